This is an optimization exercise on Yosys and OpenROAD, whose aim is small area and a short achievable clock period, not a production implementation.
RTL that was checked went through simulation tests only; none was proved equivalent to the original.
The runs stand in the order in which they began. Some may have run side by side, so a run need not build on the results above it, and the first need not be the original design.
Some runs may be left out. An edit can pass the tests and still lose a function that they never use.
No functional check of the RTL was part of runs 1 to 7, 10 to 15, 17 and 18.

<file path="design/flow/run.sh">
#!/bin/bash
# synth_recipe.tcl (not shown) runs the flow's synth.tcl, then flattens the netlist and writes it again
# the make line also repeats each setting of config.mk as NAME=value (left out here)
make -C /OpenROAD-flow-scripts/flow DESIGN_CONFIG=/design/flow/config.mk WORK_HOME=/design/flow/orfs CLKGATE_MAP_FILE= SYNTH_SCRIPT=/design/flow/synth_recipe.tcl finish
</file>
<file path="design/flow/design.v">
module c_dff
  (clk, reset, active, d, q);
   parameter width = 32;
   parameter offset = 0;
   parameter reset_type = 0;
   parameter [offset:(offset+width)-1] reset_value = {width{1'b0}};
   input clk;
   wire  clk;
   input reset;
   wire  reset;
   input active;
   wire  active;   
   input [offset:(offset+width)-1] d;
   output [offset:(offset+width)-1] q;
   reg [offset:(offset+width)-1] q;
  generate
      case(reset_type)
	0:
	  always @(posedge clk, posedge reset)
	    if(reset)
	      q <= reset_value;
	    else if(active)
	      q <= d;
	1:
	  always @(posedge clk)
	    if(reset)
	      q <= reset_value;
	    else if(active)
	      q <= d;
      endcase 
  endgenerate
endmodule
module STDPmodel_4PWL
(reset,clk, A_pre,A_post,start_replay_phase, W_previous, W_new);
 	parameter buffer_size=32;	
	parameter buffer_Time=32;
	parameter reset_type = 1;
	parameter W_MAX=32'b00000000001000000000000000000000;
	parameter [4:0] nHistory=3'b110;
	input reset; 
	input clk;
    input A_pre;	
    input A_post;
    input start_replay_phase;
	wire   AdaptW;
	wire   AdaptW_2;
	wire   AdaptW_3;
	wire   AdaptW_4;
	input [buffer_size-1:0] W_previous;
	wire  [buffer_size-1:0] W_previous_q1;
	wire  [buffer_size-1:0] W_previous_q2;
	wire  [buffer_size-1:0] W_previous_q3;
    output [buffer_size-1:0] W_new;
	reg    [buffer_size-1:0] W_new;
	wire [buffer_Time-1:0] DeltaW;
	wire [buffer_Time-1:0] DeltaW_N;
	wire [buffer_Time-1:0]   DeltaT;
	wire [buffer_size-1:0]   abs_DELTA;
	wire   [buffer_size-1:0] W_q;	
	wire   [buffer_size-1:0] W_s;	
	wire   [buffer_size-1:0] W_B;	
	wire [buffer_size-1:0]  b0 = 32'b00000000111001000000000000000000;
	wire [buffer_size-1:0]  b1 = 32'b00000010100000000000000000000000;
	wire [buffer_size-1:0]  b2 = 32'b00000111100000000000000000000000;
	wire [buffer_size-1:0]  b3 = 32'b00000010101010000000000000000000;
    wire [buffer_size-1:0]  f_20;
    wire [buffer_size-1:0]  f_21;
    wire [buffer_size-1:0]  f_22;
    wire [buffer_size-1:0]  f_23;
	wire sign_dt_s1,sign_dt_q2;
	wire sign_dt_q3,sign_dt_q4;
	wire  [1:0] region;
	wire  sign_dw;
	wire    [buffer_size-1:0]  f_1_q;
	reg     [buffer_size-1:0]  f_2_s;
	wire    [buffer_size-1:0]  f_3_q;
	wire    [buffer_size-1:0]  f_3_q_N;
	generate
        reg [2:0] Count_pre; 
        reg [2:0] Count_post;
        wire[2:0] Delta_Count;
        wire[2:0] abs_Delta_Count;
        always @(posedge clk)
        if (reset==1'b1)
          Count_pre <= 3'b0;
        else
           if (A_pre==1'b1)
               Count_pre <= nHistory; 
           else     
               if(Count_pre==3'b0)
                   Count_pre <= Count_pre;
               else
                   Count_pre <= Count_pre-3'b1;
        always @(posedge clk)
        if (reset==1'b1)
           Count_post <= 3'b0;
        else
           if (A_post==1'b1)
               Count_post <= nHistory; 
           else     
               if(Count_post==3'b0)
                   Count_post <= Count_post;
               else
                   Count_post <= Count_post-3'b1;                   
	assign AdaptW= reset ? 1'b0 : ((Count_pre==3'b0) ? 1'b0 :((Count_post==3'b0)?   1'b0  :   1'b1));
	assign Delta_Count= AdaptW  ? Count_post-Count_pre : {buffer_size{1'b0}};
	reg sign_dt_hold;
	always @(posedge clk)
	if (reset==1'b1)
	   sign_dt_hold <= 1'b0;
	else
	   sign_dt_hold <= sign_dt_s1;
	assign sign_dt_s1 = AdaptW  ? (( Delta_Count[2])? 1'b1 : 1'b0) : (AdaptW_4 ? sign_dt_hold : 1'b0);
	assign abs_Delta_Count = AdaptW ? (sign_dt_s1 ?((~Delta_Count)+3'b001) : Delta_Count) :  3'b0;
	assign abs_DELTA = {4'b0,abs_Delta_Count,25'b0000000000000000000000000}; 
	assign region= (32'b00011110000000000000000000000000 <=abs_DELTA && abs_DELTA<=32'b01010000000000000000000000000000) ?  2'b01 :           
					  ((32'b00000000000000000000000000000000 <abs_DELTA  && abs_DELTA< 32'b00011110000000000000000000000000) ?  2'b10 :  2'b00	); 
	assign W_s= ( AdaptW_4 || AdaptW ) ?(sign_dt_s1 ? W_previous : W_MAX-W_previous) : W_previous;
	assign f_1_q=abs_DELTA >> 3;
	assign f_20=(f_1_q >> 4)+(f_1_q >> 6);  
	assign f_21=(f_1_q >> 1)+(f_1_q >> 6);
	assign f_22= f_1_q +(f_1_q >> 1)+(f_1_q >> 5);
	assign f_23=(f_1_q >> 2);
	wire [buffer_size-1:0]  f_2_q;
	always @(posedge clk)begin
	if (reset)
			f_2_s <= {buffer_size{1'b0}};
	else
	 if (AdaptW )
		case({region,sign_dt_s1})
		3'b011:
			f_2_s <= b0-f_20;
		3'b101:
			f_2_s <= b1-f_21;
		3'b100:
			f_2_s <= b2-f_22;
		3'b010:
			f_2_s <= b3-f_23;
		default:
			f_2_s <= {buffer_size{1'b0}}; 
		endcase
	else
	 f_2_s <= {buffer_size{1'b0}};
	end
		 c_dff
	     #(.width(1),
	       .reset_value(1'b0),
	       .reset_type(reset_type))
	   f2active
	     (.clk(clk),
	      .reset(reset),
	      .active(1'b1),
	      .d(AdaptW),
	      .q(AdaptW_2));
		c_dff
	     #(.width(1),
	       .reset_value(1'b0),
	       .reset_type(reset_type))
	   s02active
	     (.clk(clk),
	      .reset(reset),
	      .active(1'b1),
	      .d(sign_dt_s1),
	      .q(sign_dt_q2));
			 c_dff
	     #(.width(buffer_size),
	       .reset_value({buffer_size{1'b0}}),
	       .reset_type(reset_type))
	   w_1q
	     (.clk(clk),
	      .reset(reset),
	      .active(AdaptW),
	      .d(W_s),
	      .q(W_q));
	genvar i,k,l;
	integer j;
	wire  [buffer_size-1:0]  shift_reg_s  [0:buffer_size-1];
	wire  [buffer_size-1:0]  shift_reg_q  [0:buffer_size-1];
	wire  [buffer_size-1:0]  adder1       [0:buffer_size/2-1];
	wire  [buffer_size-1:0]  adder2       [0:buffer_size/2-1];
	wire  [buffer_size-1:0]  f_3_s;
	for (i = buffer_size-1; i >= 0; i = i -1) begin:WMultF1
		assign shift_reg_s[i]= W_q[i] ? (f_2_s >> (buffer_size-1-i)) : {buffer_size{1'b0}};
	end
	for (k = buffer_size-1; k >= 0; k = k -1) begin:WMult_shift
		 c_dff
	     #(.width(buffer_size),
	       .reset_value({buffer_size{1'b0}}),
	       .reset_type(reset_type))
	   shrq
	     (.clk(clk),
	      .reset(reset),
	      .active(1'b1),
	      .d(shift_reg_s[k]),
	      .q(shift_reg_q[k]));
	end
	c_dff
	     #(.width(1),
	       .reset_value(1'b0),
	       .reset_type(reset_type))
	   f3active
	     (.clk(clk),
	      .reset(reset),
	      .active(1'b1),
	      .d(AdaptW_2),
	      .q(AdaptW_3));
	c_dff
	     #(.width(1),
	       .reset_value(1'b0),
	       .reset_type(reset_type))
	   s03active
	     (.clk(clk),
	      .reset(reset),
	      .active(1'b1),
	      .d(sign_dt_q2),
	      .q(sign_dt_q3));
	assign adder1[0]=shift_reg_q[0];
	assign adder2[0]=shift_reg_q[16];
	for (l = 1; l <= buffer_size/2-1; l = l + 1) begin:WMultadd
			 assign adder1[l]= shift_reg_q[l]+adder1[l-1];
			 assign adder2[l]= shift_reg_q[l+buffer_size/2]+adder2[l-1];
	end
	assign f_3_s=adder1[buffer_size/2-1]+adder2[buffer_size/2-1];
		   c_dff
	     #(.width(buffer_size),
	       .reset_value({buffer_size{1'b0}}),
	       .reset_type(reset_type))
	   f3q
	     (.clk(clk),
	      .reset(reset),
	      .active(1'b1),
	      .d(f_3_s),
	      .q(f_3_q));
		c_dff
	     #(.width(1),
	       .reset_value(1'b0),
	       .reset_type(reset_type))
	   f4active
	     (.clk(clk),
	      .reset(reset),
	      .active(1'b1),
	      .d(AdaptW_3),
	      .q(AdaptW_4));
		c_dff
	     #(.width(1),
	       .reset_value(1'b0),
	       .reset_type(reset_type))
	   s04active
	     (.clk(clk),
	      .reset(reset),
	      .active(1'b1),
	      .d(sign_dt_q3),
	      .q(sign_dt_q4));	
	assign DeltaW = ( AdaptW_4 || AdaptW)  ? (sign_dt_q4 ? (~f_3_q+32'b00000000000000000000000000000001) : f_3_q) : {buffer_size{1'b0}} ;		  
		   c_dff
	     #(.width(buffer_size),
	       .reset_value({buffer_size{1'b0}}),
	       .reset_type(reset_type))
	   w_p_1q
	     (.clk(clk),
	      .reset(reset),
	      .active(AdaptW),
	      .d(W_previous),
	      .q(W_previous_q1));
			c_dff
	     #(.width(buffer_size),
	       .reset_value({buffer_size{1'b0}}),
	       .reset_type(reset_type))
	   w_p_2q
	     (.clk(clk),
	      .reset(reset),
	      .active(AdaptW),
	      .d(W_previous_q1),
	      .q(W_previous_q2));
			c_dff
	     #(.width(buffer_size),
	       .reset_value({buffer_size{1'b0}}),
	       .reset_type(reset_type))
	   w_p_3q
	     (.clk(clk),
	      .reset(reset),
	      .active(AdaptW),
	      .d(W_previous_q2),
	      .q(W_previous_q3));
	assign   W_B   = AdaptW_4 ? (W_previous_q3 + DeltaW) : (W_previous + DeltaW) ;
	assign   sign_dw = W_B[buffer_size-1];
	always @(posedge clk)
	if (start_replay_phase==1'b0)
		W_new <=  W_previous;
	else
		if ( AdaptW_4 || AdaptW)
			case ({sign_dw,sign_dt_q4})
				2'b00: W_new <=  W_B;
				2'b01: W_new <=  W_B;
				2'b10: W_new <=  W_MAX;
				2'b11: W_new <=  {buffer_size{1'b0}};
			endcase
		else
		W_new <= W_previous;		
		endgenerate
	endmodule
</file>
<file path="design/flow/constraint.sdc">
create_clock -name core_clock -period 7.5 [get_ports {clk}]
set_input_delay 1.5000 -clock core_clock [delete_from_list [all_inputs] [get_ports {clk}]]
set_output_delay 1.5000 -clock core_clock [all_outputs]
set_load 0.01 [all_outputs]
</file>
<file path="design/flow/config.mk">
export PLATFORM = sky130hd
export DESIGN_NAME = STDPmodel_4PWL
export DESIGN_NICKNAME = STDPmodel_4PWL
export VERILOG_FILES = /design/flow/design.v
export SDC_FILE = /design/flow/constraint.sdc
export NUM_CORES = 4
export LEC_CHECK = 0
export CAP_MARGIN = 20
export CORE_MARGIN = 2
export CORE_UTILIZATION = 40
export SLEW_MARGIN = 20
</file>
==> flow_summary.ini, run 1 <==
[yosys]
ys_async_sr_fraction = 0
synth_top_family_by_area = adder cells
synth.largest_area_cell = dfxtp_1
ys_top_cells_by_area = dfxtp_1 36%, fa_1 15%, ha_1 10%, and2_1 6.2%, inv_1 6.0%
yosys.area_share.xor_xnor = 0.0377
synth-simple-area-share = 0.136
synth_compound_area_frac = 0.114
yosys_warnings = 3
synth.net_count = 2946
syn_inst = 2509
synth_cell_types = 72
synth_edf_count = 0
synthFlopType = dfxtp_1
avgSynthCellArea_sq_um = 9.97
ys_ff_latch = 451
synth_top_cell_area_share = 0.361
synthMuxAreaShare = 0.0168
yosys-top-cells-count = 451 x dfxtp_1, 400 x inv_1, 246 x and2_1
synth.most_common_cell = dfxtp_1
synth-adder-area-share = 0.257
synth-seq-area-share = 0.361
syn-cell-area_sq_um = 25000

[clock_network]
htree_levels = 2
post_cts.repair.setup_buffers = 0
cts_max_path_buffers = 3
cts.sinks = 451
cts_hold_buf = 0
cts_root_buffer = clkbuf_16
cts_tree = done
cts_made_buffers = 47
insertion_delay_ps = 580
cts_resized = 0
clk_pin_slew_ps = 60

[sta]
slew-limit-headroom = 0.240
rsz0062_at_grt = false
fin_crit_ps = 6390
finalWorstSetupSlack_ps = 1110
fin_skew_ps = 11.0
setup_violations = 0
finalCritPeriodShare = 0.852
max_freq_mhz = 157
worst_pin_slew_ps = 1140
fin_tns_setup_ps = 0
finalMaxSlewViolations = 0
hold_viol_final = 0

[setup_path]
slowest_stage = fa_1
cp_common_cell = fa_1
critPathLaunchType = flip-flop
endpoint_kind = flip-flop
crit_family = adder cells
crit_start = WMult_shift[15].shrq.q[29]$_SDFF_PP0_
crit_path_max_incr_delay_ps = 550
crit_buf_inv = 6
cp_cell_sequence = inv_1 > fa_1 > inv_1 > fa_1 > fa_1 > ha_1 > inv_1 > fa_1 > inv_1 > fa_1 > inv_1 > fa_1 > inv_1 > ha_1 > fa_1 > a21oi_1 > o21bai_1 > a211oi_1 > o21bai_1 > a21boi_0 > o21ai_0 > xnor2_1 > nor2_1
cp_max_fo = 4
cp.arrival_ps = 6820
critical_path_class = reg -> reg
worstPathRequired_ps = 7930
r2r_start = WMult_shift[15].shrq.q[29]$_SDFF_PP0_

[flow_run]
drv_cap = 0

[floorplanning]
die_x_um = 254
dieArea_sq_um = 64500
ios = 69
start_util = 0.405
rows = 91
die-height_um = 254
core-area_sq_um = 61700

[global_routing]
grt_pass1_wl_um = 95200
track_usage = 0.187
grt_max_degree = 96
antenna_found_initial = 0
grt_overflow_total = 0
grt_pass1_vias = 17900

[placed_design]
io_buffers = 68
hpwl_um = 41500
placed_area_sq_um = 26400
place_ws_ps = 1200
gp_congestion = 0.860

[final_layout]
stdcell_area_sq_um = 28100
drive_gt1_frac = 0.0658
area_growth_pct = 12.3
nNetsFinal = 2970
final_util = 0.455

[route]
via_per_inst = 4.92
drc_errors = 0
drt-total-wl_um = 57500
drt-initial-drc-count = 1024
post_drt_wl_per_cell_um = 16.9
route.antenna.remaining_nets = 0
first_pass_iters = 7
num_vias = 16800

[hold_path]
min_path_type = reg -> reg
holdCritStartpoint = s03active.q$_SDFF_PP0_

[run_status]
outcome = no timing/DRC/antenna violations
## final cells by class
cell class | count | area, sq um
Antenna cell | 1 | 2.50
Clock buffer | 68 | 1420
Inverter | 400 | 1500
Multi-Input combinational cell | 1553 | 14100
Sequential cell | 451 | 9030
Clock inverter | 17 | 244
Tap cell | 837 | 1050
Timing Repair Buffer | 80 | 766
Fill cell | 5953 | 33600
## kinds of logic (layout without fill, tap and decap cells)
family                   Yosys count  in the layout
XOR/XNOR                         106            106
buffers and inverters            505            565
adder cells (fa/ha/maj)          400            400
AO/OA/AOI/OAI                    392            392
flip-flops                       451            451
AND/OR/NAND/NOR                  617            617
multiplexers                      38             38
other                              0              1
## metal layers
layer | global-route usage | vias up | routed length, um
li1 | - | 8173 | -
met1 | 0.248 | 8171 | 26200
met2 | 0.319 | 327 | 27300
met3 | 0.0261 | 94 | 2560
met4 | 0.0519 | 0 | 1410
met5 | 0 | - | 0
## through the flow
stage                     cells  hold slack [ps]
after floorplan            2509              414
after global placement     3321              424
after detailed placement   3321              430
after CTS                  3406              444
after global routing       3406              459
final                      3407              441
## layout by cell type (no fill, tap or decap), drive strengths merged, types with 11 or more instances in the layout
cell	count
dfxtp	451
inv	400
and2	246
ha	209
fa	191
nor2	122
a22o	94
nand2	88
o21ai	70
xor2	69
clkbuf	68
clkdlybuf4s50	67
a21oi	56
o31ai	43
nor2b	40
xnor2	36
mux2	32
a211oi	29
a21o	20
nor3	20
nand3	18
a31oi	15
or3	15
buf	13
nand2b	12
or2	11
nor4	11
o41ai	11
## sequential cells by signal (all words and copies together) (netlist names), 3 cells and up
signal and count:
f3q.q 31, WMult_shift.shrq.q 242, W_new 32, w_p_3q.q 32, w_p_1q.q 31, f_2_s 11
Count_post 3, w_p_2q.q 32, Count_pre 3, w_1q.q 28
## worst reg2reg max path: cells and delay by family, from the launching register on
family,cells,cell delay (ps)
xor gates and xnor gates,1,210
DFF,1,310
buffers and inverters,6,310
adders and majority gates,9,3860
and+or+nand+nor,1,60
AOI/OAI and AO/OA,6,1510
## worst paths after layout
path | to | slack (ps) | cells after the start
max | f3q.q[8]$_SDFF_PP0_ | 1110 | 23
min | s04active.q$_SDFF_PP0_ | 440 | 1
max reg2reg | f3q.q[8]$_SDFF_PP0_ | 1110 | 23
min reg2reg | s04active.q$_SDFF_PP0_ | 440 | 1
Power of run 1 is not shown: the default activity estimate is doubtful for this run.
==> run 2, diff against run 1 <==
==> design/flow/design.v (replaced) <==
module c_dff
  (clk, reset, active, d, q);
   parameter width = 32;
   parameter offset = 0;
   parameter reset_type = 0;
   parameter [offset:(offset+width)-1] reset_value = {width{1'b0}};
   input clk;
   wire  clk;
   input reset;
   wire  reset;
   input active;
   wire  active;   
   input [offset:(offset+width)-1] d;
   output [offset:(offset+width)-1] q;
   reg [offset:(offset+width)-1] q;
  generate
      case(reset_type)
	0:
	  always @(posedge clk, posedge reset)
	    if(reset)
	      q <= reset_value;
	    else if(active)
	      q <= d;
	1:
	  always @(posedge clk)
	    if(reset)
	      q <= reset_value;
	    else if(active)
	      q <= d;
      endcase 
  endgenerate
endmodule
module STDPmodel_4PWL
(reset, clk, A_pre, A_post, start_replay_phase, W_previous, W_new);
	input reset;
	input clk;
	input A_pre;
	input A_post;
	input start_replay_phase;
	input  [31:0] W_previous;
	output [31:0] W_new;
	reg    [31:0] W_new;
	localparam [31:0] W_MAX = 32'h0020_0000;
	reg [2:0] Count_pre, Count_post;
	always @(posedge clk)
	  if (reset)              Count_pre <= 3'd0;
	  else if (A_pre)         Count_pre <= 3'd6;
	  else if (Count_pre!=0)  Count_pre <= Count_pre - 3'd1;
	always @(posedge clk)
	  if (reset)              Count_post <= 3'd0;
	  else if (A_post)        Count_post <= 3'd6;
	  else if (Count_post!=0) Count_post <= Count_post - 3'd1;
	wire nz     = (Count_pre != 3'd0) && (Count_post != 3'd0);
	wire AdaptW = nz && !reset;
	wire [2:0] Delta_Count = Count_post - Count_pre;
	wire d2 = Delta_Count[2];
	wire [2:0] abs_dc = d2 ? (3'd0 - Delta_Count) : Delta_Count;
	reg AdaptW_2, AdaptW_3, AdaptW_4;
	reg sign_dt_hold, sign_dt_q2, sign_dt_q3, sign_dt_q4;
	wire sign_dt_s1 = AdaptW ? d2 : (AdaptW_4 ? sign_dt_hold : 1'b0);
	always @(posedge clk)
	  if (reset) begin
	    AdaptW_2 <= 1'b0; AdaptW_3 <= 1'b0; AdaptW_4 <= 1'b0;
	    sign_dt_hold <= 1'b0;
	    sign_dt_q2 <= 1'b0; sign_dt_q3 <= 1'b0; sign_dt_q4 <= 1'b0;
	  end else begin
	    AdaptW_2 <= AdaptW; AdaptW_3 <= AdaptW_2; AdaptW_4 <= AdaptW_3;
	    sign_dt_hold <= sign_dt_s1;
	    sign_dt_q2 <= sign_dt_s1; sign_dt_q3 <= sign_dt_q2; sign_dt_q4 <= sign_dt_q3;
	  end
	reg [31:0] W_previous_q1, W_previous_q2, W_previous_q3;
	reg v1, v2, v3;
	always @(posedge clk)
	  if (nz) begin
	    W_previous_q1 <= W_previous;
	    W_previous_q2 <= W_previous_q1;
	    W_previous_q3 <= W_previous_q2;
	  end
	always @(posedge clk)
	  if (reset) begin
	    v1 <= 1'b0; v2 <= 1'b0; v3 <= 1'b0;
	  end else if (nz) begin
	    v1 <= 1'b1; v2 <= v1; v3 <= v2;
	  end
	reg        sgn2;
	reg [2:0]  a2;
	always @(posedge clk)
	  if (reset || !AdaptW) begin
	    sgn2 <= 1'b0; a2 <= 3'd0;
	  end else begin
	    sgn2 <= d2; a2 <= abs_dc;
	  end
	reg [10:0] c2;
	always @* begin
	  case ({sgn2, a2})
	    4'b1_001: c2 = 11'd607;
	    4'b1_010: c2 = 11'd574;
	    4'b1_011: c2 = 11'd541;
	    4'b1_100: c2 = 11'd508;
	    4'b0_001: c2 = 11'd1822;
	    4'b0_010: c2 = 11'd1724;
	    4'b0_011: c2 = 11'd1626;
	    default:  c2 = 11'd0;
	  endcase
	end
	wire [31:0] W_s = sgn2 ? W_previous_q1 : (W_MAX - W_previous_q1);
	reg  [27:0] prod;
	integer j;
	always @* begin
	  prod = 28'd0;
	  for (j = 0; j <= 10; j = j + 1)
	    prod = prod + ({28{c2[j]}} & (W_s >> (15 - j)));
	end
	reg [27:0] P3;
	reg        sgn3;
	always @(posedge clk) begin
	  P3   <= prod;
	  sgn3 <= sgn2;
	end
	wire [31:0] base = nz ? (v2 ? W_previous_q2 : 32'd0)
	                      : (v3 ? W_previous_q3 : 32'd0);
	wire [31:0] dW   = sgn3 ? (32'd0 - {4'd0, P3}) : {4'd0, P3};
	reg  [31:0] WB4;
	always @(posedge clk)
	  WB4 <= base + dW;
	wire [31:0] W_B = AdaptW_4 ? WB4 : W_previous;
	always @(posedge clk)
	  if (start_replay_phase && (AdaptW_4 || AdaptW) && W_B[31])
	    W_new <= sign_dt_q4 ? 32'd0 : W_MAX;
	  else if (start_replay_phase && (AdaptW_4 || AdaptW))
	    W_new <= W_B;
	  else
	    W_new <= W_previous;
endmodule
==> run 2 against run 1 <==
  * Still clean on timing, DRC and antenna
  * Critical path depth is 1 higher
  * Final cell count down 32%
  * Flip-flop and latch count decreased by 243
  * Setup slack worse by 780 ps
  * Via count down 28%
==> flow_summary.ini, run 2 <==
[floorplanning]
start_util = 0.405
rows = 74
die_x_um = 207
core-area_sq_um = 40700
ios = 69
die-height_um = 207
dieArea_sq_um = 42900

[sta]
max_freq_mhz = 140
slew-limit-headroom = 0.358
rsz0062_at_grt = true
finalMaxSlewViolations = 0
finalCritPeriodShare = 0.955
setup_violations = 0
fin_skew_ps = 26.4
worst_pin_slew_ps = 963
fin_crit_ps = 7170
hold_viol_final = 0

[setup_path]
reg2reg_depth = 24
ff2ff_setup_slack_ps = 330
crit_start = W_previous_q1[1]$_DFFE_PP_
r2r-end = P3[26]$_DFF_P_
cp_max_fo = 10
critical_path_class = reg -> reg
r2r_start = W_previous_q1[1]$_DFFE_PP_
critPathLaunchType = flip-flop
worstPathRequired_ps = 7900
cp.arrival_ps = 7560
cp-endpoint = P3[26]$_DFF_P_
endpoint_kind = flip-flop

[yosys]
synth.largest_area_cell = fa_1
yosys-top-cells-count = 240 x nand2_1, 191 x inv_1, 190 x fa_1
synth_compound_area_frac = 0.116
synth_cell_types = 66
synth-adder-area-share = 0.298
synth-simple-area-share = 0.150
ys_ff_latch = 208
synth-seq-area-share = 0.310
syn_inst = 1683
synth.net_count = 1999
ys_top_cells_by_area = fa_1 23%, edfxtp_1 17%, dfxtp_1 14%, ha_1 6.7%, nand2_1 5.5%
synth.most_common_cell = nand2_1
yosys_warnings = 1
yosys.area_share.xor_xnor = 0.0643
avgSynthCellArea_sq_um = 9.81
ys_async_sr_fraction = 0
synth_top_family_by_area = adder cells
synthFlopType = dfxtp_1
synthMuxAreaShare = 0.00311
synth_top_cell_area_share = 0.230
synth_edf_count = 96
syn-cell-area_sq_um = 16500

[flow_run]
drv_cap = 0

[run_status]
outcome = no timing/DRC/antenna violations

[clock_network]
htree_levels = 1
clk_pin_slew_ps = 60
cts_tree = done
insertion_delay_ps = 520
cts_max_path_buffers = 3
cts_root_buffer = clkbuf_16
cts.sinks = 208
cts_made_buffers = 20

[final_layout]
nNetsFinal = 2092
final_common_cell = nand2_1
stdcell_area_sq_um = 18800
n_antenna_cell = 0
drive_gt1_frac = 0.0709
area_growth_pct = 13.9
fillerInstances = 3914
most-common-layout-cells = 240 x nand2_1, 191 x inv_1, 190 x fa_1

[route]
drt-initial-drc-count = 728
first_pass_iters = 5
post_drt_wl_per_cell_um = 17.6
route.antenna.remaining_nets = 0
via_per_inst = 5.19
drc_errors = 0
drt-total-wl_um = 40800
num_vias = 12100

[global_routing]
grt_pass1_vias = 12700
grt_overflow_total = 0
antenna_found_initial = 0
track_usage = 0.195
grt_pass1_wl_um = 67300
grt_max_degree = 72

[placed_design]
hpwl_um = 33000
placed_area_sq_um = 18100
gp_congestion = 0.924
io_buffers = 68

[hold_path]
min_path_type = reg -> reg
-- run 2: cell types whose count changed after synthesis, moves of 96 or more --
cell,previous run,this run
and2_1,246,13
dfxtp_1,451,112
edfxtp_1,0,96
ha_1,209,89
inv_1,400,191
nand2_1,86,240
-- run 2: cell families (layout without fill, tap and decap cells) --
group           Yosys count  after routing
buf+inv                 253            360
mux                       5              5
fa+ha+maj               279            279
xor+xnor                116            116
simple gates            532            532
compound gates          290            290
flops                   208            208
-- run 2: worst min path at each step --
| stage | slack (ps) | to | cells after the start | start |
|---|---|---|---|---|
| final | 420 | W_new[21]$_DFF_P_ | 1 | sign_dt_q4$_SDFF_PP0_ |
| after global routing | 440 | W_new[21]$_DFF_P_ | 1 | sign_dt_q4$_SDFF_PP0_ |
| after CTS | 420 | W_new[21]$_DFF_P_ | 1 | sign_dt_q4$_SDFF_PP0_ |
| after detailed placement | 410 | W_new[21]$_DFF_P_ | 1 | sign_dt_q4$_SDFF_PP0_ |
| after global placement | 410 | W_new[21]$_DFF_P_ | 1 | sign_dt_q4$_SDFF_PP0_ |
| after floorplan | 330 | sgn3$_DFF_P_ | 0 | sgn2$_SDFF_PP0_ |
-- run 2: final cells by class --
type	count	area (sq um)	share of cell area
well taps	532	666	0.0354
inverters	191	717	0.0381
clock buffers	31	583	0.0310
clock inverters	5	57.6	0.00306
flip-flops and latches	208	5120	0.273
multi-input cells	1222	10500	0.557
repair buffers	133	1180	0.0628
-- run 2: worst max-delay path, stage by stage, from the launching register on --
cell      delay (ps)
edfxtp_1         400
or4_4            580
nor4_4           140
buf_4            190
a31oi_4          210
nor2_4           230
a21oi_1          130
xnor2_2          230
or2_2            360
fa_1             510
inv_1             50
fa_1             460
fa_1             520
fa_1             570
inv_1             70
fa_1             520
inv_1             40
ha_1             370
a21oi_1          200
nor2_1            80
or4_1            480
a41o_1           270
a41oi_1          220
o21bai_1          90
xor2_1           140
-- run 2: timing repair --
action	in CTS	in global routing
buffers inserted	0	1
endpoints found under the setup margin	0	12
hold buffers	0	0
resized for setup	0	4
-- run 2: metrics by stage --
| step | util | TNS [ps] | std cells | setup WS, ps | hold WS, ps |
|---|---|---|---|---|---|
| after floorplan | - | 0 | 1683 | 631 | 329 |
| after global placement | 0.445 | 0 | 2285 | 149 | 406 |
| after detailed placement | 0.445 | 0 | 2285 | 24.0 | 407 |
| after CTS | 0.461 | 0 | 2321 | 30.2 | 421 |
| after global routing | 0.461 | -49.9 | 2322 | -28.2 | 437 |
| final | 0.461 | 0 | 2322 | 334 | 417 |
-- run 2: metal layers --
metal	vias up	routed length, um	global-route usage	share of wire
li1	5778	-	-	-
met1	5997	18400	0.261	0.45
met2	227	20200	0.342	0.50
met3	54	1360	0.0211	0.033
met4	0	832	0.0374	0.020
met5	-	0	0	0
Power of run 2 is not shown: the default activity estimate is doubtful for this run.
==> run 3, diff against run 2 <==
--- a/design/flow/design.v
+++ b/design/flow/design.v
@@ -90,27 +90,151 @@
 	  end else begin
 	    sgn2 <= d2; a2 <= abs_dc;
 	  end
-	reg [10:0] c2;
-	always @* begin
-	  case ({sgn2, a2})
-	    4'b1_001: c2 = 11'd607;
-	    4'b1_010: c2 = 11'd574;
-	    4'b1_011: c2 = 11'd541;
-	    4'b1_100: c2 = 11'd508;
-	    4'b0_001: c2 = 11'd1822;
-	    4'b0_010: c2 = 11'd1724;
-	    4'b0_011: c2 = 11'd1626;
-	    default:  c2 = 11'd0;
-	  endcase
-	end
-	wire [31:0] W_s = sgn2 ? W_previous_q1 : (W_MAX - W_previous_q1);
-	reg  [27:0] prod;
-	integer j;
-	always @* begin
-	  prod = 28'd0;
-	  for (j = 0; j <= 10; j = j + 1)
-	    prod = prod + ({28{c2[j]}} & (W_s >> (15 - j)));
-	end
+	wire [3:0] code = {sgn2, a2};
+	wire [31:0] ws = sgn2 ? W_previous_q1 : (W_MAX - W_previous_q1);
+	wire [16:0] yh = ws[31:15];
+	reg [2:0] bc0;
+	always @* begin
+	  case (code)
+	    4'b0001: bc0 = 3'd6;
+	    4'b0010: bc0 = 3'd0;
+	    4'b0011: bc0 = 3'd6;
+	    4'b1001: bc0 = 3'd5;
+	    4'b1010: bc0 = 3'd6;
+	    4'b1011: bc0 = 3'd1;
+	    4'b1100: bc0 = 3'd0;
+	    default: bc0 = 3'd0;
+	  endcase
+	end
+	wire [17:0] bm0 = ({18{bc0[0]}} & {1'b0, yh}) | ({18{bc0[1]}} & {yh, 1'b0});
+	wire [17:0] bx0 = bm0 ^ {18{bc0[2]}};
+	wire [27:0] row0 = {{28{1'b0}}, ~bc0[2], bx0} << 0;
+	wire [27:0] rown0 = {{27{1'b0}}, bc0[2]} << 0;
+	reg [2:0] bc1;
+	always @* begin
+	  case (code)
+	    4'b0001: bc1 = 3'd0;
+	    4'b0010: bc1 = 3'd5;
+	    4'b0011: bc1 = 3'd5;
+	    4'b1001: bc1 = 3'd0;
+	    4'b1010: bc1 = 3'd0;
+	    4'b1011: bc1 = 3'd5;
+	    4'b1100: bc1 = 3'd5;
+	    default: bc1 = 3'd0;
+	  endcase
+	end
+	wire [17:0] bm1 = ({18{bc1[0]}} & {1'b0, yh}) | ({18{bc1[1]}} & {yh, 1'b0});
+	wire [17:0] bx1 = bm1 ^ {18{bc1[2]}};
+	wire [27:0] row1 = {{28{1'b0}}, ~bc1[2], bx1} << 2;
+	wire [27:0] rown1 = {{27{1'b0}}, bc1[2]} << 2;
+	reg [2:0] bc2;
+	always @* begin
+	  case (code)
+	    4'b0001: bc2 = 3'd2;
+	    4'b0010: bc2 = 3'd0;
+	    4'b0011: bc2 = 3'd2;
+	    4'b1001: bc2 = 3'd2;
+	    4'b1010: bc2 = 3'd0;
+	    4'b1011: bc2 = 3'd2;
+	    4'b1100: bc2 = 3'd0;
+	    default: bc2 = 3'd0;
+	  endcase
+	end
+	wire [17:0] bm2 = ({18{bc2[0]}} & {1'b0, yh}) | ({18{bc2[1]}} & {yh, 1'b0});
+	wire [27:0] row2 = {{28{1'b0}}, bm2} << 4;
+	reg [2:0] bc3;
+	always @* begin
+	  case (code)
+	    4'b0001: bc3 = 3'd0;
+	    4'b0010: bc3 = 3'd5;
+	    4'b0011: bc3 = 3'd1;
+	    4'b1001: bc3 = 3'd1;
+	    4'b1010: bc3 = 3'd1;
+	    4'b1011: bc3 = 3'd0;
+	    4'b1100: bc3 = 3'd0;
+	    default: bc3 = 3'd0;
+	  endcase
+	end
+	wire [17:0] bm3 = ({18{bc3[0]}} & {1'b0, yh}) | ({18{bc3[1]}} & {yh, 1'b0});
+	wire [17:0] bx3 = bm3 ^ {18{bc3[2]}};
+	wire [27:0] row3 = {{28{1'b0}}, ~bc3[2], bx3} << 6;
+	wire [27:0] rown3 = {{27{1'b0}}, bc3[2]} << 6;
+	reg [2:0] bc4;
+	always @* begin
+	  case (code)
+	    4'b0001: bc4 = 3'd5;
+	    4'b0010: bc4 = 3'd5;
+	    4'b0011: bc4 = 3'd6;
+	    4'b1001: bc4 = 3'd2;
+	    4'b1010: bc4 = 3'd2;
+	    4'b1011: bc4 = 3'd2;
+	    4'b1100: bc4 = 3'd2;
+	    default: bc4 = 3'd0;
+	  endcase
+	end
+	wire [17:0] bm4 = ({18{bc4[0]}} & {1'b0, yh}) | ({18{bc4[1]}} & {yh, 1'b0});
+	wire [17:0] bx4 = bm4 ^ {18{bc4[2]}};
+	wire [27:0] row4 = {{28{1'b0}}, ~bc4[2], bx4} << 8;
+	wire [27:0] rown4 = {{27{1'b0}}, bc4[2]} << 8;
+	reg [2:0] bc5;
+	always @* begin
+	  case (code)
+	    4'b0001: bc5 = 3'd2;
+	    4'b0010: bc5 = 3'd2;
+	    4'b0011: bc5 = 3'd2;
+	    4'b1001: bc5 = 3'd0;
+	    4'b1010: bc5 = 3'd0;
+	    4'b1011: bc5 = 3'd0;
+	    4'b1100: bc5 = 3'd0;
+	    default: bc5 = 3'd0;
+	  endcase
+	end
+	wire [17:0] bm5 = ({18{bc5[0]}} & {1'b0, yh}) | ({18{bc5[1]}} & {yh, 1'b0});
+	wire [27:0] row5 = {{28{1'b0}}, bm5} << 10;
+	reg [10:0] cl;
+	always @* begin
+	  case (code)
+	    4'b0001: cl = 11'd1822;
+	    4'b0010: cl = 11'd1724;
+	    4'b0011: cl = 11'd1626;
+	    4'b1001: cl = 11'd607;
+	    4'b1010: cl = 11'd574;
+	    4'b1011: cl = 11'd541;
+	    4'b1100: cl = 11'd508;
+	    default: cl = 11'd0;
+	  endcase
+	end
+	wire [0:0] lw1 = ws[14:14] & {1{cl[1]}};
+	wire [1:0] lw2 = ws[14:13] & {2{cl[2]}};
+	wire [2:0] lw3 = ws[14:12] & {3{cl[3]}};
+	wire [3:0] lw4 = ws[14:11] & {4{cl[4]}};
+	wire [4:0] lw5 = ws[14:10] & {5{cl[5]}};
+	wire [5:0] lw6 = ws[14:9] & {6{cl[6]}};
+	wire [6:0] lw7 = ws[14:8] & {7{cl[7]}};
+	wire [7:0] lw8 = ws[14:7] & {8{cl[8]}};
+	wire [8:0] lw9 = ws[14:6] & {9{cl[9]}};
+	wire [9:0] lw10 = ws[14:5] & {10{cl[10]}};
+	wire [27:0] prod = row0
+	    + rown0
+	    + row1
+	    + rown1
+	    + row2
+	    + row3
+	    + rown3
+	    + row4
+	    + rown4
+	    + row5
+	    + {{27{1'b0}}, lw1}
+	    + {{26{1'b0}}, lw2}
+	    + {{25{1'b0}}, lw3}
+	    + {{24{1'b0}}, lw4}
+	    + {{23{1'b0}}, lw5}
+	    + {{22{1'b0}}, lw6}
+	    + {{21{1'b0}}, lw7}
+	    + {{20{1'b0}}, lw8}
+	    + {{19{1'b0}}, lw9}
+	    + {{18{1'b0}}, lw10}
+	    + 28'd183238656;
 	reg [27:0] P3;
 	reg        sgn3;
 	always @(posedge clk) begin
--- a/design/flow/config.mk
+++ b/design/flow/config.mk
@@ -5,7 +5,9 @@
 export SDC_FILE = /design/flow/constraint.sdc
 export NUM_CORES = 4
 export LEC_CHECK = 0
+export ABC_CLOCK_PERIOD_IN_PS = 5000
 export CAP_MARGIN = 20
 export CORE_MARGIN = 2
 export CORE_UTILIZATION = 40
+export SETUP_SLACK_MARGIN = 2.0
 export SLEW_MARGIN = 20
==> run 3 against run 2 <==
  * Non-clock buffer count up 52
  * Count of clock-buffer cells in the layout is 5 higher
  * Setup slack better by 350 ps
  * Hold slack worse by 13 ps
  * Sequential share of layout area is 1.4 points lower
  * Clock skew down 13 ps
  * Synthesized cell count grew 2.7%
  * Maximum frequency increased by 5.2%
  * First-iteration DRC count grew 26%
  * Critical path depth unchanged
  * Via count up 8.4%
  * Flip-flop and latch count unchanged
  * Critical path type unchanged
  * Critical endpoint is now P3[13]$_DFF_P_
==> flow_summary.ini, run 3 <==
[yosys]
synth_top_cell_area_share = 0.180
synth.net_count = 2003
avgSynthCellArea_sq_um = 9.26
yosys-top-cells-count = 174 x inv_1, 174 x nand2_1, 152 x nor2_1
syn_inst = 1729
synth_cell_types = 74
synth_edf_count = 96
ys_async_sr_fraction = 0
synthFlopType = dfxtp_1
ys_ff_latch = 208
syn-cell-area_sq_um = 16000
synth-seq-area-share = 0.320
yosys_warnings = 1
synth.largest_area_cell = edfxtp_1
ys_top_cells_by_area = edfxtp_1 18%, dfxtp_1 14%, fa_1 14%, ha_1 9.9%, xnor2_1 5.4%

[global_routing]
grt_pass1_vias = 12900
grt_use_met3 = 0.0432
grt_max_degree = 69
grt_pass1_wl_um = 72500
met2_usage = 0.345
track_usage = 0.221
grt_overflow_total = 0
use_met1 = 0.314
top_usage_layer = met2
antenna_found_initial = 0

[sta]
max_freq_mhz = 147
fin_crit_ps = 6810
finalMaxSlewViolations = 0
fin_tns_setup_ps = 0
rsz0062_at_grt = true
slew-limit-headroom = 0.387
fin_skew_ps = 13.6
worst_pin_slew_ps = 919
hold_viol_final = 0
finalCritPeriodShare = 0.908
setup_violations = 0

[setup_path]
cp_max_fo = 5
worstPathRequired_ps = 7970
slowest_stage = fa_2
cp_cell_sequence = or4_4 > nor4_4 > buf_6 > nand4_1 > nor3_4 > nor2_4 > xnor2_4 > a22oi_1 > nor2_1 > fa_2 > inv_2 > fa_2 > fa_1 > inv_2 > fa_2 > ha_4 > ha_4 > a21o_1 > or3_4 > o211a_1 > o21a_1 > o21a_1 > or4_4 > nand3_2
crit_cells = 24
reg2reg_depth = 24
cp_common_cell = fa_2
crit_buf_inv = 3
crit_path_max_incr_delay_ps = 590
endpoint_kind = flip-flop
cp.arrival_ps = 7290
crit_family = simple AND/OR/NAND/NOR gates
critPathLaunchType = flip-flop
critical_path_class = reg -> reg
ff2ff_setup_slack_ps = 690
r2r-end = P3[13]$_DFF_P_
r2r_start = W_previous_q1[2]$_DFFE_PP_

[route]
first_pass_iters = 6
drc_errors = 0
via_per_inst = 5.43
post_drt_wl_per_cell_um = 18.9
drt-total-wl_um = 45600
route.antenna.remaining_nets = 0
num_vias = 13100
drt-initial-drc-count = 920

[hold_path]
min_path_cells = 1
holdCritStartpoint = sign_dt_q4$_SDFF_PP0_
hold_path_end = W_new[21]$_DFF_P_
min_path_type = reg -> reg

[placed_design]
hpwl_um = 34300
gp_congestion = 0.935
io_buffers = 68

[final_layout]
fillerInstances = 3654
area_growth_pct = 23.9
most-common-layout-cells = 170 x nand2_1, 164 x inv_1, 136 x nor2_1
drive_gt1_frac = 0.173
n_antenna_cell = 0
final_common_cell = nand2_1
nNetsFinal = 2140

[clock_network]
clk_pin_slew_ps = 60
htree_levels = 1
cts_made_buffers = 24
cts_root_buffer = clkbuf_16
cts_tree = done
cts_hold_buf = 0
cts_max_path_buffers = 3
insertion_delay_ps = 540
cts.sinks = 208

[run_status]
outcome = no timing/DRC/antenna violations

[floorplanning]
die-height_um = 204
dieArea_sq_um = 41700
core-area_sq_um = 39600
rows = 73
die_x_um = 204
start_util = 0.404
ios = 69

[flow_run]
drv_cap = 0
-- run 3: cell types whose count changed in the layout (fill, tap and decap cells not counted), sizes merged, moves of 12 or more --
cell | previous run | this run
xnor2 | 76 | 99
o21ai | 36 | 71
ha | 89 | 127
and2 | 13 | 25
a21oi | 106 | 118
nor3 | 21 | 39
nor2b | 40 | 15
inv | 192 | 176
buf | 65 | 117
a31oi | 6 | 19
nand2 | 240 | 176
fa | 190 | 110
nor2 | 109 | 152
a22oi | 1 | 18
-- run 3: area by class of cell --
type	count	area, sq um	area share
multi-input combinational	1272	10900	0.552
inverter	175	657	0.0331
clock inverter	8	125	0.00631
sequential	208	5120	0.258
tap	525	657	0.0331
clock buffer	36	717	0.0361
timing repair buffer	185	1610	0.0812
-- run 3: per-stage QoR --
stage	worst slack [ps]	cell area (sq um)	utilization	hold slack, ps	instances
floorplan	923	16200	-	329	1729
global route	435	19800	0.500	428	2409
detailed placement	334	17700	0.446	398	2300
global placement	393	17700	0.446	395	2300
CTS	764	19300	0.488	409	2384
finish	689	19800	0.500	404	2409
-- run 3: repair_timing --
| action | in CTS | in global routing |
|---|---|---|
| gates cloned | 1 | 0 |
| pin swaps | 59 | 60 |
| buffers inserted | 39 | 24 |
| endpoints found under the setup margin | 26 | 26 |
| gates resized for setup | 88 | 66 |
-- run 3: cell families (layout without fill, tap and decap cells) --
logic type / after synthesis / in the layout / synth area share
buffers and inverters: 249 / 404 / 0.0584
AOI/OAI and AO/OA: 380 / 380 / 0.154
and+or+nand+nor: 505 / 505 / 0.147
muxes: 17 / 17 / 0.0111
adders and majority gates: 238 / 238 / 0.237
xor gates and xnor gates: 132 / 132 / 0.0722
DFF: 208 / 208 / 0.320
-- run 3: layer usage --
| layer | vias up | routed length (um) |
|---|---|---|
| met5 | - | 0 |
| met3 | 58 | 2940 |
| li1 | 6226 | - |
| met1 | 6418 | 21100 |
| met4 | 0 | 956 |
| met2 | 371 | 20500 |
-- run 3: worst max path at each step --
stage	startpoint	to	slack, ps
after global routing	W_previous_q1[4]$_DFFE_PP_	P3[25]$_DFF_P_	430
after floorplan	W_previous_q1[4]$_DFFE_PP_	P3[27]$_DFF_P_	920
after detailed placement	W_previous_q1[4]$_DFFE_PP_	P3[26]$_DFF_P_	330
after CTS	W_previous_q1[1]$_DFFE_PP_	P3[26]$_DFF_P_	760
final	W_previous_q1[2]$_DFFE_PP_	P3[13]$_DFF_P_	690
after global placement	W_previous_q1[4]$_DFFE_PP_	P3[26]$_DFF_P_	390
Power of run 3 is not shown: the default activity estimate is doubtful for this run.
==> run 4, diff against run 3 <==
--- a/design/flow/design.v
+++ b/design/flow/design.v
@@ -108,8 +108,6 @@
 	end
 	wire [17:0] bm0 = ({18{bc0[0]}} & {1'b0, yh}) | ({18{bc0[1]}} & {yh, 1'b0});
 	wire [17:0] bx0 = bm0 ^ {18{bc0[2]}};
-	wire [27:0] row0 = {{28{1'b0}}, ~bc0[2], bx0} << 0;
-	wire [27:0] rown0 = {{27{1'b0}}, bc0[2]} << 0;
 	reg [2:0] bc1;
 	always @* begin
 	  case (code)
@@ -125,8 +123,6 @@
 	end
 	wire [17:0] bm1 = ({18{bc1[0]}} & {1'b0, yh}) | ({18{bc1[1]}} & {yh, 1'b0});
 	wire [17:0] bx1 = bm1 ^ {18{bc1[2]}};
-	wire [27:0] row1 = {{28{1'b0}}, ~bc1[2], bx1} << 2;
-	wire [27:0] rown1 = {{27{1'b0}}, bc1[2]} << 2;
 	reg [2:0] bc2;
 	always @* begin
 	  case (code)
@@ -141,7 +137,6 @@
 	  endcase
 	end
 	wire [17:0] bm2 = ({18{bc2[0]}} & {1'b0, yh}) | ({18{bc2[1]}} & {yh, 1'b0});
-	wire [27:0] row2 = {{28{1'b0}}, bm2} << 4;
 	reg [2:0] bc3;
 	always @* begin
 	  case (code)
@@ -157,8 +152,6 @@
 	end
 	wire [17:0] bm3 = ({18{bc3[0]}} & {1'b0, yh}) | ({18{bc3[1]}} & {yh, 1'b0});
 	wire [17:0] bx3 = bm3 ^ {18{bc3[2]}};
-	wire [27:0] row3 = {{28{1'b0}}, ~bc3[2], bx3} << 6;
-	wire [27:0] rown3 = {{27{1'b0}}, bc3[2]} << 6;
 	reg [2:0] bc4;
 	always @* begin
 	  case (code)
@@ -174,8 +167,6 @@
 	end
 	wire [17:0] bm4 = ({18{bc4[0]}} & {1'b0, yh}) | ({18{bc4[1]}} & {yh, 1'b0});
 	wire [17:0] bx4 = bm4 ^ {18{bc4[2]}};
-	wire [27:0] row4 = {{28{1'b0}}, ~bc4[2], bx4} << 8;
-	wire [27:0] rown4 = {{27{1'b0}}, bc4[2]} << 8;
 	reg [2:0] bc5;
 	always @* begin
 	  case (code)
@@ -190,7 +181,6 @@
 	  endcase
 	end
 	wire [17:0] bm5 = ({18{bc5[0]}} & {1'b0, yh}) | ({18{bc5[1]}} & {yh, 1'b0});
-	wire [27:0] row5 = {{28{1'b0}}, bm5} << 10;
 	reg [10:0] cl;
 	always @* begin
 	  case (code)
@@ -214,39 +204,308 @@
 	wire [7:0] lw8 = ws[14:7] & {8{cl[8]}};
 	wire [8:0] lw9 = ws[14:6] & {9{cl[9]}};
 	wire [9:0] lw10 = ws[14:5] & {10{cl[10]}};
-	wire [27:0] prod = row0
-	    + rown0
-	    + row1
-	    + rown1
-	    + row2
-	    + row3
-	    + rown3
-	    + row4
-	    + rown4
-	    + row5
-	    + {{27{1'b0}}, lw1}
-	    + {{26{1'b0}}, lw2}
-	    + {{25{1'b0}}, lw3}
-	    + {{24{1'b0}}, lw4}
-	    + {{23{1'b0}}, lw5}
-	    + {{22{1'b0}}, lw6}
-	    + {{21{1'b0}}, lw7}
-	    + {{20{1'b0}}, lw8}
-	    + {{19{1'b0}}, lw9}
-	    + {{18{1'b0}}, lw10}
-	    + 28'd183238656;
-	reg [27:0] P3;
+	wire m_s0 = bx0[0] ^ bc0[2] ^ lw1[0];
+	wire m_c0 = (bx0[0] & bc0[2]) | (bx0[0] & lw1[0]) | (bc0[2] & lw1[0]);
+	wire m_s1 = lw2[0] ^ lw3[0];
+	wire m_c1 = lw2[0] & lw3[0];
+	wire m_s2 = bx0[1] ^ lw2[1] ^ lw3[1];
+	wire m_c2 = (bx0[1] & lw2[1]) | (bx0[1] & lw3[1]) | (lw2[1] & lw3[1]);
+	wire m_s3 = lw4[1] ^ lw5[1];
+	wire m_c3 = lw4[1] & lw5[1];
+	wire m_s4 = bx0[2] ^ bx1[0] ^ bc1[2];
+	wire m_c4 = (bx0[2] & bx1[0]) | (bx0[2] & bc1[2]) | (bx1[0] & bc1[2]);
+	wire m_s5 = lw3[2] ^ lw4[2] ^ lw5[2];
+	wire m_c5 = (lw3[2] & lw4[2]) | (lw3[2] & lw5[2]) | (lw4[2] & lw5[2]);
+	wire m_s6 = bx0[3] ^ bx1[1] ^ lw4[3];
+	wire m_c6 = (bx0[3] & bx1[1]) | (bx0[3] & lw4[3]) | (bx1[1] & lw4[3]);
+	wire m_s7 = bx0[4] ^ bx1[2];
+	wire m_c7 = bx0[4] & bx1[2];
+	wire m_s8 = m_s0 ^ m_s1 ^ lw4[0];
+	wire m_c8 = (m_s0 & m_s1) | (m_s0 & lw4[0]) | (m_s1 & lw4[0]);
+	wire m_s9 = lw5[0] ^ lw6[0];
+	wire m_c9 = lw5[0] & lw6[0];
+	wire m_s10 = m_s2 ^ m_s3 ^ lw6[1];
+	wire m_c10 = (m_s2 & m_s3) | (m_s2 & lw6[1]) | (m_s3 & lw6[1]);
+	wire m_s11 = lw7[1] ^ lw8[1] ^ lw9[1];
+	wire m_c11 = (lw7[1] & lw8[1]) | (lw7[1] & lw9[1]) | (lw8[1] & lw9[1]);
+	wire m_s12 = lw10[1] ^ m_c0;
+	wire m_c12 = lw10[1] & m_c0;
+	wire m_s13 = m_s4 ^ m_s5 ^ lw6[2];
+	wire m_c13 = (m_s4 & m_s5) | (m_s4 & lw6[2]) | (m_s5 & lw6[2]);
+	wire m_s14 = lw7[2] ^ lw8[2] ^ lw9[2];
+	wire m_c14 = (lw7[2] & lw8[2]) | (lw7[2] & lw9[2]) | (lw8[2] & lw9[2]);
+	wire m_s15 = lw10[2] ^ m_c2 ^ m_c3;
+	wire m_c15 = (lw10[2] & m_c2) | (lw10[2] & m_c3) | (m_c2 & m_c3);
+	wire m_s16 = m_s6 ^ lw5[3] ^ lw6[3];
+	wire m_c16 = (m_s6 & lw5[3]) | (m_s6 & lw6[3]) | (lw5[3] & lw6[3]);
+	wire m_s17 = lw7[3] ^ lw8[3] ^ lw9[3];
+	wire m_c17 = (lw7[3] & lw8[3]) | (lw7[3] & lw9[3]) | (lw8[3] & lw9[3]);
+	wire m_s18 = lw10[3] ^ m_c4 ^ m_c5;
+	wire m_c18 = (lw10[3] & m_c4) | (lw10[3] & m_c5) | (m_c4 & m_c5);
+	wire m_s19 = m_s7 ^ bm2[0] ^ lw5[4];
+	wire m_c19 = (m_s7 & bm2[0]) | (m_s7 & lw5[4]) | (bm2[0] & lw5[4]);
+	wire m_s20 = lw6[4] ^ lw7[4] ^ lw8[4];
+	wire m_c20 = (lw6[4] & lw7[4]) | (lw6[4] & lw8[4]) | (lw7[4] & lw8[4]);
+	wire m_s21 = lw9[4] ^ lw10[4] ^ m_c6;
+	wire m_c21 = (lw9[4] & lw10[4]) | (lw9[4] & m_c6) | (lw10[4] & m_c6);
+	wire m_s22 = bx0[5] ^ bx1[3] ^ bm2[1];
+	wire m_c22 = (bx0[5] & bx1[3]) | (bx0[5] & bm2[1]) | (bx1[3] & bm2[1]);
+	wire m_s23 = lw6[5] ^ lw7[5] ^ lw8[5];
+	wire m_c23 = (lw6[5] & lw7[5]) | (lw6[5] & lw8[5]) | (lw7[5] & lw8[5]);
+	wire m_s24 = lw9[5] ^ lw10[5] ^ m_c7;
+	wire m_c24 = (lw9[5] & lw10[5]) | (lw9[5] & m_c7) | (lw10[5] & m_c7);
+	wire m_s25 = bx0[6] ^ bx1[4] ^ bm2[2];
+	wire m_c25 = (bx0[6] & bx1[4]) | (bx0[6] & bm2[2]) | (bx1[4] & bm2[2]);
+	wire m_s26 = bx3[0] ^ bc3[2] ^ lw7[6];
+	wire m_c26 = (bx3[0] & bc3[2]) | (bx3[0] & lw7[6]) | (bc3[2] & lw7[6]);
+	wire m_s27 = lw8[6] ^ lw9[6] ^ lw10[6];
+	wire m_c27 = (lw8[6] & lw9[6]) | (lw8[6] & lw10[6]) | (lw9[6] & lw10[6]);
+	wire m_s28 = bx0[7] ^ bx1[5] ^ bm2[3];
+	wire m_c28 = (bx0[7] & bx1[5]) | (bx0[7] & bm2[3]) | (bx1[5] & bm2[3]);
+	wire m_s29 = bx3[1] ^ lw8[7] ^ lw9[7];
+	wire m_c29 = (bx3[1] & lw8[7]) | (bx3[1] & lw9[7]) | (lw8[7] & lw9[7]);
+	wire m_s30 = bx0[8] ^ bx1[6] ^ bm2[4];
+	wire m_c30 = (bx0[8] & bx1[6]) | (bx0[8] & bm2[4]) | (bx1[6] & bm2[4]);
+	wire m_s31 = bx3[2] ^ bx4[0] ^ bc4[2];
+	wire m_c31 = (bx3[2] & bx4[0]) | (bx3[2] & bc4[2]) | (bx4[0] & bc4[2]);
+	wire m_s32 = bx0[9] ^ bx1[7] ^ bm2[5];
+	wire m_c32 = (bx0[9] & bx1[7]) | (bx0[9] & bm2[5]) | (bx1[7] & bm2[5]);
+	wire m_s33 = bx0[10] ^ bx1[8];
+	wire m_c33 = bx0[10] & bx1[8];
+	wire m_s34 = bx0[11] ^ bx1[9];
+	wire m_c34 = bx0[11] & bx1[9];
+	wire m_s35 = bx0[12] ^ bx1[10];
+	wire m_c35 = bx0[12] & bx1[10];
+	wire m_s36 = bx0[13] ^ bx1[11];
+	wire m_c36 = bx0[13] & bx1[11];
+	wire m_s37 = bx0[14] ^ bx1[12];
+	wire m_c37 = bx0[14] & bx1[12];
+	wire m_s38 = bx0[15] ^ bx1[13];
+	wire m_c38 = bx0[15] & bx1[13];
+	wire m_s39 = bx0[16] ^ bx1[14];
+	wire m_c39 = bx0[16] & bx1[14];
+	wire m_s40 = bx0[17] ^ bx1[15];
+	wire m_c40 = bx0[17] & bx1[15];
+	wire m_s41 = ~bc0[2] ^ bx1[16] ^ bm2[14];
+	wire m_c41 = (~bc0[2] & bx1[16]) | (~bc0[2] & bm2[14]) | (bx1[16] & bm2[14]);
+	wire m_s42 = bx1[17] ^ bm2[15];
+	wire m_c42 = bx1[17] & bm2[15];
+	wire m_s43 = m_s8 ^ m_s9 ^ lw7[0];
+	wire m_c43 = (m_s8 & m_s9) | (m_s8 & lw7[0]) | (m_s9 & lw7[0]);
+	wire m_s44 = m_s10 ^ m_s11 ^ m_s12;
+	wire m_c44 = (m_s10 & m_s11) | (m_s10 & m_s12) | (m_s11 & m_s12);
+	wire m_s45 = m_c1 ^ m_c8;
+	wire m_c45 = m_c1 & m_c8;
+	wire m_s46 = m_s13 ^ m_s14 ^ m_s15;
+	wire m_c46 = (m_s13 & m_s14) | (m_s13 & m_s15) | (m_s14 & m_s15);
+	wire m_s47 = m_c10 ^ m_c11 ^ m_c12;
+	wire m_c47 = (m_c10 & m_c11) | (m_c10 & m_c12) | (m_c11 & m_c12);
+	wire m_s48 = m_s16 ^ m_s17 ^ m_s18;
+	wire m_c48 = (m_s16 & m_s17) | (m_s16 & m_s18) | (m_s17 & m_s18);
+	wire m_s49 = m_c13 ^ m_c14 ^ m_c15;
+	wire m_c49 = (m_c13 & m_c14) | (m_c13 & m_c15) | (m_c14 & m_c15);
+	wire m_s50 = m_s19 ^ m_s20 ^ m_s21;
+	wire m_c50 = (m_s19 & m_s20) | (m_s19 & m_s21) | (m_s20 & m_s21);
+	wire m_s51 = m_c16 ^ m_c17 ^ m_c18;
+	wire m_c51 = (m_c16 & m_c17) | (m_c16 & m_c18) | (m_c17 & m_c18);
+	wire m_s52 = m_s22 ^ m_s23 ^ m_s24;
+	wire m_c52 = (m_s22 & m_s23) | (m_s22 & m_s24) | (m_s23 & m_s24);
+	wire m_s53 = m_c19 ^ m_c20 ^ m_c21;
+	wire m_c53 = (m_c19 & m_c20) | (m_c19 & m_c21) | (m_c20 & m_c21);
+	wire m_s54 = m_s25 ^ m_s26 ^ m_s27;
+	wire m_c54 = (m_s25 & m_s26) | (m_s25 & m_s27) | (m_s26 & m_s27);
+	wire m_s55 = m_c22 ^ m_c23 ^ m_c24;
+	wire m_c55 = (m_c22 & m_c23) | (m_c22 & m_c24) | (m_c23 & m_c24);
+	wire m_s56 = m_s28 ^ m_s29 ^ lw10[7];
+	wire m_c56 = (m_s28 & m_s29) | (m_s28 & lw10[7]) | (m_s29 & lw10[7]);
+	wire m_s57 = m_c25 ^ m_c26 ^ m_c27;
+	wire m_c57 = (m_c25 & m_c26) | (m_c25 & m_c27) | (m_c26 & m_c27);
+	wire m_s58 = m_s30 ^ m_s31 ^ lw9[8];
+	wire m_c58 = (m_s30 & m_s31) | (m_s30 & lw9[8]) | (m_s31 & lw9[8]);
+	wire m_s59 = lw10[8] ^ m_c28 ^ m_c29;
+	wire m_c59 = (lw10[8] & m_c28) | (lw10[8] & m_c29) | (m_c28 & m_c29);
+	wire m_s60 = m_s32 ^ bx3[3] ^ bx4[1];
+	wire m_c60 = (m_s32 & bx3[3]) | (m_s32 & bx4[1]) | (bx3[3] & bx4[1]);
+	wire m_s61 = lw10[9] ^ m_c30 ^ m_c31;
+	wire m_c61 = (lw10[9] & m_c30) | (lw10[9] & m_c31) | (m_c30 & m_c31);
+	wire m_s62 = m_s33 ^ bm2[6] ^ bx3[4];
+	wire m_c62 = (m_s33 & bm2[6]) | (m_s33 & bx3[4]) | (bm2[6] & bx3[4]);
+	wire m_s63 = bx4[2] ^ bm5[0] ^ m_c32;
+	wire m_c63 = (bx4[2] & bm5[0]) | (bx4[2] & m_c32) | (bm5[0] & m_c32);
+	wire m_s64 = m_s34 ^ bm2[7] ^ bx3[5];
+	wire m_c64 = (m_s34 & bm2[7]) | (m_s34 & bx3[5]) | (bm2[7] & bx3[5]);
+	wire m_s65 = bx4[3] ^ bm5[1] ^ m_c33;
+	wire m_c65 = (bx4[3] & bm5[1]) | (bx4[3] & m_c33) | (bm5[1] & m_c33);
+	wire m_s66 = m_s35 ^ bm2[8] ^ bx3[6];
+	wire m_c66 = (m_s35 & bm2[8]) | (m_s35 & bx3[6]) | (bm2[8] & bx3[6]);
+	wire m_s67 = bx4[4] ^ bm5[2] ^ m_c34;
+	wire m_c67 = (bx4[4] & bm5[2]) | (bx4[4] & m_c34) | (bm5[2] & m_c34);
+	wire m_s68 = m_s36 ^ bm2[9] ^ bx3[7];
+	wire m_c68 = (m_s36 & bm2[9]) | (m_s36 & bx3[7]) | (bm2[9] & bx3[7]);
+	wire m_s69 = bx4[5] ^ bm5[3] ^ m_c35;
+	wire m_c69 = (bx4[5] & bm5[3]) | (bx4[5] & m_c35) | (bm5[3] & m_c35);
+	wire m_s70 = m_s37 ^ bm2[10] ^ bx3[8];
+	wire m_c70 = (m_s37 & bm2[10]) | (m_s37 & bx3[8]) | (bm2[10] & bx3[8]);
+	wire m_s71 = bx4[6] ^ bm5[4] ^ m_c36;
+	wire m_c71 = (bx4[6] & bm5[4]) | (bx4[6] & m_c36) | (bm5[4] & m_c36);
+	wire m_s72 = m_s38 ^ bm2[11] ^ bx3[9];
+	wire m_c72 = (m_s38 & bm2[11]) | (m_s38 & bx3[9]) | (bm2[11] & bx3[9]);
+	wire m_s73 = bx4[7] ^ bm5[5] ^ m_c37;
+	wire m_c73 = (bx4[7] & bm5[5]) | (bx4[7] & m_c37) | (bm5[5] & m_c37);
+	wire m_s74 = m_s39 ^ bm2[12] ^ bx3[10];
+	wire m_c74 = (m_s39 & bm2[12]) | (m_s39 & bx3[10]) | (bm2[12] & bx3[10]);
+	wire m_s75 = bx4[8] ^ bm5[6] ^ m_c38;
+	wire m_c75 = (bx4[8] & bm5[6]) | (bx4[8] & m_c38) | (bm5[6] & m_c38);
+	wire m_s76 = m_s40 ^ bm2[13] ^ bx3[11];
+	wire m_c76 = (m_s40 & bm2[13]) | (m_s40 & bx3[11]) | (bm2[13] & bx3[11]);
+	wire m_s77 = bx4[9] ^ bm5[7] ^ m_c39;
+	wire m_c77 = (bx4[9] & bm5[7]) | (bx4[9] & m_c39) | (bm5[7] & m_c39);
+	wire m_s78 = m_s41 ^ bx3[12] ^ bx4[10];
+	wire m_c78 = (m_s41 & bx3[12]) | (m_s41 & bx4[10]) | (bx3[12] & bx4[10]);
+	wire m_s79 = bm5[8] ^ m_c40 ^ 1'b1;
+	wire m_c79 = (bm5[8] & m_c40) | (bm5[8] & 1'b1) | (m_c40 & 1'b1);
+	wire m_s80 = m_s42 ^ bx3[13] ^ bx4[11];
+	wire m_c80 = (m_s42 & bx3[13]) | (m_s42 & bx4[11]) | (bx3[13] & bx4[11]);
+	wire m_s81 = bm5[9] ^ m_c41 ^ 1'b1;
+	wire m_c81 = (bm5[9] & m_c41) | (bm5[9] & 1'b1) | (m_c41 & 1'b1);
+	wire m_s82 = ~bc1[2] ^ bm2[16] ^ bx3[14];
+	wire m_c82 = (~bc1[2] & bm2[16]) | (~bc1[2] & bx3[14]) | (bm2[16] & bx3[14]);
+	wire m_s83 = bx4[12] ^ bm5[10] ^ m_c42;
+	wire m_c83 = (bx4[12] & bm5[10]) | (bx4[12] & m_c42) | (bm5[10] & m_c42);
+	wire m_s84 = bm2[17] ^ bx3[15] ^ bx4[13];
+	wire m_c84 = (bm2[17] & bx3[15]) | (bm2[17] & bx4[13]) | (bx3[15] & bx4[13]);
+	wire m_s85 = bm5[11] ^ 1'b1;
+	wire m_c85 = bm5[11] & 1'b1;
+	wire m_s86 = bx3[16] ^ bx4[14] ^ bm5[12];
+	wire m_c86 = (bx3[16] & bx4[14]) | (bx3[16] & bm5[12]) | (bx4[14] & bm5[12]);
+	wire m_s87 = bx3[17] ^ bx4[15];
+	wire m_c87 = bx3[17] & bx4[15];
+	wire m_s88 = m_s43 ^ lw8[0];
+	wire m_c88 = m_s43 & lw8[0];
+	wire m_s89 = m_s44 ^ m_s45 ^ m_c9;
+	wire m_c89 = (m_s44 & m_s45) | (m_s44 & m_c9) | (m_s45 & m_c9);
+	wire m_s90 = m_s46 ^ m_s47 ^ m_c44;
+	wire m_c90 = (m_s46 & m_s47) | (m_s46 & m_c44) | (m_s47 & m_c44);
+	wire m_s91 = m_s48 ^ m_s49 ^ m_c46;
+	wire m_c91 = (m_s48 & m_s49) | (m_s48 & m_c46) | (m_s49 & m_c46);
+	wire m_s92 = m_s50 ^ m_s51 ^ m_c48;
+	wire m_c92 = (m_s50 & m_s51) | (m_s50 & m_c48) | (m_s51 & m_c48);
+	wire m_s93 = m_s52 ^ m_s53 ^ m_c50;
+	wire m_c93 = (m_s52 & m_s53) | (m_s52 & m_c50) | (m_s53 & m_c50);
+	wire m_s94 = m_s54 ^ m_s55 ^ m_c52;
+	wire m_c94 = (m_s54 & m_s55) | (m_s54 & m_c52) | (m_s55 & m_c52);
+	wire m_s95 = m_s56 ^ m_s57 ^ m_c54;
+	wire m_c95 = (m_s56 & m_s57) | (m_s56 & m_c54) | (m_s57 & m_c54);
+	wire m_s96 = m_s58 ^ m_s59 ^ m_c56;
+	wire m_c96 = (m_s58 & m_s59) | (m_s58 & m_c56) | (m_s59 & m_c56);
+	wire m_s97 = m_s60 ^ m_s61 ^ m_c58;
+	wire m_c97 = (m_s60 & m_s61) | (m_s60 & m_c58) | (m_s61 & m_c58);
+	wire m_s98 = m_s62 ^ m_s63 ^ m_c60;
+	wire m_c98 = (m_s62 & m_s63) | (m_s62 & m_c60) | (m_s63 & m_c60);
+	wire m_s99 = m_s64 ^ m_s65 ^ m_c62;
+	wire m_c99 = (m_s64 & m_s65) | (m_s64 & m_c62) | (m_s65 & m_c62);
+	wire m_s100 = m_s66 ^ m_s67 ^ m_c64;
+	wire m_c100 = (m_s66 & m_s67) | (m_s66 & m_c64) | (m_s67 & m_c64);
+	wire m_s101 = m_s68 ^ m_s69 ^ m_c66;
+	wire m_c101 = (m_s68 & m_s69) | (m_s68 & m_c66) | (m_s69 & m_c66);
+	wire m_s102 = m_s70 ^ m_s71 ^ m_c68;
+	wire m_c102 = (m_s70 & m_s71) | (m_s70 & m_c68) | (m_s71 & m_c68);
+	wire m_s103 = m_s72 ^ m_s73 ^ m_c70;
+	wire m_c103 = (m_s72 & m_s73) | (m_s72 & m_c70) | (m_s73 & m_c70);
+	wire m_s104 = m_s74 ^ m_s75 ^ m_c72;
+	wire m_c104 = (m_s74 & m_s75) | (m_s74 & m_c72) | (m_s75 & m_c72);
+	wire m_s105 = m_s76 ^ m_s77 ^ m_c74;
+	wire m_c105 = (m_s76 & m_s77) | (m_s76 & m_c74) | (m_s77 & m_c74);
+	wire m_s106 = m_s78 ^ m_s79 ^ m_c76;
+	wire m_c106 = (m_s78 & m_s79) | (m_s78 & m_c76) | (m_s79 & m_c76);
+	wire m_s107 = m_s80 ^ m_s81 ^ m_c78;
+	wire m_c107 = (m_s80 & m_s81) | (m_s80 & m_c78) | (m_s81 & m_c78);
+	wire m_s108 = m_s82 ^ m_s83 ^ m_c80;
+	wire m_c108 = (m_s82 & m_s83) | (m_s82 & m_c80) | (m_s83 & m_c80);
+	wire m_s109 = m_s84 ^ m_s85 ^ m_c82;
+	wire m_c109 = (m_s84 & m_s85) | (m_s84 & m_c82) | (m_s85 & m_c82);
+	wire m_s110 = m_s86 ^ m_c84 ^ m_c85;
+	wire m_c110 = (m_s86 & m_c84) | (m_s86 & m_c85) | (m_c84 & m_c85);
+	wire m_s111 = m_s87 ^ bm5[13] ^ m_c86;
+	wire m_c111 = (m_s87 & bm5[13]) | (m_s87 & m_c86) | (bm5[13] & m_c86);
+	wire m_s112 = ~bc3[2] ^ bx4[16] ^ bm5[14];
+	wire m_c112 = (~bc3[2] & bx4[16]) | (~bc3[2] & bm5[14]) | (bx4[16] & bm5[14]);
+	wire m_s113 = bx4[17] ^ bm5[15];
+	wire m_c113 = bx4[17] & bm5[15];
+	wire m_s114 = m_s88 ^ lw9[0];
+	wire m_c114 = m_s88 & lw9[0];
+	wire m_s115 = m_s89 ^ m_c43 ^ m_c88;
+	wire m_c115 = (m_s89 & m_c43) | (m_s89 & m_c88) | (m_c43 & m_c88);
+	wire m_s116 = m_s90 ^ m_c45 ^ m_c89;
+	wire m_c116 = (m_s90 & m_c45) | (m_s90 & m_c89) | (m_c45 & m_c89);
+	wire m_s117 = m_s91 ^ m_c47 ^ m_c90;
+	wire m_c117 = (m_s91 & m_c47) | (m_s91 & m_c90) | (m_c47 & m_c90);
+	wire m_s118 = m_s92 ^ m_c49 ^ m_c91;
+	wire m_c118 = (m_s92 & m_c49) | (m_s92 & m_c91) | (m_c49 & m_c91);
+	wire m_s119 = m_s93 ^ m_c51 ^ m_c92;
+	wire m_c119 = (m_s93 & m_c51) | (m_s93 & m_c92) | (m_c51 & m_c92);
+	wire m_s120 = m_s94 ^ m_c53 ^ m_c93;
+	wire m_c120 = (m_s94 & m_c53) | (m_s94 & m_c93) | (m_c53 & m_c93);
+	wire m_s121 = m_s95 ^ m_c55 ^ m_c94;
+	wire m_c121 = (m_s95 & m_c55) | (m_s95 & m_c94) | (m_c55 & m_c94);
+	wire m_s122 = m_s96 ^ m_c57 ^ m_c95;
+	wire m_c122 = (m_s96 & m_c57) | (m_s96 & m_c95) | (m_c57 & m_c95);
+	wire m_s123 = m_s97 ^ m_c59 ^ m_c96;
+	wire m_c123 = (m_s97 & m_c59) | (m_s97 & m_c96) | (m_c59 & m_c96);
+	wire m_s124 = m_s98 ^ m_c61 ^ m_c97;
+	wire m_c124 = (m_s98 & m_c61) | (m_s98 & m_c97) | (m_c61 & m_c97);
+	wire m_s125 = m_s99 ^ m_c63 ^ m_c98;
+	wire m_c125 = (m_s99 & m_c63) | (m_s99 & m_c98) | (m_c63 & m_c98);
+	wire m_s126 = m_s100 ^ m_c65 ^ m_c99;
+	wire m_c126 = (m_s100 & m_c65) | (m_s100 & m_c99) | (m_c65 & m_c99);
+	wire m_s127 = m_s101 ^ m_c67 ^ m_c100;
+	wire m_c127 = (m_s101 & m_c67) | (m_s101 & m_c100) | (m_c67 & m_c100);
+	wire m_s128 = m_s102 ^ m_c69 ^ m_c101;
+	wire m_c128 = (m_s102 & m_c69) | (m_s102 & m_c101) | (m_c69 & m_c101);
+	wire m_s129 = m_s103 ^ m_c71 ^ m_c102;
+	wire m_c129 = (m_s103 & m_c71) | (m_s103 & m_c102) | (m_c71 & m_c102);
+	wire m_s130 = m_s104 ^ m_c73 ^ m_c103;
+	wire m_c130 = (m_s104 & m_c73) | (m_s104 & m_c103) | (m_c73 & m_c103);
+	wire m_s131 = m_s105 ^ m_c75 ^ m_c104;
+	wire m_c131 = (m_s105 & m_c75) | (m_s105 & m_c104) | (m_c75 & m_c104);
+	wire m_s132 = m_s106 ^ m_c77 ^ m_c105;
+	wire m_c132 = (m_s106 & m_c77) | (m_s106 & m_c105) | (m_c77 & m_c105);
+	wire m_s133 = m_s107 ^ m_c79 ^ m_c106;
+	wire m_c133 = (m_s107 & m_c79) | (m_s107 & m_c106) | (m_c79 & m_c106);
+	wire m_s134 = m_s108 ^ m_c81 ^ m_c107;
+	wire m_c134 = (m_s108 & m_c81) | (m_s108 & m_c107) | (m_c81 & m_c107);
+	wire m_s135 = m_s109 ^ m_c83 ^ m_c108;
+	wire m_c135 = (m_s109 & m_c83) | (m_s109 & m_c108) | (m_c83 & m_c108);
+	wire m_s136 = m_s110 ^ m_c109 ^ 1'b1;
+	wire m_c136 = (m_s110 & m_c109) | (m_s110 & 1'b1) | (m_c109 & 1'b1);
+	wire m_s137 = m_s111 ^ m_c110 ^ 1'b1;
+	wire m_c137 = (m_s111 & m_c110) | (m_s111 & 1'b1) | (m_c110 & 1'b1);
+	wire m_s138 = m_s112 ^ m_c87 ^ m_c111;
+	wire m_c138 = (m_s112 & m_c87) | (m_s112 & m_c111) | (m_c87 & m_c111);
+	wire m_s139 = m_s113 ^ m_c112 ^ 1'b1;
+	wire m_c139 = (m_s113 & m_c112) | (m_s113 & 1'b1) | (m_c112 & 1'b1);
+	wire m_s140 = ~bc4[2] ^ bm5[16] ^ m_c113;
+	wire m_c140 = (~bc4[2] & bm5[16]) | (~bc4[2] & m_c113) | (bm5[16] & m_c113);
+	wire m_s141 = bm5[17] ^ 1'b1;
+	wire m_c141 = bm5[17] & 1'b1;
+	wire [31:0] prod_a = {1'b1, 1'b1, 1'b1, 1'b1, m_s141, m_s140, m_s139, m_s138, m_s137, m_s136, m_s135, m_s134, m_s133, m_s132, m_s131, m_s130, m_s129, m_s128, m_s127, m_s126, m_s125, m_s124, m_s123, m_s122, m_s121, m_s120, m_s119, m_s118, m_s117, m_s116, m_s115, m_s114};
+	wire [31:0] prod_b = {1'b0, 1'b0, 1'b0, m_c141, m_c140, m_c139, m_c138, m_c137, m_c136, m_c135, m_c134, m_c133, m_c132, m_c131, m_c130, m_c129, m_c128, m_c127, m_c126, m_c125, m_c124, m_c123, m_c122, m_c121, m_c120, m_c119, m_c118, m_c117, m_c116, m_c115, m_c114, lw10[0]};
+	reg [31:0] P3a, P3b;
 	reg        sgn3;
 	always @(posedge clk) begin
-	  P3   <= prod;
+	  P3a  <= prod_a;
+	  P3b  <= prod_b;
 	  sgn3 <= sgn2;
 	end
 	wire [31:0] base = nz ? (v2 ? W_previous_q2 : 32'd0)
 	                      : (v3 ? W_previous_q3 : 32'd0);
-	wire [31:0] dW   = sgn3 ? (32'd0 - {4'd0, P3}) : {4'd0, P3};
+	wire [31:0] xa = P3a ^ {32{sgn3}};
+	wire [31:0] xb = P3b ^ {32{sgn3}};
+	wire [31:0] cs_s = base ^ xa ^ xb;
+	wire [31:0] cs_c = (base & xa) | (base & xb) | (xa & xb);
 	reg  [31:0] WB4;
 	always @(posedge clk)
-	  WB4 <= base + dW;
+	  WB4 <= cs_s + {cs_c[30:0], sgn3} + {31'd0, sgn3};
 	wire [31:0] W_B = AdaptW_4 ? WB4 : W_previous;
 	always @(posedge clk)
 	  if (start_replay_phase && (AdaptW_4 || AdaptW) && W_B[31])
==> design/flow/config.mk (replaced) <==
export PLATFORM = sky130hd
export DESIGN_NAME = STDPmodel_4PWL
export DESIGN_NICKNAME = STDPmodel_4PWL
export VERILOG_FILES = /design/flow/design.v
export SDC_FILE = /design/flow/constraint.sdc
export NUM_CORES = 4
export LEC_CHECK = 0
export ABC_CLOCK_PERIOD_IN_PS = 4000
export CAP_MARGIN = 20
export CORE_MARGIN = 2
export CORE_UTILIZATION = 40
export SETUP_SLACK_MARGIN = 3.5
export SLEW_MARGIN = 20
==> run 4 against run 3 <==
  * Still clean
  * Non-clock buffer count up 38
  * Global-route usage grew 0.31 points
  * Hold slack improved by 2.3 ps
  * Count of clock-buffer cells in the layout shrank 7
  * Critical path type unchanged
==> flow_summary.ini, run 4 <==
[run_status]
outcome = no timing/DRC/antenna violations

[clock_network]
cts_max_path_buffers = 3
htree_levels = 1
cts_hold_buf = 0
cts.sinks = 237
clk_pin_slew_ps = 60
insertion_delay_ps = 540
cts_tree = done
cts_root_buffer = clkbuf_16
cts_made_buffers = 27

[sta]
setup_violations = 0
rsz0062_at_grt = true
fin_tns_setup_ps = 0
finalCritPeriodShare = 0.649
fin_skew_ps = 17.3
worst_pin_slew_ps = 931
max_freq_mhz = 205
slew-limit-headroom = 0.379
finalMaxSlewViolations = 0
fin_crit_ps = 4870
hold_viol_final = 0
finalWorstSetupSlack_ps = 2630

[floorplanning]
dieArea_sq_um = 40900
ios = 69
die_x_um = 202
rows = 72
start_util = 0.406
die-height_um = 202
core-area_sq_um = 38700

[setup_path]
critPathLaunchType = flip-flop
endpoint_kind = flip-flop
critical_path_class = reg -> reg
worstPathRequired_ps = 7980
cp.arrival_ps = 5350
cp_max_fo = 40
ff2ff_setup_slack_ps = 2630

[yosys]
synth.largest_area_cell = edfxtp_1
yosys_warnings = 1
yosys-top-cells-count = 173 x inv_1, 167 x nor2_1, 151 x nand2_1
avgSynthCellArea_sq_um = 9.86
ys_async_sr_fraction = 0
synth.most_common_cell = inv_1
syn_inst = 1594
ys_ff_latch = 237
ys_top_cells_by_area = edfxtp_1 18%, dfxtp_1 18%, fa_1 18%, ha_1 5.4%, xor2_1 5.0%
syn-cell-area_sq_um = 15700
synth_top_cell_area_share = 0.183
synth.net_count = 1839
synth-seq-area-share = 0.363
synth_cell_types = 75
synthFlopType = dfxtp_1
synth_edf_count = 96

[placed_design]
io_buffers = 68
gp_congestion = 0.914
dpl.cell_count = 2126
hpwl_um = 32700
placed_area_sq_um = 17400
place_ws_ps = 2190

[flow_run]
drv_cap = 0

[route]
drt-total-wl_um = 46200
route.antenna.remaining_nets = 0
num_vias = 12100
post_drt_wl_per_cell_um = 20.0
drc_errors = 0
via_per_inst = 5.25
drt-initial-drc-count = 1017
first_pass_iters = 6

[hold_path]
min_path_type = reg -> reg

[final_layout]
nNetsFinal = 2015
drive_gt1_frac = 0.287
most-common-layout-cells = 139 x nand2_1, 133 x dfxtp_1, 133 x nor2_1
stdcell_area_sq_um = 20800
area_growth_pct = 32.1
final_common_cell = nand2_1
fin_cells = 2310

[global_routing]
antenna_found_initial = 1
grt_max_degree = 70
grt_pass1_wl_um = 71400
grt_pass1_vias = 12300
grt_overflow_total = 0
track_usage = 0.224
==> run 4: cells by family after synthesis <==
group	share of synthesized area
fa+ha+maj	0.232
buf+inv	0.0607
simple gates	0.129
flops	0.363
mux	0.00645
compound gates	0.123
xor+xnor	0.0860
==> run 4: final timing paths <==
| check | cells past startpoint | end | start |
|---|---|---|---|
| worst max register to register | 14 | P3a[7]$_DFF_P_ | a2[0]$_SDFF_PP0_ |
| worst max-delay path | 14 | P3a[7]$_DFF_P_ | a2[0]$_SDFF_PP0_ |
| worst min-delay path | 1 | W_new[21]$_DFF_P_ | sign_dt_q4$_SDFF_PP0_ |
| worst min register to register | 1 | W_new[21]$_DFF_P_ | sign_dt_q4$_SDFF_PP0_ |
==> run 4: repair_timing <==
| action | in CTS | in global routing |
|---|---|---|
| pin swaps | 130 | 65 |
| setup buffers | 108 | 23 |
| gates cloned | 2 | 0 |
| resized for setup | 208 | 91 |
| endpoints found under the setup margin | 78 | 69 |
==> run 4: per-layer routing <==
| metal | track usage | part of all wire |
|---|---|---|
| met1 | 0.324 | 0.46 |
| met3 | 0.0384 | 0.068 |
| met2 | 0.349 | 0.45 |
| met5 | 0 | 0 |
| met4 | 0.0587 | 0.021 |
==> run 4: layout make-up <==
| class | count | area (sq um) |
|---|---|---|
| diodes | 2 | 5.00 |
| clock buffers | 29 | 683 |
| clock inverters | 20 | 260 |
| fillers | 3369 | 18000 |
| inverters | 176 | 662 |
| multi-input cells | 1105 | 10600 |
| flip-flops and latches | 237 | 5720 |
| well taps | 518 | 648 |
| repair buffers | 223 | 2160 |
==> run 4: per-stage QoR <==
| stage | util | hold slack (ps) |
|---|---|---|
| final | 0.536 | 406 |
| after global routing | 0.536 | 441 |
| after CTS | 0.523 | 410 |
| after detailed placement | 0.450 | 404 |
| after global placement | 0.450 | 399 |
| after floorplan | - | 354 |
==> run 4: critical path: stages (launching register included) <==
cell	delay (ps)
dfxtp_1	300
buf_4	420
clkinv_2	320
nor2_4	380
nand2_1	290
nand2_1	160
nand2_1	260
or2_2	430
fa_2	570
inv_2	40
fa_1	490
inv_1	50
fa_2	530
inv_2	40
fa_2	510
Power of run 4 is not shown: the default activity estimate is doubtful for this run.
==> run 5, diff against run 4 <==
==> design/flow/config.mk (replaced) <==
export PLATFORM = sky130hd
export DESIGN_NAME = STDPmodel_4PWL
export DESIGN_NICKNAME = STDPmodel_4PWL
export VERILOG_FILES = /design/flow/design.v
export SDC_FILE = /design/flow/constraint.sdc
export NUM_CORES = 4
export LEC_CHECK = 0
export CAP_MARGIN = 20
export CORE_MARGIN = 2
export CORE_UTILIZATION = 40
export SLEW_MARGIN = 20
==> run 5 against run 4 <==
  * Register-to-register slack got worse by 580 ps
  * Utilization fell by 7.7 points
  * Critical path type unchanged
  * Routed wire length fell by 5.7%
  * Non-clock buffer count fell by 138
  * Still clean
  * Global-route usage fell by 1.1 points
==> flow_summary.ini, run 5 <==
[setup_path]
ff2ff_setup_slack_ps = 2050
slowest_stage = xnor2_1
r2r_start = W_previous_q1[0]$_DFFE_PP_
worstPathRequired_ps = 7910
endpoint_kind = flip-flop
cp_max_fo = 8
cp.arrival_ps = 5850
cp_cell_sequence = or4_4 > nor3_4 > nand2b_1 > nor2_1 > a21oi_1 > xnor2_1 > nor2_1 > fa_1 > fa_1 > inv_1 > fa_1 > fa_1 > inv_1 > fa_1
reg2reg_depth = 14
crit_cells = 14
cp_common_cell = fa_1
critPathLaunchType = flip-flop
crit_buf_inv = 2
crit_family = adder cells
cp-endpoint = P3a[1]$_DFF_P_
r2r-end = P3a[1]$_DFF_P_
crit_path_max_incr_delay_ps = 640
crit_start = W_previous_q1[0]$_DFFE_PP_
critical_path_class = reg -> reg

[route]
drt-total-wl_um = 43600
via_per_inst = 5.24
first_pass_iters = 6
route.antenna.remaining_nets = 0
post_drt_wl_per_cell_um = 20.1
num_vias = 11400
drc_errors = 0
drt-initial-drc-count = 1003

[yosys]
synth-seq-area-share = 0.363
syn-cell-area_sq_um = 15700
ys_ff_latch = 237
synth.most_common_cell = inv_1
ys_top_cells_by_area = edfxtp_1 18%, dfxtp_1 18%, fa_1 18%, ha_1 5.4%, xor2_1 5.0%
syn_inst = 1594
yosys_warnings = 1
synthFlopType = dfxtp_1
synth.net_count = 1839
synth_edf_count = 96
synth_top_cell_area_share = 0.183
synth_cell_types = 75
yosys-top-cells-count = 173 x inv_1, 167 x nor2_1, 151 x nand2_1
synth.largest_area_cell = edfxtp_1
avgSynthCellArea_sq_um = 9.86
ys_async_sr_fraction = 0

[final_layout]
stdcell_area_sq_um = 17800
final_util = 0.459
most-common-layout-cells = 173 x inv_1, 165 x nor2_1, 151 x nand2_1
final_common_cell = inv_1
nNetsFinal = 1876
area_growth_pct = 13.1
n_antenna_cell = 0
drive_gt1_frac = 0.0569
fillerInstances = 3664

[clock_network]
cts_made_buffers = 26
insertion_delay_ps = 570
cts_hold_buf = 0
cts_resized = 0
clk_pin_slew_ps = 60
htree_levels = 1
cts.sinks = 237
cts_max_path_buffers = 3
post_cts.repair.setup_buffers = 0
cts_root_buffer = clkbuf_16
cts_tree = done

[sta]
max_freq_mhz = 184
fin_tns_setup_ps = 0
worst_pin_slew_ps = 1000
finalWorstSetupSlack_ps = 2050
rsz0062_at_grt = false
setup_violations = 0
fin_crit_ps = 5450
fin_skew_ps = 41.2
slew-limit-headroom = 0.330
finalCritPeriodShare = 0.726
finalMaxSlewViolations = 0
hold_viol_final = 0

[floorplanning]
ios = 69
start_util = 0.406
dieArea_sq_um = 40900
rows = 72
die-height_um = 202
core-area_sq_um = 38700
die_x_um = 202

[placed_design]
io_buffers = 68
hpwl_um = 33100
place_ws_ps = 2120
gp_congestion = 0.946
placed_area_sq_um = 16900

[run_status]
outcome = no timing/DRC/antenna violations

[global_routing]
track_usage = 0.213
grt_overflow_total = 0
grt_pass1_wl_um = 67600
grt_max_degree = 71
grt_pass1_vias = 11300
antenna_found_initial = 0

[flow_run]
drv_cap = 0

[hold_path]
min_path_type = reg -> reg
[run 5: cell counts after synthesis]
No cell type changed its count.
[run 5: how the worst min path moves through the flow]
stage,start,to,slack (ps),cells past startpoint
after floorplan,sgn2$_SDFF_PP0_,sgn3$_DFF_P_,350,0
after global placement,sign_dt_q4$_SDFF_PP0_,W_new[21]$_DFF_P_,410,1
after detailed placement,sign_dt_q4$_SDFF_PP0_,W_new[21]$_DFF_P_,410,1
after CTS,sign_dt_q4$_SDFF_PP0_,W_new[21]$_DFF_P_,420,1
after global routing,sign_dt_q4$_SDFF_PP0_,W_new[21]$_DFF_P_,430,1
final,sign_dt_q4$_SDFF_PP0_,W_new[21]$_DFF_P_,410,1
[run 5: area by class of cell]
type | instances | area [sq um] | share of cell area
Timing Repair Buffer | 85 | 808 | 0.0455
Clock buffer | 34 | 732 | 0.0412
Tap cell | 518 | 648 | 0.0365
Multi-Input combinational cell | 1105 | 9070 | 0.510
Inverter | 176 | 661 | 0.0372
Sequential cell | 237 | 5710 | 0.321
Clock inverter | 14 | 149 | 0.00837
[run 5: logic make-up after synthesis]
logic type	after synthesis	share of synthesized area
adder cells (fa/ha/maj)	208	0.232
buffers and inverters	252	0.0607
XOR/XNOR	151	0.0860
AND/OR/NAND/NOR	444	0.129
flip-flops	237	0.363
AO/OA/AOI/OAI	292	0.123
multiplexers	10	0.00645
[run 5: through the flow]
stage | hold WS (ps) | cells
floorplan | 354 | 1594
detailed placement | 408 | 2121
global placement | 413 | 2121
finish | 413 | 2169
global route | 432 | 2169
CTS | 417 | 2169
[run 5: layer usage]
metal | global-route usage | up-vias | wire [um]
li1 | - | 5338 | -
met1 | 0.327 | 5597 | 21100
met2 | 0.315 | 381 | 18500
met3 | 0.0332 | 49 | 3230
met4 | 0.0482 | 0 | 771
met5 | 0 | - | 0
Power of run 5 is not shown: the default activity estimate is doubtful for this run.
==> run 6, diff against run 5 <==
--- a/design/flow/design.v
+++ b/design/flow/design.v
@@ -68,14 +68,16 @@
 	    sign_dt_hold <= sign_dt_s1;
 	    sign_dt_q2 <= sign_dt_s1; sign_dt_q3 <= sign_dt_q2; sign_dt_q4 <= sign_dt_q3;
 	  end
-	reg [31:0] W_previous_q1, W_previous_q2, W_previous_q3;
-	reg v1, v2, v3;
+	wire [31:0] ws_in = d2 ? W_previous : (W_MAX - W_previous);
+	reg [31:0] Ws_q1, Ws_q2, Ws_q3;
+	reg g1, g2, g3;
 	always @(posedge clk)
 	  if (nz) begin
-	    W_previous_q1 <= W_previous;
-	    W_previous_q2 <= W_previous_q1;
-	    W_previous_q3 <= W_previous_q2;
+	    Ws_q1 <= ws_in;  g1 <= d2;
+	    Ws_q2 <= Ws_q1;  g2 <= g1;
+	    Ws_q3 <= Ws_q2;  g3 <= g2;
 	  end
+	reg v1, v2, v3;
 	always @(posedge clk)
 	  if (reset) begin
 	    v1 <= 1'b0; v2 <= 1'b0; v3 <= 1'b0;
@@ -83,137 +85,55 @@
 	    v1 <= 1'b1; v2 <= v1; v3 <= v2;
 	  end
 	reg        sgn2;
-	reg [2:0]  a2;
-	always @(posedge clk)
-	  if (reset || !AdaptW) begin
-	    sgn2 <= 1'b0; a2 <= 3'd0;
-	  end else begin
-	    sgn2 <= d2; a2 <= abs_dc;
-	  end
-	wire [3:0] code = {sgn2, a2};
-	wire [31:0] ws = sgn2 ? W_previous_q1 : (W_MAX - W_previous_q1);
-	wire [16:0] yh = ws[31:15];
-	reg [2:0] bc0;
-	always @* begin
-	  case (code)
-	    4'b0001: bc0 = 3'd6;
-	    4'b0010: bc0 = 3'd0;
-	    4'b0011: bc0 = 3'd6;
-	    4'b1001: bc0 = 3'd5;
-	    4'b1010: bc0 = 3'd6;
-	    4'b1011: bc0 = 3'd1;
-	    4'b1100: bc0 = 3'd0;
-	    default: bc0 = 3'd0;
-	  endcase
-	end
-	wire [17:0] bm0 = ({18{bc0[0]}} & {1'b0, yh}) | ({18{bc0[1]}} & {yh, 1'b0});
-	wire [17:0] bx0 = bm0 ^ {18{bc0[2]}};
-	reg [2:0] bc1;
-	always @* begin
-	  case (code)
-	    4'b0001: bc1 = 3'd0;
-	    4'b0010: bc1 = 3'd5;
-	    4'b0011: bc1 = 3'd5;
-	    4'b1001: bc1 = 3'd0;
-	    4'b1010: bc1 = 3'd0;
-	    4'b1011: bc1 = 3'd5;
-	    4'b1100: bc1 = 3'd5;
-	    default: bc1 = 3'd0;
-	  endcase
-	end
-	wire [17:0] bm1 = ({18{bc1[0]}} & {1'b0, yh}) | ({18{bc1[1]}} & {yh, 1'b0});
-	wire [17:0] bx1 = bm1 ^ {18{bc1[2]}};
-	reg [2:0] bc2;
-	always @* begin
-	  case (code)
-	    4'b0001: bc2 = 3'd2;
-	    4'b0010: bc2 = 3'd0;
-	    4'b0011: bc2 = 3'd2;
-	    4'b1001: bc2 = 3'd2;
-	    4'b1010: bc2 = 3'd0;
-	    4'b1011: bc2 = 3'd2;
-	    4'b1100: bc2 = 3'd0;
-	    default: bc2 = 3'd0;
-	  endcase
-	end
-	wire [17:0] bm2 = ({18{bc2[0]}} & {1'b0, yh}) | ({18{bc2[1]}} & {yh, 1'b0});
-	reg [2:0] bc3;
-	always @* begin
-	  case (code)
-	    4'b0001: bc3 = 3'd0;
-	    4'b0010: bc3 = 3'd5;
-	    4'b0011: bc3 = 3'd1;
-	    4'b1001: bc3 = 3'd1;
-	    4'b1010: bc3 = 3'd1;
-	    4'b1011: bc3 = 3'd0;
-	    4'b1100: bc3 = 3'd0;
-	    default: bc3 = 3'd0;
-	  endcase
-	end
-	wire [17:0] bm3 = ({18{bc3[0]}} & {1'b0, yh}) | ({18{bc3[1]}} & {yh, 1'b0});
-	wire [17:0] bx3 = bm3 ^ {18{bc3[2]}};
-	reg [2:0] bc4;
-	always @* begin
-	  case (code)
-	    4'b0001: bc4 = 3'd5;
-	    4'b0010: bc4 = 3'd5;
-	    4'b0011: bc4 = 3'd6;
-	    4'b1001: bc4 = 3'd2;
-	    4'b1010: bc4 = 3'd2;
-	    4'b1011: bc4 = 3'd2;
-	    4'b1100: bc4 = 3'd2;
-	    default: bc4 = 3'd0;
-	  endcase
-	end
-	wire [17:0] bm4 = ({18{bc4[0]}} & {1'b0, yh}) | ({18{bc4[1]}} & {yh, 1'b0});
-	wire [17:0] bx4 = bm4 ^ {18{bc4[2]}};
-	reg [2:0] bc5;
-	always @* begin
-	  case (code)
-	    4'b0001: bc5 = 3'd2;
-	    4'b0010: bc5 = 3'd2;
-	    4'b0011: bc5 = 3'd2;
-	    4'b1001: bc5 = 3'd0;
-	    4'b1010: bc5 = 3'd0;
-	    4'b1011: bc5 = 3'd0;
-	    4'b1100: bc5 = 3'd0;
-	    default: bc5 = 3'd0;
-	  endcase
-	end
-	wire [17:0] bm5 = ({18{bc5[0]}} & {1'b0, yh}) | ({18{bc5[1]}} & {yh, 1'b0});
-	reg [10:0] cl;
+	always @(posedge clk) sgn2 <= d2;
+	wire [3:0]  codeT = {d2, abs_dc};
+	wire [31:0] ws = Ws_q1;
+	reg [17:0] ctl_d;
 	always @* begin
-	  case (code)
-	    4'b0001: cl = 11'd1822;
-	    4'b0010: cl = 11'd1724;
-	    4'b0011: cl = 11'd1626;
-	    4'b1001: cl = 11'd607;
-	    4'b1010: cl = 11'd574;
-	    4'b1011: cl = 11'd541;
-	    4'b1100: cl = 11'd508;
-	    default: cl = 11'd0;
+	  case (codeT)
+	    4'b0001: ctl_d = 18'b110001110100100110;
+	    4'b0010: ctl_d = 18'b101011110111001000;
+	    4'b0011: ctl_d = 18'b100101011001101110;
+	    4'b1001: ctl_d = 18'b100101101001100101;
+	    4'b1010: ctl_d = 18'b100011101001000110;
+	    4'b1011: ctl_d = 18'b100001101000101001;
+	    4'b1100: ctl_d = 18'b011111101000001000;
+	    default: ctl_d = 18'b0;
 	  endcase
 	end
-	wire [0:0] lw1 = ws[14:14] & {1{cl[1]}};
-	wire [1:0] lw2 = ws[14:13] & {2{cl[2]}};
-	wire [2:0] lw3 = ws[14:12] & {3{cl[3]}};
-	wire [3:0] lw4 = ws[14:11] & {4{cl[4]}};
-	wire [4:0] lw5 = ws[14:10] & {5{cl[5]}};
-	wire [5:0] lw6 = ws[14:9] & {6{cl[6]}};
-	wire [6:0] lw7 = ws[14:8] & {7{cl[7]}};
-	wire [7:0] lw8 = ws[14:7] & {8{cl[8]}};
-	wire [8:0] lw9 = ws[14:6] & {9{cl[9]}};
-	wire [9:0] lw10 = ws[14:5] & {10{cl[10]}};
-	wire m_s0 = bx0[0] ^ bc0[2] ^ lw1[0];
-	wire m_c0 = (bx0[0] & bc0[2]) | (bx0[0] & lw1[0]) | (bc0[2] & lw1[0]);
+	reg [17:0] ctl;
+	always @(posedge clk) ctl <= ctl_d;
+	wire [16:0] yh = ws[31:15];
+	wire [17:0] bm0 = ({18{ctl[0]}} & {1'b0, yh}) | ({18{ctl[1]}} & {yh, 1'b0});
+	wire [17:0] bx0 = bm0 ^ {18{ctl[2]}};
+	wire [17:0] bm1 = ({18{ctl[3]}} & {1'b0, yh});
+	wire [17:0] bx1 = bm1 ^ {18{ctl[3]}};
+	wire [17:0] bm2 = ({18{ctl[5]}} & {yh, 1'b0});
+	wire [17:0] bm3 = ({18{ctl[6]}} & {1'b0, yh});
+	wire [17:0] bx3 = bm3 ^ {18{ctl[7]}};
+	wire [17:0] bm4 = ({18{ctl[8]}} & {1'b0, yh}) | ({18{ctl[9]}} & {yh, 1'b0});
+	wire [17:0] bx4 = bm4 ^ {18{ctl[10]}};
+	wire [17:0] bm5 = ({18{ctl[10]}} & {yh, 1'b0});
+	wire [0:0] lw1 = ws[14:14] & {1{ctl[2]}};
+	wire [1:0] lw2 = ws[14:13] & {2{ctl[11]}};
+	wire [2:0] lw3 = ws[14:12] & {3{ctl[12]}};
+	wire [3:0] lw4 = ws[14:11] & {4{ctl[12]}};
+	wire [4:0] lw5 = ws[14:10] & {5{ctl[13]}};
+	wire [5:0] lw6 = ws[14:9] & {6{ctl[14]}};
+	wire [6:0] lw7 = ws[14:8] & {7{ctl[15]}};
+	wire [7:0] lw8 = ws[14:7] & {8{ctl[16]}};
+	wire [8:0] lw9 = ws[14:6] & {9{ctl[17]}};
+	wire [9:0] lw10 = ws[14:5] & {10{ctl[10]}};
+	wire m_s0 = bx0[0] ^ ctl[2] ^ lw1[0];
+	wire m_c0 = (bx0[0] & ctl[2]) | (bx0[0] & lw1[0]) | (ctl[2] & lw1[0]);
 	wire m_s1 = lw2[0] ^ lw3[0];
 	wire m_c1 = lw2[0] & lw3[0];
 	wire m_s2 = bx0[1] ^ lw2[1] ^ lw3[1];
 	wire m_c2 = (bx0[1] & lw2[1]) | (bx0[1] & lw3[1]) | (lw2[1] & lw3[1]);
 	wire m_s3 = lw4[1] ^ lw5[1];
 	wire m_c3 = lw4[1] & lw5[1];
-	wire m_s4 = bx0[2] ^ bx1[0] ^ bc1[2];
-	wire m_c4 = (bx0[2] & bx1[0]) | (bx0[2] & bc1[2]) | (bx1[0] & bc1[2]);
+	wire m_s4 = bx0[2] ^ bx1[0] ^ ctl[3];
+	wire m_c4 = (bx0[2] & bx1[0]) | (bx0[2] & ctl[3]) | (bx1[0] & ctl[3]);
 	wire m_s5 = lw3[2] ^ lw4[2] ^ lw5[2];
 	wire m_c5 = (lw3[2] & lw4[2]) | (lw3[2] & lw5[2]) | (lw4[2] & lw5[2]);
 	wire m_s6 = bx0[3] ^ bx1[1] ^ lw4[3];
@@ -256,8 +176,8 @@
 	wire m_c24 = (lw9[5] & lw10[5]) | (lw9[5] & m_c7) | (lw10[5] & m_c7);
 	wire m_s25 = bx0[6] ^ bx1[4] ^ bm2[2];
 	wire m_c25 = (bx0[6] & bx1[4]) | (bx0[6] & bm2[2]) | (bx1[4] & bm2[2]);
-	wire m_s26 = bx3[0] ^ bc3[2] ^ lw7[6];
-	wire m_c26 = (bx3[0] & bc3[2]) | (bx3[0] & lw7[6]) | (bc3[2] & lw7[6]);
+	wire m_s26 = bx3[0] ^ ctl[7] ^ lw7[6];
+	wire m_c26 = (bx3[0] & ctl[7]) | (bx3[0] & lw7[6]) | (ctl[7] & lw7[6]);
 	wire m_s27 = lw8[6] ^ lw9[6] ^ lw10[6];
 	wire m_c27 = (lw8[6] & lw9[6]) | (lw8[6] & lw10[6]) | (lw9[6] & lw10[6]);
 	wire m_s28 = bx0[7] ^ bx1[5] ^ bm2[3];
@@ -266,8 +186,8 @@
 	wire m_c29 = (bx3[1] & lw8[7]) | (bx3[1] & lw9[7]) | (lw8[7] & lw9[7]);
 	wire m_s30 = bx0[8] ^ bx1[6] ^ bm2[4];
 	wire m_c30 = (bx0[8] & bx1[6]) | (bx0[8] & bm2[4]) | (bx1[6] & bm2[4]);
-	wire m_s31 = bx3[2] ^ bx4[0] ^ bc4[2];
-	wire m_c31 = (bx3[2] & bx4[0]) | (bx3[2] & bc4[2]) | (bx4[0] & bc4[2]);
+	wire m_s31 = bx3[2] ^ bx4[0] ^ ctl[10];
+	wire m_c31 = (bx3[2] & bx4[0]) | (bx3[2] & ctl[10]) | (bx4[0] & ctl[10]);
 	wire m_s32 = bx0[9] ^ bx1[7] ^ bm2[5];
 	wire m_c32 = (bx0[9] & bx1[7]) | (bx0[9] & bm2[5]) | (bx1[7] & bm2[5]);
 	wire m_s33 = bx0[10] ^ bx1[8];
@@ -286,8 +206,8 @@
 	wire m_c39 = bx0[16] & bx1[14];
 	wire m_s40 = bx0[17] ^ bx1[15];
 	wire m_c40 = bx0[17] & bx1[15];
-	wire m_s41 = ~bc0[2] ^ bx1[16] ^ bm2[14];
-	wire m_c41 = (~bc0[2] & bx1[16]) | (~bc0[2] & bm2[14]) | (bx1[16] & bm2[14]);
+	wire m_s41 = ~ctl[2] ^ bx1[16] ^ bm2[14];
+	wire m_c41 = (~ctl[2] & bx1[16]) | (~ctl[2] & bm2[14]) | (bx1[16] & bm2[14]);
 	wire m_s42 = bx1[17] ^ bm2[15];
 	wire m_c42 = bx1[17] & bm2[15];
 	wire m_s43 = m_s8 ^ m_s9 ^ lw7[0];
@@ -368,8 +288,8 @@
 	wire m_c80 = (m_s42 & bx3[13]) | (m_s42 & bx4[11]) | (bx3[13] & bx4[11]);
 	wire m_s81 = bm5[9] ^ m_c41 ^ 1'b1;
 	wire m_c81 = (bm5[9] & m_c41) | (bm5[9] & 1'b1) | (m_c41 & 1'b1);
-	wire m_s82 = ~bc1[2] ^ bm2[16] ^ bx3[14];
-	wire m_c82 = (~bc1[2] & bm2[16]) | (~bc1[2] & bx3[14]) | (bm2[16] & bx3[14]);
+	wire m_s82 = ~ctl[3] ^ bm2[16] ^ bx3[14];
+	wire m_c82 = (~ctl[3] & bm2[16]) | (~ctl[3] & bx3[14]) | (bm2[16] & bx3[14]);
 	wire m_s83 = bx4[12] ^ bm5[10] ^ m_c42;
 	wire m_c83 = (bx4[12] & bm5[10]) | (bx4[12] & m_c42) | (bm5[10] & m_c42);
 	wire m_s84 = bm2[17] ^ bx3[15] ^ bx4[13];
@@ -428,8 +348,8 @@
 	wire m_c110 = (m_s86 & m_c84) | (m_s86 & m_c85) | (m_c84 & m_c85);
 	wire m_s111 = m_s87 ^ bm5[13] ^ m_c86;
 	wire m_c111 = (m_s87 & bm5[13]) | (m_s87 & m_c86) | (bm5[13] & m_c86);
-	wire m_s112 = ~bc3[2] ^ bx4[16] ^ bm5[14];
-	wire m_c112 = (~bc3[2] & bx4[16]) | (~bc3[2] & bm5[14]) | (bx4[16] & bm5[14]);
+	wire m_s112 = ~ctl[7] ^ bx4[16] ^ bm5[14];
+	wire m_c112 = (~ctl[7] & bx4[16]) | (~ctl[7] & bm5[14]) | (bx4[16] & bm5[14]);
 	wire m_s113 = bx4[17] ^ bm5[15];
 	wire m_c113 = bx4[17] & bm5[15];
 	wire m_s114 = m_s88 ^ lw9[0];
@@ -484,8 +404,8 @@
 	wire m_c138 = (m_s112 & m_c87) | (m_s112 & m_c111) | (m_c87 & m_c111);
 	wire m_s139 = m_s113 ^ m_c112 ^ 1'b1;
 	wire m_c139 = (m_s113 & m_c112) | (m_s113 & 1'b1) | (m_c112 & 1'b1);
-	wire m_s140 = ~bc4[2] ^ bm5[16] ^ m_c113;
-	wire m_c140 = (~bc4[2] & bm5[16]) | (~bc4[2] & m_c113) | (bm5[16] & m_c113);
+	wire m_s140 = ~ctl[10] ^ bm5[16] ^ m_c113;
+	wire m_c140 = (~ctl[10] & bm5[16]) | (~ctl[10] & m_c113) | (bm5[16] & m_c113);
 	wire m_s141 = bm5[17] ^ 1'b1;
 	wire m_c141 = bm5[17] & 1'b1;
 	wire [31:0] prod_a = {1'b1, 1'b1, 1'b1, 1'b1, m_s141, m_s140, m_s139, m_s138, m_s137, m_s136, m_s135, m_s134, m_s133, m_s132, m_s131, m_s130, m_s129, m_s128, m_s127, m_s126, m_s125, m_s124, m_s123, m_s122, m_s121, m_s120, m_s119, m_s118, m_s117, m_s116, m_s115, m_s114};
@@ -497,15 +417,16 @@
 	  P3b  <= prod_b;
 	  sgn3 <= sgn2;
 	end
-	wire [31:0] base = nz ? (v2 ? W_previous_q2 : 32'd0)
-	                      : (v3 ? W_previous_q3 : 32'd0);
-	wire [31:0] xa = P3a ^ {32{sgn3}};
-	wire [31:0] xb = P3b ^ {32{sgn3}};
-	wire [31:0] cs_s = base ^ xa ^ xb;
-	wire [31:0] cs_c = (base & xa) | (base & xb) | (xa & xb);
+	wire [31:0] bs = nz ? Ws_q2 : Ws_q3;
+	wire        bg = nz ? g2 : g3;
+	wire        bv = nz ? v2 : v3;
+	wire        e  = bv & ~bg;
+	wire [31:0] bq = bv ? (bs ^ {32{~bg}}) : 32'd0;
+	wire [31:0] k  = e ? (sgn3 ? 32'hFFDF_FFFF : 32'h0020_0001) : 32'd0;
+	wire [31:0] r  = (bq ^ {32{sgn3}}) + P3a + P3b + k;
 	reg  [31:0] WB4;
 	always @(posedge clk)
-	  WB4 <= cs_s + {cs_c[30:0], sgn3} + {31'd0, sgn3};
+	  WB4 <= r ^ {32{sgn3}};
 	wire [31:0] W_B = AdaptW_4 ? WB4 : W_previous;
 	always @(posedge clk)
 	  if (start_replay_phase && (AdaptW_4 || AdaptW) && W_B[31])
==> run 6 against run 5 <==
  * Maximum frequency fell by 7.8%
  * Count of clock-buffer cells in the layout increased by 7
  * Register-to-register slack worse by 460 ps
  * Setup slack worse by 460 ps
  * Sequential share of layout area down 1.1 points
  * Hold slack worse by 89 ps
  * Clock skew is 29 ps lower
  * Synthesized cell count is 8.2% higher
  * Utilization fell by 0.32 points
  * Die area is 4.8% higher
==> flow_summary.ini, run 6 <==
[setup_path]
cp_max_fo = 42
critical_path_class = reg -> reg
slowest_stage = and2_2
worstPathRequired_ps = 7960
r2r_start = Count_post[1]$_SDFFE_PP0P_
reg2reg_depth = 19
crit_path_max_incr_delay_ps = 890
cp-endpoint = WB4[29]$_DFF_P_
ff2ff_setup_slack_ps = 1590
r2r-end = WB4[29]$_DFF_P_
cp_cell_sequence = or2_1 > o32ai_4 > mux2i_4 > inv_2 > nor2_1 > and2_2 > a21oi_1 > fa_1 > inv_1 > ha_1 > nor2b_1 > o2111ai_1 > a21boi_1 > o311ai_1 > a21oi_1 > a31o_2 > a31oi_4 > nor2_1 > a211oi_1
endpoint_kind = flip-flop
critPathLaunchType = flip-flop
cp.arrival_ps = 6370
crit_start = Count_post[1]$_SDFFE_PP0P_

[clock_network]
clk_pin_slew_ps = 60
cts_resized = 0
cts.sinks = 254
cts_root_buffer = clkbuf_16
insertion_delay_ps = 550
htree_levels = 1
cts_tree = done
post_cts.repair.setup_buffers = 0
cts_hold_buf = 0
cts_max_path_buffers = 3
cts_made_buffers = 28

[floorplanning]
core-area_sq_um = 40700
die-height_um = 207
rows = 74
start_util = 0.405
dieArea_sq_um = 42900
ios = 69
die_x_um = 207

[route]
post_drt_wl_per_cell_um = 17.4
drc_errors = 0
via_per_inst = 5.05
drt-total-wl_um = 40000
route.antenna.remaining_nets = 0
drt-initial-drc-count = 655
num_vias = 11600
first_pass_iters = 7

[yosys]
synth.largest_area_cell = dfxtp_1
ys_ff_latch = 254
synth_edf_count = 66
synth-seq-area-share = 0.348
synthFlopType = dfxtp_1
ys_top_cells_by_area = dfxtp_1 23%, fa_1 17%, edfxtp_1 12%, xnor2_1 8.0%, ha_1 6.8%
syn_inst = 1724
avgSynthCellArea_sq_um = 9.56
synth_cell_types = 63
synth.most_common_cell = nand2_1
synth_top_cell_area_share = 0.228
yosys-top-cells-count = 268 x nand2_1, 188 x dfxtp_1, 182 x inv_1
synth.net_count = 1991
ys_async_sr_fraction = 0
syn-cell-area_sq_um = 16500
yosys_warnings = 1

[global_routing]
track_usage = 0.187
antenna_found_initial = 0
grt_max_degree = 71
grt_pass1_vias = 11800
grt_pass1_wl_um = 64500
grt_overflow_total = 0

[flow_run]
drv_cap = 0

[placed_design]
hpwl_um = 29400
gp_congestion = 0.883
io_buffers = 68
place_ws_ps = 1580

[run_status]
outcome = no timing/DRC/antenna violations

[final_layout]
most-common-layout-cells = 268 x nand2_1, 186 x dfxtp_1, 181 x inv_1
multi_input_area_sq_um = 9740
regArea_sq_um = 5750
fillerInstances = 3887
drive_gt1_frac = 0.0457
n_antenna_cell = 0
final_common_cell = nand2_1
final_util = 0.456
area_growth_pct = 12.6
nNetsFinal = 2016

[sta]
setup_violations = 0
finalMaxSlewViolations = 0
slew-limit-headroom = 0.272
rsz0062_at_grt = false
finalCritPeriodShare = 0.788
hold_viol_final = 0
fin_tns_setup_ps = 0
fin_skew_ps = 12.1
worst_pin_slew_ps = 1090
max_freq_mhz = 169
fin_crit_ps = 5910
finalWorstSetupSlack_ps = 1590

[hold_path]
min_path_type = reg -> reg
==> run 6: per-stage QoR <==
step                      cell area (sq um)  cells  hold WS, ps
after floorplan                       16500   1724          310
after global placement                17600   2251          312
after detailed placement              17600   2251          315
after CTS                             18600   2303          326
after global routing                  18600   2303          332
final                                 18600   2303          325
==> run 6: worst min-delay path by stage <==
stage	depth (start not counted)	to	from	slack (ps)
3_5_place_dp	0	sgn3$_DFF_P_	sgn2$_DFF_P_	310
3_3_place_gp	0	sgn3$_DFF_P_	sgn2$_DFF_P_	310
4_1_cts	0	sgn3$_DFF_P_	sgn2$_DFF_P_	330
5_1_grt	0	sgn3$_DFF_P_	sgn2$_DFF_P_	330
2_1_floorplan	0	sgn3$_DFF_P_	sgn2$_DFF_P_	310
6_report	0	sgn3$_DFF_P_	sgn2$_DFF_P_	320
==> run 6: cell families after synthesis <==
| kind of cell | Yosys count | share of synthesized area |
|---|---|---|
| xor+xnor | 207 | 0.110 |
| simple gates | 524 | 0.148 |
| mux | 3 | 0.00182 |
| buf+inv | 271 | 0.0630 |
| compound gates | 235 | 0.0899 |
| fa+ha+maj | 230 | 0.239 |
| flops | 254 | 0.348 |
==> run 6: cell type report <==
| class | count | area share |
|---|---|---|
| sequential | 254 | 0.310 |
| tap | 532 | 0.0358 |
| multi-input combinational | 1199 | 0.524 |
| inverter | 185 | 0.0375 |
| timing repair buffer | 81 | 0.0419 |
| clock buffer | 41 | 0.0431 |
| clock inverter | 11 | 0.00761 |
==> run 6: layer usage <==
| layer | global-route usage | part of all wire | vias up |
|---|---|---|---|
| met5 | 0 | 0 | - |
| met3 | 0.0253 | 0.041 | 64 |
| met1 | 0.246 | 0.44 | 5767 |
| li1 | - | - | 5572 |
| met2 | 0.323 | 0.50 | 224 |
| met4 | 0.0483 | 0.024 | 0 |
==> run 6: worst max-delay path, delay by kind of cell (launching register included) <==
family,cells,cell delay (ps)
AOI/OAI and AO/OA,9,2490
and+or+nand+nor,5,1620
adders and majority gates,2,880
DFF,1,350
muxes,1,320
buffers and inverters,2,120
Power of run 6 is not shown: the default activity estimate is doubtful for this run.
==> run 7, diff against run 6 <==
--- a/design/flow/config.mk
+++ b/design/flow/config.mk
@@ -8,4 +8,5 @@
 export CAP_MARGIN = 20
 export CORE_MARGIN = 2
 export CORE_UTILIZATION = 40
+export SETUP_SLACK_MARGIN = 3.0
 export SLEW_MARGIN = 20
==> run 7 against run 6 <==
  * Via count up 3.8%
  * Utilization increased by 3.4 points
  * Maximum frequency is 26% higher
  * Area after synthesis unchanged
  * Synthesized cell count unchanged
  * Die area unchanged
  * Still clean
  * Critical endpoint is now WB4[28]$_DFF_P_
  * Highest routed layer unchanged
  * Global-route usage increased by 0.94 points
==> flow_summary.ini, run 7 <==
[sta]
max_freq_mhz = 213
fin_tns_setup_ps = 0
fin_crit_ps = 4680
finalMaxSlewViolations = 0
finalCritPeriodShare = 0.625
hold_ws_ps = 334
fin_skew_ps = 22.7
worst_pin_slew_ps = 965
slew-limit-headroom = 0.356
rsz0062_at_grt = true
hold_viol_final = 0
setup_violations = 0

[hold_path]
min_path_type = reg -> reg

[route]
drt-initial-drc-count = 738
route.antenna.remaining_nets = 0
post_drt_wl_per_cell_um = 18.0
num_vias = 12100
drc_errors = 0
via_per_inst = 5.09
drt-total-wl_um = 42700
first_pass_iters = 5

[setup_path]
critical_path_class = reg -> reg
critPathLaunchType = flip-flop
worstPathRequired_ps = 7920
endpoint_kind = flip-flop
cp_max_fo = 6
cp.arrival_ps = 5110

[clock_network]
insertion_delay_ps = 560
cts_made_buffers = 28
htree_levels = 1
clk_pin_slew_ps = 60
cts_tree = done
cts_hold_buf = 0
cts_max_path_buffers = 3
cts_root_buffer = clkbuf_16
cts.sinks = 254

[final_layout]
final_common_cell = nand2_1
multi_input_area_sq_um = 10300
area_growth_pct = 21.1
final_util = 0.490
most-common-layout-cells = 265 x nand2_1, 182 x dfxtp_1, 178 x inv_1
drive_gt1_frac = 0.132
n_antenna_cell = 0
fillerInstances = 3760
regArea_sq_um = 5760
fin_cells = 2372
nNetsFinal = 2085

[yosys]
ys_async_sr_fraction = 0
syn-cell-area_sq_um = 16500
synth.net_count = 1991
syn_inst = 1724
synth_cell_types = 63
synth-seq-area-share = 0.348
synthFlopType = dfxtp_1
avgSynthCellArea_sq_um = 9.56
synth.most_common_cell = nand2_1
ys_ff_latch = 254
synth_edf_count = 66
synth_top_cell_area_share = 0.228
synth.largest_area_cell = dfxtp_1
yosys-top-cells-count = 268 x nand2_1, 188 x dfxtp_1, 182 x inv_1
ys_top_cells_by_area = dfxtp_1 23%, fa_1 17%, edfxtp_1 12%, xnor2_1 8.0%, ha_1 6.8%
yosys_warnings = 1

[floorplanning]
die_x_um = 207
start_util = 0.405
rows = 74
ios = 69
die-height_um = 207
core-area_sq_um = 40700
dieArea_sq_um = 42900

[global_routing]
grt_overflow_total = 0
track_usage = 0.196
grt_pass1_wl_um = 66900
antenna_found_initial = 0
grt_pass1_vias = 12200
grt_max_degree = 54

[placed_design]
io_buffers = 68
hpwl_um = 29300
dpl.cell_count = 2252
gp_congestion = 0.885

[flow_run]
drv_cap = 0

[run_status]
outcome = no timing/DRC/antenna violations
-- run 7: cell types whose count changed in the layout (fill, tap and decap cells not counted), moves of 7 or more --
cell	change
xnor2_1	-8
buf_12	+10
buf_4	+42
a21oi_2	+17
nor3b_1	-15
o21ai_0	-7
a21oi_1	-20
ha_2	+9
clkinv_2	+7
nor3b_2	+14
ha_1	-15
-- run 7: final cells by class --
| type | instances | area share |
|---|---|---|
| Multi-Input combinational cell | 1199 | 0.515 |
| Sequential cell | 254 | 0.288 |
| Clock buffer | 38 | 0.0390 |
| Tap cell | 532 | 0.0333 |
| Timing Repair Buffer | 149 | 0.0843 |
| Timing Repair inverter | 1 | 0.000439 |
| Clock inverter | 14 | 0.00401 |
| Inverter | 185 | 0.0356 |
-- run 7: kinds of logic (layout without fill, tap and decap cells) --
| family | count (synthesis) | after routing | synth area share |
|---|---|---|---|
| buf+inv | 271 | 387 | 0.0630 |
| flops | 254 | 254 | 0.348 |
| xor+xnor | 207 | 207 | 0.110 |
| compound gates | 235 | 235 | 0.0899 |
| simple gates | 524 | 524 | 0.148 |
| mux | 3 | 3 | 0.00182 |
| fa+ha+maj | 230 | 230 | 0.239 |
-- run 7: worst max-delay path, stage by stage, from the launching register on --
cell and delay [ps]:
dfxtp_4 340, or2_4 240, o32ai_4 220, buf_12 180, mux2i_4 260, nor2_4 70, and2_4 210, buf_6 130
buf_12 130, xnor2_4 120, fa_1 520, inv_2 50, ha_4 240, a21o_1 190, a221oi_4 340, o2111ai_2 200
nor3_4 280, nor3_4 80, a2111oi_4 290, a21oi_2 130, nor4b_2 230, a211oi_1 80
-- run 7: worst paths after layout --
path | startpoint | to | slack (ps) | depth (start not counted)
hold reg to reg | sgn2$_DFF_P_ | sgn3$_DFF_P_ | 330 | 0
setup reg to reg | Count_post[1]$_SDFFE_PP0P_ | WB4[28]$_DFF_P_ | 2820 | 21
setup / recovery | Count_post[1]$_SDFFE_PP0P_ | WB4[28]$_DFF_P_ | 2820 | 21
hold / removal | sgn2$_DFF_P_ | sgn3$_DFF_P_ | 330 | 0
-- run 7: timing repair --
item,in CTS,in global routing
endpoints found under the setup margin,22,15
buffers inserted,33,24
gates cloned,9,2
pin swaps,25,39
resized for setup,86,68
endpoints found under the hold margin,0,0
-- run 7: layer usage --
metal | part of all wire | track usage
met4 | 0.027 | 0.0549
met2 | 0.49 | 0.331
met1 | 0.43 | 0.260
met5 | 0 | 0
met3 | 0.052 | 0.0329
-- run 7: stage by stage --
step                worst slack (ps)  instance area (sq um)
detailed placement              1780                  17600
finish                          2820                  20000
floorplan                       3000                  16500
global route                    2660                  20000
global placement                1870                  17600
CTS                             2810                  19400
Power of run 7 is not shown: the default activity estimate is doubtful for this run.
==> run 8, diff against run 7 <==
==> design/flow/design.v (replaced) <==
module c_dff
  (clk, reset, active, d, q);
   parameter width = 32;
   parameter offset = 0;
   parameter reset_type = 0;
   parameter [offset:(offset+width)-1] reset_value = {width{1'b0}};
   input clk;
   wire  clk;
   input reset;
   wire  reset;
   input active;
   wire  active;   
   input [offset:(offset+width)-1] d;
   output [offset:(offset+width)-1] q;
   reg [offset:(offset+width)-1] q;
  generate
      case(reset_type)
	0:
	  always @(posedge clk, posedge reset)
	    if(reset)
	      q <= reset_value;
	    else if(active)
	      q <= d;
	1:
	  always @(posedge clk)
	    if(reset)
	      q <= reset_value;
	    else if(active)
	      q <= d;
      endcase 
  endgenerate
endmodule
module STDPmodel_4PWL
(reset, clk, A_pre, A_post, start_replay_phase, W_previous, W_new);
	input reset;
	input clk;
	input A_pre;
	input A_post;
	input start_replay_phase;
	input  [31:0] W_previous;
	output [31:0] W_new;
	reg    [31:0] W_new;
	localparam [31:0] W_MAX = 32'h0020_0000;
	reg [2:0] Count_pre, Count_post;
	always @(posedge clk)
	  if (reset)              Count_pre <= 3'd0;
	  else if (A_pre)         Count_pre <= 3'd6;
	  else if (Count_pre!=0)  Count_pre <= Count_pre - 3'd1;
	always @(posedge clk)
	  if (reset)              Count_post <= 3'd0;
	  else if (A_post)        Count_post <= 3'd6;
	  else if (Count_post!=0) Count_post <= Count_post - 3'd1;
	reg nz;
	always @(posedge clk)
	  nz <= !reset && (A_pre || Count_pre > 3'd1) && (A_post || Count_post > 3'd1);
	wire AdaptW = nz && !reset;
	wire [2:0] Delta_Count = Count_post - Count_pre;
	wire d2 = Delta_Count[2];
	wire [2:0] abs_dc = d2 ? (3'd0 - Delta_Count) : Delta_Count;
	reg AdaptW_2, AdaptW_3, AdaptW_4;
	reg sign_dt_hold, sign_dt_q2, sign_dt_q3, sign_dt_q4;
	wire sign_dt_s1 = AdaptW ? d2 : (AdaptW_4 ? sign_dt_hold : 1'b0);
	always @(posedge clk)
	  if (reset) begin
	    AdaptW_2 <= 1'b0; AdaptW_3 <= 1'b0; AdaptW_4 <= 1'b0;
	    sign_dt_hold <= 1'b0;
	    sign_dt_q2 <= 1'b0; sign_dt_q3 <= 1'b0; sign_dt_q4 <= 1'b0;
	  end else begin
	    AdaptW_2 <= AdaptW; AdaptW_3 <= AdaptW_2; AdaptW_4 <= AdaptW_3;
	    sign_dt_hold <= sign_dt_s1;
	    sign_dt_q2 <= sign_dt_s1; sign_dt_q3 <= sign_dt_q2; sign_dt_q4 <= sign_dt_q3;
	  end
	wire [31:0] ws_in = d2 ? W_previous : (W_MAX - W_previous);
	reg  [31:0] Ws_q1, W_previous_q2, W_previous_q3;
	reg  g1;
	wire [31:0] w_q1  = g1 ? Ws_q1 : (W_MAX - Ws_q1);
	always @(posedge clk)
	  if (nz) begin
	    Ws_q1 <= ws_in;  g1 <= d2;
	    W_previous_q2 <= w_q1;
	    W_previous_q3 <= W_previous_q2;
	  end
	reg v1, v2, v3;
	always @(posedge clk)
	  if (reset) begin
	    v1 <= 1'b0; v2 <= 1'b0; v3 <= 1'b0;
	  end else if (nz) begin
	    v1 <= 1'b1; v2 <= v1; v3 <= v2;
	  end
	wire [3:0]  codeT = {d2, abs_dc};
	reg         sgn2;
	always @(posedge clk) sgn2 <= d2;
	wire [31:0] ws = Ws_q1;
	reg [6:0] seg;
	always @(posedge clk)
	  case (codeT)
	    4'b1001: seg <= 7'b0000001;
	    4'b1010: seg <= 7'b0000010;
	    4'b1011: seg <= 7'b0000100;
	    4'b1100: seg <= 7'b0001000;
	    4'b0001: seg <= 7'b0010000;
	    4'b0010: seg <= 7'b0100000;
	    4'b0011: seg <= 7'b1000000;
	    default: seg <= 7'b0;
	  endcase
	wire z5_1 = (ws[5] & ~ws[6]);
	wire z5_2 = (~ws[5] & ws[6]);
	wire z5_3 = (ws[5] & ws[6]);
	wire z7_1 = (ws[7] & ~ws[8]);
	wire z7_2 = (~ws[7] & ws[8]);
	wire z7_3 = (ws[7] & ws[8]);
	wire z9_1 = (ws[9] & ~ws[10]);
	wire z9_2 = (~ws[9] & ws[10]);
	wire z9_3 = (ws[9] & ws[10]);
	wire z11_1 = (ws[11] & ~ws[12]);
	wire z11_2 = (~ws[11] & ws[12]);
	wire z11_3 = (ws[11] & ws[12]);
	wire z13_1 = (ws[13] & ~ws[14]);
	wire z13_2 = (~ws[13] & ws[14]);
	wire z13_3 = (ws[13] & ws[14]);
	wire z15_1 = (ws[15] & ~ws[16]);
	wire z15_2 = (~ws[15] & ws[16]);
	wire z15_3 = (ws[15] & ws[16]);
	wire z17_1 = (ws[17] & ~ws[18]);
	wire z17_2 = (~ws[17] & ws[18]);
	wire z17_3 = (ws[17] & ws[18]);
	wire z19_1 = (ws[19] & ~ws[20]);
	wire z19_2 = (~ws[19] & ws[20]);
	wire z19_3 = (ws[19] & ws[20]);
	wire z21_1 = (ws[21] & ~ws[22]);
	wire z21_2 = (~ws[21] & ws[22]);
	wire z21_3 = (ws[21] & ws[22]);
	wire z23_1 = (ws[23] & ~ws[24]);
	wire z23_2 = (~ws[23] & ws[24]);
	wire z23_3 = (ws[23] & ws[24]);
	wire z25_1 = (ws[25] & ~ws[26]);
	wire z25_2 = (~ws[25] & ws[26]);
	wire z25_3 = (ws[25] & ws[26]);
	wire z27_1 = (ws[27] & ~ws[28]);
	wire z27_2 = (~ws[27] & ws[28]);
	wire z27_3 = (ws[27] & ws[28]);
	wire z29_1 = (ws[29] & ~ws[30]);
	wire z29_2 = (~ws[29] & ws[30]);
	wire z29_3 = (ws[29] & ws[30]);
	wire z31_1 = ws[31];
	wire z31_3 = (ws[31] & ws[32]);
	wire k0 = seg[4] | seg[5] | seg[6];
	wire k1 = seg[0] | seg[1] | seg[2] | seg[4] | seg[5] | seg[6];
	wire k2 = seg[0] | seg[1] | seg[2];
	wire k3 = seg[3] | seg[4];
	wire k4 = seg[3] | seg[5];
	wire k5 = seg[4] | seg[5];
	wire k6 = seg[0] | seg[1] | seg[2] | seg[5] | seg[6];
	wire k7 = seg[0] | seg[1] | seg[2] | seg[3] | seg[4];
	wire k8 = seg[0] | seg[3] | seg[6];
	wire k9 = seg[1] | seg[3] | seg[5];
	wire k10 = seg[0] | seg[1] | seg[5] | seg[6];
	wire k11 = seg[0] | seg[3] | seg[5] | seg[6];
	wire k12 = seg[3] | seg[4] | seg[5];
	wire k13 = seg[0] | seg[1] | seg[2] | seg[3] | seg[4] | seg[5] | seg[6];
	wire k14 = seg[2] | seg[3] | seg[4];
	wire k15 = seg[1] | seg[3];
	wire k16 = seg[0] | seg[3] | seg[4] | seg[6];
	wire k17 = seg[0] | seg[1] | seg[2] | seg[6];
	wire k18 = seg[0] | seg[1] | seg[2] | seg[3] | seg[4] | seg[5];
	wire k19 = seg[0] | seg[1] | seg[4] | seg[6];
	wire k20 = seg[2] | seg[3] | seg[5] | seg[6];
	wire k21 = seg[0] | seg[2];
	wire k22 = seg[1] | seg[2] | seg[4] | seg[6];
	wire k23 = seg[0] | seg[2] | seg[3] | seg[5] | seg[6];
	wire pp5_0 = (z5_1 & k0) | (z5_2 & k1) | (z5_3 & k2);
	wire pp5_1 = (z5_2 & k0);
	wire pp5_2 = (z5_3 & k0);
	wire pp7_0 = (z7_1 & k3) | (z7_2 & k4) | (z7_3 & k5);
	wire pp7_1 = (z7_1 & k1) | (z7_2 & k3) | (z7_3 & k6);
	wire pp7_2 = (z7_1 & k0) | (z7_2 & k1) | (z7_3 & k7);
	wire pp7_3 = (z7_2 & k0);
	wire pp7_4 = (z7_3 & k0);
	wire pp9_0 = (z9_1 & k8) | (z9_2 & k9) | (z9_3 & k10);
	wire pp9_1 = (z9_1 & k4) | (z9_2 & k8) | (z9_3 & k11);
	wire pp9_2 = (z9_1 & k3) | (z9_2 & k4) | (z9_3 & k12);
	wire pp9_3 = (z9_1 & k1) | (z9_2 & k3) | (z9_3 & k6);
	wire pp9_4 = (z9_1 & k0) | (z9_2 & k1) | (z9_3 & k7);
	wire pp9_5 = (z9_2 & k0);
	wire pp9_6 = (z9_3 & k0);
	wire pp11_0 = (z11_1 & k13) | (z11_2 & k13);
	wire pp11_1 = (z11_1 & k9) | (z11_2 & k13) | (z11_3 & k9);
	wire pp11_2 = (z11_1 & k8) | (z11_2 & k9) | (z11_3 & k14);
	wire pp11_3 = (z11_1 & k4) | (z11_2 & k8) | (z11_3 & k15);
	wire pp11_4 = (z11_1 & k3) | (z11_2 & k4) | (z11_3 & k16);
	wire pp11_5 = (z11_1 & k1) | (z11_2 & k3) | (z11_3 & k17);
	wire pp11_6 = (z11_1 & k0) | (z11_2 & k1) | (z11_3 & k18);
	wire pp11_7 = (z11_2 & k0);
	wire pp11_8 = (z11_3 & k0);
	wire pp13_0 = (z13_1 & k18) | (z13_2 & k19) | (z13_3 & k20);
	wire pp13_1 = (z13_1 & k13) | (z13_2 & k18) | (z13_3 & k19);
	wire pp13_2 = (z13_1 & k13) | (z13_2 & k13) | (z13_3 & k18);
	wire pp13_3 = (z13_1 & k9) | (z13_2 & k13) | (z13_3 & k9);
	wire pp13_4 = (z13_1 & k8) | (z13_2 & k9) | (z13_3 & k14);
	wire pp13_5 = (z13_1 & k4) | (z13_2 & k8) | (z13_3 & k15);
	wire pp13_6 = (z13_1 & k3) | (z13_2 & k4) | (z13_3 & k16);
	wire pp13_7 = (z13_1 & k1) | (z13_2 & k3) | (z13_3 & k17);
	wire pp13_8 = (z13_1 & k0) | (z13_2 & k1) | (z13_3 & k18);
	wire pp13_9 = (z13_2 & k0);
	wire pp13_10 = (z13_3 & k0);
	wire pp15_0 = (z15_1 & k21) | (z15_3 & k21);
	wire pp15_1 = (z15_1 & k19) | (z15_2 & k21) | (z15_3 & k22);
	wire pp15_2 = (z15_1 & k18) | (z15_2 & k19) | (z15_3 & k23);
	wire pp15_3 = (z15_1 & k13) | (z15_2 & k18) | (z15_3 & k19);
	wire pp15_4 = (z15_1 & k13) | (z15_2 & k13) | (z15_3 & k18);
	wire pp15_5 = (z15_1 & k9) | (z15_2 & k13) | (z15_3 & k9);
	wire pp15_6 = (z15_1 & k8) | (z15_2 & k9) | (z15_3 & k14);
	wire pp15_7 = (z15_1 & k4) | (z15_2 & k8) | (z15_3 & k15);
	wire pp15_8 = (z15_1 & k3) | (z15_2 & k4) | (z15_3 & k16);
	wire pp15_9 = (z15_1 & k1) | (z15_2 & k3) | (z15_3 & k17);
	wire pp15_10 = (z15_1 & k0) | (z15_2 & k1) | (z15_3 & k18);
	wire pp15_11 = (z15_2 & k0);
	wire pp15_12 = (z15_3 & k0);
	wire pp17_2 = (z17_1 & k21) | (z17_3 & k21);
	wire pp17_3 = (z17_1 & k19) | (z17_2 & k21) | (z17_3 & k22);
	wire pp17_4 = (z17_1 & k18) | (z17_2 & k19) | (z17_3 & k23);
	wire pp17_5 = (z17_1 & k13) | (z17_2 & k18) | (z17_3 & k19);
	wire pp17_6 = (z17_1 & k13) | (z17_2 & k13) | (z17_3 & k18);
	wire pp17_7 = (z17_1 & k9) | (z17_2 & k13) | (z17_3 & k9);
	wire pp17_8 = (z17_1 & k8) | (z17_2 & k9) | (z17_3 & k14);
	wire pp17_9 = (z17_1 & k4) | (z17_2 & k8) | (z17_3 & k15);
	wire pp17_10 = (z17_1 & k3) | (z17_2 & k4) | (z17_3 & k16);
	wire pp17_11 = (z17_1 & k1) | (z17_2 & k3) | (z17_3 & k17);
	wire pp17_12 = (z17_1 & k0) | (z17_2 & k1) | (z17_3 & k18);
	wire pp17_13 = (z17_2 & k0);
	wire pp17_14 = (z17_3 & k0);
	wire pp19_4 = (z19_1 & k21) | (z19_3 & k21);
	wire pp19_5 = (z19_1 & k19) | (z19_2 & k21) | (z19_3 & k22);
	wire pp19_6 = (z19_1 & k18) | (z19_2 & k19) | (z19_3 & k23);
	wire pp19_7 = (z19_1 & k13) | (z19_2 & k18) | (z19_3 & k19);
	wire pp19_8 = (z19_1 & k13) | (z19_2 & k13) | (z19_3 & k18);
	wire pp19_9 = (z19_1 & k9) | (z19_2 & k13) | (z19_3 & k9);
	wire pp19_10 = (z19_1 & k8) | (z19_2 & k9) | (z19_3 & k14);
	wire pp19_11 = (z19_1 & k4) | (z19_2 & k8) | (z19_3 & k15);
	wire pp19_12 = (z19_1 & k3) | (z19_2 & k4) | (z19_3 & k16);
	wire pp19_13 = (z19_1 & k1) | (z19_2 & k3) | (z19_3 & k17);
	wire pp19_14 = (z19_1 & k0) | (z19_2 & k1) | (z19_3 & k18);
	wire pp19_15 = (z19_2 & k0);
	wire pp19_16 = (z19_3 & k0);
	wire pp21_6 = (z21_1 & k21) | (z21_3 & k21);
	wire pp21_7 = (z21_1 & k19) | (z21_2 & k21) | (z21_3 & k22);
	wire pp21_8 = (z21_1 & k18) | (z21_2 & k19) | (z21_3 & k23);
	wire pp21_9 = (z21_1 & k13) | (z21_2 & k18) | (z21_3 & k19);
	wire pp21_10 = (z21_1 & k13) | (z21_2 & k13) | (z21_3 & k18);
	wire pp21_11 = (z21_1 & k9) | (z21_2 & k13) | (z21_3 & k9);
	wire pp21_12 = (z21_1 & k8) | (z21_2 & k9) | (z21_3 & k14);
	wire pp21_13 = (z21_1 & k4) | (z21_2 & k8) | (z21_3 & k15);
	wire pp21_14 = (z21_1 & k3) | (z21_2 & k4) | (z21_3 & k16);
	wire pp21_15 = (z21_1 & k1) | (z21_2 & k3) | (z21_3 & k17);
	wire pp21_16 = (z21_1 & k0) | (z21_2 & k1) | (z21_3 & k18);
	wire pp21_17 = (z21_2 & k0);
	wire pp21_18 = (z21_3 & k0);
	wire pp23_8 = (z23_1 & k21) | (z23_3 & k21);
	wire pp23_9 = (z23_1 & k19) | (z23_2 & k21) | (z23_3 & k22);
	wire pp23_10 = (z23_1 & k18) | (z23_2 & k19) | (z23_3 & k23);
	wire pp23_11 = (z23_1 & k13) | (z23_2 & k18) | (z23_3 & k19);
	wire pp23_12 = (z23_1 & k13) | (z23_2 & k13) | (z23_3 & k18);
	wire pp23_13 = (z23_1 & k9) | (z23_2 & k13) | (z23_3 & k9);
	wire pp23_14 = (z23_1 & k8) | (z23_2 & k9) | (z23_3 & k14);
	wire pp23_15 = (z23_1 & k4) | (z23_2 & k8) | (z23_3 & k15);
	wire pp23_16 = (z23_1 & k3) | (z23_2 & k4) | (z23_3 & k16);
	wire pp23_17 = (z23_1 & k1) | (z23_2 & k3) | (z23_3 & k17);
	wire pp23_18 = (z23_1 & k0) | (z23_2 & k1) | (z23_3 & k18);
	wire pp23_19 = (z23_2 & k0);
	wire pp23_20 = (z23_3 & k0);
	wire pp25_10 = (z25_1 & k21) | (z25_3 & k21);
	wire pp25_11 = (z25_1 & k19) | (z25_2 & k21) | (z25_3 & k22);
	wire pp25_12 = (z25_1 & k18) | (z25_2 & k19) | (z25_3 & k23);
	wire pp25_13 = (z25_1 & k13) | (z25_2 & k18) | (z25_3 & k19);
	wire pp25_14 = (z25_1 & k13) | (z25_2 & k13) | (z25_3 & k18);
	wire pp25_15 = (z25_1 & k9) | (z25_2 & k13) | (z25_3 & k9);
	wire pp25_16 = (z25_1 & k8) | (z25_2 & k9) | (z25_3 & k14);
	wire pp25_17 = (z25_1 & k4) | (z25_2 & k8) | (z25_3 & k15);
	wire pp25_18 = (z25_1 & k3) | (z25_2 & k4) | (z25_3 & k16);
	wire pp25_19 = (z25_1 & k1) | (z25_2 & k3) | (z25_3 & k17);
	wire pp25_20 = (z25_1 & k0) | (z25_2 & k1) | (z25_3 & k18);
	wire pp25_21 = (z25_2 & k0);
	wire pp25_22 = (z25_3 & k0);
	wire pp27_12 = (z27_1 & k21) | (z27_3 & k21);
	wire pp27_13 = (z27_1 & k19) | (z27_2 & k21) | (z27_3 & k22);
	wire pp27_14 = (z27_1 & k18) | (z27_2 & k19) | (z27_3 & k23);
	wire pp27_15 = (z27_1 & k13) | (z27_2 & k18) | (z27_3 & k19);
	wire pp27_16 = (z27_1 & k13) | (z27_2 & k13) | (z27_3 & k18);
	wire pp27_17 = (z27_1 & k9) | (z27_2 & k13) | (z27_3 & k9);
	wire pp27_18 = (z27_1 & k8) | (z27_2 & k9) | (z27_3 & k14);
	wire pp27_19 = (z27_1 & k4) | (z27_2 & k8) | (z27_3 & k15);
	wire pp27_20 = (z27_1 & k3) | (z27_2 & k4) | (z27_3 & k16);
	wire pp27_21 = (z27_1 & k1) | (z27_2 & k3) | (z27_3 & k17);
	wire pp27_22 = (z27_1 & k0) | (z27_2 & k1) | (z27_3 & k18);
	wire pp27_23 = (z27_2 & k0);
	wire pp27_24 = (z27_3 & k0);
	wire pp29_14 = (z29_1 & k21) | (z29_3 & k21);
	wire pp29_15 = (z29_1 & k19) | (z29_2 & k21) | (z29_3 & k22);
	wire pp29_16 = (z29_1 & k18) | (z29_2 & k19) | (z29_3 & k23);
	wire pp29_17 = (z29_1 & k13) | (z29_2 & k18) | (z29_3 & k19);
	wire pp29_18 = (z29_1 & k13) | (z29_2 & k13) | (z29_3 & k18);
	wire pp29_19 = (z29_1 & k9) | (z29_2 & k13) | (z29_3 & k9);
	wire pp29_20 = (z29_1 & k8) | (z29_2 & k9) | (z29_3 & k14);
	wire pp29_21 = (z29_1 & k4) | (z29_2 & k8) | (z29_3 & k15);
	wire pp29_22 = (z29_1 & k3) | (z29_2 & k4) | (z29_3 & k16);
	wire pp29_23 = (z29_1 & k1) | (z29_2 & k3) | (z29_3 & k17);
	wire pp29_24 = (z29_1 & k0) | (z29_2 & k1) | (z29_3 & k18);
	wire pp29_25 = (z29_2 & k0);
	wire pp29_26 = (z29_3 & k0);
	wire pp31_16 = (z31_1 & k21) | (z31_3 & k21);
	wire pp31_17 = (z31_1 & k19) | (z31_3 & k19);
	wire pp31_18 = (z31_1 & k18) | (z31_3 & k18);
	wire pp31_19 = (z31_1 & k13) | (z31_3 & k13);
	wire pp31_20 = (z31_1 & k13) | (z31_3 & k13);
	wire pp31_21 = (z31_1 & k9) | (z31_3 & k9);
	wire pp31_22 = (z31_1 & k8) | (z31_3 & k8);
	wire pp31_23 = (z31_1 & k4) | (z31_3 & k4);
	wire pp31_24 = (z31_1 & k3) | (z31_3 & k3);
	wire pp31_25 = (z31_1 & k1) | (z31_3 & k1);
	wire pp31_26 = (z31_1 & k0) | (z31_3 & k0);
	wire m_s0 = pp5_2 ^ pp7_2;
	wire m_c0 = pp5_2 & pp7_2;
	wire m_s1 = pp7_3 ^ pp9_3;
	wire m_c1 = pp7_3 & pp9_3;
	wire m_s2 = pp7_4 ^ pp9_4 ^ pp11_4;
	wire m_c2 = (pp7_4 & pp9_4) | (pp7_4 & pp11_4) | (pp9_4 & pp11_4);
	wire m_s3 = pp9_5 ^ pp11_5;
	wire m_c3 = pp9_5 & pp11_5;
	wire m_s4 = pp9_6 ^ pp11_6 ^ pp13_6;
	wire m_c4 = (pp9_6 & pp11_6) | (pp9_6 & pp13_6) | (pp11_6 & pp13_6);
	wire m_s5 = pp11_7 ^ pp13_7;
	wire m_c5 = pp11_7 & pp13_7;
	wire m_s6 = pp11_8 ^ pp13_8 ^ pp15_8;
	wire m_c6 = (pp11_8 & pp13_8) | (pp11_8 & pp15_8) | (pp13_8 & pp15_8);
	wire m_s7 = pp13_9 ^ pp15_9;
	wire m_c7 = pp13_9 & pp15_9;
	wire m_s8 = pp13_10 ^ pp15_10 ^ pp17_10;
	wire m_c8 = (pp13_10 & pp15_10) | (pp13_10 & pp17_10) | (pp15_10 & pp17_10);
	wire m_s9 = pp15_11 ^ pp17_11;
	wire m_c9 = pp15_11 & pp17_11;
	wire m_s10 = pp15_12 ^ pp17_12 ^ pp19_12;
	wire m_c10 = (pp15_12 & pp17_12) | (pp15_12 & pp19_12) | (pp17_12 & pp19_12);
	wire m_s11 = pp17_13 ^ pp19_13;
	wire m_c11 = pp17_13 & pp19_13;
	wire m_s12 = pp17_14 ^ pp19_14 ^ pp21_14;
	wire m_c12 = (pp17_14 & pp19_14) | (pp17_14 & pp21_14) | (pp19_14 & pp21_14);
	wire m_s13 = pp19_15 ^ pp21_15;
	wire m_c13 = pp19_15 & pp21_15;
	wire m_s14 = pp19_16 ^ pp21_16 ^ pp23_16;
	wire m_c14 = (pp19_16 & pp21_16) | (pp19_16 & pp23_16) | (pp21_16 & pp23_16);
	wire m_s15 = pp21_17 ^ pp23_17;
	wire m_c15 = pp21_17 & pp23_17;
	wire m_s16 = pp21_18 ^ pp23_18;
	wire m_c16 = pp21_18 & pp23_18;
	wire m_s17 = pp5_0 ^ pp7_0 ^ pp9_0;
	wire m_c17 = (pp5_0 & pp7_0) | (pp5_0 & pp9_0) | (pp7_0 & pp9_0);
	wire m_s18 = pp5_1 ^ pp7_1 ^ pp9_1;
	wire m_c18 = (pp5_1 & pp7_1) | (pp5_1 & pp9_1) | (pp7_1 & pp9_1);
	wire m_s19 = pp11_1 ^ pp13_1;
	wire m_c19 = pp11_1 & pp13_1;
	wire m_s20 = m_s0 ^ pp9_2 ^ pp11_2;
	wire m_c20 = (m_s0 & pp9_2) | (m_s0 & pp11_2) | (pp9_2 & pp11_2);
	wire m_s21 = pp13_2 ^ pp15_2 ^ pp17_2;
	wire m_c21 = (pp13_2 & pp15_2) | (pp13_2 & pp17_2) | (pp15_2 & pp17_2);
	wire m_s22 = m_s1 ^ pp11_3 ^ pp13_3;
	wire m_c22 = (m_s1 & pp11_3) | (m_s1 & pp13_3) | (pp11_3 & pp13_3);
	wire m_s23 = pp15_3 ^ pp17_3 ^ m_c0;
	wire m_c23 = (pp15_3 & pp17_3) | (pp15_3 & m_c0) | (pp17_3 & m_c0);
	wire m_s24 = m_s2 ^ pp13_4 ^ pp15_4;
	wire m_c24 = (m_s2 & pp13_4) | (m_s2 & pp15_4) | (pp13_4 & pp15_4);
	wire m_s25 = pp17_4 ^ pp19_4 ^ m_c1;
	wire m_c25 = (pp17_4 & pp19_4) | (pp17_4 & m_c1) | (pp19_4 & m_c1);
	wire m_s26 = m_s3 ^ pp13_5 ^ pp15_5;
	wire m_c26 = (m_s3 & pp13_5) | (m_s3 & pp15_5) | (pp13_5 & pp15_5);
	wire m_s27 = pp17_5 ^ pp19_5 ^ m_c2;
	wire m_c27 = (pp17_5 & pp19_5) | (pp17_5 & m_c2) | (pp19_5 & m_c2);
	wire m_s28 = m_s4 ^ pp15_6 ^ pp17_6;
	wire m_c28 = (m_s4 & pp15_6) | (m_s4 & pp17_6) | (pp15_6 & pp17_6);
	wire m_s29 = pp19_6 ^ pp21_6 ^ m_c3;
	wire m_c29 = (pp19_6 & pp21_6) | (pp19_6 & m_c3) | (pp21_6 & m_c3);
	wire m_s30 = m_s5 ^ pp15_7 ^ pp17_7;
	wire m_c30 = (m_s5 & pp15_7) | (m_s5 & pp17_7) | (pp15_7 & pp17_7);
	wire m_s31 = pp19_7 ^ pp21_7 ^ m_c4;
	wire m_c31 = (pp19_7 & pp21_7) | (pp19_7 & m_c4) | (pp21_7 & m_c4);
	wire m_s32 = m_s6 ^ pp17_8 ^ pp19_8;
	wire m_c32 = (m_s6 & pp17_8) | (m_s6 & pp19_8) | (pp17_8 & pp19_8);
	wire m_s33 = pp21_8 ^ pp23_8 ^ m_c5;
	wire m_c33 = (pp21_8 & pp23_8) | (pp21_8 & m_c5) | (pp23_8 & m_c5);
	wire m_s34 = m_s7 ^ pp17_9 ^ pp19_9;
	wire m_c34 = (m_s7 & pp17_9) | (m_s7 & pp19_9) | (pp17_9 & pp19_9);
	wire m_s35 = pp21_9 ^ pp23_9 ^ m_c6;
	wire m_c35 = (pp21_9 & pp23_9) | (pp21_9 & m_c6) | (pp23_9 & m_c6);
	wire m_s36 = m_s8 ^ pp19_10 ^ pp21_10;
	wire m_c36 = (m_s8 & pp19_10) | (m_s8 & pp21_10) | (pp19_10 & pp21_10);
	wire m_s37 = pp23_10 ^ pp25_10 ^ m_c7;
	wire m_c37 = (pp23_10 & pp25_10) | (pp23_10 & m_c7) | (pp25_10 & m_c7);
	wire m_s38 = m_s9 ^ pp19_11 ^ pp21_11;
	wire m_c38 = (m_s9 & pp19_11) | (m_s9 & pp21_11) | (pp19_11 & pp21_11);
	wire m_s39 = pp23_11 ^ pp25_11 ^ m_c8;
	wire m_c39 = (pp23_11 & pp25_11) | (pp23_11 & m_c8) | (pp25_11 & m_c8);
	wire m_s40 = m_s10 ^ pp21_12 ^ pp23_12;
	wire m_c40 = (m_s10 & pp21_12) | (m_s10 & pp23_12) | (pp21_12 & pp23_12);
	wire m_s41 = pp25_12 ^ pp27_12 ^ m_c9;
	wire m_c41 = (pp25_12 & pp27_12) | (pp25_12 & m_c9) | (pp27_12 & m_c9);
	wire m_s42 = m_s11 ^ pp21_13 ^ pp23_13;
	wire m_c42 = (m_s11 & pp21_13) | (m_s11 & pp23_13) | (pp21_13 & pp23_13);
	wire m_s43 = pp25_13 ^ pp27_13 ^ m_c10;
	wire m_c43 = (pp25_13 & pp27_13) | (pp25_13 & m_c10) | (pp27_13 & m_c10);
	wire m_s44 = m_s12 ^ pp23_14 ^ pp25_14;
	wire m_c44 = (m_s12 & pp23_14) | (m_s12 & pp25_14) | (pp23_14 & pp25_14);
	wire m_s45 = pp27_14 ^ pp29_14 ^ m_c11;
	wire m_c45 = (pp27_14 & pp29_14) | (pp27_14 & m_c11) | (pp29_14 & m_c11);
	wire m_s46 = m_s13 ^ pp23_15 ^ pp25_15;
	wire m_c46 = (m_s13 & pp23_15) | (m_s13 & pp25_15) | (pp23_15 & pp25_15);
	wire m_s47 = pp27_15 ^ pp29_15 ^ m_c12;
	wire m_c47 = (pp27_15 & pp29_15) | (pp27_15 & m_c12) | (pp29_15 & m_c12);
	wire m_s48 = m_s14 ^ pp25_16 ^ pp27_16;
	wire m_c48 = (m_s14 & pp25_16) | (m_s14 & pp27_16) | (pp25_16 & pp27_16);
	wire m_s49 = pp29_16 ^ pp31_16 ^ m_c13;
	wire m_c49 = (pp29_16 & pp31_16) | (pp29_16 & m_c13) | (pp31_16 & m_c13);
	wire m_s50 = m_s15 ^ pp25_17 ^ pp27_17;
	wire m_c50 = (m_s15 & pp25_17) | (m_s15 & pp27_17) | (pp25_17 & pp27_17);
	wire m_s51 = pp29_17 ^ pp31_17 ^ m_c14;
	wire m_c51 = (pp29_17 & pp31_17) | (pp29_17 & m_c14) | (pp31_17 & m_c14);
	wire m_s52 = m_s16 ^ pp25_18 ^ pp27_18;
	wire m_c52 = (m_s16 & pp25_18) | (m_s16 & pp27_18) | (pp25_18 & pp27_18);
	wire m_s53 = pp29_18 ^ pp31_18 ^ m_c15;
	wire m_c53 = (pp29_18 & pp31_18) | (pp29_18 & m_c15) | (pp31_18 & m_c15);
	wire m_s54 = pp23_19 ^ pp25_19 ^ pp27_19;
	wire m_c54 = (pp23_19 & pp25_19) | (pp23_19 & pp27_19) | (pp25_19 & pp27_19);
	wire m_s55 = pp29_19 ^ pp31_19 ^ m_c16;
	wire m_c55 = (pp29_19 & pp31_19) | (pp29_19 & m_c16) | (pp31_19 & m_c16);
	wire m_s56 = pp23_20 ^ pp25_20 ^ pp27_20;
	wire m_c56 = (pp23_20 & pp25_20) | (pp23_20 & pp27_20) | (pp25_20 & pp27_20);
	wire m_s57 = pp29_20 ^ pp31_20;
	wire m_c57 = pp29_20 & pp31_20;
	wire m_s58 = pp25_21 ^ pp27_21 ^ pp29_21;
	wire m_c58 = (pp25_21 & pp27_21) | (pp25_21 & pp29_21) | (pp27_21 & pp29_21);
	wire m_s59 = pp25_22 ^ pp27_22;
	wire m_c59 = pp25_22 & pp27_22;
	wire m_s60 = m_s17 ^ pp11_0;
	wire m_c60 = m_s17 & pp11_0;
	wire m_s61 = m_s18 ^ m_s19 ^ pp15_1;
	wire m_c61 = (m_s18 & m_s19) | (m_s18 & pp15_1) | (m_s19 & pp15_1);
	wire m_s62 = m_s20 ^ m_s21 ^ m_c18;
	wire m_c62 = (m_s20 & m_s21) | (m_s20 & m_c18) | (m_s21 & m_c18);
	wire m_s63 = m_s22 ^ m_s23 ^ m_c20;
	wire m_c63 = (m_s22 & m_s23) | (m_s22 & m_c20) | (m_s23 & m_c20);
	wire m_s64 = m_s24 ^ m_s25 ^ m_c22;
	wire m_c64 = (m_s24 & m_s25) | (m_s24 & m_c22) | (m_s25 & m_c22);
	wire m_s65 = m_s26 ^ m_s27 ^ m_c24;
	wire m_c65 = (m_s26 & m_s27) | (m_s26 & m_c24) | (m_s27 & m_c24);
	wire m_s66 = m_s28 ^ m_s29 ^ m_c26;
	wire m_c66 = (m_s28 & m_s29) | (m_s28 & m_c26) | (m_s29 & m_c26);
	wire m_s67 = m_s30 ^ m_s31 ^ m_c28;
	wire m_c67 = (m_s30 & m_s31) | (m_s30 & m_c28) | (m_s31 & m_c28);
	wire m_s68 = m_s32 ^ m_s33 ^ m_c30;
	wire m_c68 = (m_s32 & m_s33) | (m_s32 & m_c30) | (m_s33 & m_c30);
	wire m_s69 = m_s34 ^ m_s35 ^ m_c32;
	wire m_c69 = (m_s34 & m_s35) | (m_s34 & m_c32) | (m_s35 & m_c32);
	wire m_s70 = m_s36 ^ m_s37 ^ m_c34;
	wire m_c70 = (m_s36 & m_s37) | (m_s36 & m_c34) | (m_s37 & m_c34);
	wire m_s71 = m_s38 ^ m_s39 ^ m_c36;
	wire m_c71 = (m_s38 & m_s39) | (m_s38 & m_c36) | (m_s39 & m_c36);
	wire m_s72 = m_s40 ^ m_s41 ^ m_c38;
	wire m_c72 = (m_s40 & m_s41) | (m_s40 & m_c38) | (m_s41 & m_c38);
	wire m_s73 = m_s42 ^ m_s43 ^ m_c40;
	wire m_c73 = (m_s42 & m_s43) | (m_s42 & m_c40) | (m_s43 & m_c40);
	wire m_s74 = m_s44 ^ m_s45 ^ m_c42;
	wire m_c74 = (m_s44 & m_s45) | (m_s44 & m_c42) | (m_s45 & m_c42);
	wire m_s75 = m_s46 ^ m_s47 ^ m_c44;
	wire m_c75 = (m_s46 & m_s47) | (m_s46 & m_c44) | (m_s47 & m_c44);
	wire m_s76 = m_s48 ^ m_s49 ^ m_c46;
	wire m_c76 = (m_s48 & m_s49) | (m_s48 & m_c46) | (m_s49 & m_c46);
	wire m_s77 = m_s50 ^ m_s51 ^ m_c48;
	wire m_c77 = (m_s50 & m_s51) | (m_s50 & m_c48) | (m_s51 & m_c48);
	wire m_s78 = m_s52 ^ m_s53 ^ m_c50;
	wire m_c78 = (m_s52 & m_s53) | (m_s52 & m_c50) | (m_s53 & m_c50);
	wire m_s79 = m_s54 ^ m_s55 ^ m_c52;
	wire m_c79 = (m_s54 & m_s55) | (m_s54 & m_c52) | (m_s55 & m_c52);
	wire m_s80 = m_s56 ^ m_s57 ^ m_c54;
	wire m_c80 = (m_s56 & m_s57) | (m_s56 & m_c54) | (m_s57 & m_c54);
	wire m_s81 = m_s58 ^ pp31_21 ^ m_c56;
	wire m_c81 = (m_s58 & pp31_21) | (m_s58 & m_c56) | (pp31_21 & m_c56);
	wire m_s82 = m_s59 ^ pp29_22 ^ pp31_22;
	wire m_c82 = (m_s59 & pp29_22) | (m_s59 & pp31_22) | (pp29_22 & pp31_22);
	wire m_s83 = pp27_23 ^ pp29_23 ^ pp31_23;
	wire m_c83 = (pp27_23 & pp29_23) | (pp27_23 & pp31_23) | (pp29_23 & pp31_23);
	wire m_s84 = pp27_24 ^ pp29_24;
	wire m_c84 = pp27_24 & pp29_24;
	wire m_s85 = m_s60 ^ pp13_0;
	wire m_c85 = m_s60 & pp13_0;
	wire m_s86 = m_s61 ^ m_c17 ^ m_c60;
	wire m_c86 = (m_s61 & m_c17) | (m_s61 & m_c60) | (m_c17 & m_c60);
	wire m_s87 = m_s62 ^ m_c19 ^ m_c61;
	wire m_c87 = (m_s62 & m_c19) | (m_s62 & m_c61) | (m_c19 & m_c61);
	wire m_s88 = m_s63 ^ m_c21 ^ m_c62;
	wire m_c88 = (m_s63 & m_c21) | (m_s63 & m_c62) | (m_c21 & m_c62);
	wire m_s89 = m_s64 ^ m_c23 ^ m_c63;
	wire m_c89 = (m_s64 & m_c23) | (m_s64 & m_c63) | (m_c23 & m_c63);
	wire m_s90 = m_s65 ^ m_c25 ^ m_c64;
	wire m_c90 = (m_s65 & m_c25) | (m_s65 & m_c64) | (m_c25 & m_c64);
	wire m_s91 = m_s66 ^ m_c27 ^ m_c65;
	wire m_c91 = (m_s66 & m_c27) | (m_s66 & m_c65) | (m_c27 & m_c65);
	wire m_s92 = m_s67 ^ m_c29 ^ m_c66;
	wire m_c92 = (m_s67 & m_c29) | (m_s67 & m_c66) | (m_c29 & m_c66);
	wire m_s93 = m_s68 ^ m_c31 ^ m_c67;
	wire m_c93 = (m_s68 & m_c31) | (m_s68 & m_c67) | (m_c31 & m_c67);
	wire m_s94 = m_s69 ^ m_c33 ^ m_c68;
	wire m_c94 = (m_s69 & m_c33) | (m_s69 & m_c68) | (m_c33 & m_c68);
	wire m_s95 = m_s70 ^ m_c35 ^ m_c69;
	wire m_c95 = (m_s70 & m_c35) | (m_s70 & m_c69) | (m_c35 & m_c69);
	wire m_s96 = m_s71 ^ m_c37 ^ m_c70;
	wire m_c96 = (m_s71 & m_c37) | (m_s71 & m_c70) | (m_c37 & m_c70);
	wire m_s97 = m_s72 ^ m_c39 ^ m_c71;
	wire m_c97 = (m_s72 & m_c39) | (m_s72 & m_c71) | (m_c39 & m_c71);
	wire m_s98 = m_s73 ^ m_c41 ^ m_c72;
	wire m_c98 = (m_s73 & m_c41) | (m_s73 & m_c72) | (m_c41 & m_c72);
	wire m_s99 = m_s74 ^ m_c43 ^ m_c73;
	wire m_c99 = (m_s74 & m_c43) | (m_s74 & m_c73) | (m_c43 & m_c73);
	wire m_s100 = m_s75 ^ m_c45 ^ m_c74;
	wire m_c100 = (m_s75 & m_c45) | (m_s75 & m_c74) | (m_c45 & m_c74);
	wire m_s101 = m_s76 ^ m_c47 ^ m_c75;
	wire m_c101 = (m_s76 & m_c47) | (m_s76 & m_c75) | (m_c47 & m_c75);
	wire m_s102 = m_s77 ^ m_c49 ^ m_c76;
	wire m_c102 = (m_s77 & m_c49) | (m_s77 & m_c76) | (m_c49 & m_c76);
	wire m_s103 = m_s78 ^ m_c51 ^ m_c77;
	wire m_c103 = (m_s78 & m_c51) | (m_s78 & m_c77) | (m_c51 & m_c77);
	wire m_s104 = m_s79 ^ m_c53 ^ m_c78;
	wire m_c104 = (m_s79 & m_c53) | (m_s79 & m_c78) | (m_c53 & m_c78);
	wire m_s105 = m_s80 ^ m_c55 ^ m_c79;
	wire m_c105 = (m_s80 & m_c55) | (m_s80 & m_c79) | (m_c55 & m_c79);
	wire m_s106 = m_s81 ^ m_c57 ^ m_c80;
	wire m_c106 = (m_s81 & m_c57) | (m_s81 & m_c80) | (m_c57 & m_c80);
	wire m_s107 = m_s82 ^ m_c58 ^ m_c81;
	wire m_c107 = (m_s82 & m_c58) | (m_s82 & m_c81) | (m_c58 & m_c81);
	wire m_s108 = m_s83 ^ m_c59 ^ m_c82;
	wire m_c108 = (m_s83 & m_c59) | (m_s83 & m_c82) | (m_c59 & m_c82);
	wire m_s109 = m_s84 ^ pp31_24 ^ m_c83;
	wire m_c109 = (m_s84 & pp31_24) | (m_s84 & m_c83) | (pp31_24 & m_c83);
	wire m_s110 = pp29_25 ^ pp31_25 ^ m_c84;
	wire m_c110 = (pp29_25 & pp31_25) | (pp29_25 & m_c84) | (pp31_25 & m_c84);
	wire m_s111 = pp29_26 ^ pp31_26;
	wire m_c111 = pp29_26 & pp31_26;
	wire [27:0] prod_a = {m_c111, m_s111, m_s110, m_s109, m_s108, m_s107, m_s106, m_s105, m_s104, m_s103, m_s102, m_s101, m_s100, m_s99, m_s98, m_s97, m_s96, m_s95, m_s94, m_s93, m_s92, m_s91, m_s90, m_s89, m_s88, m_s87, m_s86, m_s85};
	wire [27:0] prod_b = {1'b0, m_c110, m_c109, m_c108, m_c107, m_c106, m_c105, m_c104, m_c103, m_c102, m_c101, m_c100, m_c99, m_c98, m_c97, m_c96, m_c95, m_c94, m_c93, m_c92, m_c91, m_c90, m_c89, m_c88, m_c87, m_c86, m_c85, pp15_0};
	reg [27:0] P3a, P3b;
	reg        sgn3;
	always @(posedge clk) begin
	  P3a  <= prod_a;
	  P3b  <= prod_b;
	  sgn3 <= sgn2;
	end
	wire [31:0] base = nz ? (v2 ? W_previous_q2 : 32'd0)
	                      : (v3 ? W_previous_q3 : 32'd0);
	wire [31:0] r = (base ^ {32{sgn3}}) + {4'd0, P3a} + {4'd0, P3b};
	reg  [31:0] WB4;
	always @(posedge clk)
	  WB4 <= r ^ {32{sgn3}};
	wire [31:0] W_B = AdaptW_4 ? WB4 : W_previous;
	always @(posedge clk)
	  if (start_replay_phase && (AdaptW_4 || AdaptW) && W_B[31])
	    W_new <= sign_dt_q4 ? 32'd0 : W_MAX;
	  else if (start_replay_phase && (AdaptW_4 || AdaptW))
	    W_new <= W_B;
	  else
	    W_new <= W_previous;
endmodule
==> run 8 against run 7 <==
  * Area after synthesis is 4.1% lower
  * Critical path type unchanged
  * Global-route usage is 2.6 points higher
  * Flip-flop and latch count decreased by 13
  * Register-to-register slack improved by 340 ps
==> flow_summary.ini, run 8 <==
[yosys]
yosys-top-cells-count = 201 x nand2_1, 144 x dfxtp_1, 130 x nor2_1
ys_top_cells_by_area = edfxtp_1 18%, dfxtp_1 18%, fa_1 16%, nand2_1 4.8%, xnor2_1 4.6%
ys_ff_latch = 241
syn-cell-area_sq_um = 15800
synth-seq-area-share = 0.366
synth.largest_area_cell = edfxtp_1
avgSynthCellArea_sq_um = 9.35
synthFlopType = dfxtp_1
synth_top_cell_area_share = 0.184
ys_async_sr_fraction = 0
syn_inst = 1692
yosys_warnings = 2
synth.net_count = 1907
synth_edf_count = 97
synth.most_common_cell = nand2_1
synth_cell_types = 53

[setup_path]
worstPathRequired_ps = 7900
r2r-end = P3a[16]$_DFF_P_
endpoint_kind = flip-flop
critPathLaunchType = flip-flop
ff2ff_setup_slack_ps = 3150
reg2reg_depth = 13
r2r_start = seg[2]$_DFF_P_
critical_path_class = reg -> reg
cp.arrival_ps = 4740
cp_max_fo = 22
crit_start = seg[2]$_DFF_P_

[floorplanning]
die_x_um = 203
ios = 69
core-area_sq_um = 38800
die-height_um = 203
dieArea_sq_um = 41200
rows = 72
start_util = 0.407

[placed_design]
io_buffers = 68
gp_congestion = 0.875
dpl.cell_count = 2181
hpwl_um = 33800

[final_layout]
fillerInstances = 3686
regArea_sq_um = 5800
fin_cells = 2230
drive_gt1_frac = 0.0567
most-common-layout-cells = 199 x nand2_1, 142 x dfxtp_1, 128 x nor2_1
area_growth_pct = 12.8
multi_input_area_sq_um = 9220
n_antenna_cell = 0
nNetsFinal = 1907
final_common_cell = nand2_1

[sta]
fin_tns_setup_ps = 0
finalMaxSlewViolations = 0
rsz0062_at_grt = false
max_freq_mhz = 230
fin_crit_ps = 4350
setup_violations = 0
slew-limit-headroom = 0.304
hold_viol_final = 0
finalCritPeriodShare = 0.579
fin_skew_ps = 41.1
worst_pin_slew_ps = 1040

[clock_network]
cts_made_buffers = 26
cts_tree = done
cts_max_path_buffers = 3
insertion_delay_ps = 560
cts_hold_buf = 0
cts_root_buffer = clkbuf_16
clk_pin_slew_ps = 60
htree_levels = 1
cts.sinks = 241

[run_status]
outcome = no timing/DRC/antenna violations

[flow_run]
drv_cap = 0

[global_routing]
grt_overflow_total = 0
grt_max_degree = 67
antenna_found_initial = 0
grt_pass1_vias = 12100
track_usage = 0.222
grt_pass1_wl_um = 71000

[route]
drt-total-wl_um = 45500
route.antenna.remaining_nets = 0
drc_errors = 0
via_per_inst = 5.53
drt-initial-drc-count = 1182
first_pass_iters = 5
num_vias = 12300
post_drt_wl_per_cell_um = 20.4

[hold_path]
min_path_cells = 0
hold_path_end = sgn3$_DFF_P_
holdCritStartpoint = sgn2$_DFF_P_
min_path_type = reg -> reg
[run 8: changes by cell type after synthesis, sizes merged, moves of 31 or more]
cell and change:
xnor2 -68, nand2 -67, inv -65, o21ai +63, and2 -47, dfxtp -44
nor2 +41, clkbuf +36, ha -35, o211ai +32, edfxtp +31, nor3b -31
[run 8: cells by family (layout without fill, tap and decap cells)]
logic type / after synthesis / in the layout / share of synthesized area
buf+inv: 238 / 258 / 0.0570
compound gates: 398 / 398 / 0.154
fa+ha+maj: 178 / 178 / 0.200
mux: 3 / 3 / 0.00206
flops: 241 / 241 / 0.366
simple gates: 485 / 485 / 0.139
xor+xnor: 149 / 149 / 0.0825
[run 8: timing repair]
item	CTS	global route
hold endpoints to repair	0	0
gates resized for setup	7	6
endpoints found under the setup margin	32	26
buffers inserted	0	1
[run 8: stage by stage]
| step | area, sq um | setup WS [ps] | util | hold WS (ps) |
|---|---|---|---|---|
| final | 17800 | 3150 | 0.459 | 335 |
| after global routing | 17800 | 3000 | 0.459 | 334 |
| after CTS | 17800 | 3000 | 0.458 | 335 |
| after detailed placement | 16900 | 2480 | 0.436 | 318 |
| after global placement | 16900 | 2660 | 0.435 | 313 |
| after floorplan | 15800 | 3070 | - | 310 |
[run 8: critical path: stages (launching register included)]
cell     delay [ps]
dfxtp_1         380
or2_2           530
nor2_2          300
nand2_2         250
nand2_1         180
o21ai_0         110
nand2_1         100
o21ai_0         130
fa_1            520
fa_1            570
inv_1            60
fa_1            530
inv_1            60
fa_1            490
[run 8: how the worst max path moves through the flow]
stage | to | slack, ps
2_1_floorplan | WB4[25]$_DFF_P_ | 3070
3_3_place_gp | WB4[22]$_DFF_P_ | 2660
3_5_place_dp | WB4[22]$_DFF_P_ | 2480
4_1_cts | P3a[16]$_DFF_P_ | 3000
5_1_grt | P3b[11]$_DFF_P_ | 3000
6_report | P3a[16]$_DFF_P_ | 3150
[run 8: layer usage]
| metal | global-route usage | share of wire | vias to the layer above |
|---|---|---|---|
| li1 | - | - | 5726 |
| met1 | 0.310 | 0.44 | 6051 |
| met2 | 0.365 | 0.46 | 462 |
| met3 | 0.0252 | 0.064 | 91 |
| met4 | 0.0660 | 0.030 | 0 |
| met5 | 0 | 0 | - |
[run 8: layout make-up]
| cell class | count | area share |
|---|---|---|
| multi-input cells | 1213 | 0.517 |
| clock inverters | 12 | 0.00828 |
| flip-flops and latches | 241 | 0.325 |
| repair buffers | 91 | 0.0492 |
| clock buffers | 36 | 0.0391 |
| well taps | 518 | 0.0363 |
| inverters | 119 | 0.0250 |
Power of run 8 is not shown: the default activity estimate is doubtful for this run.
==> run 9, diff against run 8 <==
--- a/design/flow/config.mk
+++ b/design/flow/config.mk
@@ -5,6 +5,7 @@
 export SDC_FILE = /design/flow/constraint.sdc
 export NUM_CORES = 4
 export LEC_CHECK = 0
+export ABC_CLOCK_PERIOD_IN_PS = 3500
 export CAP_MARGIN = 20
 export CORE_MARGIN = 2
 export CORE_UTILIZATION = 40
==> run 9 against run 8 <==
  * Still clean on timing, DRC and antenna
  * Global-route usage is the same
  * Critical path depth unchanged
  * Clock skew stayed put
  * Maximum frequency stayed put
  * Non-clock buffer count unchanged
  * Sequential share of layout area unchanged
  * Hold slack is the same
  * Register-to-register slack about the same
  * Routed wire length stayed put
  * Setup slack did not move
  * Via count is the same
  * Final area is the same
  * Highest routed layer unchanged
==> flow_summary.ini, run 9 <==
[run_status]
outcome = no timing/DRC/antenna violations

[sta]
fin_tns_setup_ps = 0
fin_skew_ps = 41.1
max_freq_mhz = 230
hold_ws_ps = 335
fin_crit_ps = 4350
slew-limit-headroom = 0.304
setup_violations = 0
finalCritPeriodShare = 0.579
rsz0062_at_grt = false
finalMaxSlewViolations = 0
hold_viol_final = 0
worst_pin_slew_ps = 1040

[hold_path]
holdCritStartpoint = sgn2$_DFF_P_
min_path_cells = 0
min_path_type = reg -> reg
hold_path_end = sgn3$_DFF_P_

[setup_path]
worstPathRequired_ps = 7900
cp.arrival_ps = 4740
reg2reg_depth = 13
endpoint_kind = flip-flop
crit_path_max_incr_delay_ps = 570
critPathLaunchType = flip-flop
critical_path_class = reg -> reg
r2r-end = P3a[16]$_DFF_P_
cp_cell_sequence = or2_2 > nor2_2 > nand2_2 > nand2_1 > o21ai_0 > nand2_1 > o21ai_0 > fa_1 > fa_1 > inv_1 > fa_1 > inv_1 > fa_1
crit_buf_inv = 2
slowest_stage = fa_1
r2r_start = seg[2]$_DFF_P_
ff2ff_setup_slack_ps = 3150
crit_family = adder cells
cp_max_fo = 22
cp_common_cell = fa_1

[yosys]
ys_ff_latch = 241
synth_cell_types = 53
yosys_warnings = 2
ys_async_sr_fraction = 0
synth_top_cell_area_share = 0.184
syn-cell-area_sq_um = 15800
synthFlopType = dfxtp_1
avgSynthCellArea_sq_um = 9.35
synth_edf_count = 97
synth-seq-area-share = 0.366
synth.largest_area_cell = edfxtp_1
synth.net_count = 1907
synth.most_common_cell = nand2_1
syn_inst = 1692
ys_top_cells_by_area = edfxtp_1 18%, dfxtp_1 18%, fa_1 16%, nand2_1 4.8%, xnor2_1 4.6%
yosys-top-cells-count = 201 x nand2_1, 144 x dfxtp_1, 130 x nor2_1

[final_layout]
final_common_cell = nand2_1
n_antenna_cell = 0
drive_gt1_frac = 0.0567
stdcell_area_sq_um = 17800
area_growth_pct = 12.8
most-common-layout-cells = 199 x nand2_1, 142 x dfxtp_1, 128 x nor2_1
nNetsFinal = 1907

[clock_network]
htree_levels = 1
insertion_delay_ps = 560
cts_hold_buf = 0
cts.sinks = 241
cts_max_path_buffers = 3
cts_made_buffers = 26
cts_root_buffer = clkbuf_16
clk_pin_slew_ps = 60
cts_tree = done

[route]
drt-total-wl_um = 45500
num_vias = 12300
post_drt_wl_per_cell_um = 20.4
route.antenna.remaining_nets = 0
via_per_inst = 5.53
drt-initial-drc-count = 1182
first_pass_iters = 5
drc_errors = 0

[floorplanning]
die_x_um = 203
dieArea_sq_um = 41200
start_util = 0.407
ios = 69
core-area_sq_um = 38800
die-height_um = 203
rows = 72

[global_routing]
grt_max_degree = 67
grt_pass1_vias = 12100
antenna_found_initial = 0
grt_pass1_wl_um = 71000
grt_overflow_total = 0
track_usage = 0.222

[placed_design]
io_buffers = 68
gp_congestion = 0.875
placed_area_sq_um = 16900
hpwl_um = 33800

[flow_run]
drv_cap = 0
-- run 9: how the worst max path moves through the flow --
stage	cells after the start	from	endpoint
finish	13	seg[2]$_DFF_P_	P3a[16]$_DFF_P_
global route	13	seg[4]$_DFF_P_	P3b[11]$_DFF_P_
floorplan	16	nz$_DFF_P_	WB4[25]$_DFF_P_
global placement	12	nz$_DFF_P_	WB4[22]$_DFF_P_
CTS	13	seg[2]$_DFF_P_	P3a[16]$_DFF_P_
detailed placement	12	nz$_DFF_P_	WB4[22]$_DFF_P_
-- run 9: metal layers --
| layer | part of all wire | vias up | GRT usage |
|---|---|---|---|
| li1 | - | 5726 | - |
| met1 | 0.44 | 6051 | 0.310 |
| met2 | 0.46 | 462 | 0.365 |
| met3 | 0.064 | 91 | 0.0252 |
| met4 | 0.030 | 0 | 0.0660 |
| met5 | 0 | - | 0 |
-- run 9: cell families after synthesis --
| family | Yosys count | synth area share |
|---|---|---|
| and+or+nand+nor | 485 | 0.139 |
| AOI/OAI and AO/OA | 398 | 0.154 |
| DFF | 241 | 0.366 |
| buffers and inverters | 238 | 0.0570 |
| adders and majority gates | 178 | 0.200 |
| xor gates and xnor gates | 149 | 0.0825 |
| muxes | 3 | 0.00206 |
-- run 9: cell type report --
type,instances,area [sq um]
clock buffers,36,698
clock inverters,12,148
fillers,3686,21000
inverters,119,447
multi-input cells,1213,9220
flip-flops and latches,241,5800
well taps,518,648
repair buffers,91,877
-- run 9: what timing repair did --
action                     CTS  global route
gates resized for setup      7             6
setup buffers                0             1
setup endpoints to repair   32            26
pin swaps                    0             0
-- run 9: per-stage QoR --
step,setup slack (ps),util,instances
after floorplan,3070,-,1692
after global placement,2660,0.435,2181
after detailed placement,2480,0.436,2181
after CTS,3000,0.458,2229
after global routing,3000,0.459,2230
final,3150,0.459,2230
Power of run 9 is not shown: the default activity estimate is doubtful for this run.
==> run 10, diff against run 9 <==
--- a/design/flow/design.v
+++ b/design/flow/design.v
@@ -70,10 +70,22 @@
 	    sign_dt_hold <= sign_dt_s1;
 	    sign_dt_q2 <= sign_dt_s1; sign_dt_q3 <= sign_dt_q2; sign_dt_q4 <= sign_dt_q3;
 	  end
-	wire [31:0] ws_in = d2 ? W_previous : (W_MAX - W_previous);
+	function [31:0] wmax_minus_mask;
+	  input [31:0] x;
+	  integer i;
+	  reg b;
+	  begin
+	    b = 1'b0;
+	    for (i = 0; i < 32; i = i + 1) begin
+	      wmax_minus_mask[i] = W_MAX[i] ^ b;
+	      b = W_MAX[i] ? (x[i] & b) : (x[i] | b);
+	    end
+	  end
+	endfunction
+	wire [31:0] ws_in = W_previous ^ ({32{~d2}} & wmax_minus_mask(W_previous));
 	reg  [31:0] Ws_q1, W_previous_q2, W_previous_q3;
 	reg  g1;
-	wire [31:0] w_q1  = g1 ? Ws_q1 : (W_MAX - Ws_q1);
+	wire [31:0] w_q1  = Ws_q1 ^ ({32{~g1}} & wmax_minus_mask(Ws_q1));
 	always @(posedge clk)
 	  if (nz) begin
 	    Ws_q1 <= ws_in;  g1 <= d2;
@@ -91,17 +103,17 @@
 	reg         sgn2;
 	always @(posedge clk) sgn2 <= d2;
 	wire [31:0] ws = Ws_q1;
-	reg [6:0] seg;
+	reg [23:0] kc;
 	always @(posedge clk)
 	  case (codeT)
-	    4'b1001: seg <= 7'b0000001;
-	    4'b1010: seg <= 7'b0000010;
-	    4'b1011: seg <= 7'b0000100;
-	    4'b1100: seg <= 7'b0001000;
-	    4'b0001: seg <= 7'b0010000;
-	    4'b0010: seg <= 7'b0100000;
-	    4'b0011: seg <= 7'b1000000;
-	    default: seg <= 7'b0;
+	    4'b1001: kc <= 24'b101011110010110111000110;
+	    4'b1010: kc <= 24'b010011101010011011000110;
+	    4'b1011: kc <= 24'b111101100110000011000110;
+	    4'b1100: kc <= 24'b100101011111101110011000;
+	    4'b0001: kc <= 24'b010011010111000010101011;
+	    4'b0010: kc <= 24'b100101000011111001110011;
+	    4'b0011: kc <= 24'b110110110010110101000011;
+	    default: kc <= 24'b0;
 	  endcase
 	wire z5_1 = (ws[5] & ~ws[6]);
 	wire z5_2 = (~ws[5] & ws[6]);
@@ -144,30 +156,30 @@
 	wire z29_3 = (ws[29] & ws[30]);
 	wire z31_1 = ws[31];
 	wire z31_3 = (ws[31] & ws[32]);
-	wire k0 = seg[4] | seg[5] | seg[6];
-	wire k1 = seg[0] | seg[1] | seg[2] | seg[4] | seg[5] | seg[6];
-	wire k2 = seg[0] | seg[1] | seg[2];
-	wire k3 = seg[3] | seg[4];
-	wire k4 = seg[3] | seg[5];
-	wire k5 = seg[4] | seg[5];
-	wire k6 = seg[0] | seg[1] | seg[2] | seg[5] | seg[6];
-	wire k7 = seg[0] | seg[1] | seg[2] | seg[3] | seg[4];
-	wire k8 = seg[0] | seg[3] | seg[6];
-	wire k9 = seg[1] | seg[3] | seg[5];
-	wire k10 = seg[0] | seg[1] | seg[5] | seg[6];
-	wire k11 = seg[0] | seg[3] | seg[5] | seg[6];
-	wire k12 = seg[3] | seg[4] | seg[5];
-	wire k13 = seg[0] | seg[1] | seg[2] | seg[3] | seg[4] | seg[5] | seg[6];
-	wire k14 = seg[2] | seg[3] | seg[4];
-	wire k15 = seg[1] | seg[3];
-	wire k16 = seg[0] | seg[3] | seg[4] | seg[6];
-	wire k17 = seg[0] | seg[1] | seg[2] | seg[6];
-	wire k18 = seg[0] | seg[1] | seg[2] | seg[3] | seg[4] | seg[5];
-	wire k19 = seg[0] | seg[1] | seg[4] | seg[6];
-	wire k20 = seg[2] | seg[3] | seg[5] | seg[6];
-	wire k21 = seg[0] | seg[2];
-	wire k22 = seg[1] | seg[2] | seg[4] | seg[6];
-	wire k23 = seg[0] | seg[2] | seg[3] | seg[5] | seg[6];
+	wire k0 = kc[0];
+	wire k1 = kc[1];
+	wire k2 = kc[2];
+	wire k3 = kc[3];
+	wire k4 = kc[4];
+	wire k5 = kc[5];
+	wire k6 = kc[6];
+	wire k7 = kc[7];
+	wire k8 = kc[8];
+	wire k9 = kc[9];
+	wire k10 = kc[10];
+	wire k11 = kc[11];
+	wire k12 = kc[12];
+	wire k13 = kc[13];
+	wire k14 = kc[14];
+	wire k15 = kc[15];
+	wire k16 = kc[16];
+	wire k17 = kc[17];
+	wire k18 = kc[18];
+	wire k19 = kc[19];
+	wire k20 = kc[20];
+	wire k21 = kc[21];
+	wire k22 = kc[22];
+	wire k23 = kc[23];
 	wire pp5_0 = (z5_1 & k0) | (z5_2 & k1) | (z5_3 & k2);
 	wire pp5_1 = (z5_2 & k0);
 	wire pp5_2 = (z5_3 & k0);
@@ -553,7 +565,10 @@
 	end
 	wire [31:0] base = nz ? (v2 ? W_previous_q2 : 32'd0)
 	                      : (v3 ? W_previous_q3 : 32'd0);
-	wire [31:0] r = (base ^ {32{sgn3}}) + {4'd0, P3a} + {4'd0, P3b};
+	wire [31:0] bx = base ^ {32{sgn3}};
+	wire [27:0] cs_s = bx[27:0] ^ P3a ^ P3b;
+	wire [27:0] cs_c = (bx[27:0] & P3a) | (bx[27:0] & P3b) | (P3a & P3b);
+	wire [31:0] r = {bx[31:28], cs_s} + {3'd0, cs_c, 1'b0};
 	reg  [31:0] WB4;
 	always @(posedge clk)
 	  WB4 <= r ^ {32{sgn3}};
==> design/flow/config.mk (replaced) <==
export PLATFORM = sky130hd
export DESIGN_NAME = STDPmodel_4PWL
export DESIGN_NICKNAME = STDPmodel_4PWL
export VERILOG_FILES = /design/flow/design.v
export SDC_FILE = /design/flow/constraint.sdc
export NUM_CORES = 4
export LEC_CHECK = 0
export CAP_MARGIN = 20
export CORE_MARGIN = 2
export CORE_UTILIZATION = 40
export SETUP_SLACK_MARGIN = 3
export SLEW_MARGIN = 20
==> run 10 against run 9 <==
  * Still clean
  * Setup slack got worse by 35 ps
  * Maximum frequency decreased by 0.79%
  * Routed wire length increased by 0.96%
  * Register-to-register slack got worse by 30 ps
  * Final area increased by 4.3%
  * Utilization decreased by 0.36 points
  * Non-clock buffer count unchanged
  * Global-route usage decreased by 1.2 points
  * Die area increased by 4.3%
  * Hold slack got worse by 8.4 ps
  * Flip-flop and latch count increased by 17
  * Count of clock-buffer cells in the layout increased by 6
  * Highest routed layer is now met5
==> flow_summary.ini, run 10 <==
[run_status]
outcome = no timing/DRC/antenna violations

[yosys]
synth_top_cell_area_share = 0.195
syn-cell-area_sq_um = 16500
yosys-top-cells-count = 216 x inv_1, 161 x dfxtp_1, 156 x nand2_1
synthFlopType = dfxtp_1
synth_cell_types = 59
ys_ff_latch = 258
avgSynthCellArea_sq_um = 9.77
yosys_warnings = 2
synth.net_count = 1903
synth_edf_count = 97
synth-seq-area-share = 0.372
synth.largest_area_cell = dfxtp_1
ys_async_sr_fraction = 0
syn_inst = 1690
ys_top_cells_by_area = dfxtp_1 20%, edfxtp_1 18%, fa_1 15%, inv_1 4.9%, xnor2_1 4.2%
synth.most_common_cell = inv_1

[route]
first_pass_iters = 5
highest_layer = met5
drt-initial-drc-count = 854
via_per_inst = 5.38
post_drt_wl_per_cell_um = 20.4
num_vias = 12100
drc_errors = 0
wl_met3_um = 2740
drt-total-wl_um = 46000
route.antenna.remaining_nets = 0
wl_met2_um = 22000
met1Wirelength_um = 19800

[setup_path]
slowest_stage = fa_1
cp.arrival_ps = 4870
cp_max_fo = 12
endpoint_kind = flip-flop
ff2ff_setup_slack_ps = 3120
crit_path_max_incr_delay_ps = 500
cp_cell_sequence = nor2b_2 > a22oi_1 > xor2_1 > fa_1 > inv_1 > ha_1 > fa_1 > a211o_1 > a2111oi_2 > o21a_1 > a211o_1 > a21oi_1 > o221ai_1 > xor2_1
critPathLaunchType = flip-flop
critical_path_class = reg -> reg
worstPathRequired_ps = 7990

[floorplanning]
core-area_sq_um = 40800
die_x_um = 207
start_util = 0.404
rows = 74
dieArea_sq_um = 42900
ios = 69
die-height_um = 207

[placed_design]
gp_congestion = 0.908
io_buffers = 68
hpwl_um = 33000

[sta]
worst_pin_slew_ps = 1210
setup_violations = 0
finalMaxSlewViolations = 0
fin_crit_ps = 4380
fin_skew_ps = 15.6
max_freq_mhz = 228
rsz0062_at_grt = false
slew-limit-headroom = 0.195
finalCritPeriodShare = 0.584
hold_viol_final = 0
fin_tns_setup_ps = 0

[clock_network]
cts_tree = done
htree_levels = 1
cts_made_buffers = 29
cts.sinks = 258
cts_root_buffer = clkbuf_16
clk_pin_slew_ps = 60
cts_hold_buf = 0
cts_max_path_buffers = 3
insertion_delay_ps = 560

[final_layout]
drive_gt1_frac = 0.0731
nNetsFinal = 1913
final_common_cell = inv_1
most-common-layout-cells = 216 x inv_1, 158 x dfxtp_1, 155 x nand2_1
n_antenna_cell = 0
area_growth_pct = 12.7
fillerInstances = 3844

[global_routing]
grt_pass1_wl_um = 70800
grt_max_degree = 62
grt_overflow_total = 0
track_usage = 0.210
grt_pass1_vias = 12400
antenna_found_initial = 1

[flow_run]
drv_cap = 0

[hold_path]
min_path_type = reg -> reg
==> run 10: changes by cell type after synthesis, moves of 9 or more <==
cell | before | now
nor2_1 | 130 | 86
o21ai_0 | 97 | 59
inv_1 | 119 | 216
mux2i_1 | 1 | 33
o22ai_1 | 11 | 2
a22oi_1 | 42 | 65
o211ai_1 | 33 | 3
dfxtp_1 | 144 | 161
a22o_1 | 14 | 37
a21oi_1 | 127 | 102
nand2_1 | 201 | 156
nor3_1 | 32 | 17
mux2_2 | 2 | 40
==> run 10: per-layer routing <==
| metal | vias to the layer above | GRT usage |
|---|---|---|
| met4 | 2 | 0.0650 |
| met3 | 92 | 0.0297 |
| met5 | - | 0 |
| li1 | 5634 | - |
| met1 | 6006 | 0.276 |
| met2 | 405 | 0.360 |
==> run 10: critical path: cells and delay by family (launching register included) <==
kind,cells,cell delay [ps]
compound gates,7,1850
flops,1,430
simple gates,1,420
xor+xnor,2,340
fa+ha+maj,3,1200
buf+inv,1,40
==> run 10: path summary, 6_finish.rpt <==
| check | from | endpoint | depth (start not counted) |
|---|---|---|---|
| worst min-delay path | sgn2$_DFF_P_ | sgn3$_DFF_P_ | 0 |
| worst min register to register | sgn2$_DFF_P_ | sgn3$_DFF_P_ | 0 |
| worst max register to register | nz$_DFF_P_ | WB4[31]$_DFF_P_ | 14 |
| worst max-delay path | nz$_DFF_P_ | WB4[31]$_DFF_P_ | 14 |
==> run 10: logic make-up after synthesis <==
| family | after synthesis | share of synthesized area |
|---|---|---|
| AOI/OAI and AO/OA | 341 | 0.135 |
| xor gates and xnor gates | 152 | 0.0806 |
| adders and majority gates | 176 | 0.190 |
| buffers and inverters | 330 | 0.0754 |
| DFF | 258 | 0.372 |
| muxes | 73 | 0.0473 |
| and+or+nand+nor | 360 | 0.100 |
==> run 10: area by class of cell <==
class | count | area [sq um] | area share
sequential | 258 | 6140 | 0.330
timing repair buffer | 91 | 881 | 0.0473
multi-input combinational | 1102 | 9170 | 0.492
inverter | 218 | 818 | 0.0440
tap | 532 | 666 | 0.0358
clock buffer | 42 | 805 | 0.0432
clock inverter | 12 | 131 | 0.00706
==> run 10: metrics by stage <==
| step | util | hold WS, ps | instance area (sq um) | cells | setup slack, ps |
|---|---|---|---|---|---|
| 6_report | 0.456 | 327 | 18600 | 2255 | 3120 |
| 2_1_floorplan | - | 310 | 16500 | 1690 | 3000 |
| 4_1_cts | 0.455 | 326 | 18600 | 2254 | 3080 |
| 3_5_place_dp | 0.431 | 315 | 17600 | 2199 | 2550 |
| 5_1_grt | 0.456 | 334 | 18600 | 2255 | 3000 |
| 3_3_place_gp | 0.431 | 311 | 17600 | 2199 | 2640 |
==> run 10: repair_timing <==
item                       CTS  global route
gates resized for setup      2             4
setup endpoints to repair   19            13
buffers inserted             1             1
gates cloned                 0             0
Power of run 10 is not shown: the default activity estimate is doubtful for this run.
==> run 11, diff against run 10 <==
--- a/design/flow/config.mk
+++ b/design/flow/config.mk
@@ -8,5 +8,5 @@
 export CAP_MARGIN = 20
 export CORE_MARGIN = 2
 export CORE_UTILIZATION = 40
-export SETUP_SLACK_MARGIN = 3
+export SETUP_SLACK_MARGIN = 4
 export SLEW_MARGIN = 20
==> run 11 against run 10 <==
  * Maximum frequency grew 23%
  * Flip-flop and latch count is the same
  * Critical path depth is the same
  * Non-clock buffer count grew 67
  * Critical endpoint is now WB4[17]$_DFF_P_
==> flow_summary.ini, run 11 <==
[route]
via_per_inst = 5.41
post_drt_wl_per_cell_um = 19.7
drt-total-wl_um = 45700
drc_errors = 0
first_pass_iters = 6
drt-initial-drc-count = 964
num_vias = 12600
route.antenna.remaining_nets = 0

[setup_path]
crit_buf_inv = 2
crit_family = compound AO/OA/AOI/OAI gates
endpoint_kind = flip-flop
reg2reg_depth = 14
ff2ff_setup_slack_ps = 3930
slowest_stage = fa_1
cp.arrival_ps = 4000
critPathLaunchType = flip-flop
r2r_start = nz$_DFF_P_
crit_path_max_incr_delay_ps = 490
r2r-end = WB4[17]$_DFF_P_
cp_cell_sequence = and2_4 > a22oi_2 > xor2_1 > fa_1 > inv_1 > ha_2 > fa_2 > a211o_1 > a2111oi_4 > o21a_2 > buf_4 > a21oi_2 > a311oi_2 > xnor2_1
worstPathRequired_ps = 7930
critical_path_class = reg -> reg
cp_max_fo = 6

[floorplanning]
dieArea_sq_um = 42900
core-area_sq_um = 40800
ios = 69
die_x_um = 207
start_util = 0.404
rows = 74
die-height_um = 207

[yosys]
synth.most_common_cell = inv_1
yosys_warnings = 2
yosys-top-cells-count = 216 x inv_1, 161 x dfxtp_1, 156 x nand2_1
synthFlopType = dfxtp_1
ys_ff_latch = 258
synth_edf_count = 97
synth-seq-area-share = 0.372
syn-cell-area_sq_um = 16500
synth.largest_area_cell = dfxtp_1
synth.net_count = 1903
synth_cell_types = 59
ys_async_sr_fraction = 0
avgSynthCellArea_sq_um = 9.77
ys_top_cells_by_area = dfxtp_1 20%, edfxtp_1 18%, fa_1 15%, inv_1 4.9%, xnor2_1 4.2%
synth_top_cell_area_share = 0.195
syn_inst = 1690

[final_layout]
drive_gt1_frac = 0.165
final_common_cell = inv_1
nNetsFinal = 1980
area_growth_pct = 19.9
fillerInstances = 3721
multi_input_area_sq_um = 9750
regArea_sq_um = 6150
most-common-layout-cells = 211 x inv_1, 154 x dfxtp_1, 153 x nand2_1

[hold_path]
min_path_cells = 0
min_path_type = reg -> reg
holdCritStartpoint = sgn2$_DFF_P_
hold_path_end = sgn3$_DFF_P_

[sta]
finalMaxSlewViolations = 0
finalCritPeriodShare = 0.476
max_freq_mhz = 280
worst_pin_slew_ps = 1140
fin_crit_ps = 3570
slew-limit-headroom = 0.239
setup_violations = 0
fin_tns_setup_ps = 0
fin_skew_ps = 22.1
rsz0062_at_grt = true
hold_viol_final = 0

[clock_network]
cts_made_buffers = 28
insertion_delay_ps = 560
cts.sinks = 258
cts_tree = done
htree_levels = 1
cts_hold_buf = 0
cts_max_path_buffers = 3
cts_root_buffer = clkbuf_16
clk_pin_slew_ps = 60

[global_routing]
grt_overflow_total = 0
grt_max_degree = 66
track_usage = 0.210
grt_pass1_wl_um = 71300
antenna_found_initial = 0
grt_pass1_vias = 13000

[flow_run]
drv_cap = 0

[placed_design]
gp_congestion = 0.862
hpwl_um = 30700
io_buffers = 68

[run_status]
outcome = no timing/DRC/antenna violations
## run 11: cell counts after synthesis
Identical to the previous run, type by type.
## run 11: kinds of logic after synthesis
group / count (synthesis) / synth area share
xor+xnor: 152 / 0.0806
mux: 73 / 0.0473
flops: 258 / 0.372
compound gates: 341 / 0.135
fa+ha+maj: 176 / 0.190
buf+inv: 330 / 0.0754
simple gates: 360 / 0.100
## run 11: stage by stage
| step | utilization | hold slack (ps) | setup WS [ps] | instances | instance area (sq um) |
|---|---|---|---|---|---|
| floorplan | - | 310 | 3190 | 1690 | 16800 |
| global placement | 0.437 | 313 | 2860 | 2196 | 17800 |
| detailed placement | 0.437 | 315 | 2810 | 2196 | 17800 |
| CTS | 0.471 | 327 | 3850 | 2289 | 19200 |
| global route | 0.485 | 337 | 3760 | 2321 | 19800 |
| finish | 0.485 | 326 | 3930 | 2322 | 19800 |
## run 11: layout make-up
| cell class | instances | area share |
|---|---|---|
| multi-input cells | 1103 | 0.492 |
| flip-flops and latches | 258 | 0.311 |
| repair buffers | 158 | 0.0740 |
| inverters | 218 | 0.0420 |
| clock buffers | 39 | 0.0411 |
| well taps | 532 | 0.0336 |
| clock inverters | 13 | 0.00619 |
| diodes | 1 | 0.000126 |
## run 11: repair_timing
item / 4_1_cts / 5_1_grt
setup endpoints to repair: 73 / 38
buffers inserted: 39 / 31
gates resized for setup: 65 / 94
pin swaps: 27 / 31
cloned: 2 / 0
## run 11: how the worst max path moves through the flow
stage                       start                   to  slack [ps]  cells after the start
floorplan              nz$_DFF_P_      WB4[17]$_DFF_P_        3190                     15
global placement    W_previous[0]  Ws_q1[31]$_DFFE_PP_        2860                      8
detailed placement  W_previous[0]  Ws_q1[31]$_DFFE_PP_        2810                      8
CTS                    nz$_DFF_P_      WB4[31]$_DFF_P_        3850                     14
global route           nz$_DFF_P_      WB4[17]$_DFF_P_        3760                     14
finish                 nz$_DFF_P_      WB4[17]$_DFF_P_        3930                     14
## run 11: layer usage
layer | routed length [um] | track usage | vias to the layer above
met2 | 22300 | 0.356 | 447
met3 | 3100 | 0.0405 | 90
li1 | - | - | 5764
met4 | 1560 | 0.0781 | 0
met5 | 0 | 0 | -
met1 | 18700 | 0.267 | 6252
Power of run 11 is not shown: the default activity estimate is doubtful for this run.
==> run 12, diff against run 11 <==
--- a/design/flow/config.mk
+++ b/design/flow/config.mk
@@ -8,5 +8,5 @@
 export CAP_MARGIN = 20
 export CORE_MARGIN = 2
 export CORE_UTILIZATION = 40
-export SETUP_SLACK_MARGIN = 4
+export SETUP_SLACK_MARGIN = 5
 export SLEW_MARGIN = 20
==> run 12 against run 11 <==
  * Maximum frequency shrank 1.5%
  * Count of clock-buffer cells in the layout shrank 5
  * Largest cell class unchanged
  * Still clean on timing, DRC and antenna
  * Critical path depth grew 1
==> flow_summary.ini, run 12 <==
[run_status]
outcome = no timing/DRC/antenna violations

[clock_network]
cts_tree = done
cts.sinks = 258
htree_levels = 1
cts_max_path_buffers = 3
cts_root_buffer = clkbuf_16
cts_hold_buf = 0
clk_pin_slew_ps = 60
cts_made_buffers = 28
insertion_delay_ps = 560

[yosys]
syn_inst = 1690
ys_top_cells_by_area = dfxtp_1 20%, edfxtp_1 18%, fa_1 15%, inv_1 4.9%, xnor2_1 4.2%
synth.net_count = 1903
synth_cell_types = 59
synth_edf_count = 97
syn-cell-area_sq_um = 16500
yosys_warnings = 2
synth.largest_area_cell = dfxtp_1
ys_ff_latch = 258
ys_async_sr_fraction = 0
synth.most_common_cell = inv_1
synthFlopType = dfxtp_1
avgSynthCellArea_sq_um = 9.77
synth_top_cell_area_share = 0.195
yosys-top-cells-count = 216 x inv_1, 161 x dfxtp_1, 156 x nand2_1
synth-seq-area-share = 0.372

[sta]
hold_viol_final = 0
hold_ws_ps = 330
finalCritPeriodShare = 0.483
finalMaxSlewViolations = 0
max_freq_mhz = 276
fin_crit_ps = 3620
setup_violations = 0
slew-limit-headroom = 0.491
rsz0062_at_grt = true
worst_pin_slew_ps = 762
fin_tns_setup_ps = 0
fin_skew_ps = 20.2

[final_layout]
final_common_cell = inv_1
most-common-layout-cells = 173 x inv_1, 142 x nand2_1, 135 x dfxtp_1
nNetsFinal = 2110
drive_gt1_frac = 0.345
fin_cells = 2451
area_growth_pct = 33.6
n_antenna_cell = 0

[route]
num_vias = 13200
route.antenna.remaining_nets = 0
drt-initial-drc-count = 984
via_per_inst = 5.37
drt-total-wl_um = 50700
post_drt_wl_per_cell_um = 20.7
drc_errors = 0
first_pass_iters = 6

[setup_path]
critPathLaunchType = flip-flop
endpoint_kind = flip-flop
worstPathRequired_ps = 7990
cp_common_cell = xor2_1
cp.arrival_ps = 4110
slowest_stage = fa_1
crit_cells = 15
crit_buf_inv = 2
cp_max_fo = 4
reg2reg_depth = 15
crit_family = compound AO/OA/AOI/OAI gates
cp_cell_sequence = nor2b_4 > buf_12 > a22oi_2 > xor2_1 > fa_1 > inv_2 > ha_4 > fa_2 > a211o_1 > a2111oi_4 > o21a_2 > a211o_4 > a21oi_4 > o221ai_2 > xor2_1
critical_path_class = reg -> reg
crit_path_max_incr_delay_ps = 540

[hold_path]
min_path_type = reg -> reg
min_path_cells = 0

[floorplanning]
die-height_um = 207
dieArea_sq_um = 42900
rows = 74
core-area_sq_um = 40800
die_x_um = 207
ios = 69
start_util = 0.404

[placed_design]
gp_congestion = 0.865
dpl.cell_count = 2192
hpwl_um = 30900
io_buffers = 68

[global_routing]
track_usage = 0.227
antenna_found_initial = 1
grt_max_degree = 54
grt_pass1_vias = 13500
grt_overflow_total = 0
grt_pass1_wl_um = 76300

[flow_run]
drv_cap = 0
==> run 12: cell counts after synthesis <==
Identical to the previous run, type by type.
==> run 12: logic make-up after synthesis <==
logic type,Yosys count,share of synthesized area
flops,258,0.372
xor+xnor,152,0.0806
compound gates,341,0.135
fa+ha+maj,176,0.190
buf+inv,330,0.0754
simple gates,360,0.100
mux,73,0.0473
==> run 12: area by class of cell <==
type | instances | area [sq um]
fill | 3500 | 18800
multi-input combinational | 1104 | 10600
sequential | 258 | 6180
timing repair buffer | 287 | 2830
inverter | 218 | 845
clock buffer | 34 | 786
tap | 532 | 666
clock inverter | 18 | 189
==> run 12: per-stage QoR <==
| stage | setup WS [ps] | util | instance area, sq um |
|---|---|---|---|
| finish | 3880 | 0.540 | 22100 |
| detailed placement | 2740 | 0.442 | 18000 |
| global placement | 2780 | 0.442 | 18000 |
| global route | 3790 | 0.540 | 22100 |
| CTS | 3810 | 0.508 | 20800 |
| floorplan | 3200 | - | 17300 |
==> run 12: routing by layer <==
| metal | up-vias | wire (um) | GRT usage |
|---|---|---|---|
| met5 | - | 13 | 0 |
| met4 | 2 | 1910 | 0.0842 |
| met3 | 116 | 3100 | 0.0390 |
| met2 | 413 | 24600 | 0.381 |
| met1 | 6612 | 21100 | 0.295 |
| li1 | 6026 | - | - |
==> run 12: worst paths after layout <==
path / startpoint / to / slack [ps]
worst max-delay path: nz$_DFF_P_ / WB4[31]$_DFF_P_ / 3880
worst min-delay path: sgn2$_DFF_P_ / sgn3$_DFF_P_ / 330
worst max register to register: nz$_DFF_P_ / WB4[31]$_DFF_P_ / 3880
worst min register to register: sgn2$_DFF_P_ / sgn3$_DFF_P_ / 330
==> run 12: repair_timing <==
action | CTS | global route
cloned | 6 | 2
pin swaps | 95 | 107
endpoints found under the setup margin | 202 | 168
hold endpoints to repair | 0 | 0
gates resized for setup | 384 | 183
setup buffers | 135 | 62
Power of run 12 is not shown: the default activity estimate is doubtful for this run.
==> run 13, diff against run 12 <==
--- a/design/flow/design.v
+++ b/design/flow/design.v
@@ -50,9 +50,9 @@
 	  if (reset)              Count_post <= 3'd0;
 	  else if (A_post)        Count_post <= 3'd6;
 	  else if (Count_post!=0) Count_post <= Count_post - 3'd1;
+	wire nz_next = !reset && (A_pre || Count_pre > 3'd1) && (A_post || Count_post > 3'd1);
 	reg nz;
-	always @(posedge clk)
-	  nz <= !reset && (A_pre || Count_pre > 3'd1) && (A_post || Count_post > 3'd1);
+	always @(posedge clk) nz <= nz_next;
 	wire AdaptW = nz && !reset;
 	wire [2:0] Delta_Count = Count_post - Count_pre;
 	wire d2 = Delta_Count[2];
@@ -83,22 +83,27 @@
 	  end
 	endfunction
 	wire [31:0] ws_in = W_previous ^ ({32{~d2}} & wmax_minus_mask(W_previous));
-	reg  [31:0] Ws_q1, W_previous_q2, W_previous_q3;
-	reg  g1;
-	wire [31:0] w_q1  = Ws_q1 ^ ({32{~g1}} & wmax_minus_mask(Ws_q1));
+	reg  [31:0] Ws_q1, W_previous_q2, base_q;
+	reg  g1, v1, v2;
+	wire [31:0] w_q1 = Ws_q1 ^ ({32{~g1}} & wmax_minus_mask(Ws_q1));
 	always @(posedge clk)
 	  if (nz) begin
 	    Ws_q1 <= ws_in;  g1 <= d2;
 	    W_previous_q2 <= w_q1;
-	    W_previous_q3 <= W_previous_q2;
 	  end
-	reg v1, v2, v3;
 	always @(posedge clk)
 	  if (reset) begin
-	    v1 <= 1'b0; v2 <= 1'b0; v3 <= 1'b0;
+	    v1 <= 1'b0; v2 <= 1'b0;
 	  end else if (nz) begin
-	    v1 <= 1'b1; v2 <= v1; v3 <= v2;
+	    v1 <= 1'b1; v2 <= v1;
 	  end
+	wire [31:0] q2_next = nz ? w_q1 : W_previous_q2;
+	wire        v2_next = nz ? v1 : v2;
+	always @(posedge clk)
+	  if (reset)
+	    base_q <= 32'd0;
+	  else if (nz_next)
+	    base_q <= v2_next ? q2_next : 32'd0;
 	wire [3:0]  codeT = {d2, abs_dc};
 	reg         sgn2;
 	always @(posedge clk) sgn2 <= d2;
@@ -563,9 +568,7 @@
 	  P3b  <= prod_b;
 	  sgn3 <= sgn2;
 	end
-	wire [31:0] base = nz ? (v2 ? W_previous_q2 : 32'd0)
-	                      : (v3 ? W_previous_q3 : 32'd0);
-	wire [31:0] bx = base ^ {32{sgn3}};
+	wire [31:0] bx = base_q ^ {32{sgn3}};
 	wire [27:0] cs_s = bx[27:0] ^ P3a ^ P3b;
 	wire [27:0] cs_c = (bx[27:0] & P3a) | (bx[27:0] & P3b) | (P3a & P3b);
 	wire [31:0] r = {bx[31:28], cs_s} + {3'd0, cs_c, 1'b0};
--- a/design/flow/config.mk
+++ b/design/flow/config.mk
@@ -8,5 +8,5 @@
 export CAP_MARGIN = 20
 export CORE_MARGIN = 2
 export CORE_UTILIZATION = 40
-export SETUP_SLACK_MARGIN = 5
+export SETUP_SLACK_MARGIN = 4
 export SLEW_MARGIN = 20
==> run 13 against run 12 <==
  * Clock skew increased by 3.6 ps
  * Sequential share of layout area rose by 0.13 points
  * Register-to-register slack worse by 320 ps
  * Setup slack worse by 1400 ps
  * Die area fell by 1.5%
  * Maximum frequency fell by 27%
  * Global-route usage fell by 1.8 points
==> flow_summary.ini, run 13 <==
[sta]
rsz0062_at_grt = true
max_freq_mhz = 200
fin_tns_setup_ps = 0
hold_viol_final = 0
setup_violations = 0
slew-limit-headroom = 0.305
worst_pin_slew_ps = 1040
finalCritPeriodShare = 0.666
finalWorstSetupSlack_ps = 2500
finalMaxSlewViolations = 0
fin_crit_ps = 5000
fin_skew_ps = 23.8

[global_routing]
antenna_found_initial = 0
grt_max_degree = 68
grt_pass1_wl_um = 69300
grt_overflow_total = 0
grt_pass1_vias = 12700
track_usage = 0.210

[setup_path]
critPathLaunchType = primary input
endpoint_kind = flip-flop
cp.arrival_ps = 5290
worstPathRequired_ps = 7790
cp_max_fo = 5
critical_path_class = in -> reg

[final_layout]
n_antenna_cell = 0
nNetsFinal = 2028
final_common_cell = dfxtp_1
most-common-layout-cells = 220 x dfxtp_1, 214 x inv_1, 142 x nand2_1
area_growth_pct = 19.9
final_util = 0.488
drive_gt1_frac = 0.167

[yosys]
ys_top_cells_by_area = dfxtp_1 28%, fa_1 15%, xnor2_1 6.6%, edfxtp_1 6.1%, inv_1 5.0%
yosys_warnings = 2
synth_cell_types = 58
avgSynthCellArea_sq_um = 9.30
synth.net_count = 1961
synth.most_common_cell = dfxtp_1
yosys-top-cells-count = 224 x dfxtp_1, 218 x inv_1, 147 x nand2_1
ys_async_sr_fraction = 0
ys_ff_latch = 257
synth-seq-area-share = 0.337
synth_edf_count = 33
synthFlopType = dfxtp_1
syn-cell-area_sq_um = 16300
synth.largest_area_cell = dfxtp_1
synth_top_cell_area_share = 0.276
syn_inst = 1748

[route]
drc_errors = 0
via_per_inst = 5.25
drt-total-wl_um = 43700
drt-initial-drc-count = 892
num_vias = 12400
first_pass_iters = 5
route.antenna.remaining_nets = 0
post_drt_wl_per_cell_um = 18.5

[clock_network]
cts_made_buffers = 28
insertion_delay_ps = 560
cts_max_path_buffers = 3
cts.sinks = 257
cts_tree = done
cts_root_buffer = clkbuf_16
clk_pin_slew_ps = 60
htree_levels = 1

[placed_design]
gp_congestion = 0.833
io_buffers = 68
hpwl_um = 29100
place_ws_ps = 1500

[floorplanning]
dieArea_sq_um = 42300
die-height_um = 206
start_util = 0.407
die_x_um = 206
rows = 73
core-area_sq_um = 39900
ios = 69

[run_status]
outcome = no timing/DRC/antenna violations

[hold_path]
min_path_type = reg -> reg

[flow_run]
drv_cap = 0
-- run 13: stage by stage --
stage	instance area, sq um	std cells	hold WS [ps]
final	19500	2362	326
after global routing	19500	2362	330
after CTS	19100	2334	325
after detailed placement	17400	2235	313
after global placement	17400	2235	310
after floorplan	16500	1748	310
-- run 13: repair_timing --
| action | CTS | global route |
|---|---|---|
| hold buffers | 0 | 0 |
| resized for setup | 61 | 45 |
| setup endpoints to repair | 78 | 57 |
| pin swaps | 26 | 22 |
| buffers inserted | 46 | 27 |
| gates cloned | 1 | 0 |
-- run 13: final cells by class --
cell class                      count  area (sq um)
Clock buffer                       41           853
Clock inverter                     11           163
Fill cell                        3701         20400
Inverter                          218           822
Multi-Input combinational cell   1150         10000
Sequential cell                   257          5490
Tap cell                          525           657
Timing Repair Buffer              160          1490
-- run 13: cells by family after synthesis --
kind of cell	share of synthesized area
AOI/OAI and AO/OA	0.131
xor gates and xnor gates	0.0873
adders and majority gates	0.193
buffers and inverters	0.0790
DFF	0.337
muxes	0.0600
and+or+nand+nor	0.113
-- run 13: path summary, 6_finish.rpt --
check	slack, ps	cells after the start	startpoint	to
max	2500	12	W_previous[0]	Ws_q1[26]$_DFFE_PP_
min	330	0	sgn2$_DFF_P_	sgn3$_DFF_P_
max reg2reg	3560	16	sgn3$_DFF_P_	WB4[23]$_DFF_P_
min reg2reg	330	0	sgn2$_DFF_P_	sgn3$_DFF_P_
-- run 13: routing by layer --
metal	share of wire	global-route usage	wire, um
met5	0	0	0
met4	0.025	0.0532	1090
met1	0.43	0.270	18700
met3	0.047	0.0279	2030
met2	0.50	0.371	21800
-- run 13: critical path, cell delays in order --
cell and delay (ps):
buf_8 100, or4_4 550, or4_4 440, or4b_4 540
or4b_4 520, or4_4 450, or4_4 470, a21oi_4 210
buf_6 130, nor2b_4 130, a21oi_1 80, xor2_1 180
Power of run 13 is not shown: the default activity estimate is doubtful for this run.
==> run 14, diff against run 13 <==
--- a/design/flow/config.mk
+++ b/design/flow/config.mk
@@ -8,5 +8,5 @@
 export CAP_MARGIN = 20
 export CORE_MARGIN = 2
 export CORE_UTILIZATION = 40
-export SETUP_SLACK_MARGIN = 4
+export SETUP_SLACK_MARGIN = 5
 export SLEW_MARGIN = 20
==> run 14 against run 13 <==
  * Register-to-register slack improved by 70 ps
  * Area after synthesis unchanged
  * First-iteration DRC count increased by 11%
==> flow_summary.ini, run 14 <==
[yosys]
avgSynthCellArea_sq_um = 9.30
syn_inst = 1748
synth.largest_area_cell = dfxtp_1
synth_top_cell_area_share = 0.276
ys_async_sr_fraction = 0
ys_top_cells_by_area = dfxtp_1 28%, fa_1 15%, xnor2_1 6.6%, edfxtp_1 6.1%, inv_1 5.0%
synthFlopType = dfxtp_1
ys_ff_latch = 257
synth_cell_types = 58
syn-cell-area_sq_um = 16300
synth-seq-area-share = 0.337
yosys_warnings = 2
synth.most_common_cell = dfxtp_1
yosys-top-cells-count = 224 x dfxtp_1, 218 x inv_1, 147 x nand2_1
synth.net_count = 1961
synth_edf_count = 33

[sta]
rsz0062_at_grt = true
worst_pin_slew_ps = 941
slew-limit-headroom = 0.367
fin_crit_ps = 4920
finalMaxSlewViolations = 0
finalWorstSetupSlack_ps = 2580
finalCritPeriodShare = 0.656
max_freq_mhz = 203
fin_skew_ps = 17.4
fin_tns_setup_ps = 0
hold_viol_final = 0
setup_violations = 0

[setup_path]
endpoint_kind = flip-flop
worstPathRequired_ps = 7800
critical_path_class = in -> reg
cp.arrival_ps = 5220
cp_max_fo = 4
reg2reg_depth = 15
critPathLaunchType = primary input

[final_layout]
area_growth_pct = 33.2
drive_gt1_frac = 0.349
multi_input_area_sq_um = 11000
regArea_sq_um = 5530
fillerInstances = 3413
final_common_cell = dfxtp_1
most-common-layout-cells = 197 x dfxtp_1, 179 x inv_1, 136 x nand2_1
nNetsFinal = 2132
final_util = 0.542

[global_routing]
grt_use_met3 = 0.0290
track_usage = 0.232
met2_usage = 0.400
grt_overflow_total = 0
top_usage_layer = met2
grt_max_degree = 62
antenna_found_initial = 0
grt_pass1_wl_um = 75500
grt_pass1_vias = 13800
use_met1 = 0.294

[hold_path]
min_path_cells = 0
min_path_type = reg -> reg

[floorplanning]
core-area_sq_um = 39900
start_util = 0.407
dieArea_sq_um = 42300
rows = 73
ios = 69
die_x_um = 206
die-height_um = 206

[clock_network]
cts_made_buffers = 29
cts_max_path_buffers = 3
cts_tree = done
cts.sinks = 257
insertion_delay_ps = 560
htree_levels = 1
cts_root_buffer = clkbuf_16
clk_pin_slew_ps = 60

[flow_run]
drv_cap = 0

[route]
first_pass_iters = 5
drt-total-wl_um = 50000
num_vias = 13100
drt-initial-drc-count = 989
route.antenna.remaining_nets = 0
drc_errors = 0
via_per_inst = 5.33
post_drt_wl_per_cell_um = 20.2

[run_status]
outcome = no timing/DRC/antenna violations

[placed_design]
hpwl_um = 30600
place_ws_ps = 1530
gp_congestion = 0.842
io_buffers = 68
[run 14: cell count changes in the layout (fill, tap and decap cells not counted), sizes merged]
cell / previous run / this run
buf: 96 / 227
clkdlybuf4s50: 64 / 27
clkinv: 4 / 10
clkinvlp: 2 / 7
clkbuf: 41 / 37
bufbuf: 0 / 3
bufinv: 4 / 1
dlygate4sd2: 0 / 3
and2: 14 / 16
diode: 0 / 2
inv: 219 / 217
dlymetal6s2s: 0 / 1
nor2: 133 / 132
[run 14: kinds of logic after synthesis]
logic type | count (synthesis) | synth area share
xor gates and xnor gates | 162 | 0.0873
adders and majority gates | 176 | 0.193
and+or+nand+nor | 398 | 0.113
DFF | 257 | 0.337
buffers and inverters | 342 | 0.0790
AOI/OAI and AO/OA | 324 | 0.131
muxes | 89 | 0.0600
[run 14: through the flow]
step           hold WS [ps]  std cells  instance area [sq um]
3_5_place_dp            321       2239                  17900
5_1_grt                 330       2466                  21600
6_report                323       2468                  21600
4_1_cts                 327       2434                  20800
2_1_floorplan           310       1748                  17200
3_3_place_gp            314       2239                  17900
[run 14: routing by layer]
metal | vias to the layer above | wire length, um
met2 | 395 | 24400
li1 | 6071 | -
met4 | 0 | 2220
met3 | 126 | 2330
met1 | 6556 | 21000
met5 | - | 0
[run 14: what timing repair did]
action / CTS / global route
resized for setup: 402 / 146
hold buffers: 0 / 0
cloned: 4 / 3
setup buffers: 138 / 29
pin swaps: 107 / 123
endpoints found under the setup margin: 236 / 214
[run 14: area by class of cell]
class	instances	share of cell area
repair buffers	262	0.124
multi-input cells	1151	0.510
diodes	2	0.000231
well taps	525	0.0303
clock buffers	36	0.0357
inverters	218	0.0381
flip-flops and latches	257	0.255
clock inverters	17	0.00618
[run 14: worst paths after layout]
path                                    start                  end  slack (ps)
worst max-delay path            W_previous[0]  Ws_q1[31]$_DFFE_PP_        2580
worst min-delay path             sgn2$_DFF_P_         sgn3$_DFF_P_         320
worst min register to register   sgn2$_DFF_P_         sgn3$_DFF_P_         320
worst max register to register   sgn3$_DFF_P_      WB4[23]$_DFF_P_        3630
[run 14: critical path: stages]
cell,delay [ps]
buf_8,90
or4_4,530
or4_4,440
or4b_4,510
or4b_4,510
or4_4,450
or4_4,470
a21oi_4,230
nand3b_4,150
o41ai_4,240
xnor2_1,100
Power of run 14 is not shown: the default activity estimate is doubtful for this run.
==> run 15, diff against run 14 <==
--- a/design/flow/design.v
+++ b/design/flow/design.v
@@ -70,22 +70,10 @@
 	    sign_dt_hold <= sign_dt_s1;
 	    sign_dt_q2 <= sign_dt_s1; sign_dt_q3 <= sign_dt_q2; sign_dt_q4 <= sign_dt_q3;
 	  end
-	function [31:0] wmax_minus_mask;
-	  input [31:0] x;
-	  integer i;
-	  reg b;
-	  begin
-	    b = 1'b0;
-	    for (i = 0; i < 32; i = i + 1) begin
-	      wmax_minus_mask[i] = W_MAX[i] ^ b;
-	      b = W_MAX[i] ? (x[i] & b) : (x[i] | b);
-	    end
-	  end
-	endfunction
-	wire [31:0] ws_in = W_previous ^ ({32{~d2}} & wmax_minus_mask(W_previous));
+	wire [31:0] ws_in = d2 ? W_previous : (W_MAX - W_previous);
 	reg  [31:0] Ws_q1, W_previous_q2, base_q;
 	reg  g1, v1, v2;
-	wire [31:0] w_q1 = Ws_q1 ^ ({32{~g1}} & wmax_minus_mask(Ws_q1));
+	wire [31:0] w_q1 = g1 ? Ws_q1 : (W_MAX - Ws_q1);
 	always @(posedge clk)
 	  if (nz) begin
 	    Ws_q1 <= ws_in;  g1 <= d2;
@@ -108,17 +96,17 @@
 	reg         sgn2;
 	always @(posedge clk) sgn2 <= d2;
 	wire [31:0] ws = Ws_q1;
-	reg [23:0] kc;
+	reg [6:0] seg;
 	always @(posedge clk)
 	  case (codeT)
-	    4'b1001: kc <= 24'b101011110010110111000110;
-	    4'b1010: kc <= 24'b010011101010011011000110;
-	    4'b1011: kc <= 24'b111101100110000011000110;
-	    4'b1100: kc <= 24'b100101011111101110011000;
-	    4'b0001: kc <= 24'b010011010111000010101011;
-	    4'b0010: kc <= 24'b100101000011111001110011;
-	    4'b0011: kc <= 24'b110110110010110101000011;
-	    default: kc <= 24'b0;
+	    4'b1001: seg <= 7'b0000001;
+	    4'b1010: seg <= 7'b0000010;
+	    4'b1011: seg <= 7'b0000100;
+	    4'b1100: seg <= 7'b0001000;
+	    4'b0001: seg <= 7'b0010000;
+	    4'b0010: seg <= 7'b0100000;
+	    4'b0011: seg <= 7'b1000000;
+	    default: seg <= 7'b0;
 	  endcase
 	wire z5_1 = (ws[5] & ~ws[6]);
 	wire z5_2 = (~ws[5] & ws[6]);
@@ -161,30 +149,30 @@
 	wire z29_3 = (ws[29] & ws[30]);
 	wire z31_1 = ws[31];
 	wire z31_3 = (ws[31] & ws[32]);
-	wire k0 = kc[0];
-	wire k1 = kc[1];
-	wire k2 = kc[2];
-	wire k3 = kc[3];
-	wire k4 = kc[4];
-	wire k5 = kc[5];
-	wire k6 = kc[6];
-	wire k7 = kc[7];
-	wire k8 = kc[8];
-	wire k9 = kc[9];
-	wire k10 = kc[10];
-	wire k11 = kc[11];
-	wire k12 = kc[12];
-	wire k13 = kc[13];
-	wire k14 = kc[14];
-	wire k15 = kc[15];
-	wire k16 = kc[16];
-	wire k17 = kc[17];
-	wire k18 = kc[18];
-	wire k19 = kc[19];
-	wire k20 = kc[20];
-	wire k21 = kc[21];
-	wire k22 = kc[22];
-	wire k23 = kc[23];
+	wire k0 = seg[4] | seg[5] | seg[6];
+	wire k1 = seg[0] | seg[1] | seg[2] | seg[4] | seg[5] | seg[6];
+	wire k2 = seg[0] | seg[1] | seg[2];
+	wire k3 = seg[3] | seg[4];
+	wire k4 = seg[3] | seg[5];
+	wire k5 = seg[4] | seg[5];
+	wire k6 = seg[0] | seg[1] | seg[2] | seg[5] | seg[6];
+	wire k7 = seg[0] | seg[1] | seg[2] | seg[3] | seg[4];
+	wire k8 = seg[0] | seg[3] | seg[6];
+	wire k9 = seg[1] | seg[3] | seg[5];
+	wire k10 = seg[0] | seg[1] | seg[5] | seg[6];
+	wire k11 = seg[0] | seg[3] | seg[5] | seg[6];
+	wire k12 = seg[3] | seg[4] | seg[5];
+	wire k13 = seg[0] | seg[1] | seg[2] | seg[3] | seg[4] | seg[5] | seg[6];
+	wire k14 = seg[2] | seg[3] | seg[4];
+	wire k15 = seg[1] | seg[3];
+	wire k16 = seg[0] | seg[3] | seg[4] | seg[6];
+	wire k17 = seg[0] | seg[1] | seg[2] | seg[6];
+	wire k18 = seg[0] | seg[1] | seg[2] | seg[3] | seg[4] | seg[5];
+	wire k19 = seg[0] | seg[1] | seg[4] | seg[6];
+	wire k20 = seg[2] | seg[3] | seg[5] | seg[6];
+	wire k21 = seg[0] | seg[2];
+	wire k22 = seg[1] | seg[2] | seg[4] | seg[6];
+	wire k23 = seg[0] | seg[2] | seg[3] | seg[5] | seg[6];
 	wire pp5_0 = (z5_1 & k0) | (z5_2 & k1) | (z5_3 & k2);
 	wire pp5_1 = (z5_2 & k0);
 	wire pp5_2 = (z5_3 & k0);
--- a/design/flow/config.mk
+++ b/design/flow/config.mk
@@ -8,5 +8,5 @@
 export CAP_MARGIN = 20
 export CORE_MARGIN = 2
 export CORE_UTILIZATION = 40
-export SETUP_SLACK_MARGIN = 5
+export SETUP_SLACK_MARGIN = 4
 export SLEW_MARGIN = 20
==> run 15 against run 14 <==
  * Still clean on timing, DRC and antenna
  * Final area fell by 9.5%
  * Count of clock-buffer cells in the layout rose by 6
  * Die area fell by 1.4%
  * Clock skew rose by 3.6 ps
  * Utilization fell by 4.8 points
==> flow_summary.ini, run 15 <==
[clock_network]
cts_hold_buf = 0
htree_levels = 1
insertion_delay_ps = 560
cts_root_buffer = clkbuf_16
cts_max_path_buffers = 3
clk_pin_slew_ps = 60
cts.sinks = 240
cts_tree = done
cts_made_buffers = 28

[floorplanning]
die-height_um = 204
start_util = 0.404
rows = 73
ios = 69
core-area_sq_um = 39600
dieArea_sq_um = 41700
die_x_um = 204

[yosys]
synthFlopType = dfxtp_1
synth_cell_types = 66
yosys-top-cells-count = 225 x inv_1, 207 x dfxtp_1, 199 x nand2_1
ys_async_sr_fraction = 0
syn_inst = 1873
synth.net_count = 2088
synth.largest_area_cell = dfxtp_1
syn-cell-area_sq_um = 16000
synth_edf_count = 33
ys_ff_latch = 240
ys_top_cells_by_area = dfxtp_1 26%, fa_1 15%, a21oi_1 6.2%, edfxtp_1 6.2%, xnor2_1 5.5%
synth-seq-area-share = 0.320
synth.most_common_cell = inv_1
avgSynthCellArea_sq_um = 8.56
yosys_warnings = 2
synth_top_cell_area_share = 0.259

[sta]
fin_tns_setup_ps = 0
slew-limit-headroom = 0.322
hold_viol_final = 0
fin_skew_ps = 21.0
finalCritPeriodShare = 0.492
max_freq_mhz = 271
fin_crit_ps = 3690
worst_pin_slew_ps = 1020
setup_violations = 0
rsz0062_at_grt = true
finalMaxSlewViolations = 0

[final_layout]
fillerInstances = 3800
multi_input_area_sq_um = 10100
n_antenna_cell = 0
regArea_sq_um = 5170
area_growth_pct = 22.3
drive_gt1_frac = 0.164
most-common-layout-cells = 205 x inv_1, 198 x dfxtp_1, 191 x a21oi_1
final_common_cell = inv_1
nNetsFinal = 2191

[global_routing]
grt_pass1_vias = 13800
grt_max_degree = 60
grt_pass1_wl_um = 76700
grt_overflow_total = 0
track_usage = 0.238
antenna_found_initial = 0

[setup_path]
worstPathRequired_ps = 7930
cp_max_fo = 9
critPathLaunchType = flip-flop
cp.arrival_ps = 4120
endpoint_kind = flip-flop
critical_path_class = reg -> reg

[route]
drt-total-wl_um = 50200
route.antenna.remaining_nets = 0
drt-initial-drc-count = 1424
num_vias = 13900
post_drt_wl_per_cell_um = 19.9
drc_errors = 0
via_per_inst = 5.49
first_pass_iters = 6

[hold_path]
min_path_type = reg -> reg

[placed_design]
gp_congestion = 0.934
hpwl_um = 33900
io_buffers = 68

[flow_run]
drv_cap = 0

[run_status]
outcome = no timing/DRC/antenna violations
## run 15: changes by cell type after synthesis, sizes merged, moves of 15 or more
cell,previous run,this run
dfxtp,224,207
o22ai,1,28
a22o,43,22
and3,27,10
a21oi,124,198
o21ai,42,107
mux2,68,5
xnor2,122,101
nand2,147,200
a22oi,44,19
o211ai,1,26
nor3,12,30
mux2i,21,6
## run 15: repair_timing
action,4_1_cts,5_1_grt
endpoints found under the setup margin,78,61
resized for setup,73,110
gates cloned,2,2
setup buffers,59,42
pin swaps,28,68
## run 15: critical path: stages (launching register included)
cell,delay [ps]
edfxtp_1,560
clkinv_1,440
nand2_1,420
o22ai_2,130
fa_2,440
fa_2,530
inv_1,50
fa_2,510
inv_1,50
fa_1,440
## run 15: final cells by class
cell class                      count  share of cell area
Clock buffer                       42              0.0426
Multi-Input combinational cell   1285               0.516
Tap cell                          525              0.0335
Inverter                          228              0.0437
Clock inverter                     10             0.00549
Sequential cell                   240               0.264
Timing Repair Buffer              193              0.0950
## run 15: worst paths after layout
path | start | to | slack [ps] | cells past startpoint
max | Ws_q1[13]$_DFFE_PP_ | P3a[8]$_DFF_P_ | 3810 | 9
min | sgn2$_DFF_P_ | sgn3$_DFF_P_ | 330 | 0
max reg2reg | Ws_q1[13]$_DFFE_PP_ | P3a[8]$_DFF_P_ | 3810 | 9
min reg2reg | sgn2$_DFF_P_ | sgn3$_DFF_P_ | 330 | 0
## run 15: per-stage QoR
stage | area [sq um] | util | setup slack, ps | std cells | hold slack, ps
final | 19600 | 0.494 | 3810 | 2523 | 325
after global routing | 19600 | 0.494 | 3750 | 2523 | 331
after CTS | 18900 | 0.476 | 3910 | 2478 | 326
after detailed placement | 17100 | 0.432 | 2620 | 2365 | 314
after global placement | 17100 | 0.432 | 2750 | 2365 | 311
after floorplan | 16200 | - | 3900 | 1873 | 310
## run 15: metal layers
metal  track usage  up-vias  part of all wire
li1              -     6386                 -
met1         0.308     6675              0.41
met2         0.394      640              0.47
met3        0.0370      154             0.074
met4         0.106        0             0.049
met5             0        -                 0
## run 15: cell families after synthesis
logic type      Yosys count  synth area share
flops                   240             0.320
xor+xnor                148            0.0809
fa+ha+maj               178             0.197
mux                      11           0.00749
simple gates            482             0.138
buf+inv                 349            0.0827
compound gates          465             0.173
Power of run 15 is not shown: the default activity estimate is doubtful for this run.
==> run 16, diff against run 15 <==
--- a/design/flow/design.v
+++ b/design/flow/design.v
@@ -50,9 +50,9 @@
 	  if (reset)              Count_post <= 3'd0;
 	  else if (A_post)        Count_post <= 3'd6;
 	  else if (Count_post!=0) Count_post <= Count_post - 3'd1;
-	wire nz_next = !reset && (A_pre || Count_pre > 3'd1) && (A_post || Count_post > 3'd1);
 	reg nz;
-	always @(posedge clk) nz <= nz_next;
+	always @(posedge clk)
+	  nz <= !reset && (A_pre || Count_pre > 3'd1) && (A_post || Count_post > 3'd1);
 	wire AdaptW = nz && !reset;
 	wire [2:0] Delta_Count = Count_post - Count_pre;
 	wire d2 = Delta_Count[2];
@@ -71,27 +71,22 @@
 	    sign_dt_q2 <= sign_dt_s1; sign_dt_q3 <= sign_dt_q2; sign_dt_q4 <= sign_dt_q3;
 	  end
 	wire [31:0] ws_in = d2 ? W_previous : (W_MAX - W_previous);
-	reg  [31:0] Ws_q1, W_previous_q2, base_q;
-	reg  g1, v1, v2;
-	wire [31:0] w_q1 = g1 ? Ws_q1 : (W_MAX - Ws_q1);
+	reg  [31:0] Ws_q1, W_previous_q2, W_previous_q3;
+	reg  g1;
+	wire [31:0] w_q1  = g1 ? Ws_q1 : (W_MAX - Ws_q1);
 	always @(posedge clk)
 	  if (nz) begin
 	    Ws_q1 <= ws_in;  g1 <= d2;
 	    W_previous_q2 <= w_q1;
+	    W_previous_q3 <= W_previous_q2;
 	  end
+	reg v1, v2, v3;
 	always @(posedge clk)
 	  if (reset) begin
-	    v1 <= 1'b0; v2 <= 1'b0;
+	    v1 <= 1'b0; v2 <= 1'b0; v3 <= 1'b0;
 	  end else if (nz) begin
-	    v1 <= 1'b1; v2 <= v1;
+	    v1 <= 1'b1; v2 <= v1; v3 <= v2;
 	  end
-	wire [31:0] q2_next = nz ? w_q1 : W_previous_q2;
-	wire        v2_next = nz ? v1 : v2;
-	always @(posedge clk)
-	  if (reset)
-	    base_q <= 32'd0;
-	  else if (nz_next)
-	    base_q <= v2_next ? q2_next : 32'd0;
 	wire [3:0]  codeT = {d2, abs_dc};
 	reg         sgn2;
 	always @(posedge clk) sgn2 <= d2;
@@ -556,10 +551,9 @@
 	  P3b  <= prod_b;
 	  sgn3 <= sgn2;
 	end
-	wire [31:0] bx = base_q ^ {32{sgn3}};
-	wire [27:0] cs_s = bx[27:0] ^ P3a ^ P3b;
-	wire [27:0] cs_c = (bx[27:0] & P3a) | (bx[27:0] & P3b) | (P3a & P3b);
-	wire [31:0] r = {bx[31:28], cs_s} + {3'd0, cs_c, 1'b0};
+	wire [31:0] base = nz ? (v2 ? W_previous_q2 : 32'd0)
+	                      : (v3 ? W_previous_q3 : 32'd0);
+	wire [31:0] r = (base ^ {32{sgn3}}) + {4'd0, P3a} + {4'd0, P3b};
 	reg  [31:0] WB4;
 	always @(posedge clk)
 	  WB4 <= r ^ {32{sgn3}};
==> run 16 against run 15 <==
  * Critical path depth up 3
  * Critical path type unchanged
  * Non-clock buffer count down 30
  * Final area down 1.6%
  * First-iteration DRC count down 6.5%
  * Routed wire length down 4.1%
  * Register-to-register slack better by 98 ps
  * Critical endpoint is now P3a[14]$_DFF_P_
  * Largest cell class unchanged
==> flow_summary.ini, run 16 <==
[run_status]
outcome = no timing/DRC/antenna violations

[global_routing]
track_usage = 0.230
grt_pass1_wl_um = 73200
grt_overflow_total = 0
grt_pass1_vias = 12700
grt_max_degree = 75
antenna_found_initial = 0

[sta]
max_freq_mhz = 278
finalMaxSlewViolations = 0
rsz0062_at_grt = true
hold_viol_final = 0
fin_crit_ps = 3590
slew-limit-headroom = 0.335
setup_violations = 0
fin_tns_setup_ps = 0
worst_pin_slew_ps = 997
finalCritPeriodShare = 0.479
fin_skew_ps = 36.1

[route]
route.antenna.remaining_nets = 0
num_vias = 12900
via_per_inst = 5.57
first_pass_iters = 6
drc_errors = 0
drt-initial-drc-count = 1331
drt-total-wl_um = 48100
post_drt_wl_per_cell_um = 20.8

[yosys]
syn_inst = 1692
yosys_warnings = 2
ys_async_sr_fraction = 0
synth.net_count = 1907
synthFlopType = dfxtp_1
avgSynthCellArea_sq_um = 9.35
synth-seq-area-share = 0.366
synth_top_cell_area_share = 0.184
synth_edf_count = 97
ys_top_cells_by_area = edfxtp_1 18%, dfxtp_1 18%, fa_1 16%, nand2_1 4.8%, xnor2_1 4.6%
synth.largest_area_cell = edfxtp_1
ys_ff_latch = 241
yosys-top-cells-count = 201 x nand2_1, 144 x dfxtp_1, 130 x nor2_1
synth_cell_types = 53
synth.most_common_cell = nand2_1
syn-cell-area_sq_um = 15800

[clock_network]
htree_levels = 1
cts_root_buffer = clkbuf_16
insertion_delay_ps = 570
cts_max_path_buffers = 3
cts_tree = done
cts.sinks = 241
cts_made_buffers = 28
clk_pin_slew_ps = 60

[placed_design]
io_buffers = 68
hpwl_um = 32500
gp_congestion = 0.897
placed_area_sq_um = 17100
dpl.cell_count = 2178

[setup_path]
critPathLaunchType = flip-flop
reg2reg_depth = 12
cp.arrival_ps = 4100
cp_max_fo = 6
endpoint_kind = flip-flop
worstPathRequired_ps = 8010
r2r_start = seg[6]$_DFF_P_
ff2ff_setup_slack_ps = 3910
critical_path_class = reg -> reg
r2r-end = P3a[14]$_DFF_P_

[hold_path]
holdCritStartpoint = sgn2$_DFF_P_
min_path_type = reg -> reg
hold_path_end = sgn3$_DFF_P_
min_path_cells = 0

[floorplanning]
core-area_sq_um = 38800
start_util = 0.407
ios = 69
die-height_um = 203
dieArea_sq_um = 41200
rows = 72
die_x_um = 203

[final_layout]
stdcell_area_sq_um = 19300
most-common-layout-cells = 189 x nand2_1, 134 x dfxtp_1, 124 x nor2_1
n_antenna_cell = 0
drive_gt1_frac = 0.172
fin_cells = 2311
nNetsFinal = 1986
final_common_cell = nand2_1
area_growth_pct = 22.0

[flow_run]
drv_cap = 0
==> run 16: cell types whose count changed after synthesis, sizes merged, moves of 18 or more <==
| cell | delta |
|---|---|
| xnor2 | -18 |
| xor2 | +19 |
| edfxtp | +64 |
| a21oi | -71 |
| dfxtp | -63 |
| inv | -106 |
| a22oi | +23 |
==> run 16: repair_timing <==
item / CTS / global route
buffers inserted: 47 / 26
pin swaps: 27 / 61
gates cloned: 7 / 1
hold buffers: 0 / 0
resized for setup: 84 / 77
setup endpoints to repair: 77 / 58
==> run 16: cell type report <==
type / instances / area (sq um)
Clock inverter: 19 / 124
Timing Repair Buffer: 163 / 1560
Clock buffer: 33 / 793
Fill cell: 3571 / 19500
Sequential cell: 241 / 5830
Multi-Input combinational cell: 1218 / 9890
Tap cell: 518 / 648
Inverter: 119 / 447
==> run 16: how the worst max path moves through the flow <==
stage	depth (start not counted)	slack [ps]	startpoint	end
floorplan	16	3350	nz$_DFF_P_	WB4[21]$_DFF_P_
global placement	11	3070	seg[5]$_DFF_P_	P3a[14]$_DFF_P_
detailed placement	11	2970	seg[4]$_DFF_P_	P3a[16]$_DFF_P_
CTS	12	3930	seg[5]$_DFF_P_	P3a[16]$_DFF_P_
global route	12	3820	seg[3]$_DFF_P_	P3a[16]$_DFF_P_
finish	12	3910	seg[6]$_DFF_P_	P3a[14]$_DFF_P_
==> run 16: cells by family (layout without fill, tap and decap cells) <==
family / count (synthesis) / count (layout) / share of synthesized area
fa+ha+maj: 178 / 178 / 0.200
simple gates: 485 / 490 / 0.139
flops: 241 / 241 / 0.366
compound gates: 398 / 398 / 0.154
xor+xnor: 149 / 149 / 0.0825
mux: 3 / 3 / 0.00206
buf+inv: 238 / 334 / 0.0570
==> run 16: worst max-delay path, stage by stage (launching register included) <==
cell,delay (ps)
dfxtp_4,370
or3_4,400
nor3_4,240
buf_6,160
o21ai_2,70
nand2_1,80
o21ai_2,80
fa_2,490
fa_2,540
inv_2,40
fa_2,520
inv_2,40
fa_2,500
==> run 16: metal layers <==
layer / up-vias / track usage / share of wire
li1: 5902 / - / -
met2: 572 / 0.373 / 0.47
met4: 0 / 0.0938 / 0.041
met1: 6291 / 0.308 / 0.41
met3: 103 / 0.0356 / 0.073
met5: - / 0 / 0
==> run 16: through the flow <==
stage	setup slack, ps	utilization	hold WS, ps
2_1_floorplan	3350	-	310
3_3_place_gp	3070	0.439	311
3_5_place_dp	2970	0.439	313
4_1_cts	3930	0.484	326
5_1_grt	3820	0.497	333
6_report	3910	0.497	325
Power of run 16 is not shown: the default activity estimate is doubtful for this run.
==> run 17, diff against run 16 <==
--- a/design/flow/design.v
+++ b/design/flow/design.v
@@ -50,9 +50,9 @@
 	  if (reset)              Count_post <= 3'd0;
 	  else if (A_post)        Count_post <= 3'd6;
 	  else if (Count_post!=0) Count_post <= Count_post - 3'd1;
+	wire nz_next = !reset && (A_pre || Count_pre > 3'd1) && (A_post || Count_post > 3'd1);
 	reg nz;
-	always @(posedge clk)
-	  nz <= !reset && (A_pre || Count_pre > 3'd1) && (A_post || Count_post > 3'd1);
+	always @(posedge clk) nz <= nz_next;
 	wire AdaptW = nz && !reset;
 	wire [2:0] Delta_Count = Count_post - Count_pre;
 	wire d2 = Delta_Count[2];
@@ -71,22 +71,27 @@
 	    sign_dt_q2 <= sign_dt_s1; sign_dt_q3 <= sign_dt_q2; sign_dt_q4 <= sign_dt_q3;
 	  end
 	wire [31:0] ws_in = d2 ? W_previous : (W_MAX - W_previous);
-	reg  [31:0] Ws_q1, W_previous_q2, W_previous_q3;
-	reg  g1;
-	wire [31:0] w_q1  = g1 ? Ws_q1 : (W_MAX - Ws_q1);
+	reg  [31:0] Ws_q1, W_previous_q2, base_q;
+	reg  g1, v1, v2;
+	wire [31:0] w_q1 = g1 ? Ws_q1 : (W_MAX - Ws_q1);
 	always @(posedge clk)
 	  if (nz) begin
 	    Ws_q1 <= ws_in;  g1 <= d2;
 	    W_previous_q2 <= w_q1;
-	    W_previous_q3 <= W_previous_q2;
 	  end
-	reg v1, v2, v3;
 	always @(posedge clk)
 	  if (reset) begin
-	    v1 <= 1'b0; v2 <= 1'b0; v3 <= 1'b0;
+	    v1 <= 1'b0; v2 <= 1'b0;
 	  end else if (nz) begin
-	    v1 <= 1'b1; v2 <= v1; v3 <= v2;
+	    v1 <= 1'b1; v2 <= v1;
 	  end
+	wire [31:0] q2_next = nz ? w_q1 : W_previous_q2;
+	wire        v2_next = nz ? v1 : v2;
+	always @(posedge clk)
+	  if (reset)
+	    base_q <= 32'd0;
+	  else if (nz_next)
+	    base_q <= v2_next ? q2_next : 32'd0;
 	wire [3:0]  codeT = {d2, abs_dc};
 	reg         sgn2;
 	always @(posedge clk) sgn2 <= d2;
@@ -551,9 +556,10 @@
 	  P3b  <= prod_b;
 	  sgn3 <= sgn2;
 	end
-	wire [31:0] base = nz ? (v2 ? W_previous_q2 : 32'd0)
-	                      : (v3 ? W_previous_q3 : 32'd0);
-	wire [31:0] r = (base ^ {32{sgn3}}) + {4'd0, P3a} + {4'd0, P3b};
+	wire [31:0] bx = base_q ^ {32{sgn3}};
+	wire [27:0] cs_s = bx[27:0] ^ P3a ^ P3b;
+	wire [27:0] cs_c = (bx[27:0] & P3a) | (bx[27:0] & P3b) | (P3a & P3b);
+	wire [31:0] r = {bx[31:28], cs_s} + {3'd0, cs_c, 1'b0};
 	reg  [31:0] WB4;
 	always @(posedge clk)
 	  WB4 <= r ^ {32{sgn3}};
--- a/design/flow/config.mk
+++ b/design/flow/config.mk
@@ -8,5 +8,5 @@
 export CAP_MARGIN = 20
 export CORE_MARGIN = 2
 export CORE_UTILIZATION = 40
-export SETUP_SLACK_MARGIN = 4
+export SETUP_SLACK_MARGIN = 4.5
 export SLEW_MARGIN = 20
==> run 17 against run 16 <==
  * Final cell count up 11%
  * Maximum frequency down 1.3%
  * Routed wire length up 13%
  * Final area up 9.0%
  * Critical path depth up 1
  * Area after synthesis up 1.3%
  * Die area up 1.3%
  * Flip-flop and latch count down 1
  * First-iteration DRC count down 13%
  * Largest cell class unchanged
  * Clock skew down 20 ps
==> flow_summary.ini, run 17 <==
[route]
drt-total-wl_um = 54400
route.antenna.remaining_nets = 0
via_per_inst = 5.53
num_vias = 14200
drc_errors = 0
post_drt_wl_per_cell_um = 21.2
drt-initial-drc-count = 1163
first_pass_iters = 6

[floorplanning]
rows = 73
dieArea_sq_um = 41700
die_x_um = 204
die-height_um = 204
start_util = 0.404
core-area_sq_um = 39600
ios = 69

[placed_design]
io_buffers = 68
gp_congestion = 0.918
hpwl_um = 34800

[sta]
finalMaxSlewViolations = 0
fin_skew_ps = 15.9
fin_tns_setup_ps = 0
worst_pin_slew_ps = 913
hold_viol_final = 0
rsz0062_at_grt = true
slew-limit-headroom = 0.391
fin_crit_ps = 3640
max_freq_mhz = 275
finalCritPeriodShare = 0.485
setup_violations = 0

[yosys]
avgSynthCellArea_sq_um = 8.56
synth.largest_area_cell = dfxtp_1
ys_ff_latch = 240
syn_inst = 1873
synth_cell_types = 66
synth.most_common_cell = inv_1
synth-seq-area-share = 0.320
synth_top_cell_area_share = 0.259
yosys-top-cells-count = 225 x inv_1, 207 x dfxtp_1, 199 x nand2_1
synth.net_count = 2088
yosys_warnings = 2
syn-cell-area_sq_um = 16000
ys_top_cells_by_area = dfxtp_1 26%, fa_1 15%, a21oi_1 6.2%, edfxtp_1 6.2%, xnor2_1 5.5%
ys_async_sr_fraction = 0
synthFlopType = dfxtp_1
synth_edf_count = 33

[setup_path]
cp.arrival_ps = 4150
crit_buf_inv = 3
critPathLaunchType = flip-flop
crit_path_max_incr_delay_ps = 510
crit_family = adder cells
worstPathRequired_ps = 8010
cp_cell_sequence = or2_4 > nor3_4 > nand2b_4 > buf_12 > mux2_4 > nand2_2 > o21ai_2 > fa_2 > fa_1 > inv_1 > fa_1 > inv_2 > fa_2
cp_max_fo = 5
endpoint_kind = flip-flop
critical_path_class = reg -> reg
slowest_stage = fa_2

[clock_network]
cts_tree = done
cts_root_buffer = clkbuf_16
insertion_delay_ps = 570
cts_hold_buf = 0
clk_pin_slew_ps = 60
cts.sinks = 240
cts_max_path_buffers = 3
htree_levels = 1
cts_made_buffers = 29

[final_layout]
area_growth_pct = 31.2
final_common_cell = dfxtp_1
nNetsFinal = 2230
most-common-layout-cells = 198 x dfxtp_1, 185 x inv_1, 181 x nand2_1
drive_gt1_frac = 0.249

[run_status]
outcome = no timing/DRC/antenna violations

[flow_run]
drv_cap = 0

[global_routing]
antenna_found_initial = 0
grt_max_degree = 64
grt_pass1_vias = 14200
track_usage = 0.257
grt_overflow_total = 0
grt_pass1_wl_um = 82200

[hold_path]
min_path_type = reg -> reg
## run 17: cell types whose count changed in the layout (fill, tap and decap cells not counted), moves of 16 or more
cell / delta
buf_4: +31
inv_1: +78
edfxtp_1: -64
a21oi_1: +50
a22oi_1: -16
fa_2: +22
inv_2: +28
xor2_1: -19
dfxtp_1: +64
buf_6: +18
fa_1: -22
## run 17: what timing repair did
action / CTS / global route
buffers inserted: 91 / 40
pin swaps: 79 / 90
setup endpoints to repair: 97 / 131
cloned: 9 / 2
gates resized for setup: 237 / 149
## run 17: worst paths after layout
check / start / end / slack [ps] / cells past startpoint
worst max-delay path: seg[4]$_DFF_P_ / P3a[6]$_DFF_P_ / 3860 / 13
worst min-delay path: sgn2$_DFF_P_ / sgn3$_DFF_P_ / 330 / 0
worst max register to register: seg[4]$_DFF_P_ / P3a[6]$_DFF_P_ / 3860 / 13
worst min register to register: sgn2$_DFF_P_ / sgn3$_DFF_P_ / 330 / 0
## run 17: through the flow
stage	worst slack [ps]	hold slack, ps	utilization	std cells	instance area (sq um)
2_1_floorplan	3910	310	-	1873	16300
3_3_place_gp	3220	312	0.435	2366	17200
3_5_place_dp	3090	314	0.436	2367	17300
4_1_cts	3890	328	0.509	2521	20200
5_1_grt	3760	338	0.530	2563	21000
6_report	3860	334	0.530	2564	21000
## run 17: final cells by class
class                      count  area, sq um
fill                        3600        18600
multi-input combinational   1286        10900
sequential                   240         5170
timing repair buffer         230         2410
inverter                     228          861
clock buffer                  33          761
tap                          525          657
clock inverter                21          300
antenna                        1         2.50
## run 17: per-layer routing
layer  vias to the layer above  share of wire  GRT usage
met5                         -              0          0
met4                         0          0.049      0.120
met3                       155          0.072     0.0411
met2                       603           0.47      0.419
met1                      6931           0.41      0.335
li1                       6486              -          -
## run 17: logic make-up after synthesis
kind of cell    after synthesis  synth area share
simple gates                482             0.138
mux                          11           0.00749
xor+xnor                    148            0.0809
buf+inv                     349            0.0827
compound gates              465             0.173
fa+ha+maj                   178             0.197
flops                       240             0.320
Power of run 17 is not shown: the default activity estimate is doubtful for this run.
==> run 18, diff against run 17 <==
==> design/flow/design.v (replaced) <==
module c_dff
  (clk, reset, active, d, q);
   parameter width = 32;
   parameter offset = 0;
   parameter reset_type = 0;
   parameter [offset:(offset+width)-1] reset_value = {width{1'b0}};
   input clk;
   wire  clk;
   input reset;
   wire  reset;
   input active;
   wire  active;   
   input [offset:(offset+width)-1] d;
   output [offset:(offset+width)-1] q;
   reg [offset:(offset+width)-1] q;
  generate
      case(reset_type)
	0:
	  always @(posedge clk, posedge reset)
	    if(reset)
	      q <= reset_value;
	    else if(active)
	      q <= d;
	1:
	  always @(posedge clk)
	    if(reset)
	      q <= reset_value;
	    else if(active)
	      q <= d;
      endcase 
  endgenerate
endmodule
module STDPmodel_4PWL
(reset, clk, A_pre, A_post, start_replay_phase, W_previous, W_new);
	input reset;
	input clk;
	input A_pre;
	input A_post;
	input start_replay_phase;
	input  [31:0] W_previous;
	output [31:0] W_new;
	reg    [31:0] W_new;
	localparam [31:0] W_MAX = 32'h0020_0000;
	reg [2:0] Count_pre, Count_post;
	always @(posedge clk)
	  if (reset)              Count_pre <= 3'd0;
	  else if (A_pre)         Count_pre <= 3'd6;
	  else if (Count_pre!=0)  Count_pre <= Count_pre - 3'd1;
	always @(posedge clk)
	  if (reset)              Count_post <= 3'd0;
	  else if (A_post)        Count_post <= 3'd6;
	  else if (Count_post!=0) Count_post <= Count_post - 3'd1;
	wire nz_next = !reset && (A_pre || Count_pre > 3'd1) && (A_post || Count_post > 3'd1);
	reg nz;
	always @(posedge clk) nz <= nz_next;
	wire AdaptW = nz && !reset;
	wire [2:0] Delta_Count = Count_post - Count_pre;
	wire d2 = Delta_Count[2];
	wire [2:0] abs_dc = d2 ? (3'd0 - Delta_Count) : Delta_Count;
	reg AdaptW_2, AdaptW_3, AdaptW_4;
	reg sign_dt_hold, sign_dt_q2, sign_dt_q3, sign_dt_q4;
	wire sign_dt_s1 = AdaptW ? d2 : (AdaptW_4 ? sign_dt_hold : 1'b0);
	always @(posedge clk)
	  if (reset) begin
	    AdaptW_2 <= 1'b0; AdaptW_3 <= 1'b0; AdaptW_4 <= 1'b0;
	    sign_dt_hold <= 1'b0;
	    sign_dt_q2 <= 1'b0; sign_dt_q3 <= 1'b0; sign_dt_q4 <= 1'b0;
	  end else begin
	    AdaptW_2 <= AdaptW; AdaptW_3 <= AdaptW_2; AdaptW_4 <= AdaptW_3;
	    sign_dt_hold <= sign_dt_s1;
	    sign_dt_q2 <= sign_dt_s1; sign_dt_q3 <= sign_dt_q2; sign_dt_q4 <= sign_dt_q3;
	  end
	wire [31:0] ws_in = d2 ? W_previous : (W_MAX - W_previous);
	reg  [31:0] Ws_q1, W_previous_q2, base_q;
	reg  g1, v1, v2;
	wire [31:0] w_q1 = g1 ? Ws_q1 : (W_MAX - Ws_q1);
	always @(posedge clk)
	  if (nz) begin
	    Ws_q1 <= ws_in;  g1 <= d2;
	    W_previous_q2 <= w_q1;
	  end
	always @(posedge clk)
	  if (reset) begin
	    v1 <= 1'b0; v2 <= 1'b0;
	  end else if (nz) begin
	    v1 <= 1'b1; v2 <= v1;
	  end
	wire [31:0] q2_next = nz ? w_q1 : W_previous_q2;
	wire        v2_next = nz ? v1 : v2;
	always @(posedge clk)
	  if (reset)
	    base_q <= 32'd0;
	  else if (nz_next)
	    base_q <= v2_next ? q2_next : 32'd0;
	wire [3:0]  codeT = {d2, abs_dc};
	reg         sgn2;
	always @(posedge clk) sgn2 <= d2;
	wire [31:0] ws = Ws_q1;
	reg [6:0] seg;
	always @(posedge clk)
	  case (codeT)
	    4'b1001: seg <= 7'b0000001;
	    4'b1010: seg <= 7'b0000010;
	    4'b1011: seg <= 7'b0000100;
	    4'b1100: seg <= 7'b0001000;
	    4'b0001: seg <= 7'b0010000;
	    4'b0010: seg <= 7'b0100000;
	    4'b0011: seg <= 7'b1000000;
	    default: seg <= 7'b0;
	  endcase
	wire z5_6_1 = (ws[5] & ~ws[6]);
	wire z5_6_2 = (~ws[5] & ws[6]);
	wire z5_6_3 = (ws[5] & ws[6]);
	wire z7_8_1 = (ws[7] & ~ws[8]);
	wire z7_8_2 = (~ws[7] & ws[8]);
	wire z7_8_3 = (ws[7] & ws[8]);
	wire z9_10_11_1 = (ws[9] & ~ws[10] & ~ws[11]);
	wire z9_10_11_2 = (~ws[9] & ws[10] & ~ws[11]);
	wire z9_10_11_3 = (ws[9] & ws[10] & ~ws[11]);
	wire z9_10_11_4 = (~ws[9] & ~ws[10] & ws[11]);
	wire z9_10_11_5 = (ws[9] & ~ws[10] & ws[11]);
	wire z9_10_11_6 = (~ws[9] & ws[10] & ws[11]);
	wire z9_10_11_7 = (ws[9] & ws[10] & ws[11]);
	wire z12_13_1 = (ws[12] & ~ws[13]);
	wire z12_13_2 = (~ws[12] & ws[13]);
	wire z12_13_3 = (ws[12] & ws[13]);
	wire z14_15_1 = (ws[14] & ~ws[15]);
	wire z14_15_2 = (~ws[14] & ws[15]);
	wire z14_15_3 = (ws[14] & ws[15]);
	wire z16_17_1 = (ws[16] & ~ws[17]);
	wire z16_17_2 = (~ws[16] & ws[17]);
	wire z16_17_3 = (ws[16] & ws[17]);
	wire z18_19_1 = (ws[18] & ~ws[19]);
	wire z18_19_2 = (~ws[18] & ws[19]);
	wire z18_19_3 = (ws[18] & ws[19]);
	wire z20_21_22_1 = (ws[20] & ~ws[21] & ~ws[22]);
	wire z20_21_22_2 = (~ws[20] & ws[21] & ~ws[22]);
	wire z20_21_22_3 = (ws[20] & ws[21] & ~ws[22]);
	wire z20_21_22_4 = (~ws[20] & ~ws[21] & ws[22]);
	wire z20_21_22_5 = (ws[20] & ~ws[21] & ws[22]);
	wire z20_21_22_6 = (~ws[20] & ws[21] & ws[22]);
	wire z20_21_22_7 = (ws[20] & ws[21] & ws[22]);
	wire z23_24_1 = (ws[23] & ~ws[24]);
	wire z23_24_2 = (~ws[23] & ws[24]);
	wire z23_24_3 = (ws[23] & ws[24]);
	wire z25_26_1 = (ws[25] & ~ws[26]);
	wire z25_26_2 = (~ws[25] & ws[26]);
	wire z25_26_3 = (ws[25] & ws[26]);
	wire z27_28_1 = (ws[27] & ~ws[28]);
	wire z27_28_2 = (~ws[27] & ws[28]);
	wire z27_28_3 = (ws[27] & ws[28]);
	wire z29_30_1 = (ws[29] & ~ws[30]);
	wire z29_30_2 = (~ws[29] & ws[30]);
	wire z29_30_3 = (ws[29] & ws[30]);
	wire z31_1 = ws[31];
	wire k0 = seg[4] | seg[5] | seg[6];
	wire k1 = seg[0] | seg[1] | seg[2] | seg[4] | seg[5] | seg[6];
	wire k2 = seg[0] | seg[1] | seg[2];
	wire k3 = seg[3] | seg[4];
	wire k4 = seg[3] | seg[5];
	wire k5 = seg[4] | seg[5];
	wire k6 = seg[0] | seg[1] | seg[2] | seg[5] | seg[6];
	wire k7 = seg[0] | seg[1] | seg[2] | seg[3] | seg[4];
	wire k8 = seg[0] | seg[3] | seg[6];
	wire k9 = seg[1] | seg[3] | seg[5];
	wire k10 = seg[0] | seg[1] | seg[5] | seg[6];
	wire k11 = seg[0] | seg[1] | seg[2] | seg[3] | seg[4] | seg[5] | seg[6];
	wire k12 = seg[1] | seg[2] | seg[4] | seg[5];
	wire k13 = seg[0] | seg[2] | seg[4] | seg[6];
	wire k14 = seg[2] | seg[3] | seg[4];
	wire k15 = seg[0] | seg[3] | seg[5] | seg[6];
	wire k16 = seg[0] | seg[1] | seg[3] | seg[6];
	wire k17 = seg[5];
	wire k18 = seg[3] | seg[4] | seg[5];
	wire k19 = seg[0] | seg[3] | seg[4] | seg[5] | seg[6];
	wire k20 = seg[1] | seg[3] | seg[4];
	wire k21 = seg[0] | seg[1] | seg[2] | seg[4] | seg[6];
	wire k22 = seg[1] | seg[2] | seg[5];
	wire k23 = seg[6];
	wire k24 = seg[0] | seg[1] | seg[2] | seg[6];
	wire k25 = seg[1] | seg[2] | seg[3] | seg[5] | seg[6];
	wire k26 = seg[0] | seg[1] | seg[2] | seg[3] | seg[6];
	wire k27 = seg[0] | seg[1] | seg[2] | seg[3] | seg[4] | seg[5];
	wire k28 = seg[0] | seg[4];
	wire k29 = seg[1] | seg[3];
	wire k30 = seg[0] | seg[3] | seg[4] | seg[6];
	wire k31 = seg[0] | seg[1] | seg[4] | seg[6];
	wire k32 = seg[0] | seg[2];
	wire k33 = seg[1] | seg[2] | seg[4] | seg[6];
	wire k34 = seg[0] | seg[2] | seg[3] | seg[5] | seg[6];
	wire k35 = seg[1] | seg[3] | seg[4] | seg[5];
	wire k36 = seg[3] | seg[5] | seg[6];
	wire k37 = seg[0] | seg[3] | seg[5];
	wire k38 = seg[0] | seg[1] | seg[2] | seg[4];
	wire k39 = seg[1] | seg[3] | seg[5] | seg[6];
	wire k40 = seg[2] | seg[3] | seg[4] | seg[6];
	wire k41 = seg[0] | seg[2] | seg[3] | seg[4] | seg[5] | seg[6];
	wire k42 = seg[0] | seg[1] | seg[3] | seg[4] | seg[5] | seg[6];
	wire pp5_6_0 = (z5_6_1 & k0) | (z5_6_2 & k1) | (z5_6_3 & k2);
	wire pp5_6_1 = (z5_6_2 & k0);
	wire pp5_6_2 = (z5_6_3 & k0);
	wire pp7_8_0 = (z7_8_1 & k3) | (z7_8_2 & k4) | (z7_8_3 & k5);
	wire pp7_8_1 = (z7_8_1 & k1) | (z7_8_2 & k3) | (z7_8_3 & k6);
	wire pp7_8_2 = (z7_8_1 & k0) | (z7_8_2 & k1) | (z7_8_3 & k7);
	wire pp7_8_3 = (z7_8_2 & k0);
	wire pp7_8_4 = (z7_8_3 & k0);
	wire pp9_10_11_0 = (z9_10_11_1 & k8) | (z9_10_11_2 & k9) | (z9_10_11_3 & k10) | (z9_10_11_4 & k11) | (z9_10_11_5 & k12) | (z9_10_11_6 & k13) | (z9_10_11_7 & k14);
	wire pp9_10_11_1 = (z9_10_11_1 & k4) | (z9_10_11_2 & k8) | (z9_10_11_3 & k15) | (z9_10_11_4 & k9) | (z9_10_11_5 & k16) | (z9_10_11_6 & k8) | (z9_10_11_7 & k17);
	wire pp9_10_11_2 = (z9_10_11_1 & k3) | (z9_10_11_2 & k4) | (z9_10_11_3 & k18) | (z9_10_11_4 & k8) | (z9_10_11_5 & k19) | (z9_10_11_6 & k16) | (z9_10_11_7 & k20);
	wire pp9_10_11_3 = (z9_10_11_1 & k1) | (z9_10_11_2 & k3) | (z9_10_11_3 & k6) | (z9_10_11_4 & k4) | (z9_10_11_5 & k21) | (z9_10_11_6 & k3) | (z9_10_11_7 & k22);
	wire pp9_10_11_4 = (z9_10_11_1 & k0) | (z9_10_11_2 & k1) | (z9_10_11_3 & k7) | (z9_10_11_4 & k3) | (z9_10_11_5 & k23) | (z9_10_11_6 & k24) | (z9_10_11_7 & k25);
	wire pp9_10_11_5 = (z9_10_11_2 & k0) | (z9_10_11_4 & k1) | (z9_10_11_5 & k26) | (z9_10_11_6 & k27) | (z9_10_11_7 & k25);
	wire pp9_10_11_6 = (z9_10_11_3 & k0) | (z9_10_11_4 & k0) | (z9_10_11_5 & k23) | (z9_10_11_7 & k28);
	wire pp9_10_11_7 = (z9_10_11_5 & k5) | (z9_10_11_6 & k0) | (z9_10_11_7 & k0);
	wire pp12_13_0 = (z12_13_1 & k11) | (z12_13_2 & k27) | (z12_13_3 & k23);
	wire pp12_13_1 = (z12_13_1 & k11) | (z12_13_2 & k11) | (z12_13_3 & k27);
	wire pp12_13_2 = (z12_13_1 & k9) | (z12_13_2 & k11) | (z12_13_3 & k9);
	wire pp12_13_3 = (z12_13_1 & k8) | (z12_13_2 & k9) | (z12_13_3 & k14);
	wire pp12_13_4 = (z12_13_1 & k4) | (z12_13_2 & k8) | (z12_13_3 & k29);
	wire pp12_13_5 = (z12_13_1 & k3) | (z12_13_2 & k4) | (z12_13_3 & k30);
	wire pp12_13_6 = (z12_13_1 & k1) | (z12_13_2 & k3) | (z12_13_3 & k24);
	wire pp12_13_7 = (z12_13_1 & k0) | (z12_13_2 & k1) | (z12_13_3 & k27);
	wire pp12_13_8 = (z12_13_2 & k0);
	wire pp12_13_9 = (z12_13_3 & k0);
	wire pp14_15_0 = (z14_15_1 & k31) | (z14_15_2 & k32) | (z14_15_3 & k33);
	wire pp14_15_1 = (z14_15_1 & k27) | (z14_15_2 & k31) | (z14_15_3 & k34);
	wire pp14_15_2 = (z14_15_1 & k11) | (z14_15_2 & k27) | (z14_15_3 & k31);
	wire pp14_15_3 = (z14_15_1 & k11) | (z14_15_2 & k11) | (z14_15_3 & k27);
	wire pp14_15_4 = (z14_15_1 & k9) | (z14_15_2 & k11) | (z14_15_3 & k9);
	wire pp14_15_5 = (z14_15_1 & k8) | (z14_15_2 & k9) | (z14_15_3 & k14);
	wire pp14_15_6 = (z14_15_1 & k4) | (z14_15_2 & k8) | (z14_15_3 & k29);
	wire pp14_15_7 = (z14_15_1 & k3) | (z14_15_2 & k4) | (z14_15_3 & k30);
	wire pp14_15_8 = (z14_15_1 & k1) | (z14_15_2 & k3) | (z14_15_3 & k24);
	wire pp14_15_9 = (z14_15_1 & k0) | (z14_15_2 & k1) | (z14_15_3 & k27);
	wire pp14_15_10 = (z14_15_2 & k0);
	wire pp14_15_11 = (z14_15_3 & k0);
	wire pp16_17_1 = (z16_17_1 & k32) | (z16_17_3 & k32);
	wire pp16_17_2 = (z16_17_1 & k31) | (z16_17_2 & k32) | (z16_17_3 & k33);
	wire pp16_17_3 = (z16_17_1 & k27) | (z16_17_2 & k31) | (z16_17_3 & k34);
	wire pp16_17_4 = (z16_17_1 & k11) | (z16_17_2 & k27) | (z16_17_3 & k31);
	wire pp16_17_5 = (z16_17_1 & k11) | (z16_17_2 & k11) | (z16_17_3 & k27);
	wire pp16_17_6 = (z16_17_1 & k9) | (z16_17_2 & k11) | (z16_17_3 & k9);
	wire pp16_17_7 = (z16_17_1 & k8) | (z16_17_2 & k9) | (z16_17_3 & k14);
	wire pp16_17_8 = (z16_17_1 & k4) | (z16_17_2 & k8) | (z16_17_3 & k29);
	wire pp16_17_9 = (z16_17_1 & k3) | (z16_17_2 & k4) | (z16_17_3 & k30);
	wire pp16_17_10 = (z16_17_1 & k1) | (z16_17_2 & k3) | (z16_17_3 & k24);
	wire pp16_17_11 = (z16_17_1 & k0) | (z16_17_2 & k1) | (z16_17_3 & k27);
	wire pp16_17_12 = (z16_17_2 & k0);
	wire pp16_17_13 = (z16_17_3 & k0);
	wire pp18_19_3 = (z18_19_1 & k32) | (z18_19_3 & k32);
	wire pp18_19_4 = (z18_19_1 & k31) | (z18_19_2 & k32) | (z18_19_3 & k33);
	wire pp18_19_5 = (z18_19_1 & k27) | (z18_19_2 & k31) | (z18_19_3 & k34);
	wire pp18_19_6 = (z18_19_1 & k11) | (z18_19_2 & k27) | (z18_19_3 & k31);
	wire pp18_19_7 = (z18_19_1 & k11) | (z18_19_2 & k11) | (z18_19_3 & k27);
	wire pp18_19_8 = (z18_19_1 & k9) | (z18_19_2 & k11) | (z18_19_3 & k9);
	wire pp18_19_9 = (z18_19_1 & k8) | (z18_19_2 & k9) | (z18_19_3 & k14);
	wire pp18_19_10 = (z18_19_1 & k4) | (z18_19_2 & k8) | (z18_19_3 & k29);
	wire pp18_19_11 = (z18_19_1 & k3) | (z18_19_2 & k4) | (z18_19_3 & k30);
	wire pp18_19_12 = (z18_19_1 & k1) | (z18_19_2 & k3) | (z18_19_3 & k24);
	wire pp18_19_13 = (z18_19_1 & k0) | (z18_19_2 & k1) | (z18_19_3 & k27);
	wire pp18_19_14 = (z18_19_2 & k0);
	wire pp18_19_15 = (z18_19_3 & k0);
	wire pp20_21_22_5 = (z20_21_22_1 & k32) | (z20_21_22_3 & k32) | (z20_21_22_5 & k32) | (z20_21_22_7 & k32);
	wire pp20_21_22_6 = (z20_21_22_1 & k31) | (z20_21_22_2 & k32) | (z20_21_22_3 & k33) | (z20_21_22_5 & k31) | (z20_21_22_6 & k32) | (z20_21_22_7 & k33);
	wire pp20_21_22_7 = (z20_21_22_1 & k27) | (z20_21_22_2 & k31) | (z20_21_22_3 & k34) | (z20_21_22_4 & k32) | (z20_21_22_5 & k35) | (z20_21_22_6 & k33) | (z20_21_22_7 & k36);
	wire pp20_21_22_8 = (z20_21_22_1 & k11) | (z20_21_22_2 & k27) | (z20_21_22_3 & k31) | (z20_21_22_4 & k31) | (z20_21_22_5 & k37) | (z20_21_22_6 & k34) | (z20_21_22_7 & k32);
	wire pp20_21_22_9 = (z20_21_22_1 & k11) | (z20_21_22_2 & k11) | (z20_21_22_3 & k27) | (z20_21_22_4 & k27) | (z20_21_22_5 & k38) | (z20_21_22_6 & k31) | (z20_21_22_7 & k31);
	wire pp20_21_22_10 = (z20_21_22_1 & k9) | (z20_21_22_2 & k11) | (z20_21_22_3 & k9) | (z20_21_22_4 & k11) | (z20_21_22_5 & k9) | (z20_21_22_6 & k27) | (z20_21_22_7 & k39);
	wire pp20_21_22_11 = (z20_21_22_1 & k8) | (z20_21_22_2 & k9) | (z20_21_22_3 & k14) | (z20_21_22_4 & k11) | (z20_21_22_5 & k8) | (z20_21_22_6 & k9) | (z20_21_22_7 & k40);
	wire pp20_21_22_12 = (z20_21_22_1 & k4) | (z20_21_22_2 & k8) | (z20_21_22_3 & k29) | (z20_21_22_4 & k9) | (z20_21_22_5 & k41) | (z20_21_22_6 & k14) | (z20_21_22_7 & k7);
	wire pp20_21_22_13 = (z20_21_22_1 & k3) | (z20_21_22_2 & k4) | (z20_21_22_3 & k30) | (z20_21_22_4 & k8) | (z20_21_22_5 & k42) | (z20_21_22_6 & k29) | (z20_21_22_7 & k35);
	wire pp20_21_22_14 = (z20_21_22_1 & k1) | (z20_21_22_2 & k3) | (z20_21_22_3 & k24) | (z20_21_22_4 & k4) | (z20_21_22_5 & k21) | (z20_21_22_6 & k30) | (z20_21_22_7 & k22);
	wire pp20_21_22_15 = (z20_21_22_1 & k0) | (z20_21_22_2 & k1) | (z20_21_22_3 & k27) | (z20_21_22_4 & k3) | (z20_21_22_5 & k23) | (z20_21_22_6 & k24) | (z20_21_22_7 & k25);
	wire pp20_21_22_16 = (z20_21_22_2 & k0) | (z20_21_22_4 & k1) | (z20_21_22_5 & k26) | (z20_21_22_6 & k27) | (z20_21_22_7 & k25);
	wire pp20_21_22_17 = (z20_21_22_3 & k0) | (z20_21_22_4 & k0) | (z20_21_22_5 & k23) | (z20_21_22_7 & k28);
	wire pp20_21_22_18 = (z20_21_22_5 & k5) | (z20_21_22_6 & k0) | (z20_21_22_7 & k0);
	wire pp23_24_8 = (z23_24_1 & k32) | (z23_24_3 & k32);
	wire pp23_24_9 = (z23_24_1 & k31) | (z23_24_2 & k32) | (z23_24_3 & k33);
	wire pp23_24_10 = (z23_24_1 & k27) | (z23_24_2 & k31) | (z23_24_3 & k34);
	wire pp23_24_11 = (z23_24_1 & k11) | (z23_24_2 & k27) | (z23_24_3 & k31);
	wire pp23_24_12 = (z23_24_1 & k11) | (z23_24_2 & k11) | (z23_24_3 & k27);
	wire pp23_24_13 = (z23_24_1 & k9) | (z23_24_2 & k11) | (z23_24_3 & k9);
	wire pp23_24_14 = (z23_24_1 & k8) | (z23_24_2 & k9) | (z23_24_3 & k14);
	wire pp23_24_15 = (z23_24_1 & k4) | (z23_24_2 & k8) | (z23_24_3 & k29);
	wire pp23_24_16 = (z23_24_1 & k3) | (z23_24_2 & k4) | (z23_24_3 & k30);
	wire pp23_24_17 = (z23_24_1 & k1) | (z23_24_2 & k3) | (z23_24_3 & k24);
	wire pp23_24_18 = (z23_24_1 & k0) | (z23_24_2 & k1) | (z23_24_3 & k27);
	wire pp23_24_19 = (z23_24_2 & k0);
	wire pp23_24_20 = (z23_24_3 & k0);
	wire pp25_26_10 = (z25_26_1 & k32) | (z25_26_3 & k32);
	wire pp25_26_11 = (z25_26_1 & k31) | (z25_26_2 & k32) | (z25_26_3 & k33);
	wire pp25_26_12 = (z25_26_1 & k27) | (z25_26_2 & k31) | (z25_26_3 & k34);
	wire pp25_26_13 = (z25_26_1 & k11) | (z25_26_2 & k27) | (z25_26_3 & k31);
	wire pp25_26_14 = (z25_26_1 & k11) | (z25_26_2 & k11) | (z25_26_3 & k27);
	wire pp25_26_15 = (z25_26_1 & k9) | (z25_26_2 & k11) | (z25_26_3 & k9);
	wire pp25_26_16 = (z25_26_1 & k8) | (z25_26_2 & k9) | (z25_26_3 & k14);
	wire pp25_26_17 = (z25_26_1 & k4) | (z25_26_2 & k8) | (z25_26_3 & k29);
	wire pp25_26_18 = (z25_26_1 & k3) | (z25_26_2 & k4) | (z25_26_3 & k30);
	wire pp25_26_19 = (z25_26_1 & k1) | (z25_26_2 & k3) | (z25_26_3 & k24);
	wire pp25_26_20 = (z25_26_1 & k0) | (z25_26_2 & k1) | (z25_26_3 & k27);
	wire pp25_26_21 = (z25_26_2 & k0);
	wire pp25_26_22 = (z25_26_3 & k0);
	wire pp27_28_12 = (z27_28_1 & k32) | (z27_28_3 & k32);
	wire pp27_28_13 = (z27_28_1 & k31) | (z27_28_2 & k32) | (z27_28_3 & k33);
	wire pp27_28_14 = (z27_28_1 & k27) | (z27_28_2 & k31) | (z27_28_3 & k34);
	wire pp27_28_15 = (z27_28_1 & k11) | (z27_28_2 & k27) | (z27_28_3 & k31);
	wire pp27_28_16 = (z27_28_1 & k11) | (z27_28_2 & k11) | (z27_28_3 & k27);
	wire pp27_28_17 = (z27_28_1 & k9) | (z27_28_2 & k11) | (z27_28_3 & k9);
	wire pp27_28_18 = (z27_28_1 & k8) | (z27_28_2 & k9) | (z27_28_3 & k14);
	wire pp27_28_19 = (z27_28_1 & k4) | (z27_28_2 & k8) | (z27_28_3 & k29);
	wire pp27_28_20 = (z27_28_1 & k3) | (z27_28_2 & k4) | (z27_28_3 & k30);
	wire pp27_28_21 = (z27_28_1 & k1) | (z27_28_2 & k3) | (z27_28_3 & k24);
	wire pp27_28_22 = (z27_28_1 & k0) | (z27_28_2 & k1) | (z27_28_3 & k27);
	wire pp27_28_23 = (z27_28_2 & k0);
	wire pp27_28_24 = (z27_28_3 & k0);
	wire pp29_30_14 = (z29_30_1 & k32) | (z29_30_3 & k32);
	wire pp29_30_15 = (z29_30_1 & k31) | (z29_30_2 & k32) | (z29_30_3 & k33);
	wire pp29_30_16 = (z29_30_1 & k27) | (z29_30_2 & k31) | (z29_30_3 & k34);
	wire pp29_30_17 = (z29_30_1 & k11) | (z29_30_2 & k27) | (z29_30_3 & k31);
	wire pp29_30_18 = (z29_30_1 & k11) | (z29_30_2 & k11) | (z29_30_3 & k27);
	wire pp29_30_19 = (z29_30_1 & k9) | (z29_30_2 & k11) | (z29_30_3 & k9);
	wire pp29_30_20 = (z29_30_1 & k8) | (z29_30_2 & k9) | (z29_30_3 & k14);
	wire pp29_30_21 = (z29_30_1 & k4) | (z29_30_2 & k8) | (z29_30_3 & k29);
	wire pp29_30_22 = (z29_30_1 & k3) | (z29_30_2 & k4) | (z29_30_3 & k30);
	wire pp29_30_23 = (z29_30_1 & k1) | (z29_30_2 & k3) | (z29_30_3 & k24);
	wire pp29_30_24 = (z29_30_1 & k0) | (z29_30_2 & k1) | (z29_30_3 & k27);
	wire pp29_30_25 = (z29_30_2 & k0);
	wire pp29_30_26 = (z29_30_3 & k0);
	wire pp31_16 = (z31_1 & k32);
	wire pp31_17 = (z31_1 & k31);
	wire pp31_18 = (z31_1 & k27);
	wire pp31_19 = (z31_1 & k11);
	wire pp31_20 = (z31_1 & k11);
	wire pp31_21 = (z31_1 & k9);
	wire pp31_22 = (z31_1 & k8);
	wire pp31_23 = (z31_1 & k4);
	wire pp31_24 = (z31_1 & k3);
	wire pp31_25 = (z31_1 & k1);
	wire pp31_26 = (z31_1 & k0);
	wire m_s0 = pp5_6_0 ^ pp7_8_0;
	wire m_c0 = pp5_6_0 & pp7_8_0;
	wire m_s1 = pp5_6_1 ^ pp7_8_1 ^ pp9_10_11_1;
	wire m_c1 = (pp5_6_1 & pp7_8_1) | (pp5_6_1 & pp9_10_11_1) | (pp7_8_1 & pp9_10_11_1);
	wire m_s2 = pp12_13_1 ^ pp14_15_1;
	wire m_c2 = pp12_13_1 & pp14_15_1;
	wire m_s3 = pp5_6_2 ^ pp7_8_2 ^ pp9_10_11_2;
	wire m_c3 = (pp5_6_2 & pp7_8_2) | (pp5_6_2 & pp9_10_11_2) | (pp7_8_2 & pp9_10_11_2);
	wire m_s4 = pp12_13_2 ^ pp14_15_2 ^ pp16_17_2;
	wire m_c4 = (pp12_13_2 & pp14_15_2) | (pp12_13_2 & pp16_17_2) | (pp14_15_2 & pp16_17_2);
	wire m_s5 = pp7_8_3 ^ pp9_10_11_3 ^ pp12_13_3;
	wire m_c5 = (pp7_8_3 & pp9_10_11_3) | (pp7_8_3 & pp12_13_3) | (pp9_10_11_3 & pp12_13_3);
	wire m_s6 = pp14_15_3 ^ pp16_17_3 ^ pp18_19_3;
	wire m_c6 = (pp14_15_3 & pp16_17_3) | (pp14_15_3 & pp18_19_3) | (pp16_17_3 & pp18_19_3);
	wire m_s7 = pp7_8_4 ^ pp9_10_11_4 ^ pp12_13_4;
	wire m_c7 = (pp7_8_4 & pp9_10_11_4) | (pp7_8_4 & pp12_13_4) | (pp9_10_11_4 & pp12_13_4);
	wire m_s8 = pp14_15_4 ^ pp16_17_4 ^ pp18_19_4;
	wire m_c8 = (pp14_15_4 & pp16_17_4) | (pp14_15_4 & pp18_19_4) | (pp16_17_4 & pp18_19_4);
	wire m_s9 = pp9_10_11_5 ^ pp12_13_5 ^ pp14_15_5;
	wire m_c9 = (pp9_10_11_5 & pp12_13_5) | (pp9_10_11_5 & pp14_15_5) | (pp12_13_5 & pp14_15_5);
	wire m_s10 = pp16_17_5 ^ pp18_19_5 ^ pp20_21_22_5;
	wire m_c10 = (pp16_17_5 & pp18_19_5) | (pp16_17_5 & pp20_21_22_5) | (pp18_19_5 & pp20_21_22_5);
	wire m_s11 = pp9_10_11_6 ^ pp12_13_6 ^ pp14_15_6;
	wire m_c11 = (pp9_10_11_6 & pp12_13_6) | (pp9_10_11_6 & pp14_15_6) | (pp12_13_6 & pp14_15_6);
	wire m_s12 = pp16_17_6 ^ pp18_19_6 ^ pp20_21_22_6;
	wire m_c12 = (pp16_17_6 & pp18_19_6) | (pp16_17_6 & pp20_21_22_6) | (pp18_19_6 & pp20_21_22_6);
	wire m_s13 = pp9_10_11_7 ^ pp12_13_7 ^ pp14_15_7;
	wire m_c13 = (pp9_10_11_7 & pp12_13_7) | (pp9_10_11_7 & pp14_15_7) | (pp12_13_7 & pp14_15_7);
	wire m_s14 = pp16_17_7 ^ pp18_19_7 ^ pp20_21_22_7;
	wire m_c14 = (pp16_17_7 & pp18_19_7) | (pp16_17_7 & pp20_21_22_7) | (pp18_19_7 & pp20_21_22_7);
	wire m_s15 = pp12_13_8 ^ pp14_15_8 ^ pp16_17_8;
	wire m_c15 = (pp12_13_8 & pp14_15_8) | (pp12_13_8 & pp16_17_8) | (pp14_15_8 & pp16_17_8);
	wire m_s16 = pp18_19_8 ^ pp20_21_22_8 ^ pp23_24_8;
	wire m_c16 = (pp18_19_8 & pp20_21_22_8) | (pp18_19_8 & pp23_24_8) | (pp20_21_22_8 & pp23_24_8);
	wire m_s17 = pp12_13_9 ^ pp14_15_9 ^ pp16_17_9;
	wire m_c17 = (pp12_13_9 & pp14_15_9) | (pp12_13_9 & pp16_17_9) | (pp14_15_9 & pp16_17_9);
	wire m_s18 = pp18_19_9 ^ pp20_21_22_9 ^ pp23_24_9;
	wire m_c18 = (pp18_19_9 & pp20_21_22_9) | (pp18_19_9 & pp23_24_9) | (pp20_21_22_9 & pp23_24_9);
	wire m_s19 = pp14_15_10 ^ pp16_17_10 ^ pp18_19_10;
	wire m_c19 = (pp14_15_10 & pp16_17_10) | (pp14_15_10 & pp18_19_10) | (pp16_17_10 & pp18_19_10);
	wire m_s20 = pp20_21_22_10 ^ pp23_24_10 ^ pp25_26_10;
	wire m_c20 = (pp20_21_22_10 & pp23_24_10) | (pp20_21_22_10 & pp25_26_10) | (pp23_24_10 & pp25_26_10);
	wire m_s21 = pp14_15_11 ^ pp16_17_11 ^ pp18_19_11;
	wire m_c21 = (pp14_15_11 & pp16_17_11) | (pp14_15_11 & pp18_19_11) | (pp16_17_11 & pp18_19_11);
	wire m_s22 = pp20_21_22_11 ^ pp23_24_11 ^ pp25_26_11;
	wire m_c22 = (pp20_21_22_11 & pp23_24_11) | (pp20_21_22_11 & pp25_26_11) | (pp23_24_11 & pp25_26_11);
	wire m_s23 = pp16_17_12 ^ pp18_19_12 ^ pp20_21_22_12;
	wire m_c23 = (pp16_17_12 & pp18_19_12) | (pp16_17_12 & pp20_21_22_12) | (pp18_19_12 & pp20_21_22_12);
	wire m_s24 = pp23_24_12 ^ pp25_26_12 ^ pp27_28_12;
	wire m_c24 = (pp23_24_12 & pp25_26_12) | (pp23_24_12 & pp27_28_12) | (pp25_26_12 & pp27_28_12);
	wire m_s25 = pp16_17_13 ^ pp18_19_13 ^ pp20_21_22_13;
	wire m_c25 = (pp16_17_13 & pp18_19_13) | (pp16_17_13 & pp20_21_22_13) | (pp18_19_13 & pp20_21_22_13);
	wire m_s26 = pp23_24_13 ^ pp25_26_13 ^ pp27_28_13;
	wire m_c26 = (pp23_24_13 & pp25_26_13) | (pp23_24_13 & pp27_28_13) | (pp25_26_13 & pp27_28_13);
	wire m_s27 = pp18_19_14 ^ pp20_21_22_14 ^ pp23_24_14;
	wire m_c27 = (pp18_19_14 & pp20_21_22_14) | (pp18_19_14 & pp23_24_14) | (pp20_21_22_14 & pp23_24_14);
	wire m_s28 = pp25_26_14 ^ pp27_28_14 ^ pp29_30_14;
	wire m_c28 = (pp25_26_14 & pp27_28_14) | (pp25_26_14 & pp29_30_14) | (pp27_28_14 & pp29_30_14);
	wire m_s29 = pp18_19_15 ^ pp20_21_22_15 ^ pp23_24_15;
	wire m_c29 = (pp18_19_15 & pp20_21_22_15) | (pp18_19_15 & pp23_24_15) | (pp20_21_22_15 & pp23_24_15);
	wire m_s30 = pp25_26_15 ^ pp27_28_15 ^ pp29_30_15;
	wire m_c30 = (pp25_26_15 & pp27_28_15) | (pp25_26_15 & pp29_30_15) | (pp27_28_15 & pp29_30_15);
	wire m_s31 = pp20_21_22_16 ^ pp23_24_16 ^ pp25_26_16;
	wire m_c31 = (pp20_21_22_16 & pp23_24_16) | (pp20_21_22_16 & pp25_26_16) | (pp23_24_16 & pp25_26_16);
	wire m_s32 = pp27_28_16 ^ pp29_30_16 ^ pp31_16;
	wire m_c32 = (pp27_28_16 & pp29_30_16) | (pp27_28_16 & pp31_16) | (pp29_30_16 & pp31_16);
	wire m_s33 = pp20_21_22_17 ^ pp23_24_17 ^ pp25_26_17;
	wire m_c33 = (pp20_21_22_17 & pp23_24_17) | (pp20_21_22_17 & pp25_26_17) | (pp23_24_17 & pp25_26_17);
	wire m_s34 = pp27_28_17 ^ pp29_30_17 ^ pp31_17;
	wire m_c34 = (pp27_28_17 & pp29_30_17) | (pp27_28_17 & pp31_17) | (pp29_30_17 & pp31_17);
	wire m_s35 = pp20_21_22_18 ^ pp23_24_18 ^ pp25_26_18;
	wire m_c35 = (pp20_21_22_18 & pp23_24_18) | (pp20_21_22_18 & pp25_26_18) | (pp23_24_18 & pp25_26_18);
	wire m_s36 = pp27_28_18 ^ pp29_30_18 ^ pp31_18;
	wire m_c36 = (pp27_28_18 & pp29_30_18) | (pp27_28_18 & pp31_18) | (pp29_30_18 & pp31_18);
	wire m_s37 = pp23_24_19 ^ pp25_26_19 ^ pp27_28_19;
	wire m_c37 = (pp23_24_19 & pp25_26_19) | (pp23_24_19 & pp27_28_19) | (pp25_26_19 & pp27_28_19);
	wire m_s38 = pp29_30_19 ^ pp31_19;
	wire m_c38 = pp29_30_19 & pp31_19;
	wire m_s39 = pp23_24_20 ^ pp25_26_20 ^ pp27_28_20;
	wire m_c39 = (pp23_24_20 & pp25_26_20) | (pp23_24_20 & pp27_28_20) | (pp25_26_20 & pp27_28_20);
	wire m_s40 = pp29_30_20 ^ pp31_20;
	wire m_c40 = pp29_30_20 & pp31_20;
	wire m_s41 = pp25_26_21 ^ pp27_28_21 ^ pp29_30_21;
	wire m_c41 = (pp25_26_21 & pp27_28_21) | (pp25_26_21 & pp29_30_21) | (pp27_28_21 & pp29_30_21);
	wire m_s42 = pp25_26_22 ^ pp27_28_22;
	wire m_c42 = pp25_26_22 & pp27_28_22;
	wire m_s43 = m_s0 ^ pp9_10_11_0;
	wire m_c43 = m_s0 & pp9_10_11_0;
	wire m_s44 = m_s1 ^ m_s2 ^ pp16_17_1;
	wire m_c44 = (m_s1 & m_s2) | (m_s1 & pp16_17_1) | (m_s2 & pp16_17_1);
	wire m_s45 = m_s3 ^ m_s4 ^ m_c1;
	wire m_c45 = (m_s3 & m_s4) | (m_s3 & m_c1) | (m_s4 & m_c1);
	wire m_s46 = m_s5 ^ m_s6 ^ m_c3;
	wire m_c46 = (m_s5 & m_s6) | (m_s5 & m_c3) | (m_s6 & m_c3);
	wire m_s47 = m_s7 ^ m_s8 ^ m_c5;
	wire m_c47 = (m_s7 & m_s8) | (m_s7 & m_c5) | (m_s8 & m_c5);
	wire m_s48 = m_s9 ^ m_s10 ^ m_c7;
	wire m_c48 = (m_s9 & m_s10) | (m_s9 & m_c7) | (m_s10 & m_c7);
	wire m_s49 = m_s11 ^ m_s12 ^ m_c9;
	wire m_c49 = (m_s11 & m_s12) | (m_s11 & m_c9) | (m_s12 & m_c9);
	wire m_s50 = m_s13 ^ m_s14 ^ m_c11;
	wire m_c50 = (m_s13 & m_s14) | (m_s13 & m_c11) | (m_s14 & m_c11);
	wire m_s51 = m_s15 ^ m_s16 ^ m_c13;
	wire m_c51 = (m_s15 & m_s16) | (m_s15 & m_c13) | (m_s16 & m_c13);
	wire m_s52 = m_s17 ^ m_s18 ^ m_c15;
	wire m_c52 = (m_s17 & m_s18) | (m_s17 & m_c15) | (m_s18 & m_c15);
	wire m_s53 = m_s19 ^ m_s20 ^ m_c17;
	wire m_c53 = (m_s19 & m_s20) | (m_s19 & m_c17) | (m_s20 & m_c17);
	wire m_s54 = m_s21 ^ m_s22 ^ m_c19;
	wire m_c54 = (m_s21 & m_s22) | (m_s21 & m_c19) | (m_s22 & m_c19);
	wire m_s55 = m_s23 ^ m_s24 ^ m_c21;
	wire m_c55 = (m_s23 & m_s24) | (m_s23 & m_c21) | (m_s24 & m_c21);
	wire m_s56 = m_s25 ^ m_s26 ^ m_c23;
	wire m_c56 = (m_s25 & m_s26) | (m_s25 & m_c23) | (m_s26 & m_c23);
	wire m_s57 = m_s27 ^ m_s28 ^ m_c25;
	wire m_c57 = (m_s27 & m_s28) | (m_s27 & m_c25) | (m_s28 & m_c25);
	wire m_s58 = m_s29 ^ m_s30 ^ m_c27;
	wire m_c58 = (m_s29 & m_s30) | (m_s29 & m_c27) | (m_s30 & m_c27);
	wire m_s59 = m_s31 ^ m_s32 ^ m_c29;
	wire m_c59 = (m_s31 & m_s32) | (m_s31 & m_c29) | (m_s32 & m_c29);
	wire m_s60 = m_s33 ^ m_s34 ^ m_c31;
	wire m_c60 = (m_s33 & m_s34) | (m_s33 & m_c31) | (m_s34 & m_c31);
	wire m_s61 = m_s35 ^ m_s36 ^ m_c33;
	wire m_c61 = (m_s35 & m_s36) | (m_s35 & m_c33) | (m_s36 & m_c33);
	wire m_s62 = m_s37 ^ m_s38 ^ m_c35;
	wire m_c62 = (m_s37 & m_s38) | (m_s37 & m_c35) | (m_s38 & m_c35);
	wire m_s63 = m_s39 ^ m_s40 ^ m_c37;
	wire m_c63 = (m_s39 & m_s40) | (m_s39 & m_c37) | (m_s40 & m_c37);
	wire m_s64 = m_s41 ^ pp31_21 ^ m_c39;
	wire m_c64 = (m_s41 & pp31_21) | (m_s41 & m_c39) | (pp31_21 & m_c39);
	wire m_s65 = m_s42 ^ pp29_30_22 ^ pp31_22;
	wire m_c65 = (m_s42 & pp29_30_22) | (m_s42 & pp31_22) | (pp29_30_22 & pp31_22);
	wire m_s66 = pp27_28_23 ^ pp29_30_23 ^ pp31_23;
	wire m_c66 = (pp27_28_23 & pp29_30_23) | (pp27_28_23 & pp31_23) | (pp29_30_23 & pp31_23);
	wire m_s67 = pp27_28_24 ^ pp29_30_24;
	wire m_c67 = pp27_28_24 & pp29_30_24;
	wire m_s68 = m_s43 ^ pp12_13_0;
	wire m_c68 = m_s43 & pp12_13_0;
	wire m_s69 = m_s44 ^ m_c0 ^ m_c43;
	wire m_c69 = (m_s44 & m_c0) | (m_s44 & m_c43) | (m_c0 & m_c43);
	wire m_s70 = m_s45 ^ m_c2 ^ m_c44;
	wire m_c70 = (m_s45 & m_c2) | (m_s45 & m_c44) | (m_c2 & m_c44);
	wire m_s71 = m_s46 ^ m_c4 ^ m_c45;
	wire m_c71 = (m_s46 & m_c4) | (m_s46 & m_c45) | (m_c4 & m_c45);
	wire m_s72 = m_s47 ^ m_c6 ^ m_c46;
	wire m_c72 = (m_s47 & m_c6) | (m_s47 & m_c46) | (m_c6 & m_c46);
	wire m_s73 = m_s48 ^ m_c8 ^ m_c47;
	wire m_c73 = (m_s48 & m_c8) | (m_s48 & m_c47) | (m_c8 & m_c47);
	wire m_s74 = m_s49 ^ m_c10 ^ m_c48;
	wire m_c74 = (m_s49 & m_c10) | (m_s49 & m_c48) | (m_c10 & m_c48);
	wire m_s75 = m_s50 ^ m_c12 ^ m_c49;
	wire m_c75 = (m_s50 & m_c12) | (m_s50 & m_c49) | (m_c12 & m_c49);
	wire m_s76 = m_s51 ^ m_c14 ^ m_c50;
	wire m_c76 = (m_s51 & m_c14) | (m_s51 & m_c50) | (m_c14 & m_c50);
	wire m_s77 = m_s52 ^ m_c16 ^ m_c51;
	wire m_c77 = (m_s52 & m_c16) | (m_s52 & m_c51) | (m_c16 & m_c51);
	wire m_s78 = m_s53 ^ m_c18 ^ m_c52;
	wire m_c78 = (m_s53 & m_c18) | (m_s53 & m_c52) | (m_c18 & m_c52);
	wire m_s79 = m_s54 ^ m_c20 ^ m_c53;
	wire m_c79 = (m_s54 & m_c20) | (m_s54 & m_c53) | (m_c20 & m_c53);
	wire m_s80 = m_s55 ^ m_c22 ^ m_c54;
	wire m_c80 = (m_s55 & m_c22) | (m_s55 & m_c54) | (m_c22 & m_c54);
	wire m_s81 = m_s56 ^ m_c24 ^ m_c55;
	wire m_c81 = (m_s56 & m_c24) | (m_s56 & m_c55) | (m_c24 & m_c55);
	wire m_s82 = m_s57 ^ m_c26 ^ m_c56;
	wire m_c82 = (m_s57 & m_c26) | (m_s57 & m_c56) | (m_c26 & m_c56);
	wire m_s83 = m_s58 ^ m_c28 ^ m_c57;
	wire m_c83 = (m_s58 & m_c28) | (m_s58 & m_c57) | (m_c28 & m_c57);
	wire m_s84 = m_s59 ^ m_c30 ^ m_c58;
	wire m_c84 = (m_s59 & m_c30) | (m_s59 & m_c58) | (m_c30 & m_c58);
	wire m_s85 = m_s60 ^ m_c32 ^ m_c59;
	wire m_c85 = (m_s60 & m_c32) | (m_s60 & m_c59) | (m_c32 & m_c59);
	wire m_s86 = m_s61 ^ m_c34 ^ m_c60;
	wire m_c86 = (m_s61 & m_c34) | (m_s61 & m_c60) | (m_c34 & m_c60);
	wire m_s87 = m_s62 ^ m_c36 ^ m_c61;
	wire m_c87 = (m_s62 & m_c36) | (m_s62 & m_c61) | (m_c36 & m_c61);
	wire m_s88 = m_s63 ^ m_c38 ^ m_c62;
	wire m_c88 = (m_s63 & m_c38) | (m_s63 & m_c62) | (m_c38 & m_c62);
	wire m_s89 = m_s64 ^ m_c40 ^ m_c63;
	wire m_c89 = (m_s64 & m_c40) | (m_s64 & m_c63) | (m_c40 & m_c63);
	wire m_s90 = m_s65 ^ m_c41 ^ m_c64;
	wire m_c90 = (m_s65 & m_c41) | (m_s65 & m_c64) | (m_c41 & m_c64);
	wire m_s91 = m_s66 ^ m_c42 ^ m_c65;
	wire m_c91 = (m_s66 & m_c42) | (m_s66 & m_c65) | (m_c42 & m_c65);
	wire m_s92 = m_s67 ^ pp31_24 ^ m_c66;
	wire m_c92 = (m_s67 & pp31_24) | (m_s67 & m_c66) | (pp31_24 & m_c66);
	wire m_s93 = pp29_30_25 ^ pp31_25 ^ m_c67;
	wire m_c93 = (pp29_30_25 & pp31_25) | (pp29_30_25 & m_c67) | (pp31_25 & m_c67);
	wire m_s94 = pp29_30_26 ^ pp31_26;
	wire m_c94 = pp29_30_26 & pp31_26;
	wire [27:0] prod_a = {m_c94, m_s94, m_s93, m_s92, m_s91, m_s90, m_s89, m_s88, m_s87, m_s86, m_s85, m_s84, m_s83, m_s82, m_s81, m_s80, m_s79, m_s78, m_s77, m_s76, m_s75, m_s74, m_s73, m_s72, m_s71, m_s70, m_s69, m_s68};
	wire [27:0] prod_b = {1'b0, m_c93, m_c92, m_c91, m_c90, m_c89, m_c88, m_c87, m_c86, m_c85, m_c84, m_c83, m_c82, m_c81, m_c80, m_c79, m_c78, m_c77, m_c76, m_c75, m_c74, m_c73, m_c72, m_c71, m_c70, m_c69, m_c68, pp14_15_0};
	reg [27:0] P3a, P3b;
	reg        sgn3;
	always @(posedge clk) begin
	  P3a  <= prod_a;
	  P3b  <= prod_b;
	  sgn3 <= sgn2;
	end
	wire [31:0] bx = base_q ^ {32{sgn3}};
	wire [27:0] cs_s = bx[27:0] ^ P3a ^ P3b;
	wire [27:0] cs_c = (bx[27:0] & P3a) | (bx[27:0] & P3b) | (P3a & P3b);
	wire [31:0] r = {bx[31:28], cs_s} + {3'd0, cs_c, 1'b0};
	reg  [31:0] WB4;
	always @(posedge clk)
	  WB4 <= r ^ {32{sgn3}};
	wire [31:0] w_clip = sign_dt_q4 ? 32'd0 : W_MAX;
	wire [31:0] w_sel  = AdaptW_4 ? (WB4[31] ? w_clip : WB4) : w_clip;
	wire        take   = start_replay_phase &&
	                     (AdaptW_4 || (nz && !reset && W_previous[31]));
	always @(posedge clk)
	  W_new <= take ? w_sel : W_previous;
endmodule
--- a/design/flow/config.mk
+++ b/design/flow/config.mk
@@ -8,5 +8,5 @@
 export CAP_MARGIN = 20
 export CORE_MARGIN = 2
 export CORE_UTILIZATION = 40
-export SETUP_SLACK_MARGIN = 4.5
+export SETUP_SLACK_MARGIN = 4
 export SLEW_MARGIN = 20
==> run 18 against run 17 <==
  * Still clean on timing, DRC and antenna
  * Count of clock-buffer cells in the layout shrank 5
  * Synthesized cell count grew 3.7%
  * Register-to-register slack gained 80 ps
  * Area after synthesis grew 0.79%
  * Hold slack gained 13 ps
  * First-iteration DRC count grew 32%
  * Via count grew 0.80%
  * Clock skew grew 4.3 ps
  * Critical path depth shrank 1
  * Sequential share of layout area grew 1.9 points
  * Critical endpoint is now P3a[14]$_DFF_P_
==> flow_summary.ini, run 18 <==
[flow_run]
drv_cap = 0

[setup_path]
crit_cells = 12
cp_cell_sequence = or2_4 > nor4_4 > and2_4 > buf_12 > nor2_2 > a21oi_1 > o22ai_2 > fa_1 > inv_1 > fa_1 > inv_2 > fa_2
crit_buf_inv = 3
cp_max_fo = 6
endpoint_kind = flip-flop
crit_path_max_incr_delay_ps = 550
slowest_stage = fa_1
critical_path_class = reg -> reg
ff2ff_setup_slack_ps = 3940
crit_family = adder cells
reg2reg_depth = 12
worstPathRequired_ps = 7980
cp.arrival_ps = 4050
r2r-end = P3a[14]$_DFF_P_
r2r_start = seg[2]$_DFF_P_
cp_common_cell = fa_1
critPathLaunchType = flip-flop

[yosys]
syn-cell-area_sq_um = 16200
ys_async_sr_fraction = 0
synth.most_common_cell = dfxtp_1
synth_edf_count = 33
synth.net_count = 2141
avgSynthCellArea_sq_um = 8.31
yosys-top-cells-count = 207 x dfxtp_1, 205 x inv_1, 188 x nand2_1
synthFlopType = dfxtp_1
ys_top_cells_by_area = dfxtp_1 26%, fa_1 14%, edfxtp_1 6.1%, xnor2_1 5.9%, a21oi_1 5.1%
ys_ff_latch = 240
synth.largest_area_cell = dfxtp_1
synth-seq-area-share = 0.318
synth_cell_types = 70
syn_inst = 1943
yosys_warnings = 1
synth_top_cell_area_share = 0.257

[route]
drc_errors = 0
post_drt_wl_per_cell_um = 20.0
drt-total-wl_um = 51000
num_vias = 14300
drt-initial-drc-count = 1537
via_per_inst = 5.59
route.antenna.remaining_nets = 0
first_pass_iters = 5

[final_layout]
final_common_cell = dfxtp_1
most-common-layout-cells = 199 x dfxtp_1, 196 x inv_1, 182 x nand2_1
drive_gt1_frac = 0.145
area_growth_pct = 20.9
n_antenna_cell = 0
nNetsFinal = 2207

[sta]
hold_viol_final = 0
max_freq_mhz = 281
finalCritPeriodShare = 0.475
fin_skew_ps = 20.3
finalMaxSlewViolations = 0
setup_violations = 0
rsz0062_at_grt = true
fin_crit_ps = 3560
slew-limit-headroom = 0.269
fin_tns_setup_ps = 0
worst_pin_slew_ps = 1100

[global_routing]
antenna_found_initial = 0
grt_pass1_wl_um = 76200
grt_overflow_total = 0
track_usage = 0.233
grt_pass1_vias = 13500
grt_max_degree = 75

[clock_network]
cts_root_buffer = clkbuf_16
cts_tree = done
cts.sinks = 240
cts_hold_buf = 0
insertion_delay_ps = 550
htree_levels = 1
cts_made_buffers = 26
cts_max_path_buffers = 3
clk_pin_slew_ps = 60

[placed_design]
io_buffers = 68
hpwl_um = 33800
gp_congestion = 0.892

[floorplanning]
dieArea_sq_um = 42000
rows = 73
start_util = 0.406
core-area_sq_um = 39800
ios = 69
die_x_um = 205
die-height_um = 205

[hold_path]
min_path_cells = 0
holdCritStartpoint = sgn2$_DFF_P_
hold_path_end = sgn3$_DFF_P_
min_path_type = reg -> reg

[run_status]
outcome = no timing/DRC/antenna violations
-- run 18: cell count changes in the layout (fill, tap and decap cells not counted), moves of 21 or more --
cell and delta:
fa_2 -33, fa_1 +24, a31oi_1 +21, buf_4 -25
inv_2 -32, o21ai_0 +59, nor2_1 +48
-- run 18: cell type report --
class	count	area (sq um)
clock inverter	20	229
timing repair buffer	174	1730
fill	3770	20300
sequential	240	5160
tap	525	657
inverter	206	779
clock buffer	28	689
multi-input combinational	1361	10300
-- run 18: worst max-delay path by stage --
stage,from,endpoint,slack (ps)
2_1_floorplan,W_previous[10],Ws_q1[27]$_DFFE_PP_,3810
3_3_place_gp,W_previous[2],Ws_q1[23]$_DFFE_PP_,2980
3_5_place_dp,W_previous[2],Ws_q1[27]$_DFFE_PP_,2880
4_1_cts,Ws_q1[11]$_DFFE_PP_,P3a[1]$_DFF_P_,3870
5_1_grt,seg[2]$_DFF_P_,P3a[14]$_DFF_P_,3880
6_report,seg[2]$_DFF_P_,P3a[14]$_DFF_P_,3940
-- run 18: metal layers --
layer / wire [um] / vias to the layer above / GRT usage
li1: - / 6606 / -
met5: 0 / - / 0
met1: 21000 / 6878 / 0.310
met4: 1970 / 0 / 0.0704
met2: 23800 / 675 / 0.389
met3: 4190 / 129 / 0.0377
-- run 18: repair_timing --
item	in CTS	in global routing
pin swaps	36	69
resized for setup	102	102
gates cloned	5	3
setup buffers	25	55
endpoints found under the setup margin	82	68
-- run 18: cell families after synthesis --
kind of cell | share of synthesized area
buf+inv | 0.0815
flops | 0.318
fa+ha+maj | 0.178
xor+xnor | 0.0813
compound gates | 0.183
mux | 0.00728
simple gates | 0.151
-- run 18: metrics by stage --
stage	setup slack [ps]	area [sq um]	utilization	hold slack, ps	cells
3_3_place_gp	2980	17200	0.431	314	2417
3_5_place_dp	2880	17200	0.431	320	2417
2_1_floorplan	3810	16300	-	310	1943
4_1_cts	3870	18600	0.468	339	2495
5_1_grt	3880	19500	0.490	346	2554
6_report	3940	19500	0.490	347	2554
Power of run 18 is not shown: the default activity estimate is doubtful for this run.
==> run 19, diff against run 18 <==
--- a/design/flow/design.v
+++ b/design/flow/design.v
@@ -70,8 +70,9 @@
 	    sign_dt_hold <= sign_dt_s1;
 	    sign_dt_q2 <= sign_dt_s1; sign_dt_q3 <= sign_dt_q2; sign_dt_q4 <= sign_dt_q3;
 	  end
+	reg sgn2, sgn3;    
 	wire [31:0] ws_in = d2 ? W_previous : (W_MAX - W_previous);
-	reg  [31:0] Ws_q1, W_previous_q2, base_q;
+	reg  [31:0] Ws_q1, W_previous_q2;
 	reg  g1, v1, v2;
 	wire [31:0] w_q1 = g1 ? Ws_q1 : (W_MAX - Ws_q1);
 	always @(posedge clk)
@@ -87,26 +88,26 @@
 	  end
 	wire [31:0] q2_next = nz ? w_q1 : W_previous_q2;
 	wire        v2_next = nz ? v1 : v2;
+	reg  [31:0] base_x;
+	wire [31:0] base_d = reset   ? 32'd0 :
+	                     nz_next ? (v2_next ? q2_next : 32'd0) :
+	                               (base_x ^ {32{sgn3}});
 	always @(posedge clk)
-	  if (reset)
-	    base_q <= 32'd0;
-	  else if (nz_next)
-	    base_q <= v2_next ? q2_next : 32'd0;
+	  base_x <= base_d ^ {32{sgn2}};
 	wire [3:0]  codeT = {d2, abs_dc};
-	reg         sgn2;
 	always @(posedge clk) sgn2 <= d2;
 	wire [31:0] ws = Ws_q1;
-	reg [6:0] seg;
+	reg [42:0] kc;
 	always @(posedge clk)
 	  case (codeT)
-	    4'b1001: seg <= 7'b0000001;
-	    4'b1010: seg <= 7'b0000010;
-	    4'b1011: seg <= 7'b0000100;
-	    4'b1100: seg <= 7'b0001000;
-	    4'b0001: seg <= 7'b0010000;
-	    4'b0010: seg <= 7'b0100000;
-	    4'b0011: seg <= 7'b1000000;
-	    default: seg <= 7'b0;
+	    4'b1001: kc <= 43'b1100110010111011101001010011010110111000110;
+	    4'b1010: kc <= 43'b1001100101010101111011100010001111011000110;
+	    4'b1011: kc <= 43'b0110100011100001111011000000111100011000110;
+	    4'b1100: kc <= 43'b1111011110001101110000111011100101110011000;
+	    4'b0001: kc <= 43'b1110100101011011000001111000111100010101011;
+	    4'b0010: kc <= 43'b1101011110000001010010011101001111001110011;
+	    4'b0011: kc <= 43'b1111001011011000111101010011010110101000011;
+	    default: kc <= 43'b0;
 	  endcase
 	wire z5_6_1 = (ws[5] & ~ws[6]);
 	wire z5_6_2 = (~ws[5] & ws[6]);
@@ -153,49 +154,49 @@
 	wire z29_30_2 = (~ws[29] & ws[30]);
 	wire z29_30_3 = (ws[29] & ws[30]);
 	wire z31_1 = ws[31];
-	wire k0 = seg[4] | seg[5] | seg[6];
-	wire k1 = seg[0] | seg[1] | seg[2] | seg[4] | seg[5] | seg[6];
-	wire k2 = seg[0] | seg[1] | seg[2];
-	wire k3 = seg[3] | seg[4];
-	wire k4 = seg[3] | seg[5];
-	wire k5 = seg[4] | seg[5];
-	wire k6 = seg[0] | seg[1] | seg[2] | seg[5] | seg[6];
-	wire k7 = seg[0] | seg[1] | seg[2] | seg[3] | seg[4];
-	wire k8 = seg[0] | seg[3] | seg[6];
-	wire k9 = seg[1] | seg[3] | seg[5];
-	wire k10 = seg[0] | seg[1] | seg[5] | seg[6];
-	wire k11 = seg[0] | seg[1] | seg[2] | seg[3] | seg[4] | seg[5] | seg[6];
-	wire k12 = seg[1] | seg[2] | seg[4] | seg[5];
-	wire k13 = seg[0] | seg[2] | seg[4] | seg[6];
-	wire k14 = seg[2] | seg[3] | seg[4];
-	wire k15 = seg[0] | seg[3] | seg[5] | seg[6];
-	wire k16 = seg[0] | seg[1] | seg[3] | seg[6];
-	wire k17 = seg[5];
-	wire k18 = seg[3] | seg[4] | seg[5];
-	wire k19 = seg[0] | seg[3] | seg[4] | seg[5] | seg[6];
-	wire k20 = seg[1] | seg[3] | seg[4];
-	wire k21 = seg[0] | seg[1] | seg[2] | seg[4] | seg[6];
-	wire k22 = seg[1] | seg[2] | seg[5];
-	wire k23 = seg[6];
-	wire k24 = seg[0] | seg[1] | seg[2] | seg[6];
-	wire k25 = seg[1] | seg[2] | seg[3] | seg[5] | seg[6];
-	wire k26 = seg[0] | seg[1] | seg[2] | seg[3] | seg[6];
-	wire k27 = seg[0] | seg[1] | seg[2] | seg[3] | seg[4] | seg[5];
-	wire k28 = seg[0] | seg[4];
-	wire k29 = seg[1] | seg[3];
-	wire k30 = seg[0] | seg[3] | seg[4] | seg[6];
-	wire k31 = seg[0] | seg[1] | seg[4] | seg[6];
-	wire k32 = seg[0] | seg[2];
-	wire k33 = seg[1] | seg[2] | seg[4] | seg[6];
-	wire k34 = seg[0] | seg[2] | seg[3] | seg[5] | seg[6];
-	wire k35 = seg[1] | seg[3] | seg[4] | seg[5];
-	wire k36 = seg[3] | seg[5] | seg[6];
-	wire k37 = seg[0] | seg[3] | seg[5];
-	wire k38 = seg[0] | seg[1] | seg[2] | seg[4];
-	wire k39 = seg[1] | seg[3] | seg[5] | seg[6];
-	wire k40 = seg[2] | seg[3] | seg[4] | seg[6];
-	wire k41 = seg[0] | seg[2] | seg[3] | seg[4] | seg[5] | seg[6];
-	wire k42 = seg[0] | seg[1] | seg[3] | seg[4] | seg[5] | seg[6];
+	wire k0 = kc[0];
+	wire k1 = kc[1];
+	wire k2 = kc[2];
+	wire k3 = kc[3];
+	wire k4 = kc[4];
+	wire k5 = kc[5];
+	wire k6 = kc[6];
+	wire k7 = kc[7];
+	wire k8 = kc[8];
+	wire k9 = kc[9];
+	wire k10 = kc[10];
+	wire k11 = kc[11];
+	wire k12 = kc[12];
+	wire k13 = kc[13];
+	wire k14 = kc[14];
+	wire k15 = kc[15];
+	wire k16 = kc[16];
+	wire k17 = kc[17];
+	wire k18 = kc[18];
+	wire k19 = kc[19];
+	wire k20 = kc[20];
+	wire k21 = kc[21];
+	wire k22 = kc[22];
+	wire k23 = kc[23];
+	wire k24 = kc[24];
+	wire k25 = kc[25];
+	wire k26 = kc[26];
+	wire k27 = kc[27];
+	wire k28 = kc[28];
+	wire k29 = kc[29];
+	wire k30 = kc[30];
+	wire k31 = kc[31];
+	wire k32 = kc[32];
+	wire k33 = kc[33];
+	wire k34 = kc[34];
+	wire k35 = kc[35];
+	wire k36 = kc[36];
+	wire k37 = kc[37];
+	wire k38 = kc[38];
+	wire k39 = kc[39];
+	wire k40 = kc[40];
+	wire k41 = kc[41];
+	wire k42 = kc[42];
 	wire pp5_6_0 = (z5_6_1 & k0) | (z5_6_2 & k1) | (z5_6_3 & k2);
 	wire pp5_6_1 = (z5_6_2 & k0);
 	wire pp5_6_2 = (z5_6_3 & k0);
@@ -530,21 +531,19 @@
 	wire [27:0] prod_a = {m_c94, m_s94, m_s93, m_s92, m_s91, m_s90, m_s89, m_s88, m_s87, m_s86, m_s85, m_s84, m_s83, m_s82, m_s81, m_s80, m_s79, m_s78, m_s77, m_s76, m_s75, m_s74, m_s73, m_s72, m_s71, m_s70, m_s69, m_s68};
 	wire [27:0] prod_b = {1'b0, m_c93, m_c92, m_c91, m_c90, m_c89, m_c88, m_c87, m_c86, m_c85, m_c84, m_c83, m_c82, m_c81, m_c80, m_c79, m_c78, m_c77, m_c76, m_c75, m_c74, m_c73, m_c72, m_c71, m_c70, m_c69, m_c68, pp14_15_0};
 	reg [27:0] P3a, P3b;
-	reg        sgn3;
 	always @(posedge clk) begin
 	  P3a  <= prod_a;
 	  P3b  <= prod_b;
 	  sgn3 <= sgn2;
 	end
-	wire [31:0] bx = base_q ^ {32{sgn3}};
-	wire [27:0] cs_s = bx[27:0] ^ P3a ^ P3b;
-	wire [27:0] cs_c = (bx[27:0] & P3a) | (bx[27:0] & P3b) | (P3a & P3b);
-	wire [31:0] r = {bx[31:28], cs_s} + {3'd0, cs_c, 1'b0};
+	wire [27:0] cs_s = base_x[27:0] ^ P3a ^ P3b;
+	wire [27:0] cs_c = (base_x[27:0] & P3a) | (base_x[27:0] & P3b) | (P3a & P3b);
 	reg  [31:0] WB4;
 	always @(posedge clk)
-	  WB4 <= r ^ {32{sgn3}};
+	  WB4 <= {base_x[31:28], cs_s} + {3'd0, cs_c, 1'b0};
 	wire [31:0] w_clip = sign_dt_q4 ? 32'd0 : W_MAX;
-	wire [31:0] w_sel  = AdaptW_4 ? (WB4[31] ? w_clip : WB4) : w_clip;
+	wire [31:0] W_B    = WB4 ^ {32{sign_dt_q4}};
+	wire [31:0] w_sel  = AdaptW_4 ? (W_B[31] ? w_clip : W_B) : w_clip;
 	wire        take   = start_replay_phase &&
 	                     (AdaptW_4 || (nz && !reset && W_previous[31]));
 	always @(posedge clk)
==> run 19 against run 18 <==
  * Synthesized cell count is 8.5% lower
  * Area after synthesis is 4.8% higher
  * Die area grew 4.7%
  * Global-route usage is 3.0 points lower
  * First-iteration DRC count fell by 30%
  * Critical path depth down 3
  * Hold slack improved by 86 ps
  * Maximum frequency increased by 2.9%
  * Setup slack improved by 100 ps
  * Register-to-register slack gained 140 ps
  * Count of clock-buffer cells in the layout increased by 19
  * Non-clock buffer count is 63 lower
==> flow_summary.ini, run 19 <==
[setup_path]
cp.arrival_ps = 3760
crit_path_max_incr_delay_ps = 490
endpoint_kind = flip-flop
critPathLaunchType = primary input
worstPathRequired_ps = 7800
cp_max_fo = 5
critical_path_class = in -> reg
cp_cell_sequence = clkdlybuf4s50_1 > nor3_2 > nand3_2 > nor4_4 > nand2b_1 > and2_1 > nor3_1 > a21oi_1 > xor2_1
slowest_stage = clkdlybuf4s50_1

[placed_design]
io_buffers = 68
gp_congestion = 0.850
hpwl_um = 31700

[run_status]
outcome = no timing/DRC/antenna violations

[global_routing]
grt_overflow_total = 0
antenna_found_initial = 0
grt_pass1_vias = 12800
grt_max_degree = 88
grt_pass1_wl_um = 71200
track_usage = 0.204

[yosys]
synth_top_cell_area_share = 0.287
avgSynthCellArea_sq_um = 9.52
yosys_warnings = 1
synth-seq-area-share = 0.346
syn_inst = 1777
synth_edf_count = 33
ys_async_sr_fraction = 0
yosys-top-cells-count = 243 x dfxtp_1, 147 x nor2_1, 133 x a21oi_1
synth_cell_types = 67
synth.most_common_cell = dfxtp_1
synth.largest_area_cell = dfxtp_1
ys_ff_latch = 276
synth.net_count = 1975
ys_top_cells_by_area = dfxtp_1 29%, fa_1 14%, edfxtp_1 5.9%, xnor2_1 4.9%, a21oi_1 3.9%
syn-cell-area_sq_um = 16900
synthFlopType = dfxtp_1

[final_layout]
n_antenna_cell = 0
area_growth_pct = 13.1
drive_gt1_frac = 0.101
most-common-layout-cells = 238 x dfxtp_1, 146 x nor2_1, 130 x a21oi_1
top_register = kc
largest_register_ffs = 43
nNetsFinal = 1981
final_common_cell = dfxtp_1

[clock_network]
cts.sinks = 276
cts_made_buffers = 30
cts_max_path_buffers = 3
insertion_delay_ps = 560
clk_pin_slew_ps = 60
cts_hold_buf = 0
htree_levels = 1
cts_root_buffer = clkbuf_16
cts_tree = done

[sta]
max_freq_mhz = 289
setup_violations = 0
fin_tns_setup_ps = 0
slew-limit-headroom = 0.251
worst_pin_slew_ps = 1120
hold_viol_final = 0
finalCritPeriodShare = 0.462
fin_skew_ps = 16.4
finalMaxSlewViolations = 0
hold_ws_ps = 433
fin_crit_ps = 3460
rsz0062_at_grt = true

[floorplanning]
die-height_um = 210
rows = 75
dieArea_sq_um = 44000
ios = 69
core-area_sq_um = 41900
start_util = 0.404
die_x_um = 210

[hold_path]
min_path_type = reg -> reg

[flow_run]
drv_cap = 0

[route]
drt-initial-drc-count = 1076
route.antenna.remaining_nets = 0
via_per_inst = 5.45
drc_errors = 0
first_pass_iters = 5
num_vias = 12800
drt-total-wl_um = 44900
post_drt_wl_per_cell_um = 19.1
[run 19: final timing paths]
check / start / end / slack, ps / cells past startpoint
worst max-delay path: W_previous[2] / Ws_q1[31]$_DFFE_PP_ / 4040 / 9
worst min-delay path: sign_dt_q3$_SDFF_PP0_ / sign_dt_q4$_SDFF_PP0_ / 430 / 1
worst max register to register: base_x[2]$_DFF_P_ / WB4[28]$_DFF_P_ / 4080 / 10
worst min register to register: sign_dt_q3$_SDFF_PP0_ / sign_dt_q4$_SDFF_PP0_ / 430 / 1
[run 19: final cells by class]
class / instances / area (sq um)
Fill cell: 3992 / 22700
Timing Repair Buffer: 111 / 1010
Sequential cell: 276 / 5870
Inverter: 105 / 394
Multi-Input combinational cell: 1259 / 10300
Clock inverter: 7 / 72.6
Tap cell: 539 / 674
Clock buffer: 47 / 856
[run 19: timing repair]
item	CTS	global route
pin swaps	5	5
gates cloned	1	0
setup endpoints to repair	45	33
buffers inserted	2	17
endpoints found under the hold margin	0	0
resized for setup	21	16
[run 19: worst max-delay path: cells and delay by family]
family,cells,cell delay [ps]
AOI/OAI and AO/OA,1,120
buffers and inverters,1,490
and+or+nand+nor,6,1460
xor gates and xnor gates,1,180
[run 19: metal layers]
layer,share of wire,wire (um),global-route usage,vias to the layer above
met5,0,0,0,-
met4,0.022,993,0.0597,0
met2,0.45,20300,0.326,390
met3,0.059,2650,0.0319,74
met1,0.47,20900,0.285,6225
li1,-,-,-,6086
[run 19: per-stage QoR]
step                setup WS [ps]  area [sq um]  utilization  instances
floorplan                    4000         16900            -       1777
finish                       4040         19100        0.457       2344
detailed placement           2930         17900        0.427       2269
CTS                          3960         18900        0.452       2326
global placement             2930         17900        0.427       2269
global route                 3840         19100        0.457       2344
[run 19: cells by family (layout without fill, tap and decap cells)]
kind of cell | after synthesis | count (layout) | synth area share
AND/OR/NAND/NOR | 428 | 429 | 0.118
AO/OA/AOI/OAI | 424 | 424 | 0.165
flip-flops | 276 | 276 | 0.346
buffers and inverters | 243 | 270 | 0.0603
XOR/XNOR | 165 | 165 | 0.0854
adder cells (fa/ha/maj) | 161 | 161 | 0.170
multiplexers | 80 | 80 | 0.0546
Power of run 19 is not shown: the default activity estimate is doubtful for this run.
==> run 20, diff against run 19 <==
--- a/design/flow/design.v
+++ b/design/flow/design.v
@@ -97,17 +97,17 @@
 	wire [3:0]  codeT = {d2, abs_dc};
 	always @(posedge clk) sgn2 <= d2;
 	wire [31:0] ws = Ws_q1;
-	reg [42:0] kc;
+	reg [6:0] seg;
 	always @(posedge clk)
 	  case (codeT)
-	    4'b1001: kc <= 43'b1100110010111011101001010011010110111000110;
-	    4'b1010: kc <= 43'b1001100101010101111011100010001111011000110;
-	    4'b1011: kc <= 43'b0110100011100001111011000000111100011000110;
-	    4'b1100: kc <= 43'b1111011110001101110000111011100101110011000;
-	    4'b0001: kc <= 43'b1110100101011011000001111000111100010101011;
-	    4'b0010: kc <= 43'b1101011110000001010010011101001111001110011;
-	    4'b0011: kc <= 43'b1111001011011000111101010011010110101000011;
-	    default: kc <= 43'b0;
+	    4'b1001: seg <= 7'b0000001;
+	    4'b1010: seg <= 7'b0000010;
+	    4'b1011: seg <= 7'b0000100;
+	    4'b1100: seg <= 7'b0001000;
+	    4'b0001: seg <= 7'b0010000;
+	    4'b0010: seg <= 7'b0100000;
+	    4'b0011: seg <= 7'b1000000;
+	    default: seg <= 7'b0;
 	  endcase
 	wire z5_6_1 = (ws[5] & ~ws[6]);
 	wire z5_6_2 = (~ws[5] & ws[6]);
@@ -154,49 +154,49 @@
 	wire z29_30_2 = (~ws[29] & ws[30]);
 	wire z29_30_3 = (ws[29] & ws[30]);
 	wire z31_1 = ws[31];
-	wire k0 = kc[0];
-	wire k1 = kc[1];
-	wire k2 = kc[2];
-	wire k3 = kc[3];
-	wire k4 = kc[4];
-	wire k5 = kc[5];
-	wire k6 = kc[6];
-	wire k7 = kc[7];
-	wire k8 = kc[8];
-	wire k9 = kc[9];
-	wire k10 = kc[10];
-	wire k11 = kc[11];
-	wire k12 = kc[12];
-	wire k13 = kc[13];
-	wire k14 = kc[14];
-	wire k15 = kc[15];
-	wire k16 = kc[16];
-	wire k17 = kc[17];
-	wire k18 = kc[18];
-	wire k19 = kc[19];
-	wire k20 = kc[20];
-	wire k21 = kc[21];
-	wire k22 = kc[22];
-	wire k23 = kc[23];
-	wire k24 = kc[24];
-	wire k25 = kc[25];
-	wire k26 = kc[26];
-	wire k27 = kc[27];
-	wire k28 = kc[28];
-	wire k29 = kc[29];
-	wire k30 = kc[30];
-	wire k31 = kc[31];
-	wire k32 = kc[32];
-	wire k33 = kc[33];
-	wire k34 = kc[34];
-	wire k35 = kc[35];
-	wire k36 = kc[36];
-	wire k37 = kc[37];
-	wire k38 = kc[38];
-	wire k39 = kc[39];
-	wire k40 = kc[40];
-	wire k41 = kc[41];
-	wire k42 = kc[42];
+	wire k0 = seg[4] | seg[5] | seg[6];
+	wire k1 = seg[0] | seg[1] | seg[2] | seg[4] | seg[5] | seg[6];
+	wire k2 = seg[0] | seg[1] | seg[2];
+	wire k3 = seg[3] | seg[4];
+	wire k4 = seg[3] | seg[5];
+	wire k5 = seg[4] | seg[5];
+	wire k6 = seg[0] | seg[1] | seg[2] | seg[5] | seg[6];
+	wire k7 = seg[0] | seg[1] | seg[2] | seg[3] | seg[4];
+	wire k8 = seg[0] | seg[3] | seg[6];
+	wire k9 = seg[1] | seg[3] | seg[5];
+	wire k10 = seg[0] | seg[1] | seg[5] | seg[6];
+	wire k11 = seg[0] | seg[1] | seg[2] | seg[3] | seg[4] | seg[5] | seg[6];
+	wire k12 = seg[1] | seg[2] | seg[4] | seg[5];
+	wire k13 = seg[0] | seg[2] | seg[4] | seg[6];
+	wire k14 = seg[2] | seg[3] | seg[4];
+	wire k15 = seg[0] | seg[3] | seg[5] | seg[6];
+	wire k16 = seg[0] | seg[1] | seg[3] | seg[6];
+	wire k17 = seg[5];
+	wire k18 = seg[3] | seg[4] | seg[5];
+	wire k19 = seg[0] | seg[3] | seg[4] | seg[5] | seg[6];
+	wire k20 = seg[1] | seg[3] | seg[4];
+	wire k21 = seg[0] | seg[1] | seg[2] | seg[4] | seg[6];
+	wire k22 = seg[1] | seg[2] | seg[5];
+	wire k23 = seg[6];
+	wire k24 = seg[0] | seg[1] | seg[2] | seg[6];
+	wire k25 = seg[1] | seg[2] | seg[3] | seg[5] | seg[6];
+	wire k26 = seg[0] | seg[1] | seg[2] | seg[3] | seg[6];
+	wire k27 = seg[0] | seg[1] | seg[2] | seg[3] | seg[4] | seg[5];
+	wire k28 = seg[0] | seg[4];
+	wire k29 = seg[1] | seg[3];
+	wire k30 = seg[0] | seg[3] | seg[4] | seg[6];
+	wire k31 = seg[0] | seg[1] | seg[4] | seg[6];
+	wire k32 = seg[0] | seg[2];
+	wire k33 = seg[1] | seg[2] | seg[4] | seg[6];
+	wire k34 = seg[0] | seg[2] | seg[3] | seg[5] | seg[6];
+	wire k35 = seg[1] | seg[3] | seg[4] | seg[5];
+	wire k36 = seg[3] | seg[5] | seg[6];
+	wire k37 = seg[0] | seg[3] | seg[5];
+	wire k38 = seg[0] | seg[1] | seg[2] | seg[4];
+	wire k39 = seg[1] | seg[3] | seg[5] | seg[6];
+	wire k40 = seg[2] | seg[3] | seg[4] | seg[6];
+	wire k41 = seg[0] | seg[2] | seg[3] | seg[4] | seg[5] | seg[6];
+	wire k42 = seg[0] | seg[1] | seg[3] | seg[4] | seg[5] | seg[6];
 	wire pp5_6_0 = (z5_6_1 & k0) | (z5_6_2 & k1) | (z5_6_3 & k2);
 	wire pp5_6_1 = (z5_6_2 & k0);
 	wire pp5_6_2 = (z5_6_3 & k0);
==> run 20 against run 19 <==
  * Die area down 4.8%
  * Final cell count up 3.0%
  * Count of clock-buffer cells in the layout decreased by 6
  * Hold slack better by 11 ps
  * Via count rose by 9.8%
  * Area after synthesis fell by 4.9%
  * Non-clock buffer count grew 28
  * Setup slack got worse by 69 ps
  * Final area fell by 1.5%
  * Maximum frequency is 2.0% lower
  * First-iteration DRC count increased by 37%
  * Routed wire length up 11%
  * Highest routed layer unchanged
==> flow_summary.ini, run 20 <==
[route]
first_pass_iters = 6
drt-initial-drc-count = 1477
post_drt_wl_per_cell_um = 20.6
route.antenna.remaining_nets = 0
num_vias = 14000
drc_errors = 0
drt-total-wl_um = 49700
via_per_inst = 5.81

[sta]
setup_violations = 0
rsz0062_at_grt = true
max_freq_mhz = 283
slew-limit-headroom = 0.227
fin_skew_ps = 9.16
fin_crit_ps = 3530
fin_tns_setup_ps = 0
hold_viol_final = 0
finalWorstSetupSlack_ps = 3970
finalMaxSlewViolations = 0
finalCritPeriodShare = 0.471
worst_pin_slew_ps = 1160

[clock_network]
htree_levels = 1
cts.sinks = 240
cts_made_buffers = 27
insertion_delay_ps = 550
cts_root_buffer = clkbuf_16
clk_pin_slew_ps = 60
cts_max_path_buffers = 3
cts_tree = done

[yosys]
ys_ff_latch = 240
synth.most_common_cell = dfxtp_1
ys_top_cells_by_area = dfxtp_1 26%, fa_1 14%, edfxtp_1 6.2%, a21oi_1 5.6%, xor2_1 4.5%
synth.net_count = 2039
synthFlopType = dfxtp_1
synth-seq-area-share = 0.319
synth_compound_area_frac = 0.207
synth-adder-area-share = 0.179
synth_edf_count = 33
yosys-top-cells-count = 207 x dfxtp_1, 179 x a21oi_1, 162 x nor2_1
syn-cell-area_sq_um = 16100
synth-simple-area-share = 0.143
synthMuxAreaShare = 0.00793
synth_cell_types = 69
yosys_warnings = 1
synth_top_cell_area_share = 0.257
synth_top_family_by_area = compound AO/OA/AOI/OAI gates
avgSynthCellArea_sq_um = 8.74
ys_async_sr_fraction = 0
synth.largest_area_cell = dfxtp_1
yosys.area_share.xor_xnor = 0.0854
syn_inst = 1841

[setup_path]
reg2reg_depth = 8
critical_path_class = reg -> reg
cp.arrival_ps = 3960
worstPathRequired_ps = 7930
r2r-end = P3a[9]$_DFF_P_
endpoint_kind = flip-flop
cp_max_fo = 6
critPathLaunchType = flip-flop
r2r_start = seg[1]$_DFF_P_
ff2ff_setup_slack_ps = 3970
cp-endpoint = P3a[9]$_DFF_P_
crit_start = seg[1]$_DFF_P_

[final_layout]
most-common-layout-cells = 197 x dfxtp_1, 174 x a21oi_1, 152 x nor2_1
fillerInstances = 3713
stdcell_area_sq_um = 18800
final_util = 0.474
area_growth_pct = 17.1
nNetsFinal = 2068
drive_gt1_frac = 0.114
final_common_cell = dfxtp_1
n_antenna_cell = 0

[global_routing]
track_usage = 0.231
grt_max_degree = 87
grt_pass1_vias = 13200
grt_overflow_total = 0
grt_pass1_wl_um = 75600
antenna_found_initial = 0

[floorplanning]
ios = 69
core-area_sq_um = 39700
start_util = 0.405
die_x_um = 205
rows = 73
dieArea_sq_um = 41900
die-height_um = 205

[hold_path]
holdCritStartpoint = AdaptW_3$_SDFF_PP0_
min_path_type = reg -> reg

[placed_design]
place_ws_ps = 3010
hpwl_um = 34500
io_buffers = 68
gp_congestion = 0.889
placed_area_sq_um = 17100

[run_status]
outcome = no timing/DRC/antenna violations

[flow_run]
drv_cap = 0
## run 20: cell types whose count changed after synthesis, moves of 23 or more
cell / change
mux2_2: -41
nand2_1: +33
a21oi_1: +46
dfxtp_1: -36
a22o_1: -31
o211ai_1: +29
mux2i_1: -23
o21ai_0: +28
clkbuf_1: +24
## run 20: per-stage QoR
step	hold slack [ps]	cells
after global routing	463	2414
after CTS	445	2387
after floorplan	329	1841
after detailed placement	431	2318
final	444	2414
after global placement	416	2318
## run 20: worst min path at each step
stage / slack [ps] / to / cells after the start
after floorplan: 330 / sgn3$_DFF_P_ / 0
final: 440 / AdaptW_4$_SDFF_PP0_ / 1
after global placement: 420 / sign_dt_q4$_SDFF_PP0_ / 1
after detailed placement: 430 / AdaptW_4$_SDFF_PP0_ / 1
after CTS: 440 / AdaptW_4$_SDFF_PP0_ / 1
after global routing: 460 / AdaptW_4$_SDFF_PP0_ / 1
## run 20: repair_timing
item | CTS | global route
cloned | 2 | 1
pin swaps | 19 | 32
setup endpoints to repair | 81 | 66
hold buffers | 0 | 0
setup buffers | 19 | 25
gates resized for setup | 73 | 50
## run 20: logic make-up after synthesis
kind of cell | after synthesis
simple gates | 495
buf+inv | 248
mux | 11
compound gates | 529
xor+xnor | 157
fa+ha+maj | 161
flops | 240
## run 20: critical path, stage by stage, from the launching register on
cell and delay (ps):
dfxtp_4 370, or3_4 450, or3_4 460, nand2_1 100
o21ai_0 90, mux4_2 500, fa_1 510, fa_1 450
fa_1 470
## run 20: area by class of cell
type	instances	area, sq um	share of cell area
Multi-Input combinational cell	1356	10400	0.553
Sequential cell	240	5160	0.274
Timing Repair Buffer	139	1270	0.0673
Clock buffer	41	832	0.0441
Tap cell	525	657	0.0349
Inverter	106	402	0.0213
Clock inverter	7	98.8	0.00524
## run 20: metal layers
metal / global-route usage / share of wire / vias up
li1: - / - / 6464
met1: 0.311 / 0.42 / 6825
met2: 0.378 / 0.47 / 596
met3: 0.0307 / 0.070 / 136
met4: 0.0883 / 0.043 / 0
met5: 0 / 0 / -
Power of run 20 is not shown: the default activity estimate is doubtful for this run.
==> run 21, diff against run 20 <==
--- a/design/flow/config.mk
+++ b/design/flow/config.mk
@@ -8,5 +8,5 @@
 export CAP_MARGIN = 20
 export CORE_MARGIN = 2
 export CORE_UTILIZATION = 40
-export SETUP_SLACK_MARGIN = 4
+export SETUP_SLACK_MARGIN = 4.4
 export SLEW_MARGIN = 20
==> run 21 against run 20 <==
  * Still clean on timing, DRC and antenna
  * Final cell count grew 4.0%
  * Utilization is 4.6 points higher
  * Synthesized cell count unchanged
  * Sequential share of layout area decreased by 2.4 points
  * Flip-flop and latch count stayed put
  * Die area unchanged
  * Area after synthesis unchanged
  * Maximum frequency down 0.25%
  * Non-clock buffer count rose by 94
  * Setup slack worse by 8.8 ps
  * Critical path type unchanged
  * Highest routed layer unchanged
==> flow_summary.ini, run 21 <==
[global_routing]
grt_pass1_wl_um = 83200
track_usage = 0.256
grt_pass1_vias = 14400
grt_overflow_total = 0
antenna_found_initial = 0
met2_usage = 0.409
use_met1 = 0.333
grt_max_degree = 58
top_usage_layer = met2
grt_use_met3 = 0.0523

[yosys]
synth-seq-area-share = 0.319
ys_async_sr_fraction = 0
synthFlopType = dfxtp_1
synth_top_cell_area_share = 0.257
synth_cell_types = 69
ys_top_cells_by_area = dfxtp_1 26%, fa_1 14%, edfxtp_1 6.2%, a21oi_1 5.6%, xor2_1 4.5%
synth.largest_area_cell = dfxtp_1
synth.net_count = 2039
synth.most_common_cell = dfxtp_1
avgSynthCellArea_sq_um = 8.74
syn_inst = 1841
yosys_warnings = 1
ys_ff_latch = 240
yosys-top-cells-count = 207 x dfxtp_1, 179 x a21oi_1, 162 x nor2_1
syn-cell-area_sq_um = 16100
synth_edf_count = 33

[floorplanning]
dieArea_sq_um = 41900
rows = 73
die_x_um = 205
ios = 69
die-height_um = 205
core-area_sq_um = 39700
start_util = 0.405

[setup_path]
critical_path_class = reg -> reg
crit_buf_inv = 1
critPathLaunchType = flip-flop
cp.arrival_ps = 3980
crit_start = seg[0]$_DFF_P_
crit_family = adder cells
r2r-end = P3a[9]$_DFF_P_
slowest_stage = fa_2
cp_cell_sequence = or3_4 > or3_4 > buf_12 > nor2_4 > a31oi_4 > mux4_2 > fa_1 > fa_2 > fa_2
cp_max_fo = 5
ff2ff_setup_slack_ps = 3960
crit_path_max_incr_delay_ps = 570
worstPathRequired_ps = 7940
endpoint_kind = flip-flop
crit_cells = 9
reg2reg_depth = 9
cp-endpoint = P3a[9]$_DFF_P_
r2r_start = seg[0]$_DFF_P_

[clock_network]
htree_levels = 1
cts_max_path_buffers = 3
cts.sinks = 240
cts_hold_buf = 0
cts_tree = done
cts_root_buffer = clkbuf_16
clk_pin_slew_ps = 60
insertion_delay_ps = 570
cts_made_buffers = 27

[sta]
finalMaxSlewViolations = 0
fin_tns_setup_ps = 0
fin_crit_ps = 3540
slew-limit-headroom = 0.249
finalCritPeriodShare = 0.472
hold_ws_ps = 438
worst_pin_slew_ps = 1130
max_freq_mhz = 282
hold_viol_final = 0
rsz0062_at_grt = true
fin_skew_ps = 31.0
setup_violations = 0

[placed_design]
gp_congestion = 0.929
io_buffers = 68
hpwl_um = 35200

[flow_run]
drv_cap = 0

[final_layout]
final_common_cell = dfxtp_1
n_antenna_cell = 0
drive_gt1_frac = 0.230
nNetsFinal = 2163
area_growth_pct = 28.3
most-common-layout-cells = 194 x dfxtp_1, 156 x a21oi_1, 143 x nor2_1

[route]
drt-total-wl_um = 54600
post_drt_wl_per_cell_um = 21.7
drt-initial-drc-count = 1767
first_pass_iters = 6
drc_errors = 0
num_vias = 14700
route.antenna.remaining_nets = 0
via_per_inst = 5.86

[hold_path]
min_path_cells = 1
min_path_type = reg -> reg

[run_status]
outcome = no timing/DRC/antenna violations
[run 21: metrics by stage]
step	cells	utilization	cell area [sq um]	setup WS [ps]
5_1_grt	2511	0.520	20700	3910
3_5_place_dp	2321	0.436	17300	3130
2_1_floorplan	1841	-	16300	4020
3_3_place_gp	2321	0.436	17300	3110
4_1_cts	2480	0.503	20000	3990
6_report	2511	0.520	20700	3960
[run 21: kinds of logic after synthesis]
logic type | count (synthesis) | synth area share
buffers and inverters | 248 | 0.0590
AND/OR/NAND/NOR | 495 | 0.143
adder cells (fa/ha/maj) | 161 | 0.179
flip-flops | 240 | 0.319
multiplexers | 11 | 0.00793
XOR/XNOR | 157 | 0.0854
AO/OA/AOI/OAI | 529 | 0.207
[run 21: layer usage]
| layer | vias up | share of wire |
|---|---|---|
| met2 | 754 | 0.46 |
| li1 | 6669 | - |
| met4 | 0 | 0.049 |
| met3 | 194 | 0.086 |
| met5 | - | 0 |
| met1 | 7094 | 0.40 |
[run 21: area by class of cell]
class | count | area (sq um)
inverters | 106 | 404
flip-flops and latches | 240 | 5170
clock inverters | 17 | 225
repair buffers | 233 | 2290
multi-input cells | 1357 | 11200
well taps | 525 | 657
clock buffers | 33 | 728
fillers | 3559 | 19100
[run 21: repair_timing]
| action | in CTS | in global routing |
|---|---|---|
| resized for setup | 242 | 92 |
| hold endpoints to repair | 0 | 0 |
| pin swaps | 92 | 71 |
| gates cloned | 9 | 0 |
| setup endpoints to repair | 142 | 118 |
| buffers inserted | 100 | 30 |
[run 21: how the worst min path moves through the flow]
stage                               start               endpoint
finish                AdaptW_2$_SDFF_PP0_    AdaptW_3$_SDFF_PP0_
CTS                   AdaptW_2$_SDFF_PP0_    AdaptW_3$_SDFF_PP0_
global route        sign_dt_q3$_SDFF_PP0_  sign_dt_q4$_SDFF_PP0_
floorplan                    sgn2$_DFF_P_           sgn3$_DFF_P_
detailed placement    AdaptW_2$_SDFF_PP0_    AdaptW_3$_SDFF_PP0_
global placement      AdaptW_2$_SDFF_PP0_    AdaptW_3$_SDFF_PP0_
Power of run 21 is not shown: the default activity estimate is doubtful for this run.
==> run 22, diff against run 21 <==
--- a/design/flow/config.mk
+++ b/design/flow/config.mk
@@ -8,5 +8,6 @@
 export CAP_MARGIN = 20
 export CORE_MARGIN = 2
 export CORE_UTILIZATION = 40
-export SETUP_SLACK_MARGIN = 4.4
+export CTS_BUF_LIST = sky130_fd_sc_hd__clkbuf_4 sky130_fd_sc_hd__clkbuf_8
+export SETUP_SLACK_MARGIN = 4
 export SLEW_MARGIN = 20
==> run 22 against run 21 <==
  * Flip-flop and latch count unchanged
  * Register-to-register slack improved by 30 ps
  * Sequential share of layout area increased by 2.5 points
  * Synthesized cell count unchanged
  * First-iteration DRC count decreased by 21%
==> flow_summary.ini, run 22 <==
[floorplanning]
ios = 69
die_x_um = 205
core-area_sq_um = 39700
die-height_um = 205
dieArea_sq_um = 41900
start_util = 0.405
rows = 73

[yosys]
synth_top_cell_area_share = 0.257
syn_inst = 1841
ys_top_cells_by_area = dfxtp_1 26%, fa_1 14%, edfxtp_1 6.2%, a21oi_1 5.6%, xor2_1 4.5%
synthFlopType = dfxtp_1
synth_top_family_by_area = compound AO/OA/AOI/OAI gates
yosys-top-cells-count = 207 x dfxtp_1, 179 x a21oi_1, 162 x nor2_1
synth.largest_area_cell = dfxtp_1
ys_ff_latch = 240
avgSynthCellArea_sq_um = 8.74
synth-simple-area-share = 0.143
synth-adder-area-share = 0.179
ys_async_sr_fraction = 0
synth_compound_area_frac = 0.207
yosys.area_share.xor_xnor = 0.0854
syn-cell-area_sq_um = 16100
synth.net_count = 2039
synth_edf_count = 33
synthMuxAreaShare = 0.00793
yosys_warnings = 1
synth-seq-area-share = 0.319
synth_cell_types = 69
synth.most_common_cell = dfxtp_1

[global_routing]
met2_usage = 0.374
use_met1 = 0.308
grt_overflow_total = 0
antenna_found_initial = 0
grt_use_met3 = 0.0367
top_usage_layer = met2
grt_pass1_wl_um = 75600
grt_max_degree = 87
grt_pass1_vias = 13400
track_usage = 0.232

[final_layout]
final_common_cell = dfxtp_1
drive_gt1_frac = 0.125
most-common-layout-cells = 197 x dfxtp_1, 176 x a21oi_1, 152 x nor2_1
fillerInstances = 3764
nNetsFinal = 2073
n_antenna_cell = 0
area_growth_pct = 16.6

[setup_path]
cp.arrival_ps = 3930
critPathLaunchType = flip-flop
worstPathRequired_ps = 7930
endpoint_kind = flip-flop
cp_max_fo = 9
critical_path_class = reg -> reg

[sta]
hold_viol_final = 0
setup_violations = 0
fin_skew_ps = 38.8
worst_pin_slew_ps = 1170
finalMaxSlewViolations = 0
max_freq_mhz = 285
rsz0062_at_grt = true
slew-limit-headroom = 0.220
fin_crit_ps = 3510
hold_ws_ps = 443
finalCritPeriodShare = 0.468
fin_tns_setup_ps = 0

[placed_design]
hpwl_um = 34500
io_buffers = 68
gp_congestion = 0.889

[route]
first_pass_iters = 6
drt-initial-drc-count = 1397
drc_errors = 0
via_per_inst = 5.75
post_drt_wl_per_cell_um = 20.3
drt-total-wl_um = 49500
route.antenna.remaining_nets = 0
num_vias = 14000

[clock_network]
cts_root_buffer = clkbuf_8
cts_hold_buf = 0
cts.sinks = 240
clk_pin_slew_ps = 60
insertion_delay_ps = 580
cts_tree = done
htree_levels = 2
cts_max_path_buffers = 3
cts_made_buffers = 43

[hold_path]
min_path_type = reg -> reg

[run_status]
outcome = no timing/DRC/antenna violations

[flow_run]
drv_cap = 0
-- run 22: cell counts after synthesis --
No cell type changed its count.
-- run 22: routing by layer --
metal	share of wire	up-vias
met4	0.035	0
met3	0.068	117
met2	0.48	588
li1	-	6477
met1	0.42	6805
met5	0	-
-- run 22: cell type report --
type | instances | area, sq um | area share
timing repair buffer | 129 | 1190 | 0.0632
tap | 525 | 657 | 0.0350
multi-input combinational | 1355 | 10400 | 0.554
sequential | 240 | 5160 | 0.275
clock buffer | 68 | 805 | 0.0429
clock inverter | 11 | 148 | 0.00787
inverter | 106 | 405 | 0.0216
-- run 22: logic make-up after synthesis --
family | after synthesis
xor gates and xnor gates | 157
and+or+nand+nor | 495
AOI/OAI and AO/OA | 529
buffers and inverters | 248
adders and majority gates | 161
muxes | 11
DFF | 240
-- run 22: worst paths after layout --
check                           slack, ps             endpoint  cells after the start                start
worst max-delay path                 3990      P3a[15]$_DFF_P_                      9       seg[2]$_DFF_P_
worst min-delay path                  440  AdaptW_4$_SDFF_PP0_                      1  AdaptW_3$_SDFF_PP0_
worst max register to register       3990      P3a[15]$_DFF_P_                      9       seg[2]$_DFF_P_
worst min register to register        440  AdaptW_4$_SDFF_PP0_                      1  AdaptW_3$_SDFF_PP0_
-- run 22: worst max-delay path, cell delays in order, from the launching register on --
cell	delay (ps)
dfxtp_2	390
or3_4	400
nor3_2	620
o21ai_0	160
a22o_1	230
fa_1	510
inv_1	50
fa_1	490
inv_1	50
fa_1	460
-- run 22: metrics by stage --
| stage | instance area, sq um | setup WS (ps) | instances | utilization |
|---|---|---|---|---|
| finish | 18800 | 3990 | 2434 | 0.472 |
| global route | 18800 | 3970 | 2434 | 0.472 |
| CTS | 18400 | 3960 | 2415 | 0.464 |
| detailed placement | 17100 | 3010 | 2318 | 0.432 |
| global placement | 17100 | 3100 | 2318 | 0.431 |
| floorplan | 16200 | 3990 | 1841 | - |
-- run 22: repair_timing --
action | CTS | global route
resized for setup | 66 | 52
cloned | 2 | 0
setup endpoints to repair | 81 | 69
buffers inserted | 16 | 18
pin swaps | 15 | 25
Power of run 22 is not shown: the default activity estimate is doubtful for this run.
==> run 23, diff against run 22 <==
==> design/flow/flow/run.sh (new file) <==
#!/bin/bash
# The standard layout (standard.sh, standard synthesis included),
# except that the port buffers are buf_2 cells rather than the resizer's
# default pick.  Every port still gets its buffer.
set -euo pipefail
export BUFFER_PORTS_ARGS="-buffer_cell sky130_fd_sc_hd__buf_2"
bash standard.sh > standard.log 2>&1
==> design/flow/standard.sh (new file) <==
#!/bin/bash
# synth_recipe.tcl (not shown) runs the flow's synth.tcl, then flattens the netlist and writes it again
# the make line also repeats each setting of config.mk as NAME=value (left out here)
make -C /OpenROAD-flow-scripts/flow DESIGN_CONFIG=/design/flow/config.mk WORK_HOME=/design/flow/orfs CLKGATE_MAP_FILE= SYNTH_SCRIPT=/design/flow/synth_recipe.tcl "${@:-finish}"
--- a/design/flow/config.mk
+++ b/design/flow/config.mk
@@ -8,6 +8,7 @@
 export CAP_MARGIN = 20
 export CORE_MARGIN = 2
 export CORE_UTILIZATION = 40
-export CTS_BUF_LIST = sky130_fd_sc_hd__clkbuf_4 sky130_fd_sc_hd__clkbuf_8
+export CTS_BUF_LIST = sky130_fd_sc_hd__clkbuf_8
+export CTS_CLUSTER_SIZE = 30
 export SETUP_SLACK_MARGIN = 4
 export SLEW_MARGIN = 20
removed: design/flow/run.sh
==> run 23 against run 22 <==
  * Still clean
  * Setup slack improved by 12 ps
  * Via count rose by 0.51%
  * First-iteration DRC count rose by 10%
  * Die area stayed put
  * Final cell count grew 0.74%
  * Hold slack got worse by 7.5 ps
  * Critical path depth down 1
  * Register-to-register slack is essentially flat
  * Maximum frequency up 0.34%
  * Flip-flop and latch count unchanged
  * Final area shrank 1.3%
  * Utilization shrank 0.59 points
  * Largest cell class unchanged
==> flow_summary.ini, run 23 <==
[yosys]
synth-seq-area-share = 0.319
ys_ff_latch = 240
synth_top_cell_area_share = 0.257
synth_edf_count = 33
synth_cell_types = 69
syn_inst = 1841
avgSynthCellArea_sq_um = 8.74
synth.largest_area_cell = dfxtp_1
synth.net_count = 2039
ys_top_cells_by_area = dfxtp_1 26%, fa_1 14%, edfxtp_1 6.2%, a21oi_1 5.6%, xor2_1 4.5%
synthFlopType = dfxtp_1
synth.most_common_cell = dfxtp_1
ys_async_sr_fraction = 0
yosys_warnings = 1
yosys-top-cells-count = 207 x dfxtp_1, 179 x a21oi_1, 162 x nor2_1
syn-cell-area_sq_um = 16100

[floorplanning]
die_x_um = 205
ios = 69
rows = 73
start_util = 0.405
die-height_um = 205
core-area_sq_um = 39700
dieArea_sq_um = 41900

[global_routing]
grt_pass1_vias = 13300
track_usage = 0.235
grt_pass1_wl_um = 76700
antenna_found_initial = 0
grt_max_degree = 82
grt_overflow_total = 0

[route]
post_drt_wl_per_cell_um = 20.6
drt-total-wl_um = 50600
via_per_inst = 5.73
first_pass_iters = 6
drc_errors = 0
drt-initial-drc-count = 1541
num_vias = 14100
route.antenna.remaining_nets = 0

[sta]
setup_violations = 0
hold_viol_final = 0
slew-limit-headroom = 0.227
rsz0062_at_grt = true
fin_tns_setup_ps = 0
max_freq_mhz = 286
finalMaxSlewViolations = 0
fin_skew_ps = 35.1
worst_pin_slew_ps = 1160
fin_crit_ps = 3500
finalCritPeriodShare = 0.466

[final_layout]
final_common_cell = dfxtp_1
final_util = 0.466
fillerInstances = 3812
n_antenna_cell = 0
area_growth_pct = 15.1
nNetsFinal = 2091
most-common-layout-cells = 197 x dfxtp_1, 173 x a21oi_1, 150 x nor2_1
drive_gt1_frac = 0.159

[clock_network]
cts_made_buffers = 42
cts_root_buffer = clkbuf_8
htree_levels = 2
cts.sinks = 240
insertion_delay_ps = 590
cts_max_path_buffers = 3
cts_hold_buf = 0
clk_pin_slew_ps = 60
cts_tree = done

[setup_path]
cp.arrival_ps = 3920
critPathLaunchType = flip-flop
crit_start = Ws_q1[9]$_DFFE_PP_
worstPathRequired_ps = 7920
cp-endpoint = base_x[23]$_DFF_P_
critical_path_class = reg -> reg
r2r_start = Ws_q1[9]$_DFFE_PP_
reg2reg_depth = 8
r2r-end = base_x[23]$_DFF_P_
endpoint_kind = flip-flop
cp_max_fo = 13
ff2ff_setup_slack_ps = 4000

[hold_path]
min_path_type = reg -> reg

[placed_design]
hpwl_um = 34500
gp_congestion = 0.916
io_buffers = 68

[run_status]
outcome = no timing/DRC/antenna violations

[flow_run]
drv_cap = 0
run 23: cell count changes in the layout (fill, tap and decap cells not counted), moves of 5 or more:
| cell | delta |
|---|---|
| clkbuf_8 | +11 |
| nor3_2 | -5 |
| buf_2 | +69 |
| buf_4 | +18 |
| clkdlybuf4s50_1 | -63 |
| clkbuf_4 | -22 |
| inv_1 | +15 |
run 23: logic make-up after synthesis:
logic type | after synthesis | share of synthesized area
AOI/OAI and AO/OA | 529 | 0.207
xor gates and xnor gates | 157 | 0.0854
adders and majority gates | 161 | 0.179
buffers and inverters | 248 | 0.0590
DFF | 240 | 0.319
muxes | 11 | 0.00793
and+or+nand+nor | 495 | 0.143
run 23: layout make-up:
class                   instances  area (sq um)  area share
clock buffers                  56           771      0.0416
well taps                     525           657      0.0354
multi-input cells            1357         10400       0.560
flip-flops and latches        240          5170       0.279
inverters                     106           404      0.0218
repair buffers                146           980      0.0529
clock inverters                22           163     0.00878
run 23: metal layers:
layer / track usage / wire (um) / vias up
li1: - / - / 6525
met1: 0.316 / 21000 / 6737
met2: 0.383 / 24000 / 676
met3: 0.0326 / 3650 / 120
met4: 0.0914 / 1950 / 0
met5: 0 / 0 / -
run 23: timing repair:
item | in CTS | in global routing
setup buffers | 17 | 32
gates cloned | 3 | 2
endpoints found under the hold margin | 0 | 0
pin swaps | 12 | 18
setup endpoints to repair | 55 | 51
gates resized for setup | 56 | 46
run 23: worst min path at each step:
stage	from	to	slack [ps]	cells after the start
detailed placement	AdaptW_2$_SDFF_PP0_	AdaptW_3$_SDFF_PP0_	420	1
finish	AdaptW_2$_SDFF_PP0_	AdaptW_3$_SDFF_PP0_	440	1
global placement	AdaptW_3$_SDFF_PP0_	AdaptW_4$_SDFF_PP0_	420	1
global route	sign_dt_q3$_SDFF_PP0_	sign_dt_q4$_SDFF_PP0_	460	1
floorplan	sgn2$_DFF_P_	sgn3$_DFF_P_	330	0
CTS	AdaptW_2$_SDFF_PP0_	AdaptW_3$_SDFF_PP0_	440	1
run 23: critical path, stage by stage (launching register included):
cell      delay, ps
edfxtp_1        640
clkbuf_8        300
or4_4           570
nor3_1          650
a41o_1          490
a21oi_1         170
xnor2_1         220
o21ai_0         150
xor2_1          160
run 23: metrics by stage:
step | area [sq um] | hold slack [ps] | std cells | worst slack (ps)
floorplan | 16200 | 329 | 1841 | 3990
finish | 18500 | 435 | 2452 | 4000
global placement | 16800 | 418 | 2320 | 3210
CTS | 18100 | 436 | 2418 | 4000
global route | 18500 | 457 | 2452 | 3930
detailed placement | 16800 | 422 | 2320 | 3030
Power of run 23 is not shown: the default activity estimate is doubtful for this run.
==> run 24, diff against run 23 <==
==> design/flow/run.sh (new file) <==
#!/bin/bash
# synth_recipe.tcl (not shown) runs the flow's synth.tcl, then flattens the netlist and writes it again
# the make line also repeats each setting of config.mk as NAME=value (left out here)
make -C /OpenROAD-flow-scripts/flow DESIGN_CONFIG=/design/flow/config.mk WORK_HOME=/design/flow/orfs CLKGATE_MAP_FILE= SYNTH_SCRIPT=/design/flow/synth_recipe.tcl finish
removed: design/flow/flow/run.sh
removed: design/flow/standard.sh
==> run 24 against run 23 <==
  * Count of clock-buffer cells in the layout down 9
  * Final area up 0.86%
  * Critical path depth up 1
  * Routed wire length down 2.2%
  * Critical path type unchanged
  * Non-clock buffer count down 15
  * Die area unchanged
  * Via count down 0.28%
  * Setup slack worse by 12 ps
  * Sequential share of layout area down 0.27 points
  * Register-to-register slack about the same
  * First-iteration DRC count up 1.3%
  * Final cell count down 0.65%
==> flow_summary.ini, run 24 <==
[setup_path]
cp_cell_sequence = or3_4 > nor3_2 > o21ai_0 > a22o_1 > fa_1 > inv_1 > fa_1 > inv_1 > fa_1
r2r-end = P3a[15]$_DFF_P_
endpoint_kind = flip-flop
critPathLaunchType = flip-flop
critical_path_class = reg -> reg
reg2reg_depth = 9
ff2ff_setup_slack_ps = 3990
worstPathRequired_ps = 7920
crit_family = adder cells
r2r_start = seg[0]$_DFF_P_
crit_path_max_incr_delay_ps = 610
cp_common_cell = fa_1
cp.arrival_ps = 3930
slowest_stage = nor3_2
cp_max_fo = 9
crit_buf_inv = 2

[final_layout]
n_antenna_cell = 0
nNetsFinal = 2075
final_common_cell = dfxtp_1
area_growth_pct = 16.1
drive_gt1_frac = 0.115
final_util = 0.470
most-common-layout-cells = 197 x dfxtp_1, 176 x a21oi_1, 152 x nor2_1

[global_routing]
grt_max_degree = 87
grt_overflow_total = 0
use_met1 = 0.307
grt_pass1_vias = 13400
grt_pass1_wl_um = 75700
met2_usage = 0.375
top_usage_layer = met2
antenna_found_initial = 0
track_usage = 0.232
grt_use_met3 = 0.0371

[yosys]
yosys-top-cells-count = 207 x dfxtp_1, 179 x a21oi_1, 162 x nor2_1
synth.largest_area_cell = dfxtp_1
synth_edf_count = 33
syn-cell-area_sq_um = 16100
synth_cell_types = 69
yosys_warnings = 1
synth-seq-area-share = 0.319
avgSynthCellArea_sq_um = 8.74
ys_top_cells_by_area = dfxtp_1 26%, fa_1 14%, edfxtp_1 6.2%, a21oi_1 5.6%, xor2_1 4.5%
syn_inst = 1841
ys_async_sr_fraction = 0
synth.net_count = 2039
ys_ff_latch = 240
synth.most_common_cell = dfxtp_1
synth_top_cell_area_share = 0.257
synthFlopType = dfxtp_1

[route]
first_pass_iters = 6
drt-initial-drc-count = 1561
route.antenna.remaining_nets = 0
drt-total-wl_um = 49500
num_vias = 14000
via_per_inst = 5.75
drc_errors = 0
post_drt_wl_per_cell_um = 20.3

[clock_network]
cts_hold_buf = 0
cts_made_buffers = 43
clk_pin_slew_ps = 60
insertion_delay_ps = 570
htree_levels = 2
cts_max_path_buffers = 3
cts.sinks = 240
cts_root_buffer = clkbuf_8
cts_tree = done

[floorplanning]
start_util = 0.405
dieArea_sq_um = 41900
die-height_um = 205
core-area_sq_um = 39700
rows = 73
die_x_um = 205
ios = 69

[sta]
max_freq_mhz = 285
finalCritPeriodShare = 0.468
fin_tns_setup_ps = 0
slew-limit-headroom = 0.220
finalMaxSlewViolations = 0
fin_crit_ps = 3510
setup_violations = 0
rsz0062_at_grt = true
fin_skew_ps = 37.0
worst_pin_slew_ps = 1170
hold_viol_final = 0

[placed_design]
hpwl_um = 34500
io_buffers = 68
gp_congestion = 0.889

[hold_path]
min_path_cells = 1
holdCritStartpoint = AdaptW_3$_SDFF_PP0_
min_path_type = reg -> reg
hold_path_end = AdaptW_4$_SDFF_PP0_

[run_status]
outcome = no timing/DRC/antenna violations

[flow_run]
drv_cap = 0
[run 24: cell counts after synthesis]
Identical to the previous run, type by type.
[run 24: per-layer routing]
metal,part of all wire,vias to the layer above
met5,0,-
met4,0.036,0
met3,0.069,128
met2,0.48,613
met1,0.42,6790
li1,-,6488
[run 24: timing repair]
action / CTS / global route
cloned: 2 / 0
gates resized for setup: 66 / 49
pin swaps: 15 / 24
buffers inserted: 16 / 20
hold endpoints to repair: 0 / 0
endpoints found under the setup margin: 81 / 69
[run 24: worst max-delay path by stage]
| stage | from | endpoint | slack [ps] | cells past startpoint |
|---|---|---|---|---|
| after floorplan | W_previous[5] | Ws_q1[26]$_DFFE_PP_ | 3990 | 7 |
| after global placement | reset | base_x[29]$_DFF_P_ | 3100 | 8 |
| after detailed placement | seg[4]$_DFF_P_ | P3a[5]$_DFF_P_ | 3010 | 12 |
| after CTS | seg[4]$_DFF_P_ | P3a[16]$_DFF_P_ | 3960 | 13 |
| after global routing | seg[1]$_DFF_P_ | P3a[9]$_DFF_P_ | 3970 | 8 |
| final | seg[0]$_DFF_P_ | P3a[15]$_DFF_P_ | 3990 | 9 |
[run 24: worst reg2reg max path, delay by kind of cell (launching register included)]
family                   cells  cell delay (ps)
buffers and inverters        2              100
adder cells (fa/ha/maj)      3             1460
flip-flops                   1              370
AND/OR/NAND/NOR              2             1030
AO/OA/AOI/OAI                2              410
[run 24: cell families after synthesis]
logic type	count (synthesis)	synth area share
compound gates	529	0.207
simple gates	495	0.143
buf+inv	248	0.0590
xor+xnor	157	0.0854
mux	11	0.00793
fa+ha+maj	161	0.179
flops	240	0.319
[run 24: final cells by class]
type	count	area [sq um]
Fill cell	3769	21000
Sequential cell	240	5160
Timing Repair Buffer	131	1200
Multi-Input combinational cell	1355	10400
Clock inverter	32	226
Inverter	106	404
Tap cell	525	657
Clock buffer	47	647
[run 24: per-stage QoR]
| step | worst slack, ps | std cells | hold slack, ps | area [sq um] |
|---|---|---|---|---|
| 2_1_floorplan | 3990 | 1841 | 329 | 16200 |
| 3_3_place_gp | 3100 | 2318 | 416 | 17100 |
| 3_5_place_dp | 3010 | 2318 | 431 | 17100 |
| 4_1_cts | 3960 | 2415 | 444 | 18300 |
| 5_1_grt | 3970 | 2436 | 463 | 18700 |
| 6_report | 3990 | 2436 | 441 | 18700 |
Power of run 24 is not shown: the default activity estimate is doubtful for this run.
==> run 25, diff against run 24 <==
==> design/flow/design.v: back to that of run 19 <==
--- a/design/flow/config.mk
+++ b/design/flow/config.mk
@@ -10,5 +10,5 @@
 export CORE_UTILIZATION = 40
 export CTS_BUF_LIST = sky130_fd_sc_hd__clkbuf_8
 export CTS_CLUSTER_SIZE = 30
-export SETUP_SLACK_MARGIN = 4
+export SETUP_SLACK_MARGIN = 4.4
 export SLEW_MARGIN = 20
==> run 25 against run 24 <==
  * Critical endpoint is now WB4[27]$_DFF_P_
  * Largest cell class unchanged
  * Routed wire length decreased by 0.43%
  * Area after synthesis increased by 5.1%
  * Clock skew about the same
  * Die area increased by 5.0%
  * Still clean
  * Flip-flop and latch count up 36
==> flow_summary.ini, run 25 <==
[yosys]
avgSynthCellArea_sq_um = 9.52
synth_edf_count = 33
synth_top_family_by_area = adder cells
synth-simple-area-share = 0.118
synth.largest_area_cell = dfxtp_1
yosys_warnings = 1
ys_top_cells_by_area = dfxtp_1 29%, fa_1 14%, edfxtp_1 5.9%, xnor2_1 4.9%, a21oi_1 3.9%
syn-cell-area_sq_um = 16900
synth_cell_types = 67
synth.net_count = 1975
ys_ff_latch = 276
synth-seq-area-share = 0.346
synthFlopType = dfxtp_1
synth_compound_area_frac = 0.165
syn_inst = 1777
yosys.area_share.xor_xnor = 0.0854
ys_async_sr_fraction = 0
synth.most_common_cell = dfxtp_1
synthMuxAreaShare = 0.0546
synth_top_cell_area_share = 0.287
synth-adder-area-share = 0.170
yosys-top-cells-count = 243 x dfxtp_1, 147 x nor2_1, 133 x a21oi_1

[final_layout]
drive_gt1_frac = 0.201
area_growth_pct = 20.9
nNetsFinal = 2067
n_antenna_cell = 0
most-common-layout-cells = 230 x dfxtp_1, 143 x nor2_1, 123 x a21oi_1
top_register = kc
final_common_cell = dfxtp_1
largest_register_ffs = 43
fin_cells = 2445
fillerInstances = 3831

[setup_path]
worstPathRequired_ps = 7990
cp_max_fo = 4
critPathLaunchType = flip-flop
ff2ff_setup_slack_ps = 4370
r2r_start = P3b[1]$_DFF_P_
cp.arrival_ps = 3620
endpoint_kind = flip-flop
reg2reg_depth = 12
r2r-end = WB4[27]$_DFF_P_
critical_path_class = reg -> reg

[route]
post_drt_wl_per_cell_um = 20.2
via_per_inst = 5.46
num_vias = 13400
first_pass_iters = 6
drc_errors = 0
drt-initial-drc-count = 1174
route.antenna.remaining_nets = 0
drt-total-wl_um = 49300

[floorplanning]
dieArea_sq_um = 44000
start_util = 0.404
ios = 69
die_x_um = 210
rows = 75
core-area_sq_um = 41900
die-height_um = 210

[sta]
setup_violations = 0
finalMaxSlewViolations = 0
finalWorstSetupSlack_ps = 4370
fin_tns_setup_ps = 0
max_freq_mhz = 320
slew-limit-headroom = 0.235
rsz0062_at_grt = true
finalCritPeriodShare = 0.417
fin_crit_ps = 3130
worst_pin_slew_ps = 1150
fin_skew_ps = 37.2
hold_viol_final = 0

[global_routing]
antenna_found_initial = 0
grt_pass1_wl_um = 75300
grt_overflow_total = 0
grt_pass1_vias = 13300
track_usage = 0.221
grt_max_degree = 67

[run_status]
outcome = no timing/DRC/antenna violations

[clock_network]
cts_tree = done
cts_max_path_buffers = 3
cts.sinks = 276
cts_root_buffer = clkbuf_8
clk_pin_slew_ps = 70
insertion_delay_ps = 630
cts_made_buffers = 48
htree_levels = 2

[placed_design]
place_ws_ps = 3470
io_buffers = 68
gp_congestion = 0.867
hpwl_um = 31600
dpl.cell_count = 2271

[hold_path]
min_path_cells = 1
hold_path_end = AdaptW_4$_SDFF_PP0_
min_path_type = reg -> reg
holdCritStartpoint = AdaptW_3$_SDFF_PP0_

[flow_run]
drv_cap = 0
## run 25: cell count changes after synthesis, sizes merged, moves of 24 or more
cell / change
nand2: -33
a21oi: -46
o211ai: -30
a22o: +31
o21ai: -28
clkbuf: -24
dfxtp: +36
mux2: +42
## run 25: kinds of logic after synthesis
| family | after synthesis |
|---|---|
| XOR/XNOR | 165 |
| multiplexers | 80 |
| buffers and inverters | 243 |
| AO/OA/AOI/OAI | 424 |
| flip-flops | 276 |
| adder cells (fa/ha/maj) | 161 |
| AND/OR/NAND/NOR | 428 |
## run 25: per-layer routing
metal | GRT usage | routed length, um | up-vias
met5 | 0 | 0 | -
met4 | 0.0746 | 1180 | 0
met3 | 0.0543 | 4060 | 92
met2 | 0.348 | 21900 | 515
met1 | 0.296 | 22100 | 6485
li1 | - | - | 6262
## run 25: cell type report
class	count	area (sq um)	area share
clock inverter	29	183	0.00893
sequential	276	5880	0.287
tap	539	674	0.0330
inverter	105	409	0.0200
clock buffer	58	798	0.0390
multi-input combinational	1259	10800	0.527
timing repair buffer	179	1740	0.0852
## run 25: what timing repair did
| item | CTS | global route |
|---|---|---|
| gates cloned | 3 | 1 |
| hold buffers | 0 | 0 |
| endpoints found under the setup margin | 108 | 65 |
| pin swaps | 26 | 52 |
| setup buffers | 57 | 26 |
| hold endpoints to repair | 0 | 0 |
| resized for setup | 89 | 125 |
## run 25: through the flow
step	utilization	cell area (sq um)	hold slack (ps)
CTS	0.473	19800	449
floorplan	-	17000	332
finish	0.489	20500	445
detailed placement	0.429	18000	435
global route	0.489	20500	461
global placement	0.429	18000	419
## run 25: worst max-delay path by stage
stage	start	endpoint	slack, ps	cells past startpoint
4_1_cts	P3b[1]$_DFF_P_	WB4[27]$_DFF_P_	4370	12
3_3_place_gp	start_replay_phase	W_new[5]$_DFF_P_	3520	5
6_report	P3b[1]$_DFF_P_	WB4[27]$_DFF_P_	4370	12
2_1_floorplan	base_x[1]$_DFF_P_	WB4[27]$_DFF_P_	4400	12
5_1_grt	P3b[6]$_DFF_P_	WB4[25]$_DFF_P_	4280	11
3_5_place_dp	W_previous[5]	Ws_q1[30]$_DFFE_PP_	3470	9
## run 25: critical path, stage by stage, from the launching register on
cell	delay, ps
dfxtp_2	320
fa_1	540
ha_2	180
inv_2	40
fa_2	330
nand2b_4	160
a21oi_4	220
o21ai_4	100
o31ai_4	250
o221a_4	260
a21o_1	200
a2111oi_2	90
or3_1	310
Power of run 25 is not shown: the default activity estimate is doubtful for this run.
==> run 26, diff against run 25 <==
--- a/design/flow/config.mk
+++ b/design/flow/config.mk
@@ -10,5 +10,5 @@
 export CORE_UTILIZATION = 40
 export CTS_BUF_LIST = sky130_fd_sc_hd__clkbuf_8
 export CTS_CLUSTER_SIZE = 30
-export SETUP_SLACK_MARGIN = 4.4
+export SETUP_SLACK_MARGIN = 4.2
 export SLEW_MARGIN = 20
==> run 26 against run 25 <==
  * Utilization shrank 2.0 points
  * Flip-flop and latch count stayed put
  * Synthesized cell count is the same
  * Routed wire length fell by 6.6%
  * Die area is the same
  * Final cell count is 1.8% lower
  * Critical path type unchanged
  * Highest routed layer unchanged
==> flow_summary.ini, run 26 <==
[floorplanning]
dieArea_sq_um = 44000
ios = 69
die-height_um = 210
start_util = 0.404
die_x_um = 210
core-area_sq_um = 41900
rows = 75

[yosys]
avgSynthCellArea_sq_um = 9.52
ys_ff_latch = 276
synth.largest_area_cell = dfxtp_1
synth_edf_count = 33
synthFlopType = dfxtp_1
synth.most_common_cell = dfxtp_1
synth-seq-area-share = 0.346
syn_inst = 1777
yosys-top-cells-count = 243 x dfxtp_1, 147 x nor2_1, 133 x a21oi_1
synth_top_cell_area_share = 0.287
ys_async_sr_fraction = 0
yosys_warnings = 1
ys_top_cells_by_area = dfxtp_1 29%, fa_1 14%, edfxtp_1 5.9%, xnor2_1 4.9%, a21oi_1 3.9%
syn-cell-area_sq_um = 16900
synth_cell_types = 67
synth.net_count = 1975

[global_routing]
grt_pass1_wl_um = 70100
grt_use_met3 = 0.0417
grt_overflow_total = 0
antenna_found_initial = 0
met2_usage = 0.314
use_met1 = 0.285
grt_max_degree = 69
track_usage = 0.204
top_usage_layer = met2
grt_pass1_vias = 12700

[final_layout]
largest_register_ffs = 43
final_common_cell = dfxtp_1
area_growth_pct = 15.9
nNetsFinal = 2025
fin_cells = 2402
n_antenna_cell = 0
most-common-layout-cells = 232 x dfxtp_1, 145 x nor2_1, 130 x a21oi_1
stdcell_area_sq_um = 19600
top_register = kc
drive_gt1_frac = 0.139
fillerInstances = 3879

[sta]
slew-limit-headroom = 0.255
max_freq_mhz = 306
finalCritPeriodShare = 0.436
hold_viol_final = 0
setup_violations = 0
fin_crit_ps = 3270
finalMaxSlewViolations = 0
fin_skew_ps = 40.7
rsz0062_at_grt = true
fin_tns_setup_ps = 0
finalWorstSetupSlack_ps = 4230
worst_pin_slew_ps = 1120

[route]
post_drt_wl_per_cell_um = 19.2
drt-total-wl_um = 46000
via_per_inst = 5.40
num_vias = 13000
first_pass_iters = 7
route.antenna.remaining_nets = 0
drc_errors = 0
drt-initial-drc-count = 1116

[placed_design]
gp_congestion = 0.914
placed_area_sq_um = 17900
place_ws_ps = 3130
io_buffers = 68
dpl.cell_count = 2271
hpwl_um = 31100

[setup_path]
cp.arrival_ps = 3750
worstPathRequired_ps = 7980
cp_max_fo = 36
critPathLaunchType = flip-flop
endpoint_kind = flip-flop
critical_path_class = reg -> reg

[flow_run]
drv_cap = 0

[clock_network]
cts_tree = done
cts.sinks = 276
insertion_delay_ps = 620
cts_root_buffer = clkbuf_8
cts_max_path_buffers = 3
clk_pin_slew_ps = 60
cts_made_buffers = 46
htree_levels = 2

[run_status]
outcome = no timing/DRC/antenna violations

[hold_path]
min_path_type = reg -> reg
run 26: cell types whose count changed in the layout (fill, tap and decap cells not counted), moves of 6 or more:
| cell | delta |
|---|---|
| nor2b_1 | +10 |
| a21oi_1 | +7 |
| buf_4 | -25 |
| ha_4 | -8 |
| nor2b_2 | -7 |
| inv_1 | +11 |
| clkdlybuf4s50_1 | +9 |
| inv_2 | -6 |
| clkbuf_2 | -6 |
| buf_6 | -8 |
| o21ai_0 | +7 |
| ha_1 | +9 |
| buf_12 | -7 |
run 26: worst paths after layout:
check	startpoint	end	slack (ps)	cells past startpoint
setup / recovery	Ws_q1[20]$_DFFE_PP_	P3a[7]$_DFF_P_	4230	7
hold / removal	AdaptW_2$_SDFF_PP0_	AdaptW_3$_SDFF_PP0_	440	1
setup reg to reg	Ws_q1[20]$_DFFE_PP_	P3a[7]$_DFF_P_	4230	7
hold reg to reg	AdaptW_2$_SDFF_PP0_	AdaptW_3$_SDFF_PP0_	440	1
run 26: kinds of logic (layout without fill, tap and decap cells):
family	Yosys count	in the layout	synth area share
adder cells (fa/ha/maj)	161	161	0.170
AO/OA/AOI/OAI	424	424	0.165
AND/OR/NAND/NOR	428	429	0.118
multiplexers	80	80	0.0546
flip-flops	276	276	0.346
buffers and inverters	243	328	0.0603
XOR/XNOR	165	165	0.0854
run 26: what timing repair did:
action                                  4_1_cts  5_1_grt
cloned                                        0        2
pin swaps                                     9       23
hold buffers                                  0        0
resized for setup                            32       49
setup buffers                                25       19
endpoints found under the setup margin       60       74
run 26: per-stage QoR:
step / hold WS (ps) / util
3_5_place_dp: 438 / 0.427
3_3_place_gp: 422 / 0.427
6_report: 441 / 0.469
2_1_floorplan: 332 / -
4_1_cts: 444 / 0.459
5_1_grt: 463 / 0.469
run 26: worst max-delay path, stage by stage (launching register included):
cell and delay [ps]:
edfxtp_1 380, buf_8 260, nor2b_1 410, a22oi_1 180, o221ai_2 380, fa_1 520
fa_1 510, fa_1 480
run 26: routing by layer:
layer | vias to the layer above | wire [um]
met5 | - | 0
met3 | 89 | 3130
li1 | 6182 | -
met4 | 0 | 1210
met1 | 6258 | 21400
met2 | 440 | 20300
run 26: layout make-up:
type	instances	area (sq um)	share of cell area
clock buffer	58	798	0.0407
inverter	105	398	0.0203
multi-input combinational	1259	10400	0.529
sequential	276	5880	0.300
clock inverter	26	188	0.00957
tap	539	674	0.0344
timing repair buffer	139	1300	0.0662
Power of run 26 is not shown: the default activity estimate is doubtful for this run.
==> run 27, diff against run 26 <==
--- a/design/flow/config.mk
+++ b/design/flow/config.mk
@@ -10,5 +10,6 @@
 export CORE_UTILIZATION = 40
 export CTS_BUF_LIST = sky130_fd_sc_hd__clkbuf_8
 export CTS_CLUSTER_SIZE = 30
+export PLACE_DENSITY = 0.7
 export SETUP_SLACK_MARGIN = 4.2
 export SLEW_MARGIN = 20
==> run 27 against run 26 <==
  * Area after synthesis stayed put
  * Sequential share of layout area increased by 0.15 points
  * Setup slack improved by 36 ps
  * Hold slack got worse by 3.0 ps
  * Synthesized cell count unchanged
  * Clock skew shrank 14 ps
  * First-iteration DRC count up 9.6%
  * Critical path type is now in -> reg
  * Critical endpoint is now base_x[23]$_DFF_P_
==> flow_summary.ini, run 27 <==
[yosys]
syn-cell-area_sq_um = 16900
synthMuxAreaShare = 0.0546
synth_top_cell_area_share = 0.287
synth_top_family_by_area = adder cells
synth_edf_count = 33
synth-seq-area-share = 0.346
ys_async_sr_fraction = 0
avgSynthCellArea_sq_um = 9.52
synth-simple-area-share = 0.118
synth.net_count = 1975
synthFlopType = dfxtp_1
synth_compound_area_frac = 0.165
ys_top_cells_by_area = dfxtp_1 29%, fa_1 14%, edfxtp_1 5.9%, xnor2_1 4.9%, a21oi_1 3.9%
synth-adder-area-share = 0.170
yosys.area_share.xor_xnor = 0.0854
yosys-top-cells-count = 243 x dfxtp_1, 147 x nor2_1, 133 x a21oi_1
synth.most_common_cell = dfxtp_1
ys_ff_latch = 276
synth.largest_area_cell = dfxtp_1
synth_cell_types = 67
yosys_warnings = 1
syn_inst = 1777

[setup_path]
cp-endpoint = base_x[23]$_DFF_P_
slowest_stage = clkdlybuf4s50_1
crit_start = A_post
r2r_start = base_x[9]$_DFF_P_
cp_max_fo = 30
cp.arrival_ps = 3660
critical_path_class = in -> reg
crit_family = buffers and inverters
crit_cells = 8
endpoint_kind = flip-flop
critPathLaunchType = primary input
worstPathRequired_ps = 7930
r2r-end = WB4[27]$_DFF_P_
ff2ff_setup_slack_ps = 4270
cp_cell_sequence = clkdlybuf4s50_1 > nor3_1 > nor4_2 > buf_4 > nor2b_1 > a22oi_1 > o21ai_0 > xor2_1
crit_path_max_incr_delay_ps = 540
reg2reg_depth = 11
crit_buf_inv = 2

[run_status]
outcome = no timing/DRC/antenna violations

[sta]
hold_viol_final = 0
finalCritPeriodShare = 0.432
fin_skew_ps = 26.9
finalMaxSlewViolations = 0
slew-limit-headroom = 0.274
worst_pin_slew_ps = 1090
setup_violations = 0
max_freq_mhz = 309
fin_crit_ps = 3240
rsz0062_at_grt = true
fin_tns_setup_ps = 0

[route]
first_pass_iters = 5
num_vias = 13200
drt-total-wl_um = 44100
drt-initial-drc-count = 1223
via_per_inst = 5.50
route.antenna.remaining_nets = 0
post_drt_wl_per_cell_um = 18.4
drc_errors = 0

[final_layout]
nNetsFinal = 2021
top_register = kc
largest_register_ffs = 43
final_common_cell = dfxtp_1
drive_gt1_frac = 0.137
area_growth_pct = 15.3
most-common-layout-cells = 234 x dfxtp_1, 144 x nor2_1, 130 x a21oi_1
fin_cells = 2399
n_antenna_cell = 0

[placed_design]
gp_congestion = 0.891
hpwl_um = 30300
dpl.cell_count = 2267
io_buffers = 68

[global_routing]
antenna_found_initial = 1
grt_max_degree = 84
grt_pass1_vias = 12900
met2_usage = 0.317
grt_overflow_total = 0
grt_use_met3 = 0.0328
use_met1 = 0.263
track_usage = 0.196
top_usage_layer = met2
grt_pass1_wl_um = 68600

[floorplanning]
die_x_um = 210
start_util = 0.404
rows = 75
core-area_sq_um = 41900
dieArea_sq_um = 44000
die-height_um = 210
ios = 69

[clock_network]
cts_root_buffer = clkbuf_8
cts_max_path_buffers = 3
cts_tree = done
htree_levels = 2
insertion_delay_ps = 590
clk_pin_slew_ps = 60
cts.sinks = 276
cts_hold_buf = 0
cts_made_buffers = 45

[flow_run]
drv_cap = 0

[hold_path]
min_path_type = reg -> reg
-- run 27: cell counts after synthesis --
Identical to the previous run, type by type.
-- run 27: routing by layer --
metal  vias up  routed length (um)
met3       121                3330
met5         -                  12
met2       547               20100
met1      6341               19400
li1       6175                   -
met4         2                1270
-- run 27: cells by family (layout without fill, tap and decap cells) --
| logic type | after synthesis | after routing |
|---|---|---|
| adders and majority gates | 161 | 161 |
| buffers and inverters | 243 | 326 |
| and+or+nand+nor | 428 | 428 |
| muxes | 80 | 80 |
| xor gates and xnor gates | 165 | 165 |
| AOI/OAI and AO/OA | 424 | 424 |
| DFF | 276 | 276 |
-- run 27: area by class of cell --
type | instances | area, sq um
timing repair buffer | 137 | 1270
tap | 539 | 674
inverter | 105 | 398
clock inverter | 30 | 169
fill | 3831 | 22300
sequential | 276 | 5870
multi-input combinational | 1258 | 10400
clock buffer | 54 | 743
-- run 27: how the worst min path moves through the flow --
stage,startpoint,endpoint,slack (ps),depth (start not counted)
finish,AdaptW_3$_SDFF_PP0_,AdaptW_4$_SDFF_PP0_,440,1
floorplan,sgn2$_DFF_P_,sgn3$_DFF_P_,330,0
global placement,AdaptW_2$_SDFF_PP0_,AdaptW_3$_SDFF_PP0_,420,1
detailed placement,AdaptW_2$_SDFF_PP0_,AdaptW_3$_SDFF_PP0_,430,1
CTS,AdaptW_3$_SDFF_PP0_,AdaptW_4$_SDFF_PP0_,440,1
global route,sign_dt_q3$_SDFF_PP0_,sign_dt_q4$_SDFF_PP0_,460,1
-- run 27: metrics by stage --
stage	hold slack (ps)	instance area (sq um)	util	worst slack, ps
6_report	438	19500	0.466	4260
5_1_grt	456	19500	0.466	4130
4_1_cts	441	19100	0.457	4090
3_5_place_dp	433	17900	0.427	3110
3_3_place_gp	419	17900	0.427	3140
2_1_floorplan	332	16900	-	4200
-- run 27: worst register-to-register path: cells and delay by family (launching register included) --
kind | cells | cell delay, ps
AO/OA/AOI/OAI | 6 | 1270
adder cells (fa/ha/maj) | 2 | 870
buffers and inverters | 1 | 140
flip-flops | 1 | 340
AND/OR/NAND/NOR | 2 | 490
-- run 27: what timing repair did --
| item | CTS | global route |
|---|---|---|
| endpoints found under the setup margin | 64 | 51 |
| cloned | 0 | 1 |
| gates resized for setup | 35 | 43 |
| pin swaps | 10 | 16 |
| buffers inserted | 24 | 22 |
Power of run 27 is not shown: the default activity estimate is doubtful for this run.
==> run 28, diff against run 27 <==
--- a/design/flow/config.mk
+++ b/design/flow/config.mk
@@ -7,9 +7,8 @@
 export LEC_CHECK = 0
 export CAP_MARGIN = 20
 export CORE_MARGIN = 2
-export CORE_UTILIZATION = 40
+export CORE_UTILIZATION = 50
 export CTS_BUF_LIST = sky130_fd_sc_hd__clkbuf_8
 export CTS_CLUSTER_SIZE = 30
-export PLACE_DENSITY = 0.7
 export SETUP_SLACK_MARGIN = 4.2
 export SLEW_MARGIN = 20
==> run 28 against run 27 <==
  * Count of clock-buffer cells in the layout unchanged
  * Global-route usage up 6.7 points
  * Via count down 0.84%
  * Critical endpoint is now WB4[27]$_DFF_P_
==> flow_summary.ini, run 28 <==
[setup_path]
crit_start = P3b[6]$_DFF_P_
slowest_stage = fa_1
cp_max_fo = 4
crit_path_max_incr_delay_ps = 580
r2r_start = P3b[6]$_DFF_P_
critPathLaunchType = flip-flop
critical_path_class = reg -> reg
ff2ff_setup_slack_ps = 4210
crit_buf_inv = 1
cp.arrival_ps = 3790
crit_cells = 11
cp-endpoint = WB4[27]$_DFF_P_
endpoint_kind = flip-flop
crit_family = compound AO/OA/AOI/OAI gates
worstPathRequired_ps = 7990
reg2reg_depth = 11
r2r-end = WB4[27]$_DFF_P_
cp_cell_sequence = fa_1 > ha_4 > a21o_1 > or3_4 > o21ai_4 > o31ai_4 > o221a_4 > a21o_4 > buf_4 > and4_1 > or3_1

[global_routing]
track_usage = 0.263
grt_overflow_total = 0
grt_pass1_wl_um = 72300
grt_pass1_vias = 12800
grt_max_degree = 85
antenna_found_initial = 0

[sta]
fin_tns_setup_ps = 0
hold_viol_final = 0
finalCritPeriodShare = 0.439
rsz0062_at_grt = true
worst_pin_slew_ps = 1140
finalMaxSlewViolations = 0
fin_crit_ps = 3290
fin_skew_ps = 34.2
slew-limit-headroom = 0.241
setup_violations = 0
max_freq_mhz = 304

[floorplanning]
die-height_um = 188
die_x_um = 188
ios = 69
rows = 67
core-area_sq_um = 33400
start_util = 0.506
dieArea_sq_um = 35300

[clock_network]
cts_tree = done
cts.sinks = 276
cts_max_path_buffers = 3
cts_made_buffers = 47
htree_levels = 2
insertion_delay_ps = 630
clk_pin_slew_ps = 60
cts_root_buffer = clkbuf_8

[final_layout]
area_growth_pct = 15.2
top_register = kc
final_common_cell = dfxtp_1
largest_register_ffs = 43
nNetsFinal = 2025
most-common-layout-cells = 231 x dfxtp_1, 145 x nor2_1, 131 x a21oi_1
drive_gt1_frac = 0.145

[yosys]
syn_inst = 1777
synth_cell_types = 67
synthFlopType = dfxtp_1
synth.largest_area_cell = dfxtp_1
synth-seq-area-share = 0.346
ys_ff_latch = 276
avgSynthCellArea_sq_um = 9.52
yosys_warnings = 1
ys_top_cells_by_area = dfxtp_1 29%, fa_1 14%, edfxtp_1 5.9%, xnor2_1 4.9%, a21oi_1 3.9%
synth.net_count = 1975
yosys-top-cells-count = 243 x dfxtp_1, 147 x nor2_1, 133 x a21oi_1
synth_top_cell_area_share = 0.287
syn-cell-area_sq_um = 16900
ys_async_sr_fraction = 0
synth_edf_count = 33
synth.most_common_cell = dfxtp_1

[route]
drt-initial-drc-count = 1171
first_pass_iters = 5
post_drt_wl_per_cell_um = 20.5
route.antenna.remaining_nets = 0
drt-total-wl_um = 47400
drc_errors = 0
num_vias = 13100
via_per_inst = 5.65

[placed_design]
io_buffers = 68
gp_congestion = 0.858
hpwl_um = 31400

[hold_path]
min_path_type = reg -> reg
holdCritStartpoint = sign_dt_q3$_SDFF_PP0_

[run_status]
outcome = no timing/DRC/antenna violations

[flow_run]
drv_cap = 0
run 28: cell counts after synthesis:
Identical to the previous run, type by type.
run 28: final cells by class:
cell class,instances,area [sq um]
clock buffer,54,743
clock inverter,33,208
timing repair buffer,137,1280
inverter,105,405
timing repair inverter,1,5.00
sequential,276,5870
tap,448,561
fill,2893,14000
multi-input combinational,1259,10400
antenna,1,2.50
run 28: per-stage QoR:
stage          utilization  instance area, sq um  worst slack [ps]  std cells  hold slack, ps
2_1_floorplan            -                 16900              4200       1777             332
3_3_place_gp         0.531                 17800              3060       2178             420
3_5_place_dp         0.531                 17800              3020       2179             421
4_1_cts              0.573                 19200              4130       2298             433
5_1_grt              0.583                 19500              4160       2313             454
6_report             0.583                 19500              4210       2314             433
run 28: cells by family after synthesis:
logic type	Yosys count	synth area share
xor gates and xnor gates	165	0.0854
adders and majority gates	161	0.170
buffers and inverters	243	0.0603
DFF	276	0.346
AOI/OAI and AO/OA	424	0.165
and+or+nand+nor	428	0.118
muxes	80	0.0546
run 28: worst register-to-register path, delay by kind of cell, from the launching register on:
| family | cells | cell delay [ps] |
|---|---|---|
| AOI/OAI and AO/OA | 5 | 1020 |
| adders and majority gates | 2 | 810 |
| and+or+nand+nor | 3 | 880 |
| buffers and inverters | 1 | 140 |
| DFF | 1 | 320 |
run 28: per-layer routing:
metal | track usage | part of all wire
met5 | 0 | 0
met4 | 0.0899 | 0.024
met3 | 0.0528 | 0.079
met2 | 0.397 | 0.43
met1 | 0.375 | 0.46
run 28: how the worst min path moves through the flow:
stage	depth (start not counted)	slack [ps]	to
after floorplan	0	330	sgn3$_DFF_P_
after global placement	1	420	AdaptW_3$_SDFF_PP0_
after detailed placement	1	420	sign_dt_q4$_SDFF_PP0_
after CTS	1	430	sign_dt_q4$_SDFF_PP0_
after global routing	1	450	AdaptW_3$_SDFF_PP0_
final	1	430	sign_dt_q4$_SDFF_PP0_
run 28: what timing repair did:
| item | in CTS | in global routing |
|---|---|---|
| hold buffers | 0 | 0 |
| cloned | 0 | 3 |
| gates resized for setup | 47 | 46 |
| buffers inserted | 32 | 12 |
| setup endpoints to repair | 58 | 73 |
| pin swaps | 20 | 23 |
Power of run 28 is not shown: the default activity estimate is doubtful for this run.
==> run 29, diff against run 28 <==
==> design/flow/flow/run.sh (new file) <==
#!/bin/bash
# The standard layout (standard.sh, standard synthesis included),
# with two changes that only save cells: the port buffers are buf_2 cells
# rather than the resizer's default pick (every port still gets its
# buffer), and clock tree synthesis adds no dummy load cells.
set -euo pipefail
export BUFFER_PORTS_ARGS="-buffer_cell sky130_fd_sc_hd__buf_2"
export CTS_ARGS="-sink_clustering_enable -repair_clock_nets -sink_clustering_size 30 -buf_list sky130_fd_sc_hd__clkbuf_8 -dont_use_dummy_load"
bash standard.sh > standard.log 2>&1
==> design/flow/standard.sh (new file) <==
#!/bin/bash
# synth_recipe.tcl (not shown) runs the flow's synth.tcl, then flattens the netlist and writes it again
# the make line also repeats each setting of config.mk as NAME=value (left out here)
make -C /OpenROAD-flow-scripts/flow DESIGN_CONFIG=/design/flow/config.mk WORK_HOME=/design/flow/orfs CLKGATE_MAP_FILE= SYNTH_SCRIPT=/design/flow/synth_recipe.tcl "${@:-finish}"
--- a/design/flow/config.mk
+++ b/design/flow/config.mk
@@ -7,7 +7,7 @@
 export LEC_CHECK = 0
 export CAP_MARGIN = 20
 export CORE_MARGIN = 2
-export CORE_UTILIZATION = 50
+export CORE_UTILIZATION = 40
 export CTS_BUF_LIST = sky130_fd_sc_hd__clkbuf_8
 export CTS_CLUSTER_SIZE = 30
 export SETUP_SLACK_MARGIN = 4.2
removed: design/flow/run.sh
==> run 29 against run 28 <==
  * Via count shrank 0.89%
  * Largest cell class unchanged
  * Still clean
  * Maximum frequency down 0.15%
  * First-iteration DRC count rose by 18%
  * Highest routed layer is now met5
==> flow_summary.ini, run 29 <==
[yosys]
synth-seq-area-share = 0.346
ys_async_sr_fraction = 0
synth_top_family_by_area = adder cells
synth_cell_types = 67
yosys_warnings = 1
synth_compound_area_frac = 0.165
synthFlopType = dfxtp_1
syn_inst = 1777
yosys.area_share.xor_xnor = 0.0854
avgSynthCellArea_sq_um = 9.52
synth.net_count = 1975
synth_top_cell_area_share = 0.287
synth.most_common_cell = dfxtp_1
ys_top_cells_by_area = dfxtp_1 29%, fa_1 14%, edfxtp_1 5.9%, xnor2_1 4.9%, a21oi_1 3.9%
synth.largest_area_cell = dfxtp_1
synthMuxAreaShare = 0.0546
ys_ff_latch = 276
synth-simple-area-share = 0.118
yosys-top-cells-count = 243 x dfxtp_1, 147 x nor2_1, 133 x a21oi_1
synth-adder-area-share = 0.170
synth_edf_count = 33
syn-cell-area_sq_um = 16900

[clock_network]
cts_made_buffers = 45
cts_root_buffer = clkbuf_8
htree_levels = 2
cts_max_path_buffers = 3
clk_pin_slew_ps = 60
insertion_delay_ps = 560
cts_tree = done
cts_hold_buf = 0
cts.sinks = 276

[setup_path]
r2r_start = Ws_q1[22]$_DFFE_PP_
r2r-end = P3a[14]$_DFF_P_
cp.arrival_ps = 3720
worstPathRequired_ps = 7920
ff2ff_setup_slack_ps = 4200
cp_cell_sequence = buf_12 > clkinvlp_4 > nor2_2 > a221oi_1 > a21oi_1 > a21oi_1 > fa_1 > fa_1 > inv_1 > fa_1
slowest_stage = fa_1
crit_buf_inv = 3
reg2reg_depth = 10
crit_family = adder cells
cp_max_fo = 5
critical_path_class = reg -> reg
critPathLaunchType = flip-flop
cp_common_cell = fa_1
endpoint_kind = flip-flop
crit_path_max_incr_delay_ps = 540

[sta]
max_freq_mhz = 303
finalCritPeriodShare = 0.440
setup_violations = 0
fin_crit_ps = 3300
worst_pin_slew_ps = 1100
slew-limit-headroom = 0.264
finalMaxSlewViolations = 0
fin_skew_ps = 27.3
fin_tns_setup_ps = 0
rsz0062_at_grt = true
hold_viol_final = 0

[final_layout]
top_register = kc
n_antenna_cell = 0
largest_register_ffs = 43
area_growth_pct = 11.4
drive_gt1_frac = 0.163
final_common_cell = dfxtp_1
most-common-layout-cells = 235 x dfxtp_1, 144 x nor2_1, 130 x a21oi_1
nNetsFinal = 2025

[global_routing]
grt_max_degree = 80
antenna_found_initial = 1
grt_pass1_wl_um = 71000
track_usage = 0.204
grt_pass1_vias = 12800
grt_overflow_total = 0

[hold_path]
hold_path_end = sign_dt_q4$_SDFF_PP0_
min_path_type = reg -> reg
holdCritStartpoint = sign_dt_q3$_SDFF_PP0_
min_path_cells = 1

[route]
route.antenna.remaining_nets = 0
post_drt_wl_per_cell_um = 19.4
via_per_inst = 5.48
num_vias = 13000
drt-total-wl_um = 45800
drc_errors = 0
first_pass_iters = 7
drt-initial-drc-count = 1376

[placed_design]
gp_congestion = 0.860
hpwl_um = 31600
io_buffers = 68

[run_status]
outcome = no timing/DRC/antenna violations

[floorplanning]
ios = 69
die-height_um = 210
dieArea_sq_um = 44000
start_util = 0.404
core-area_sq_um = 41900
die_x_um = 210
rows = 75

[flow_run]
drv_cap = 0
-- run 29: cell counts after synthesis --
No cell type changed its count.
-- run 29: cell families after synthesis --
| kind of cell | Yosys count |
|---|---|
| and+or+nand+nor | 428 |
| AOI/OAI and AO/OA | 424 |
| DFF | 276 |
| buffers and inverters | 243 |
| xor gates and xnor gates | 165 |
| adders and majority gates | 161 |
| muxes | 80 |
-- run 29: worst max-delay path by stage --
stage | from | to | slack [ps] | depth (start not counted)
floorplan | W_previous[2] | Ws_q1[29]$_DFFE_PP_ | 4200 | 8
global placement | W_previous[2] | Ws_q1[29]$_DFFE_PP_ | 3480 | 9
detailed placement | W_previous[2] | Ws_q1[29]$_DFFE_PP_ | 3390 | 9
CTS | base_x[0]$_DFF_P_ | WB4[27]$_DFF_P_ | 4090 | 14
global route | Ws_q1[22]$_DFFE_PP_ | P3a[14]$_DFF_P_ | 4110 | 10
finish | Ws_q1[22]$_DFFE_PP_ | P3a[14]$_DFF_P_ | 4200 | 10
-- run 29: layout make-up --
cell class | count | area (sq um)
timing repair buffer | 141 | 995
multi-input combinational | 1258 | 10300
sequential | 276 | 5870
tap | 539 | 674
inverter | 105 | 402
fill | 4005 | 23000
clock buffer | 45 | 619
-- run 29: metrics by stage --
step,instance area [sq um],hold WS (ps),std cells,worst slack (ps),util
after detailed placement,17600,426,2272,3390,0.419
after floorplan,16900,332,1777,4200,-
after CTS,18500,421,2342,4090,0.441
final,18900,425,2364,4200,0.451
after global routing,18900,440,2364,4110,0.451
after global placement,17500,420,2272,3480,0.419
-- run 29: what timing repair did --
action	CTS	global route
resized for setup	21	34
pin swaps	6	9
cloned	0	2
buffers inserted	25	19
setup endpoints to repair	50	42
-- run 29: per-layer routing --
layer | share of wire | GRT usage | vias to the layer above
li1 | - | - | 6151
met1 | 0.45 | 0.282 | 6288
met2 | 0.45 | 0.323 | 431
met3 | 0.075 | 0.0386 | 86
met4 | 0.025 | 0.0655 | 2
met5 | 0.00028 | 0 | -
Power of run 29 is not shown: the default activity estimate is doubtful for this run.
==> run 30, diff against run 29 <==
==> design/flow/flow/run.sh (replaced) <==
#!/bin/bash
# The standard layout (standard.sh, standard synthesis included),
# with two changes that only save cells: the port buffers are buf_1 cells
# rather than the resizer's default pick (every port still gets its
# buffer), and clock tree synthesis adds no dummy load cells.
set -euo pipefail
export BUFFER_PORTS_ARGS="-buffer_cell sky130_fd_sc_hd__buf_1"
export CTS_ARGS="-sink_clustering_enable -repair_clock_nets -sink_clustering_size 30 -buf_list sky130_fd_sc_hd__clkbuf_8 -dont_use_dummy_load"
bash standard.sh > standard.log 2>&1
==> run 30 against run 29 <==
  * Still clean
  * Utilization shrank 0.26 points
  * Via count fell by 0.22%
  * Hold slack better by 9.0 ps
  * Sequential share of layout area up 0.19 points
  * Area after synthesis unchanged
  * Critical endpoint is now P3a[16]$_DFF_P_
==> flow_summary.ini, run 30 <==
[clock_network]
htree_levels = 2
cts_tree = done
cts_hold_buf = 0
clk_pin_slew_ps = 60
cts_root_buffer = clkbuf_8
cts.sinks = 276
cts_max_path_buffers = 3
insertion_delay_ps = 570
cts_made_buffers = 46

[route]
post_drt_wl_per_cell_um = 19.0
drt-total-wl_um = 44900
first_pass_iters = 5
num_vias = 12900
drt-initial-drc-count = 1320
drc_errors = 0
via_per_inst = 5.48
route.antenna.remaining_nets = 0

[global_routing]
antenna_found_initial = 0
grt_pass1_vias = 12800
track_usage = 0.202
grt_overflow_total = 0
grt_max_degree = 76
grt_pass1_wl_um = 70200

[yosys]
synth.largest_area_cell = dfxtp_1
ys_ff_latch = 276
ys_top_cells_by_area = dfxtp_1 29%, fa_1 14%, edfxtp_1 5.9%, xnor2_1 4.9%, a21oi_1 3.9%
yosys_warnings = 1
synth-adder-area-share = 0.170
synth_cell_types = 67
synthFlopType = dfxtp_1
syn_inst = 1777
synth_top_family_by_area = adder cells
synth_compound_area_frac = 0.165
yosys.area_share.xor_xnor = 0.0854
synthMuxAreaShare = 0.0546
synth.net_count = 1975
syn-cell-area_sq_um = 16900
synth-simple-area-share = 0.118
yosys-top-cells-count = 243 x dfxtp_1, 147 x nor2_1, 133 x a21oi_1
synth_edf_count = 33
avgSynthCellArea_sq_um = 9.52
synth_top_cell_area_share = 0.287
synth.most_common_cell = dfxtp_1
ys_async_sr_fraction = 0
synth-seq-area-share = 0.346

[hold_path]
min_path_type = reg -> reg
hold_path_end = sign_dt_q4$_SDFF_PP0_
holdCritStartpoint = sign_dt_q3$_SDFF_PP0_
min_path_cells = 1

[setup_path]
worstPathRequired_ps = 7890
cp_common_cell = fa_1
cp_max_fo = 34
r2r_start = Ws_q1[21]$_DFFE_PP_
cp.arrival_ps = 3640
r2r-end = P3a[16]$_DFF_P_
endpoint_kind = flip-flop
crit_family = adder cells
cp_cell_sequence = buf_8 > mux4_2 > nand2_1 > o21ai_0 > fa_1 > inv_1 > fa_1 > inv_1 > fa_1
critical_path_class = reg -> reg
crit_path_max_incr_delay_ps = 560
ff2ff_setup_slack_ps = 4250
slowest_stage = fa_1
critPathLaunchType = flip-flop
crit_buf_inv = 3
reg2reg_depth = 9

[sta]
setup_violations = 0
hold_viol_final = 0
max_freq_mhz = 308
rsz0062_at_grt = true
finalCritPeriodShare = 0.433
fin_skew_ps = 62.5
worst_pin_slew_ps = 1160
fin_tns_setup_ps = 0
fin_crit_ps = 3250
finalMaxSlewViolations = 0
slew-limit-headroom = 0.225

[final_layout]
nNetsFinal = 2021
stdcell_area_sq_um = 18700
top_register = kc
final_common_cell = dfxtp_1
drive_gt1_frac = 0.130
most-common-layout-cells = 232 x dfxtp_1, 144 x nor2_1, 129 x a21oi_1
fillerInstances = 3959
n_antenna_cell = 0
largest_register_ffs = 43
area_growth_pct = 10.8

[placed_design]
gp_congestion = 0.860
io_buffers = 68
hpwl_um = 31200
placed_area_sq_um = 17500

[floorplanning]
start_util = 0.404
core-area_sq_um = 41900
rows = 75
ios = 69
dieArea_sq_um = 44000
die_x_um = 210
die-height_um = 210

[flow_run]
drv_cap = 0

[run_status]
outcome = no timing/DRC/antenna violations
[run 30: cell types whose count changed in the layout (fill, tap and decap cells not counted), moves of 3 or more]
cell | before | now
buf_1 | 0 | 68
buf_2 | 68 | 0
buf_4 | 64 | 61
dfxtp_1 | 235 | 232
dfxtp_2 | 5 | 9
[run 30: how the worst max path moves through the flow]
stage | slack (ps) | endpoint | depth (start not counted) | startpoint
final | 4250 | P3a[16]$_DFF_P_ | 9 | Ws_q1[21]$_DFFE_PP_
after CTS | 4070 | WB4[27]$_DFF_P_ | 12 | base_x[1]$_DFF_P_
after global placement | 3490 | Ws_q1[29]$_DFFE_PP_ | 9 | W_previous[2]
after global routing | 4140 | WB4[27]$_DFF_P_ | 14 | base_x[0]$_DFF_P_
after floorplan | 4200 | Ws_q1[29]$_DFFE_PP_ | 8 | W_previous[2]
after detailed placement | 3460 | Ws_q1[29]$_DFFE_PP_ | 9 | W_previous[2]
[run 30: cell families (layout without fill, tap and decap cells)]
kind of cell | count (synthesis) | in the layout
flip-flops | 276 | 276
multiplexers | 80 | 80
AND/OR/NAND/NOR | 428 | 428
XOR/XNOR | 165 | 165
AO/OA/AOI/OAI | 424 | 424
adder cells (fa/ha/maj) | 161 | 161
buffers and inverters | 243 | 287
[run 30: through the flow]
step,setup slack [ps],utilization,cells,hold slack [ps]
6_report,4250,0.448,2360,434
4_1_cts,4070,0.440,2341,441
3_5_place_dp,3460,0.417,2271,427
2_1_floorplan,4200,-,1777,332
5_1_grt,4140,0.448,2360,469
3_3_place_gp,3490,0.417,2271,421
[run 30: final cells by class]
type,instances,area (sq um),area share
clock buffer,46,633,0.0338
inverter,105,398,0.0212
multi-input combinational,1258,10300,0.551
sequential,276,5870,0.313
tap,539,674,0.0360
timing repair buffer,136,845,0.0451
[run 30: layer usage]
layer  GRT usage  part of all wire
met1       0.286              0.47
met2       0.318              0.44
met3      0.0298             0.064
met4      0.0638             0.027
met5           0                 0
[run 30: repair_timing]
item,4_1_cts,5_1_grt
setup endpoints to repair,50,33
setup buffers,24,18
gates resized for setup,24,41
gates cloned,0,1
pin swaps,5,11
[run 30: worst register-to-register path, stage by stage (launching register included)]
cell	delay, ps
edfxtp_1	380
buf_8	250
mux4_2	570
nand2_1	70
o21ai_0	110
fa_1	560
inv_1	70
fa_1	530
inv_1	60
fa_1	470
Power of run 30 is not shown: the default activity estimate is doubtful for this run.
==> run 31, diff against run 30 <==
==> design/flow/flow/run.sh (replaced) <==
#!/bin/bash
# The standard layout (standard.sh, standard synthesis included),
# with two changes that only save cells: the port buffers are buf_2 cells
# rather than the resizer's default pick (every port still gets its
# buffer), and clock tree synthesis adds no dummy load cells.
set -euo pipefail
export BUFFER_PORTS_ARGS="-buffer_cell sky130_fd_sc_hd__buf_2"
export CTS_ARGS='-sink_clustering_enable -repair_clock_nets -sink_clustering_size 30 -buf_list {sky130_fd_sc_hd__clkbuf_4 sky130_fd_sc_hd__clkbuf_8} -dont_use_dummy_load'
bash standard.sh > standard.log 2>&1
--- a/design/flow/config.mk
+++ b/design/flow/config.mk
@@ -10,5 +10,5 @@
 export CORE_UTILIZATION = 40
 export CTS_BUF_LIST = sky130_fd_sc_hd__clkbuf_8
 export CTS_CLUSTER_SIZE = 30
-export SETUP_SLACK_MARGIN = 4.2
+export SETUP_SLACK_MARGIN = 4.3
 export SLEW_MARGIN = 20
==> run 31 against run 30 <==
  * Still clean
  * Non-clock buffer count increased by 7
  * Synthesized cell count stayed put
  * Flip-flop and latch count did not move
  * Global-route usage grew 1.2 points
  * Critical path type unchanged
  * Critical endpoint is now WB4[27]$_DFF_P_
  * Largest cell class unchanged
  * Highest routed layer is now met5
==> flow_summary.ini, run 31 <==
[yosys]
ys_ff_latch = 276
ys_top_cells_by_area = dfxtp_1 29%, fa_1 14%, edfxtp_1 5.9%, xnor2_1 4.9%, a21oi_1 3.9%
yosys_warnings = 1
synth.net_count = 1975
synthFlopType = dfxtp_1
synth_top_cell_area_share = 0.287
avgSynthCellArea_sq_um = 9.52
ys_async_sr_fraction = 0
synth.most_common_cell = dfxtp_1
synth_cell_types = 67
syn_inst = 1777
synth_edf_count = 33
synth.largest_area_cell = dfxtp_1
syn-cell-area_sq_um = 16900
synth-seq-area-share = 0.346
yosys-top-cells-count = 243 x dfxtp_1, 147 x nor2_1, 133 x a21oi_1

[setup_path]
cp.arrival_ps = 3600
ff2ff_setup_slack_ps = 4340
cp_common_cell = a21o_1
crit_path_max_incr_delay_ps = 570
critical_path_class = reg -> reg
reg2reg_depth = 11
cp_max_fo = 4
endpoint_kind = flip-flop
r2r-end = WB4[27]$_DFF_P_
critPathLaunchType = flip-flop
cp_cell_sequence = fa_1 > ha_4 > a21o_1 > or3_4 > o21ai_4 > o31ai_4 > o221a_4 > a21o_1 > buf_4 > and4_1 > or3_1
worstPathRequired_ps = 7950
r2r_start = P3b[6]$_DFF_P_
slowest_stage = fa_1

[clock_network]
cts_hold_buf = 0
cts_made_buffers = 48
cts_root_buffer = clkbuf_8
cts.sinks = 276
insertion_delay_ps = 570
cts_max_path_buffers = 3
cts_tree = done
htree_levels = 2
clk_pin_slew_ps = 60

[hold_path]
min_path_type = reg -> reg
hold_path_end = AdaptW_3$_SDFF_PP0_
holdCritStartpoint = AdaptW_2$_SDFF_PP0_
min_path_cells = 1

[route]
post_drt_wl_per_cell_um = 19.9
route.antenna.remaining_nets = 0
drc_errors = 0
first_pass_iters = 5
drt-initial-drc-count = 1008
drt-total-wl_um = 47100
via_per_inst = 5.49
num_vias = 13000

[sta]
fin_skew_ps = 44.4
max_freq_mhz = 317
hold_viol_final = 0
finalMaxSlewViolations = 0
fin_crit_ps = 3160
fin_tns_setup_ps = 0
finalCritPeriodShare = 0.421
slew-limit-headroom = 0.252
setup_violations = 0
rsz0062_at_grt = true
worst_pin_slew_ps = 1120

[global_routing]
antenna_found_initial = 1
grt_max_degree = 66
grt_pass1_vias = 13200
grt_pass1_wl_um = 73500
track_usage = 0.213
grt_overflow_total = 0

[final_layout]
nNetsFinal = 2030
largest_register_ffs = 43
n_antenna_cell = 0
final_common_cell = dfxtp_1
fillerInstances = 3973
area_growth_pct = 12.0
drive_gt1_frac = 0.173
most-common-layout-cells = 232 x dfxtp_1, 146 x nor2_1, 129 x a21oi_1
top_register = kc

[floorplanning]
rows = 75
start_util = 0.404
core-area_sq_um = 41900
dieArea_sq_um = 44000
die-height_um = 210
ios = 69
die_x_um = 210

[placed_design]
hpwl_um = 32000
io_buffers = 68
gp_congestion = 0.884

[run_status]
outcome = no timing/DRC/antenna violations

[flow_run]
drv_cap = 0
[run 31: cell counts after synthesis]
Identical to the previous run, type by type.
[run 31: logic make-up (layout without fill, tap and decap cells)]
| group | Yosys count | in the layout | synth area share |
|---|---|---|---|
| simple gates | 428 | 428 | 0.118 |
| compound gates | 424 | 424 | 0.165 |
| buf+inv | 243 | 296 | 0.0603 |
| mux | 80 | 80 | 0.0546 |
| xor+xnor | 165 | 165 | 0.0854 |
| flops | 276 | 276 | 0.346 |
| fa+ha+maj | 161 | 161 | 0.170 |
[run 31: stage by stage]
| step | setup WS [ps] | cells | hold slack (ps) | area, sq um | utilization |
|---|---|---|---|---|---|
| 6_report | 4340 | 2369 | 451 | 19000 | 0.453 |
| 4_1_cts | 4310 | 2359 | 451 | 18800 | 0.448 |
| 5_1_grt | 4230 | 2369 | 464 | 19000 | 0.453 |
| 2_1_floorplan | 4300 | 1777 | 332 | 17000 | - |
| 3_5_place_dp | 3730 | 2265 | 427 | 17500 | 0.419 |
| 3_3_place_gp | 3800 | 2265 | 419 | 17500 | 0.419 |
[run 31: area by class of cell]
type | count | area (sq um) | share of cell area
clock buffers | 48 | 661 | 0.0349
inverters | 105 | 398 | 0.0210
multi-input cells | 1258 | 10300 | 0.546
flip-flops and latches | 276 | 5880 | 0.310
well taps | 539 | 674 | 0.0356
repair buffers | 143 | 993 | 0.0524
[run 31: critical path, delay by kind of cell (launching register included)]
| kind | cells | cell delay (ps) |
|---|---|---|
| buffers and inverters | 1 | 150 |
| adders and majority gates | 2 | 790 |
| and+or+nand+nor | 3 | 840 |
| DFF | 1 | 310 |
| AOI/OAI and AO/OA | 5 | 930 |
[run 31: how the worst max path moves through the flow]
stage	startpoint	end	cells after the start
after floorplan	W_previous[6]	Ws_q1[29]$_DFFE_PP_	8
after global placement	Ws_q1[21]$_DFFE_PP_	P3a[16]$_DFF_P_	8
after detailed placement	Ws_q1[22]$_DFFE_PP_	P3a[8]$_DFF_P_	7
after CTS	Ws_q1[28]$_DFFE_PP_	P3a[18]$_DFF_P_	6
after global routing	base_x[1]$_DFF_P_	WB4[27]$_DFF_P_	12
final	P3b[6]$_DFF_P_	WB4[27]$_DFF_P_	11
[run 31: layer usage]
metal | up-vias | wire [um] | global-route usage
li1 | 6157 | - | -
met2 | 541 | 20800 | 0.343
met4 | 2 | 1270 | 0.0719
met1 | 6212 | 21300 | 0.289
met3 | 96 | 3610 | 0.0417
met5 | - | 11 | 0
[run 31: what timing repair did]
action	in CTS	in global routing
pin swaps	14	9
setup endpoints to repair	54	39
gates cloned	0	0
resized for setup	34	24
endpoints found under the hold margin	0	0
setup buffers	46	10
Power of run 31 is not shown: the default activity estimate is doubtful for this run.
==> run 32, diff against run 31 <==
--- a/design/flow/flow/run.sh
+++ b/design/flow/flow/run.sh
@@ -4,6 +4,6 @@
 # rather than the resizer's default pick (every port still gets its
 # buffer), and clock tree synthesis adds no dummy load cells.
 set -euo pipefail
-export BUFFER_PORTS_ARGS="-buffer_cell sky130_fd_sc_hd__buf_2"
+export BUFFER_PORTS_ARGS="-buffer_cell sky130_fd_sc_hd__buf_1"
 export CTS_ARGS='-sink_clustering_enable -repair_clock_nets -sink_clustering_size 30 -buf_list {sky130_fd_sc_hd__clkbuf_4 sky130_fd_sc_hd__clkbuf_8} -dont_use_dummy_load'
 bash standard.sh > standard.log 2>&1
==> run 32 against run 31 <==
  * Area after synthesis unchanged
  * Flip-flop and latch count unchanged
  * Register-to-register slack worse by 20 ps
  * Clock skew up 38 ps
  * Critical path type unchanged
  * Count of clock-buffer cells in the layout down 1
==> flow_summary.ini, run 32 <==
[yosys]
avgSynthCellArea_sq_um = 9.52
yosys.area_share.xor_xnor = 0.0854
synth_top_family_by_area = adder cells
ys_ff_latch = 276
syn-cell-area_sq_um = 16900
synth.largest_area_cell = dfxtp_1
synth-simple-area-share = 0.118
ys_top_cells_by_area = dfxtp_1 29%, fa_1 14%, edfxtp_1 5.9%, xnor2_1 4.9%, a21oi_1 3.9%
synth_top_cell_area_share = 0.287
synthMuxAreaShare = 0.0546
yosys_warnings = 1
yosys-top-cells-count = 243 x dfxtp_1, 147 x nor2_1, 133 x a21oi_1
synth.net_count = 1975
synth-seq-area-share = 0.346
ys_async_sr_fraction = 0
synthFlopType = dfxtp_1
synth.most_common_cell = dfxtp_1
synth-adder-area-share = 0.170
synth_edf_count = 33
syn_inst = 1777
synth_compound_area_frac = 0.165
synth_cell_types = 67

[setup_path]
worstPathRequired_ps = 7980
crit_family = adder cells
cp_cell_sequence = buf_6 > bufbuf_16 > a22o_1 > a22o_1 > fa_1 > inv_1 > fa_1 > inv_1 > fa_1
ff2ff_setup_slack_ps = 4320
endpoint_kind = flip-flop
r2r_start = Ws_q1[21]$_DFFE_PP_
slowest_stage = fa_1
crit_path_max_incr_delay_ps = 540
crit_buf_inv = 4
r2r-end = P3a[17]$_DFF_P_
cp_common_cell = fa_1
critical_path_class = reg -> reg
cp_max_fo = 17
reg2reg_depth = 9
critPathLaunchType = flip-flop
cp.arrival_ps = 3650

[floorplanning]
start_util = 0.404
die-height_um = 210
dieArea_sq_um = 44000
die_x_um = 210
ios = 69
rows = 75
core-area_sq_um = 41900

[run_status]
outcome = no timing/DRC/antenna violations

[final_layout]
area_growth_pct = 12.4
drive_gt1_frac = 0.148
nNetsFinal = 2037
final_common_cell = dfxtp_1
top_register = kc
n_antenna_cell = 0
largest_register_ffs = 43
most-common-layout-cells = 231 x dfxtp_1, 143 x nor2_1, 126 x a21oi_1
fin_cells = 2376

[clock_network]
cts_root_buffer = clkbuf_8
cts_max_path_buffers = 3
htree_levels = 2
insertion_delay_ps = 600
cts.sinks = 276
clk_pin_slew_ps = 60
cts_made_buffers = 47
cts_tree = done

[route]
via_per_inst = 5.53
num_vias = 13100
first_pass_iters = 6
drt-total-wl_um = 46400
route.antenna.remaining_nets = 0
drc_errors = 0
post_drt_wl_per_cell_um = 19.5
drt-initial-drc-count = 1270

[sta]
setup_violations = 0
fin_skew_ps = 82.3
worst_pin_slew_ps = 1110
finalMaxSlewViolations = 0
rsz0062_at_grt = true
fin_tns_setup_ps = 0
slew-limit-headroom = 0.259
fin_crit_ps = 3180
hold_viol_final = 0
max_freq_mhz = 315
finalCritPeriodShare = 0.424

[global_routing]
track_usage = 0.208
grt_max_degree = 79
grt_pass1_vias = 12900
antenna_found_initial = 1
grt_pass1_wl_um = 71700
grt_overflow_total = 0

[placed_design]
io_buffers = 68
hpwl_um = 31400
dpl.cell_count = 2273
gp_congestion = 0.858

[hold_path]
min_path_cells = 1
holdCritStartpoint = AdaptW_3$_SDFF_PP0_
hold_path_end = AdaptW_4$_SDFF_PP0_
min_path_type = reg -> reg

[flow_run]
drv_cap = 0
==> run 32: worst max path at each step <==
stage	from	endpoint	cells past startpoint
2_1_floorplan	W_previous[6]	Ws_q1[29]$_DFFE_PP_	8
3_3_place_gp	W_previous[6]	Ws_q1[29]$_DFFE_PP_	9
3_5_place_dp	W_previous[6]	Ws_q1[30]$_DFFE_PP_	9
4_1_cts	base_x[0]$_DFF_P_	WB4[27]$_DFF_P_	14
5_1_grt	base_x[6]$_DFF_P_	WB4[27]$_DFF_P_	11
6_report	Ws_q1[21]$_DFFE_PP_	P3a[17]$_DFF_P_	9
==> run 32: layer usage <==
metal | track usage | part of all wire | routed length [um] | up-vias
met1 | 0.283 | 0.44 | 20600 | 6368
met2 | 0.330 | 0.45 | 20800 | 511
met3 | 0.0444 | 0.081 | 3750 | 96
met4 | 0.0695 | 0.026 | 1230 | 0
met5 | 0 | 0 | 0 | -
li1 | - | - | - | 6170
==> run 32: cell families after synthesis <==
| family | after synthesis |
|---|---|
| buffers and inverters | 243 |
| adder cells (fa/ha/maj) | 161 |
| flip-flops | 276 |
| multiplexers | 80 |
| XOR/XNOR | 165 |
| AO/OA/AOI/OAI | 424 |
| AND/OR/NAND/NOR | 428 |
==> run 32: cell type report <==
type	instances	area, sq um
fill	3953	22800
multi-input combinational	1258	10400
sequential	276	5880
timing repair buffer	151	1030
tap	539	674
clock buffer	47	647
inverter	105	405
==> run 32: repair_timing <==
item	4_1_cts	5_1_grt
pin swaps	6	18
gates resized for setup	35	56
setup endpoints to repair	48	55
hold endpoints to repair	0	0
hold buffers	0	0
buffers inserted	27	25
cloned	2	1
==> run 32: through the flow <==
stage	hold slack (ps)	area [sq um]	setup WS, ps	util
6_report	460	19000	4320	0.454
5_1_grt	466	19000	4240	0.454
4_1_cts	452	18600	4210	0.444
3_5_place_dp	428	17500	3740	0.418
3_3_place_gp	429	17500	3800	0.418
2_1_floorplan	332	17000	4300	-
==> run 32: worst reg2reg max path: stages, from the launching register on <==
cell       delay (ps)
edfxtp_1          460
buf_6             170
bufbuf_16         290
a22o_1            220
a22o_1            210
fa_1              540
inv_1              70
fa_1              520
inv_1              50
fa_1              520
Power of run 32 is not shown: the default activity estimate is doubtful for this run.

-- afterwards: timing with drivers on the ports --
How much do the figures lean on ideal ports? The routed layouts below were timed once more, with nothing changed but the port constraints. Step 1, drivers: a clkbuf_16 drives clk and a buf_2 each remaining input, both assumed. Step 2 also shifts input and output timing later by t, the mid clock arrival at the registers, as if the neighbouring blocks saw the same clock. Slacks: ideal ports / drivers / drivers and shift; pairs: ideal ports / drivers.
run | shift t [ns] | setup WS [ns] | worst setup path at the end | slew at the worst register clock pin (ns) | cell pins on the clock port's net
run 1 | 0.633 | 1.111 / 1.111 / 1.111 | register to register | 0.07 / 0.07 | 1
run 2 | 0.548 | 0.334 / 0.334 / 0.334 | register to register | 0.07 / 0.07 | 1
run 3 | 0.585 | 0.689 / 0.689 / 0.689 | register to register | 0.07 / 0.07 | 1
run 4 | 0.576 | 2.631 / 2.631 / 2.631 | register to register | 0.06 / 0.06 | 1
run 5 | 0.598 | 2.053 / 2.053 / 2.053 | register to register | 0.07 / 0.07 | 1
run 6 | 0.599 | 1.589 / 1.589 / 1.589 | register to register | 0.07 / 0.07 | 1
run 7 | 0.601 | 2.815 / 2.815 / 2.815 | register to register | 0.06 / 0.06 | 1
run 8 | 0.593 | 3.155 / 3.155 / 2.951 | input to register | 0.07 / 0.07 | 1
run 9 | 0.593 | 3.155 / 3.155 / 2.951 | input to register | 0.07 / 0.07 | 1
run 10 | 0.601 | 3.120 / 3.120 / 2.723 | input to register | 0.07 / 0.07 | 1
run 11 | 0.603 | 3.929 / 3.929 / 3.521 | input to register | 0.07 / 0.07 | 1
run 12 | 0.605 | 3.876 / 3.876 / 3.610 | input to register | 0.07 / 0.07 | 1
run 13 | 0.599 | 2.502 / 2.512 / 1.913 | input to register | 0.07 / 0.07 | 1
run 14 | 0.605 | 2.580 / 2.592 / 1.986 | input to register | 0.07 / 0.07 | 1
run 15 | 0.605 | 3.810 / 3.810 / 3.527 | input to register | 0.06 / 0.06 | 1
run 16 | 0.603 | 3.908 / 3.908 / 3.556 | input to register | 0.07 / 0.07 | 1
run 17 | 0.615 | 3.859 / 3.859 / 3.671 | input to register | 0.07 / 0.07 | 1
run 18 | 0.599 | 3.935 / 3.935 / 3.483 | input to register | 0.07 / 0.07 | 1
run 19 | 0.603 | 4.037 / 4.059 / 3.455 | input to register | 0.06 / 0.06 | 1
run 20 | 0.599 | 3.967 / 3.967 / 3.540 | input to register | 0.06 / 0.06 | 1
run 21 | 0.601 | 3.959 / 3.959 / 3.607 | input to register | 0.07 / 0.07 | 1
run 22 | 0.607 | 3.992 / 3.992 / 3.524 | input to register | 0.07 / 0.07 | 1
run 23 | 0.621 | 4.004 / 4.004 / 3.471 | input to register | 0.07 / 0.07 | 1
run 24 | 0.605 | 3.992 / 3.992 / 3.526 | input to register | 0.07 / 0.07 | 1
run 25 | 0.668 | 4.373 / 4.373 / 3.836 | input to register | 0.07 / 0.07 | 1
run 26 | 0.645 | 4.227 / 4.227 / 3.672 | input to register | 0.07 / 0.07 | 1
run 27 | 0.625 | 4.264 / 4.273 / 3.648 | input to register | 0.07 / 0.07 | 1
run 28 | 0.662 | 4.205 / 4.205 / 3.693 | input to register | 0.07 / 0.07 | 1
run 29 | 0.595 | 4.200 / 4.200 / 3.760 | input to register | 0.07 / 0.07 | 1
run 30 | 0.594 | 4.252 / 4.252 / 3.840 | input to register | 0.06 / 0.06 | 1
run 31 | 0.599 | 4.341 / 4.341 / 3.895 | input to register | 0.06 / 0.06 | 1
run 32 | 0.609 | 4.321 / 4.321 / 3.879 | input to register | 0.07 / 0.07 | 1
After both steps every run listed still meets setup and hold. For run 27, which loses most, drivers alone change the setup slack by +0.009 ns; drivers and shift together by -0.616 ns.
